Source: an optimization exercise on an open RTL-to-GDS flow (aim: small area). Production flows keep margins and buffers that such runs may drop. RTL that was checked went through simulation tests only; none was proved equivalent to the original. Order is by start time. A run may have started before the one above it ended, and the first run may already hold edits. The series may have gaps, and a smaller design here may also do less where the tests do not look. The RTL of runs 2 to 4, 10, 12 to 16, 19, 21, 23 to 25 and 31 was laid out without a check of its function. No activity file was given, so power comes from the tool's default toggle rates.

==> design.v <==
module multAdd4x8(
	input [0:7] a_pq, input [0:7] b_pq, 
	input [0:7] a_rs, input [0:7] b_rs, 
	output [0:16] c_mn
	);
	wire [0:15] ab_pq = a_pq*b_pq;
	wire [0:15] ab_rs = a_rs*b_rs;
	assign c_mn = ab_pq+ab_rs;
endmodule
module matMult4x4x8(
	input [0:7] a_11, input [0:7] b_11, 
	input [0:7] a_12, input [0:7] b_12, 
	input [0:7] a_21, input [0:7] b_21, 
	input [0:7] a_22, input [0:7] b_22, 
	output [0:16] c_11,
	output [0:16] c_12,
	output [0:16] c_21,
	output [0:16] c_22
	);
	multAdd4x8 ma_11 (a_11, b_11, a_12, b_21, c_11);
	multAdd4x8 ma_12 (a_11, b_12, a_12, b_22, c_12);
	multAdd4x8 ma_21 (a_21, b_11, a_22, b_21, c_21);
	multAdd4x8 ma_22 (a_21, b_12, a_22, b_22, c_22);
endmodule
module p_1d(
	input clk, input rst, 
	input [0:7] a_11, input [0:7] b_11, 
	input [0:7] a_12, input [0:7] b_12, 
	input [0:7] a_21, input [0:7] b_21, 
	input [0:7] a_22, input [0:7] b_22, 
	output [0:16] c_11,
	output [0:16] c_12,
	output [0:16] c_21,
	output [0:16] c_22
	);
	wire [0:16] w_11, w_12, w_21, w_22;
	reg [0:16] r_11, r_12, r_21, r_22;
	assign c_11 = r_11;
	assign c_12 = r_12;
	assign c_21 = r_21;
	assign c_22 = r_22;
	matMult4x4x8 mm4x4x8 (	
		a_11, b_11, a_12, b_12,
		a_21, b_21, a_22, b_22,	
		w_11, w_12, w_21, w_22
		);
	always @(posedge clk) begin
		if (rst) begin
			r_11 <= 8'b0;
			r_12 <= 8'b0;
			r_21 <= 8'b0;
			r_22 <= 8'b0;
		end
		else begin
			r_11 <= w_11;
			r_12 <= w_12;
			r_21 <= w_21;
			r_22 <= w_22;
		end
	end
endmodule
==> run.sh <==
#!/bin/bash
# synth_recipe.tcl (not shown) runs the flow's synth.tcl, then flattens the netlist and writes it again
# the make line also repeats each setting of config.mk as NAME=value (left out here)
make -C /OpenROAD-flow-scripts/flow DESIGN_CONFIG=/design/flow/config.mk WORK_HOME=/design/flow/orfs CLKGATE_MAP_FILE= SYNTH_SCRIPT=/design/flow/synth_recipe.tcl finish
==> config.mk <==
export PLATFORM = sky130hd
export DESIGN_NAME = p_1d
export DESIGN_NICKNAME = p_1d
export VERILOG_FILES = /design/flow/design.v
export SDC_FILE = /design/flow/constraint.sdc
export NUM_CORES = 4
export LEC_CHECK = 0
export CAP_MARGIN = 20
export CORE_MARGIN = 2
export CORE_UTILIZATION = 40
export SLEW_MARGIN = 20
==> constraint.sdc <==
create_clock -name core_clock -period 7.0 [get_ports {clk}]
set_input_delay 1.4000 -clock core_clock [delete_from_list [all_inputs] [get_ports {clk}]]
set_output_delay 1.4000 -clock core_clock [all_outputs]
set_load 0.01 [all_outputs]
==> summary.txt, run 1 <==
- The flow ran to the end and the layout has no timing, DRC or antenna violations.
- The worst endpoint required time is about 7.3 ns.
- The cell-internal power is 0.00619 W.
- For this run the aggregate overflow at the end of global routing stands at 0.
- The register share of total power is 0.054.
- The worst setup path is captured at a flip-flop.
- The setup slack of the critical path after layout is ~0.24 ns.
- The warning count from the yosys run is 1.
- The category of the worst setup path launch point is a primary input.
- The power after layout is between 0.01 and 0.015 W.
- For this design, the CTS-stage hold fixing added 0 buffers.
- The proportion of layout cells with a drive suffix above 1 is 0.0744.
- In the global route stage, overall resource usage came out at 0.202.
- Before CTS, the worst setup slack after placement is -0.113 ns.
- The share of async-settable or async-resettable flops after synthesis is 0.
- The maximum count of clock buffers along a single path is 2.
- The net switching component of the power is 0.00577 W.
- The number of antenna violations at the first check in global routing is 2.
- In this run the horizontal extent of the chip is between 200 and 250 um.
- The main flop type after synthesis is sky130_fd_sc_hd__dfxtp_1.
- The number of nets in the final layout is 3102.
- The number of global-route vias before repair came to 16541.
- After synthesis, the cell types taking the most area are sky130_fd_sc_hd__fa_1 40%, sky130_fd_sc_hd__ha_1 17%, sky130_fd_sc_hd__and2_1 11%, sky130_fd_sc_hd__inv_1 10%, sky130_fd_sc_hd__dfxtp_1 7.0%.
- The post-route DRC violation count is 0.
- The average wire length per cell after detail routing is about 16 um.
- The cell sitting at the root of the clock tree is a sky130_fd_sc_hd__clkbuf_16.
- The switching power as a share of total power is 0.482.
- The final hold violation count is 0.
- After synthesis the netlist holds a flip-flop and latch count of between 60 and 70.
- The final antenna diode count is 0.
- The CTS tree is done.
- The initial utilization of the core area, before any placement, comes to 0.402.
- The number of vias per cell is between 4 and 5.
- The clock transition at the register clock pins on the worst setup and hold paths after CTS is roughly 0.070 ns.
- The clock buffer count from CTS is 9.
- The initialized floorplan defines between 80 and 90 standard-cell rows.
- For this run, the share of the core covered by cells in the final layout is 0.479.
- Post-CTS timing repair inserted 0 buffers for setup.
- The congestion estimate from routability-driven global placement came to between 0.8 and 0.9.
- The max-capacitance violation count is 0.
- Summing over every cut layer, the via total after detailed routing is about 15000.
- Along the worst path, the maximum fanout reaches 7.
- For this block, the initial DRC count from the detailed router was slightly below 700.
- The mapped netlist covers 19600 um2.
- In this run, synthesis inferred 0 flip-flops with an integrated enable.
- Detailed placement finished with a half-perimeter wire length of ~39000 um.
- The share of the cycle needed by the critical path after routing is 0.965.
- The number of gates resized after cts is 0.
- The relative slew slack is 0.339.
- By startpoint and endpoint, the worst setup path is classified as primary input to flip-flop.
- The synthesized netlist cell count is ~2200.
- The instance area at placement is approximately 23000 um2.
- The min-delay analysis places its worst path in the category primary input to flip-flop.
- The number of pins exceeding their max-slew limit in the final report is 0.
- The die covers a little over 50000 um2.
- The fill cell total of the finished layout is 4727.
- Setup repair after global routing left no endpoint under its margin.
- The final number of setup-violating endpoints is 0.
- around 130 I/O pins were placed.
- The pre-antenna-repair detailed-routing pass consisted of 4 iterations.
- The maximum number of pins on one net before global-route repair is 90.
- For the pin with the worst max-slew slack, the measured transition is 0.991 ns.
- The area growth from synthesis to layout is 19.1%.
- The static leakage power is ~12 nW.
- The post-route standard cell area excluding fillers is between 20000 and 25000 um2.
- The post-synthesis area per instance is about 9 um2.
- Static timing analysis puts the maximum clock frequency at about 150 MHz.
- The number of I/O port buffers is between 100 and 150.
- The tree built by TritonCTS fans out to just under 70 sinks.
- The total power per unit cell area is between 500 and 600 nW/um2.
- The share of total power dissipated in combinational logic is 0.902.
- The time the worst path needs with I/O delays and setup is between 6 and 7 ns.
- The dominant cell type by area after synthesis is sky130_fd_sc_hd__fa_1.
- Yosys mapped the design onto 56 distinct sky130hd cell types.
- The floorplan die height is 225 um.
- The routed design has roughly 47000 um of wire.
- The depth of the CTS H-tree is 3.
- The share of total power dissipated in the clock network is 0.045.
- Once detail routing completed, the nets flagged for antenna violations numbered 0.
- The area fraction of the dominant cell type after synthesis is 0.397.
- For this run, the register share of the synthesized area comes to 0.0695.
- The global-route wire length before repair is 80600 um.
- VDD sags by at most around 0.00049 V.
- The region available for standard cell placement spans a little under 50000 um2.
- The data arrival time of the critical path is between 7 and 8 ns.
metal layers:
layer  share of wire  vias to the layer above  wire [um]  GRT usage
met5         0.00051                        -         24          0
met4           0.029                        4       1340     0.0688
met3           0.045                       68       2090     0.0336
met2            0.49                      297      23200      0.344
met1            0.43                     7526      20200      0.259
li1                -                     6896          -          -
worst paths after layout:
| check | startpoint | end | depth (start not counted) |
|---|---|---|---|
| max | b_22[5] | r_12[1]$_SDFF_PP0_ | 17 |
| min | rst | r_22[4]$_SDFF_PP0_ | 2 |
cells in the final DEF, fill, tap and decap left out, types with 12 or more instances in the layout:
cell	count
sky130_fd_sc_hd__nand2_1	199
sky130_fd_sc_hd__buf_4	96
sky130_fd_sc_hd__fa_1	388
sky130_fd_sc_hd__clkdlybuf4s50_1	132
sky130_fd_sc_hd__o21ai_0	19
sky130_fd_sc_hd__dfxtp_1	68
sky130_fd_sc_hd__xor2_1	15
sky130_fd_sc_hd__ha_1	260
sky130_fd_sc_hd__nor2_1	54
sky130_fd_sc_hd__and2_1	339
sky130_fd_sc_hd__a21oi_1	46
sky130_fd_sc_hd__buf_12	43
sky130_fd_sc_hd__mux2_2	12
sky130_fd_sc_hd__a21o_1	19
sky130_fd_sc_hd__xnor2_1	16
sky130_fd_sc_hd__inv_1	534
sky130_fd_sc_hd__nand3_1	14
sky130_fd_sc_hd__nor2b_1	33
through the flow:
stage | cells | hold WS, ns | TNS (ns)
6_report | 3015 | 1.65 | 0
4_1_cts | 3015 | 1.64 | 0
3_5_place_dp | 2999 | 2.07 | -0.429
3_3_place_gp | 2999 | 2.05 | -0.0229
5_1_grt | 3015 | 1.70 | 0
2_1_floorplan | 2182 | 1.70 | 0
kinds of logic (layout without fill, tap and decap cells):
family	Yosys count	in the layout	share of synthesized area
and+or+nand+nor	671	671	0.182
adders and majority gates	648	648	0.563
buffers and inverters	610	821	0.117
xor gates and xnor gates	31	31	0.0139
AOI/OAI and AO/OA	141	141	0.0472
DFF	68	68	0.0695
muxes	13	13	0.00741
synth_stat cells (2+ instances only):
library cell,count
sky130_fd_sc_hd__inv_1,534
sky130_fd_sc_hd__fa_1,388
sky130_fd_sc_hd__and2_1,339
sky130_fd_sc_hd__ha_1,260
sky130_fd_sc_hd__nand2_1,199
sky130_fd_sc_hd__clkbuf_1,72
sky130_fd_sc_hd__dfxtp_1,68
sky130_fd_sc_hd__nor2_1,54
sky130_fd_sc_hd__a21oi_1,46
sky130_fd_sc_hd__nor2b_1,33
sky130_fd_sc_hd__a21o_1,19
sky130_fd_sc_hd__o21ai_0,19
sky130_fd_sc_hd__xnor2_1,16
sky130_fd_sc_hd__xor2_1,15
sky130_fd_sc_hd__nand3_1,14
sky130_fd_sc_hd__mux2_2,12
sky130_fd_sc_hd__a211oi_1,6
sky130_fd_sc_hd__and3_1,6
sky130_fd_sc_hd__nor3_1,6
sky130_fd_sc_hd__o211ai_1,6
sky130_fd_sc_hd__a31oi_1,5
sky130_fd_sc_hd__nand4_1,5
sky130_fd_sc_hd__buf_1,4
sky130_fd_sc_hd__o21a_1,4
sky130_fd_sc_hd__o21bai_1,4
sky130_fd_sc_hd__or3_1,4
sky130_fd_sc_hd__a311oi_1,3
sky130_fd_sc_hd__o21ai_1,3
sky130_fd_sc_hd__a211o_1,2
sky130_fd_sc_hd__a21boi_0,2
sky130_fd_sc_hd__a221o_1,2
sky130_fd_sc_hd__a221oi_1,2
sky130_fd_sc_hd__a31o_2,2
sky130_fd_sc_hd__a41oi_1,2
sky130_fd_sc_hd__nor3b_1,2
sky130_fd_sc_hd__o211a_1,2
sky130_fd_sc_hd__o311ai_0,2
sky130_fd_sc_hd__or2_2,2
registers in the layout, indices dropped and copies added, names as in the netlist:
name	cells
r_12	17
r_21	17
r_11	17
r_22	17
worst max-delay path, cell delays in order:
cell	delay, ns
sky130_fd_sc_hd__clkdlybuf4s50_1	0.58
sky130_fd_sc_hd__buf_4	0.25
sky130_fd_sc_hd__and2_1	0.16
sky130_fd_sc_hd__fa_1	0.51
sky130_fd_sc_hd__fa_1	0.58
sky130_fd_sc_hd__fa_1	0.46
sky130_fd_sc_hd__fa_1	0.42
sky130_fd_sc_hd__fa_1	0.51
sky130_fd_sc_hd__inv_1	0.05
sky130_fd_sc_hd__fa_1	0.47
sky130_fd_sc_hd__inv_1	0.04
sky130_fd_sc_hd__ha_1	0.34
sky130_fd_sc_hd__a21o_1	0.18
sky130_fd_sc_hd__a31oi_1	0.19
sky130_fd_sc_hd__o21ai_1	0.14
sky130_fd_sc_hd__a311oi_1	0.35
sky130_fd_sc_hd__mux2_2	0.38
power by group through the flow:
stage | registers, W | logic [W] | clock network [W]
floorplan | 0.000713 | 0.00718 | 0
global placement | 0.000660 | 0.0106 | 0
detailed placement | 0.000655 | 0.0108 | 0
CTS | 0.000650 | 0.0109 | 0.000564
global route | 0.000659 | 0.0123 | 0.000576
finish | 0.000642 | 0.0108 | 0.000534
cell type report:
class                           instances  area [um2]  share of cell area
Clock inverter                          5        83.8             0.00360
Timing Repair Buffer                  271        2900               0.124
Tap cell                              622         778              0.0334
Clock buffer                           11         253              0.0108
Sequential cell                        68        1360              0.0584
Multi-Input combinational cell       1504       15900               0.683
Inverter                              534        2000              0.0860
==> inputs of run 2 (changes only) <==
==> design.v (replaced) <==
module fa(input a, input b, input c, output s, output co);
	assign s = a ^ b ^ c;
	assign co = (a & b) | (a & c) | (b & c);
endmodule
module hac(input a, input b, output s, output co);
	assign s = ~(a ^ b);
	assign co = a | b;
endmodule
module dotc(input [7:0] x1, input [7:0] y1, input [7:0] x2, input [7:0] y2, output [16:0] t);
  hac un1(.a(~(x1[0]&y1[0])),.b(~(x2[0]&y2[0])),.s(n1),.co(n2));
  fa un3(.a(~(x1[0]&y1[1])),.b(~(x1[1]&y1[0])),.c(~(x2[0]&y2[1])),.s(n3),.co(n4));
  fa un5(.a(~(x2[1]&y2[0])),.b(n2),.c(n3),.s(n5),.co(n6));
  fa un7(.a(~(x1[0]&y1[2])),.b(~(x1[1]&y1[1])),.c(~(x1[2]&y1[0])),.s(n7),.co(n8));
  fa un9(.a(~(x2[0]&y2[2])),.b(~(x2[1]&y2[1])),.c(~(x2[2]&y2[0])),.s(n9),.co(n10));
  fa un11(.a(n4),.b(n7),.c(n9),.s(n11),.co(n12));
  hac un13(.a(n6),.b(n11),.s(n13),.co(n14));
  fa un15(.a(~(x1[0]&y1[3])),.b(~(x1[1]&y1[2])),.c(~(x1[2]&y1[1])),.s(n15),.co(n16));
  fa un17(.a(~(x1[3]&y1[0])),.b(~(x2[0]&y2[3])),.c(~(x2[1]&y2[2])),.s(n17),.co(n18));
  fa un19(.a(~(x2[2]&y2[1])),.b(~(x2[3]&y2[0])),.c(n10),.s(n19),.co(n20));
  fa un21(.a(n8),.b(n15),.c(n17),.s(n21),.co(n22));
  fa un23(.a(n19),.b(n12),.c(n21),.s(n23),.co(n24));
  hac un25(.a(n14),.b(n23),.s(n25),.co(n26));
  fa un27(.a(~(x1[0]&y1[4])),.b(~(x1[1]&y1[3])),.c(~(x1[2]&y1[2])),.s(n27),.co(n28));
  fa un29(.a(~(x1[3]&y1[1])),.b(~(x1[4]&y1[0])),.c(~(x2[0]&y2[4])),.s(n29),.co(n30));
  fa un31(.a(~(x2[1]&y2[3])),.b(~(x2[2]&y2[2])),.c(~(x2[3]&y2[1])),.s(n31),.co(n32));
  fa un33(.a(~(x2[4]&y2[0])),.b(n16),.c(n18),.s(n33),.co(n34));
  fa un35(.a(n27),.b(n29),.c(n31),.s(n35),.co(n36));
  fa un37(.a(n20),.b(n22),.c(n33),.s(n37),.co(n38));
  fa un39(.a(n35),.b(n24),.c(n37),.s(n39),.co(n40));
  hac un41(.a(n26),.b(n39),.s(n41),.co(n42));
  fa un43(.a(~(x1[0]&y1[5])),.b(~(x1[1]&y1[4])),.c(~(x1[2]&y1[3])),.s(n43),.co(n44));
  fa un45(.a(~(x1[3]&y1[2])),.b(~(x1[4]&y1[1])),.c(~(x1[5]&y1[0])),.s(n45),.co(n46));
  fa un47(.a(~(x2[0]&y2[5])),.b(~(x2[1]&y2[4])),.c(~(x2[2]&y2[3])),.s(n47),.co(n48));
  fa un49(.a(~(x2[3]&y2[2])),.b(~(x2[4]&y2[1])),.c(~(x2[5]&y2[0])),.s(n49),.co(n50));
  fa un51(.a(n28),.b(n30),.c(n32),.s(n51),.co(n52));
  fa un53(.a(n43),.b(n45),.c(n47),.s(n53),.co(n54));
  fa un55(.a(n49),.b(n34),.c(n36),.s(n55),.co(n56));
  fa un57(.a(n51),.b(n53),.c(n38),.s(n57),.co(n58));
  fa un59(.a(n55),.b(n40),.c(n57),.s(n59),.co(n60));
  hac un61(.a(n42),.b(n59),.s(n61),.co(n62));
  fa un63(.a(~(x1[0]&y1[6])),.b(~(x1[1]&y1[5])),.c(~(x1[2]&y1[4])),.s(n63),.co(n64));
  fa un65(.a(~(x1[3]&y1[3])),.b(~(x1[4]&y1[2])),.c(~(x1[5]&y1[1])),.s(n65),.co(n66));
  fa un67(.a(~(x1[6]&y1[0])),.b(~(x2[0]&y2[6])),.c(~(x2[1]&y2[5])),.s(n67),.co(n68));
  fa un69(.a(~(x2[2]&y2[4])),.b(~(x2[3]&y2[3])),.c(~(x2[4]&y2[2])),.s(n69),.co(n70));
  fa un71(.a(~(x2[5]&y2[1])),.b(~(x2[6]&y2[0])),.c(n44),.s(n71),.co(n72));
  fa un73(.a(n46),.b(n48),.c(n50),.s(n73),.co(n74));
  fa un75(.a(n63),.b(n65),.c(n67),.s(n75),.co(n76));
  fa un77(.a(n69),.b(n52),.c(n71),.s(n77),.co(n78));
  fa un79(.a(n54),.b(n73),.c(n75),.s(n79),.co(n80));
  fa un81(.a(n56),.b(n77),.c(n79),.s(n81),.co(n82));
  fa un83(.a(n58),.b(n81),.c(n60),.s(n83),.co(n84));
  hac un85(.a(n62),.b(n83),.s(n85),.co(n86));
  fa un87(.a(~(x1[0]&y1[7])),.b(~(x1[1]&y1[6])),.c(~(x1[2]&y1[5])),.s(n87),.co(n88));
  fa un89(.a(~(x1[3]&y1[4])),.b(~(x1[4]&y1[3])),.c(~(x1[5]&y1[2])),.s(n89),.co(n90));
  fa un91(.a(~(x1[6]&y1[1])),.b(~(x1[7]&y1[0])),.c(~(x2[0]&y2[7])),.s(n91),.co(n92));
  fa un93(.a(~(x2[1]&y2[6])),.b(~(x2[2]&y2[5])),.c(~(x2[3]&y2[4])),.s(n93),.co(n94));
  fa un95(.a(~(x2[4]&y2[3])),.b(~(x2[5]&y2[2])),.c(~(x2[6]&y2[1])),.s(n95),.co(n96));
  fa un97(.a(~(x2[7]&y2[0])),.b(n64),.c(n66),.s(n97),.co(n98));
  fa un99(.a(n68),.b(n70),.c(n87),.s(n99),.co(n100));
  fa un101(.a(n89),.b(n91),.c(n93),.s(n101),.co(n102));
  fa un103(.a(n95),.b(n72),.c(n74),.s(n103),.co(n104));
  fa un105(.a(n76),.b(n97),.c(n99),.s(n105),.co(n106));
  fa un107(.a(n101),.b(n78),.c(n103),.s(n107),.co(n108));
  fa un109(.a(n80),.b(n105),.c(n107),.s(n109),.co(n110));
  fa un111(.a(n82),.b(n109),.c(n84),.s(n111),.co(n112));
  hac un113(.a(n86),.b(n111),.s(n113),.co(n114));
  fa un115(.a(~(x1[1]&y1[7])),.b(~(x1[2]&y1[6])),.c(~(x1[3]&y1[5])),.s(n115),.co(n116));
  fa un117(.a(~(x1[4]&y1[4])),.b(~(x1[5]&y1[3])),.c(~(x1[6]&y1[2])),.s(n117),.co(n118));
  fa un119(.a(~(x1[7]&y1[1])),.b(~(x2[1]&y2[7])),.c(~(x2[2]&y2[6])),.s(n119),.co(n120));
  fa un121(.a(~(x2[3]&y2[5])),.b(~(x2[4]&y2[4])),.c(~(x2[5]&y2[3])),.s(n121),.co(n122));
  fa un123(.a(~(x2[6]&y2[2])),.b(~(x2[7]&y2[1])),.c(n88),.s(n123),.co(n124));
  fa un125(.a(n90),.b(n92),.c(n94),.s(n125),.co(n126));
  fa un127(.a(n96),.b(n115),.c(n117),.s(n127),.co(n128));
  fa un129(.a(n119),.b(n121),.c(n98),.s(n129),.co(n130));
  fa un131(.a(n100),.b(n123),.c(n102),.s(n131),.co(n132));
  fa un133(.a(n125),.b(n127),.c(n104),.s(n133),.co(n134));
  fa un135(.a(n129),.b(n106),.c(n131),.s(n135),.co(n136));
  fa un137(.a(n133),.b(n108),.c(n135),.s(n137),.co(n138));
  fa un139(.a(n110),.b(n137),.c(n112),.s(n139),.co(n140));
  hac un141(.a(n114),.b(n139),.s(n141),.co(n142));
  fa un143(.a(~(x1[2]&y1[7])),.b(~(x1[3]&y1[6])),.c(~(x1[4]&y1[5])),.s(n143),.co(n144));
  fa un145(.a(~(x1[5]&y1[4])),.b(~(x1[6]&y1[3])),.c(~(x1[7]&y1[2])),.s(n145),.co(n146));
  fa un147(.a(~(x2[2]&y2[7])),.b(~(x2[3]&y2[6])),.c(~(x2[4]&y2[5])),.s(n147),.co(n148));
  fa un149(.a(~(x2[5]&y2[4])),.b(~(x2[6]&y2[3])),.c(~(x2[7]&y2[2])),.s(n149),.co(n150));
  fa un151(.a(n116),.b(n118),.c(n120),.s(n151),.co(n152));
  fa un153(.a(n122),.b(n143),.c(n145),.s(n153),.co(n154));
  fa un155(.a(n147),.b(n149),.c(n124),.s(n155),.co(n156));
  fa un157(.a(n126),.b(n128),.c(n151),.s(n157),.co(n158));
  fa un159(.a(n153),.b(n130),.c(n155),.s(n159),.co(n160));
  fa un161(.a(n132),.b(n157),.c(n134),.s(n161),.co(n162));
  fa un163(.a(n159),.b(n136),.c(n161),.s(n163),.co(n164));
  fa un165(.a(n138),.b(n163),.c(n140),.s(n165),.co(n166));
  hac un167(.a(n142),.b(n165),.s(n167),.co(n168));
  fa un169(.a(~(x1[3]&y1[7])),.b(~(x1[4]&y1[6])),.c(~(x1[5]&y1[5])),.s(n169),.co(n170));
  fa un171(.a(~(x1[6]&y1[4])),.b(~(x1[7]&y1[3])),.c(~(x2[3]&y2[7])),.s(n171),.co(n172));
  fa un173(.a(~(x2[4]&y2[6])),.b(~(x2[5]&y2[5])),.c(~(x2[6]&y2[4])),.s(n173),.co(n174));
  fa un175(.a(~(x2[7]&y2[3])),.b(n144),.c(n146),.s(n175),.co(n176));
  fa un177(.a(n148),.b(n150),.c(n169),.s(n177),.co(n178));
  fa un179(.a(n171),.b(n173),.c(n152),.s(n179),.co(n180));
  fa un181(.a(n154),.b(n175),.c(n177),.s(n181),.co(n182));
  fa un183(.a(n156),.b(n179),.c(n158),.s(n183),.co(n184));
  fa un185(.a(n181),.b(n160),.c(n183),.s(n185),.co(n186));
  fa un187(.a(n162),.b(n185),.c(n164),.s(n187),.co(n188));
  fa un189(.a(n187),.b(n166),.c(n168),.s(n189),.co(n190));
  fa un191(.a(~(x1[4]&y1[7])),.b(~(x1[5]&y1[6])),.c(~(x1[6]&y1[5])),.s(n191),.co(n192));
  fa un193(.a(~(x1[7]&y1[4])),.b(~(x2[4]&y2[7])),.c(~(x2[5]&y2[6])),.s(n193),.co(n194));
  fa un195(.a(~(x2[6]&y2[5])),.b(~(x2[7]&y2[4])),.c(n170),.s(n195),.co(n196));
  fa un197(.a(n172),.b(n174),.c(n191),.s(n197),.co(n198));
  fa un199(.a(n193),.b(n176),.c(n178),.s(n199),.co(n200));
  fa un201(.a(n195),.b(n197),.c(n180),.s(n201),.co(n202));
  fa un203(.a(n182),.b(n199),.c(n201),.s(n203),.co(n204));
  fa un205(.a(n184),.b(n203),.c(n186),.s(n205),.co(n206));
  fa un207(.a(n205),.b(n188),.c(n190),.s(n207),.co(n208));
  fa un209(.a(~(x1[5]&y1[7])),.b(~(x1[6]&y1[6])),.c(~(x1[7]&y1[5])),.s(n209),.co(n210));
  fa un211(.a(~(x2[5]&y2[7])),.b(~(x2[6]&y2[6])),.c(~(x2[7]&y2[5])),.s(n211),.co(n212));
  fa un213(.a(n192),.b(n194),.c(n209),.s(n213),.co(n214));
  fa un215(.a(n211),.b(n196),.c(n198),.s(n215),.co(n216));
  fa un217(.a(n213),.b(n200),.c(n215),.s(n217),.co(n218));
  fa un219(.a(n202),.b(n217),.c(n204),.s(n219),.co(n220));
  fa un221(.a(n219),.b(n206),.c(n208),.s(n221),.co(n222));
  fa un223(.a(~(x1[6]&y1[7])),.b(~(x1[7]&y1[6])),.c(~(x2[6]&y2[7])),.s(n223),.co(n224));
  fa un225(.a(~(x2[7]&y2[6])),.b(n210),.c(n212),.s(n225),.co(n226));
  fa un227(.a(n223),.b(n214),.c(n225),.s(n227),.co(n228));
  fa un229(.a(n216),.b(n227),.c(n218),.s(n229),.co(n230));
  fa un231(.a(n229),.b(n220),.c(n222),.s(n231),.co(n232));
  fa un233(.a(~(x1[7]&y1[7])),.b(~(x2[7]&y2[7])),.c(n224),.s(n233),.co(n234));
  fa un235(.a(n226),.b(n233),.c(n228),.s(n235),.co(n236));
  fa un237(.a(n235),.b(n230),.c(n232),.s(n237),.co(n238));
  fa un239(.a(n234),.b(n236),.c(n238),.s(n239),.co(n240));
  assign t[0] = n1;
  assign t[1] = n5;
  assign t[2] = n13;
  assign t[3] = n25;
  assign t[4] = n41;
  assign t[5] = n61;
  assign t[6] = n85;
  assign t[7] = n113;
  assign t[8] = n141;
  assign t[9] = n167;
  assign t[10] = n189;
  assign t[11] = n207;
  assign t[12] = n221;
  assign t[13] = n231;
  assign t[14] = n237;
  assign t[15] = n239;
  assign t[16] = n240;
endmodule
module p_1d(
	input clk, input rst,
	input [0:7] a_11, input [0:7] b_11,
	input [0:7] a_12, input [0:7] b_12,
	input [0:7] a_21, input [0:7] b_21,
	input [0:7] a_22, input [0:7] b_22,
	output [0:16] c_11,
	output [0:16] c_12,
	output [0:16] c_21,
	output [0:16] c_22
	);
	wire [16:0] t_11, t_12, t_21, t_22;
	reg [0:16] r_11, r_12, r_21, r_22;
	assign c_11 = r_11;
	assign c_12 = r_12;
	assign c_21 = r_21;
	assign c_22 = r_22;
	dotc d_11 (a_11, b_11, a_12, b_21, t_11);
	dotc d_12 (a_11, b_12, a_12, b_22, t_12);
	dotc d_21 (a_21, b_11, a_22, b_21, t_21);
	dotc d_22 (a_21, b_12, a_22, b_22, t_22);
	always @(posedge clk) begin
		if (rst) begin
			r_11 <= 17'b0;
			r_12 <= 17'b0;
			r_21 <= 17'b0;
			r_22 <= 17'b0;
		end
		else begin
			r_11 <= ~t_11;
			r_12 <= ~t_12;
			r_21 <= ~t_21;
			r_22 <= ~t_22;
		end
	end
endmodule
--- a/config.mk
+++ b/config.mk
@@ -9,3 +9,4 @@
 export CORE_MARGIN = 2
 export CORE_UTILIZATION = 40
 export SLEW_MARGIN = 20
+export SYNTH_HIERARCHICAL = 1
==> run 2 against run 1 <==
Against the previous run: critical endpoint is now r_21[1]$_SDFF_PP0_; now fails the layout checks on setup timing; highest routed layer is now met4; utilization up 2.4 points; sequential cell count unchanged; first-iteration DRC count grew 12%.
==> summary.txt, run 2 <==
- The worst hold path belongs to the class primary input to flip-flop.
- Setup repair after global routing could not meet its margin everywhere.
- The top cell types in the final layout, fill and taps aside, are 458 x sky130_fd_sc_hd__nand2_1, 325 x sky130_fd_sc_hd__fa_1, 197 x sky130_fd_sc_hd__buf_4, 141 x sky130_fd_sc_hd__inv_1, 119 x sky130_fd_sc_hd__fa_2.
- In the synthesized netlist the dominant register cell turns out to be sky130_fd_sc_hd__dfxtp_1.
- The count of flip-flops with a built-in enable after synthesis is 0 (unchanged).
- The clock sink total is 68 (unchanged).
- The post-route standard cell area excluding fillers is 19400 um2 (-17%).
- The setup slack of the critical path after layout came to -0.631 ns (-0.874 ns).
- The worst hold slack was 1.37 ns (-0.276 ns).
- The share of async-settable or async-resettable flops after synthesis is 0 (unchanged).
- The floorplan die height is 201 um (-11%).
- The final routed wirelength across all metal layers came to 43400 um (-7.3%).
- The synthesized netlist cell count is 1476 (-32%).
- The number of I/O port buffers came to 133 (unchanged).
- The post-synthesis area per instance was 10.5 um2 (+17%).
- The final antenna diode count is 0 (unchanged).
- The I/O pin count is 134 (unchanged).
- The number of vias per cell was 4.89 (-0.25%).
- The switching power as a share of total power is 0.453 (-0.0291).
- By instance count, the cell type seen most on the critical path is sky130_fd_sc_hd__fa_2.
- The average wire length per cell after detail routing was 19.5 um (+26%).
- The final number of setup-violating endpoints was 12 (+12).
- The path type of the worst setup path is primary input to flip-flop.
- The post-route DRC violation count is 0 (unchanged).
- The width of the die came to 201 um (-11%).
- The final cell count without fillers is 2220 (-26%).
- By count the netlist is led by 512 x sky130_fd_sc_hd__nand2_1, 444 x sky130_fd_sc_hd__fa_1, 144 x sky130_fd_sc_hd__inv_1, 131 x sky130_fd_sc_hd__buf_6.
- The clock transition at the register clock pins on the worst setup and hold paths after CTS was 0.06 ns (about the same).
- Walking the worst path, the cells encountered are clkdlybuf4s15_1 > buf_12 > nand2_1 > fa_1 > fa_1 > fa_1 > fa_1 > fa_2 > fa_2 > fa_2 > fa_1 > inv_1 > ha_2 > inv_2 > fa_2 > fa_2 > fa_2 > fa_2 > fa_2 > fa_2 > nor2_1.
- The number of pins exceeding their max-slew limit in the final report is 0 (unchanged).
- The top fanout value on the critical path is 5 (-2).
- The DRC marker count from the first detailed-route iteration is 755 (+12%).
- The number of antenna violations at the first check in global routing was 0 (-2).
- The total iterations of the first detailed-routing run was 5 (+1).
- The maximum number of pins on one net before global-route repair is 46 (-49%).
- The clock share of power is 0.073 (+0.028).
- The maximum count of clock buffers along a single path is 2 (unchanged).
- The total number of vias is 10864 (-27%).
- The depth of the CTS H-tree is 3 (unchanged).
- The global-route wire length before repair is 69700 um (-14%).
- The count of antenna-violating nets left after detailed routing is 0 (unchanged).
- The total power per unit cell area came to 334 nW/um2 (-35%).
- By instance count, the leading cell after synthesis is sky130_fd_sc_hd__nand2_1.
- The final hold violation count is 0 (unchanged).
- The total grt overflow is 0 (unchanged).
- The time the worst path needs with I/O delays and setup came to 7.63 ns (+0.874 ns).
- The fill cell total of the finished layout is 3396 (-28%).
- The instance area at placement is 17800 um2 (-23%).
- The count of standard-cell rows was 72 (-11%).
- The number of instances in the placed design is 2112 (-30%).
- The run finished, with violations left.
- A clean result was blocked by setup timing.
- The highest achievable clock rate came to 131 MHz (-11%).
- The clock tree root driver cell is sky130_fd_sc_hd__clkbuf_16.
- The net switching component of the power is 0.00293 W (-49%).
- The placed wire-length estimate after detailed placement is 34100 um (-14%).
- The stage delay of the slowest cell on the critical path is 0.57 ns (about the same).
- The global-route usage over all layers is 0.230 (+0.0286).
- The area fraction of the dominant cell type after synthesis is 0.572 (+0.175).
- The cell-internal power is 0.00353 W (-43%).
- The worst setup path is captured at a flip-flop.
- The number of nets in the final layout is 2243 (-28%).
- The worst endpoint required time was 7.24 ns (-0.02 ns).
- The count of unique library cells instantiated by Yosys is 12 (-79%).
- The register share of total power came to 0.095 (+0.041).
- The number of synthesized register bits was 68 (unchanged).
- The effective utilization at floorplan was 0.404 (+0.00164).
- The transition time at the pin with the least slew margin is 0.739 ns (-0.252 ns).
- The static leakage power is 7.86 nW (-35%).
- sky130_fd_sc_hd__fa_1 takes more of the synthesized area than any other cell.
- TritonCTS built the clock tree.
- In this design, the largest share of critical-path delay is due to adder cells.
- The proportion of layout cells with a drive suffix above 1 is 0.317 (+0.242).
- The count of buffering cells on the critical path with inverters included came to 4 (unchanged).
- The relative slew slack is 0.507 (+0.168).
- The max-capacitance violation count came to 0 (unchanged).
- The clock buffer count from CTS is 9 (unchanged).
- The placeable core region is 38500 um2 (-21%).
- The warning count from the yosys run is 247 (+246).
- The maximum vdd drop is 0.000366 V (-26%).
- Compared with the post-synthesis result, the final layout area differs by 24.7%.
- After synthesis, the cell types taking the most area are sky130_fd_sc_hd__fa_1 57%, sky130_fd_sc_hd__nand2_1 12%, sky130_fd_sc_hd__buf_6 9.5%, sky130_fd_sc_hd__dfxtp_1 8.8%, sky130_fd_sc_hd__inv_1 3.5%.
- The relative contribution of combinational cells to total power came to 0.832 (-0.070).
- The die area is 40500 um2 (-20%).
- The library cell contributing the largest single delay on the critical path is sky130_fd_sc_hd__fa_1.
- The number of global-route vias before repair came to 12591 (-24%).
- The post-synthesis instance area is 15500 um2 (-21%).
- The share of the cycle needed by the critical path after routing is 1.09 (+0.125).
- The category of the worst setup path launch point is a primary input.
- The data arrival time of the critical path was 7.87 ns (+0.85 ns).
- The final core area utilization was 0.504 (+0.0245).
- The global placement routability congestion is 0.942 (+11%).
- Leaving out fill and tap cells, the most frequent cell in the layout is sky130_fd_sc_hd__nand2_1.
- The fraction of the yosys area taken by sequential cells is 0.0876 (+0.0180).
## run 2: changes by cell type in the layout (fill, tap and decap cells not counted), sizes merged, moves of 22 or more
cell	before	now
nor2b	33	0
inv	534	144
fa	388	444
clkdlybuf4s50	132	74
and2	339	0
buf	139	305
o21ai	22	0
a21oi	47	0
nand2	199	512
ha	260	36
## run 2: worst paths after layout
kind / end / depth (start not counted) / from / slack (ns)
hold / removal: r_21[13]$_SDFF_PP0_ / 2 / rst / 1.37
setup / recovery: r_21[1]$_SDFF_PP0_ / 21 / b_11[2] / -0.63
## run 2: area by class of cell
cell class	count	area [um2]	area share
well taps	518	648	0.0334
clock inverters	7	67.6	0.00349
repair buffers	414	4400	0.227
clock buffers	9	225	0.0116
flip-flops and latches	68	1360	0.0702
multi-input cells	1060	12100	0.626
inverters	144	541	0.0279
## run 2: what timing repair did
action                     4_1_cts  5_1_grt
cloned                          10        0
resized for setup              332       34
hold buffers                     0        0
pin swaps                       70       45
setup endpoints to repair       20       16
setup buffers                   84        3
## run 2: power by group through the flow
| stage | Sequential, W | Clock (W) | Combinational (W) |
|---|---|---|---|
| after CTS | 0.000618 | 0.000494 | 0.00556 |
| after floorplan | 0.000687 | 0 | 0.00538 |
| after global routing | 0.000628 | 0.000507 | 0.00627 |
| after detailed placement | 0.000625 | 0 | 0.00540 |
| final | 0.000613 | 0.000471 | 0.00538 |
| after global placement | 0.000626 | 0 | 0.00534 |
## run 2: metrics by stage
step | TNS (ns) | setup slack [ns] | power, W
floorplan | -7.39 | -0.755 | 0.00607
global placement | -21.03 | -1.47 | 0.00596
detailed placement | -22.21 | -1.52 | 0.00603
CTS | -5.85 | -0.678 | 0.00667
global route | -7.55 | -0.799 | 0.00741
finish | -5.21 | -0.631 | 0.00646
## run 2: cells by family (layout without fill, tap and decap cells)
family,Yosys count,count (layout),synth area share
simple gates,580,580,0.147
fa+ha+maj,480,480,0.601
buf+inv,348,574,0.165
flops,68,68,0.0876
## run 2: Yosys stat by module, one instance, submodules excluded
| module | copies in the design | flip-flops and latches | cell area [um2] |
|---|---|---|---|
| fa | 444 | 0 | 20.0 |
| p_1d | 1 | 68 | 1790 |
| hac | 36 | 0 | 27.5 |
| dotc | 4 | 0 | 968 |
## run 2: per-layer routing
metal	global-route usage	up-vias	part of all wire
li1	-	4585	-
met1	0.289	5600	0.38
met2	0.376	542	0.49
met3	0.0486	137	0.078
met4	0.122	0	0.053
met5	0	-	0
==> inputs of run 3 (changes only) <==
==> design.v (replaced) <==
module fa(input a, input b, input c, output s, output co);
	assign s = a ^ b ^ c;
	assign co = (a & b) | (a & c) | (b & c);
endmodule
module hac(input a, input b, output s, output co);
	assign s = ~(a ^ b);
	assign co = a | b;
endmodule
module add10(input [9:0] x, input [9:0] y, input ci, output [9:0] s);
	wire [10:0] g = {x & y, ci};
	wire [10:0] p = {x ^ y, 1'b0};
	wire [9:0] hp = x ^ y;
	wire G1 = g[1] | (p[1] & g[0]);
	wire P1 = p[1] & p[0];
	wire G2 = g[3] | (p[3] & g[2]);
	wire P2 = p[3] & p[2];
	wire G3 = g[5] | (p[5] & g[4]);
	wire P3 = p[5] & p[4];
	wire G4 = g[7] | (p[7] & g[6]);
	wire P4 = p[7] & p[6];
	wire G5 = g[9] | (p[9] & g[8]);
	wire P5 = p[9] & p[8];
	wire G6 = G2 | (P2 & G1);
	wire P6 = P2 & P1;
	wire G7 = G4 | (P4 & G3);
	wire P7 = P4 & P3;
	wire G8 = G7 | (P7 & G6);
	wire P8 = P7 & P6;
	wire G9 = G3 | (P3 & G6);
	wire P9 = P3 & P6;
	wire G10 = G5 | (P5 & G8);
	wire P10 = P5 & P8;
	wire G11 = g[2] | (p[2] & G1);
	wire P11 = p[2] & P1;
	wire G12 = g[4] | (p[4] & G6);
	wire P12 = p[4] & P6;
	wire G13 = g[6] | (p[6] & G9);
	wire P13 = p[6] & P9;
	wire G14 = g[8] | (p[8] & G8);
	wire P14 = p[8] & P8;
	wire G15 = g[10] | (p[10] & G10);
	wire P15 = p[10] & P10;
	assign s[0] = hp[0] ^ g[0];
	assign s[1] = hp[1] ^ G1;
	assign s[2] = hp[2] ^ G11;
	assign s[3] = hp[3] ^ G6;
	assign s[4] = hp[4] ^ G12;
	assign s[5] = hp[5] ^ G9;
	assign s[6] = hp[6] ^ G13;
	assign s[7] = hp[7] ^ G8;
	assign s[8] = hp[8] ^ G14;
	assign s[9] = hp[9] ^ G10;
endmodule
module dotc(input [7:0] x1, input [7:0] y1, input [7:0] x2, input [7:0] y2, output [16:0] t);
	hac un1 (.a(~(x1[0] & y1[0])), .b(~(x2[0] & y2[0])), .s(n1), .co(n2));
	fa un3 (.a(~(x1[0] & y1[1])), .b(~(x1[1] & y1[0])), .c(~(x2[0] & y2[1])), .s(n3), .co(n4));
	fa un5 (.a(~(x2[1] & y2[0])), .b(n2), .c(n3), .s(n5), .co(n6));
	fa un7 (.a(~(x1[0] & y1[2])), .b(~(x1[1] & y1[1])), .c(~(x1[2] & y1[0])), .s(n7), .co(n8));
	fa un9 (.a(~(x2[0] & y2[2])), .b(~(x2[1] & y2[1])), .c(~(x2[2] & y2[0])), .s(n9), .co(n10));
	fa un11 (.a(n4), .b(n7), .c(n9), .s(n11), .co(n12));
	hac un13 (.a(n6), .b(n11), .s(n13), .co(n14));
	fa un15 (.a(~(x1[0] & y1[3])), .b(~(x1[1] & y1[2])), .c(~(x1[2] & y1[1])), .s(n15), .co(n16));
	fa un17 (.a(~(x1[3] & y1[0])), .b(~(x2[0] & y2[3])), .c(~(x2[1] & y2[2])), .s(n17), .co(n18));
	fa un19 (.a(~(x2[2] & y2[1])), .b(~(x2[3] & y2[0])), .c(n10), .s(n19), .co(n20));
	fa un21 (.a(n8), .b(n15), .c(n17), .s(n21), .co(n22));
	fa un23 (.a(n19), .b(n12), .c(n21), .s(n23), .co(n24));
	hac un25 (.a(n14), .b(n23), .s(n25), .co(n26));
	fa un27 (.a(~(x1[0] & y1[4])), .b(~(x1[1] & y1[3])), .c(~(x1[2] & y1[2])), .s(n27), .co(n28));
	fa un29 (.a(~(x1[3] & y1[1])), .b(~(x1[4] & y1[0])), .c(~(x2[0] & y2[4])), .s(n29), .co(n30));
	fa un31 (.a(~(x2[1] & y2[3])), .b(~(x2[2] & y2[2])), .c(~(x2[3] & y2[1])), .s(n31), .co(n32));
	fa un33 (.a(~(x2[4] & y2[0])), .b(n16), .c(n18), .s(n33), .co(n34));
	fa un35 (.a(n27), .b(n29), .c(n31), .s(n35), .co(n36));
	fa un37 (.a(n20), .b(n22), .c(n33), .s(n37), .co(n38));
	fa un39 (.a(n35), .b(n24), .c(n37), .s(n39), .co(n40));
	hac un41 (.a(n26), .b(n39), .s(n41), .co(n42));
	fa un43 (.a(~(x1[0] & y1[5])), .b(~(x1[1] & y1[4])), .c(~(x1[2] & y1[3])), .s(n43), .co(n44));
	fa un45 (.a(~(x1[3] & y1[2])), .b(~(x1[4] & y1[1])), .c(~(x1[5] & y1[0])), .s(n45), .co(n46));
	fa un47 (.a(~(x2[0] & y2[5])), .b(~(x2[1] & y2[4])), .c(~(x2[2] & y2[3])), .s(n47), .co(n48));
	fa un49 (.a(~(x2[3] & y2[2])), .b(~(x2[4] & y2[1])), .c(~(x2[5] & y2[0])), .s(n49), .co(n50));
	fa un51 (.a(n28), .b(n30), .c(n32), .s(n51), .co(n52));
	fa un53 (.a(n43), .b(n45), .c(n47), .s(n53), .co(n54));
	fa un55 (.a(n49), .b(n34), .c(n36), .s(n55), .co(n56));
	fa un57 (.a(n51), .b(n53), .c(n38), .s(n57), .co(n58));
	fa un59 (.a(n55), .b(n40), .c(n57), .s(n59), .co(n60));
	hac un61 (.a(n42), .b(n59), .s(n61), .co(n62));
	fa un63 (.a(~(x1[0] & y1[6])), .b(~(x1[1] & y1[5])), .c(~(x1[2] & y1[4])), .s(n63), .co(n64));
	fa un65 (.a(~(x1[3] & y1[3])), .b(~(x1[4] & y1[2])), .c(~(x1[5] & y1[1])), .s(n65), .co(n66));
	fa un67 (.a(~(x1[6] & y1[0])), .b(~(x2[0] & y2[6])), .c(~(x2[1] & y2[5])), .s(n67), .co(n68));
	fa un69 (.a(~(x2[2] & y2[4])), .b(~(x2[3] & y2[3])), .c(~(x2[4] & y2[2])), .s(n69), .co(n70));
	fa un71 (.a(~(x2[5] & y2[1])), .b(~(x2[6] & y2[0])), .c(n44), .s(n71), .co(n72));
	fa un73 (.a(n46), .b(n48), .c(n50), .s(n73), .co(n74));
	fa un75 (.a(n63), .b(n65), .c(n67), .s(n75), .co(n76));
	fa un77 (.a(n69), .b(n52), .c(n71), .s(n77), .co(n78));
	fa un79 (.a(n54), .b(n73), .c(n75), .s(n79), .co(n80));
	fa un81 (.a(n56), .b(n77), .c(n79), .s(n81), .co(n82));
	fa un83 (.a(n58), .b(n81), .c(n60), .s(n83), .co(n84));
	hac un85 (.a(n62), .b(n83), .s(n85), .co(n86));
	fa un87 (.a(~(x1[0] & y1[7])), .b(~(x1[1] & y1[6])), .c(~(x1[2] & y1[5])), .s(n87), .co(n88));
	fa un89 (.a(~(x1[3] & y1[4])), .b(~(x1[4] & y1[3])), .c(~(x1[5] & y1[2])), .s(n89), .co(n90));
	fa un91 (.a(~(x1[6] & y1[1])), .b(~(x1[7] & y1[0])), .c(~(x2[0] & y2[7])), .s(n91), .co(n92));
	fa un93 (.a(~(x2[1] & y2[6])), .b(~(x2[2] & y2[5])), .c(~(x2[3] & y2[4])), .s(n93), .co(n94));
	fa un95 (.a(~(x2[4] & y2[3])), .b(~(x2[5] & y2[2])), .c(~(x2[6] & y2[1])), .s(n95), .co(n96));
	fa un97 (.a(~(x2[7] & y2[0])), .b(n64), .c(n66), .s(n97), .co(n98));
	fa un99 (.a(n68), .b(n70), .c(n87), .s(n99), .co(n100));
	fa un101 (.a(n89), .b(n91), .c(n93), .s(n101), .co(n102));
	fa un103 (.a(n95), .b(n72), .c(n74), .s(n103), .co(n104));
	fa un105 (.a(n76), .b(n97), .c(n99), .s(n105), .co(n106));
	fa un107 (.a(n101), .b(n78), .c(n103), .s(n107), .co(n108));
	fa un109 (.a(n80), .b(n105), .c(n107), .s(n109), .co(n110));
	fa un111 (.a(n82), .b(n109), .c(n84), .s(n111), .co(n112));
	fa un113 (.a(~(x1[1] & y1[7])), .b(~(x1[2] & y1[6])), .c(~(x1[3] & y1[5])), .s(n113), .co(n114));
	fa un115 (.a(~(x1[4] & y1[4])), .b(~(x1[5] & y1[3])), .c(~(x1[6] & y1[2])), .s(n115), .co(n116));
	fa un117 (.a(~(x1[7] & y1[1])), .b(~(x2[1] & y2[7])), .c(~(x2[2] & y2[6])), .s(n117), .co(n118));
	fa un119 (.a(~(x2[3] & y2[5])), .b(~(x2[4] & y2[4])), .c(~(x2[5] & y2[3])), .s(n119), .co(n120));
	fa un121 (.a(~(x2[6] & y2[2])), .b(~(x2[7] & y2[1])), .c(n88), .s(n121), .co(n122));
	fa un123 (.a(n90), .b(n92), .c(n94), .s(n123), .co(n124));
	fa un125 (.a(n96), .b(n113), .c(n115), .s(n125), .co(n126));
	fa un127 (.a(n117), .b(n119), .c(n98), .s(n127), .co(n128));
	fa un129 (.a(n100), .b(n121), .c(n102), .s(n129), .co(n130));
	fa un131 (.a(n123), .b(n125), .c(n104), .s(n131), .co(n132));
	fa un133 (.a(n127), .b(n106), .c(n129), .s(n133), .co(n134));
	fa un135 (.a(n131), .b(n108), .c(n133), .s(n135), .co(n136));
	fa un137 (.a(n110), .b(n135), .c(n112), .s(n137), .co(n138));
	fa un139 (.a(~(x1[2] & y1[7])), .b(~(x1[3] & y1[6])), .c(~(x1[4] & y1[5])), .s(n139), .co(n140));
	fa un141 (.a(~(x1[5] & y1[4])), .b(~(x1[6] & y1[3])), .c(~(x1[7] & y1[2])), .s(n141), .co(n142));
	fa un143 (.a(~(x2[2] & y2[7])), .b(~(x2[3] & y2[6])), .c(~(x2[4] & y2[5])), .s(n143), .co(n144));
	fa un145 (.a(~(x2[5] & y2[4])), .b(~(x2[6] & y2[3])), .c(~(x2[7] & y2[2])), .s(n145), .co(n146));
	fa un147 (.a(n114), .b(n116), .c(n118), .s(n147), .co(n148));
	fa un149 (.a(n120), .b(n139), .c(n141), .s(n149), .co(n150));
	fa un151 (.a(n143), .b(n145), .c(n122), .s(n151), .co(n152));
	fa un153 (.a(n124), .b(n126), .c(n147), .s(n153), .co(n154));
	fa un155 (.a(n149), .b(n128), .c(n151), .s(n155), .co(n156));
	fa un157 (.a(n130), .b(n153), .c(n132), .s(n157), .co(n158));
	fa un159 (.a(n155), .b(n134), .c(n157), .s(n159), .co(n160));
	fa un161 (.a(n136), .b(n159), .c(n138), .s(n161), .co(n162));
	fa un163 (.a(~(x1[3] & y1[7])), .b(~(x1[4] & y1[6])), .c(~(x1[5] & y1[5])), .s(n163), .co(n164));
	fa un165 (.a(~(x1[6] & y1[4])), .b(~(x1[7] & y1[3])), .c(~(x2[3] & y2[7])), .s(n165), .co(n166));
	fa un167 (.a(~(x2[4] & y2[6])), .b(~(x2[5] & y2[5])), .c(~(x2[6] & y2[4])), .s(n167), .co(n168));
	fa un169 (.a(~(x2[7] & y2[3])), .b(n140), .c(n142), .s(n169), .co(n170));
	fa un171 (.a(n144), .b(n146), .c(n163), .s(n171), .co(n172));
	fa un173 (.a(n165), .b(n167), .c(n148), .s(n173), .co(n174));
	fa un175 (.a(n150), .b(n169), .c(n171), .s(n175), .co(n176));
	fa un177 (.a(n152), .b(n173), .c(n154), .s(n177), .co(n178));
	fa un179 (.a(n175), .b(n156), .c(n177), .s(n179), .co(n180));
	fa un181 (.a(n158), .b(n179), .c(n160), .s(n181), .co(n182));
	fa un183 (.a(~(x1[4] & y1[7])), .b(~(x1[5] & y1[6])), .c(~(x1[6] & y1[5])), .s(n183), .co(n184));
	fa un185 (.a(~(x1[7] & y1[4])), .b(~(x2[4] & y2[7])), .c(~(x2[5] & y2[6])), .s(n185), .co(n186));
	fa un187 (.a(~(x2[6] & y2[5])), .b(~(x2[7] & y2[4])), .c(n164), .s(n187), .co(n188));
	fa un189 (.a(n166), .b(n168), .c(n183), .s(n189), .co(n190));
	fa un191 (.a(n185), .b(n170), .c(n172), .s(n191), .co(n192));
	fa un193 (.a(n187), .b(n189), .c(n174), .s(n193), .co(n194));
	fa un195 (.a(n176), .b(n191), .c(n193), .s(n195), .co(n196));
	fa un197 (.a(n178), .b(n195), .c(n180), .s(n197), .co(n198));
	fa un199 (.a(~(x1[5] & y1[7])), .b(~(x1[6] & y1[6])), .c(~(x1[7] & y1[5])), .s(n199), .co(n200));
	fa un201 (.a(~(x2[5] & y2[7])), .b(~(x2[6] & y2[6])), .c(~(x2[7] & y2[5])), .s(n201), .co(n202));
	fa un203 (.a(n184), .b(n186), .c(n199), .s(n203), .co(n204));
	fa un205 (.a(n201), .b(n188), .c(n190), .s(n205), .co(n206));
	fa un207 (.a(n203), .b(n192), .c(n205), .s(n207), .co(n208));
	fa un209 (.a(n194), .b(n207), .c(n196), .s(n209), .co(n210));
	fa un211 (.a(~(x1[6] & y1[7])), .b(~(x1[7] & y1[6])), .c(~(x2[6] & y2[7])), .s(n211), .co(n212));
	fa un213 (.a(~(x2[7] & y2[6])), .b(n200), .c(n202), .s(n213), .co(n214));
	fa un215 (.a(n211), .b(n204), .c(n213), .s(n215), .co(n216));
	fa un217 (.a(n206), .b(n215), .c(n208), .s(n217), .co(n218));
	fa un219 (.a(~(x1[7] & y1[7])), .b(~(x2[7] & y2[7])), .c(n212), .s(n219), .co(n220));
	fa un221 (.a(n214), .b(n219), .c(n216), .s(n221), .co(n222));
	assign t[0] = n1;
	assign t[1] = n5;
	assign t[2] = n13;
	assign t[3] = n25;
	assign t[4] = n41;
	assign t[5] = n61;
	assign t[6] = n85;
	add10 ua (.x({1'b1, n220, n221, n217, n209, n197, n181, n161, n137, n111}), .y({1'b1, n222, n218, n210, n198, n182, n162, 1'b1, 1'b1, 1'b1}), .ci(n86), .s(t[16:7]));
endmodule
module p_1d(
	input clk, input rst,
	input [0:7] a_11, input [0:7] b_11,
	input [0:7] a_12, input [0:7] b_12,
	input [0:7] a_21, input [0:7] b_21,
	input [0:7] a_22, input [0:7] b_22,
	output [0:16] c_11,
	output [0:16] c_12,
	output [0:16] c_21,
	output [0:16] c_22
	);
	wire [16:0] t_11, t_12, t_21, t_22;
	reg [0:16] r_11, r_12, r_21, r_22;
	assign c_11 = r_11;
	assign c_12 = r_12;
	assign c_21 = r_21;
	assign c_22 = r_22;
	dotc d_11 (a_11, b_11, a_12, b_21, t_11);
	dotc d_12 (a_11, b_12, a_12, b_22, t_12);
	dotc d_21 (a_21, b_11, a_22, b_21, t_21);
	dotc d_22 (a_21, b_12, a_22, b_22, t_22);
	always @(posedge clk) begin
		if (rst) begin
			r_11 <= 17'b0;
			r_12 <= 17'b0;
			r_21 <= 17'b0;
			r_22 <= 17'b0;
		end
		else begin
			r_11 <= ~t_11;
			r_12 <= ~t_12;
			r_21 <= ~t_21;
			r_22 <= ~t_22;
		end
	end
endmodule
==> run 3 against run 2 <==
Against the previous run: the run now finishes clean; combinational power increased by 83%; first-iteration DRC count grew 12%; non-clock buffer count shrank 65; count of clock-buffer cells in the layout did not move; critical path depth down 2; die area is 2.9% higher; cell count rose by 2.6%; design area shrank 0.63%; total power grew 71%; critical endpoint is now r_21[4]$_SDFF_PP0_; highest routed layer is now met5.
==> summary.txt, run 3 <==
- The run finished with no timing, DRC or antenna violations.
- The startpoint of the tightest hold check path is rst.
- The count of standard-cell rows came to 73 (+1.4%).
- The die area is 41600 um2 (+2.9%).
- The placeable core region is 39600 um2 (+3.1%).
- The floorplan die height was 204 um (+1.4%).
- The fraction of the yosys area taken by sequential cells is 0.0851 (-0.00252).
- The final cell count without fillers is 2278 (+2.6%).
- By area the synthesized netlist is led by sky130_fd_sc_hd__fa_1 55%, sky130_fd_sc_hd__nand2_1 12%, sky130_fd_sc_hd__buf_6 9.2%, sky130_fd_sc_hd__dfxtp_1 8.5%, sky130_fd_sc_hd__ha_1 4.4%.
- The global-route usage over all layers was 0.213 (-0.0176).
- The met3 demand-to-capacity share in global routing is 0.0445 (-0.00411).
- The total of hold buffers inserted after clock tree synthesis is 0 (unchanged).
- The post-synthesis area per instance is 10.4 um2 (-0.80%).
- The transition time at the pin with the least slew margin came to 0.630 ns (-0.109 ns).
- The final number of setup-violating endpoints is 0 (-12).
- The setup slack of the critical path after layout is 0.163 ns (+0.794 ns).
- The total power per unit cell area is 572 nW/um2 (+72%).
- After global routing, the most crowded layer is met2.
- The clock tree root driver cell is sky130_fd_sc_hd__clkbuf_16.
- The number of vias per cell is 4.93 (+0.84%).
- The worst min-delay path class is primary input to flip-flop.
- Setup repair after global routing left no endpoint under its margin.
- The relative slew slack is 0.580 (+0.0727).
- The clock buffer count from CTS is 9 (unchanged).
- In the layout the commonest cells are 513 x sky130_fd_sc_hd__nand2_1, 370 x sky130_fd_sc_hd__fa_1, 161 x sky130_fd_sc_hd__buf_4, 112 x sky130_fd_sc_hd__inv_1, 98 x sky130_fd_sc_hd__clkdlybuf4s50_1.
- The met2 track demand over resource in global routing came to 0.349 (-0.0264).
- The count of flip-flops with a built-in enable after synthesis is 0 (unchanged).
- The final hold violation count is 0 (unchanged).
- The clock transition at the register clock pins on the worst setup and hold paths after CTS is 0.06 ns (about the same).
- The share of async-settable or async-resettable flops after synthesis is 0 (unchanged).
- The category of the worst setup path launch point is a primary input.
- The top fanout value on the critical path is 5 (unchanged).
- The total iterations of the first detailed-routing run is 5 (unchanged).
- The number of global-route vias before repair is 12339 (-2.0%).
- The average wire length per cell after detail routing came to 18.5 um (-5.5%).
- The share of the cycle needed by the critical path after routing was 0.977 (-0.113).
- The time the worst path needs with I/O delays and setup is 6.84 ns (-0.794 ns).
- The static leakage power was 7.82 nW (-0.56%).
- The number of nets in the final layout is 2306 (+2.8%).
- The cell that appears most often on the critical path is sky130_fd_sc_hd__fa_2.
- The number of instances in the placed design is 2247 (+6.4%).
- The instance area at placement is 18300 um2 (+3.3%).
- The area fraction of the dominant cell type after synthesis is 0.545 (-0.0265).
- The highest achievable clock rate came to 146 MHz (+12%).
- The global-route wire length before repair is 66900 um (-4.0%).
- The biggest area contributor in the post-synthesis netlist is sky130_fd_sc_hd__fa_1.
- The post-route standard cell area excluding fillers is 19300 um2 (-0.63%).
- The area growth from synthesis to layout is 20.3%.
- The maximum number of pins on one net before global-route repair is 38 (-17%).
- The post-synthesis instance area came to 16000 um2 (+3.0%).
- The proportion of layout cells with a drive suffix above 1 was 0.200 (-0.116).
- The placed wire-length estimate after detailed placement is 35900 um (+5.3%).
- The number of I/O port buffers is 133 (unchanged).
- The number of pins exceeding their max-slew limit in the final report is 0 (unchanged).
- The worst setup path is of the primary input to flip-flop kind.
- The CTS tree is done.
- The max-capacitance violation count is 0 (unchanged).
- The number of synthesized register bits is 68 (unchanged).
- The total grt overflow is 0 (unchanged).
- The stage delay of the slowest cell on the critical path is 0.59 ns (+0.02 ns).
- The synthesized netlist cell count is 1532 (+3.8%).
- Among all stages on the critical path, the largest delay is contributed by sky130_fd_sc_hd__fa_2.
- The clock sink total was 68 (unchanged).
- The warning count from the yosys run is 229 (-7.3%).
- The number of stages on the worst hold path is 2 (unchanged).
- The worst slack at placement is -0.809 ns (+0.712 ns).
- The worst endpoint required time is 7.25 ns (about the same).
- The maximum vdd drop came to 0.000571 V (+56%).
- The final antenna diode count was 0 (unchanged).
- The count of antenna-violating nets left after detailed routing came to 0 (unchanged).
- The effective utilization at floorplan is 0.404 (about the same).
- The dominant cell by count in the synthesized netlist is sky130_fd_sc_hd__nand2_1.
- The maximum count of clock buffers along a single path came to 2 (unchanged).
- The fill cell total of the finished layout was 3725 (+9.7%).
- The path with the worst hold slack has its endpoint at r_21[8]$_SDFF_PP0_.
- The I/O pin count is 134 (unchanged).
- The signal on the critical path passes through dlygate4sd2_1 > buf_4 > buf_4 > nand2_1 > fa_1 > fa_2 > fa_1 > fa_2 > fa_2 > fa_2 > fa_2 > fa_1 > ha_4 > o21ai_4 > nor2_2 > o21ai_1 > nand2b_1 > fa_2 > nor2_1.
- The power after layout is 0.0110 W (+71%).
- The met1 demand-to-capacity share in global routing is 0.285 (-0.00431).
- The commonest cells after synthesis are 516 x sky130_fd_sc_hd__nand2_1, 436 x sky130_fd_sc_hd__fa_1, 131 x sky130_fd_sc_hd__buf_6, 112 x sky130_fd_sc_hd__inv_1.
- The DRC marker count from the first detailed-route iteration is 848 (+12%).
- The total number of vias is 11241 (+3.5%).
- The post-route DRC violation count is 0 (unchanged).
- For this run, the leading register cell type out of synthesis is sky130_fd_sc_hd__dfxtp_1.
- The number of antenna violations at the first check in global routing came to 1 (+1).
- The width of the die is 204 um (+1.4%).
- The depth of the CTS H-tree was 3 (unchanged).
- The global placement routability congestion was 0.920 (-2.3%).
- The data arrival time of the critical path is 7.09 ns (-0.78 ns).
- The worst setup path is captured at a flip-flop.
- The count of unique library cells instantiated by Yosys is 28 (+16).
- The final routed wirelength across all metal layers is 42100 um (-3.1%).
- The commonest non-fill, non-tap cell in the layout is sky130_fd_sc_hd__nand2_1.
- The worst hold slack is 1.42 ns (+0.0406 ns).
## run 3: layer usage
layer	routed length [um]	vias to the layer above
li1	-	4885
met1	17000	5804
met2	20700	488
met3	3280	62
met4	1070	2
met5	13	-
## run 3: worst max path at each step
stage | start | depth (start not counted) | end | slack [ns]
after floorplan | a_11[7] | 19 | r_12[3]$_SDFF_PP0_ | 0.08
after global placement | a_21[6] | 20 | r_21[3]$_SDFF_PP0_ | -0.72
after detailed placement | a_21[6] | 20 | r_21[3]$_SDFF_PP0_ | -0.81
after CTS | a_11[5] | 18 | r_12[2]$_SDFF_PP0_ | 0.002
after global routing | b_21[7] | 19 | r_21[4]$_SDFF_PP0_ | 0.002
final | a_21[6] | 19 | r_21[4]$_SDFF_PP0_ | 0.16
## run 3: timing repair
item	in CTS	in global routing
resized for setup	62	83
cloned	0	3
buffers inserted	5	7
pin swaps	20	57
setup endpoints to repair	20	20
## run 3: logic make-up (layout without fill, tap and decap cells)
logic type / Yosys count / count (layout) / share of synthesized area
other: 4 / 24 / 0.000938
AO/OA/AOI/OAI: 48 / 48 / 0.0231
adder cells (fa/ha/maj): 492 / 492 / 0.589
flip-flops: 68 / 68 / 0.0851
XOR/XNOR: 20 / 20 / 0.0109
buffers and inverters: 276 / 477 / 0.134
AND/OR/NAND/NOR: 624 / 624 / 0.157
## run 3: area by class of cell
type                       instances  area [um2]  share of cell area
sequential                        68        1360              0.0707
multi-input combinational       1208       12800               0.667
clock buffer                       9         225              0.0117
tap                              525         657              0.0341
inverter                         112         420              0.0218
timing repair buffer             349        3630               0.189
clock inverter                     7         124             0.00643
## run 3: per-module statistics from Yosys, one instance, submodules excluded
module / times used / cells inside / flops+latches
dotc: 4 / 168 / 0
add10: 4 / 44 / 0
p_1d: 1 / 144 / 68
fa: 420 / 1 / 0
hac: 24 / 5 / 0
## run 3: where the power goes
| part | total [W] | leakage, nW | internal, W | switching [W] |
|---|---|---|---|---|
| clock | 0.000547 | 0.166 | 0.000350 | 0.000197 |
| sequential | 0.000649 | 0.566 | 0.000604 | 0.0000456 |
| combinational | 0.00983 | 7.09 | 0.00509 | 0.00474 |
| total | 0.0110 | 7.82 | 0.00604 | 0.00498 |
## run 3: through the flow
stage	setup TNS, ns	util
2_1_floorplan	0	-
3_3_place_gp	-13.98	0.463
3_5_place_dp	-15.34	0.463
4_1_cts	0	0.476
5_1_grt	0	0.486
6_report	0	0.486
## run 3: worst max-delay path, delay by kind of cell
kind | cells | cell delay, ns
simple gates | 4 | 0.27
buf+inv | 3 | 0.72
fa+ha+maj | 10 | 4.37
compound gates | 2 | 0.30
==> inputs of run 4 (changes only) <==
--- a/config.mk
+++ b/config.mk
@@ -7,6 +7,7 @@
 export LEC_CHECK = 0
 export CAP_MARGIN = 20
 export CORE_MARGIN = 2
-export CORE_UTILIZATION = 40
+export CORE_UTILIZATION = 65
+export PLACE_DENSITY = 0.75
 export SLEW_MARGIN = 20
 export SYNTH_HIERARCHICAL = 1
==> run 4 against run 3 <==
Against the previous run: still clean on timing, DRC and antenna; critical endpoint is now r_21[0]$_SDFF_PP0_; synthesized cell count unchanged; total power grew 4.0%; sequential power fell by 0.6%; non-clock buffer count is 5 higher; sequential cell count unchanged; routed wire length up 0.82%; highest routed layer is now met4; setup slack worse by 0.050 ns; sequential share of layout area is 0.13 points higher; clock power down 4.4%; first-iteration DRC count rose by 34%.
==> summary.txt, run 4 <==
- The run finished with no timing, DRC or antenna violations.
- The clock transition at the register clock pins on the worst setup and hold paths after CTS is 0.06 ns (about the same).
- The top cell types in the final layout, fill and taps aside, are 511 x sky130_fd_sc_hd__nand2_1, 350 x sky130_fd_sc_hd__fa_1, 163 x sky130_fd_sc_hd__buf_4, 112 x sky130_fd_sc_hd__inv_1, 89 x sky130_fd_sc_hd__clkdlybuf4s50_1.
- The cell-internal power is 0.00616 W (+2.0%).
- The count of unique library cells instantiated by Yosys is 28 (unchanged).
- The I/O pin count is 134 (unchanged).
- The maximum count of clock buffers along a single path is 2 (unchanged).
- The worst slack at placement came to -0.849 ns (-0.0406 ns).
- The dominant cell type by area after synthesis is sky130_fd_sc_hd__fa_1.
- The share of async-settable or async-resettable flops after synthesis is 0 (unchanged).
- The floorplan die height is 161 um (-21%).
- The post-synthesis area per instance is 10.4 um2 (unchanged).
- The number of nets in the final layout is 2311 (+0.22%).
- The relative slew slack came to 0.340 (-0.240).
- The clock sink total was 68 (unchanged).
- CTS placed an instance of sky130_fd_sc_hd__clkbuf_16 at the clock tree root.
- The depth of the CTS H-tree is 3 (unchanged).
- The effective utilization at floorplan was 0.660 (+0.256).
- The count of standard-cell rows came to 57 (-22%).
- The post-route DRC violation count is 0 (unchanged).
- The final hold violation count is 0 (unchanged).
- Sorting the synthesized cells by area gives the leading types as sky130_fd_sc_hd__fa_1 55%, sky130_fd_sc_hd__nand2_1 12%, sky130_fd_sc_hd__buf_6 9.2%, sky130_fd_sc_hd__dfxtp_1 8.5%, sky130_fd_sc_hd__ha_1 4.4%.
- The post-synthesis instance area was 16000 um2 (unchanged).
- The fraction of the yosys area taken by sequential cells is 0.0851 (unchanged).
- The count of antenna-violating nets left after detailed routing is 0 (unchanged).
- The final routed wirelength across all metal layers is 42400 um (+0.82%).
- The count of flip-flops with a built-in enable after synthesis is 0 (unchanged).
- The DRC marker count from the first detailed-route iteration came to 1138 (+34%).
- The transition time at the pin with the least slew margin is 0.990 ns (+0.360 ns).
- The placeable core region came to 24200 um2 (-39%).
- The path type of the worst setup path is primary input to flip-flop.
- The total iterations of the first detailed-routing run was 6 (+1).
- The register share of total power came to 0.056 (-0.003).
- sky130_fd_sc_hd__nand2_1 is the most common cell in the netlist.
- The type of destination of the critical path is a flip-flop.
- The global placement routability congestion is 0.970 (+5.4%).
- The total power per unit cell area was 606 nW/um2 (+5.9%).
- The final cell count without fillers is 2082 (-8.6%).
- The main flop type after synthesis is sky130_fd_sc_hd__dfxtp_1.
- The max-capacitance violation count is 0 (unchanged).
- The global-route wire length before repair is 68000 um (+1.6%).
- The clock buffer count from CTS is 9 (unchanged).
- The data arrival time of the critical path came to 7.17 ns (+0.08 ns).
- The number of instances in the placed design is 2041 (-9.2%).
- The setup slack of the critical path after layout was 0.113 ns (-0.0503 ns).
- The total number of vias is 11820 (+5.2%).
- The number of global-route vias before repair is 13287 (+7.7%).
- The highest achievable clock rate was 145 MHz (-0.73%).
- The number of vias per cell is 5.68 (+15%).
- The power after layout came to 0.0115 W (+4.0%).
- The number of I/O port buffers came to 133 (unchanged).
- The switching power as a share of total power is 0.463 (+0.0107).
- The static leakage power came to 7.71 nW (-1.4%).
- The worst endpoint required time is 7.29 ns (+0.04 ns).
- Ranked by instance count, the synthesized netlist is headed by 516 x sky130_fd_sc_hd__nand2_1, 436 x sky130_fd_sc_hd__fa_1, 131 x sky130_fd_sc_hd__buf_6, 112 x sky130_fd_sc_hd__inv_1.
- The area growth from synthesis to layout is 18.2%.
- The total grt overflow was 0 (unchanged).
- The placed wire-length estimate after detailed placement came to 34100 um (-5.0%).
- The flip-flop and latch area is 1360 um2 (unchanged).
- The worst min-delay path class is primary input to flip-flop.
- The area fraction of the dominant cell type after synthesis is 0.545 (unchanged).
- The worst hold slack is 1.64 ns (+0.228 ns).
- The fill cell total of the finished layout is 1552 (-58%).
- The width of the die was 161 um (-21%).
- The relative contribution of combinational cells to total power was 0.898 (+0.006).
- The multi-input logic area is 12900 um2 (+0.66%).
- The proportion of layout cells with a drive suffix above 1 is 0.219 (+0.0189).
- The number of pins exceeding their max-slew limit in the final report was 0 (unchanged).
- The worst setup path is launched from a primary input.
- The time the worst path needs with I/O delays and setup was 6.89 ns (+0.0503 ns).
- The net switching component of the power is 0.00531 W (+6.5%).
- The warning count from the yosys run is 229 (unchanged).
- The number of synthesized register bits is 68 (unchanged).
- The number of antenna violations at the first check in global routing was 1 (unchanged).
- The CTS tree is done.
- The die area is 25900 um2 (-38%).
- The average wire length per cell after detail routing came to 20.4 um (+10%).
- The global-route usage over all layers came to 0.348 (+0.135).
- The share of the cycle needed by the critical path after routing is 0.984 (+0.00719).
- The maximum vdd drop is 0.00131 V (+130%).
- The final number of setup-violating endpoints is 0 (unchanged).
- The clock share of power came to 0.046 (-0.004).
- The top fanout value on the critical path is 5 (unchanged).
- The maximum number of pins on one net before global-route repair is 69 (+82%).
- The library cell used most frequently in the layout, excluding fill and tap cells, is sky130_fd_sc_hd__nand2_1.
- The synthesized netlist cell count is 1532 (unchanged).
[run 4: cell count changes in the layout (fill, tap and decap cells not counted), moves of 8 or more]
| cell | previous run | this run |
|---|---|---|
| sky130_fd_sc_hd__clkdlybuf4s50_1 | 98 | 89 |
| sky130_fd_sc_hd__fa_1 | 370 | 350 |
| sky130_fd_sc_hd__clkbuf_2 | 1 | 9 |
| sky130_fd_sc_hd__buf_12 | 41 | 31 |
| sky130_fd_sc_hd__dlymetal6s2s_1 | 29 | 19 |
| sky130_fd_sc_hd__buf_6 | 10 | 26 |
| sky130_fd_sc_hd__fa_2 | 66 | 86 |
| sky130_fd_sc_hd__dlygate4sd2_1 | 4 | 14 |
[run 4: kinds of logic (layout without fill, tap and decap cells)]
group,Yosys count,count (layout),share of synthesized area
AND/OR/NAND/NOR,624,624,0.157
flip-flops,68,68,0.0851
buffers and inverters,276,481,0.134
AO/OA/AOI/OAI,48,48,0.0231
adder cells (fa/ha/maj),492,492,0.589
other,4,25,0.000938
XOR/XNOR,20,20,0.0109
[run 4: worst paths after layout]
check / start / end / depth (start not counted)
worst max-delay path: b_11[7] / r_21[0]$_SDFF_PP0_ / 21
worst min-delay path: rst / r_12[12]$_SDFF_PP0_ / 2
[run 4: cell type report]
class,instances,area share
clock buffers,9,0.0119
repair buffers,354,0.185
flip-flops and latches,68,0.0720
diodes,1,0.000132
multi-input cells,1208,0.683
clock inverters,6,0.00470
inverters,112,0.0222
well taps,324,0.0214
[run 4: critical path: stages]
cell	delay, ns
sky130_fd_sc_hd__dlygate4sd2_1	0.26
sky130_fd_sc_hd__buf_12	0.13
sky130_fd_sc_hd__buf_4	0.16
sky130_fd_sc_hd__buf_4	0.15
sky130_fd_sc_hd__nand2_1	0.08
sky130_fd_sc_hd__fa_1	0.44
sky130_fd_sc_hd__fa_1	0.60
sky130_fd_sc_hd__fa_1	0.44
sky130_fd_sc_hd__fa_1	0.49
sky130_fd_sc_hd__fa_2	0.38
sky130_fd_sc_hd__fa_2	0.34
sky130_fd_sc_hd__fa_2	0.35
sky130_fd_sc_hd__fa_1	0.51
sky130_fd_sc_hd__ha_4	0.21
sky130_fd_sc_hd__a211oi_4	0.20
sky130_fd_sc_hd__o211ai_1	0.20
sky130_fd_sc_hd__buf_4	0.18
sky130_fd_sc_hd__buf_4	0.12
sky130_fd_sc_hd__a2111oi_2	0.31
sky130_fd_sc_hd__a211oi_1	0.10
sky130_fd_sc_hd__nor2_1	0.11
[run 4: repair_timing]
action,in CTS,in global routing
resized for setup,111,99
cloned,1,0
buffers inserted,13,11
pin swaps,53,78
hold buffers,0,0
setup endpoints to repair,21,20
[run 4: per-layer routing]
| metal | vias to the layer above | track usage | share of wire |
|---|---|---|---|
| li1 | 4896 | - | - |
| met1 | 5955 | 0.424 | 0.34 |
| met2 | 745 | 0.573 | 0.50 |
| met3 | 224 | 0.0808 | 0.094 |
| met4 | 0 | 0.200 | 0.065 |
| met5 | - | 0 | 0 |
[run 4: power by group through the flow]
stage / combinational (W) / sequential, W / clock (W)
2_1_floorplan: 0.00651 / 0.000720 / 0
3_3_place_gp: 0.00878 / 0.000652 / 0
3_5_place_dp: 0.00909 / 0.000652 / 0
4_1_cts: 0.00968 / 0.000647 / 0.000525
5_1_grt: 0.0115 / 0.000659 / 0.000546
6_report: 0.0103 / 0.000645 / 0.000523
[run 4: per-module statistics from Yosys, one instance, submodules excluded]
module | copies in the design | cells | area [um2] | flip-flops and latches
p_1d | 1 | 144 | 1790 | 68
dotc | 4 | 168 | 897 | 0
hac | 24 | 5 | 27.5 | 0
fa | 420 | 1 | 20.0 | 0
add10 | 4 | 44 | 389 | 0
[run 4: through the flow]
stage	TNS (ns)	area [um2]	util
after floorplan	0	16100	-
after global placement	-13.36	17900	0.740
after detailed placement	-16.05	17900	0.740
after CTS	0	18600	0.767
after global routing	-0.0301	18900	0.780
final	0	18900	0.780
==> inputs of run 5 (changes only) <==
--- a/design.v
+++ b/design.v
@@ -5,51 +5,6 @@
 module hac(input a, input b, output s, output co);
 	assign s = ~(a ^ b);
 	assign co = a | b;
-endmodule
-module add10(input [9:0] x, input [9:0] y, input ci, output [9:0] s);
-	wire [10:0] g = {x & y, ci};
-	wire [10:0] p = {x ^ y, 1'b0};
-	wire [9:0] hp = x ^ y;
-	wire G1 = g[1] | (p[1] & g[0]);
-	wire P1 = p[1] & p[0];
-	wire G2 = g[3] | (p[3] & g[2]);
-	wire P2 = p[3] & p[2];
-	wire G3 = g[5] | (p[5] & g[4]);
-	wire P3 = p[5] & p[4];
-	wire G4 = g[7] | (p[7] & g[6]);
-	wire P4 = p[7] & p[6];
-	wire G5 = g[9] | (p[9] & g[8]);
-	wire P5 = p[9] & p[8];
-	wire G6 = G2 | (P2 & G1);
-	wire P6 = P2 & P1;
-	wire G7 = G4 | (P4 & G3);
-	wire P7 = P4 & P3;
-	wire G8 = G7 | (P7 & G6);
-	wire P8 = P7 & P6;
-	wire G9 = G3 | (P3 & G6);
-	wire P9 = P3 & P6;
-	wire G10 = G5 | (P5 & G8);
-	wire P10 = P5 & P8;
-	wire G11 = g[2] | (p[2] & G1);
-	wire P11 = p[2] & P1;
-	wire G12 = g[4] | (p[4] & G6);
-	wire P12 = p[4] & P6;
-	wire G13 = g[6] | (p[6] & G9);
-	wire P13 = p[6] & P9;
-	wire G14 = g[8] | (p[8] & G8);
-	wire P14 = p[8] & P8;
-	wire G15 = g[10] | (p[10] & G10);
-	wire P15 = p[10] & P10;
-	assign s[0] = hp[0] ^ g[0];
-	assign s[1] = hp[1] ^ G1;
-	assign s[2] = hp[2] ^ G11;
-	assign s[3] = hp[3] ^ G6;
-	assign s[4] = hp[4] ^ G12;
-	assign s[5] = hp[5] ^ G9;
-	assign s[6] = hp[6] ^ G13;
-	assign s[7] = hp[7] ^ G8;
-	assign s[8] = hp[8] ^ G14;
-	assign s[9] = hp[9] ^ G10;
 endmodule
 module dotc(input [7:0] x1, input [7:0] y1, input [7:0] x2, input [7:0] y2, output [16:0] t);
 	hac un1 (.a(~(x1[0] & y1[0])), .b(~(x2[0] & y2[0])), .s(n1), .co(n2));
@@ -170,7 +125,54 @@
 	assign t[4] = n41;
 	assign t[5] = n61;
 	assign t[6] = n85;
-	add10 ua (.x({1'b1, n220, n221, n217, n209, n197, n181, n161, n137, n111}), .y({1'b1, n222, n218, n210, n198, n182, n162, 1'b1, 1'b1, 1'b1}), .ci(n86), .s(t[16:7]));
+	wire [9:0] x = {1'b1, n220, n221, n217, n209, n197, n181, n161, n137, n111};
+	wire [9:0] y = {1'b1, n222, n218, n210, n198, n182, n162, 1'b1, 1'b1, 1'b1};
+	wire ci = n86;
+	wire [9:0] s;
+	assign t[16:7] = s;
+	wire [10:0] g = {x & y, ci};
+	wire [10:0] p = {x ^ y, 1'b0};
+	wire [9:0] hp = x ^ y;
+	wire G1 = g[1] | (p[1] & g[0]);
+	wire P1 = p[1] & p[0];
+	wire G2 = g[3] | (p[3] & g[2]);
+	wire P2 = p[3] & p[2];
+	wire G3 = g[5] | (p[5] & g[4]);
+	wire P3 = p[5] & p[4];
+	wire G4 = g[7] | (p[7] & g[6]);
+	wire P4 = p[7] & p[6];
+	wire G5 = g[9] | (p[9] & g[8]);
+	wire P5 = p[9] & p[8];
+	wire G6 = G2 | (P2 & G1);
+	wire P6 = P2 & P1;
+	wire G7 = G4 | (P4 & G3);
+	wire P7 = P4 & P3;
+	wire G8 = G7 | (P7 & G6);
+	wire P8 = P7 & P6;
+	wire G9 = G3 | (P3 & G6);
+	wire P9 = P3 & P6;
+	wire G10 = G5 | (P5 & G8);
+	wire P10 = P5 & P8;
+	wire G11 = g[2] | (p[2] & G1);
+	wire P11 = p[2] & P1;
+	wire G12 = g[4] | (p[4] & G6);
+	wire P12 = p[4] & P6;
+	wire G13 = g[6] | (p[6] & G9);
+	wire P13 = p[6] & P9;
+	wire G14 = g[8] | (p[8] & G8);
+	wire P14 = p[8] & P8;
+	wire G15 = g[10] | (p[10] & G10);
+	wire P15 = p[10] & P10;
+	assign s[0] = hp[0] ^ g[0];
+	assign s[1] = hp[1] ^ G1;
+	assign s[2] = hp[2] ^ G11;
+	assign s[3] = hp[3] ^ G6;
+	assign s[4] = hp[4] ^ G12;
+	assign s[5] = hp[5] ^ G9;
+	assign s[6] = hp[6] ^ G13;
+	assign s[7] = hp[7] ^ G8;
+	assign s[8] = hp[8] ^ G14;
+	assign s[9] = hp[9] ^ G10;
 endmodule
 module p_1d(
 	input clk, input rst,
--- a/config.mk
+++ b/config.mk
@@ -7,7 +7,7 @@
 export LEC_CHECK = 0
 export CAP_MARGIN = 20
 export CORE_MARGIN = 2
-export CORE_UTILIZATION = 65
-export PLACE_DENSITY = 0.75
+export CORE_UTILIZATION = 40
+export GPL_TIMING_DRIVEN = 0
 export SLEW_MARGIN = 20
 export SYNTH_HIERARCHICAL = 1
==> run 5 against run 4 <==
Against the previous run: routed wire length is 11% lower; die area up 49%; sequential cell count is the same; still clean on timing, DRC and antenna; largest cell class unchanged; cell count down 1.2%; clock power is 9.8% lower; sequential power shrank 4.2%; worst hold slack got worse by 0.20 ns; setup slack gained 0.048 ns.
==> summary.txt, run 5 <==
- The flow ran to the end and the layout has no timing, DRC or antenna violations.
- The end point of the most critical hold path is r_21[9]$_SDFF_PP0_.
- The maximum vdd drop is 0.000736 V (-44%).
- The total iterations of the first detailed-routing run was 7 (+1).
- The worst min-delay path class is primary input to flip-flop.
- The fill cell total of the finished layout is 3558 (+130%).
- The number of global-route vias before repair is 11633 (-12%).
- The most used flip-flop cell after synthesis is sky130_fd_sc_hd__dfxtp_1.
- The clock sink total came to 68 (unchanged).
- The number of pins exceeding their max-slew limit in the final report is 0 (unchanged).
- The number of I/O port buffers is 68 (-49%).
- The transition time at the pin with the least slew margin is 0.575 ns (-0.415 ns).
- The path type of the worst setup path is primary input to flip-flop.
- The commonest non-fill, non-tap cell in the layout is sky130_fd_sc_hd__nand2_1.
- The final number of setup-violating endpoints was 0 (unchanged).
- The width of the die came to 196 um (+22%).
- The global-route usage over all layers was 0.214 (-0.134).
- The synthesized netlist cell count came to 1504 (-1.8%).
- The highest achievable clock rate is 146 MHz (+0.71%).
- Leaving out fill and tap cells, the most frequent cells in the layout are 524 x sky130_fd_sc_hd__nand2_1, 432 x sky130_fd_sc_hd__fa_1, 140 x sky130_fd_sc_hd__inv_1, 90 x sky130_fd_sc_hd__clkbuf_1.
- The proportion of layout cells with a drive suffix above 1 was 0.0793 (-0.140).
- The number of antenna violations at the first check in global routing is 0 (-1).
- The total number of vias is 10207 (-14%).
- The buffer count from post-CTS setup fixing came to 0 (-13).
- The count of standard-cell rows is 70 (+23%).
- The total grt overflow came to 0 (unchanged).
- The fraction of the yosys area taken by sequential cells is 0.0920 (+0.00693).
- The global placement routability congestion is 0.945 (-2.6%).
- The number of vias per cell is 4.96 (-13%).
- Relative to the synthesized area, the layout overhead comes to 10.8%.
- The total of hold buffers inserted after clock tree synthesis is 0 (unchanged).
- The multi-input logic area came to 12100 um2 (-6.2%).
- The depth of the CTS H-tree was 3 (unchanged).
- The placeable core region is 36500 um2 (+51%).
- The count of flip-flops with a built-in enable after synthesis is 0 (unchanged).
- The worst setup path is captured at a flip-flop.
- The flip-flop and latch area is 1360 um2 (unchanged).
- The most critical setup path has its startpoint at a_22[6].
- The maximum number of pins on one net before global-route repair is 12 (-83%).
- Setup repair after global routing could not meet its margin everywhere.
- The effective utilization at floorplan is 0.405 (-0.255).
- The floorplan die height was 196 um (+22%).
- The category of the worst setup path launch point is a primary input.
- The final hold violation count came to 0 (unchanged).
- After synthesis, the cell types taking the most area are sky130_fd_sc_hd__fa_1 58%, sky130_fd_sc_hd__nand2_1 13%, sky130_fd_sc_hd__dfxtp_1 9.2%, sky130_fd_sc_hd__ha_1 4.7%, sky130_fd_sc_hd__inv_1 3.6%.
- The final cell count without fillers is 2056 (-1.2%).
- The static leakage power came to 6.42 nW (-17%).
- The final core area utilization is 0.449 (-0.331).
- The data arrival time of the critical path is 7.10 ns (-0.07 ns).
- The max-capacitance violation count was 0 (unchanged).
- The number of synthesized register bits was 68 (unchanged).
- The share of async-settable or async-resettable flops after synthesis is 0 (unchanged).
- The final antenna diode count is 0 (-1).
- The global-route wire length before repair is 62200 um (-8.5%).
- In the synthesized netlist, the cells that appear most often are 524 x sky130_fd_sc_hd__nand2_1, 432 x sky130_fd_sc_hd__fa_1, 140 x sky130_fd_sc_hd__inv_1, 128 x sky130_fd_sc_hd__clkbuf_1, 68 x sky130_fd_sc_hd__dfxtp_1.
- The total power per unit cell area came to 470 nW/um2 (-22%).
- The DRC marker count from the first detailed-route iteration is 725 (-36%).
- The relative slew slack is 0.617 (+0.277).
- The area fraction of the dominant cell type after synthesis is 0.584 (+0.0390).
- The post-synthesis instance area is 14800 um2 (-7.5%).
- The number of stages on the worst hold path is 3 (+1).
- The time the worst path needs with I/O delays and setup is 6.84 ns (-0.0483 ns).
- The number of instances in the placed design is 2040 (-0.049%).
- The count of unique library cells instantiated by Yosys came to 21 (-25%).
- The dominant cell type by area after synthesis is sky130_fd_sc_hd__fa_1.
- The final routed wirelength across all metal layers is 37800 um (-11%).
- The clock tree root driver cell is sky130_fd_sc_hd__clkbuf_16.
- The clock transition at the register clock pins on the worst setup and hold paths after CTS is 0.07 ns (about the same).
- The count of antenna-violating nets left after detailed routing came to 0 (unchanged).
- The worst endpoint required time was 7.27 ns (-0.02 ns).
- The instance area at placement is 16100 um2 (-10%).
- The die area came to 38500 um2 (+49%).
- The post-synthesis area per instance came to 9.84 um2 (-5.8%).
- The post-route DRC violation count is 0 (unchanged).
- The post-route standard cell area excluding fillers came to 16400 um2 (-13%).
- The clock buffer count from CTS is 9 (unchanged).
- The startpoint of the tightest hold check path is rst.
- The CTS tree is done.
- The average wire length per cell after detail routing was 18.4 um (-9.8%).
- The I/O pin count came to 134 (unchanged).
- The top fanout value on the critical path is 8 (+3).
- The placed wire-length estimate after detailed placement came to 32800 um (-3.6%).
- The number of nets in the final layout is 2137 (-7.5%).
- The warning count from the yosys run is 229 (unchanged).
- The maximum count of clock buffers along a single path is 2 (unchanged).
- The share of the cycle needed by the critical path after routing is 0.977 (-0.00690).
- The dominant cell by count in the synthesized netlist is sky130_fd_sc_hd__nand2_1.
run 5: changes by cell type in the layout (fill, tap and decap cells not counted), sizes merged, moves of 8 or more:
| cell | previous run | this run |
|---|---|---|
| dlygate4sd2 | 14 | 0 |
| dlymetal6s2s | 19 | 0 |
| o21a | 0 | 8 |
| and2 | 8 | 0 |
| clkbuf | 18 | 141 |
| nor2 | 88 | 68 |
| nand2 | 516 | 524 |
| clkdlybuf4s50 | 89 | 68 |
| buf | 221 | 40 |
| inv | 113 | 140 |
| a21oi | 4 | 12 |
| o21ai | 16 | 4 |
| a211oi | 12 | 0 |
| conb | 24 | 0 |
run 5: power breakdown:
group          internal [W]  switching, W  leakage [nW]
registers          0.000580     0.0000376         0.566
clock network      0.000268      0.000204         0.138
logic               0.00315       0.00346          5.72
total               0.00400       0.00371          6.42
run 5: worst max-delay path: stages:
cell	delay [ns]
sky130_fd_sc_hd__clkbuf_1	0.32
sky130_fd_sc_hd__nand2_1	0.15
sky130_fd_sc_hd__fa_1	0.44
sky130_fd_sc_hd__fa_1	0.48
sky130_fd_sc_hd__fa_1	0.45
sky130_fd_sc_hd__fa_1	0.44
sky130_fd_sc_hd__fa_1	0.43
sky130_fd_sc_hd__fa_1	0.41
sky130_fd_sc_hd__fa_1	0.41
sky130_fd_sc_hd__fa_1	0.39
sky130_fd_sc_hd__fa_1	0.49
sky130_fd_sc_hd__nor3b_2	0.27
sky130_fd_sc_hd__o21a_4	0.22
sky130_fd_sc_hd__o21ai_1	0.08
sky130_fd_sc_hd__fa_1	0.38
sky130_fd_sc_hd__xor2_1	0.26
sky130_fd_sc_hd__nor2_1	0.08
run 5: cell type report:
type,instances,share of cell area
Multi-Input combinational cell,1128,0.739
Tap cell,468,0.0357
Clock buffer,13,0.0165
Buffer,168,0.0514
Timing Repair Buffer,68,0.0415
Clock inverter,3,0.00122
Sequential cell,68,0.0830
Inverter,140,0.0320
run 5: per-layer routing:
metal  wire (um)  vias to the layer above  part of all wire  GRT usage
met2       18500                      362              0.49      0.350
li1            -                     4469                 -          -
met5           0                        -                 0          0
met1       14700                     5321              0.39      0.276
met3        3630                       55             0.096     0.0654
met4         863                        0             0.023     0.0570
run 5: worst max path at each step:
| stage | end | slack (ns) | depth (start not counted) |
|---|---|---|---|
| 2_1_floorplan | r_12[1]$_SDFF_PP0_ | 0.17 | 17 |
| 3_3_place_gp | r_21[1]$_SDFF_PP0_ | -0.30 | 17 |
| 3_5_place_dp | r_12[1]$_SDFF_PP0_ | -0.35 | 18 |
| 4_1_cts | r_12[1]$_SDFF_PP0_ | 0.05 | 17 |
| 5_1_grt | r_22[1]$_SDFF_PP0_ | -0.01 | 17 |
| 6_report | r_21[1]$_SDFF_PP0_ | 0.16 | 17 |
run 5: timing repair:
item	CTS	global route
resized for setup	0	78
setup endpoints to repair	0	8
endpoints found under the hold margin	0	0
run 5: kinds of logic (layout without fill, tap and decap cells):
kind of cell             after synthesis  in the layout  share of synthesized area
AO/OA/AOI/OAI                         28             28                     0.0172
adder cells (fa/ha/maj)              488            488                      0.632
buffers and inverters                308            392                     0.0892
flip-flops                            68             68                     0.0920
AND/OR/NAND/NOR                      596            596                      0.160
XOR/XNOR                              16             16                    0.00947
run 5: per-stage QoR:
stage	hold slack [ns]	total power, W	setup WS (ns)	TNS [ns]
2_1_floorplan	1.69	0.00590	0.170	0
3_3_place_gp	1.82	0.00718	-0.299	-2.17
3_5_place_dp	1.83	0.00736	-0.355	-3.00
4_1_cts	1.43	0.00789	0.0480	0
5_1_grt	1.44	0.00885	-0.0126	-0.0126
6_report	1.44	0.00771	0.161	0
run 5: per-module statistics from Yosys, one instance, submodules excluded:
module  area [um2]  times used
hac           27.5          24
fa            20.0         420
dotc           985           4
p_1d          1790           1
==> inputs of run 6 (changes only) <==
==> config.mk (replaced) <==
export PLATFORM = sky130hd
export DESIGN_NAME = p_1d
export DESIGN_NICKNAME = p_1d
export VERILOG_FILES = /design/flow/design.v
export SDC_FILE = /design/flow/constraint.sdc
export NUM_CORES = 4
export LEC_CHECK = 0
export CAP_MARGIN = 0
export CORE_MARGIN = 2
export CORE_UTILIZATION = 60
export GPL_TIMING_DRIVEN = 0
export SLEW_MARGIN = 0
export SYNTH_HIERARCHICAL = 1
==> run 6 against run 5 <==
Against the previous run: clock power shrank 4.9%; synthesized cell count is the same; utilization grew 22 points; total power shrank 1.1%; critical path depth is the same; via count grew 1.9%; critical endpoint unchanged; highest routed layer unchanged.
==> summary.txt, run 6 <==
- The data arrival time of the critical path came to 7.07 ns (-0.03 ns).
- The dominant cell by count in the synthesized netlist is sky130_fd_sc_hd__nand2_1.
- The final setup TNS is 0 ns (unchanged).
- The worst endpoint required time is 7.23 ns (-0.04 ns).
- The worst hold path belongs to the class primary input to flip-flop.
- The area fraction of the dominant cell type after synthesis is 0.584 (unchanged).
- The power after layout came to 0.00762 W (-1.1%).
- The depth of the CTS H-tree is 3 (unchanged).
- The number of I/O port buffers is 68 (unchanged).
- The dominant cell type by area after synthesis is sky130_fd_sc_hd__fa_1.
- The global-route usage over all layers is 0.305 (+0.0915).
- The share of async-settable or async-resettable flops after synthesis was 0 (unchanged).
- The critical path startpoint is b_21[4].
- The floorplan die height is 161 um (-18%).
- The worst setup path is captured at a flip-flop.
- The synthesized netlist cell count is 1504 (unchanged).
- The share of the cycle needed by the critical path after routing is 0.977 (about the same).
- The time the worst path needs with I/O delays and setup is 6.84 ns (+0.00103 ns).
- The critical path is of the primary input to flip-flop type.
- The average wire length per cell after detail routing was 19.0 um (+3.7%).
- The post-synthesis instance area is 14800 um2 (unchanged).
- The main flop type after synthesis is sky130_fd_sc_hd__dfxtp_1.
- The number of antenna violations at the first check in global routing is 0 (unchanged).
- The fraction of the yosys area taken by sequential cells is 0.0920 (unchanged).
- The instance area at placement is 15900 um2 (-1.1%).
- The proportion of layout cells with a drive suffix above 1 is 0.0750 (-0.00436).
- The number of global-route vias before repair is 11517 (-1.0%).
- In the synthesized netlist, the cells that appear most often are 524 x sky130_fd_sc_hd__nand2_1, 432 x sky130_fd_sc_hd__fa_1, 140 x sky130_fd_sc_hd__inv_1, 128 x sky130_fd_sc_hd__clkbuf_1, 68 x sky130_fd_sc_hd__dfxtp_1.
- The total power per unit cell area is 470 nW/um2 (about the same).
- The total number of vias is 10396 (+1.9%).
- The clock transition at the register clock pins on the worst setup and hold paths after CTS is 0.06 ns (about the same).
- The final hold violation count is 0 (unchanged).
- The I/O pin count is 134 (unchanged).
- The multi-input logic area is 12100 um2 (about the same).
- The worst hold slack was 1.46 ns (+0.0172 ns).
- In the layout the commonest cells are 524 x sky130_fd_sc_hd__nand2_1, 432 x sky130_fd_sc_hd__fa_1, 140 x sky130_fd_sc_hd__inv_1, 97 x sky130_fd_sc_hd__clkbuf_1.
- The effective utilization at floorplan is 0.610 (+0.205).
- The fill cell total of the finished layout is 2017 (-43%).
- The tree is rooted in a sky130_fd_sc_hd__clkbuf_16.
- The number of synthesized register bits is 68 (unchanged).
- The placed wire-length estimate after detailed placement is 30300 um (-7.6%).
- The number of vias per cell was 5.44 (+9.6%).
- The max-capacitance violation count is 0 (unchanged).
- The top fanout value on the critical path is 8 (unchanged).
- The number of stages on the worst hold path is 3 (unchanged).
- The flip-flop and latch area came to 1360 um2 (unchanged).
- The post-synthesis area per instance is 9.84 um2 (unchanged).
- The transition time at the pin with the least slew margin is 0.594 ns (+0.0195 ns).
- The width of the die was 161 um (-18%).
- The startpoint of the tightest hold check path is rst.
- The maximum number of pins on one net before global-route repair is 11 (-1).
- The final antenna diode count came to 0 (unchanged).
- The clock sink total is 68 (unchanged).
- The final routed wirelength across all metal layers came to 36400 um (-3.6%).
- The warning count from the yosys run was 229 (unchanged).
- The category of the worst setup path launch point is a primary input.
- The run finished with no timing, DRC or antenna violations.
- Leaving out fill and tap cells, the most frequent cell in the layout is sky130_fd_sc_hd__nand2_1.
- The final number of setup-violating endpoints is 0 (unchanged).
- The number of pins exceeding their max-slew limit in the final report was 0 (unchanged).
- The placeable core region is 24200 um2 (-34%).
- The number of nets in the final layout was 2137 (unchanged).
- The post-route DRC violation count is 0 (unchanged).
- The post-route standard cell area excluding fillers came to 16200 um2 (-1.2%).
- The buffer count from post-CTS setup fixing was 0 (unchanged).
- The maximum vdd drop was 0.000891 V (+21%).
- The total iterations of the first detailed-routing run is 5 (-2).
- The global-route wire length before repair was 60400 um (-2.9%).
- The worst hold path terminates at r_22[10]$_SDFF_PP0_.
- The count of antenna-violating nets left after detailed routing came to 0 (unchanged).
- The DRC marker count from the first detailed-route iteration was 772 (+6.5%).
- The static leakage power came to 6.40 nW (-0.29%).
- The die area is 25900 um2 (-33%).
- The global placement routability congestion is 0.919 (-2.7%).
- The CTS tree is done.
- The count of flip-flops with a built-in enable after synthesis is 0 (unchanged).
- The maximum count of clock buffers along a single path is 2 (unchanged).
- The highest achievable clock rate is 146 MHz (about the same).
- The clock buffer count from CTS is 9 (unchanged).
- The relative slew slack is 0.604 (-0.0130).
- Relative to the synthesized area, the layout overhead comes to 9.53%.
- Sorting the synthesized cells by area gives the leading types as sky130_fd_sc_hd__fa_1 58%, sky130_fd_sc_hd__nand2_1 13%, sky130_fd_sc_hd__dfxtp_1 9.2%, sky130_fd_sc_hd__ha_1 4.7%, sky130_fd_sc_hd__inv_1 3.6%.
- The count of unique library cells instantiated by Yosys is 21 (unchanged).
- The total grt overflow came to 0 (unchanged).
- The count of standard-cell rows is 57 (-19%).
run 6: cell types whose count changed in the layout (fill, tap and decap cells not counted), sizes merged:
cell,previous run,this run
buf,40,42
clkbuf,141,139
clkinvlp,2,0
clkinv,1,2
run 6: timing repair:
item / in CTS / in global routing
hold endpoints to repair: 0 / 0
hold buffers: 0 / 0
setup endpoints to repair: 0 / 8
gates resized for setup: 0 / 73
run 6: cell families (layout without fill, tap and decap cells):
kind of cell | count (synthesis) | in the layout | share of synthesized area
simple gates | 596 | 596 | 0.160
buf+inv | 308 | 391 | 0.0892
xor+xnor | 16 | 16 | 0.00947
compound gates | 28 | 28 | 0.0172
flops | 68 | 68 | 0.0920
fa+ha+maj | 488 | 488 | 0.632
run 6: per-stage QoR:
step	utilization	setup slack [ns]	cells
after floorplan	-	0.170	1504
after global placement	0.655	-0.316	1896
after CTS	0.666	0.0145	1911
after global routing	0.668	-0.0157	1911
final	0.668	0.160	1911
after detailed placement	0.655	-0.343	1896
run 6: cell type report:
cell class | instances | share of cell area
inverters | 140 | 0.0324
multi-input cells | 1128 | 0.748
flip-flops and latches | 68 | 0.0840
clock buffers | 13 | 0.0161
repair buffers | 68 | 0.0420
clock inverters | 2 | 0.000618
well taps | 324 | 0.0250
plain buffers | 168 | 0.0519
run 6: how the worst max path moves through the flow:
stage / end / slack, ns / cells past startpoint
5_1_grt: r_12[1]$_SDFF_PP0_ / -0.02 / 18
2_1_floorplan: r_12[1]$_SDFF_PP0_ / 0.17 / 17
3_3_place_gp: r_12[1]$_SDFF_PP0_ / -0.32 / 17
6_report: r_21[1]$_SDFF_PP0_ / 0.16 / 17
3_5_place_dp: r_12[1]$_SDFF_PP0_ / -0.34 / 18
4_1_cts: r_12[1]$_SDFF_PP0_ / 0.01 / 17
run 6: critical path: stages:
cell                       delay, ns
sky130_fd_sc_hd__clkbuf_1       0.39
sky130_fd_sc_hd__nand2_1        0.15
sky130_fd_sc_hd__fa_1           0.55
sky130_fd_sc_hd__fa_1           0.43
sky130_fd_sc_hd__fa_1           0.41
sky130_fd_sc_hd__fa_1           0.43
sky130_fd_sc_hd__fa_1           0.43
sky130_fd_sc_hd__fa_1           0.39
sky130_fd_sc_hd__fa_1           0.40
sky130_fd_sc_hd__fa_1           0.39
sky130_fd_sc_hd__fa_1           0.50
sky130_fd_sc_hd__nor3b_2        0.31
sky130_fd_sc_hd__o21a_4         0.22
sky130_fd_sc_hd__o21ai_1        0.08
sky130_fd_sc_hd__fa_1           0.38
sky130_fd_sc_hd__xor2_1         0.16
sky130_fd_sc_hd__nor2_1         0.06
run 6: report_power, final:
part           leakage, nW  total, W  switching (W)  internal [W]
combinational         5.70   0.00656        0.00341       0.00316
sequential           0.566  0.000613      0.0000326      0.000580
clock                0.135  0.000449       0.000192      0.000257
total                 6.40   0.00762        0.00363       0.00399
run 6: layer usage:
metal | GRT usage | up-vias | routed length, um
li1 | - | 4465 | -
met1 | 0.404 | 5361 | 14100
met2 | 0.500 | 483 | 18000
met3 | 0.0734 | 87 | 2990
met4 | 0.108 | 0 | 1230
met5 | 0 | - | 0
run 6: Yosys stat by module (local to each module, per instance):
module  cells  flops+latches
p_1d      144             68
dotc      205              0
hac         5              0
fa          1              0
==> inputs of run 7 (changes only) <==
--- a/design.v
+++ b/design.v
@@ -6,20 +6,22 @@
 	assign s = ~(a ^ b);
 	assign co = a | b;
 endmodule
-module dotc(input [7:0] x1, input [7:0] y1, input [7:0] x2, input [7:0] y2, output [16:0] t);
-	hac un1 (.a(~(x1[0] & y1[0])), .b(~(x2[0] & y2[0])), .s(n1), .co(n2));
+module dotc(input rst, input [7:0] x1, input [7:0] y1, input [7:0] x2, input [7:0] y2, output [16:0] o);
+	wire [16:0] t;
+	assign o = ~(t | {17{rst}});
+	fa un1 (.a(~(x1[0] & y1[0])), .b(~(x2[0] & y2[0])), .c(1'b1), .s(n1), .co(n2));
 	fa un3 (.a(~(x1[0] & y1[1])), .b(~(x1[1] & y1[0])), .c(~(x2[0] & y2[1])), .s(n3), .co(n4));
 	fa un5 (.a(~(x2[1] & y2[0])), .b(n2), .c(n3), .s(n5), .co(n6));
 	fa un7 (.a(~(x1[0] & y1[2])), .b(~(x1[1] & y1[1])), .c(~(x1[2] & y1[0])), .s(n7), .co(n8));
 	fa un9 (.a(~(x2[0] & y2[2])), .b(~(x2[1] & y2[1])), .c(~(x2[2] & y2[0])), .s(n9), .co(n10));
 	fa un11 (.a(n4), .b(n7), .c(n9), .s(n11), .co(n12));
-	hac un13 (.a(n6), .b(n11), .s(n13), .co(n14));
+	fa un13 (.a(n6), .b(n11), .c(1'b1), .s(n13), .co(n14));
 	fa un15 (.a(~(x1[0] & y1[3])), .b(~(x1[1] & y1[2])), .c(~(x1[2] & y1[1])), .s(n15), .co(n16));
 	fa un17 (.a(~(x1[3] & y1[0])), .b(~(x2[0] & y2[3])), .c(~(x2[1] & y2[2])), .s(n17), .co(n18));
 	fa un19 (.a(~(x2[2] & y2[1])), .b(~(x2[3] & y2[0])), .c(n10), .s(n19), .co(n20));
 	fa un21 (.a(n8), .b(n15), .c(n17), .s(n21), .co(n22));
 	fa un23 (.a(n19), .b(n12), .c(n21), .s(n23), .co(n24));
-	hac un25 (.a(n14), .b(n23), .s(n25), .co(n26));
+	fa un25 (.a(n14), .b(n23), .c(1'b1), .s(n25), .co(n26));
 	fa un27 (.a(~(x1[0] & y1[4])), .b(~(x1[1] & y1[3])), .c(~(x1[2] & y1[2])), .s(n27), .co(n28));
 	fa un29 (.a(~(x1[3] & y1[1])), .b(~(x1[4] & y1[0])), .c(~(x2[0] & y2[4])), .s(n29), .co(n30));
 	fa un31 (.a(~(x2[1] & y2[3])), .b(~(x2[2] & y2[2])), .c(~(x2[3] & y2[1])), .s(n31), .co(n32));
@@ -27,7 +29,7 @@
 	fa un35 (.a(n27), .b(n29), .c(n31), .s(n35), .co(n36));
 	fa un37 (.a(n20), .b(n22), .c(n33), .s(n37), .co(n38));
 	fa un39 (.a(n35), .b(n24), .c(n37), .s(n39), .co(n40));
-	hac un41 (.a(n26), .b(n39), .s(n41), .co(n42));
+	fa un41 (.a(n26), .b(n39), .c(1'b1), .s(n41), .co(n42));
 	fa un43 (.a(~(x1[0] & y1[5])), .b(~(x1[1] & y1[4])), .c(~(x1[2] & y1[3])), .s(n43), .co(n44));
 	fa un45 (.a(~(x1[3] & y1[2])), .b(~(x1[4] & y1[1])), .c(~(x1[5] & y1[0])), .s(n45), .co(n46));
 	fa un47 (.a(~(x2[0] & y2[5])), .b(~(x2[1] & y2[4])), .c(~(x2[2] & y2[3])), .s(n47), .co(n48));
@@ -37,7 +39,7 @@
 	fa un55 (.a(n49), .b(n34), .c(n36), .s(n55), .co(n56));
 	fa un57 (.a(n51), .b(n53), .c(n38), .s(n57), .co(n58));
 	fa un59 (.a(n55), .b(n40), .c(n57), .s(n59), .co(n60));
-	hac un61 (.a(n42), .b(n59), .s(n61), .co(n62));
+	fa un61 (.a(n42), .b(n59), .c(1'b1), .s(n61), .co(n62));
 	fa un63 (.a(~(x1[0] & y1[6])), .b(~(x1[1] & y1[5])), .c(~(x1[2] & y1[4])), .s(n63), .co(n64));
 	fa un65 (.a(~(x1[3] & y1[3])), .b(~(x1[4] & y1[2])), .c(~(x1[5] & y1[1])), .s(n65), .co(n66));
 	fa un67 (.a(~(x1[6] & y1[0])), .b(~(x2[0] & y2[6])), .c(~(x2[1] & y2[5])), .s(n67), .co(n68));
@@ -49,7 +51,7 @@
 	fa un79 (.a(n54), .b(n73), .c(n75), .s(n79), .co(n80));
 	fa un81 (.a(n56), .b(n77), .c(n79), .s(n81), .co(n82));
 	fa un83 (.a(n58), .b(n81), .c(n60), .s(n83), .co(n84));
-	hac un85 (.a(n62), .b(n83), .s(n85), .co(n86));
+	fa un85 (.a(n62), .b(n83), .c(1'b1), .s(n85), .co(n86));
 	fa un87 (.a(~(x1[0] & y1[7])), .b(~(x1[1] & y1[6])), .c(~(x1[2] & y1[5])), .s(n87), .co(n88));
 	fa un89 (.a(~(x1[3] & y1[4])), .b(~(x1[4] & y1[3])), .c(~(x1[5] & y1[2])), .s(n89), .co(n90));
 	fa un91 (.a(~(x1[6] & y1[1])), .b(~(x1[7] & y1[0])), .c(~(x2[0] & y2[7])), .s(n91), .co(n92));
@@ -191,22 +193,14 @@
 	assign c_12 = r_12;
 	assign c_21 = r_21;
 	assign c_22 = r_22;
-	dotc d_11 (a_11, b_11, a_12, b_21, t_11);
-	dotc d_12 (a_11, b_12, a_12, b_22, t_12);
-	dotc d_21 (a_21, b_11, a_22, b_21, t_21);
-	dotc d_22 (a_21, b_12, a_22, b_22, t_22);
+	dotc d_11 (rst, a_11, b_11, a_12, b_21, t_11);
+	dotc d_12 (rst, a_11, b_12, a_12, b_22, t_12);
+	dotc d_21 (rst, a_21, b_11, a_22, b_21, t_21);
+	dotc d_22 (rst, a_21, b_12, a_22, b_22, t_22);
 	always @(posedge clk) begin
-		if (rst) begin
-			r_11 <= 17'b0;
-			r_12 <= 17'b0;
-			r_21 <= 17'b0;
-			r_22 <= 17'b0;
-		end
-		else begin
-			r_11 <= ~t_11;
-			r_12 <= ~t_12;
-			r_21 <= ~t_21;
-			r_22 <= ~t_22;
-		end
+		r_11 <= t_11;
+		r_12 <= t_12;
+		r_21 <= t_21;
+		r_22 <= t_22;
 	end
 endmodule
--- a/config.mk
+++ b/config.mk
@@ -8,6 +8,9 @@
 export CAP_MARGIN = 0
 export CORE_MARGIN = 2
 export CORE_UTILIZATION = 60
+export CTS_BUF_LIST = sky130_fd_sc_hd__clkbuf_4 sky130_fd_sc_hd__clkbuf_8
+export CTS_CLUSTER_DIAMETER = 100
+export CTS_CLUSTER_SIZE = 30
 export GPL_TIMING_DRIVEN = 0
 export SLEW_MARGIN = 0
 export SYNTH_HIERARCHICAL = 1
==> run 7 against run 6 <==
Against the previous run: sequential cell count unchanged; highest routed layer unchanged; critical endpoint is now r_22[1]$_DFF_P_; cell count decreased by 6.4%; fmax increased by 0.40%; die area decreased by 4.0%; largest power group unchanged; utilization increased by 0.16 points; sequential power increased by 3%.
==> summary.txt, run 7 <==
- The time the worst path needs with I/O delays and setup is 6.81 ns (-0.0276 ns).
- The effective utilization at floorplan is 0.608 (-0.00195).
- The synthesized netlist cell count is 1364 (-9.3%).
- The total iterations of the first detailed-routing run is 5 (unchanged).
- The width of the die was 158 um (-2.0%).
- The total number of vias is 10077 (-3.1%).
- The final setup TNS was 0 ns (unchanged).
- The main flop type after synthesis is sky130_fd_sc_hd__dfxtp_1.
- The number of pins exceeding their max-slew limit in the final report is 0 (unchanged).
- Leaving out fill and tap cells, the most frequent cell in the layout is sky130_fd_sc_hd__nand2_1.
- Traced cell by cell, the critical path runs through clkbuf_1 > nand2_1 > fa_1 > fa_1 > fa_1 > fa_1 > fa_1 > fa_1 > fa_1 > fa_1 > fa_1 > ha_1 > a21oi_1 > o21a_2 > o21ai_1 > fa_1 > xor2_1 > nor2_1.
- The final number of setup-violating endpoints is 0 (unchanged).
- The final antenna diode count is 0 (unchanged).
- Of all cell types, the one taking the most synthesized area is sky130_fd_sc_hd__fa_1.
- CTS placed an instance of sky130_fd_sc_hd__clkbuf_8 at the clock tree root.
- The fraction of the yosys area taken by sequential cells came to 0.0959 (+0.00392).
- The depth of the CTS H-tree is 3 (unchanged).
- The die area is 24900 um2 (-4.0%).
- The number of global-route vias before repair is 11546 (+0.25%).
- The final core area utilization is 0.670 (+0.00162).
- The number of nets in the final layout is 2018 (-5.6%).
- The transition time at the pin with the least slew margin is 0.799 ns (+0.205 ns).
- Counting stages on the worst path, the most repeated cell is sky130_fd_sc_hd__fa_1.
- The fill cell total of the finished layout is 1935 (-4.1%).
- The final routed wirelength across all metal layers is 35400 um (-2.7%).
- The share of the cycle needed by the critical path after routing is 0.973 (-0.00394).
- The global-route usage over all layers came to 0.317 (+0.0117).
- The data arrival time of the critical path is 7.08 ns (about the same).
- The clock transition at the register clock pins on the worst setup and hold paths after CTS is 0.09 ns (+0.03 ns).
- The post-synthesis instance area is 14200 um2 (-4.1%).
- The warning count from the yosys run is 229 (unchanged).
- The count of standard-cell rows is 56 (-1.8%).
- The number of synthesized register bits is 68 (unchanged).
- The global placement routability congestion is 0.906 (-1.5%).
- The count of flip-flops with a built-in enable after synthesis was 0 (unchanged).
- The clock sink total is 68 (unchanged).
- The number of antenna violations at the first check in global routing came to 0 (unchanged).
- Setup repair after global routing could not meet its margin everywhere.
- The total grt overflow is 0 (unchanged).
- STA classifies the critical path endpoint as a flip-flop.
- The final hold violation count is 0 (unchanged).
- Leaving out fill and tap cells, the most frequent cells in the layout are 524 x sky130_fd_sc_hd__nand2_1, 456 x sky130_fd_sc_hd__fa_1, 99 x sky130_fd_sc_hd__clkbuf_1, 68 x sky130_fd_sc_hd__clkdlybuf4s50_1, 68 x sky130_fd_sc_hd__dfxtp_1.
- The static leakage power is 5.61 nW (-12%).
- The clock share of power is 0.057 (-0.002).
- The number of instances in the placed design was 1772 (-6.5%).
- The highest achievable clock rate was 147 MHz (+0.40%).
- The clock buffer count from CTS is 9 (unchanged).
- From synthesis to final layout, the design area changed by 10.1%.
- The worst endpoint required time came to 7.26 ns (+0.03 ns).
- The stage delay of the slowest cell on the critical path came to 0.58 ns (+0.03 ns).
- The floorplan die height is 158 um (-2.0%).
- The maximum count of clock buffers along a single path was 2 (unchanged).
- The path type of the worst setup path is primary input to flip-flop.
- The area fraction of the dominant cell type after synthesis came to 0.643 (+0.0587).
- The number of I/O port buffers is 69 (+1.5%).
- The setup slack of the critical path after layout is 0.188 ns (+0.0276 ns).
- The placeable core region came to 23300 um2 (-3.8%).
- The total of hold buffers inserted after clock tree synthesis was 0 (unchanged).
- The CTS tree is done.
- The proportion of layout cells with a drive suffix above 1 came to 0.0395 (-0.0355).
- The average wire length per cell after detail routing came to 19.8 um (+4.0%).
- The worst min-delay path class is primary input to flip-flop.
- The count of antenna-violating nets left after detailed routing is 0 (unchanged).
- The placed wire-length estimate after detailed placement is 29100 um (-4.2%).
- The total power per unit cell area came to 479 nW/um2 (+1.8%).
- The global-route wire length before repair is 58500 um (-3.2%).
- The register share of total power came to 0.084 (+0.004).
- The dominant cell by count in the synthesized netlist is sky130_fd_sc_hd__nand2_1.
- The post-route DRC violation count is 0 (unchanged).
- The power after layout is 0.00749 W (-1.8%).
- The count of unique library cells instantiated by Yosys came to 21 (unchanged).
- The maximum vdd drop is 0.000648 V (-27%).
- The I/O pin count is 134 (unchanged).
- The share of async-settable or async-resettable flops after synthesis is 0 (unchanged).
- The maximum number of pins on one net before global-route repair is 33 (+22).
- The final cell count without fillers is 1788 (-6.4%).
- The relative slew slack was 0.467 (-0.137).
- The post-synthesis area per instance came to 10.4 um2 (+5.8%).
- The top fanout value on the critical path is 8 (unchanged).
- The relative contribution of combinational cells to total power is 0.859 (-0.002).
- The net switching component of the power is 0.00347 W (-4.6%).
- The max-capacitance violation count is 0 (unchanged).
- The flow ran to the end and the layout has no timing, DRC or antenna violations.
- The switching power as a share of total power was 0.463 (-0.0134).
- Sorting the synthesized cells by area gives the leading types as sky130_fd_sc_hd__fa_1 64%, sky130_fd_sc_hd__nand2_1 14%, sky130_fd_sc_hd__dfxtp_1 9.6%, sky130_fd_sc_hd__clkbuf_1 3.4%, sky130_fd_sc_hd__ha_1 2.8%.
- The cell-internal power is 0.00402 W (+0.73%).
- The category of the worst setup path launch point is a primary input.
- The library cell contributing the largest single delay on the critical path is sky130_fd_sc_hd__fa_1.
- The DRC marker count from the first detailed-route iteration came to 619 (-20%).
- The number of vias per cell is 5.64 (+3.6%).
- Ranked by instance count, the synthesized netlist is headed by 524 x sky130_fd_sc_hd__nand2_1, 456 x sky130_fd_sc_hd__fa_1, 128 x sky130_fd_sc_hd__clkbuf_1, 68 x sky130_fd_sc_hd__dfxtp_1, 48 x sky130_fd_sc_hd__nor2_1.
- The worst slack at placement came to -0.281 ns (+0.0629 ns).
run 7: changes by cell type in the layout (fill, tap and decap cells not counted), sizes merged, moves of 16 or more:
cell	change
conb	+24
inv	-112
ha	-24
fa	+24
buf	-37
nor2b	+16
nor2	-20
run 7: worst max-delay path, delay by kind of cell:
family                   cells  cell delay, ns
buffers and inverters        1            0.34
XOR/XNOR                     1            0.19
AND/OR/NAND/NOR              2            0.20
adder cells (fa/ha/maj)     11            4.50
AO/OA/AOI/OAI                3            0.45
run 7: logic make-up after synthesis:
family                   after synthesis  share of synthesized area
AO/OA/AOI/OAI                         32                     0.0138
XOR/XNOR                              16                    0.00987
adder cells (fa/ha/maj)              488                      0.671
buffers and inverters                160                     0.0427
flip-flops                            68                     0.0959
other                                  4                    0.00106
AND/OR/NAND/NOR                      596                      0.165
run 7: final timing paths:
kind / start / to / slack [ns] / cells past startpoint
worst max-delay path: b_12[7] / r_22[1]$_DFF_P_ / 0.19 / 18
worst min-delay path: a_11[7] / r_12[16]$_DFF_P_ / 1.54 / 4
run 7: metrics by stage:
stage / hold slack [ns] / instance area (um2)
global placement: 1.96 / 15400
CTS: 1.55 / 15600
detailed placement: 1.98 / 15400
global route: 1.56 / 15600
finish: 1.54 / 15600
floorplan: 1.47 / 14300
run 7: power groups by stage:
stage | clock network (W) | logic [W] | registers (W)
2_1_floorplan | 0 | 0.00511 | 0.000716
3_3_place_gp | 0 | 0.00638 | 0.000639
3_5_place_dp | 0 | 0.00652 | 0.000641
4_1_cts | 0.000438 | 0.00658 | 0.000632
5_1_grt | 0.000451 | 0.00761 | 0.000644
6_report | 0.000424 | 0.00643 | 0.000630
run 7: timing repair:
item / in CTS / in global routing
setup endpoints to repair: 0 / 7
setup buffers: 0 / 0
gates resized for setup: 0 / 58
run 7: modules after synthesis (local to each module, per instance):
module / flip-flops and latches / times used
dotc: 0 / 4
p_1d: 68 / 1
fa: 0 / 444
run 7: layout make-up:
class | instances | area [um2] | share of cell area
multi-input combinational | 1156 | 12300 | 0.787
sequential | 68 | 1360 | 0.0871
timing repair buffer | 69 | 686 | 0.0439
buffer | 132 | 537 | 0.0343
tap | 319 | 399 | 0.0255
clock buffer | 10 | 131 | 0.00840
clock inverter | 6 | 113 | 0.00720
inverter | 28 | 105 | 0.00672
run 7: routing by layer:
metal | vias up | part of all wire | track usage
li1 | 4200 | - | -
met2 | 466 | 0.51 | 0.541
met1 | 5299 | 0.36 | 0.396
met3 | 112 | 0.080 | 0.0605
met4 | 0 | 0.048 | 0.142
met5 | - | 0 | 0
==> inputs of run 8 (changes only) <==
==> flow/run.sh (new file) <==
#!/bin/bash
# Own layout flow: the standard flow (standard.sh, unchanged synthesis)
# with smaller port buffers, a leaner clock tree (no dummy loads) and area
# recovery on paths with slack. The make output goes to flow_standard.log;
# ORFS keeps each step's own log under orfs/logs/.
set -euo pipefail
bash standard.sh \
  "BUFFER_PORTS_ARGS=-buffer_cell sky130_fd_sc_hd__buf_1" \
  "CTS_ARGS=-sink_clustering_enable -repair_clock_nets -sink_clustering_size 30 -sink_clustering_max_diameter 100 -buf_list {sky130_fd_sc_hd__clkbuf_4 sky130_fd_sc_hd__clkbuf_8} -dont_use_dummy_load" \
  RECOVER_POWER=100 REMOVE_ABC_BUFFERS=1 \
  finish > flow_standard.log 2>&1
==> standard.sh (new file) <==
#!/bin/bash
# synth_recipe.tcl (not shown) runs the flow's synth.tcl, then flattens the netlist and writes it again
# the make line also repeats each setting of config.mk as NAME=value (left out here)
make -C /OpenROAD-flow-scripts/flow DESIGN_CONFIG=/design/flow/config.mk WORK_HOME=/design/flow/orfs CLKGATE_MAP_FILE= SYNTH_SCRIPT=/design/flow/synth_recipe.tcl "${@:-finish}"
removed: run.sh
==> run 8 against run 7 <==
Against the previous run: count of clock-buffer cells in the layout down 1; synthesized cell count unchanged; critical path depth down 2; clock power down 32%; combinational power up 3%; synthesized area unchanged; largest cell class unchanged; die area unchanged; routed wire length down 4.0%; worst hold slack worse by 0.020 ns.
==> summary.txt, run 8 <==
- The placed wire-length estimate after detailed placement was 24700 um (-15%).
- The count of flip-flops with a built-in enable after synthesis was 0 (unchanged).
- The worst min-delay path class is primary input to flip-flop.
- The maximum number of pins on one net before global-route repair is 42 (+27%).
- The number of stages on the worst hold path came to 2 (-2).
- The max-capacitance violation count is 0 (unchanged).
- The number of global-route vias before repair was 10461 (-9.4%).
- TritonCTS built the clock tree.
- The post-route DRC violation count is 0 (unchanged).
- The maximum vdd drop is 0.000415 V (-36%).
- The clock sink total is 68 (unchanged).
- The die area is 24900 um2 (unchanged).
- The fraction of the yosys area taken by sequential cells is 0.0959 (unchanged).
- The main flop type after synthesis is sky130_fd_sc_hd__dfxtp_1.
- The warning count from the yosys run is 229 (unchanged).
- The number of antenna violations at the first check in global routing came to 0 (unchanged).
- The startpoint of the tightest hold check path is rst.
- The average wire length per cell after detail routing is 19.8 um (about the same).
- The global placement routability congestion is 0.844 (-6.8%).
- The total grt overflow is 0 (unchanged).
- The total of hold buffers inserted after clock tree synthesis is 0 (unchanged).
- The relative slew slack is 0.345 (-0.122).
- The I/O pin count came to 134 (unchanged).
- The number of pins exceeding their max-slew limit in the final report is 0 (unchanged).
- Setup repair after global routing left no endpoint under its margin.
- The library cell used most frequently in the layout, excluding fill and tap cells, is sky130_fd_sc_hd__nand2_1.
- The total number of vias is 9674 (-4.0%).
- The commonest cells after synthesis are 524 x sky130_fd_sc_hd__nand2_1, 456 x sky130_fd_sc_hd__fa_1, 128 x sky130_fd_sc_hd__clkbuf_1, 68 x sky130_fd_sc_hd__dfxtp_1, 48 x sky130_fd_sc_hd__nor2_1.
- The type of destination of the critical path is a flip-flop.
- The final hold violation count is 0 (unchanged).
- The worst hold slack came to 1.52 ns (-0.0201 ns).
- The final antenna diode count came to 0 (unchanged).
- The total iterations of the first detailed-routing run is 5 (unchanged).
- The number of vias per cell came to 5.64 (about the same).
- The flow ran to the end and the layout has no timing, DRC or antenna violations.
- The proportion of layout cells with a drive suffix above 1 came to 0.0537 (+0.0142).
- The share of async-settable or async-resettable flops after synthesis was 0 (unchanged).
- The dominant cell type by area after synthesis is sky130_fd_sc_hd__fa_1.
- The transition time at the pin with the least slew margin was 0.983 ns (+0.183 ns).
- The final cell count without fillers is 1716 (-4.0%).
- The static leakage power is 5.41 nW (-3.6%).
- The top fanout value on the critical path came to 16 (+8).
- The number of synthesized register bits is 68 (unchanged).
- The data arrival time of the critical path was 7.03 ns (-0.05 ns).
- The time the worst path needs with I/O delays and setup was 6.80 ns (-0.0112 ns).
- The count of antenna-violating nets left after detailed routing is 0 (unchanged).
- The maximum count of clock buffers along a single path is 2 (unchanged).
- The count of standard-cell rows is 56 (unchanged).
- The instance area at placement is 14700 um2 (-4.3%).
- The placeable core region is 23300 um2 (unchanged).
- The number of instances in the placed design was 1705 (-3.8%).
- In the layout the commonest cells are 524 x sky130_fd_sc_hd__nand2_1, 456 x sky130_fd_sc_hd__fa_1, 78 x sky130_fd_sc_hd__buf_1, 68 x sky130_fd_sc_hd__dfxtp_1, 48 x sky130_fd_sc_hd__nor2_1.
- The clock tree root driver cell is sky130_fd_sc_hd__clkbuf_8.
- By startpoint and endpoint, the worst setup path is classified as primary input to flip-flop.
- The effective utilization at floorplan was 0.608 (unchanged).
- The clock buffer count from CTS is 9 (unchanged).
- The number of I/O port buffers is 133 (+93%).
- The final number of setup-violating endpoints is 0 (unchanged).
- The count of unique library cells instantiated by Yosys is 21 (unchanged).
- The floorplan die height came to 158 um (unchanged).
- The worst setup path is launched from a primary input.
- The highest achievable clock rate is 147 MHz (+0.16%).
- The DRC marker count from the first detailed-route iteration is 703 (+14%).
- The post-synthesis instance area came to 14200 um2 (unchanged).
- The post-synthesis area per instance was 10.4 um2 (unchanged).
- The post-route standard cell area excluding fillers is 15100 um2 (-3.7%).
- By area the synthesized netlist is led by sky130_fd_sc_hd__fa_1 64%, sky130_fd_sc_hd__nand2_1 14%, sky130_fd_sc_hd__dfxtp_1 9.6%, sky130_fd_sc_hd__clkbuf_1 3.4%, sky130_fd_sc_hd__ha_1 2.8%.
- The clock transition at the register clock pins on the worst setup and hold paths after CTS is 0.09 ns (about the same).
- The end point of the most critical hold path is r_21[12]$_DFF_P_.
- The synthesized netlist cell count is 1364 (unchanged).
- The worst endpoint required time is 7.23 ns (-0.03 ns).
- The share of the cycle needed by the critical path after routing is 0.972 (-0.00160).
- The final routed wirelength across all metal layers is 34000 um (-4.0%).
- From synthesis to final layout, the design area changed by 6.06%.
- The width of the die is 158 um (unchanged).
- The total power per unit cell area is 500 nW/um2 (+4.5%).
- The depth of the CTS H-tree is 3 (unchanged).
- The global-route usage over all layers is 0.308 (-0.00913).
- The area fraction of the dominant cell type after synthesis is 0.643 (unchanged).
- Yosys instantiated no cell more often than sky130_fd_sc_hd__nand2_1.
- The number of nets in the final layout came to 1953 (-3.2%).
- The global-route wire length before repair is 57000 um (-2.5%).
==> run 8: final cells by class <==
type,instances,area [um2]
inverters,28,105
flip-flops and latches,68,1360
multi-input cells,1156,12300
fillers,1968,8280
well taps,319,399
repair buffers,136,762
clock buffers,9,124
==> run 8: logic make-up (layout without fill, tap and decap cells) <==
kind of cell,Yosys count,after routing,share of synthesized area
AO/OA/AOI/OAI,32,32,0.0138
adder cells (fa/ha/maj),488,488,0.671
flip-flops,68,68,0.0959
AND/OR/NAND/NOR,596,596,0.165
buffers and inverters,160,173,0.0427
other,4,24,0.00106
XOR/XNOR,16,16,0.00987
==> run 8: repair_timing <==
action | 4_1_cts | 5_1_grt
resized for setup | 116 | 87
pin swaps | 0 | 1
setup endpoints to repair | 20 | 16
cloned | 0 | 0
buffers inserted | 0 | 2
==> run 8: per-layer routing <==
| layer | track usage | up-vias | share of wire |
|---|---|---|---|
| met4 | 0.0615 | 0 | 0.015 |
| met5 | 0 | - | 0 |
| met3 | 0.0898 | 31 | 0.12 |
| li1 | - | 4062 | - |
| met2 | 0.451 | 540 | 0.44 |
| met1 | 0.466 | 5041 | 0.43 |
==> run 8: worst max-delay path by stage <==
stage | startpoint | end | slack (ns) | cells past startpoint
floorplan | b_11[4] | r_11[1]$_DFF_P_ | 0.52 | 16
global route | b_11[1] | r_11[1]$_DFF_P_ | 0.003 | 17
finish | b_12[2] | r_22[1]$_DFF_P_ | 0.20 | 16
detailed placement | b_22[4] | r_22[1]$_DFF_P_ | -0.84 | 17
global placement | b_22[4] | r_22[1]$_DFF_P_ | -0.84 | 17
CTS | a_21[6] | r_22[1]$_DFF_P_ | 0.0009 | 17
==> run 8: power by group <==
group          switching [W]  internal [W]
Sequential         0.0000301      0.000599
Clock               0.000171      0.000115
Combinational        0.00351       0.00311
Total                0.00371       0.00382
==> run 8: critical path: stages <==
cell and delay, ns:
sky130_fd_sc_hd__clkdlybuf4s18_2 0.48, sky130_fd_sc_hd__nand2_1 0.15, sky130_fd_sc_hd__fa_1 0.53, sky130_fd_sc_hd__fa_1 0.46, sky130_fd_sc_hd__fa_1 0.57, sky130_fd_sc_hd__fa_1 0.44, sky130_fd_sc_hd__fa_1 0.42, sky130_fd_sc_hd__fa_1 0.39
sky130_fd_sc_hd__fa_1 0.39, sky130_fd_sc_hd__fa_1 0.52, sky130_fd_sc_hd__nor3b_4 0.32, sky130_fd_sc_hd__o21a_2 0.21, sky130_fd_sc_hd__o21ai_1 0.10, sky130_fd_sc_hd__fa_1 0.40, sky130_fd_sc_hd__xor2_1 0.17, sky130_fd_sc_hd__nor2_1 0.06
==> run 8: stage by stage <==
| stage | setup slack (ns) | total power, W | utilization | setup TNS [ns] |
|---|---|---|---|---|
| 5_1_grt | 0.00322 | 0.00866 | 0.645 | 0 |
| 6_report | 0.199 | 0.00753 | 0.645 | 0 |
| 3_3_place_gp | -0.841 | 0.00717 | 0.629 | -15.24 |
| 3_5_place_dp | -0.843 | 0.00727 | 0.630 | -14.15 |
| 4_1_cts | 0.000941 | 0.00764 | 0.647 | 0 |
| 2_1_floorplan | 0.523 | 0.00576 | - | 0 |
==> run 8: modules after synthesis, one instance, submodules excluded <==
module,cell area (um2),cells inside,flops+latches,times used
fa,20.0,1,0,444
dotc,986,213,0,4
p_1d,1360,68,68,1
==> inputs of run 9 (changes only) <==
--- a/flow/run.sh
+++ b/flow/run.sh
@@ -7,5 +7,5 @@
 bash standard.sh \
   "BUFFER_PORTS_ARGS=-buffer_cell sky130_fd_sc_hd__buf_1" \
   "CTS_ARGS=-sink_clustering_enable -repair_clock_nets -sink_clustering_size 30 -sink_clustering_max_diameter 100 -buf_list {sky130_fd_sc_hd__clkbuf_4 sky130_fd_sc_hd__clkbuf_8} -dont_use_dummy_load" \
-  RECOVER_POWER=100 REMOVE_ABC_BUFFERS=1 \
+  RECOVER_POWER=100 \
   finish > flow_standard.log 2>&1
==> run 9 against run 8 <==
Against the previous run: critical endpoint is now r_11[1]$_DFF_P_; synthesized area did not move; non-clock buffer count rose by 65; via count rose by 3.0%; utilization rose by 0.15 points; still clean on timing, DRC and antenna; worst hold slack improved by 0.032 ns; design area rose by 0.23%.
==> summary.txt, run 9 <==
- The run finished with no timing, DRC or antenna violations.
- The time the worst path needs with I/O delays and setup is 6.78 ns (-0.0255 ns).
- By count the netlist is led by 524 x sky130_fd_sc_hd__nand2_1, 456 x sky130_fd_sc_hd__fa_1, 128 x sky130_fd_sc_hd__clkbuf_1, 68 x sky130_fd_sc_hd__dfxtp_1, 48 x sky130_fd_sc_hd__nor2_1.
- The final antenna diode count is 0 (unchanged).
- The final core area utilization is 0.647 (+0.00150).
- The width of the die is 158 um (unchanged).
- The share of async-settable or async-resettable flops after synthesis is 0 (unchanged).
- The fill cell total of the finished layout is 2034 (+3.4%).
- The top cell types in the final layout, fill and taps aside, are 524 x sky130_fd_sc_hd__nand2_1, 456 x sky130_fd_sc_hd__fa_1, 99 x sky130_fd_sc_hd__clkbuf_1, 68 x sky130_fd_sc_hd__buf_1, 68 x sky130_fd_sc_hd__dfxtp_1.
- The switching power as a share of total power is 0.478 (-0.0139).
- The final setup TNS is 0 ns (unchanged).
- The top fanout value on the critical path came to 8 (-8).
- The static leakage power was 5.39 nW (-0.47%).
- The effective utilization at floorplan is 0.608 (unchanged).
- The xor-xnor portion of the synthesized cell area came to 0.00987 (unchanged).
- The count of standard-cell rows came to 56 (unchanged).
- The number of global-route vias before repair is 11263 (+7.7%).
- The register share of total power came to 0.088 (+0.004).
- The number of gates resized after cts is 0 (-100%).
- The worst setup path is launched from a primary input.
- The CTS tree is done.
- The worst hold path belongs to the class primary input to flip-flop.
- The worst slack at placement is -0.281 ns (+0.562 ns).
- The maximum vdd drop was 0.000661 V (+59%).
- The tree is rooted in a sky130_fd_sc_hd__clkbuf_8.
- Setup repair after global routing left no endpoint under its margin.
- The net switching component of the power was 0.00342 W (-7.8%).
- The setup slack of the critical path after layout is 0.224 ns (+0.0255 ns).
- The mux share of post-synthesis cell area came to 0 (unchanged).
- The number of vias per cell was 5.59 (-0.77%).
- The multi-input logic area is 12300 um2 (unchanged).
- The data arrival time of the critical path is 7.04 ns (about the same).
- The count of unique library cells instantiated by Yosys is 21 (unchanged).
- The placeable core region came to 23300 um2 (unchanged).
- The number of nets in the final layout is 2018 (+3.3%).
- The post-route DRC violation count came to 0 (unchanged).
- The I/O pin count was 134 (unchanged).
- The total iterations of the first detailed-routing run came to 6 (+1).
- The cell-internal power came to 0.00373 W (-2.5%).
- By area the synthesized netlist is led by sky130_fd_sc_hd__fa_1 64%, sky130_fd_sc_hd__nand2_1 14%, sky130_fd_sc_hd__dfxtp_1 9.6%, sky130_fd_sc_hd__clkbuf_1 3.4%, sky130_fd_sc_hd__ha_1 2.8%.
- The post-synthesis instance area came to 14200 um2 (unchanged).
- The clock buffer count from CTS is 9 (unchanged).
- The global placement routability congestion is 0.921 (+9.1%).
- The post-synthesis area per instance came to 10.4 um2 (unchanged).
- The main flop type after synthesis is sky130_fd_sc_hd__dfxtp_1.
- The number of pins exceeding their max-slew limit in the final report is 0 (unchanged).
- The synthesized-area fraction occupied by ao, oa, aoi and oai cells is 0.0138 (unchanged).
- The floorplan die height is 158 um (unchanged).
- The clock share of power is 0.038 (about the same).
- The count of antenna-violating nets left after detailed routing is 0 (unchanged).
- The clock sink total is 68 (unchanged).
- The flip-flop and latch area is 1360 um2 (unchanged).
- The proportion of layout cells with a drive suffix above 1 is 0.0349 (-0.0188).
- The number of I/O port buffers came to 69 (-48%).
- The average wire length per cell after detail routing is 19.8 um (+0.11%).
- The depth of the CTS H-tree was 3 (unchanged).
- The maximum count of clock buffers along a single path came to 2 (unchanged).
- The buffer count from post-CTS setup fixing was 0 (unchanged).
- The global-route wire length before repair came to 57900 um (+1.6%).
- The max-capacitance violation count is 0 (unchanged).
- The placed wire-length estimate after detailed placement is 29000 um (+17%).
- The worst endpoint required time was 7.27 ns (+0.04 ns).
- Leaving out fill and tap cells, the most frequent cell in the layout is sky130_fd_sc_hd__nand2_1.
- The number of synthesized register bits came to 68 (unchanged).
- The biggest area contributor in the post-synthesis netlist is sky130_fd_sc_hd__fa_1.
- The maximum number of pins on one net before global-route repair is 33 (-21%).
- The share of the cycle needed by the critical path after routing is 0.968 (-0.00364).
- The count of flip-flops with a built-in enable after synthesis is 0 (unchanged).
- Yosys instantiated no cell more often than sky130_fd_sc_hd__nand2_1.
- The total grt overflow is 0 (unchanged).
- The post-synthesis share of cell area spent on full adders, half adders and majority gates is 0.671 (unchanged).
- The synthesized netlist cell count was 1364 (unchanged).
- The total power per unit cell area is 474 nW/um2 (-5.3%).
- The relative slew slack is 0.465 (+0.120).
- The final routed wirelength across all metal layers is 35300 um (+3.9%).
- The type of destination of the critical path is a flip-flop.
- The die area is 24900 um2 (unchanged).
- The highest achievable clock rate was 148 MHz (+0.38%).
- The DRC marker count from the first detailed-route iteration is 625 (-11%).
- The total number of vias was 9963 (+3.0%).
- The clock transition at the register clock pins on the worst setup and hold paths after CTS came to 0.09 ns (about the same).
- The final number of setup-violating endpoints is 0 (unchanged).
- The final hold violation count is 0 (unchanged).
- After synthesis, the largest family of logic cells by area is adder cells.
- The fraction of the yosys area taken by sequential cells is 0.0959 (unchanged).
- The warning count from the yosys run came to 229 (unchanged).
- The number of antenna violations at the first check in global routing was 0 (unchanged).
- Compared with the post-synthesis result, the final layout area differs by 6.30%.
- The relative contribution of combinational cells to total power came to 0.874 (-0.004).
- The path type of the worst setup path is primary input to flip-flop.
- The total of hold buffers inserted after clock tree synthesis is 0 (unchanged).
- The power after layout is 0.00715 W (-5.1%).
- The global-route usage over all layers is 0.312 (+0.00453).
- The transition time at the pin with the least slew margin is 0.803 ns (-0.180 ns).
- The area fraction of the dominant cell type after synthesis was 0.643 (unchanged).
- The area fraction in and, or, nand and nor cells after synthesis is 0.165 (unchanged).
==> run 9: cell counts after synthesis <==
Identical to the previous run, type by type.
==> run 9: power by group through the flow <==
| stage | clock, W | combinational, W | sequential [W] |
|---|---|---|---|
| finish | 0.000270 | 0.00625 | 0.000628 |
| global route | 0.000296 | 0.00734 | 0.000644 |
| CTS | 0.000284 | 0.00640 | 0.000630 |
| detailed placement | 0 | 0.00636 | 0.000639 |
| global placement | 0 | 0.00620 | 0.000636 |
| floorplan | 0 | 0.00511 | 0.000716 |
==> run 9: layer usage <==
layer	wire, um	vias up	GRT usage	part of all wire
met5	0	-	0	0
met4	1590	0	0.127	0.045
met3	2680	92	0.0591	0.076
met2	17900	451	0.533	0.51
met1	13200	5224	0.397	0.37
li1	-	4196	-	-
==> run 9: worst paths after layout <==
path | start | endpoint | slack (ns) | depth (start not counted)
hold / removal | a_21[7] | r_22[16]$_DFF_P_ | 1.55 | 4
setup / recovery | a_11[4] | r_11[1]$_DFF_P_ | 0.22 | 17
==> run 9: final cells by class <==
class / count / share of cell area
Buffer: 132 / 0.0356
Timing Repair Buffer: 69 / 0.0172
Clock buffer: 9 / 0.00821
Sequential cell: 68 / 0.0902
Inverter: 28 / 0.00697
Tap cell: 319 / 0.0265
Multi-Input combinational cell: 1156 / 0.815
==> run 9: cells by family after synthesis <==
kind of cell	count (synthesis)
compound gates	32
xor+xnor	16
fa+ha+maj	488
buf+inv	160
flops	68
other cells	4
simple gates	596
==> run 9: per-stage QoR <==
stage,cell area (um2),hold WS [ns],cells
final,15100,1.55,1781
after global routing,15100,1.58,1781
after CTS,15100,1.57,1781
after detailed placement,14900,1.79,1772
after global placement,14900,1.79,1772
after floorplan,14300,1.47,1384
==> run 9: worst max-delay path: stages <==
cell and delay (ns):
sky130_fd_sc_hd__clkbuf_1 0.38, sky130_fd_sc_hd__nand2_1 0.16, sky130_fd_sc_hd__fa_1 0.57, sky130_fd_sc_hd__fa_1 0.44, sky130_fd_sc_hd__fa_1 0.42, sky130_fd_sc_hd__fa_1 0.44
sky130_fd_sc_hd__fa_1 0.42, sky130_fd_sc_hd__fa_1 0.38, sky130_fd_sc_hd__fa_1 0.38, sky130_fd_sc_hd__fa_1 0.38, sky130_fd_sc_hd__fa_1 0.51, sky130_fd_sc_hd__nor3b_4 0.28
sky130_fd_sc_hd__o21a_2 0.19, sky130_fd_sc_hd__o21ai_1 0.09, sky130_fd_sc_hd__fa_1 0.38, sky130_fd_sc_hd__xor2_1 0.15, sky130_fd_sc_hd__nor2_1 0.05
==> run 9: modules after synthesis, one instance, submodules excluded <==
module,cells inside,copies in the design
dotc,213,4
fa,1,444
p_1d,68,1
==> inputs of run 10 (changes only) <==
==> design.v (replaced) <==
module fa(input a, input b, input c, output s, output co);
	assign s = a ^ b ^ c;
	assign co = (a & b) | (a & c) | (b & c);
endmodule
module hac(input a, input b, output s, output co);
	assign s = ~(a ^ b);
	assign co = a | b;
endmodule
module dotc(input rst, input [7:0] x1, input [7:0] y1, input [7:0] x2, input [7:0] y2, output [16:0] o);
	wire [16:0] t;
	assign o = ~(t | {17{rst}});
	fa un1 (.a(~(x1[0] & y1[0])), .b(~(x2[0] & y2[0])), .c(1'b1), .s(n1), .co(n2));
	fa un3 (.a(~(x1[0] & y1[1])), .b(~(x1[1] & y1[0])), .c(~(x2[0] & y2[1])), .s(n3), .co(n4));
	fa un5 (.a(~(x2[1] & y2[0])), .b(n2), .c(n3), .s(n5), .co(n6));
	fa un7 (.a(~(x1[0] & y1[2])), .b(~(x1[1] & y1[1])), .c(~(x1[2] & y1[0])), .s(n7), .co(n8));
	fa un9 (.a(~(x2[0] & y2[2])), .b(~(x2[1] & y2[1])), .c(~(x2[2] & y2[0])), .s(n9), .co(n10));
	fa un11 (.a(n4), .b(n7), .c(n9), .s(n11), .co(n12));
	fa un13 (.a(n6), .b(n11), .c(1'b1), .s(n13), .co(n14));
	fa un15 (.a(~(x1[0] & y1[3])), .b(~(x1[1] & y1[2])), .c(~(x1[2] & y1[1])), .s(n15), .co(n16));
	fa un17 (.a(~(x1[3] & y1[0])), .b(~(x2[0] & y2[3])), .c(~(x2[1] & y2[2])), .s(n17), .co(n18));
	fa un19 (.a(~(x2[2] & y2[1])), .b(~(x2[3] & y2[0])), .c(n10), .s(n19), .co(n20));
	fa un21 (.a(n8), .b(n15), .c(n17), .s(n21), .co(n22));
	fa un23 (.a(n19), .b(n12), .c(n21), .s(n23), .co(n24));
	fa un25 (.a(n14), .b(n23), .c(1'b1), .s(n25), .co(n26));
	fa un27 (.a(~(x1[0] & y1[4])), .b(~(x1[1] & y1[3])), .c(~(x1[2] & y1[2])), .s(n27), .co(n28));
	fa un29 (.a(~(x1[3] & y1[1])), .b(~(x1[4] & y1[0])), .c(~(x2[0] & y2[4])), .s(n29), .co(n30));
	fa un31 (.a(~(x2[1] & y2[3])), .b(~(x2[2] & y2[2])), .c(~(x2[3] & y2[1])), .s(n31), .co(n32));
	fa un33 (.a(~(x2[4] & y2[0])), .b(n16), .c(n18), .s(n33), .co(n34));
	fa un35 (.a(n27), .b(n29), .c(n31), .s(n35), .co(n36));
	fa un37 (.a(n20), .b(n22), .c(n33), .s(n37), .co(n38));
	fa un39 (.a(n35), .b(n24), .c(n37), .s(n39), .co(n40));
	fa un41 (.a(n26), .b(n39), .c(1'b1), .s(n41), .co(n42));
	fa un43 (.a(~(x1[0] & y1[5])), .b(~(x1[1] & y1[4])), .c(~(x1[2] & y1[3])), .s(n43), .co(n44));
	fa un45 (.a(~(x1[3] & y1[2])), .b(~(x1[4] & y1[1])), .c(~(x1[5] & y1[0])), .s(n45), .co(n46));
	fa un47 (.a(~(x2[0] & y2[5])), .b(~(x2[1] & y2[4])), .c(~(x2[2] & y2[3])), .s(n47), .co(n48));
	fa un49 (.a(~(x2[3] & y2[2])), .b(~(x2[4] & y2[1])), .c(~(x2[5] & y2[0])), .s(n49), .co(n50));
	fa un51 (.a(n28), .b(n30), .c(n32), .s(n51), .co(n52));
	fa un53 (.a(n43), .b(n45), .c(n47), .s(n53), .co(n54));
	fa un55 (.a(n49), .b(n34), .c(n36), .s(n55), .co(n56));
	fa un57 (.a(n51), .b(n53), .c(n38), .s(n57), .co(n58));
	fa un59 (.a(n55), .b(n40), .c(n57), .s(n59), .co(n60));
	fa un61 (.a(~(x1[0] & y1[6])), .b(~(x1[1] & y1[5])), .c(~(x1[2] & y1[4])), .s(n61), .co(n62));
	fa un63 (.a(~(x1[3] & y1[3])), .b(~(x1[4] & y1[2])), .c(~(x1[5] & y1[1])), .s(n63), .co(n64));
	fa un65 (.a(~(x1[6] & y1[0])), .b(~(x2[0] & y2[6])), .c(~(x2[1] & y2[5])), .s(n65), .co(n66));
	fa un67 (.a(~(x2[2] & y2[4])), .b(~(x2[3] & y2[3])), .c(~(x2[4] & y2[2])), .s(n67), .co(n68));
	fa un69 (.a(~(x2[5] & y2[1])), .b(~(x2[6] & y2[0])), .c(n44), .s(n69), .co(n70));
	fa un71 (.a(n46), .b(n48), .c(n50), .s(n71), .co(n72));
	fa un73 (.a(n61), .b(n63), .c(n65), .s(n73), .co(n74));
	fa un75 (.a(n67), .b(n52), .c(n69), .s(n75), .co(n76));
	fa un77 (.a(n54), .b(n71), .c(n73), .s(n77), .co(n78));
	fa un79 (.a(n56), .b(n75), .c(n77), .s(n79), .co(n80));
	fa un81 (.a(n58), .b(n79), .c(n60), .s(n81), .co(n82));
	fa un83 (.a(~(x1[0] & y1[7])), .b(~(x1[1] & y1[6])), .c(~(x1[2] & y1[5])), .s(n83), .co(n84));
	fa un85 (.a(~(x1[3] & y1[4])), .b(~(x1[4] & y1[3])), .c(~(x1[5] & y1[2])), .s(n85), .co(n86));
	fa un87 (.a(~(x1[6] & y1[1])), .b(~(x1[7] & y1[0])), .c(~(x2[0] & y2[7])), .s(n87), .co(n88));
	fa un89 (.a(~(x2[1] & y2[6])), .b(~(x2[2] & y2[5])), .c(~(x2[3] & y2[4])), .s(n89), .co(n90));
	fa un91 (.a(~(x2[4] & y2[3])), .b(~(x2[5] & y2[2])), .c(~(x2[6] & y2[1])), .s(n91), .co(n92));
	fa un93 (.a(~(x2[7] & y2[0])), .b(n62), .c(n64), .s(n93), .co(n94));
	fa un95 (.a(n66), .b(n68), .c(n83), .s(n95), .co(n96));
	fa un97 (.a(n85), .b(n87), .c(n89), .s(n97), .co(n98));
	fa un99 (.a(n91), .b(n70), .c(n72), .s(n99), .co(n100));
	fa un101 (.a(n74), .b(n93), .c(n95), .s(n101), .co(n102));
	fa un103 (.a(n97), .b(n76), .c(n99), .s(n103), .co(n104));
	fa un105 (.a(n78), .b(n101), .c(n103), .s(n105), .co(n106));
	fa un107 (.a(n80), .b(n105), .c(n82), .s(n107), .co(n108));
	fa un109 (.a(~(x1[1] & y1[7])), .b(~(x1[2] & y1[6])), .c(~(x1[3] & y1[5])), .s(n109), .co(n110));
	fa un111 (.a(~(x1[4] & y1[4])), .b(~(x1[5] & y1[3])), .c(~(x1[6] & y1[2])), .s(n111), .co(n112));
	fa un113 (.a(~(x1[7] & y1[1])), .b(~(x2[1] & y2[7])), .c(~(x2[2] & y2[6])), .s(n113), .co(n114));
	fa un115 (.a(~(x2[3] & y2[5])), .b(~(x2[4] & y2[4])), .c(~(x2[5] & y2[3])), .s(n115), .co(n116));
	fa un117 (.a(~(x2[6] & y2[2])), .b(~(x2[7] & y2[1])), .c(n84), .s(n117), .co(n118));
	fa un119 (.a(n86), .b(n88), .c(n90), .s(n119), .co(n120));
	fa un121 (.a(n92), .b(n109), .c(n111), .s(n121), .co(n122));
	fa un123 (.a(n113), .b(n115), .c(n94), .s(n123), .co(n124));
	fa un125 (.a(n96), .b(n117), .c(n119), .s(n125), .co(n126));
	fa un127 (.a(n98), .b(n121), .c(n100), .s(n127), .co(n128));
	fa un129 (.a(n123), .b(n102), .c(n125), .s(n129), .co(n130));
	fa un131 (.a(n127), .b(n104), .c(n129), .s(n131), .co(n132));
	fa un133 (.a(n106), .b(n131), .c(n108), .s(n133), .co(n134));
	fa un135 (.a(~(x1[2] & y1[7])), .b(~(x1[3] & y1[6])), .c(~(x1[4] & y1[5])), .s(n135), .co(n136));
	fa un137 (.a(~(x1[5] & y1[4])), .b(~(x1[6] & y1[3])), .c(~(x1[7] & y1[2])), .s(n137), .co(n138));
	fa un139 (.a(~(x2[2] & y2[7])), .b(~(x2[3] & y2[6])), .c(~(x2[4] & y2[5])), .s(n139), .co(n140));
	fa un141 (.a(~(x2[5] & y2[4])), .b(~(x2[6] & y2[3])), .c(~(x2[7] & y2[2])), .s(n141), .co(n142));
	fa un143 (.a(n110), .b(n112), .c(n114), .s(n143), .co(n144));
	fa un145 (.a(n116), .b(n135), .c(n137), .s(n145), .co(n146));
	fa un147 (.a(n139), .b(n141), .c(n118), .s(n147), .co(n148));
	fa un149 (.a(n120), .b(n122), .c(n143), .s(n149), .co(n150));
	fa un151 (.a(n145), .b(n124), .c(n147), .s(n151), .co(n152));
	fa un153 (.a(n126), .b(n149), .c(n128), .s(n153), .co(n154));
	fa un155 (.a(n151), .b(n130), .c(n153), .s(n155), .co(n156));
	fa un157 (.a(n132), .b(n155), .c(n134), .s(n157), .co(n158));
	fa un159 (.a(~(x1[3] & y1[7])), .b(~(x1[4] & y1[6])), .c(~(x1[5] & y1[5])), .s(n159), .co(n160));
	fa un161 (.a(~(x1[6] & y1[4])), .b(~(x1[7] & y1[3])), .c(~(x2[3] & y2[7])), .s(n161), .co(n162));
	fa un163 (.a(~(x2[4] & y2[6])), .b(~(x2[5] & y2[5])), .c(~(x2[6] & y2[4])), .s(n163), .co(n164));
	fa un165 (.a(~(x2[7] & y2[3])), .b(n136), .c(n138), .s(n165), .co(n166));
	fa un167 (.a(n140), .b(n142), .c(n159), .s(n167), .co(n168));
	fa un169 (.a(n161), .b(n163), .c(n144), .s(n169), .co(n170));
	fa un171 (.a(n146), .b(n165), .c(n167), .s(n171), .co(n172));
	fa un173 (.a(n148), .b(n169), .c(n150), .s(n173), .co(n174));
	fa un175 (.a(n171), .b(n152), .c(n173), .s(n175), .co(n176));
	fa un177 (.a(n154), .b(n175), .c(n156), .s(n177), .co(n178));
	fa un179 (.a(~(x1[4] & y1[7])), .b(~(x1[5] & y1[6])), .c(~(x1[6] & y1[5])), .s(n179), .co(n180));
	fa un181 (.a(~(x1[7] & y1[4])), .b(~(x2[4] & y2[7])), .c(~(x2[5] & y2[6])), .s(n181), .co(n182));
	fa un183 (.a(~(x2[6] & y2[5])), .b(~(x2[7] & y2[4])), .c(n160), .s(n183), .co(n184));
	fa un185 (.a(n162), .b(n164), .c(n179), .s(n185), .co(n186));
	fa un187 (.a(n181), .b(n166), .c(n168), .s(n187), .co(n188));
	fa un189 (.a(n183), .b(n185), .c(n170), .s(n189), .co(n190));
	fa un191 (.a(n172), .b(n187), .c(n189), .s(n191), .co(n192));
	fa un193 (.a(n174), .b(n191), .c(n176), .s(n193), .co(n194));
	fa un195 (.a(~(x1[5] & y1[7])), .b(~(x1[6] & y1[6])), .c(~(x1[7] & y1[5])), .s(n195), .co(n196));
	fa un197 (.a(~(x2[5] & y2[7])), .b(~(x2[6] & y2[6])), .c(~(x2[7] & y2[5])), .s(n197), .co(n198));
	fa un199 (.a(n180), .b(n182), .c(n195), .s(n199), .co(n200));
	fa un201 (.a(n197), .b(n184), .c(n186), .s(n201), .co(n202));
	fa un203 (.a(n199), .b(n188), .c(n201), .s(n203), .co(n204));
	fa un205 (.a(n190), .b(n203), .c(n192), .s(n205), .co(n206));
	fa un207 (.a(~(x1[6] & y1[7])), .b(~(x1[7] & y1[6])), .c(~(x2[6] & y2[7])), .s(n207), .co(n208));
	fa un209 (.a(~(x2[7] & y2[6])), .b(n196), .c(n198), .s(n209), .co(n210));
	fa un211 (.a(n207), .b(n200), .c(n209), .s(n211), .co(n212));
	fa un213 (.a(n202), .b(n211), .c(n204), .s(n213), .co(n214));
	fa un215 (.a(~(x1[7] & y1[7])), .b(~(x2[7] & y2[7])), .c(n208), .s(n215), .co(n216));
	fa un217 (.a(n210), .b(n215), .c(n212), .s(n217), .co(n218));
	assign t[0] = n1;
	assign t[1] = n5;
	assign t[2] = n13;
	assign t[3] = n25;
	assign t[4] = n41;
	wire [11:0] x = {1'b1, n216, n217, n213, n205, n193, n177, n157, n133, n107, n81, n59};
	wire [11:0] y = {1'b1, n218, n214, n206, n194, n178, n158, 1'b1, 1'b1, 1'b1, 1'b1, 1'b1};
	wire ci = n42;
	wire [11:0] s;
	assign t[16:5] = s;
	wire [12:0] g = {x & y, ci};
	wire [12:0] p = {x ^ y, 1'b0};
	wire [11:0] hp = x ^ y;
	wire G1 = g[1] | (p[1] & g[0]);
	wire P1 = p[1] & p[0];
	wire G2 = g[3] | (p[3] & g[2]);
	wire P2 = p[3] & p[2];
	wire G3 = g[5] | (p[5] & g[4]);
	wire P3 = p[5] & p[4];
	wire G4 = g[7] | (p[7] & g[6]);
	wire P4 = p[7] & p[6];
	wire G5 = g[9] | (p[9] & g[8]);
	wire P5 = p[9] & p[8];
	wire G6 = g[11] | (p[11] & g[10]);
	wire P6 = p[11] & p[10];
	wire G7 = G2 | (P2 & G1);
	wire P7 = P2 & P1;
	wire G8 = G4 | (P4 & G3);
	wire P8 = P4 & P3;
	wire G9 = G6 | (P6 & G5);
	wire P9 = P6 & P5;
	wire G10 = G8 | (P8 & G7);
	wire P10 = P8 & P7;
	wire G11 = G9 | (P9 & G10);
	wire P11 = P9 & P10;
	wire G12 = G3 | (P3 & G7);
	wire P12 = P3 & P7;
	wire G13 = G5 | (P5 & G10);
	wire P13 = P5 & P10;
	wire G14 = g[2] | (p[2] & G1);
	wire P14 = p[2] & P1;
	wire G15 = g[4] | (p[4] & G7);
	wire P15 = p[4] & P7;
	wire G16 = g[6] | (p[6] & G12);
	wire P16 = p[6] & P12;
	wire G17 = g[8] | (p[8] & G10);
	wire P17 = p[8] & P10;
	wire G18 = g[10] | (p[10] & G13);
	wire P18 = p[10] & P13;
	wire G19 = g[12] | (p[12] & G11);
	wire P19 = p[12] & P11;
	assign s[0] = hp[0] ^ g[0];
	assign s[1] = hp[1] ^ G1;
	assign s[2] = hp[2] ^ G14;
	assign s[3] = hp[3] ^ G7;
	assign s[4] = hp[4] ^ G15;
	assign s[5] = hp[5] ^ G12;
	assign s[6] = hp[6] ^ G16;
	assign s[7] = hp[7] ^ G10;
	assign s[8] = hp[8] ^ G17;
	assign s[9] = hp[9] ^ G13;
	assign s[10] = hp[10] ^ G18;
	assign s[11] = hp[11] ^ G11;
endmodule
module p_1d(
	input clk, input rst,
	input [0:7] a_11, input [0:7] b_11,
	input [0:7] a_12, input [0:7] b_12,
	input [0:7] a_21, input [0:7] b_21,
	input [0:7] a_22, input [0:7] b_22,
	output [0:16] c_11,
	output [0:16] c_12,
	output [0:16] c_21,
	output [0:16] c_22
	);
	wire [16:0] t_11, t_12, t_21, t_22;
	reg [0:16] r_11, r_12, r_21, r_22;
	assign c_11 = r_11;
	assign c_12 = r_12;
	assign c_21 = r_21;
	assign c_22 = r_22;
	dotc d_11 (rst, a_11, b_11, a_12, b_21, t_11);
	dotc d_12 (rst, a_11, b_12, a_12, b_22, t_12);
	dotc d_21 (rst, a_21, b_11, a_22, b_21, t_21);
	dotc d_22 (rst, a_21, b_12, a_22, b_22, t_22);
	always @(posedge clk) begin
		r_11 <= t_11;
		r_12 <= t_12;
		r_21 <= t_21;
		r_22 <= t_22;
	end
endmodule
--- a/flow/run.sh
+++ b/flow/run.sh
@@ -7,5 +7,5 @@
 bash standard.sh \
   "BUFFER_PORTS_ARGS=-buffer_cell sky130_fd_sc_hd__buf_1" \
   "CTS_ARGS=-sink_clustering_enable -repair_clock_nets -sink_clustering_size 30 -sink_clustering_max_diameter 100 -buf_list {sky130_fd_sc_hd__clkbuf_4 sky130_fd_sc_hd__clkbuf_8} -dont_use_dummy_load" \
-  RECOVER_POWER=100 \
+  RECOVER_POWER=100 REMOVE_ABC_BUFFERS=1 \
   finish > flow_standard.log 2>&1
==> run 10 against run 9 <==
Against the previous run: sequential power decreased by 1%; die area rose by 0.65%; synthesized cell count increased by 1.2%; global-route usage shrank 0.57 points; total power increased by 8.7%; fmax is 0.25% lower; critical path type unchanged; largest cell class unchanged; largest power group unchanged.
==> summary.txt, run 10 <==
- The run finished with no timing, DRC or antenna violations.
- The number of instances in the placed design was 1713 (-3.3%).
- The worst setup path is launched from a primary input.
- The final hold violation count came to 0 (unchanged).
- The width of the die was 158 um (+0.33%).
- The number of vias per cell came to 5.68 (+1.6%).
- The top fanout value on the critical path came to 16 (+8).
- The commonest non-fill, non-tap cell in the layout is sky130_fd_sc_hd__nand2_1.
- The main flop type after synthesis is sky130_fd_sc_hd__dfxtp_1.
- The CTS tree is done.
- The highest achievable clock rate came to 147 MHz (-0.25%).
- The post-synthesis instance area is 14300 um2 (+0.67%).
- The total number of vias came to 9789 (-1.7%).
- The number of stages on the worst hold path is 4 (unchanged).
- The type of destination of the critical path is a flip-flop.
- The final number of setup-violating endpoints is 0 (unchanged).
- The max-capacitance violation count is 0 (unchanged).
- The count of antenna-violating nets left after detailed routing is 0 (unchanged).
- The clock tree root driver cell is sky130_fd_sc_hd__clkbuf_8.
- The total power per unit cell area is 512 nW/um2 (+8.1%).
- The average wire length per cell after detail routing is 19.9 um (+0.62%).
- Setup repair after global routing could not meet its margin everywhere.
- The relative slew slack is 0.249 (-0.216).
- The I/O pin count is 134 (unchanged).
- The die area was 25100 um2 (+0.65%).
- The maximum count of clock buffers along a single path was 2 (unchanged).
- The warning count from the yosys run was 225 (-1.7%).
- The final routed wirelength across all metal layers was 34400 um (-2.7%).
- The share of the cycle needed by the critical path after routing was 0.970 (+0.00242).
- The power after layout is 0.00777 W (+8.7%).
- The depth of the CTS H-tree is 3 (unchanged).
- The global-route usage over all layers is 0.307 (-0.00569).
- The critical path goes through clkdlybuf4s18_2 > nand2_1 > fa_1 > fa_1 > fa_1 > fa_1 > fa_1 > fa_1 > fa_1 > fa_2 > ha_1 > nor3_2 > a211o_1 > o21ai_1 > fa_1 > xor2_1 > nor2_1.
- The worst endpoint required time was 7.23 ns (-0.04 ns).
- The post-synthesis share of cell area spent on full adders, half adders and majority gates is 0.659 (-0.0122).
- The final antenna diode count came to 0 (unchanged).
- The global-route wire length before repair is 57000 um (-1.6%).
- The dominant cell by count in the synthesized netlist is sky130_fd_sc_hd__nand2_1.
- The placed wire-length estimate after detailed placement came to 25200 um (-13%).
- For hold timing, the worst endpoint is r_12[16]$_DFF_P_.
- The area fraction of the dominant cell type after synthesis is 0.628 (-0.0155).
- The mux share of post-synthesis cell area was 0 (unchanged).
- The effective utilization at floorplan came to 0.611 (+0.00224).
- The largest total area in the synthesized netlist belongs to sky130_fd_sc_hd__fa_1.
- The final cell count without fillers is 1723 (-3.3%).
- The library cell appearing most often on the critical path is sky130_fd_sc_hd__fa_1.
- The placeable core region came to 23400 um2 (+0.30%).
- The number of antenna violations at the first check in global routing was 0 (unchanged).
- Relative to the synthesized area, the layout overhead comes to 6.17%.
- The combinational family with the most area after synthesis is adder cells.
- The commonest cells after synthesis are 516 x sky130_fd_sc_hd__nand2_1, 448 x sky130_fd_sc_hd__fa_1, 132 x sky130_fd_sc_hd__clkbuf_1, 68 x sky130_fd_sc_hd__dfxtp_1, 48 x sky130_fd_sc_hd__nor2_1.
- The count of unique library cells instantiated by Yosys was 23 (+9.5%).
- The startpoint of the tightest hold check path is b_12[7].
- The fraction of the yosys area taken by sequential cells is 0.0953 (-0.000638).
- The data arrival time of the critical path is 7.02 ns (-0.02 ns).
- The synthesized netlist cell count is 1380 (+1.2%).
- The number of pins exceeding their max-slew limit in the final report is 0 (unchanged).
- The area fraction in and, or, nand and nor cells after synthesis came to 0.172 (+0.00696).
- The static leakage power is 5.48 nW (+1.8%).
- The number of global-route vias before repair is 10386 (-7.8%).
- The time the worst path needs with I/O delays and setup is 6.79 ns (+0.0169 ns).
- Yosys attributes the largest share of cell area to sky130_fd_sc_hd__fa_1 63%, sky130_fd_sc_hd__nand2_1 14%, sky130_fd_sc_hd__dfxtp_1 9.5%, sky130_fd_sc_hd__clkbuf_1 3.5%, sky130_fd_sc_hd__ha_1 3.2%.
- The clock buffer count from CTS is 9 (unchanged).
- The maximum number of pins on one net before global-route repair is 42 (+27%).
- The share of async-settable or async-resettable flops after synthesis was 0 (unchanged).
- The post-route DRC violation count came to 0 (unchanged).
- The worst min-delay path class is primary input to flip-flop.
- The global placement routability congestion is 0.835 (-9.3%).
- The count of standard-cell rows was 56 (unchanged).
- The total iterations of the first detailed-routing run is 8 (+2).
- The number of synthesized register bits is 68 (unchanged).
- The number of I/O port buffers was 133 (+93%).
- In the layout the commonest cells are 516 x sky130_fd_sc_hd__nand2_1, 447 x sky130_fd_sc_hd__fa_1, 78 x sky130_fd_sc_hd__buf_1, 68 x sky130_fd_sc_hd__dfxtp_1, 48 x sky130_fd_sc_hd__nor2_1.
- The proportion of layout cells with a drive suffix above 1 was 0.0591 (+0.0242).
- The number of nets in the final layout came to 1956 (-3.1%).
- The clock sink total is 68 (unchanged).
- The count of flip-flops with a built-in enable after synthesis was 0 (unchanged).
- The xor-xnor portion of the synthesized cell area is 0.0123 (+0.00239).
- The maximum vdd drop is 0.000538 V (-19%).
- The stage delay of the slowest cell on the critical path is 0.58 ns (about the same).
- Among cell families on the critical path, the largest total delay comes from adder cells.
- The worst hold slack came to 1.51 ns (-0.0374 ns).
- The floorplan die height came to 158 um (+0.33%).
- The total of hold buffers inserted after clock tree synthesis is 0 (unchanged).
- The critical path in this run is classified as primary input to flip-flop.
- The synthesized-area fraction occupied by ao, oa, aoi and oai cells is 0.0158 (+0.00201).
- The clock transition at the register clock pins on the worst setup and hold paths after CTS is 0.09 ns (about the same).
- The DRC marker count from the first detailed-route iteration is 686 (+9.8%).
- The fill cell total of the finished layout is 1951 (-4.1%).
- The post-synthesis area per instance is 10.4 um2 (-0.50%).
- The final core area utilization is 0.648 (+0.00159).
- The count of buffering cells on the critical path with inverters included is 1 (unchanged).
- The slowest stage of the critical path belongs to the cell sky130_fd_sc_hd__fa_1.
- The total grt overflow was 0 (unchanged).
- The transition time at the pin with the least slew margin is 1.13 ns (+0.324 ns).
==> run 10: how the worst max path moves through the flow <==
stage / startpoint / endpoint / slack (ns) / cells past startpoint
global route: a_11[7] / r_12[1]$_DFF_P_ / -0.02 / 18
detailed placement: b_22[4] / r_22[1]$_DFF_P_ / -0.91 / 18
global placement: b_21[5] / r_11[1]$_DFF_P_ / -0.91 / 18
floorplan: b_11[4] / r_11[1]$_DFF_P_ / 0.40 / 17
finish: b_11[1] / r_11[1]$_DFF_P_ / 0.21 / 17
CTS: b_21[7] / r_21[1]$_DFF_P_ / 0.0006 / 18
==> run 10: cell type report <==
type                       instances  area, um2  share of cell area
clock buffer                       9        124             0.00816
sequential                        68       1360              0.0897
inverter                          36        135             0.00891
tap                              319        399              0.0263
timing repair buffer             135        778              0.0513
multi-input combinational       1156      12400               0.816
==> run 10: repair_timing <==
item / in CTS / in global routing
resized for setup: 156 / 86
buffers inserted: 0 / 1
endpoints found under the setup margin: 20 / 15
pin swaps: 0 / 4
==> run 10: cell families after synthesis <==
logic type      after synthesis
simple gates                608
other cells                   4
flops                        68
buf+inv                     168
xor+xnor                     20
fa+ha+maj                   484
compound gates               28
==> run 10: per-module statistics from Yosys, one instance, submodules excluded <==
module  cell area (um2)  flip-flops and latches
p_1d               1360                      68
dotc               1050                       0
fa                 20.0                       0
==> run 10: routing by layer <==
metal | wire [um] | GRT usage | up-vias
met3 | 3710 | 0.0792 | 20
met5 | 0 | 0 | -
met1 | 15100 | 0.474 | 5142
met2 | 15300 | 0.455 | 500
li1 | - | - | 4127
met4 | 303 | 0.0433 | 0
==> run 10: stage by stage <==
stage | area (um2) | setup TNS (ns) | setup slack [ns]
after floorplan | 13800 | 0 | 0.396
after global placement | 14700 | -17.98 | -0.910
after detailed placement | 14800 | -16.58 | -0.908
after CTS | 15100 | 0 | 0.000613
after global routing | 15200 | -0.0272 | -0.0156
final | 15200 | 0 | 0.207
==> run 10: power breakdown <==
part           internal [W]  leakage [nW]  switching (W)  total [W]
clock network      0.000115        0.0647       0.000164   0.000279
logic               0.00316          4.85        0.00371    0.00687
registers          0.000591         0.566      0.0000319   0.000622
==> inputs of run 11 (changes only) <==
==> design.v: back to that of run 7 <==
--- a/config.mk
+++ b/config.mk
@@ -7,7 +7,7 @@
 export LEC_CHECK = 0
 export CAP_MARGIN = 0
 export CORE_MARGIN = 2
-export CORE_UTILIZATION = 60
+export CORE_UTILIZATION = 75
 export CTS_BUF_LIST = sky130_fd_sc_hd__clkbuf_4 sky130_fd_sc_hd__clkbuf_8
 export CTS_CLUSTER_DIAMETER = 100
 export CTS_CLUSTER_SIZE = 30
==> run 11 against run 10 <==
Against the previous run: first-iteration DRC count is 15% higher; fmax is 0.62% higher; total power is 1.7% lower; die area is 20% lower; sequential cell count stayed put; sequential share of layout area is 0.19 points higher; utilization is 15 points higher; critical path depth stayed put; routed wire length is 2.3% lower.
==> summary.txt, run 11 <==
- STA classifies the critical path startpoint as a primary input.
- The CTS tree is done.
- In this run the most critical hold path is launched from rst.
- The max-capacitance violation count is 0 (unchanged).
- The library cell contributing the largest single delay on the critical path is sky130_fd_sc_hd__fa_1.
- The highest achievable clock rate is 148 MHz (+0.62%).
- The critical path goes through clkbuf_4 > nand2_1 > fa_1 > fa_1 > fa_1 > fa_1 > fa_1 > fa_1 > fa_1 > fa_1 > fa_1 > nor3b_4 > o21a_2 > o21ai_1 > fa_1 > xor2_1 > nor2_1.
- The path type of the worst setup path is primary input to flip-flop.
- Counting instances in the post-synthesis netlist gives the leading cell types as 524 x sky130_fd_sc_hd__nand2_1, 456 x sky130_fd_sc_hd__fa_1, 128 x sky130_fd_sc_hd__clkbuf_1, 68 x sky130_fd_sc_hd__dfxtp_1, 48 x sky130_fd_sc_hd__nor2_1.
- The synthesized-area fraction occupied by ao, oa, aoi and oai cells is 0.0138 (-0.00201).
- The average wire length per cell after detail routing is 20.6 um (+3.2%).
- The global-route wire length before repair came to 57100 um (+0.30%).
- The transition time at the pin with the least slew margin was 1.00 ns (-0.124 ns).
- The clock transition at the register clock pins on the worst setup and hold paths after CTS is 0.09 ns (about the same).
- The top cell types in the final layout, fill and taps aside, are 524 x sky130_fd_sc_hd__nand2_1, 456 x sky130_fd_sc_hd__fa_1, 77 x sky130_fd_sc_hd__buf_1, 68 x sky130_fd_sc_hd__dfxtp_1, 48 x sky130_fd_sc_hd__nor2_1.
- The worst slack at placement is -0.721 ns (+0.187 ns).
- The power after layout is 0.00764 W (-1.7%).
- The worst endpoint required time is 7.23 ns (about the same).
- The main flop type after synthesis is sky130_fd_sc_hd__dfxtp_1.
- The xor-xnor portion of the synthesized cell area is 0.00987 (-0.00239).
- The final core area utilization was 0.797 (+0.149).
- The final hold violation count came to 0 (unchanged).
- The number of nets in the final layout is 1952 (-0.20%).
- The largest total area in the synthesized netlist belongs to sky130_fd_sc_hd__fa_1.
- The share of the cycle needed by the critical path after routing is 0.964 (-0.00601).
- The number of synthesized register bits is 68 (unchanged).
- The warning count from the yosys run is 229 (+1.8%).
- The count of flip-flops with a built-in enable after synthesis is 0 (unchanged).
- From synthesis to final layout, the design area changed by 4.68%.
- Setup repair after global routing left no endpoint under its margin.
- The floorplan die height is 142 um (-11%).
- The relative slew slack was 0.331 (+0.0827).
- The proportion of layout cells with a drive suffix above 1 is 0.0537 (-0.00539).
- The count of unique library cells instantiated by Yosys is 21 (-8.7%).
- The fill cell total of the finished layout is 1220 (-37%).
- The post-synthesis instance area was 14200 um2 (-0.67%).
- The number of I/O port buffers is 133 (unchanged).
- The dominant cell by count in the synthesized netlist is sky130_fd_sc_hd__nand2_1.
- The effective utilization at floorplan is 0.761 (+0.151).
- The area fraction in and, or, nand and nor cells after synthesis was 0.165 (-0.00696).
- The number of antenna violations at the first check in global routing came to 0 (unchanged).
- The clock buffer count from CTS is 9 (unchanged).
- The post-route DRC violation count is 0 (unchanged).
- The DRC marker count from the first detailed-route iteration is 792 (+15%).
- The count of standard-cell rows is 50 (-11%).
- The data arrival time of the critical path came to 6.98 ns (-0.04 ns).
- The mux share of post-synthesis cell area came to 0 (unchanged).
- In this run the worst hold path is classified as primary input to flip-flop.
- The worst hold slack came to 1.50 ns (-0.0145 ns).
- After synthesis, the largest family of logic cells by area is adder cells.
- The stage delay of the slowest cell on the critical path is 0.52 ns (-0.06 ns).
- The final antenna diode count is 0 (unchanged).
- The static leakage power is 5.40 nW (-1.5%).
- The total grt overflow came to 0 (unchanged).
- The library cell appearing most often on the critical path is sky130_fd_sc_hd__fa_1.
- The commonest non-fill, non-tap cell in the layout is sky130_fd_sc_hd__nand2_1.
- The fraction of the yosys area taken by sequential cells is 0.0959 (+0.000638).
- The area fraction of the dominant cell type after synthesis was 0.643 (+0.0155).
- The maximum number of pins on one net before global-route repair is 43 (+2.4%).
- The time the worst path needs with I/O delays and setup is 6.75 ns (-0.0421 ns).
- The global-route usage over all layers is 0.378 (+0.0716).
- The number of vias per cell is 6.17 (+8.6%).
- The depth of the CTS H-tree is 3 (unchanged).
- The placed wire-length estimate after detailed placement is 24400 um (-3.3%).
- The die area is 20000 um2 (-20%).
- The maximum vdd drop is 0.000681 V (+27%).
- The total of hold buffers inserted after clock tree synthesis is 0 (unchanged).
- The final number of setup-violating endpoints is 0 (unchanged).
- The flow ran to the end and the layout has no timing, DRC or antenna violations.
- In the post-synthesis netlist, the biggest area contributors are sky130_fd_sc_hd__fa_1 64%, sky130_fd_sc_hd__nand2_1 14%, sky130_fd_sc_hd__dfxtp_1 9.6%, sky130_fd_sc_hd__clkbuf_1 3.4%, sky130_fd_sc_hd__ha_1 2.8%.
- The width of the die is 142 um (-11%).
- The I/O pin count is 134 (unchanged).
- The top fanout value on the critical path was 16 (unchanged).
- The total iterations of the first detailed-routing run came to 5 (-3).
- The total number of vias is 10058 (+2.7%).
- The share of async-settable or async-resettable flops after synthesis is 0 (unchanged).
- The number of global-route vias before repair came to 11336 (+9.1%).
- The number of pins exceeding their max-slew limit in the final report is 0 (unchanged).
- The count of antenna-violating nets left after detailed routing is 0 (unchanged).
- The setup slack of the critical path after layout was 0.250 ns (+0.0421 ns).
- The post-synthesis area per instance is 10.4 um2 (+0.50%).
- The post-synthesis share of cell area spent on full adders, half adders and majority gates came to 0.671 (+0.0122).
- The clock tree root driver cell is sky130_fd_sc_hd__clkbuf_8.
- The critical path startpoint is b_22[5].
- The synthesized netlist cell count came to 1364 (-1.2%).
- The total power per unit cell area is 514 nW/um2 (+0.34%).
- The clock sink total is 68 (unchanged).
- The global placement routability congestion is 0.879 (+5.3%).
- The final routed wirelength across all metal layers is 33600 um (-2.3%).
- The maximum count of clock buffers along a single path is 2 (unchanged).
- The placeable core region is 18600 um2 (-20%).
- The final setup TNS is 0 ns (unchanged).
- The type of destination of the critical path is a flip-flop.
==> run 11: critical path, delay by kind of cell <==
family / cells / cell delay, ns
AOI/OAI and AO/OA: 2 / 0.29
xor gates and xnor gates: 1 / 0.16
adders and majority gates: 10 / 4.31
buffers and inverters: 1 / 0.30
and+or+nand+nor: 3 / 0.51
==> run 11: cell families (layout without fill, tap and decap cells) <==
family	Yosys count	after routing
buffers and inverters	160	172
other	4	24
XOR/XNOR	16	16
AND/OR/NAND/NOR	596	596
flip-flops	68	68
adder cells (fa/ha/maj)	488	488
AO/OA/AOI/OAI	32	32
==> run 11: path summary, 6_finish.rpt <==
check	endpoint	slack, ns	depth (start not counted)
worst max-delay path	r_22[1]$_DFF_P_	0.25	17
worst min-delay path	r_22[12]$_DFF_P_	1.50	2
==> run 11: metal layers <==
metal / global-route usage / up-vias / routed length (um) / part of all wire
li1: - / 4070 / - / -
met1: 0.542 / 5135 / 12300 / 0.37
met2: 0.589 / 774 / 15600 / 0.47
met3: 0.109 / 79 / 4770 / 0.14
met4: 0.0984 / 0 / 888 / 0.026
met5: 0 / - / 0 / 0
==> run 11: repair_timing <==
item | 4_1_cts | 5_1_grt
buffers inserted | 0 | 1
resized for setup | 68 | 126
setup endpoints to repair | 19 | 16
pin swaps | 0 | 1
==> run 11: final cells by class <==
class / count / area (um2) / area share
clock buffers: 9 / 124 / 0.00834
inverters: 28 / 105 / 0.00707
multi-input cells: 1156 / 12300 / 0.828
flip-flops and latches: 68 / 1360 / 0.0916
well taps: 234 / 293 / 0.0197
repair buffers: 135 / 669 / 0.0451
==> run 11: report_power, final <==
part | internal, W | switching (W)
Clock | 0.000115 | 0.000157
Combinational | 0.00314 | 0.00359
Sequential | 0.000600 | 0.0000348
==> run 11: per-stage QoR <==
step           instances  area (um2)
3_3_place_gp        1619       14600
3_5_place_dp        1620       14600
5_1_grt             1630       14900
4_1_cts             1629       14900
2_1_floorplan       1252       13800
6_report            1630       14900
==> run 11: Yosys stat by module, one instance, submodules excluded <==
module  area, um2  cells inside  times used
dotc          986           213           4
p_1d         1360            68           1
fa           20.0             1         444
==> inputs of run 12 (changes only) <==
==> design.v (replaced) <==
module fa(input a, input b, input c, output s, output co);
	assign s = a ^ b ^ c;
	assign co = (a & b) | (a & c) | (b & c);
endmodule
module hac(input a, input b, output s, output co);
	assign s = ~(a ^ b);
	assign co = a | b;
endmodule
module dotc(input rst, input [7:0] x1, input [7:0] y1, input [7:0] x2, input [7:0] y2, output [16:0] o);
	wire [16:0] t;
	assign o = ~(t | {17{rst}});
	fa un1 (.a(~(x1[0] & y1[0])), .b(~(x2[0] & y2[0])), .c(1'b1), .s(n1), .co(n2));
	fa un3 (.a(~(x1[0] & y1[1])), .b(~(x1[1] & y1[0])), .c(~(x2[0] & y2[1])), .s(n3), .co(n4));
	fa un5 (.a(~(x2[1] & y2[0])), .b(n2), .c(n3), .s(n5), .co(n6));
	fa un7 (.a(~(x1[0] & y1[2])), .b(~(x1[1] & y1[1])), .c(~(x1[2] & y1[0])), .s(n7), .co(n8));
	fa un9 (.a(~(x2[0] & y2[2])), .b(~(x2[1] & y2[1])), .c(~(x2[2] & y2[0])), .s(n9), .co(n10));
	fa un11 (.a(n4), .b(n7), .c(n9), .s(n11), .co(n12));
	fa un13 (.a(n6), .b(n11), .c(1'b1), .s(n13), .co(n14));
	fa un15 (.a(~(x1[0] & y1[3])), .b(~(x1[1] & y1[2])), .c(~(x1[2] & y1[1])), .s(n15), .co(n16));
	fa un17 (.a(~(x1[3] & y1[0])), .b(~(x2[0] & y2[3])), .c(~(x2[1] & y2[2])), .s(n17), .co(n18));
	fa un19 (.a(~(x2[2] & y2[1])), .b(~(x2[3] & y2[0])), .c(n10), .s(n19), .co(n20));
	fa un21 (.a(n8), .b(n15), .c(n17), .s(n21), .co(n22));
	fa un23 (.a(n19), .b(n12), .c(n21), .s(n23), .co(n24));
	fa un25 (.a(n14), .b(n23), .c(1'b1), .s(n25), .co(n26));
	fa un27 (.a(~(x1[0] & y1[4])), .b(~(x1[1] & y1[3])), .c(~(x1[2] & y1[2])), .s(n27), .co(n28));
	fa un29 (.a(~(x1[3] & y1[1])), .b(~(x1[4] & y1[0])), .c(~(x2[0] & y2[4])), .s(n29), .co(n30));
	fa un31 (.a(~(x2[1] & y2[3])), .b(~(x2[2] & y2[2])), .c(~(x2[3] & y2[1])), .s(n31), .co(n32));
	fa un33 (.a(~(x2[4] & y2[0])), .b(n16), .c(n18), .s(n33), .co(n34));
	fa un35 (.a(n27), .b(n29), .c(n31), .s(n35), .co(n36));
	fa un37 (.a(n20), .b(n22), .c(n33), .s(n37), .co(n38));
	fa un39 (.a(n35), .b(n24), .c(n37), .s(n39), .co(n40));
	fa un41 (.a(n26), .b(n39), .c(1'b1), .s(n41), .co(n42));
	fa un43 (.a(~(x1[0] & y1[5])), .b(~(x1[1] & y1[4])), .c(~(x1[2] & y1[3])), .s(n43), .co(n44));
	fa un45 (.a(~(x1[3] & y1[2])), .b(~(x1[4] & y1[1])), .c(~(x1[5] & y1[0])), .s(n45), .co(n46));
	fa un47 (.a(~(x2[0] & y2[5])), .b(~(x2[1] & y2[4])), .c(~(x2[2] & y2[3])), .s(n47), .co(n48));
	fa un49 (.a(~(x2[3] & y2[2])), .b(~(x2[4] & y2[1])), .c(~(x2[5] & y2[0])), .s(n49), .co(n50));
	fa un51 (.a(n28), .b(n30), .c(n32), .s(n51), .co(n52));
	fa un53 (.a(n43), .b(n45), .c(n47), .s(n53), .co(n54));
	fa un55 (.a(n49), .b(n34), .c(n36), .s(n55), .co(n56));
	fa un57 (.a(n51), .b(n53), .c(n38), .s(n57), .co(n58));
	fa un59 (.a(n55), .b(n40), .c(n57), .s(n59), .co(n60));
	fa un61 (.a(n42), .b(n59), .c(1'b1), .s(n61), .co(n62));
	fa un63 (.a(~(x1[0] & y1[6])), .b(~(x1[1] & y1[5])), .c(~(x1[2] & y1[4])), .s(n63), .co(n64));
	fa un65 (.a(~(x1[3] & y1[3])), .b(~(x1[4] & y1[2])), .c(~(x1[5] & y1[1])), .s(n65), .co(n66));
	fa un67 (.a(~(x1[6] & y1[0])), .b(~(x2[0] & y2[6])), .c(~(x2[1] & y2[5])), .s(n67), .co(n68));
	fa un69 (.a(~(x2[2] & y2[4])), .b(~(x2[3] & y2[3])), .c(~(x2[4] & y2[2])), .s(n69), .co(n70));
	fa un71 (.a(~(x2[5] & y2[1])), .b(~(x2[6] & y2[0])), .c(n44), .s(n71), .co(n72));
	fa un73 (.a(n46), .b(n48), .c(n50), .s(n73), .co(n74));
	fa un75 (.a(n63), .b(n65), .c(n67), .s(n75), .co(n76));
	fa un77 (.a(n69), .b(n52), .c(n71), .s(n77), .co(n78));
	fa un79 (.a(n54), .b(n73), .c(n75), .s(n79), .co(n80));
	fa un81 (.a(n56), .b(n77), .c(n79), .s(n81), .co(n82));
	fa un83 (.a(n58), .b(n81), .c(n60), .s(n83), .co(n84));
	fa un85 (.a(~(x1[0] & y1[7])), .b(~(x1[1] & y1[6])), .c(~(x1[2] & y1[5])), .s(n85), .co(n86));
	fa un87 (.a(~(x1[3] & y1[4])), .b(~(x1[4] & y1[3])), .c(~(x1[5] & y1[2])), .s(n87), .co(n88));
	fa un89 (.a(~(x1[6] & y1[1])), .b(~(x1[7] & y1[0])), .c(~(x2[0] & y2[7])), .s(n89), .co(n90));
	fa un91 (.a(~(x2[1] & y2[6])), .b(~(x2[2] & y2[5])), .c(~(x2[3] & y2[4])), .s(n91), .co(n92));
	fa un93 (.a(~(x2[4] & y2[3])), .b(~(x2[5] & y2[2])), .c(~(x2[6] & y2[1])), .s(n93), .co(n94));
	fa un95 (.a(~(x2[7] & y2[0])), .b(n64), .c(n66), .s(n95), .co(n96));
	fa un97 (.a(n68), .b(n70), .c(n85), .s(n97), .co(n98));
	fa un99 (.a(n87), .b(n89), .c(n91), .s(n99), .co(n100));
	fa un101 (.a(n93), .b(n72), .c(n74), .s(n101), .co(n102));
	fa un103 (.a(n76), .b(n95), .c(n97), .s(n103), .co(n104));
	fa un105 (.a(n99), .b(n78), .c(n101), .s(n105), .co(n106));
	fa un107 (.a(n80), .b(n103), .c(n105), .s(n107), .co(n108));
	fa un109 (.a(n82), .b(n107), .c(n84), .s(n109), .co(n110));
	fa un111 (.a(~(x1[1] & y1[7])), .b(~(x1[2] & y1[6])), .c(~(x1[3] & y1[5])), .s(n111), .co(n112));
	fa un113 (.a(~(x1[4] & y1[4])), .b(~(x1[5] & y1[3])), .c(~(x1[6] & y1[2])), .s(n113), .co(n114));
	fa un115 (.a(~(x1[7] & y1[1])), .b(~(x2[1] & y2[7])), .c(~(x2[2] & y2[6])), .s(n115), .co(n116));
	fa un117 (.a(~(x2[3] & y2[5])), .b(~(x2[4] & y2[4])), .c(~(x2[5] & y2[3])), .s(n117), .co(n118));
	fa un119 (.a(~(x2[6] & y2[2])), .b(~(x2[7] & y2[1])), .c(n86), .s(n119), .co(n120));
	fa un121 (.a(n88), .b(n90), .c(n92), .s(n121), .co(n122));
	fa un123 (.a(n94), .b(n111), .c(n113), .s(n123), .co(n124));
	fa un125 (.a(n115), .b(n117), .c(n96), .s(n125), .co(n126));
	fa un127 (.a(n98), .b(n119), .c(n100), .s(n127), .co(n128));
	fa un129 (.a(n121), .b(n123), .c(n102), .s(n129), .co(n130));
	fa un131 (.a(n125), .b(n104), .c(n127), .s(n131), .co(n132));
	fa un133 (.a(n129), .b(n106), .c(n131), .s(n133), .co(n134));
	fa un135 (.a(n108), .b(n133), .c(n110), .s(n135), .co(n136));
	fa un137 (.a(~(x1[2] & y1[7])), .b(~(x1[3] & y1[6])), .c(~(x1[4] & y1[5])), .s(n137), .co(n138));
	fa un139 (.a(~(x1[5] & y1[4])), .b(~(x1[6] & y1[3])), .c(~(x1[7] & y1[2])), .s(n139), .co(n140));
	fa un141 (.a(~(x2[2] & y2[7])), .b(~(x2[3] & y2[6])), .c(~(x2[4] & y2[5])), .s(n141), .co(n142));
	fa un143 (.a(~(x2[5] & y2[4])), .b(~(x2[6] & y2[3])), .c(~(x2[7] & y2[2])), .s(n143), .co(n144));
	fa un145 (.a(n112), .b(n114), .c(n116), .s(n145), .co(n146));
	fa un147 (.a(n118), .b(n137), .c(n139), .s(n147), .co(n148));
	fa un149 (.a(n141), .b(n143), .c(n120), .s(n149), .co(n150));
	fa un151 (.a(n122), .b(n124), .c(n145), .s(n151), .co(n152));
	fa un153 (.a(n147), .b(n126), .c(n149), .s(n153), .co(n154));
	fa un155 (.a(n128), .b(n151), .c(n130), .s(n155), .co(n156));
	fa un157 (.a(n153), .b(n132), .c(n155), .s(n157), .co(n158));
	fa un159 (.a(n134), .b(n157), .c(n136), .s(n159), .co(n160));
	fa un161 (.a(~(x1[3] & y1[7])), .b(~(x1[4] & y1[6])), .c(~(x1[5] & y1[5])), .s(n161), .co(n162));
	fa un163 (.a(~(x1[6] & y1[4])), .b(~(x1[7] & y1[3])), .c(~(x2[3] & y2[7])), .s(n163), .co(n164));
	fa un165 (.a(~(x2[4] & y2[6])), .b(~(x2[5] & y2[5])), .c(~(x2[6] & y2[4])), .s(n165), .co(n166));
	fa un167 (.a(~(x2[7] & y2[3])), .b(n138), .c(n140), .s(n167), .co(n168));
	fa un169 (.a(n142), .b(n144), .c(n161), .s(n169), .co(n170));
	fa un171 (.a(n163), .b(n165), .c(n146), .s(n171), .co(n172));
	fa un173 (.a(n148), .b(n167), .c(n169), .s(n173), .co(n174));
	fa un175 (.a(n150), .b(n171), .c(n152), .s(n175), .co(n176));
	fa un177 (.a(n173), .b(n154), .c(n175), .s(n177), .co(n178));
	fa un179 (.a(n156), .b(n177), .c(n158), .s(n179), .co(n180));
	fa un181 (.a(~(x1[4] & y1[7])), .b(~(x1[5] & y1[6])), .c(~(x1[6] & y1[5])), .s(n181), .co(n182));
	fa un183 (.a(~(x1[7] & y1[4])), .b(~(x2[4] & y2[7])), .c(~(x2[5] & y2[6])), .s(n183), .co(n184));
	fa un185 (.a(~(x2[6] & y2[5])), .b(~(x2[7] & y2[4])), .c(n162), .s(n185), .co(n186));
	fa un187 (.a(n164), .b(n166), .c(n181), .s(n187), .co(n188));
	fa un189 (.a(n183), .b(n168), .c(n170), .s(n189), .co(n190));
	fa un191 (.a(n185), .b(n187), .c(n172), .s(n191), .co(n192));
	fa un193 (.a(n174), .b(n189), .c(n191), .s(n193), .co(n194));
	fa un195 (.a(n176), .b(n193), .c(n178), .s(n195), .co(n196));
	fa un197 (.a(~(x1[5] & y1[7])), .b(~(x1[6] & y1[6])), .c(~(x1[7] & y1[5])), .s(n197), .co(n198));
	fa un199 (.a(~(x2[5] & y2[7])), .b(~(x2[6] & y2[6])), .c(~(x2[7] & y2[5])), .s(n199), .co(n200));
	fa un201 (.a(n182), .b(n184), .c(n197), .s(n201), .co(n202));
	fa un203 (.a(n199), .b(n186), .c(n188), .s(n203), .co(n204));
	fa un205 (.a(n201), .b(n190), .c(n203), .s(n205), .co(n206));
	fa un207 (.a(n192), .b(n205), .c(n194), .s(n207), .co(n208));
	fa un209 (.a(~(x1[6] & y1[7])), .b(~(x1[7] & y1[6])), .c(~(x2[6] & y2[7])), .s(n209), .co(n210));
	fa un211 (.a(~(x2[7] & y2[6])), .b(n198), .c(n200), .s(n211), .co(n212));
	fa un213 (.a(n209), .b(n202), .c(n211), .s(n213), .co(n214));
	fa un215 (.a(n204), .b(n213), .c(n206), .s(n215), .co(n216));
	fa un217 (.a(~(x1[7] & y1[7])), .b(~(x2[7] & y2[7])), .c(n210), .s(n217), .co(n218));
	fa un219 (.a(n212), .b(n217), .c(n214), .s(n219), .co(n220));
	assign t[0] = n1;
	assign t[1] = n5;
	assign t[2] = n13;
	assign t[3] = n25;
	assign t[4] = n41;
	assign t[5] = n61;
	wire [10:0] x = {1'b1, n218, n219, n215, n207, n195, n179, n159, n135, n109, n83};
	wire [10:0] y = {1'b1, n220, n216, n208, n196, n180, n160, 1'b1, 1'b1, 1'b1, 1'b1};
	wire ci = n62;
	wire [10:0] s;
	assign t[16:6] = s;
	wire [11:0] g = {x & y, ci};
	wire [11:0] p = {x ^ y, 1'b0};
	wire [10:0] hp = x ^ y;
	wire G1 = g[1] | (p[1] & g[0]);
	wire P1 = p[1] & p[0];
	wire G2 = g[3] | (p[3] & g[2]);
	wire P2 = p[3] & p[2];
	wire G3 = g[5] | (p[5] & g[4]);
	wire P3 = p[5] & p[4];
	wire G4 = g[7] | (p[7] & g[6]);
	wire P4 = p[7] & p[6];
	wire G5 = g[9] | (p[9] & g[8]);
	wire P5 = p[9] & p[8];
	wire G6 = g[11] | (p[11] & g[10]);
	wire P6 = p[11] & p[10];
	wire G7 = G2 | (P2 & G1);
	wire P7 = P2 & P1;
	wire G8 = G4 | (P4 & G3);
	wire P8 = P4 & P3;
	wire G9 = G6 | (P6 & G5);
	wire P9 = P6 & P5;
	wire G10 = G8 | (P8 & G7);
	wire P10 = P8 & P7;
	wire G11 = G9 | (P9 & G10);
	wire P11 = P9 & P10;
	wire G12 = G3 | (P3 & G7);
	wire P12 = P3 & P7;
	wire G13 = G5 | (P5 & G10);
	wire P13 = P5 & P10;
	wire G14 = g[2] | (p[2] & G1);
	wire P14 = p[2] & P1;
	wire G15 = g[4] | (p[4] & G7);
	wire P15 = p[4] & P7;
	wire G16 = g[6] | (p[6] & G12);
	wire P16 = p[6] & P12;
	wire G17 = g[8] | (p[8] & G10);
	wire P17 = p[8] & P10;
	wire G18 = g[10] | (p[10] & G13);
	wire P18 = p[10] & P13;
	assign s[0] = hp[0] ^ g[0];
	assign s[1] = hp[1] ^ G1;
	assign s[2] = hp[2] ^ G14;
	assign s[3] = hp[3] ^ G7;
	assign s[4] = hp[4] ^ G15;
	assign s[5] = hp[5] ^ G12;
	assign s[6] = hp[6] ^ G16;
	assign s[7] = hp[7] ^ G10;
	assign s[8] = hp[8] ^ G17;
	assign s[9] = hp[9] ^ G13;
	assign s[10] = hp[10] ^ G18;
endmodule
module p_1d(
	input clk, input rst,
	input [0:7] a_11, input [0:7] b_11,
	input [0:7] a_12, input [0:7] b_12,
	input [0:7] a_21, input [0:7] b_21,
	input [0:7] a_22, input [0:7] b_22,
	output [0:16] c_11,
	output [0:16] c_12,
	output [0:16] c_21,
	output [0:16] c_22
	);
	wire [16:0] t_11, t_12, t_21, t_22;
	reg [0:16] r_11, r_12, r_21, r_22;
	assign c_11 = r_11;
	assign c_12 = r_12;
	assign c_21 = r_21;
	assign c_22 = r_22;
	dotc d_11 (rst, a_11, b_11, a_12, b_21, t_11);
	dotc d_12 (rst, a_11, b_12, a_12, b_22, t_12);
	dotc d_21 (rst, a_21, b_11, a_22, b_21, t_21);
	dotc d_22 (rst, a_21, b_12, a_22, b_22, t_22);
	always @(posedge clk) begin
		r_11 <= t_11;
		r_12 <= t_12;
		r_21 <= t_21;
		r_22 <= t_22;
	end
endmodule
--- a/config.mk
+++ b/config.mk
@@ -7,7 +7,7 @@
 export LEC_CHECK = 0
 export CAP_MARGIN = 0
 export CORE_MARGIN = 2
-export CORE_UTILIZATION = 75
+export CORE_UTILIZATION = 60
 export CTS_BUF_LIST = sky130_fd_sc_hd__clkbuf_4 sky130_fd_sc_hd__clkbuf_8
 export CTS_CLUSTER_DIAMETER = 100
 export CTS_CLUSTER_SIZE = 30
==> run 12 against run 11 <==
Against the previous run: largest power group unchanged; routed wire length rose by 0.16%; sequential cell count unchanged; largest cell class unchanged; first-iteration DRC count is 17% lower.
==> summary.txt, run 12 <==
- The fraction of the yosys area taken by sequential cells was 0.0964 (+0.000476).
- The width of the die was 157 um (+11%).
- The maximum vdd drop came to 0.000511 V (-25%).
- The worst setup path is launched from a primary input.
- The number of antenna violations at the first check in global routing came to 0 (unchanged).
- The final number of setup-violating endpoints was 0 (unchanged).
- The top fanout value on the critical path came to 16 (unchanged).
- The placeable core region came to 23300 um2 (+25%).
- The count of buffering cells on the critical path with inverters included is 1 (unchanged).
- The synthesized netlist cell count is 1360 (-0.29%).
- The count of standard-cell rows is 56 (+12%).
- The highest achievable clock rate was 146 MHz (-1.4%).
- The dominant cell type by area after synthesis is sky130_fd_sc_hd__fa_1.
- The worst slack at placement is -1.07 ns (-0.350 ns).
- The post-synthesis instance area is 14100 um2 (-0.49%).
- The global-route usage over all layers is 0.299 (-0.0788).
- The post-synthesis area per instance was 10.4 um2 (-0.20%).
- The share of the cycle needed by the critical path after routing is 0.978 (+0.0134).
- The relative contribution of combinational cells to total power came to 0.879 (-0.002).
- The cell-internal power came to 0.00391 W (+1.5%).
- The total of hold buffers inserted after clock tree synthesis came to 0 (unchanged).
- The total grt overflow came to 0 (unchanged).
- The area growth from synthesis to layout is 6.98%.
- The clock sink total is 68 (unchanged).
- The maximum number of pins on one net before global-route repair is 38 (-12%).
- The die area came to 24800 um2 (+24%).
- The global placement routability congestion is 0.830 (-5.6%).
- The number of I/O port buffers is 133 (unchanged).
- The count of unique library cells instantiated by Yosys is 16 (-24%).
- The data arrival time of the critical path is 7.08 ns (+0.10 ns).
- The relative slew slack is 0.344 (+0.0127).
- The worst setup path is captured at a flip-flop.
- The clock buffer count from CTS came to 9 (unchanged).
- The net switching component of the power is 0.00355 W (-6.2%).
- Among cell families on the critical path, the largest total delay comes from adder cells.
- The run finished with no timing, DRC or antenna violations.
- The register share of total power came to 0.085 (+0.002).
- The worst endpoint required time was 7.24 ns (about the same).
- The CTS tree is done.
- The fill cell total of the finished layout is 1992 (+63%).
- The final routed wirelength across all metal layers was 33600 um (+0.16%).
- The share of async-settable or async-resettable flops after synthesis is 0 (unchanged).
- The stage delay of the slowest cell on the critical path is 0.58 ns (+0.06 ns).
- The final hold violation count is 0 (unchanged).
- The number of synthesized register bits is 68 (unchanged).
- The number of global-route vias before repair came to 10168 (-10%).
- The dominant cell by count in the synthesized netlist is sky130_fd_sc_hd__nand2_1.
- The clock transition at the register clock pins on the worst setup and hold paths after CTS is 0.09 ns (about the same).
- The final antenna diode count is 0 (unchanged).
- The warning count from the yosys run was 227 (-0.87%).
- The placed wire-length estimate after detailed placement was 24500 um (+0.40%).
- The max-capacitance violation count is 0 (unchanged).
- The global-route wire length before repair is 55200 um (-3.4%).
- The count of antenna-violating nets left after detailed routing is 0 (unchanged).
- By count the netlist is led by 516 x sky130_fd_sc_hd__nand2_1, 452 x sky130_fd_sc_hd__fa_1, 132 x sky130_fd_sc_hd__clkbuf_1, 68 x sky130_fd_sc_hd__dfxtp_1, 44 x sky130_fd_sc_hd__nor2_1.
- In the post-synthesis netlist, the biggest area contributors are sky130_fd_sc_hd__fa_1 64%, sky130_fd_sc_hd__nand2_1 14%, sky130_fd_sc_hd__dfxtp_1 9.6%, sky130_fd_sc_hd__clkbuf_1 3.5%, sky130_fd_sc_hd__ha_1 2.8%.
- The main flop type after synthesis is sky130_fd_sc_hd__dfxtp_1.
- The average wire length per cell after detail routing is 19.7 um (-4.5%).
- The clock share of power is 0.037 (about the same).
- The effective utilization at floorplan is 0.607 (-0.154).
- The setup slack of the critical path after layout is 0.156 ns (-0.0937 ns).
- The proportion of layout cells with a drive suffix above 1 came to 0.0654 (+0.0117).
- The transition time at the pin with the least slew margin was 0.984 ns (-0.0190 ns).
- The number of pins exceeding their max-slew limit in the final report is 0 (unchanged).
- In the layout the commonest cells are 516 x sky130_fd_sc_hd__nand2_1, 444 x sky130_fd_sc_hd__fa_1, 72 x sky130_fd_sc_hd__buf_1, 68 x sky130_fd_sc_hd__dfxtp_1, 44 x sky130_fd_sc_hd__nor2_1.
- The library cell contributing the largest single delay on the critical path is sky130_fd_sc_hd__fa_1.
- The total number of vias is 9619 (-4.4%).
- The maximum count of clock buffers along a single path is 2 (unchanged).
- The total power per unit cell area was 494 nW/um2 (-3.9%).
- The clock tree root driver cell is sky130_fd_sc_hd__clkbuf_8.
- The number of nets in the final layout is 1943 (-0.46%).
- The DRC marker count from the first detailed-route iteration came to 661 (-17%).
- The library cell appearing most often on the critical path is sky130_fd_sc_hd__fa_1.
- The I/O pin count is 134 (unchanged).
- The path type of the worst setup path is primary input to flip-flop.
- The power after layout came to 0.00746 W (-2.3%).
- The total iterations of the first detailed-routing run came to 5 (unchanged).
- The switching power as a share of total power is 0.475 (-0.0197).
- The time the worst path needs with I/O delays and setup came to 6.84 ns (+0.0937 ns).
- The library cell used most frequently in the layout, excluding fill and tap cells, is sky130_fd_sc_hd__nand2_1.
- The floorplan die height is 157 um (+11%).
- The number of vias per cell is 5.63 (-8.8%).
- The post-route DRC violation count was 0 (unchanged).
- The signal on the critical path passes through buf_2 > nand2_1 > fa_1 > fa_1 > fa_1 > fa_1 > fa_1 > fa_1 > fa_2 > fa_1 > ha_1 > a21boi_2 > a311oi_2 > o21a_1 > fa_1 > nor2b_1.
- In this run the worst hold path is classified as primary input to flip-flop.
- The depth of the CTS H-tree is 3 (unchanged).
- The static leakage power is 5.53 nW (+2.4%).
- The area fraction of the dominant cell type after synthesis is 0.641 (-0.00248).
- The count of flip-flops with a built-in enable after synthesis is 0 (unchanged).
run 12: cells by family (layout without fill, tap and decap cells):
logic type                 after synthesis  count (layout)  synth area share
and+or+nand+nor                        596             596             0.167
DFF                                     68              68            0.0964
adders and majority gates              484             484             0.669
xor gates and xnor gates                16              16           0.00992
other                                    4              20           0.00106
buffers and inverters                  172             187            0.0457
AOI/OAI and AO/OA                       20              20            0.0113
run 12: layer usage:
layer / wire length (um) / global-route usage / vias up
met5: 0 / 0 / -
met3: 3480 / 0.0688 / 23
li1: - / - / 4018
met4: 538 / 0.0619 / 0
met2: 15200 / 0.443 / 497
met1: 14400 / 0.461 / 5081
run 12: final cells by class:
| class | count | area, um2 | share of cell area |
|---|---|---|---|
| clock buffers | 9 | 124 | 0.00820 |
| well taps | 319 | 399 | 0.0264 |
| flip-flops and latches | 68 | 1360 | 0.0901 |
| multi-input cells | 1136 | 12200 | 0.808 |
| inverters | 40 | 150 | 0.00994 |
| repair buffers | 138 | 863 | 0.0571 |
run 12: worst paths after layout:
check,from,to,slack (ns),cells past startpoint
min,a_22[6],r_22[15]$_DFF_P_,1.51,4
max,b_11[2],r_21[1]$_DFF_P_,0.16,16
run 12: per-module statistics from Yosys (local to each module, per instance):
module / cells inside / flops+latches / area, um2 / copies in the design
dotc: 213 / 0 / 988 / 4
fa: 1 / 0 / 20.0 / 440
p_1d: 68 / 68 / 1360 / 1
run 12: tightest hold or removal path: cells and delay by family:
kind / cells / cell delay [ns]
fa+ha+maj: 1 / 0.16
buf+inv: 1 / 0.15
simple gates: 2 / 0.14
run 12: per-stage QoR:
step	cell area, um2	instances	hold WS (ns)	TNS (ns)	util
2_1_floorplan	13700	1244	1.47	0	-
3_3_place_gp	14600	1696	1.79	-22.10	0.627
3_5_place_dp	14600	1697	1.78	-20.59	0.628
4_1_cts	15000	1706	1.53	0	0.645
5_1_grt	15100	1710	1.53	-0.0233	0.650
6_report	15100	1710	1.51	0	0.650
run 12: power groups by stage:
| stage | sequential [W] | clock, W | combinational (W) |
|---|---|---|---|
| after floorplan | 0.000717 | 0 | 0.00477 |
| after global placement | 0.000643 | 0 | 0.00620 |
| after detailed placement | 0.000640 | 0 | 0.00635 |
| after CTS | 0.000632 | 0.000286 | 0.00644 |
| after global routing | 0.000646 | 0.000300 | 0.00760 |
| final | 0.000631 | 0.000275 | 0.00656 |
run 12: repair_timing:
action	in CTS	in global routing
setup buffers	0	4
endpoints found under the setup margin	24	15
resized for setup	198	91
pin swaps	2	6
==> inputs of run 13 (changes only) <==
--- a/config.mk
+++ b/config.mk
@@ -7,7 +7,7 @@
 export LEC_CHECK = 0
 export CAP_MARGIN = 0
 export CORE_MARGIN = 2
-export CORE_UTILIZATION = 60
+export CORE_UTILIZATION = 75
 export CTS_BUF_LIST = sky130_fd_sc_hd__clkbuf_4 sky130_fd_sc_hd__clkbuf_8
 export CTS_CLUSTER_DIAMETER = 100
 export CTS_CLUSTER_SIZE = 30
==> run 13 against run 12 <==
Against the previous run: worst hold slack worse by 0.012 ns; critical path depth decreased by 1; still clean on timing, DRC and antenna; synthesized cell count unchanged; via count increased by 3.0%.
==> summary.txt, run 13 <==
- After global routing, the most crowded layer is met2.
- The count of unique library cells instantiated by Yosys came to 16 (unchanged).
- The library cells used most frequently in the layout, excluding fill and tap cells, are 516 x sky130_fd_sc_hd__nand2_1, 445 x sky130_fd_sc_hd__fa_1, 72 x sky130_fd_sc_hd__buf_1, 68 x sky130_fd_sc_hd__dfxtp_1, 44 x sky130_fd_sc_hd__nor2_1.
- The count of antenna-violating nets left after detailed routing was 0 (unchanged).
- The final hold violation count is 0 (unchanged).
- In this run the most critical hold path is launched from rst.
- The worst setup path is of the primary input to flip-flop kind.
- The count of flip-flops with a built-in enable after synthesis is 0 (unchanged).
- The end point of the most critical hold path is r_22[12]$_DFF_P_.
- The I/O pin count is 134 (unchanged).
- The fraction of the yosys area taken by sequential cells is 0.0964 (unchanged).
- In the post-synthesis netlist, the cell with the most instances is sky130_fd_sc_hd__nand2_1.
- The global-route usage over all layers is 0.373 (+0.0735).
- The stage delay of the slowest cell on the critical path is 0.69 ns (+0.11 ns).
- The final setup TNS is 0 ns (unchanged).
- The average wire length per cell after detail routing is 20.7 um (+5.1%).
- The path class of the tightest hold or removal check is primary input to flip-flop.
- The final routed wirelength across all metal layers is 33500 um (-0.32%).
- The placed wire-length estimate after detailed placement is 24000 um (-1.9%).
- The count of standard-cell rows is 50 (-11%).
- The data arrival time of the critical path is 7.09 ns (about the same).
- The total number of vias came to 9908 (+3.0%).
- The met2 track demand over resource in global routing came to 0.576 (+0.133).
- The run finished with no timing, DRC or antenna violations.
- The total power per unit cell area is 495 nW/um2 (+0.18%).
- The most used flip-flop cell after synthesis is sky130_fd_sc_hd__dfxtp_1.
- The met3 demand-to-capacity share in global routing is 0.0927 (+0.0239).
- The number of antenna violations at the first check in global routing is 0 (unchanged).
- The static leakage power was 5.51 nW (-0.30%).
- The share of the cycle needed by the critical path after routing came to 0.980 (+0.00208).
- The clock buffer count from CTS is 9 (unchanged).
- The max-capacitance violation count is 0 (unchanged).
- The number of I/O port buffers is 133 (unchanged).
- The width of the die is 141 um (-10%).
- The number of vias per cell is 6.11 (+8.6%).
- The CTS tree is done.
- The number of stages on the worst hold path was 2 (-2).
- The time the worst path needs with I/O delays and setup is 6.86 ns (+0.0145 ns).
- Setup repair after global routing left no endpoint under its margin.
- The share of async-settable or async-resettable flops after synthesis is 0 (unchanged).
- By count the netlist is led by 516 x sky130_fd_sc_hd__nand2_1, 452 x sky130_fd_sc_hd__fa_1, 132 x sky130_fd_sc_hd__clkbuf_1, 68 x sky130_fd_sc_hd__dfxtp_1, 44 x sky130_fd_sc_hd__nor2_1.
- The instance area at placement is 14500 um2 (-0.73%).
- The cell that appears most often on the critical path is sky130_fd_sc_hd__fa_1.
- Yosys attributes the largest share of cell area to sky130_fd_sc_hd__fa_1 64%, sky130_fd_sc_hd__nand2_1 14%, sky130_fd_sc_hd__dfxtp_1 9.6%, sky130_fd_sc_hd__clkbuf_1 3.5%, sky130_fd_sc_hd__ha_1 2.8%.
- The dominant cell type by area after synthesis is sky130_fd_sc_hd__fa_1.
- The post-synthesis area per instance was 10.4 um2 (unchanged).
- The number of global-route vias before repair is 11035 (+8.5%).
- The total grt overflow was 0 (unchanged).
- The maximum number of pins on one net before global-route repair came to 43 (+13%).
- The clock sink total is 68 (unchanged).
- The number of synthesized register bits is 68 (unchanged).
- The post-route DRC violation count is 0 (unchanged).
- The total iterations of the first detailed-routing run is 6 (+1).
- The number of pins exceeding their max-slew limit in the final report is 0 (unchanged).
- The final number of setup-violating endpoints is 0 (unchanged).
- The placeable core region is 18600 um2 (-20%).
- The proportion of layout cells with a drive suffix above 1 came to 0.0641 (-0.00130).
- The synthesized netlist cell count is 1360 (unchanged).
- The library cell contributing the largest single delay on the critical path is sky130_fd_sc_hd__clkbuf_1.
- STA classifies the critical path startpoint as a primary input.
- The post-synthesis instance area is 14100 um2 (unchanged).
- The post-route standard cell area excluding fillers came to 15000 um2 (-0.98%).
- The worst endpoint required time came to 7.23 ns (about the same).
- The depth of the CTS H-tree is 3 (unchanged).
- The global placement routability congestion is 0.879 (+5.9%).
- The met1 demand-to-capacity share in global routing is 0.546 (+0.0854).
- The area fraction of the dominant cell type after synthesis came to 0.641 (unchanged).
- The commonest non-fill, non-tap cell in the layout is sky130_fd_sc_hd__nand2_1.
- The worst setup path is captured at a flip-flop.
- The warning count from the yosys run was 227 (unchanged).
- The global-route wire length before repair is 56300 um (+1.9%).
- The area growth from synthesis to layout is 5.94%.
- The top fanout value on the critical path is 16 (unchanged).
- The number of nets in the final layout is 1940 (-0.15%).
- The DRC marker count from the first detailed-route iteration was 838 (+27%).
- The signal on the critical path passes through clkbuf_1 > nand2_1 > fa_1 > fa_1 > fa_1 > fa_1 > fa_1 > fa_2 > fa_1 > ha_1 > a21boi_2 > a311oi_2 > clkbuf_4 > fa_1 > nor2b_1.
- The final antenna diode count is 0 (unchanged).
- The maximum vdd drop came to 0.000521 V (+1.9%).
- The clock tree root driver cell is sky130_fd_sc_hd__clkbuf_8.
- The maximum count of clock buffers along a single path is 2 (unchanged).
- The floorplan die height is 141 um (-10%).
- The relative slew slack came to 0.337 (-0.00712).
- The effective utilization at floorplan is 0.760 (+0.153).
- The highest achievable clock rate is 146 MHz (-0.21%).
- The transition time at the pin with the least slew margin is 0.995 ns (+0.0107 ns).
- The clock transition at the register clock pins on the worst setup and hold paths after CTS is 0.10 ns (about the same).
- The die area is 19900 um2 (-20%).
## run 13: worst max-delay path by stage
stage,startpoint,to,slack (ns),depth (start not counted)
after floorplan,b_11[4],r_11[1]$_DFF_P_,0.26,16
after global placement,b_21[5],r_11[1]$_DFF_P_,-1.01,17
after detailed placement,b_21[5],r_21[1]$_DFF_P_,-1.02,17
after CTS,b_21[5],r_21[1]$_DFF_P_,0.007,17
after global routing,b_21[0],r_11[1]$_DFF_P_,0.003,15
final,b_21[0],r_21[3]$_DFF_P_,0.14,15
## run 13: metal layers
| layer | routed length [um] | share of wire |
|---|---|---|
| met2 | 15800 | 0.47 |
| met4 | 755 | 0.023 |
| met3 | 4550 | 0.14 |
| met5 | 0 | 0 |
| met1 | 12400 | 0.37 |
## run 13: modules after synthesis, one instance, submodules excluded
module | flip-flops and latches | times used | cells | cell area, um2
p_1d | 68 | 1 | 68 | 1360
dotc | 0 | 4 | 213 | 988
fa | 0 | 440 | 1 | 20.0
## run 13: repair_timing
item | 4_1_cts | 5_1_grt
resized for setup | 191 | 95
pin swaps | 1 | 8
hold buffers | 0 | 0
setup endpoints to repair | 24 | 14
buffers inserted | 0 | 1
## run 13: kinds of logic after synthesis
logic type,synth area share
other,0.00106
AOI/OAI and AO/OA,0.0113
buffers and inverters,0.0457
adders and majority gates,0.669
and+or+nand+nor,0.167
DFF,0.0964
xor gates and xnor gates,0.00992
## run 13: stage by stage
step,std cells,hold slack (ns),worst slack (ns),total power [W],util
floorplan,1244,1.47,0.257,0.00549,-
global placement,1611,1.79,-1.01,0.00670,0.779
detailed placement,1612,1.78,-1.02,0.00697,0.780
CTS,1621,1.50,0.00723,0.00733,0.802
global route,1622,1.51,0.00334,0.00839,0.805
finish,1622,1.50,0.141,0.00740,0.805
## run 13: area by class of cell
cell class                 instances  area (um2)
multi-input combinational       1136       12200
clock buffer                       9         124
inverter                          40         150
timing repair buffer             135         828
fill                            1183        3620
sequential                        68        1360
tap                              234         293
## run 13: worst max-delay path: cells and delay by family
family,cells,cell delay [ns]
buffers and inverters,2,0.90
adders and majority gates,9,3.89
and+or+nand+nor,2,0.29
AOI/OAI and AO/OA,2,0.58
## run 13: where the power goes
group          internal, W  leakage (nW)  total (W)  switching, W
registers         0.000599         0.566   0.000633     0.0000339
logic              0.00309          4.88    0.00650       0.00340
clock network     0.000115        0.0647   0.000273      0.000158
==> inputs of run 14 (changes only) <==
==> design.v (replaced) <==
module fa(input a, input b, input c, output s, output co);
	assign s = a ^ b ^ c;
	assign co = (a & b) | (a & c) | (b & c);
endmodule
module hac(input a, input b, output s, output co);
	assign s = ~(a ^ b);
	assign co = a | b;
endmodule
module dotc(input rst, input [7:0] x1, input [7:0] y1, input [7:0] x2, input [7:0] y2, output [16:0] o);
	wire [16:0] t;
	assign o = ~(t | {17{rst}});
	fa un1 (.a(~(x1[0] & y1[0])), .b(~(x2[0] & y2[0])), .c(1'b1), .s(n1), .co(n2));
	fa un3 (.a(~(x1[0] & y1[1])), .b(~(x1[1] & y1[0])), .c(~(x2[0] & y2[1])), .s(n3), .co(n4));
	fa un5 (.a(~(x2[1] & y2[0])), .b(n2), .c(n3), .s(n5), .co(n6));
	fa un7 (.a(~(x1[0] & y1[2])), .b(~(x1[1] & y1[1])), .c(~(x1[2] & y1[0])), .s(n7), .co(n8));
	fa un9 (.a(~(x2[0] & y2[2])), .b(~(x2[1] & y2[1])), .c(~(x2[2] & y2[0])), .s(n9), .co(n10));
	fa un11 (.a(n4), .b(n7), .c(n9), .s(n11), .co(n12));
	fa un13 (.a(n6), .b(n11), .c(1'b1), .s(n13), .co(n14));
	fa un15 (.a(~(x1[0] & y1[3])), .b(~(x1[1] & y1[2])), .c(~(x1[2] & y1[1])), .s(n15), .co(n16));
	fa un17 (.a(~(x1[3] & y1[0])), .b(~(x2[0] & y2[3])), .c(~(x2[1] & y2[2])), .s(n17), .co(n18));
	fa un19 (.a(~(x2[2] & y2[1])), .b(~(x2[3] & y2[0])), .c(n10), .s(n19), .co(n20));
	fa un21 (.a(n8), .b(n15), .c(n17), .s(n21), .co(n22));
	fa un23 (.a(n19), .b(n12), .c(n21), .s(n23), .co(n24));
	fa un25 (.a(n14), .b(n23), .c(1'b1), .s(n25), .co(n26));
	fa un27 (.a(~(x1[0] & y1[4])), .b(~(x1[1] & y1[3])), .c(~(x1[2] & y1[2])), .s(n27), .co(n28));
	fa un29 (.a(~(x1[3] & y1[1])), .b(~(x1[4] & y1[0])), .c(~(x2[0] & y2[4])), .s(n29), .co(n30));
	fa un31 (.a(~(x2[1] & y2[3])), .b(~(x2[2] & y2[2])), .c(~(x2[3] & y2[1])), .s(n31), .co(n32));
	fa un33 (.a(~(x2[4] & y2[0])), .b(n16), .c(n18), .s(n33), .co(n34));
	fa un35 (.a(n27), .b(n29), .c(n31), .s(n35), .co(n36));
	fa un37 (.a(n20), .b(n22), .c(n33), .s(n37), .co(n38));
	fa un39 (.a(n35), .b(n24), .c(n37), .s(n39), .co(n40));
	fa un41 (.a(n26), .b(n39), .c(1'b1), .s(n41), .co(n42));
	fa un43 (.a(~(x1[0] & y1[5])), .b(~(x1[1] & y1[4])), .c(~(x1[2] & y1[3])), .s(n43), .co(n44));
	fa un45 (.a(~(x1[3] & y1[2])), .b(~(x1[4] & y1[1])), .c(~(x1[5] & y1[0])), .s(n45), .co(n46));
	fa un47 (.a(~(x2[0] & y2[5])), .b(~(x2[1] & y2[4])), .c(~(x2[2] & y2[3])), .s(n47), .co(n48));
	fa un49 (.a(~(x2[3] & y2[2])), .b(~(x2[4] & y2[1])), .c(~(x2[5] & y2[0])), .s(n49), .co(n50));
	fa un51 (.a(n28), .b(n30), .c(n32), .s(n51), .co(n52));
	fa un53 (.a(n43), .b(n45), .c(n47), .s(n53), .co(n54));
	fa un55 (.a(n49), .b(n34), .c(n36), .s(n55), .co(n56));
	fa un57 (.a(n51), .b(n53), .c(n38), .s(n57), .co(n58));
	fa un59 (.a(n55), .b(n40), .c(n57), .s(n59), .co(n60));
	fa un61 (.a(n42), .b(n59), .c(1'b1), .s(n61), .co(n62));
	fa un63 (.a(~(x1[0] & y1[6])), .b(~(x1[1] & y1[5])), .c(~(x1[2] & y1[4])), .s(n63), .co(n64));
	fa un65 (.a(~(x1[3] & y1[3])), .b(~(x1[4] & y1[2])), .c(~(x1[5] & y1[1])), .s(n65), .co(n66));
	fa un67 (.a(~(x1[6] & y1[0])), .b(~(x2[0] & y2[6])), .c(~(x2[1] & y2[5])), .s(n67), .co(n68));
	fa un69 (.a(~(x2[2] & y2[4])), .b(~(x2[3] & y2[3])), .c(~(x2[4] & y2[2])), .s(n69), .co(n70));
	fa un71 (.a(~(x2[5] & y2[1])), .b(~(x2[6] & y2[0])), .c(n44), .s(n71), .co(n72));
	fa un73 (.a(n46), .b(n48), .c(n50), .s(n73), .co(n74));
	fa un75 (.a(n63), .b(n65), .c(n67), .s(n75), .co(n76));
	fa un77 (.a(n69), .b(n52), .c(n71), .s(n77), .co(n78));
	fa un79 (.a(n54), .b(n73), .c(n75), .s(n79), .co(n80));
	fa un81 (.a(n56), .b(n77), .c(n79), .s(n81), .co(n82));
	fa un83 (.a(n58), .b(n81), .c(n60), .s(n83), .co(n84));
	fa un85 (.a(n62), .b(n83), .c(1'b1), .s(n85), .co(n86));
	fa un87 (.a(~(x1[0] & y1[7])), .b(~(x1[1] & y1[6])), .c(~(x1[2] & y1[5])), .s(n87), .co(n88));
	fa un89 (.a(~(x1[3] & y1[4])), .b(~(x1[4] & y1[3])), .c(~(x1[5] & y1[2])), .s(n89), .co(n90));
	fa un91 (.a(~(x1[6] & y1[1])), .b(~(x1[7] & y1[0])), .c(~(x2[0] & y2[7])), .s(n91), .co(n92));
	fa un93 (.a(~(x2[1] & y2[6])), .b(~(x2[2] & y2[5])), .c(~(x2[3] & y2[4])), .s(n93), .co(n94));
	fa un95 (.a(~(x2[4] & y2[3])), .b(~(x2[5] & y2[2])), .c(~(x2[6] & y2[1])), .s(n95), .co(n96));
	fa un97 (.a(~(x2[7] & y2[0])), .b(n64), .c(n66), .s(n97), .co(n98));
	fa un99 (.a(n68), .b(n70), .c(n87), .s(n99), .co(n100));
	fa un101 (.a(n89), .b(n91), .c(n93), .s(n101), .co(n102));
	fa un103 (.a(n95), .b(n72), .c(n74), .s(n103), .co(n104));
	fa un105 (.a(n76), .b(n97), .c(n99), .s(n105), .co(n106));
	fa un107 (.a(n101), .b(n78), .c(n103), .s(n107), .co(n108));
	fa un109 (.a(n80), .b(n105), .c(n107), .s(n109), .co(n110));
	fa un111 (.a(n82), .b(n109), .c(n84), .s(n111), .co(n112));
	fa un113 (.a(n86), .b(n111), .c(1'b1), .s(n113), .co(n114));
	fa un115 (.a(~(x1[1] & y1[7])), .b(~(x1[2] & y1[6])), .c(~(x1[3] & y1[5])), .s(n115), .co(n116));
	fa un117 (.a(~(x1[4] & y1[4])), .b(~(x1[5] & y1[3])), .c(~(x1[6] & y1[2])), .s(n117), .co(n118));
	fa un119 (.a(~(x1[7] & y1[1])), .b(~(x2[1] & y2[7])), .c(~(x2[2] & y2[6])), .s(n119), .co(n120));
	fa un121 (.a(~(x2[3] & y2[5])), .b(~(x2[4] & y2[4])), .c(~(x2[5] & y2[3])), .s(n121), .co(n122));
	fa un123 (.a(~(x2[6] & y2[2])), .b(~(x2[7] & y2[1])), .c(n88), .s(n123), .co(n124));
	fa un125 (.a(n90), .b(n92), .c(n94), .s(n125), .co(n126));
	fa un127 (.a(n96), .b(n115), .c(n117), .s(n127), .co(n128));
	fa un129 (.a(n119), .b(n121), .c(n98), .s(n129), .co(n130));
	fa un131 (.a(n100), .b(n123), .c(n102), .s(n131), .co(n132));
	fa un133 (.a(n125), .b(n127), .c(n104), .s(n133), .co(n134));
	fa un135 (.a(n129), .b(n106), .c(n131), .s(n135), .co(n136));
	fa un137 (.a(n133), .b(n108), .c(n135), .s(n137), .co(n138));
	fa un139 (.a(n110), .b(n137), .c(n112), .s(n139), .co(n140));
	fa un141 (.a(~(x1[2] & y1[7])), .b(~(x1[3] & y1[6])), .c(~(x1[4] & y1[5])), .s(n141), .co(n142));
	fa un143 (.a(~(x1[5] & y1[4])), .b(~(x1[6] & y1[3])), .c(~(x1[7] & y1[2])), .s(n143), .co(n144));
	fa un145 (.a(~(x2[2] & y2[7])), .b(~(x2[3] & y2[6])), .c(~(x2[4] & y2[5])), .s(n145), .co(n146));
	fa un147 (.a(~(x2[5] & y2[4])), .b(~(x2[6] & y2[3])), .c(~(x2[7] & y2[2])), .s(n147), .co(n148));
	fa un149 (.a(n116), .b(n118), .c(n120), .s(n149), .co(n150));
	fa un151 (.a(n122), .b(n141), .c(n143), .s(n151), .co(n152));
	fa un153 (.a(n145), .b(n147), .c(n124), .s(n153), .co(n154));
	fa un155 (.a(n126), .b(n128), .c(n149), .s(n155), .co(n156));
	fa un157 (.a(n151), .b(n130), .c(n153), .s(n157), .co(n158));
	fa un159 (.a(n132), .b(n155), .c(n134), .s(n159), .co(n160));
	fa un161 (.a(n157), .b(n136), .c(n159), .s(n161), .co(n162));
	fa un163 (.a(n138), .b(n161), .c(n140), .s(n163), .co(n164));
	fa un165 (.a(~(x1[3] & y1[7])), .b(~(x1[4] & y1[6])), .c(~(x1[5] & y1[5])), .s(n165), .co(n166));
	fa un167 (.a(~(x1[6] & y1[4])), .b(~(x1[7] & y1[3])), .c(~(x2[3] & y2[7])), .s(n167), .co(n168));
	fa un169 (.a(~(x2[4] & y2[6])), .b(~(x2[5] & y2[5])), .c(~(x2[6] & y2[4])), .s(n169), .co(n170));
	fa un171 (.a(~(x2[7] & y2[3])), .b(n142), .c(n144), .s(n171), .co(n172));
	fa un173 (.a(n146), .b(n148), .c(n165), .s(n173), .co(n174));
	fa un175 (.a(n167), .b(n169), .c(n150), .s(n175), .co(n176));
	fa un177 (.a(n152), .b(n171), .c(n173), .s(n177), .co(n178));
	fa un179 (.a(n154), .b(n175), .c(n156), .s(n179), .co(n180));
	fa un181 (.a(n177), .b(n158), .c(n179), .s(n181), .co(n182));
	fa un183 (.a(n160), .b(n181), .c(n162), .s(n183), .co(n184));
	fa un185 (.a(~(x1[4] & y1[7])), .b(~(x1[5] & y1[6])), .c(~(x1[6] & y1[5])), .s(n185), .co(n186));
	fa un187 (.a(~(x1[7] & y1[4])), .b(~(x2[4] & y2[7])), .c(~(x2[5] & y2[6])), .s(n187), .co(n188));
	fa un189 (.a(~(x2[6] & y2[5])), .b(~(x2[7] & y2[4])), .c(n166), .s(n189), .co(n190));
	fa un191 (.a(n168), .b(n170), .c(n185), .s(n191), .co(n192));
	fa un193 (.a(n187), .b(n172), .c(n174), .s(n193), .co(n194));
	fa un195 (.a(n189), .b(n191), .c(n176), .s(n195), .co(n196));
	fa un197 (.a(n178), .b(n193), .c(n195), .s(n197), .co(n198));
	fa un199 (.a(n180), .b(n197), .c(n182), .s(n199), .co(n200));
	fa un201 (.a(~(x1[5] & y1[7])), .b(~(x1[6] & y1[6])), .c(~(x1[7] & y1[5])), .s(n201), .co(n202));
	fa un203 (.a(~(x2[5] & y2[7])), .b(~(x2[6] & y2[6])), .c(~(x2[7] & y2[5])), .s(n203), .co(n204));
	fa un205 (.a(n186), .b(n188), .c(n201), .s(n205), .co(n206));
	fa un207 (.a(n203), .b(n190), .c(n192), .s(n207), .co(n208));
	fa un209 (.a(n205), .b(n194), .c(n207), .s(n209), .co(n210));
	fa un211 (.a(n196), .b(n209), .c(n198), .s(n211), .co(n212));
	fa un213 (.a(~(x1[6] & y1[7])), .b(~(x1[7] & y1[6])), .c(~(x2[6] & y2[7])), .s(n213), .co(n214));
	fa un215 (.a(~(x2[7] & y2[6])), .b(n202), .c(n204), .s(n215), .co(n216));
	fa un217 (.a(n213), .b(n206), .c(n215), .s(n217), .co(n218));
	fa un219 (.a(n208), .b(n217), .c(n210), .s(n219), .co(n220));
	fa un221 (.a(~(x1[7] & y1[7])), .b(~(x2[7] & y2[7])), .c(n214), .s(n221), .co(n222));
	fa un223 (.a(n216), .b(n221), .c(n218), .s(n223), .co(n224));
	assign t[0] = n1;
	assign t[1] = n5;
	assign t[2] = n13;
	assign t[3] = n25;
	assign t[4] = n41;
	assign t[5] = n61;
	assign t[6] = n85;
	assign t[7] = n113;
	wire [8:0] x = {1'b1, n222, n223, n219, n211, n199, n183, n163, n139};
	wire [8:0] y = {1'b1, n224, n220, n212, n200, n184, n164, 1'b1, 1'b1};
	wire ci = n114;
	wire [8:0] s;
	assign t[16:8] = s;
	wire [9:0] g = {x & y, ci};
	wire [9:0] p = {x ^ y, 1'b0};
	wire [8:0] hp = x ^ y;
	wire G1 = g[1] | (p[1] & g[0]);
	wire P1 = p[1] & p[0];
	wire G2 = g[3] | (p[3] & g[2]);
	wire P2 = p[3] & p[2];
	wire G3 = g[5] | (p[5] & g[4]);
	wire P3 = p[5] & p[4];
	wire G4 = g[7] | (p[7] & g[6]);
	wire P4 = p[7] & p[6];
	wire G5 = g[9] | (p[9] & g[8]);
	wire P5 = p[9] & p[8];
	wire G6 = G2 | (P2 & G1);
	wire P6 = P2 & P1;
	wire G7 = G4 | (P4 & G3);
	wire P7 = P4 & P3;
	wire G8 = G7 | (P7 & G6);
	wire P8 = P7 & P6;
	wire G9 = G3 | (P3 & G6);
	wire P9 = P3 & P6;
	wire G10 = G5 | (P5 & G8);
	wire P10 = P5 & P8;
	wire G11 = g[2] | (p[2] & G1);
	wire P11 = p[2] & P1;
	wire G12 = g[4] | (p[4] & G6);
	wire P12 = p[4] & P6;
	wire G13 = g[6] | (p[6] & G9);
	wire P13 = p[6] & P9;
	wire G14 = g[8] | (p[8] & G8);
	wire P14 = p[8] & P8;
	assign s[0] = hp[0] ^ g[0];
	assign s[1] = hp[1] ^ G1;
	assign s[2] = hp[2] ^ G11;
	assign s[3] = hp[3] ^ G6;
	assign s[4] = hp[4] ^ G12;
	assign s[5] = hp[5] ^ G9;
	assign s[6] = hp[6] ^ G13;
	assign s[7] = hp[7] ^ G8;
	assign s[8] = hp[8] ^ G14;
endmodule
module p_1d(
	input clk, input rst,
	input [0:7] a_11, input [0:7] b_11,
	input [0:7] a_12, input [0:7] b_12,
	input [0:7] a_21, input [0:7] b_21,
	input [0:7] a_22, input [0:7] b_22,
	output [0:16] c_11,
	output [0:16] c_12,
	output [0:16] c_21,
	output [0:16] c_22
	);
	wire [16:0] t_11, t_12, t_21, t_22;
	reg [0:16] r_11, r_12, r_21, r_22;
	assign c_11 = r_11;
	assign c_12 = r_12;
	assign c_21 = r_21;
	assign c_22 = r_22;
	dotc d_11 (rst, a_11, b_11, a_12, b_21, t_11);
	dotc d_12 (rst, a_11, b_12, a_12, b_22, t_12);
	dotc d_21 (rst, a_21, b_11, a_22, b_21, t_21);
	dotc d_22 (rst, a_21, b_12, a_22, b_22, t_22);
	always @(posedge clk) begin
		r_11 <= t_11;
		r_12 <= t_12;
		r_21 <= t_21;
		r_22 <= t_22;
	end
endmodule
--- a/config.mk
+++ b/config.mk
@@ -7,7 +7,7 @@
 export LEC_CHECK = 0
 export CAP_MARGIN = 0
 export CORE_MARGIN = 2
-export CORE_UTILIZATION = 75
+export CORE_UTILIZATION = 60
 export CTS_BUF_LIST = sky130_fd_sc_hd__clkbuf_4 sky130_fd_sc_hd__clkbuf_8
 export CTS_CLUSTER_DIAMETER = 100
 export CTS_CLUSTER_SIZE = 30
==> run 14 against run 13 <==
Against the previous run: design area up 0.85%; non-clock buffer count is 1 lower; setup slack improved by 0.030 ns; fmax up 0.45%; utilization shrank 16 points; routed wire length grew 0.32%; sequential power rose by 1%; total power rose by 3.9%; count of clock-buffer cells in the layout did not move; combinational power grew 4.3%; sequential cell count stayed put; global-route usage fell by 7.3 points; highest routed layer unchanged.
==> summary.txt, run 14 <==
- The total grt overflow was 0 (unchanged).
- The area fraction of the dominant cell type after synthesis came to 0.647 (+0.00652).
- The post-synthesis instance area is 14200 um2 (+0.74%).
- The final number of setup-violating endpoints is 0 (unchanged).
- The floorplan die height was 158 um (+12%).
- The data arrival time of the critical path is 7.07 ns (-0.02 ns).
- The global-route usage over all layers is 0.300 (-0.0732).
- The time the worst path needs with I/O delays and setup is 6.83 ns (-0.0305 ns).
- The final antenna diode count is 0 (unchanged).
- The layout overhead on the synthesized area is 6.05%.
- The maximum count of clock buffers along a single path was 2 (unchanged).
- The final routed wirelength across all metal layers is 33600 um (+0.32%).
- The dominant cell by count in the synthesized netlist is sky130_fd_sc_hd__nand2_1.
- The post-route DRC violation count came to 0 (unchanged).
- The number of I/O port buffers is 133 (unchanged).
- Setup repair after global routing left no endpoint under its margin.
- The placed wire-length estimate after detailed placement is 24500 um (+1.9%).
- The worst slack at placement is -0.802 ns (+0.217 ns).
- The I/O pin count came to 134 (unchanged).
- The total of hold buffers inserted after clock tree synthesis is 0 (unchanged).
- The number of pins exceeding their max-slew limit in the final report came to 0 (unchanged).
- The CTS tree is done.
- The relative contribution of combinational cells to total power is 0.881 (+0.003).
- The count of unique library cells instantiated by Yosys is 17 (+1).
- The clock transition at the register clock pins on the worst setup and hold paths after CTS is 0.08 ns (-0.02 ns).
- The relative slew slack is 0.265 (-0.0724).
- The width of the die was 158 um (+12%).
- The global placement routability congestion is 0.837 (-4.8%).
- The die area is 25000 um2 (+25%).
- The number of antenna violations at the first check in global routing is 0 (unchanged).
- The total iterations of the first detailed-routing run was 5 (-1).
- The share of async-settable or async-resettable flops after synthesis is 0 (unchanged).
- The path type of the worst setup path is primary input to flip-flop.
- The clock sink total is 68 (unchanged).
- The count of flip-flops with a built-in enable after synthesis is 0 (unchanged).
- The switching power as a share of total power is 0.488 (+0.00242).
- The register share of total power came to 0.083 (-0.003).
- The worst endpoint required time is 7.24 ns (about the same).
- The cell-internal power is 0.00394 W (+3.5%).
- The DRC marker count from the first detailed-route iteration is 710 (-15%).
- The transition time at the pin with the least slew margin is 1.10 ns (+0.109 ns).
- In the synthesized netlist the dominant register cell turns out to be sky130_fd_sc_hd__dfxtp_1.
- The number of vias per cell came to 5.66 (-7.4%).
- The final setup TNS is 0 ns (unchanged).
- The warning count from the yosys run is 231 (+1.8%).
- The global-route wire length before repair is 55600 um (-1.2%).
- The clock buffer count from CTS came to 9 (unchanged).
- The top fanout value on the critical path came to 16 (unchanged).
- The total number of vias was 9696 (-2.1%).
- The highest achievable clock rate came to 146 MHz (+0.45%).
- The count of standard-cell rows is 56 (+12%).
- The net switching component of the power is 0.00376 W (+4.5%).
- The static leakage power is 5.46 nW (-0.89%).
- The final hold violation count came to 0 (unchanged).
- The clock tree root driver cell is sky130_fd_sc_hd__clkbuf_8.
- The number of nets in the final layout is 1951 (+0.57%).
- The commonest non-fill, non-tap cell in the layout is sky130_fd_sc_hd__nand2_1.
- The run finished with no timing, DRC or antenna violations.
- STA classifies the critical path endpoint as a flip-flop.
- The fraction of the yosys area taken by sequential cells was 0.0957 (-0.000712).
- The effective utilization at floorplan is 0.608 (-0.152).
- The placeable core region is 23400 um2 (+26%).
- The proportion of layout cells with a drive suffix above 1 came to 0.0552 (-0.00892).
- Ranked by total cell area, the synthesized netlist is headed by sky130_fd_sc_hd__fa_1 65%, sky130_fd_sc_hd__nand2_1 14%, sky130_fd_sc_hd__dfxtp_1 9.6%, sky130_fd_sc_hd__clkbuf_1 3.4%, sky130_fd_sc_hd__ha_1 2.5%.
- The share of the cycle needed by the critical path after routing was 0.975 (-0.00435).
- The instance area at placement is 14700 um2 (+1.6%).
- The synthesized netlist cell count is 1360 (unchanged).
- The worst min-delay path class is primary input to flip-flop.
- The buffer count from post-CTS setup fixing is 0 (unchanged).
- The number of global-route vias before repair was 10146 (-8.1%).
- The max-capacitance violation count was 0 (unchanged).
- The total power per unit cell area is 510 nW/um2 (+3.1%).
- The setup slack of the critical path after layout is 0.172 ns (+0.0305 ns).
- The count of antenna-violating nets left after detailed routing came to 0 (unchanged).
- The clock share of power is 0.036 (about the same).
- In the layout the commonest cells are 516 x sky130_fd_sc_hd__nand2_1, 460 x sky130_fd_sc_hd__fa_1, 78 x sky130_fd_sc_hd__buf_1, 68 x sky130_fd_sc_hd__dfxtp_1, 48 x sky130_fd_sc_hd__nor2_1.
- After synthesis, the most frequently instantiated cells are 516 x sky130_fd_sc_hd__nand2_1, 460 x sky130_fd_sc_hd__fa_1, 128 x sky130_fd_sc_hd__clkbuf_1, 68 x sky130_fd_sc_hd__dfxtp_1, 48 x sky130_fd_sc_hd__nor2_1.
- The category of the worst setup path launch point is a primary input.
- The number of synthesized register bits is 68 (unchanged).
- The dominant cell type by area after synthesis is sky130_fd_sc_hd__fa_1.
- The post-route standard cell area excluding fillers is 15100 um2 (+0.85%).
- The final core area utilization is 0.645 (-0.160).
- The post-synthesis area per instance came to 10.5 um2 (+0.74%).
- The depth of the CTS H-tree is 3 (unchanged).
- The average wire length per cell after detail routing was 19.6 um (-5.1%).
- The maximum number of pins on one net before global-route repair is 42 (-2.3%).
- The maximum vdd drop is 0.000524 V (+0.72%).
## run 14: cells by family (layout without fill, tap and decap cells)
family,Yosys count,after routing,share of synthesized area
simple gates,596,596,0.165
xor+xnor,12,12,0.00739
buf+inv,168,179,0.0454
fa+ha+maj,488,488,0.672
other cells,4,28,0.00105
flops,68,68,0.0957
compound gates,24,24,0.0141
## run 14: Yosys stat by module, one instance, submodules excluded
module | cell area, um2 | flops+latches | cells | copies in the design
dotc | 975 | 0 | 211 | 4
fa | 20.0 | 0 | 1 | 448
p_1d | 1360 | 68 | 68 | 1
## run 14: area by class of cell
| cell class | count | area [um2] |
|---|---|---|
| multi-input cells | 1148 | 12300 |
| fillers | 1991 | 8310 |
| flip-flops and latches | 68 | 1360 |
| repair buffers | 134 | 758 |
| well taps | 319 | 399 |
| inverters | 36 | 135 |
| clock buffers | 9 | 124 |
## run 14: metal layers
metal  up-vias  GRT usage  wire length (um)
met5         -          0                 0
met4         0     0.0541               512
met3        33     0.0786              3440
met2       496      0.438             15000
met1      5135      0.465             14700
li1       4032          -                 -
## run 14: final timing paths
kind,start,end,cells past startpoint
max,b_12[1],r_22[1]$_DFF_P_,16
min,rst,r_21[11]$_DFF_P_,2
## run 14: what timing repair did
action                     in CTS  in global routing
pin swaps                       0                  0
gates resized for setup       117                 70
setup endpoints to repair      24                 16
cloned                          0                  0
## run 14: worst max-delay path, stage by stage
cell and delay [ns]:
sky130_fd_sc_hd__clkdlybuf4s15_2 0.48, sky130_fd_sc_hd__nand2_1 0.15, sky130_fd_sc_hd__fa_1 0.53, sky130_fd_sc_hd__fa_1 0.59, sky130_fd_sc_hd__fa_1 0.43, sky130_fd_sc_hd__fa_1 0.46
sky130_fd_sc_hd__fa_1 0.41, sky130_fd_sc_hd__fa_1 0.39, sky130_fd_sc_hd__fa_1 0.42, sky130_fd_sc_hd__fa_1 0.38, sky130_fd_sc_hd__ha_1 0.36, sky130_fd_sc_hd__o211ai_2 0.22
sky130_fd_sc_hd__o211ai_2 0.11, sky130_fd_sc_hd__o211ai_1 0.15, sky130_fd_sc_hd__fa_1 0.45, sky130_fd_sc_hd__nor2b_1 0.13
## run 14: power groups by stage
stage          clock network [W]  logic, W  registers (W)
2_1_floorplan                  0   0.00517       0.000732
3_3_place_gp                   0   0.00677       0.000656
3_5_place_dp                   0   0.00692       0.000649
4_1_cts                 0.000292   0.00697       0.000640
5_1_grt                 0.000302   0.00784       0.000659
6_report                0.000275   0.00678       0.000640
## run 14: through the flow
stage	power (W)	cells	hold WS (ns)
final	0.00769	1714	1.51
after global routing	0.00880	1714	1.52
after CTS	0.00791	1714	1.50
after detailed placement	0.00756	1705	1.78
after global placement	0.00743	1704	1.79
after floorplan	0.00590	1252	1.47
==> inputs of run 15 (changes only) <==
--- a/design.v
+++ b/design.v
@@ -1,6 +1,10 @@
 module fa(input a, input b, input c, output s, output co);
 	assign s = a ^ b ^ c;
 	assign co = (a & b) | (a & c) | (b & c);
+endmodule
+module ha(input a, input b, output s, output co);
+	assign s = a ^ b;
+	assign co = a & b;
 endmodule
 module hac(input a, input b, output s, output co);
 	assign s = ~(a ^ b);
@@ -65,62 +69,61 @@
 	fa un107 (.a(n101), .b(n78), .c(n103), .s(n107), .co(n108));
 	fa un109 (.a(n80), .b(n105), .c(n107), .s(n109), .co(n110));
 	fa un111 (.a(n82), .b(n109), .c(n84), .s(n111), .co(n112));
-	fa un113 (.a(n86), .b(n111), .c(1'b1), .s(n113), .co(n114));
-	fa un115 (.a(~(x1[1] & y1[7])), .b(~(x1[2] & y1[6])), .c(~(x1[3] & y1[5])), .s(n115), .co(n116));
-	fa un117 (.a(~(x1[4] & y1[4])), .b(~(x1[5] & y1[3])), .c(~(x1[6] & y1[2])), .s(n117), .co(n118));
-	fa un119 (.a(~(x1[7] & y1[1])), .b(~(x2[1] & y2[7])), .c(~(x2[2] & y2[6])), .s(n119), .co(n120));
-	fa un121 (.a(~(x2[3] & y2[5])), .b(~(x2[4] & y2[4])), .c(~(x2[5] & y2[3])), .s(n121), .co(n122));
-	fa un123 (.a(~(x2[6] & y2[2])), .b(~(x2[7] & y2[1])), .c(n88), .s(n123), .co(n124));
-	fa un125 (.a(n90), .b(n92), .c(n94), .s(n125), .co(n126));
-	fa un127 (.a(n96), .b(n115), .c(n117), .s(n127), .co(n128));
-	fa un129 (.a(n119), .b(n121), .c(n98), .s(n129), .co(n130));
-	fa un131 (.a(n100), .b(n123), .c(n102), .s(n131), .co(n132));
-	fa un133 (.a(n125), .b(n127), .c(n104), .s(n133), .co(n134));
-	fa un135 (.a(n129), .b(n106), .c(n131), .s(n135), .co(n136));
-	fa un137 (.a(n133), .b(n108), .c(n135), .s(n137), .co(n138));
-	fa un139 (.a(n110), .b(n137), .c(n112), .s(n139), .co(n140));
-	fa un141 (.a(~(x1[2] & y1[7])), .b(~(x1[3] & y1[6])), .c(~(x1[4] & y1[5])), .s(n141), .co(n142));
-	fa un143 (.a(~(x1[5] & y1[4])), .b(~(x1[6] & y1[3])), .c(~(x1[7] & y1[2])), .s(n143), .co(n144));
-	fa un145 (.a(~(x2[2] & y2[7])), .b(~(x2[3] & y2[6])), .c(~(x2[4] & y2[5])), .s(n145), .co(n146));
-	fa un147 (.a(~(x2[5] & y2[4])), .b(~(x2[6] & y2[3])), .c(~(x2[7] & y2[2])), .s(n147), .co(n148));
-	fa un149 (.a(n116), .b(n118), .c(n120), .s(n149), .co(n150));
-	fa un151 (.a(n122), .b(n141), .c(n143), .s(n151), .co(n152));
-	fa un153 (.a(n145), .b(n147), .c(n124), .s(n153), .co(n154));
-	fa un155 (.a(n126), .b(n128), .c(n149), .s(n155), .co(n156));
-	fa un157 (.a(n151), .b(n130), .c(n153), .s(n157), .co(n158));
-	fa un159 (.a(n132), .b(n155), .c(n134), .s(n159), .co(n160));
-	fa un161 (.a(n157), .b(n136), .c(n159), .s(n161), .co(n162));
-	fa un163 (.a(n138), .b(n161), .c(n140), .s(n163), .co(n164));
-	fa un165 (.a(~(x1[3] & y1[7])), .b(~(x1[4] & y1[6])), .c(~(x1[5] & y1[5])), .s(n165), .co(n166));
-	fa un167 (.a(~(x1[6] & y1[4])), .b(~(x1[7] & y1[3])), .c(~(x2[3] & y2[7])), .s(n167), .co(n168));
-	fa un169 (.a(~(x2[4] & y2[6])), .b(~(x2[5] & y2[5])), .c(~(x2[6] & y2[4])), .s(n169), .co(n170));
-	fa un171 (.a(~(x2[7] & y2[3])), .b(n142), .c(n144), .s(n171), .co(n172));
-	fa un173 (.a(n146), .b(n148), .c(n165), .s(n173), .co(n174));
-	fa un175 (.a(n167), .b(n169), .c(n150), .s(n175), .co(n176));
-	fa un177 (.a(n152), .b(n171), .c(n173), .s(n177), .co(n178));
-	fa un179 (.a(n154), .b(n175), .c(n156), .s(n179), .co(n180));
-	fa un181 (.a(n177), .b(n158), .c(n179), .s(n181), .co(n182));
-	fa un183 (.a(n160), .b(n181), .c(n162), .s(n183), .co(n184));
-	fa un185 (.a(~(x1[4] & y1[7])), .b(~(x1[5] & y1[6])), .c(~(x1[6] & y1[5])), .s(n185), .co(n186));
-	fa un187 (.a(~(x1[7] & y1[4])), .b(~(x2[4] & y2[7])), .c(~(x2[5] & y2[6])), .s(n187), .co(n188));
-	fa un189 (.a(~(x2[6] & y2[5])), .b(~(x2[7] & y2[4])), .c(n166), .s(n189), .co(n190));
-	fa un191 (.a(n168), .b(n170), .c(n185), .s(n191), .co(n192));
-	fa un193 (.a(n187), .b(n172), .c(n174), .s(n193), .co(n194));
-	fa un195 (.a(n189), .b(n191), .c(n176), .s(n195), .co(n196));
-	fa un197 (.a(n178), .b(n193), .c(n195), .s(n197), .co(n198));
-	fa un199 (.a(n180), .b(n197), .c(n182), .s(n199), .co(n200));
-	fa un201 (.a(~(x1[5] & y1[7])), .b(~(x1[6] & y1[6])), .c(~(x1[7] & y1[5])), .s(n201), .co(n202));
-	fa un203 (.a(~(x2[5] & y2[7])), .b(~(x2[6] & y2[6])), .c(~(x2[7] & y2[5])), .s(n203), .co(n204));
-	fa un205 (.a(n186), .b(n188), .c(n201), .s(n205), .co(n206));
-	fa un207 (.a(n203), .b(n190), .c(n192), .s(n207), .co(n208));
-	fa un209 (.a(n205), .b(n194), .c(n207), .s(n209), .co(n210));
-	fa un211 (.a(n196), .b(n209), .c(n198), .s(n211), .co(n212));
-	fa un213 (.a(~(x1[6] & y1[7])), .b(~(x1[7] & y1[6])), .c(~(x2[6] & y2[7])), .s(n213), .co(n214));
-	fa un215 (.a(~(x2[7] & y2[6])), .b(n202), .c(n204), .s(n215), .co(n216));
-	fa un217 (.a(n213), .b(n206), .c(n215), .s(n217), .co(n218));
-	fa un219 (.a(n208), .b(n217), .c(n210), .s(n219), .co(n220));
-	fa un221 (.a(~(x1[7] & y1[7])), .b(~(x2[7] & y2[7])), .c(n214), .s(n221), .co(n222));
-	fa un223 (.a(n216), .b(n221), .c(n218), .s(n223), .co(n224));
+	fa un113 (.a(~(x1[1] & y1[7])), .b(~(x1[2] & y1[6])), .c(~(x1[3] & y1[5])), .s(n113), .co(n114));
+	fa un115 (.a(~(x1[4] & y1[4])), .b(~(x1[5] & y1[3])), .c(~(x1[6] & y1[2])), .s(n115), .co(n116));
+	fa un117 (.a(~(x1[7] & y1[1])), .b(~(x2[1] & y2[7])), .c(~(x2[2] & y2[6])), .s(n117), .co(n118));
+	fa un119 (.a(~(x2[3] & y2[5])), .b(~(x2[4] & y2[4])), .c(~(x2[5] & y2[3])), .s(n119), .co(n120));
+	fa un121 (.a(~(x2[6] & y2[2])), .b(~(x2[7] & y2[1])), .c(n88), .s(n121), .co(n122));
+	fa un123 (.a(n90), .b(n92), .c(n94), .s(n123), .co(n124));
+	fa un125 (.a(n96), .b(n113), .c(n115), .s(n125), .co(n126));
+	fa un127 (.a(n117), .b(n119), .c(n98), .s(n127), .co(n128));
+	fa un129 (.a(n100), .b(n121), .c(n102), .s(n129), .co(n130));
+	fa un131 (.a(n123), .b(n125), .c(n104), .s(n131), .co(n132));
+	fa un133 (.a(n127), .b(n106), .c(n129), .s(n133), .co(n134));
+	fa un135 (.a(n131), .b(n108), .c(n133), .s(n135), .co(n136));
+	fa un137 (.a(n110), .b(n135), .c(n112), .s(n137), .co(n138));
+	fa un139 (.a(~(x1[2] & y1[7])), .b(~(x1[3] & y1[6])), .c(~(x1[4] & y1[5])), .s(n139), .co(n140));
+	fa un141 (.a(~(x1[5] & y1[4])), .b(~(x1[6] & y1[3])), .c(~(x1[7] & y1[2])), .s(n141), .co(n142));
+	fa un143 (.a(~(x2[2] & y2[7])), .b(~(x2[3] & y2[6])), .c(~(x2[4] & y2[5])), .s(n143), .co(n144));
+	fa un145 (.a(~(x2[5] & y2[4])), .b(~(x2[6] & y2[3])), .c(~(x2[7] & y2[2])), .s(n145), .co(n146));
+	fa un147 (.a(n114), .b(n116), .c(n118), .s(n147), .co(n148));
+	fa un149 (.a(n120), .b(n139), .c(n141), .s(n149), .co(n150));
+	fa un151 (.a(n143), .b(n145), .c(n122), .s(n151), .co(n152));
+	fa un153 (.a(n124), .b(n126), .c(n147), .s(n153), .co(n154));
+	fa un155 (.a(n149), .b(n128), .c(n151), .s(n155), .co(n156));
+	fa un157 (.a(n130), .b(n153), .c(n132), .s(n157), .co(n158));
+	fa un159 (.a(n155), .b(n134), .c(n157), .s(n159), .co(n160));
+	fa un161 (.a(n136), .b(n159), .c(n138), .s(n161), .co(n162));
+	fa un163 (.a(~(x1[3] & y1[7])), .b(~(x1[4] & y1[6])), .c(~(x1[5] & y1[5])), .s(n163), .co(n164));
+	fa un165 (.a(~(x1[6] & y1[4])), .b(~(x1[7] & y1[3])), .c(~(x2[3] & y2[7])), .s(n165), .co(n166));
+	fa un167 (.a(~(x2[4] & y2[6])), .b(~(x2[5] & y2[5])), .c(~(x2[6] & y2[4])), .s(n167), .co(n168));
+	fa un169 (.a(~(x2[7] & y2[3])), .b(n140), .c(n142), .s(n169), .co(n170));
+	fa un171 (.a(n144), .b(n146), .c(n163), .s(n171), .co(n172));
+	fa un173 (.a(n165), .b(n167), .c(n148), .s(n173), .co(n174));
+	fa un175 (.a(n150), .b(n169), .c(n171), .s(n175), .co(n176));
+	fa un177 (.a(n152), .b(n173), .c(n154), .s(n177), .co(n178));
+	fa un179 (.a(n175), .b(n156), .c(n177), .s(n179), .co(n180));
+	fa un181 (.a(n158), .b(n179), .c(n160), .s(n181), .co(n182));
+	fa un183 (.a(~(x1[4] & y1[7])), .b(~(x1[5] & y1[6])), .c(~(x1[6] & y1[5])), .s(n183), .co(n184));
+	fa un185 (.a(~(x1[7] & y1[4])), .b(~(x2[4] & y2[7])), .c(~(x2[5] & y2[6])), .s(n185), .co(n186));
+	fa un187 (.a(~(x2[6] & y2[5])), .b(~(x2[7] & y2[4])), .c(n164), .s(n187), .co(n188));
+	fa un189 (.a(n166), .b(n168), .c(n183), .s(n189), .co(n190));
+	fa un191 (.a(n185), .b(n170), .c(n172), .s(n191), .co(n192));
+	fa un193 (.a(n187), .b(n189), .c(n174), .s(n193), .co(n194));
+	fa un195 (.a(n176), .b(n191), .c(n193), .s(n195), .co(n196));
+	fa un197 (.a(n178), .b(n195), .c(n180), .s(n197), .co(n198));
+	fa un199 (.a(~(x1[5] & y1[7])), .b(~(x1[6] & y1[6])), .c(~(x1[7] & y1[5])), .s(n199), .co(n200));
+	fa un201 (.a(~(x2[5] & y2[7])), .b(~(x2[6] & y2[6])), .c(~(x2[7] & y2[5])), .s(n201), .co(n202));
+	fa un203 (.a(n184), .b(n186), .c(n199), .s(n203), .co(n204));
+	fa un205 (.a(n201), .b(n188), .c(n190), .s(n205), .co(n206));
+	fa un207 (.a(n203), .b(n192), .c(n205), .s(n207), .co(n208));
+	fa un209 (.a(n194), .b(n207), .c(n196), .s(n209), .co(n210));
+	fa un211 (.a(~(x1[6] & y1[7])), .b(~(x1[7] & y1[6])), .c(~(x2[6] & y2[7])), .s(n211), .co(n212));
+	fa un213 (.a(~(x2[7] & y2[6])), .b(n200), .c(n202), .s(n213), .co(n214));
+	fa un215 (.a(n211), .b(n204), .c(n213), .s(n215), .co(n216));
+	fa un217 (.a(n206), .b(n215), .c(n208), .s(n217), .co(n218));
+	fa un219 (.a(~(x1[7] & y1[7])), .b(~(x2[7] & y2[7])), .c(n212), .s(n219), .co(n220));
+	fa un221 (.a(n214), .b(n219), .c(n216), .s(n221), .co(n222));
 	assign t[0] = n1;
 	assign t[1] = n5;
 	assign t[2] = n13;
@@ -128,15 +131,30 @@
 	assign t[4] = n41;
 	assign t[5] = n61;
 	assign t[6] = n85;
-	assign t[7] = n113;
-	wire [8:0] x = {1'b1, n222, n223, n219, n211, n199, n183, n163, n139};
-	wire [8:0] y = {1'b1, n224, n220, n212, n200, n184, n164, 1'b1, 1'b1};
-	wire ci = n114;
-	wire [8:0] s;
-	assign t[16:8] = s;
-	wire [9:0] g = {x & y, ci};
-	wire [9:0] p = {x ^ y, 1'b0};
-	wire [8:0] hp = x ^ y;
+	wire [9:0] x = {1'b1, n220, n221, n217, n209, n197, n181, n161, n137, n111};
+	wire [9:0] y = {1'b1, n222, n218, n210, n198, n182, n162, 1'b1, 1'b1, 1'b1};
+	wire ci = n86;
+	wire [9:0] s;
+	assign t[16:7] = s;
+	wire [10:0] g, p;
+	wire [9:0] hp;
+	assign g[0] = ci;
+	assign p[0] = 1'b0;
+	assign hp[0] = ~x[0];
+	assign g[1] = x[0];
+	assign hp[1] = ~x[1];
+	assign g[2] = x[1];
+	assign hp[2] = ~x[2];
+	assign g[3] = x[2];
+	ha ug3 (.a(x[3]), .b(y[3]), .s(hp[3]), .co(g[4]));
+	ha ug4 (.a(x[4]), .b(y[4]), .s(hp[4]), .co(g[5]));
+	ha ug5 (.a(x[5]), .b(y[5]), .s(hp[5]), .co(g[6]));
+	ha ug6 (.a(x[6]), .b(y[6]), .s(hp[6]), .co(g[7]));
+	ha ug7 (.a(x[7]), .b(y[7]), .s(hp[7]), .co(g[8]));
+	ha ug8 (.a(x[8]), .b(y[8]), .s(hp[8]), .co(g[9]));
+	assign hp[9] = 1'b0;
+	assign g[10] = 1'b1;
+	assign p[10:1] = hp;
 	wire G1 = g[1] | (p[1] & g[0]);
 	wire P1 = p[1] & p[0];
 	wire G2 = g[3] | (p[3] & g[2]);
@@ -165,6 +183,8 @@
 	wire P13 = p[6] & P9;
 	wire G14 = g[8] | (p[8] & G8);
 	wire P14 = p[8] & P8;
+	wire G15 = g[10] | (p[10] & G10);
+	wire P15 = p[10] & P10;
 	assign s[0] = hp[0] ^ g[0];
 	assign s[1] = hp[1] ^ G1;
 	assign s[2] = hp[2] ^ G11;
@@ -174,6 +194,7 @@
 	assign s[6] = hp[6] ^ G13;
 	assign s[7] = hp[7] ^ G8;
 	assign s[8] = hp[8] ^ G14;
+	assign s[9] = hp[9] ^ G10;
 endmodule
 module p_1d(
 	input clk, input rst,
--- a/config.mk
+++ b/config.mk
@@ -7,7 +7,7 @@
 export LEC_CHECK = 0
 export CAP_MARGIN = 0
 export CORE_MARGIN = 2
-export CORE_UTILIZATION = 60
+export CORE_UTILIZATION = 75
 export CTS_BUF_LIST = sky130_fd_sc_hd__clkbuf_4 sky130_fd_sc_hd__clkbuf_8
 export CTS_CLUSTER_DIAMETER = 100
 export CTS_CLUSTER_SIZE = 30
==> run 15 against run 14 <==
Against the previous run: combinational power fell by 5.6%; worst hold slack improved by 0.029 ns; setup slack got worse by 0.070 ns; cell count fell by 4.8%; critical path depth did not move; clock power fell by 4%; first-iteration DRC count rose by 21%; total power fell by 5.3%; sequential cell count did not move; utilization rose by 15 points; sequential share of layout area rose by 0.15 points; largest power group unchanged.
==> summary.txt, run 15 <==
- The transition time at the pin with the least slew margin is 0.982 ns (-0.121 ns).
- The final cell count without fillers is 1631 (-4.8%).
- The run finished with no timing, DRC or antenna violations.
- STA classifies the critical path endpoint as a flip-flop.
- The total of hold buffers inserted after clock tree synthesis is 0 (unchanged).
- The maximum count of clock buffers along a single path is 2 (unchanged).
- The relative slew slack came to 0.345 (+0.0807).
- The category of cells accounting for the largest share of critical-path delay is adder cells.
- The dominant cell by count in the synthesized netlist is sky130_fd_sc_hd__nand2_1.
- The placeable core region is 18600 um2 (-21%).
- Clock tree synthesis selected as its root buffer the cell sky130_fd_sc_hd__clkbuf_8.
- The switching power as a share of total power is 0.505 (+0.0166).
- The highest achievable clock rate is 145 MHz (-1.0%).
- The signal on the critical path passes through clkdlybuf4s15_2 > nand2_1 > fa_1 > fa_1 > fa_1 > fa_1 > fa_1 > fa_1 > fa_1 > fa_1 > nor3b_4 > o22ai_1 > nand2b_1 > ha_1 > or3_1 > a21oi_1.
- The number of instances in the placed design is 1620 (-5.0%).
- The stage delay of the slowest cell on the critical path was 0.54 ns (-0.05 ns).
- The area fraction of the dominant cell type after synthesis is 0.631 (-0.0165).
- The fraction of the yosys area taken by sequential cells is 0.0966 (+0.000917).
- The synthesized netlist cell count is 1368 (+0.59%).
- The clock sink total is 68 (unchanged).
- The max-capacitance violation count is 0 (unchanged).
- The post-synthesis instance area is 14100 um2 (-0.95%).
- The data arrival time of the critical path is 7.17 ns (+0.10 ns).
- The total stage count of the critical path is 16 (unchanged).
- The maximum number of pins on one net before global-route repair is 42 (unchanged).
- The number of nets in the final layout is 1953 (+0.10%).
- By count the netlist is led by 524 x sky130_fd_sc_hd__nand2_1, 444 x sky130_fd_sc_hd__fa_1, 128 x sky130_fd_sc_hd__clkbuf_1, 68 x sky130_fd_sc_hd__dfxtp_1.
- The net switching component of the power is 0.00368 W (-2.1%).
- The I/O pin count is 134 (unchanged).
- The count of unique library cells instantiated by Yosys came to 21 (+4).
- The final antenna diode count was 0 (unchanged).
- Yosys attributes the largest share of cell area to sky130_fd_sc_hd__fa_1 63%, sky130_fd_sc_hd__nand2_1 14%, sky130_fd_sc_hd__dfxtp_1 9.7%, sky130_fd_sc_hd__ha_1 3.9%, sky130_fd_sc_hd__clkbuf_1 3.4%.
- The relative contribution of combinational cells to total power is 0.878 (-0.003).
- The clock buffer count from CTS is 9 (unchanged).
- The maximum vdd drop is 0.000569 V (+8.4%).
- The placed wire-length estimate after detailed placement came to 24200 um (-1.0%).
- The cell-internal power came to 0.00361 W (-8.3%).
- The share of async-settable or async-resettable flops after synthesis is 0 (unchanged).
- The static leakage power is 5.32 nW (-2.6%).
- The floorplan die height is 141 um (-11%).
- The global placement routability congestion is 0.874 (+4.5%).
- The layout overhead on the synthesized area is 5.26%.
- The final core area utilization is 0.798 (+0.154).
- The warning count from the yosys run was 229 (-0.87%).
- By instance count, the cell type seen most on the critical path is sky130_fd_sc_hd__fa_1.
- The main flop type after synthesis is sky130_fd_sc_hd__dfxtp_1.
- The number of synthesized register bits was 68 (unchanged).
- The depth of the CTS H-tree is 3 (unchanged).
- The post-route DRC violation count was 0 (unchanged).
- The global-route wire length before repair came to 55800 um (+0.35%).
- The setup path with the least slack is of type primary input to flip-flop.
- The count of standard-cell rows is 50 (-11%).
- The average wire length per cell after detail routing is 20.4 um (+3.7%).
- In this run the worst setup path begins at b_22[3].
- The worst endpoint required time came to 7.27 ns (+0.03 ns).
- The time the worst path needs with I/O delays and setup is 6.90 ns (+0.0696 ns).
- The clock share of power came to 0.036 (about the same).
- The share of the cycle needed by the critical path after routing is 0.985 (+0.00995).
- The register share of total power is 0.086 (+0.003).
- The final hold violation count is 0 (unchanged).
- The dominant cell type by area after synthesis is sky130_fd_sc_hd__fa_1.
- The total number of vias was 10099 (+4.2%).
- The die area is 19900 um2 (-20%).
- The library cell contributing the largest single delay on the critical path is sky130_fd_sc_hd__fa_1.
- The number of global-route vias before repair came to 11063 (+9.0%).
- The effective utilization at floorplan is 0.759 (+0.151).
- The proportion of layout cells with a drive suffix above 1 is 0.0530 (-0.00223).
- The fill cell total of the finished layout was 1200 (-40%).
- The total iterations of the first detailed-routing run is 6 (+1).
- The CTS tree is done.
- The clock transition at the register clock pins on the worst setup and hold paths after CTS came to 0.07 ns (about the same).
- The final number of setup-violating endpoints is 0 (unchanged).
- The post-synthesis area per instance is 10.3 um2 (-1.5%).
- The count of antenna-violating nets left after detailed routing is 0 (unchanged).
- The total grt overflow is 0 (unchanged).
- The library cells used most frequently in the layout, excluding fill and tap cells, are 524 x sky130_fd_sc_hd__nand2_1, 444 x sky130_fd_sc_hd__fa_1, 78 x sky130_fd_sc_hd__buf_1, 68 x sky130_fd_sc_hd__dfxtp_1.
- The number of I/O port buffers was 133 (unchanged).
- The library cell used most frequently in the layout, excluding fill and tap cells, is sky130_fd_sc_hd__nand2_1.
- The category of the worst setup path launch point is a primary input.
- The number of antenna violations at the first check in global routing is 0 (unchanged).
- The global-route usage over all layers is 0.369 (+0.0696).
- The count of buffering cells on the critical path with inverters included is 1 (unchanged).
- The number of pins exceeding their max-slew limit in the final report is 0 (unchanged).
- The total power per unit cell area is 491 nW/um2 (-3.7%).
- The count of flip-flops with a built-in enable after synthesis is 0 (unchanged).
- The worst hold path belongs to the class primary input to flip-flop.
- The DRC marker count from the first detailed-route iteration is 856 (+21%).
- The width of the die is 141 um (-11%).
- The number of vias per cell is 6.19 (+9.5%).
- The final routed wirelength across all metal layers is 33200 um (-1.3%).
- The top fanout value on the critical path was 16 (unchanged).
- The number of stages on the worst hold path came to 2 (unchanged).
- The multi-input logic area is 12200 um2 (-0.63%).
- The critical path ends at r_12[1]$_DFF_P_.
- The flip-flop and latch area is 1360 um2 (unchanged).
run 15: cell types whose count changed after synthesis, moves of 8 or more:
cell	previous run	this run
sky130_fd_sc_hd__or3_1	4	12
sky130_fd_sc_hd__inv_1	36	16
sky130_fd_sc_hd__o211ai_2	8	0
sky130_fd_sc_hd__a21oi_1	8	20
sky130_fd_sc_hd__nor2b_1	24	8
sky130_fd_sc_hd__nand2_1	516	524
sky130_fd_sc_hd__o21ai_0	0	20
sky130_fd_sc_hd__ha_1	28	44
sky130_fd_sc_hd__fa_1	460	444
sky130_fd_sc_hd__xnor2_1	12	0
run 15: cells by family after synthesis:
logic type / after synthesis / share of synthesized area
other: 4 / 0.00107
buffers and inverters: 152 / 0.0430
xor gates and xnor gates: 4 / 0.00249
and+or+nand+nor: 600 / 0.167
DFF: 68 / 0.0966
adders and majority gates: 488 / 0.670
AOI/OAI and AO/OA: 52 / 0.0199
run 15: through the flow:
step                      hold WS, ns  worst slack [ns]  setup TNS (ns)  total power (W)  instance area, um2
after floorplan                  1.47             0.499               0          0.00524               13600
after global routing             1.55           -0.0353         -0.0622          0.00832               14800
final                            1.54             0.102               0          0.00729               14800
after global placement           1.79            -0.747          -10.42          0.00642               14400
after CTS                        1.53           0.00109               0          0.00711               14800
after detailed placement         1.78            -0.866          -11.20          0.00673               14400
run 15: layout make-up:
| type | count | share of cell area |
|---|---|---|
| clock buffers | 9 | 0.00835 |
| repair buffers | 136 | 0.0514 |
| inverters | 16 | 0.00405 |
| flip-flops and latches | 68 | 0.0918 |
| well taps | 234 | 0.0197 |
| multi-input cells | 1168 | 0.825 |
run 15: modules after synthesis (local to each module, per instance):
module	flip-flops and latches	cells	area, um2
p_1d	68	68	1360
fa	0	1	20.0
dotc	0	208	886
ha	0	1	12.5
run 15: worst min path at each step:
stage / start / endpoint / slack, ns
after floorplan: rst / r_11[1]$_DFF_P_ / 1.47
after global placement: r_22[12]$_DFF_P_ / c_22[12] / 1.79
after detailed placement: r_22[16]$_DFF_P_ / c_22[16] / 1.78
after CTS: rst / r_22[11]$_DFF_P_ / 1.53
after global routing: a_11[7] / r_12[16]$_DFF_P_ / 1.55
final: rst / r_22[10]$_DFF_P_ / 1.54
run 15: repair_timing:
| item | CTS | global route |
|---|---|---|
| endpoints found under the setup margin | 16 | 7 |
| gates resized for setup | 136 | 90 |
| pin swaps | 0 | 3 |
| setup buffers | 0 | 2 |
run 15: routing by layer:
| metal | track usage | vias to the layer above | wire length [um] |
|---|---|---|---|
| li1 | - | 4126 | - |
| met1 | 0.534 | 5136 | 12300 |
| met2 | 0.570 | 744 | 15400 |
| met3 | 0.0965 | 93 | 4460 |
| met4 | 0.108 | 0 | 974 |
| met5 | 0 | - | 0 |
run 15: power by group through the flow:
stage / Combinational, W / Sequential [W] / Clock, W
3_5_place_dp: 0.00610 / 0.000635 / 0
6_report: 0.00640 / 0.000627 / 0.000263
2_1_floorplan: 0.00453 / 0.000712 / 0
5_1_grt: 0.00740 / 0.000639 / 0.000283
3_3_place_gp: 0.00578 / 0.000639 / 0
4_1_cts: 0.00622 / 0.000627 / 0.000266
==> inputs of run 16 (changes only) <==
--- a/config.mk
+++ b/config.mk
@@ -7,10 +7,11 @@
 export LEC_CHECK = 0
 export CAP_MARGIN = 0
 export CORE_MARGIN = 2
-export CORE_UTILIZATION = 75
+export CORE_UTILIZATION = 85
 export CTS_BUF_LIST = sky130_fd_sc_hd__clkbuf_4 sky130_fd_sc_hd__clkbuf_8
 export CTS_CLUSTER_DIAMETER = 100
 export CTS_CLUSTER_SIZE = 30
 export GPL_TIMING_DRIVEN = 0
+export PLACE_DENSITY = 0.9
 export SLEW_MARGIN = 0
 export SYNTH_HIERARCHICAL = 1
==> run 16 against run 15 <==
Against the previous run: the layout now fails its checks (setup timing); critical endpoint unchanged; clock power hardly changed; first-iteration DRC count rose by 79%; count of clock-buffer cells in the layout stayed put; total power increased by 9.9%; synthesized cell count is the same; combinational power grew 11%; setup slack worse by 0.12 ns; non-clock buffer count unchanged; utilization is 11 points higher.
==> summary.txt, run 16 <==
- The time the worst path needs with I/O delays and setup was 7.02 ns (+0.119 ns).
- The I/O pin count was 134 (unchanged).
- The main flop type after synthesis is sky130_fd_sc_hd__dfxtp_1.
- The area fraction of the dominant cell type after synthesis came to 0.631 (unchanged).
- The final routed wirelength across all metal layers is 40000 um (+21%).
- By startpoint and endpoint, the worst setup path is classified as primary input to flip-flop.
- The run finished, with violations left.
- By count the netlist is led by 524 x sky130_fd_sc_hd__nand2_1, 444 x sky130_fd_sc_hd__fa_1, 128 x sky130_fd_sc_hd__clkbuf_1, 68 x sky130_fd_sc_hd__dfxtp_1.
- The number of I/O port buffers came to 133 (unchanged).
- The clock buffer count from CTS is 9 (unchanged).
- The total grt overflow is 0 (unchanged).
- The transition time at the pin with the least slew margin is 1.14 ns (+0.159 ns).
- The global placement routability congestion was 0.904 (+3.5%).
- The final cell count without fillers is 1617 (-0.86%).
- The placed wire-length estimate after detailed placement is 26900 um (+11%).
- The total power per unit cell area is 538 nW/um2 (+9.6%).
- The fill cell total of the finished layout is 651 (-46%).
- The net switching component of the power was 0.00421 W (+15%).
- The number of synthesized register bits is 68 (unchanged).
- The highest achievable clock rate is 143 MHz (-1.7%).
- The count of unique library cells instantiated by Yosys came to 21 (unchanged).
- Among all cell types in the netlist, the one instantiated most often is sky130_fd_sc_hd__nand2_1.
- The data arrival time of the critical path was 7.28 ns (+0.11 ns).
- The maximum vdd drop is 0.000560 V (-1.6%).
- The top fanout value on the critical path came to 16 (unchanged).
- The global-route usage over all layers came to 0.470 (+0.101).
- The switching power as a share of total power was 0.526 (+0.0215).
- The worst endpoint required time was 7.26 ns (about the same).
- The DRC marker count from the first detailed-route iteration is 1535 (+79%).
- The effective utilization at floorplan was 0.859 (+0.100).
- The total number of vias came to 11059 (+9.5%).
- The checks that failed: setup timing.
- The number of pins exceeding their max-slew limit in the final report is 0 (unchanged).
- The clock transition at the register clock pins on the worst setup and hold paths after CTS came to 0.06 ns (about the same).
- The share of the cycle needed by the critical path after routing was 1.00 (+0.0170).
- The number of instances in the placed design is 1606 (-0.86%).
- The depth of the CTS H-tree is 3 (unchanged).
- The setup slack of the critical path after layout is -0.0166 ns (-0.119 ns).
- The count of antenna-violating nets left after detailed routing is 0 (unchanged).
- The placeable core region came to 16400 um2 (-12%).
- Ranked by total cell area, the synthesized netlist is headed by sky130_fd_sc_hd__fa_1 63%, sky130_fd_sc_hd__nand2_1 14%, sky130_fd_sc_hd__dfxtp_1 9.7%, sky130_fd_sc_hd__ha_1 3.9%, sky130_fd_sc_hd__clkbuf_1 3.4%.
- The share of async-settable or async-resettable flops after synthesis came to 0 (unchanged).
- The type of destination of the critical path is a flip-flop.
- The max-capacitance violation count is 0 (unchanged).
- The relative slew slack is 0.239 (-0.106).
- The category of the worst setup path launch point is a primary input.
- The proportion of layout cells with a drive suffix above 1 is 0.0537 (+0.000716).
- The fraction of the yosys area taken by sequential cells came to 0.0966 (unchanged).
- The register share of total power is 0.079 (-0.007).
- The width of the die is 133 um (-5.9%).
- The count of standard-cell rows came to 47 (-6.0%).
- The final number of setup-violating endpoints is 1 (+1).
- The number of antenna violations at the first check in global routing is 0 (unchanged).
- The worst min-delay path class is primary input to flip-flop.
- The warning count from the yosys run is 229 (unchanged).
- The static leakage power was 5.34 nW (+0.48%).
- From synthesis to final layout, the design area changed by 5.54%.
- The synthesized netlist cell count came to 1368 (unchanged).
- The clock sink total was 68 (unchanged).
- The number of vias per cell is 6.84 (+10%).
- The dominant cell type by area after synthesis is sky130_fd_sc_hd__fa_1.
- The maximum count of clock buffers along a single path is 2 (unchanged).
- The floorplan die height was 133 um (-5.9%).
- The cell-internal power is 0.00379 W (+5.1%).
- In the layout the commonest cells are 524 x sky130_fd_sc_hd__nand2_1, 443 x sky130_fd_sc_hd__fa_1, 77 x sky130_fd_sc_hd__buf_1, 68 x sky130_fd_sc_hd__dfxtp_1.
- The number of nets in the final layout is 1953 (unchanged).
- The total of hold buffers inserted after clock tree synthesis is 0 (unchanged).
- The total iterations of the first detailed-routing run came to 7 (+1).
- The count of flip-flops with a built-in enable after synthesis came to 0 (unchanged).
- The power after layout was 0.00801 W (+9.9%).
- The cell sitting at the root of the clock tree is a sky130_fd_sc_hd__clkbuf_8.
- The global-route wire length before repair came to 61900 um (+11%).
- The library cell used most frequently in the layout, excluding fill and tap cells, is sky130_fd_sc_hd__nand2_1.
- The CTS tree is done.
- The die area is 17600 um2 (-11%).
- The final antenna diode count came to 0 (unchanged).
- The post-synthesis instance area is 14100 um2 (unchanged).
- The post-synthesis area per instance is 10.3 um2 (unchanged).
- The final hold violation count is 0 (unchanged).
- The clock share of power is 0.032 (-0.004).
- The maximum number of pins on one net before global-route repair is 38 (-9.5%).
- The number of global-route vias before repair is 12382 (+12%).
- The relative contribution of combinational cells to total power was 0.888 (+0.010).
- The post-route DRC violation count came to 0 (unchanged).
- The average wire length per cell after detail routing is 24.8 um (+22%).
-- run 16: cell counts after synthesis --
Identical to the previous run, type by type.
-- run 16: worst paths after layout --
| kind | to | slack (ns) | cells past startpoint | start |
|---|---|---|---|---|
| setup / recovery | r_12[1]$_DFF_P_ | -0.02 | 16 | a_12[4] |
| hold / removal | r_12[15]$_DFF_P_ | 1.55 | 4 | a_12[6] |
-- run 16: worst max-delay path: stages --
cell and delay (ns):
sky130_fd_sc_hd__clkdlybuf4s15_2 0.52, sky130_fd_sc_hd__nand2_1 0.18, sky130_fd_sc_hd__fa_1 0.45, sky130_fd_sc_hd__fa_1 0.40, sky130_fd_sc_hd__fa_1 0.46, sky130_fd_sc_hd__fa_1 0.55
sky130_fd_sc_hd__fa_1 0.46, sky130_fd_sc_hd__fa_1 0.44, sky130_fd_sc_hd__fa_1 0.42, sky130_fd_sc_hd__fa_2 0.52, sky130_fd_sc_hd__nor3b_4 0.36, sky130_fd_sc_hd__o22ai_2 0.16
sky130_fd_sc_hd__nand2b_1 0.18, sky130_fd_sc_hd__ha_1 0.19, sky130_fd_sc_hd__or3_1 0.38, sky130_fd_sc_hd__a21oi_1 0.21
-- run 16: through the flow --
stage	setup TNS (ns)	worst slack [ns]	hold slack (ns)	cell area, um2	util
after floorplan	0	0.499	1.47	13600	-
after global placement	-8.19	-0.663	1.78	14400	0.878
after detailed placement	-13.38	-0.961	1.78	14400	0.879
after CTS	0	0.00141	1.55	14800	0.902
after global routing	-0.202	-0.0637	1.55	14900	0.907
final	-0.0166	-0.0166	1.55	14900	0.907
-- run 16: cell families after synthesis --
logic type | synth area share
fa+ha+maj | 0.670
flops | 0.0966
buf+inv | 0.0430
compound gates | 0.0199
other cells | 0.00107
simple gates | 0.167
xor+xnor | 0.00249
-- run 16: cell type report --
cell class / count / area, um2 / share of cell area
Multi-Input combinational cell: 1168 / 12200 / 0.823
Sequential cell: 68 / 1360 / 0.0915
Timing Repair Buffer: 136 / 812 / 0.0546
Tap cell: 220 / 275 / 0.0185
Clock buffer: 9 / 124 / 0.00833
Inverter: 16 / 60.1 / 0.00404
-- run 16: power by group through the flow --
stage / sequential [W] / clock [W] / combinational, W
after global routing: 0.000644 / 0.000278 / 0.00782
final: 0.000636 / 0.000260 / 0.00711
after detailed placement: 0.000638 / 0 / 0.00643
after floorplan: 0.000712 / 0 / 0.00453
after CTS: 0.000631 / 0.000262 / 0.00663
after global placement: 0.000639 / 0 / 0.00569
-- run 16: per-module statistics from Yosys, one instance, submodules excluded --
module / cell area (um2) / cells inside / flip-flops and latches
fa: 20.0 / 1 / 0
dotc: 886 / 208 / 0
p_1d: 1360 / 68 / 68
ha: 12.5 / 1 / 0
-- run 16: timing repair --
item	CTS	global route
gates resized for setup	170	77
setup endpoints to repair	18	5
gates cloned	0	0
buffers inserted	0	2
pin swaps	0	3
-- run 16: per-layer routing --
layer / track usage / wire, um / vias up
met2: 0.742 / 19000 / 1208
met4: 0.275 / 3220 / 0
met3: 0.141 / 6180 / 334
met1: 0.589 / 11600 / 5391
li1: - / - / 4126
met5: 0 / 0 / -
==> inputs of run 17 (changes only) <==
--- a/design.v
+++ b/design.v
@@ -6,26 +6,28 @@
 	assign s = a ^ b;
 	assign co = a & b;
 endmodule
+module xo(input a, input b, input r, output o);
+	assign o = ~(~(a ^ b) | r);
+endmodule
 module hac(input a, input b, output s, output co);
 	assign s = ~(a ^ b);
 	assign co = a | b;
 endmodule
 module dotc(input rst, input [7:0] x1, input [7:0] y1, input [7:0] x2, input [7:0] y2, output [16:0] o);
 	wire [16:0] t;
-	assign o = ~(t | {17{rst}});
-	fa un1 (.a(~(x1[0] & y1[0])), .b(~(x2[0] & y2[0])), .c(1'b1), .s(n1), .co(n2));
+	wire n2 = ~(x1[0] & y1[0]) | ~(x2[0] & y2[0]);
 	fa un3 (.a(~(x1[0] & y1[1])), .b(~(x1[1] & y1[0])), .c(~(x2[0] & y2[1])), .s(n3), .co(n4));
 	fa un5 (.a(~(x2[1] & y2[0])), .b(n2), .c(n3), .s(n5), .co(n6));
 	fa un7 (.a(~(x1[0] & y1[2])), .b(~(x1[1] & y1[1])), .c(~(x1[2] & y1[0])), .s(n7), .co(n8));
 	fa un9 (.a(~(x2[0] & y2[2])), .b(~(x2[1] & y2[1])), .c(~(x2[2] & y2[0])), .s(n9), .co(n10));
 	fa un11 (.a(n4), .b(n7), .c(n9), .s(n11), .co(n12));
-	fa un13 (.a(n6), .b(n11), .c(1'b1), .s(n13), .co(n14));
+	wire n14 = n6 | n11;
 	fa un15 (.a(~(x1[0] & y1[3])), .b(~(x1[1] & y1[2])), .c(~(x1[2] & y1[1])), .s(n15), .co(n16));
 	fa un17 (.a(~(x1[3] & y1[0])), .b(~(x2[0] & y2[3])), .c(~(x2[1] & y2[2])), .s(n17), .co(n18));
 	fa un19 (.a(~(x2[2] & y2[1])), .b(~(x2[3] & y2[0])), .c(n10), .s(n19), .co(n20));
 	fa un21 (.a(n8), .b(n15), .c(n17), .s(n21), .co(n22));
 	fa un23 (.a(n19), .b(n12), .c(n21), .s(n23), .co(n24));
-	fa un25 (.a(n14), .b(n23), .c(1'b1), .s(n25), .co(n26));
+	wire n26 = n14 | n23;
 	fa un27 (.a(~(x1[0] & y1[4])), .b(~(x1[1] & y1[3])), .c(~(x1[2] & y1[2])), .s(n27), .co(n28));
 	fa un29 (.a(~(x1[3] & y1[1])), .b(~(x1[4] & y1[0])), .c(~(x2[0] & y2[4])), .s(n29), .co(n30));
 	fa un31 (.a(~(x2[1] & y2[3])), .b(~(x2[2] & y2[2])), .c(~(x2[3] & y2[1])), .s(n31), .co(n32));
@@ -33,7 +35,7 @@
 	fa un35 (.a(n27), .b(n29), .c(n31), .s(n35), .co(n36));
 	fa un37 (.a(n20), .b(n22), .c(n33), .s(n37), .co(n38));
 	fa un39 (.a(n35), .b(n24), .c(n37), .s(n39), .co(n40));
-	fa un41 (.a(n26), .b(n39), .c(1'b1), .s(n41), .co(n42));
+	wire n42 = n26 | n39;
 	fa un43 (.a(~(x1[0] & y1[5])), .b(~(x1[1] & y1[4])), .c(~(x1[2] & y1[3])), .s(n43), .co(n44));
 	fa un45 (.a(~(x1[3] & y1[2])), .b(~(x1[4] & y1[1])), .c(~(x1[5] & y1[0])), .s(n45), .co(n46));
 	fa un47 (.a(~(x2[0] & y2[5])), .b(~(x2[1] & y2[4])), .c(~(x2[2] & y2[3])), .s(n47), .co(n48));
@@ -43,7 +45,7 @@
 	fa un55 (.a(n49), .b(n34), .c(n36), .s(n55), .co(n56));
 	fa un57 (.a(n51), .b(n53), .c(n38), .s(n57), .co(n58));
 	fa un59 (.a(n55), .b(n40), .c(n57), .s(n59), .co(n60));
-	fa un61 (.a(n42), .b(n59), .c(1'b1), .s(n61), .co(n62));
+	wire n62 = n42 | n59;
 	fa un63 (.a(~(x1[0] & y1[6])), .b(~(x1[1] & y1[5])), .c(~(x1[2] & y1[4])), .s(n63), .co(n64));
 	fa un65 (.a(~(x1[3] & y1[3])), .b(~(x1[4] & y1[2])), .c(~(x1[5] & y1[1])), .s(n65), .co(n66));
 	fa un67 (.a(~(x1[6] & y1[0])), .b(~(x2[0] & y2[6])), .c(~(x2[1] & y2[5])), .s(n67), .co(n68));
@@ -55,7 +57,7 @@
 	fa un79 (.a(n54), .b(n73), .c(n75), .s(n79), .co(n80));
 	fa un81 (.a(n56), .b(n77), .c(n79), .s(n81), .co(n82));
 	fa un83 (.a(n58), .b(n81), .c(n60), .s(n83), .co(n84));
-	fa un85 (.a(n62), .b(n83), .c(1'b1), .s(n85), .co(n86));
+	wire n86 = n62 | n83;
 	fa un87 (.a(~(x1[0] & y1[7])), .b(~(x1[1] & y1[6])), .c(~(x1[2] & y1[5])), .s(n87), .co(n88));
 	fa un89 (.a(~(x1[3] & y1[4])), .b(~(x1[4] & y1[3])), .c(~(x1[5] & y1[2])), .s(n89), .co(n90));
 	fa un91 (.a(~(x1[6] & y1[1])), .b(~(x1[7] & y1[0])), .c(~(x2[0] & y2[7])), .s(n91), .co(n92));
@@ -124,13 +126,30 @@
 	fa un217 (.a(n206), .b(n215), .c(n208), .s(n217), .co(n218));
 	fa un219 (.a(~(x1[7] & y1[7])), .b(~(x2[7] & y2[7])), .c(n212), .s(n219), .co(n220));
 	fa un221 (.a(n214), .b(n219), .c(n216), .s(n221), .co(n222));
-	assign t[0] = n1;
+	xo ux0 (.a(~(x1[0] & y1[0])), .b(~(x2[0] & y2[0])), .r(rst), .o(o[0]));
+	assign t[0] = 1'b0;
 	assign t[1] = n5;
-	assign t[2] = n13;
-	assign t[3] = n25;
-	assign t[4] = n41;
-	assign t[5] = n61;
-	assign t[6] = n85;
+	xo ux2 (.a(n6), .b(n11), .r(rst), .o(o[2]));
+	assign t[2] = 1'b0;
+	xo ux3 (.a(n14), .b(n23), .r(rst), .o(o[3]));
+	assign t[3] = 1'b0;
+	xo ux4 (.a(n26), .b(n39), .r(rst), .o(o[4]));
+	assign t[4] = 1'b0;
+	xo ux5 (.a(n42), .b(n59), .r(rst), .o(o[5]));
+	assign t[5] = 1'b0;
+	xo ux6 (.a(n62), .b(n83), .r(rst), .o(o[6]));
+	assign t[6] = 1'b0;
+	assign o[1] = ~(t[1] | rst);
+	assign o[7] = ~(t[7] | rst);
+	assign o[8] = ~(t[8] | rst);
+	assign o[9] = ~(t[9] | rst);
+	assign o[10] = ~(t[10] | rst);
+	assign o[11] = ~(t[11] | rst);
+	assign o[12] = ~(t[12] | rst);
+	assign o[13] = ~(t[13] | rst);
+	assign o[14] = ~(t[14] | rst);
+	assign o[15] = ~(t[15] | rst);
+	assign o[16] = ~(t[16] | rst);
 	wire [9:0] x = {1'b1, n220, n221, n217, n209, n197, n181, n161, n137, n111};
 	wire [9:0] y = {1'b1, n222, n218, n210, n198, n182, n162, 1'b1, 1'b1, 1'b1};
 	wire ci = n86;
==> flow/run.sh (replaced) <==
#!/bin/bash
# Own layout flow: the standard flow (standard.sh, unchanged synthesis)
# with smaller port buffers, a leaner clock tree (no dummy loads), the ABC
# buffers left to the resizer, and the delay cells kept out of the resizer's
# choices. The make output goes to flow_standard.log; ORFS keeps each step's
# own log under orfs/logs/.
set -euo pipefail
# appended to the platform's own DONT_USE_CELLS list by its config.mk
export DONT_USE_CELLS="sky130_fd_sc_hd__clkdlybuf4s15_1 sky130_fd_sc_hd__clkdlybuf4s15_2 sky130_fd_sc_hd__clkdlybuf4s18_1 sky130_fd_sc_hd__clkdlybuf4s18_2 sky130_fd_sc_hd__clkdlybuf4s25_1 sky130_fd_sc_hd__clkdlybuf4s25_2 sky130_fd_sc_hd__clkdlybuf4s50_1 sky130_fd_sc_hd__clkdlybuf4s50_2 sky130_fd_sc_hd__dlygate4sd1_1 sky130_fd_sc_hd__dlygate4sd2_1 sky130_fd_sc_hd__dlygate4sd3_1 sky130_fd_sc_hd__dlymetal6s2s_1 sky130_fd_sc_hd__dlymetal6s4s_1 sky130_fd_sc_hd__dlymetal6s6s_1"
bash standard.sh \
  "BUFFER_PORTS_ARGS=-buffer_cell sky130_fd_sc_hd__buf_1" \
  "CTS_ARGS=-sink_clustering_enable -repair_clock_nets -sink_clustering_size 30 -sink_clustering_max_diameter 100 -buf_list {sky130_fd_sc_hd__clkbuf_4 sky130_fd_sc_hd__clkbuf_8} -dont_use_dummy_load" \
  REMOVE_ABC_BUFFERS=1 \
  finish > flow_standard.log 2>&1
--- a/config.mk
+++ b/config.mk
@@ -7,11 +7,10 @@
 export LEC_CHECK = 0
 export CAP_MARGIN = 0
 export CORE_MARGIN = 2
-export CORE_UTILIZATION = 85
+export CORE_UTILIZATION = 70
 export CTS_BUF_LIST = sky130_fd_sc_hd__clkbuf_4 sky130_fd_sc_hd__clkbuf_8
 export CTS_CLUSTER_DIAMETER = 100
 export CTS_CLUSTER_SIZE = 30
 export GPL_TIMING_DRIVEN = 0
-export PLACE_DENSITY = 0.9
 export SLEW_MARGIN = 0
 export SYNTH_HIERARCHICAL = 1
==> run 17 against run 16 <==
Against the previous run: now clean on timing, DRC and antenna; sequential power fell by 4.2%; fmax rose by 2.9%; global-route usage fell by 12 points; utilization fell by 15 points; combinational power fell by 22%; via count fell by 9.6%; total power fell by 19%.
==> summary.txt, run 17 <==
- The run finished with no timing, DRC or antenna violations.
- The cell-internal power is 0.00323 W (-15%).
- The total power per unit cell area is 441 nW/um2 (-18%).
- The worst min-delay path class is primary input to flip-flop.
- The net switching component of the power came to 0.00323 W (-23%).
- The met3 demand-to-capacity share in global routing is 0.0871 (-0.0543).
- The maximum number of pins on one net before global-route repair is 38 (unchanged).
- For this run, the leading register cell type out of synthesis is sky130_fd_sc_hd__dfxtp_1.
- The fill cell total of the finished layout is 1405 (+120%).
- The final number of setup-violating endpoints is 0 (-1).
- The highest achievable clock rate is 147 MHz (+2.9%).
- The I/O pin count was 134 (unchanged).
- The count of flip-flops with a built-in enable after synthesis came to 0 (unchanged).
- Setup repair after global routing left no endpoint under its margin.
- The relative contribution of combinational cells to total power is 0.864 (-0.024).
- Tracing the worst setup path back leads to its startpoint at b_11[1].
- The buffer count from post-CTS setup fixing is 0 (unchanged).
- The share of the cycle needed by the critical path after routing is 0.974 (-0.0283).
- The final core area utilization is 0.754 (-0.153).
- The synthesized netlist cell count came to 1380 (+0.88%).
- The fraction of the yosys area taken by sequential cells is 0.0979 (+0.00129).
- The clock tree root driver cell is sky130_fd_sc_hd__clkbuf_8.
- The number of pins exceeding their max-slew limit in the final report is 0 (unchanged).
- The top fanout value on the critical path is 16 (unchanged).
- The number of nets in the final layout was 1923 (-1.5%).
- The met2 track demand over resource in global routing was 0.533 (-0.209).
- The total iterations of the first detailed-routing run is 5 (-2).
- The global-route wire length before repair is 57400 um (-7.4%).
- The CTS tree is done.
- The maximum count of clock buffers along a single path is 2 (unchanged).
- The post-synthesis area per instance came to 10.1 um2 (-2.2%).
- The dominant cell by count in the synthesized netlist is sky130_fd_sc_hd__nand2_1.
- The path type of the worst setup path is primary input to flip-flop.
- The count of unique library cells instantiated by Yosys is 24 (+14%).
- The final cell count without fillers is 1656 (+2.4%).
- The area fraction of the dominant cell type after synthesis is 0.605 (-0.0261).
- The width of the die came to 145 um (+9.2%).
- The number of I/O port buffers is 133 (unchanged).
- The average wire length per cell after detail routing is 20.1 um (-19%).
- The met1 demand-to-capacity share in global routing is 0.521 (-0.0681).
- The worst setup path endpoint is r_21[1]$_DFF_P_.
- Yosys attributes the largest share of cell area to sky130_fd_sc_hd__fa_1 60%, sky130_fd_sc_hd__nand2_1 14%, sky130_fd_sc_hd__dfxtp_1 9.8%, sky130_fd_sc_hd__ha_1 4.0%, sky130_fd_sc_hd__clkbuf_1 3.6%.
- The final antenna diode count is 0 (unchanged).
- STA classifies the critical path startpoint as a primary input.
- The effective utilization at floorplan is 0.715 (-0.144).
- The synthesized design spends more area on one cell type than any other, namely sky130_fd_sc_hd__fa_1.
- The total grt overflow came to 0 (unchanged).
- The post-route DRC violation count was 0 (unchanged).
- The number of instances in the placed design is 1647 (+2.6%).
- The global placement routability congestion is 0.885 (-2.2%).
- The warning count from the yosys run is 217 (-5.2%).
- The maximum vdd drop is 0.000493 V (-12%).
- The count of standard-cell rows was 51 (+8.5%).
- The number of global-route vias before repair is 11171 (-9.8%).
- In this run the most used layer during global routing was met2.
- The transition time at the pin with the least slew margin came to 1.02 ns (-0.119 ns).
- The number of vias per cell is 6.04 (-12%).
- The placeable core region is 19500 um2 (+19%).
- The commonest cells after synthesis are 524 x sky130_fd_sc_hd__nand2_1, 420 x sky130_fd_sc_hd__fa_1, 132 x sky130_fd_sc_hd__clkbuf_1, 68 x sky130_fd_sc_hd__dfxtp_1.
- The depth of the CTS H-tree was 3 (unchanged).
- The post-synthesis instance area is 13900 um2 (-1.3%).
- Leaving out fill and tap cells, the most frequent cells in the layout are 524 x sky130_fd_sc_hd__nand2_1, 420 x sky130_fd_sc_hd__fa_1, 78 x sky130_fd_sc_hd__buf_1, 68 x sky130_fd_sc_hd__dfxtp_1.
- The worst endpoint required time is 7.32 ns (+0.06 ns).
- The number of synthesized register bits is 68 (unchanged).
- The relative slew slack is 0.319 (+0.0794).
- The static leakage power was 5.16 nW (-3.5%).
- The count of antenna-violating nets left after detailed routing was 0 (unchanged).
- The clock buffer count from CTS is 9 (unchanged).
- The floorplan die height was 145 um (+9.2%).
- The number of antenna violations at the first check in global routing came to 0 (unchanged).
- The max-capacitance violation count was 0 (unchanged).
- The clock sink total was 68 (unchanged).
- The share of async-settable or async-resettable flops after synthesis is 0 (unchanged).
- The time the worst path needs with I/O delays and setup is 6.82 ns (-0.198 ns).
- The proportion of layout cells with a drive suffix above 1 is 0.0640 (+0.0103).
- Leaving out fill and tap cells, the most frequent cell in the layout is sky130_fd_sc_hd__nand2_1.
- The total number of vias is 9994 (-9.6%).
- The clock share of power is 0.042 (+0.010).
- The register share of total power is 0.094 (+0.015).
- The final routed wirelength across all metal layers is 33200 um (-17%).
- The data arrival time of the critical path came to 7.13 ns (-0.15 ns).
- The switching power as a share of total power was 0.500 (-0.0258).
- The type of destination of the critical path is a flip-flop.
- The placed wire-length estimate after detailed placement came to 24100 um (-10%).
- The die area is 21000 um2 (+19%).
- The DRC marker count from the first detailed-route iteration is 859 (-44%).
- The clock transition at the register clock pins on the worst setup and hold paths after CTS was 0.08 ns (+0.02 ns).
- The final hold violation count is 0 (unchanged).
- The global-route usage over all layers is 0.351 (-0.119).
- The power after layout is 0.00646 W (-19%).
- The layout overhead on the synthesized area was 5.47% (about the same).
-- run 17: kinds of logic after synthesis --
kind of cell / Yosys count / synth area share
AO/OA/AOI/OAI: 52 / 0.0202
XOR/XNOR: 28 / 0.0176
adder cells (fa/ha/maj): 464 / 0.644
buffers and inverters: 144 / 0.0389
flip-flops: 68 / 0.0979
AND/OR/NAND/NOR: 624 / 0.181
-- run 17: how the worst min path moves through the flow --
stage          cells past startpoint          endpoint  slack, ns             start
6_report                           4  r_21[16]$_DFF_P_       1.43           b_11[7]
5_1_grt                            4  r_22[16]$_DFF_P_       1.45           b_12[7]
4_1_cts                            4  r_21[16]$_DFF_P_       1.55           a_21[7]
3_5_place_dp                       1          c_22[11]       1.78  r_22[11]$_DFF_P_
3_3_place_gp                       1          c_22[10]       1.79  r_22[10]$_DFF_P_
2_1_floorplan                      1   r_11[1]$_DFF_P_       1.47               rst
-- run 17: critical path: stages --
cell,delay (ns)
sky130_fd_sc_hd__clkdlybuf4s18_2,0.45
sky130_fd_sc_hd__nand2_1,0.15
sky130_fd_sc_hd__fa_1,0.53
sky130_fd_sc_hd__fa_1,0.58
sky130_fd_sc_hd__fa_1,0.43
sky130_fd_sc_hd__fa_1,0.48
sky130_fd_sc_hd__fa_1,0.43
sky130_fd_sc_hd__fa_1,0.40
sky130_fd_sc_hd__fa_1,0.39
sky130_fd_sc_hd__fa_1,0.53
sky130_fd_sc_hd__nor3b_4,0.34
sky130_fd_sc_hd__o22ai_1,0.16
sky130_fd_sc_hd__nand2b_1,0.18
sky130_fd_sc_hd__ha_1,0.19
sky130_fd_sc_hd__or3_1,0.36
sky130_fd_sc_hd__a21oi_1,0.14
-- run 17: repair_timing --
item	CTS	global route
resized for setup	142	100
hold buffers	0	0
pin swaps	0	1
endpoints found under the setup margin	23	11
-- run 17: through the flow --
| step | TNS [ns] | setup slack, ns | hold slack (ns) | instance area, um2 |
|---|---|---|---|---|
| floorplan | 0 | 0.458 | 1.47 | 13400 |
| global placement | -16.85 | -0.963 | 1.79 | 14200 |
| detailed placement | -18.13 | -1.05 | 1.78 | 14300 |
| CTS | 0 | 0.000943 | 1.55 | 14700 |
| global route | 0 | 0.000392 | 1.45 | 14700 |
| finish | 0 | 0.182 | 1.43 | 14700 |
-- run 17: modules after synthesis, one instance, submodules excluded --
module / flops+latches / area [um2]
fa: 0 / 20.0
ha: 0 / 12.5
p_1d: 68 / 1360
dotc: 0 / 885
xo: 0 / 12.5
-- run 17: final cells by class --
cell class                      count  area (um2)  share of cell area
Inverter                           12        45.0             0.00307
Sequential cell                    68        1360              0.0928
Timing Repair Buffer              134         762              0.0519
Tap cell                          265         332              0.0226
Multi-Input combinational cell   1168       12000               0.821
Clock buffer                        9         124             0.00844
-- run 17: routing by layer --
layer  vias up  wire [um]
met5         -          0
li1       4181          -
met3        78       4030
met4         0        866
met2       642      15100
met1      5093      13200
-- run 17: power by group through the flow --
stage               combinational, W  clock (W)  sequential (W)
floorplan                    0.00407          0        0.000692
global placement             0.00520          0        0.000619
detailed placement           0.00542          0        0.000617
CTS                          0.00553   0.000276        0.000609
global route                 0.00650   0.000292        0.000619
finish                       0.00558   0.000270        0.000609
==> inputs of run 18 (changes only) <==
--- a/flow/run.sh
+++ b/flow/run.sh
@@ -10,5 +10,5 @@
 bash standard.sh \
   "BUFFER_PORTS_ARGS=-buffer_cell sky130_fd_sc_hd__buf_1" \
   "CTS_ARGS=-sink_clustering_enable -repair_clock_nets -sink_clustering_size 30 -sink_clustering_max_diameter 100 -buf_list {sky130_fd_sc_hd__clkbuf_4 sky130_fd_sc_hd__clkbuf_8} -dont_use_dummy_load" \
-  REMOVE_ABC_BUFFERS=1 \
+  REMOVE_ABC_BUFFERS=1 RECOVER_POWER=100 \
   finish > flow_standard.log 2>&1
==> run 18 against run 17 <==
Against the previous run: the layout now fails its checks (capacitance limit, slew limit); utilization hardly changed; cell count stayed put; combinational power hardly changed; first-iteration DRC count stayed put; count of clock-buffer cells in the layout stayed put; global-route usage stayed put; critical path type unchanged.
==> summary.txt, run 18 <==
- The most used flip-flop cell after synthesis is sky130_fd_sc_hd__dfxtp_1.
- The maximum vdd drop is 0.000494 V (+0.32%).
- The final hold violation count is 0 (unchanged).
- The buffer count from post-CTS setup fixing is 0 (unchanged).
- The path type of the worst setup path is primary input to flip-flop.
- By instance count, the cell type seen most on the critical path is sky130_fd_sc_hd__fa_1.
- The maximum count of clock buffers along a single path is 2 (unchanged).
- The time the worst path needs with I/O delays and setup was 6.82 ns (+0.00323 ns).
- TritonCTS built the clock tree.
- The static leakage power is 5.15 nW (about the same).
- The number of vias per cell is 6.06 (+0.34%).
- The average wire length per cell after detail routing is 20.1 um (+0.11%).
- The total iterations of the first detailed-routing run is 5 (unchanged).
- The final core area utilization is 0.753 (about the same).
- The count of flip-flops with a built-in enable after synthesis is 0 (unchanged).
- The final cell count without fillers is 1656 (unchanged).
- The number of synthesized register bits is 68 (unchanged).
- The layout overhead on the synthesized area is 5.43% (about the same).
- The count of standard-cell rows is 51 (unchanged).
- The maximum number of pins on one net before global-route repair is 38 (unchanged).
- The die area is 21000 um2 (unchanged).
- The count of antenna-violating nets left after detailed routing came to 0 (unchanged).
- The category of cells accounting for the largest share of critical-path delay is adder cells.
- The clock transition at the register clock pins on the worst setup and hold paths after CTS came to 0.08 ns (about the same).
- The effective utilization at floorplan came to 0.715 (unchanged).
- The instance area at placement came to 14300 um2 (unchanged).
- The commonest non-fill, non-tap cell in the layout is sky130_fd_sc_hd__nand2_1.
- The count of buffering cells on the critical path with inverters included is 1 (unchanged).
- The library cell contributing the largest single delay on the critical path is sky130_fd_sc_hd__fa_1.
- The post-route DRC violation count came to 0 (unchanged).
- The setup slack of the critical path after layout came to 0.178 ns (-0.00323 ns).
- The highest achievable clock rate came to 147 MHz (about the same).
- Summed over all instances, the cell type with the most area after synthesis is sky130_fd_sc_hd__fa_1.
- The data arrival time of the critical path was 7.14 ns (about the same).
- The final routed wirelength across all metal layers was 33300 um (+0.11%).
- The total power per unit cell area is 441 nW/um2 (+0.15%).
- The post-synthesis area per instance came to 10.1 um2 (unchanged).
- The warning count from the yosys run was 217 (unchanged).
- The number of pins exceeding their max-slew limit in the final report was 37 (+37).
- The fraction of the yosys area taken by sequential cells is 0.0979 (unchanged).
- Setup repair after global routing left no endpoint under its margin.
- The share of the cycle needed by the critical path after routing came to 0.975 (about the same).
- The floorplan die height is 145 um (unchanged).
- The I/O pin count is 134 (unchanged).
- The stage delay of the slowest cell on the critical path is 0.58 ns (about the same).
- The relative slew slack was -0.229 (-0.548).
- The flow ran to the end, but the layout failed its checks.
- The final antenna diode count is 0 (unchanged).
- The count of unique library cells instantiated by Yosys is 24 (unchanged).
- The number of antenna violations at the first check in global routing is 0 (unchanged).
- In this run the clock root is driven by a sky130_fd_sc_hd__clkbuf_8.
- The dominant cell by count in the synthesized netlist is sky130_fd_sc_hd__nand2_1.
- The placed wire-length estimate after detailed placement is 24100 um (unchanged).
- The fill cell total of the finished layout is 1407 (+0.14%).
- The placeable core region is 19500 um2 (unchanged).
- In the post-synthesis netlist, the biggest area contributors are sky130_fd_sc_hd__fa_1 60%, sky130_fd_sc_hd__nand2_1 14%, sky130_fd_sc_hd__dfxtp_1 9.8%, sky130_fd_sc_hd__ha_1 4.0%, sky130_fd_sc_hd__clkbuf_1 3.6%.
- The global-route wire length before repair is 57400 um (unchanged).
- Traced cell by cell, the critical path runs through clkdlybuf4s18_2 > nand2_1 > fa_1 > fa_1 > fa_1 > fa_1 > fa_1 > fa_1 > fa_1 > fa_1 > nor3b_4 > o22ai_1 > nand2b_1 > ha_1 > or3_1 > a21oi_1.
- The clock buffer count from CTS came to 9 (unchanged).
- The post-route standard cell area excluding fillers is 14700 um2 (about the same).
- The top fanout value on the critical path is 16 (unchanged).
- The final number of setup-violating endpoints is 0 (unchanged).
- The total grt overflow is 0 (unchanged).
- The width of the die is 145 um (unchanged).
- The worst slack at placement came to -1.05 ns (unchanged).
- The type of destination of the critical path is a flip-flop.
- The max-capacitance violation count was 1 (+1).
- The commonest cells after synthesis are 524 x sky130_fd_sc_hd__nand2_1, 420 x sky130_fd_sc_hd__fa_1, 132 x sky130_fd_sc_hd__clkbuf_1, 68 x sky130_fd_sc_hd__dfxtp_1.
- The worst min-delay path class is primary input to flip-flop.
- The worst endpoint required time is 7.31 ns (about the same).
- The number of instances in the placed design came to 1647 (unchanged).
- The layout checks failed on capacitance limit, slew limit.
- The share of async-settable or async-resettable flops after synthesis was 0 (unchanged).
- The category of the worst setup path launch point is a primary input.
- The clock sink total was 68 (unchanged).
- The number of global-route vias before repair was 11171 (unchanged).
- The post-synthesis instance area came to 13900 um2 (unchanged).
- The library cells used most frequently in the layout, excluding fill and tap cells, are 524 x sky130_fd_sc_hd__nand2_1, 420 x sky130_fd_sc_hd__fa_1, 78 x sky130_fd_sc_hd__buf_1, 68 x sky130_fd_sc_hd__dfxtp_1.
- The number of I/O port buffers is 133 (unchanged).
- The proportion of layout cells with a drive suffix above 1 is 0.0625 (-0.00144).
- The DRC marker count from the first detailed-route iteration is 859 (unchanged).
- The area fraction of the dominant cell type after synthesis is 0.605 (unchanged).
- The transition time at the pin with the least slew margin is 1.84 ns (+0.822 ns).
- The number of nets in the final layout was 1923 (unchanged).
- The global placement routability congestion was 0.885 (unchanged).
- The synthesized netlist cell count is 1380 (unchanged).
- The depth of the CTS H-tree came to 3 (unchanged).
- The global-route usage over all layers is 0.351 (unchanged).
- The total number of vias is 10028 (+0.34%).
- The total of hold buffers inserted after clock tree synthesis is 0 (unchanged).
==> run 18: cell counts after synthesis <==
No cell type changed its count.
==> run 18: layout make-up <==
cell class,count,area [um2],area share
Clock buffer,9,124,0.00845
Inverter,12,45.0,0.00307
Multi-Input combinational cell,1168,12000,0.821
Sequential cell,68,1360,0.0928
Tap cell,265,332,0.0226
Timing Repair Buffer,134,761,0.0519
==> run 18: logic make-up (layout without fill, tap and decap cells) <==
family / Yosys count / in the layout / synth area share
compound gates: 52 / 52 / 0.0202
xor+xnor: 28 / 28 / 0.0176
buf+inv: 144 / 155 / 0.0389
fa+ha+maj: 464 / 464 / 0.644
simple gates: 624 / 624 / 0.181
flops: 68 / 68 / 0.0979
==> run 18: timing repair <==
| item | 4_1_cts | 5_1_grt |
|---|---|---|
| pin swaps | 0 | 1 |
| cloned | 0 | 0 |
| resized for setup | 142 | 100 |
| setup endpoints to repair | 23 | 11 |
==> run 18: stage by stage <==
| stage | hold WS (ns) | setup TNS (ns) | total power, W |
|---|---|---|---|
| global placement | 1.79 | -16.85 | 0.00582 |
| CTS | 1.55 | 0 | 0.00641 |
| floorplan | 1.47 | 0 | 0.00476 |
| detailed placement | 1.78 | -18.13 | 0.00604 |
| finish | 1.43 | 0 | 0.00647 |
| global route | 1.45 | 0 | 0.00741 |
==> run 18: power by group <==
| group | total, W | switching [W] | internal, W |
|---|---|---|---|
| combinational | 0.00559 | 0.00305 | 0.00254 |
| sequential | 0.000609 | 0.0000311 | 0.000578 |
| clock | 0.000269 | 0.000155 | 0.000115 |
| total | 0.00647 | 0.00324 | 0.00323 |
==> run 18: path summary, 6_finish.rpt <==
kind / start / endpoint / slack (ns) / cells past startpoint
hold / removal: b_11[7] / r_21[16]$_DFF_P_ / 1.43 / 4
setup / recovery: b_11[1] / r_21[1]$_DFF_P_ / 0.18 / 16
==> run 18: metal layers <==
metal	vias to the layer above	track usage	wire [um]
li1	4181	-	-
met3	67	0.0871	4010
met2	657	0.533	15200
met1	5123	0.521	13300
met4	0	0.0886	807
met5	-	0	0
==> run 18: modules after synthesis, one instance, submodules excluded <==
module	flops+latches	cell area (um2)
p_1d	68	1360
dotc	0	885
fa	0	20.0
ha	0	12.5
xo	0	12.5
==> run 18: tightest hold or removal path, stage by stage <==
cell                      delay [ns]
sky130_fd_sc_hd__buf_6          0.15
sky130_fd_sc_hd__nand2_1        0.08
sky130_fd_sc_hd__xnor2_1        0.06
sky130_fd_sc_hd__nor2_1         0.07
==> inputs of run 19 (changes only) <==
--- a/design.v
+++ b/design.v
@@ -184,36 +184,40 @@
 	wire P4 = p[7] & p[6];
 	wire G5 = g[9] | (p[9] & g[8]);
 	wire P5 = p[9] & p[8];
-	wire G6 = G2 | (P2 & G1);
-	wire P6 = P2 & P1;
-	wire G7 = G4 | (P4 & G3);
-	wire P7 = P4 & P3;
-	wire G8 = G7 | (P7 & G6);
-	wire P8 = P7 & P6;
-	wire G9 = G3 | (P3 & G6);
-	wire P9 = P3 & P6;
-	wire G10 = G5 | (P5 & G8);
-	wire P10 = P5 & P8;
-	wire G11 = g[2] | (p[2] & G1);
-	wire P11 = p[2] & P1;
-	wire G12 = g[4] | (p[4] & G6);
-	wire P12 = p[4] & P6;
-	wire G13 = g[6] | (p[6] & G9);
-	wire P13 = p[6] & P9;
-	wire G14 = g[8] | (p[8] & G8);
-	wire P14 = p[8] & P8;
-	wire G15 = g[10] | (p[10] & G10);
-	wire P15 = p[10] & P10;
+	wire G6 = g[2] | (p[2] & G1);
+	wire P6 = p[2] & P1;
+	wire G7 = G2 | (P2 & G1);
+	wire P7 = P2 & P1;
+	wire G8 = g[6] | (p[6] & G3);
+	wire P8 = p[6] & P3;
+	wire G9 = G4 | (P4 & G3);
+	wire P9 = P4 & P3;
+	wire G10 = g[10] | (p[10] & G5);
+	wire P10 = p[10] & P5;
+	wire G11 = g[4] | (p[4] & G7);
+	wire P11 = p[4] & P7;
+	wire G12 = G3 | (P3 & G7);
+	wire P12 = P3 & P7;
+	wire G13 = G8 | (P8 & G7);
+	wire P13 = P8 & P7;
+	wire G14 = G9 | (P9 & G7);
+	wire P14 = P9 & P7;
+	wire G15 = g[8] | (p[8] & G14);
+	wire P15 = p[8] & P14;
+	wire G16 = G5 | (P5 & G14);
+	wire P16 = P5 & P14;
+	wire G17 = G10 | (P10 & G14);
+	wire P17 = P10 & P14;
 	assign s[0] = hp[0] ^ g[0];
 	assign s[1] = hp[1] ^ G1;
-	assign s[2] = hp[2] ^ G11;
-	assign s[3] = hp[3] ^ G6;
-	assign s[4] = hp[4] ^ G12;
-	assign s[5] = hp[5] ^ G9;
+	assign s[2] = hp[2] ^ G6;
+	assign s[3] = hp[3] ^ G7;
+	assign s[4] = hp[4] ^ G11;
+	assign s[5] = hp[5] ^ G12;
 	assign s[6] = hp[6] ^ G13;
-	assign s[7] = hp[7] ^ G8;
-	assign s[8] = hp[8] ^ G14;
-	assign s[9] = hp[9] ^ G10;
+	assign s[7] = hp[7] ^ G14;
+	assign s[8] = hp[8] ^ G15;
+	assign s[9] = hp[9] ^ G16;
 endmodule
 module p_1d(
 	input clk, input rst,
--- a/flow/run.sh
+++ b/flow/run.sh
@@ -10,5 +10,5 @@
 bash standard.sh \
   "BUFFER_PORTS_ARGS=-buffer_cell sky130_fd_sc_hd__buf_1" \
   "CTS_ARGS=-sink_clustering_enable -repair_clock_nets -sink_clustering_size 30 -sink_clustering_max_diameter 100 -buf_list {sky130_fd_sc_hd__clkbuf_4 sky130_fd_sc_hd__clkbuf_8} -dont_use_dummy_load" \
-  REMOVE_ABC_BUFFERS=1 RECOVER_POWER=100 \
+  REMOVE_ABC_BUFFERS=1 \
   finish > flow_standard.log 2>&1
==> run 19 against run 18 <==
Against the previous run: now clean on timing, DRC and antenna; sequential share of layout area down 0.20 points; total power up 8.4%; count of clock-buffer cells in the layout unchanged; cell count up 1.5%; global-route usage about the same; sequential cell count unchanged; utilization down 0.53 points; critical path depth up 1; critical endpoint is now r_12[1]$_DFF_P_; highest routed layer unchanged.
==> summary.txt, run 19 <==
- The maximum vdd drop is 0.000462 V (-6.4%).
- In the synthesized netlist the dominant register cell turns out to be sky130_fd_sc_hd__dfxtp_1.
- The count of unique library cells instantiated by Yosys is 31 (+29%).
- The placeable core region is 20000 um2 (+3.0%).
- The transition time at the pin with the least slew margin came to 1.04 ns (-0.800 ns).
- The clock tree root driver cell is sky130_fd_sc_hd__clkbuf_8.
- By area the synthesized netlist is led by sky130_fd_sc_hd__fa_1 59%, sky130_fd_sc_hd__nand2_1 14%, sky130_fd_sc_hd__dfxtp_1 9.6%, sky130_fd_sc_hd__ha_1 3.5%, sky130_fd_sc_hd__clkbuf_1 3.4%.
- The placed wire-length estimate after detailed placement is 24500 um (+1.7%).
- The final antenna diode count came to 0 (unchanged).
- The top fanout value on the critical path came to 16 (unchanged).
- The commonest non-fill, non-tap cell in the layout is sky130_fd_sc_hd__nand2_1.
- The area fraction in and, or, nand and nor cells after synthesis came to 0.183 (+0.00145).
- The instance area at placement was 14500 um2 (+1.4%).
- The final number of setup-violating endpoints came to 0 (unchanged).
- The dominant cell type by area after synthesis is sky130_fd_sc_hd__fa_1.
- The number of vias per cell is 6.13 (+1.3%).
- The worst hold slack is 1.42 ns (-0.0117 ns).
- The number of I/O port buffers was 133 (unchanged).
- The final routed wirelength across all metal layers is 34100 um (+2.5%).
- The max-capacitance violation count came to 0 (-1).
- The worst setup path is launched from a primary input.
- In this run the worst hold path is classified as primary input to flip-flop.
- The share of async-settable or async-resettable flops after synthesis was 0 (unchanged).
- The area growth from synthesis to layout is 5.93%.
- The fraction of the yosys area taken by sequential cells is 0.0962 (-0.00170).
- The clock sink total came to 68 (unchanged).
- The CTS tree is done.
- The number of antenna violations at the first check in global routing is 0 (unchanged).
- The maximum number of pins on one net before global-route repair is 45 (+18%).
- The count of flip-flops with a built-in enable after synthesis is 0 (unchanged).
- The mux share of post-synthesis cell area is 0.00318 (+0.00318).
- The I/O pin count is 134 (unchanged).
- The final cell count without fillers is 1681 (+1.5%).
- The highest achievable clock rate is 146 MHz (-0.24%).
- The worst endpoint required time is 7.28 ns (-0.03 ns).
- The number of synthesized register bits is 68 (unchanged).
- The met2 track demand over resource in global routing came to 0.532 (-0.00149).
- The floorplan die height is 146 um (+0.86%).
- The number of global-route vias before repair is 11157 (-0.13%).
- The static leakage power is 5.31 nW (+3.1%).
- The met3 demand-to-capacity share in global routing is 0.0719 (-0.0152).
- The proportion of layout cells with a drive suffix above 1 is 0.0673 (+0.00478).
- The post-route DRC violation count is 0 (unchanged).
- The DRC marker count from the first detailed-route iteration is 782 (-9.0%).
- The time the worst path needs with I/O delays and setup is 6.84 ns (+0.0165 ns).
- The met1 demand-to-capacity share in global routing is 0.531 (+0.0107).
- The post-synthesis instance area is 14200 um2 (+1.8%).
- The layer with the highest usage is met2.
- The total iterations of the first detailed-routing run is 5 (unchanged).
- The final hold violation count is 0 (unchanged).
- The number of nets in the final layout was 1939 (+0.83%).
- The synthesized netlist cell count is 1400 (+1.4%).
- The warning count from the yosys run was 217 (unchanged).
- The most common cell in the synthesized netlist is sky130_fd_sc_hd__nand2_1.
- The count of antenna-violating nets left after detailed routing came to 0 (unchanged).
- The global-route wire length before repair is 58100 um (+1.2%).
- The total grt overflow is 0 (unchanged).
- The post-synthesis area per instance was 10.1 um2 (+0.31%).
- The total of hold buffers inserted after clock tree synthesis is 0 (unchanged).
- Sorting the synthesized cells by how often they occur yields 516 x sky130_fd_sc_hd__nand2_1, 420 x sky130_fd_sc_hd__fa_1, 128 x sky130_fd_sc_hd__clkbuf_1, 68 x sky130_fd_sc_hd__dfxtp_1, 52 x sky130_fd_sc_hd__nor2_1.
- The global placement routability congestion is 0.878 (-0.79%).
- The clock buffer count from CTS is 9 (unchanged).
- The maximum count of clock buffers along a single path came to 2 (unchanged).
- The number of instances in the placed design is 1668 (+1.3%).
- The width of the die is 146 um (+0.86%).
- The area fraction of the dominant cell type after synthesis is 0.594 (-0.0105).
- The data arrival time of the critical path is 7.12 ns (-0.02 ns).
- The fill cell total of the finished layout was 1430 (+1.6%).
- The effective utilization at floorplan is 0.706 (-0.00833).
- The synthesized-area fraction occupied by ao, oa, aoi and oai cells came to 0.0304 (+0.0103).
- The worst setup path is of the primary input to flip-flop kind.
- The final setup TNS is 0 ns (unchanged).
- The flow ran to the end and the layout has no timing, DRC or antenna violations.
- The number of pins exceeding their max-slew limit in the final report is 0 (-100%).
- The die area is 21400 um2 (+1.7%).
- After synthesis, the largest family of logic cells by area is adder cells.
- The total number of vias was 10311 (+2.8%).
- The total power per unit cell area was 468 nW/um2 (+6.0%).
- The depth of the CTS H-tree came to 3 (unchanged).
- In the layout the commonest cells are 516 x sky130_fd_sc_hd__nand2_1, 415 x sky130_fd_sc_hd__fa_1, 72 x sky130_fd_sc_hd__buf_1, 68 x sky130_fd_sc_hd__dfxtp_1, 52 x sky130_fd_sc_hd__nor2_1.
- The global-route usage over all layers is 0.351 (about the same).
- The xor-xnor portion of the synthesized cell area is 0.0173 (-0.000306).
- The relative slew slack was 0.305 (+0.533).
- The post-synthesis share of cell area spent on full adders, half adders and majority gates is 0.629 (-0.0147).
- The post-route standard cell area excluding fillers is 15000 um2 (+2.2%).
- The type of destination of the critical path is a flip-flop.
- The share of the cycle needed by the critical path after routing is 0.977 (+0.00236).
- The clock transition at the register clock pins on the worst setup and hold paths after CTS is 0.09 ns (about the same).
- The average wire length per cell after detail routing is 20.3 um (+0.99%).
- The count of standard-cell rows was 52 (+2.0%).
## run 19: changes by cell type in the layout (fill, tap and decap cells not counted), sizes merged, moves of 8 or more
cell | before | now
a21oi | 20 | 12
buf | 105 | 121
clkdlybuf4s15 | 9 | 1
o21a | 0 | 8
and3b | 0 | 8
o21ai | 20 | 12
nand2 | 524 | 516
## run 19: kinds of logic after synthesis
kind of cell / after synthesis
flops: 68
compound gates: 60
fa+ha+maj: 460
simple gates: 636
xor+xnor: 28
buf+inv: 144
mux: 4
## run 19: routing by layer
| layer | up-vias | part of all wire | wire (um) |
|---|---|---|---|
| li1 | 4293 | - | - |
| met1 | 5291 | 0.40 | 13700 |
| met2 | 668 | 0.45 | 15500 |
| met3 | 59 | 0.12 | 4220 |
| met4 | 0 | 0.022 | 741 |
| met5 | - | 0 | 0 |
## run 19: per-module statistics from Yosys (local to each module, per instance)
module / cell area (um2) / cells inside / flops+latches / copies in the design
dotc: 946 / 210 / 0 / 4
ha: 12.5 / 1 / 0 / 24
fa: 20.0 / 1 / 0 / 420
p_1d: 1360 / 68 / 68 / 1
xo: 12.5 / 2 / 0 / 24
## run 19: worst paths after layout
check	from	to	slack (ns)	cells after the start
worst min-delay path	a_11[7]	r_12[16]$_DFF_P_	1.42	4
worst max-delay path	b_12[4]	r_12[1]$_DFF_P_	0.16	17
## run 19: layout make-up
cell class,instances,area [um2],share of cell area
well taps,270,338,0.0225
clock buffers,9,124,0.00826
inverters,8,30.0,0.00200
multi-input cells,1188,12300,0.818
repair buffers,138,875,0.0583
flip-flops and latches,68,1360,0.0908
## run 19: metrics by stage
stage / utilization / total power [W] / setup slack (ns)
floorplan: - / 0.00511 / 0.227
global placement: 0.721 / 0.00626 / -1.00
detailed placement: 0.722 / 0.00649 / -1.04
CTS: 0.741 / 0.00684 / 0.00364
global route: 0.748 / 0.00794 / -0.000620
finish: 0.748 / 0.00701 / 0.162
## run 19: where the power goes
group | switching, W | internal (W) | leakage (nW) | total [W]
combinational | 0.00333 | 0.00279 | 4.68 | 0.00612
sequential | 0.0000324 | 0.000580 | 0.566 | 0.000613
clock | 0.000159 | 0.000115 | 0.0647 | 0.000274
total | 0.00352 | 0.00349 | 5.31 | 0.00701
## run 19: critical path, cell delays in order
cell                      delay (ns)
sky130_fd_sc_hd__buf_6          0.17
sky130_fd_sc_hd__nand2_1        0.10
sky130_fd_sc_hd__fa_1           0.57
sky130_fd_sc_hd__fa_1           0.46
sky130_fd_sc_hd__fa_1           0.41
sky130_fd_sc_hd__fa_2           0.39
sky130_fd_sc_hd__fa_1           0.42
sky130_fd_sc_hd__fa_1           0.39
sky130_fd_sc_hd__fa_1           0.41
sky130_fd_sc_hd__fa_1           0.39
sky130_fd_sc_hd__fa_1           0.48
sky130_fd_sc_hd__or3b_4         0.44
sky130_fd_sc_hd__a31oi_4        0.22
sky130_fd_sc_hd__o21ai_0        0.13
sky130_fd_sc_hd__ha_1           0.20
sky130_fd_sc_hd__or3_1          0.37
sky130_fd_sc_hd__a21oi_1        0.16
## run 19: repair_timing
action                                 in CTS  in global routing
pin swaps                                   0                  4
setup endpoints to repair                  18                  4
buffers inserted                            0                  4
endpoints found under the hold margin       0                  0
resized for setup                         216                 90
==> inputs of run 20 (changes only) <==
--- a/design.v
+++ b/design.v
@@ -184,40 +184,36 @@
 	wire P4 = p[7] & p[6];
 	wire G5 = g[9] | (p[9] & g[8]);
 	wire P5 = p[9] & p[8];
-	wire G6 = g[2] | (p[2] & G1);
-	wire P6 = p[2] & P1;
-	wire G7 = G2 | (P2 & G1);
-	wire P7 = P2 & P1;
-	wire G8 = g[6] | (p[6] & G3);
-	wire P8 = p[6] & P3;
-	wire G9 = G4 | (P4 & G3);
-	wire P9 = P4 & P3;
-	wire G10 = g[10] | (p[10] & G5);
-	wire P10 = p[10] & P5;
-	wire G11 = g[4] | (p[4] & G7);
-	wire P11 = p[4] & P7;
-	wire G12 = G3 | (P3 & G7);
-	wire P12 = P3 & P7;
-	wire G13 = G8 | (P8 & G7);
-	wire P13 = P8 & P7;
-	wire G14 = G9 | (P9 & G7);
-	wire P14 = P9 & P7;
-	wire G15 = g[8] | (p[8] & G14);
-	wire P15 = p[8] & P14;
-	wire G16 = G5 | (P5 & G14);
-	wire P16 = P5 & P14;
-	wire G17 = G10 | (P10 & G14);
-	wire P17 = P10 & P14;
+	wire G6 = G2 | (P2 & G1);
+	wire P6 = P2 & P1;
+	wire G7 = G4 | (P4 & G3);
+	wire P7 = P4 & P3;
+	wire G8 = G7 | (P7 & G6);
+	wire P8 = P7 & P6;
+	wire G9 = G3 | (P3 & G6);
+	wire P9 = P3 & P6;
+	wire G10 = G5 | (P5 & G8);
+	wire P10 = P5 & P8;
+	wire G11 = g[2] | (p[2] & G1);
+	wire P11 = p[2] & P1;
+	wire G12 = g[4] | (p[4] & G6);
+	wire P12 = p[4] & P6;
+	wire G13 = g[6] | (p[6] & G9);
+	wire P13 = p[6] & P9;
+	wire G14 = g[8] | (p[8] & G8);
+	wire P14 = p[8] & P8;
+	wire G15 = g[10] | (p[10] & G10);
+	wire P15 = p[10] & P10;
 	assign s[0] = hp[0] ^ g[0];
 	assign s[1] = hp[1] ^ G1;
-	assign s[2] = hp[2] ^ G6;
-	assign s[3] = hp[3] ^ G7;
-	assign s[4] = hp[4] ^ G11;
-	assign s[5] = hp[5] ^ G12;
+	assign s[2] = hp[2] ^ G11;
+	assign s[3] = hp[3] ^ G6;
+	assign s[4] = hp[4] ^ G12;
+	assign s[5] = hp[5] ^ G9;
 	assign s[6] = hp[6] ^ G13;
-	assign s[7] = hp[7] ^ G14;
-	assign s[8] = hp[8] ^ G15;
-	assign s[9] = hp[9] ^ G16;
+	assign s[7] = hp[7] ^ G8;
+	assign s[8] = hp[8] ^ G14;
+	assign s[9] = hp[9] ^ G10;
 endmodule
 module p_1d(
 	input clk, input rst,
--- a/flow/run.sh
+++ b/flow/run.sh
@@ -9,6 +9,6 @@
 export DONT_USE_CELLS="sky130_fd_sc_hd__clkdlybuf4s15_1 sky130_fd_sc_hd__clkdlybuf4s15_2 sky130_fd_sc_hd__clkdlybuf4s18_1 sky130_fd_sc_hd__clkdlybuf4s18_2 sky130_fd_sc_hd__clkdlybuf4s25_1 sky130_fd_sc_hd__clkdlybuf4s25_2 sky130_fd_sc_hd__clkdlybuf4s50_1 sky130_fd_sc_hd__clkdlybuf4s50_2 sky130_fd_sc_hd__dlygate4sd1_1 sky130_fd_sc_hd__dlygate4sd2_1 sky130_fd_sc_hd__dlygate4sd3_1 sky130_fd_sc_hd__dlymetal6s2s_1 sky130_fd_sc_hd__dlymetal6s4s_1 sky130_fd_sc_hd__dlymetal6s6s_1"
 bash standard.sh \
   "BUFFER_PORTS_ARGS=-buffer_cell sky130_fd_sc_hd__buf_1" \
-  "CTS_ARGS=-sink_clustering_enable -repair_clock_nets -sink_clustering_size 30 -sink_clustering_max_diameter 100 -buf_list {sky130_fd_sc_hd__clkbuf_4 sky130_fd_sc_hd__clkbuf_8} -dont_use_dummy_load" \
+  "CTS_ARGS=-sink_clustering_enable -repair_clock_nets -sink_clustering_size 40 -sink_clustering_max_diameter 250 -root_buf sky130_fd_sc_hd__clkbuf_8 -buf_list {sky130_fd_sc_hd__clkbuf_4} -dont_use_dummy_load" \
   REMOVE_ABC_BUFFERS=1 \
   finish > flow_standard.log 2>&1
==> run 20 against run 19 <==
Against the previous run: still clean; combinational power down 8.8%; sequential cell count unchanged; synthesized area down 1.7%; setup slack better by 0.020 ns; via count down 3.1%; fmax up 0.29%; sequential power down 0.7%; count of clock-buffer cells in the layout unchanged; non-clock buffer count down 4.
==> summary.txt, run 20 <==
- The clock transition at the register clock pins on the worst setup and hold paths after CTS is 0.08 ns (about the same).
- The count of buffering cells on the critical path with inverters included is 1 (unchanged).
- The I/O pin count is 134 (unchanged).
- The global-route usage over all layers is 0.351 (about the same).
- Compared with the post-synthesis result, the final layout area differs by 5.47%.
- For hold timing, the worst endpoint is r_21[16]$_DFF_P_.
- The count of flip-flops with a built-in enable after synthesis is 0 (unchanged).
- The post-synthesis instance area is 13900 um2 (-1.7%).
- The depth of the CTS H-tree is 3 (unchanged).
- The global-route wire length before repair is 57400 um (-1.2%).
- The final cell count without fillers is 1656 (-1.5%).
- The number of stages on the worst hold path is 4 (unchanged).
- The library cell used most frequently in the layout, excluding fill and tap cells, is sky130_fd_sc_hd__nand2_1.
- Of all cell types, the one taking the most synthesized area is sky130_fd_sc_hd__fa_1.
- The total number of vias was 9994 (-3.1%).
- Setup repair after global routing left no endpoint under its margin.
- The total of hold buffers inserted after clock tree synthesis is 0 (unchanged).
- The time the worst path needs with I/O delays and setup is 6.82 ns (-0.0197 ns).
- The most common cell in the synthesized netlist is sky130_fd_sc_hd__nand2_1.
- The fraction of the yosys area taken by sequential cells is 0.0979 (+0.00170).
- The wire length on met3 is 4030 um (-4.6%).
- The category of cells accounting for the largest share of critical-path delay is adder cells.
- In the post-synthesis netlist, the biggest area contributors are sky130_fd_sc_hd__fa_1 60%, sky130_fd_sc_hd__nand2_1 14%, sky130_fd_sc_hd__dfxtp_1 9.8%, sky130_fd_sc_hd__ha_1 4.0%, sky130_fd_sc_hd__clkbuf_1 3.6%.
- The final setup TNS is 0 ns (unchanged).
- The share of the cycle needed by the critical path after routing is 0.974 (-0.00282).
- The total routed wire length on the met1 layer is 13200 um (-3.2%).
- The synthesized netlist cell count was 1380 (-1.4%).
- The number of vias per cell is 6.04 (-1.6%).
- STA classifies the critical path endpoint as a flip-flop.
- The top fanout value on the critical path is 16 (unchanged).
- The total iterations of the first detailed-routing run was 5 (unchanged).
- The stage delay of the slowest cell on the critical path came to 0.58 ns (about the same).
- The post-route DRC violation count came to 0 (unchanged).
- The count of unique library cells instantiated by Yosys is 24 (-23%).
- The average wire length per cell after detail routing is 20.1 um (-1.1%).
- By instance count, the cell type seen most on the critical path is sky130_fd_sc_hd__fa_1.
- The final core area utilization is 0.754 (+0.00552).
- The maximum vdd drop is 0.000493 V (+6.5%).
- The placed wire-length estimate after detailed placement is 24100 um (-1.7%).
- The data arrival time of the critical path came to 7.13 ns (about the same).
- The highest achievable clock rate came to 147 MHz (+0.29%).
- The global placement routability congestion was 0.885 (+0.80%).
- The maximum number of pins on one net before global-route repair came to 38 (-16%).
- The count of antenna-violating nets left after detailed routing is 0 (unchanged).
- The die area was 21000 um2 (-1.7%).
- The effective utilization at floorplan is 0.715 (+0.00833).
- The amount of wire on met2 after detailed routing is 15100 um (-2.3%).
- By count the netlist is led by 524 x sky130_fd_sc_hd__nand2_1, 420 x sky130_fd_sc_hd__fa_1, 132 x sky130_fd_sc_hd__clkbuf_1, 68 x sky130_fd_sc_hd__dfxtp_1.
- The transition time at the pin with the least slew margin is 1.02 ns (-0.0215 ns).
- On the critical path, the stage with the largest delay is an instance of sky130_fd_sc_hd__fa_1.
- TritonCTS built the clock tree.
- The flip-flop and latch area came to 1360 um2 (unchanged).
- The DRC marker count from the first detailed-route iteration came to 859 (+9.8%).
- The final antenna diode count was 0 (unchanged).
- The proportion of layout cells with a drive suffix above 1 was 0.0640 (-0.00335).
- The maximum count of clock buffers along a single path was 2 (unchanged).
- The final number of setup-violating endpoints came to 0 (unchanged).
- The buffer count from post-CTS setup fixing is 0 (unchanged).
- The placeable core region is 19500 um2 (-2.9%).
- The count of standard-cell rows came to 51 (-1.9%).
- The number of I/O port buffers is 133 (unchanged).
- The final routed wirelength across all metal layers is 33200 um (-2.6%).
- The floorplan die height is 145 um (-0.85%).
- The multi-input logic area is 12000 um2 (-1.8%).
- The category of the worst setup path launch point is a primary input.
- The relative slew slack is 0.319 (+0.0143).
- The share of async-settable or async-resettable flops after synthesis came to 0 (unchanged).
- The post-synthesis area per instance is 10.1 um2 (-0.31%).
- The power after layout came to 0.00646 W (-7.8%).
- The warning count from the yosys run is 217 (unchanged).
- The final hold violation count was 0 (unchanged).
- Signal routing reaches up to met4.
- The clock sink total came to 68 (unchanged).
- The worst endpoint required time is 7.32 ns (+0.04 ns).
- The critical path goes through clkdlybuf4s18_2 > nand2_1 > fa_1 > fa_1 > fa_1 > fa_1 > fa_1 > fa_1 > fa_1 > fa_1 > nor3b_4 > o22ai_1 > nand2b_1 > ha_1 > or3_1 > a21oi_1.
- The max-capacitance violation count was 0 (unchanged).
- The number of global-route vias before repair is 11171 (+0.13%).
- The static leakage power is 5.16 nW (-2.9%).
- The total grt overflow is 0 (unchanged).
- The number of synthesized register bits is 68 (unchanged).
- The area fraction of the dominant cell type after synthesis is 0.605 (+0.0105).
- The fill cell total of the finished layout is 1405 (-1.7%).
- The main flop type after synthesis is sky130_fd_sc_hd__dfxtp_1.
- The cell sitting at the root of the clock tree is a sky130_fd_sc_hd__clkbuf_8.
- The number of nets in the final layout is 1923 (-0.83%).
- The number of pins exceeding their max-slew limit in the final report is 0 (unchanged).
- The startpoint identified for the worst hold timing path is b_11[7].
- The clock buffer count from CTS is 9 (unchanged).
- The worst min-delay path class is primary input to flip-flop.
- The library cells used most frequently in the layout, excluding fill and tap cells, are 524 x sky130_fd_sc_hd__nand2_1, 420 x sky130_fd_sc_hd__fa_1, 78 x sky130_fd_sc_hd__buf_1, 68 x sky130_fd_sc_hd__dfxtp_1.
- The flow ran to the end and the layout has no timing, DRC or antenna violations.
- The width of the die came to 145 um (-0.85%).
- The number of antenna violations at the first check in global routing was 0 (unchanged).
- The worst setup path is of the primary input to flip-flop kind.
- The number of instances in the placed design is 1647 (-1.3%).
- The total power per unit cell area came to 441 nW/um2 (-5.8%).
run 20: cell types whose count changed after synthesis, moves of 8 or more:
cell                      delta
sky130_fd_sc_hd__o21ai_0     +8
sky130_fd_sc_hd__a21oi_1     +8
sky130_fd_sc_hd__and3b_1     -8
sky130_fd_sc_hd__nor2_1      -8
sky130_fd_sc_hd__o21a_1      -8
sky130_fd_sc_hd__nand2_1     +8
run 20: per-layer routing:
metal | global-route usage | vias up
met5 | 0 | -
met4 | 0.0886 | 0
met3 | 0.0871 | 78
met2 | 0.533 | 642
met1 | 0.521 | 5093
li1 | - | 4181
run 20: timing repair:
item / CTS / global route
setup endpoints to repair: 23 / 11
gates resized for setup: 142 / 100
pin swaps: 0 / 1
run 20: area by class of cell:
class                   count  area share
repair buffers            134      0.0519
multi-input cells        1168       0.821
inverters                  12     0.00307
clock buffers               9     0.00844
flip-flops and latches     68      0.0928
well taps                 265      0.0226
run 20: how the worst max path moves through the flow:
stage / from / endpoint / slack [ns] / cells after the start
after floorplan: b_11[4] / r_11[1]$_DFF_P_ / 0.46 / 16
after global placement: b_21[4] / r_21[1]$_DFF_P_ / -0.96 / 17
after detailed placement: b_22[5] / r_12[1]$_DFF_P_ / -1.05 / 17
after CTS: b_22[7] / r_12[1]$_DFF_P_ / 0.0009 / 17
after global routing: b_12[4] / r_12[1]$_DFF_P_ / 0.0004 / 18
final: b_11[1] / r_21[1]$_DFF_P_ / 0.18 / 16
run 20: cell families (layout without fill, tap and decap cells):
| logic type | count (synthesis) | count (layout) | share of synthesized area |
|---|---|---|---|
| and+or+nand+nor | 624 | 624 | 0.181 |
| adders and majority gates | 464 | 464 | 0.644 |
| buffers and inverters | 144 | 155 | 0.0389 |
| DFF | 68 | 68 | 0.0979 |
| AOI/OAI and AO/OA | 52 | 52 | 0.0202 |
| xor gates and xnor gates | 28 | 28 | 0.0176 |
run 20: power breakdown:
| group | switching [W] | internal, W |
|---|---|---|
| clock | 0.000155 | 0.000115 |
| combinational | 0.00305 | 0.00254 |
| sequential | 0.0000311 | 0.000578 |
run 20: through the flow:
stage          setup WS, ns  area (um2)  hold WS [ns]
2_1_floorplan         0.458       13400          1.47
3_3_place_gp         -0.963       14200          1.79
3_5_place_dp          -1.05       14300          1.78
4_1_cts            0.000943       14700          1.55
5_1_grt            0.000392       14700          1.45
6_report              0.182       14700          1.43
run 20: per-module statistics from Yosys (local to each module, per instance):
| module | cells inside | cell area [um2] | flops+latches | times used |
|---|---|---|---|---|
| ha | 1 | 12.5 | 0 | 24 |
| p_1d | 68 | 1360 | 68 | 1 |
| dotc | 205 | 885 | 0 | 4 |
| xo | 2 | 12.5 | 0 | 24 |
| fa | 1 | 20.0 | 0 | 420 |
==> inputs of run 21 (changes only) <==
--- a/design.v
+++ b/design.v
@@ -71,61 +71,62 @@
 	fa un107 (.a(n101), .b(n78), .c(n103), .s(n107), .co(n108));
 	fa un109 (.a(n80), .b(n105), .c(n107), .s(n109), .co(n110));
 	fa un111 (.a(n82), .b(n109), .c(n84), .s(n111), .co(n112));
-	fa un113 (.a(~(x1[1] & y1[7])), .b(~(x1[2] & y1[6])), .c(~(x1[3] & y1[5])), .s(n113), .co(n114));
-	fa un115 (.a(~(x1[4] & y1[4])), .b(~(x1[5] & y1[3])), .c(~(x1[6] & y1[2])), .s(n115), .co(n116));
-	fa un117 (.a(~(x1[7] & y1[1])), .b(~(x2[1] & y2[7])), .c(~(x2[2] & y2[6])), .s(n117), .co(n118));
-	fa un119 (.a(~(x2[3] & y2[5])), .b(~(x2[4] & y2[4])), .c(~(x2[5] & y2[3])), .s(n119), .co(n120));
-	fa un121 (.a(~(x2[6] & y2[2])), .b(~(x2[7] & y2[1])), .c(n88), .s(n121), .co(n122));
-	fa un123 (.a(n90), .b(n92), .c(n94), .s(n123), .co(n124));
-	fa un125 (.a(n96), .b(n113), .c(n115), .s(n125), .co(n126));
-	fa un127 (.a(n117), .b(n119), .c(n98), .s(n127), .co(n128));
-	fa un129 (.a(n100), .b(n121), .c(n102), .s(n129), .co(n130));
-	fa un131 (.a(n123), .b(n125), .c(n104), .s(n131), .co(n132));
-	fa un133 (.a(n127), .b(n106), .c(n129), .s(n133), .co(n134));
-	fa un135 (.a(n131), .b(n108), .c(n133), .s(n135), .co(n136));
-	fa un137 (.a(n110), .b(n135), .c(n112), .s(n137), .co(n138));
-	fa un139 (.a(~(x1[2] & y1[7])), .b(~(x1[3] & y1[6])), .c(~(x1[4] & y1[5])), .s(n139), .co(n140));
-	fa un141 (.a(~(x1[5] & y1[4])), .b(~(x1[6] & y1[3])), .c(~(x1[7] & y1[2])), .s(n141), .co(n142));
-	fa un143 (.a(~(x2[2] & y2[7])), .b(~(x2[3] & y2[6])), .c(~(x2[4] & y2[5])), .s(n143), .co(n144));
-	fa un145 (.a(~(x2[5] & y2[4])), .b(~(x2[6] & y2[3])), .c(~(x2[7] & y2[2])), .s(n145), .co(n146));
-	fa un147 (.a(n114), .b(n116), .c(n118), .s(n147), .co(n148));
-	fa un149 (.a(n120), .b(n139), .c(n141), .s(n149), .co(n150));
-	fa un151 (.a(n143), .b(n145), .c(n122), .s(n151), .co(n152));
-	fa un153 (.a(n124), .b(n126), .c(n147), .s(n153), .co(n154));
-	fa un155 (.a(n149), .b(n128), .c(n151), .s(n155), .co(n156));
-	fa un157 (.a(n130), .b(n153), .c(n132), .s(n157), .co(n158));
-	fa un159 (.a(n155), .b(n134), .c(n157), .s(n159), .co(n160));
-	fa un161 (.a(n136), .b(n159), .c(n138), .s(n161), .co(n162));
-	fa un163 (.a(~(x1[3] & y1[7])), .b(~(x1[4] & y1[6])), .c(~(x1[5] & y1[5])), .s(n163), .co(n164));
-	fa un165 (.a(~(x1[6] & y1[4])), .b(~(x1[7] & y1[3])), .c(~(x2[3] & y2[7])), .s(n165), .co(n166));
-	fa un167 (.a(~(x2[4] & y2[6])), .b(~(x2[5] & y2[5])), .c(~(x2[6] & y2[4])), .s(n167), .co(n168));
-	fa un169 (.a(~(x2[7] & y2[3])), .b(n140), .c(n142), .s(n169), .co(n170));
-	fa un171 (.a(n144), .b(n146), .c(n163), .s(n171), .co(n172));
-	fa un173 (.a(n165), .b(n167), .c(n148), .s(n173), .co(n174));
-	fa un175 (.a(n150), .b(n169), .c(n171), .s(n175), .co(n176));
-	fa un177 (.a(n152), .b(n173), .c(n154), .s(n177), .co(n178));
-	fa un179 (.a(n175), .b(n156), .c(n177), .s(n179), .co(n180));
-	fa un181 (.a(n158), .b(n179), .c(n160), .s(n181), .co(n182));
-	fa un183 (.a(~(x1[4] & y1[7])), .b(~(x1[5] & y1[6])), .c(~(x1[6] & y1[5])), .s(n183), .co(n184));
-	fa un185 (.a(~(x1[7] & y1[4])), .b(~(x2[4] & y2[7])), .c(~(x2[5] & y2[6])), .s(n185), .co(n186));
-	fa un187 (.a(~(x2[6] & y2[5])), .b(~(x2[7] & y2[4])), .c(n164), .s(n187), .co(n188));
-	fa un189 (.a(n166), .b(n168), .c(n183), .s(n189), .co(n190));
-	fa un191 (.a(n185), .b(n170), .c(n172), .s(n191), .co(n192));
-	fa un193 (.a(n187), .b(n189), .c(n174), .s(n193), .co(n194));
-	fa un195 (.a(n176), .b(n191), .c(n193), .s(n195), .co(n196));
-	fa un197 (.a(n178), .b(n195), .c(n180), .s(n197), .co(n198));
-	fa un199 (.a(~(x1[5] & y1[7])), .b(~(x1[6] & y1[6])), .c(~(x1[7] & y1[5])), .s(n199), .co(n200));
-	fa un201 (.a(~(x2[5] & y2[7])), .b(~(x2[6] & y2[6])), .c(~(x2[7] & y2[5])), .s(n201), .co(n202));
-	fa un203 (.a(n184), .b(n186), .c(n199), .s(n203), .co(n204));
-	fa un205 (.a(n201), .b(n188), .c(n190), .s(n205), .co(n206));
-	fa un207 (.a(n203), .b(n192), .c(n205), .s(n207), .co(n208));
-	fa un209 (.a(n194), .b(n207), .c(n196), .s(n209), .co(n210));
-	fa un211 (.a(~(x1[6] & y1[7])), .b(~(x1[7] & y1[6])), .c(~(x2[6] & y2[7])), .s(n211), .co(n212));
-	fa un213 (.a(~(x2[7] & y2[6])), .b(n200), .c(n202), .s(n213), .co(n214));
-	fa un215 (.a(n211), .b(n204), .c(n213), .s(n215), .co(n216));
-	fa un217 (.a(n206), .b(n215), .c(n208), .s(n217), .co(n218));
-	fa un219 (.a(~(x1[7] & y1[7])), .b(~(x2[7] & y2[7])), .c(n212), .s(n219), .co(n220));
-	fa un221 (.a(n214), .b(n219), .c(n216), .s(n221), .co(n222));
+	wire n114 = n86 | n111;
+	fa un115 (.a(~(x1[1] & y1[7])), .b(~(x1[2] & y1[6])), .c(~(x1[3] & y1[5])), .s(n115), .co(n116));
+	fa un117 (.a(~(x1[4] & y1[4])), .b(~(x1[5] & y1[3])), .c(~(x1[6] & y1[2])), .s(n117), .co(n118));
+	fa un119 (.a(~(x1[7] & y1[1])), .b(~(x2[1] & y2[7])), .c(~(x2[2] & y2[6])), .s(n119), .co(n120));
+	fa un121 (.a(~(x2[3] & y2[5])), .b(~(x2[4] & y2[4])), .c(~(x2[5] & y2[3])), .s(n121), .co(n122));
+	fa un123 (.a(~(x2[6] & y2[2])), .b(~(x2[7] & y2[1])), .c(n88), .s(n123), .co(n124));
+	fa un125 (.a(n90), .b(n92), .c(n94), .s(n125), .co(n126));
+	fa un127 (.a(n96), .b(n115), .c(n117), .s(n127), .co(n128));
+	fa un129 (.a(n119), .b(n121), .c(n98), .s(n129), .co(n130));
+	fa un131 (.a(n100), .b(n123), .c(n102), .s(n131), .co(n132));
+	fa un133 (.a(n125), .b(n127), .c(n104), .s(n133), .co(n134));
+	fa un135 (.a(n129), .b(n106), .c(n131), .s(n135), .co(n136));
+	fa un137 (.a(n133), .b(n108), .c(n135), .s(n137), .co(n138));
+	fa un139 (.a(n110), .b(n137), .c(n112), .s(n139), .co(n140));
+	fa un141 (.a(~(x1[2] & y1[7])), .b(~(x1[3] & y1[6])), .c(~(x1[4] & y1[5])), .s(n141), .co(n142));
+	fa un143 (.a(~(x1[5] & y1[4])), .b(~(x1[6] & y1[3])), .c(~(x1[7] & y1[2])), .s(n143), .co(n144));
+	fa un145 (.a(~(x2[2] & y2[7])), .b(~(x2[3] & y2[6])), .c(~(x2[4] & y2[5])), .s(n145), .co(n146));
+	fa un147 (.a(~(x2[5] & y2[4])), .b(~(x2[6] & y2[3])), .c(~(x2[7] & y2[2])), .s(n147), .co(n148));
+	fa un149 (.a(n116), .b(n118), .c(n120), .s(n149), .co(n150));
+	fa un151 (.a(n122), .b(n141), .c(n143), .s(n151), .co(n152));
+	fa un153 (.a(n145), .b(n147), .c(n124), .s(n153), .co(n154));
+	fa un155 (.a(n126), .b(n128), .c(n149), .s(n155), .co(n156));
+	fa un157 (.a(n151), .b(n130), .c(n153), .s(n157), .co(n158));
+	fa un159 (.a(n132), .b(n155), .c(n134), .s(n159), .co(n160));
+	fa un161 (.a(n157), .b(n136), .c(n159), .s(n161), .co(n162));
+	fa un163 (.a(n138), .b(n161), .c(n140), .s(n163), .co(n164));
+	fa un165 (.a(~(x1[3] & y1[7])), .b(~(x1[4] & y1[6])), .c(~(x1[5] & y1[5])), .s(n165), .co(n166));
+	fa un167 (.a(~(x1[6] & y1[4])), .b(~(x1[7] & y1[3])), .c(~(x2[3] & y2[7])), .s(n167), .co(n168));
+	fa un169 (.a(~(x2[4] & y2[6])), .b(~(x2[5] & y2[5])), .c(~(x2[6] & y2[4])), .s(n169), .co(n170));
+	fa un171 (.a(~(x2[7] & y2[3])), .b(n142), .c(n144), .s(n171), .co(n172));
+	fa un173 (.a(n146), .b(n148), .c(n165), .s(n173), .co(n174));
+	fa un175 (.a(n167), .b(n169), .c(n150), .s(n175), .co(n176));
+	fa un177 (.a(n152), .b(n171), .c(n173), .s(n177), .co(n178));
+	fa un179 (.a(n154), .b(n175), .c(n156), .s(n179), .co(n180));
+	fa un181 (.a(n177), .b(n158), .c(n179), .s(n181), .co(n182));
+	fa un183 (.a(n160), .b(n181), .c(n162), .s(n183), .co(n184));
+	fa un185 (.a(~(x1[4] & y1[7])), .b(~(x1[5] & y1[6])), .c(~(x1[6] & y1[5])), .s(n185), .co(n186));
+	fa un187 (.a(~(x1[7] & y1[4])), .b(~(x2[4] & y2[7])), .c(~(x2[5] & y2[6])), .s(n187), .co(n188));
+	fa un189 (.a(~(x2[6] & y2[5])), .b(~(x2[7] & y2[4])), .c(n166), .s(n189), .co(n190));
+	fa un191 (.a(n168), .b(n170), .c(n185), .s(n191), .co(n192));
+	fa un193 (.a(n187), .b(n172), .c(n174), .s(n193), .co(n194));
+	fa un195 (.a(n189), .b(n191), .c(n176), .s(n195), .co(n196));
+	fa un197 (.a(n178), .b(n193), .c(n195), .s(n197), .co(n198));
+	fa un199 (.a(n180), .b(n197), .c(n182), .s(n199), .co(n200));
+	fa un201 (.a(~(x1[5] & y1[7])), .b(~(x1[6] & y1[6])), .c(~(x1[7] & y1[5])), .s(n201), .co(n202));
+	fa un203 (.a(~(x2[5] & y2[7])), .b(~(x2[6] & y2[6])), .c(~(x2[7] & y2[5])), .s(n203), .co(n204));
+	fa un205 (.a(n186), .b(n188), .c(n201), .s(n205), .co(n206));
+	fa un207 (.a(n203), .b(n190), .c(n192), .s(n207), .co(n208));
+	fa un209 (.a(n205), .b(n194), .c(n207), .s(n209), .co(n210));
+	fa un211 (.a(n196), .b(n209), .c(n198), .s(n211), .co(n212));
+	fa un213 (.a(~(x1[6] & y1[7])), .b(~(x1[7] & y1[6])), .c(~(x2[6] & y2[7])), .s(n213), .co(n214));
+	fa un215 (.a(~(x2[7] & y2[6])), .b(n202), .c(n204), .s(n215), .co(n216));
+	fa un217 (.a(n213), .b(n206), .c(n215), .s(n217), .co(n218));
+	fa un219 (.a(n208), .b(n217), .c(n210), .s(n219), .co(n220));
+	fa un221 (.a(~(x1[7] & y1[7])), .b(~(x2[7] & y2[7])), .c(n214), .s(n221), .co(n222));
+	fa un223 (.a(n216), .b(n221), .c(n218), .s(n223), .co(n224));
 	xo ux0 (.a(~(x1[0] & y1[0])), .b(~(x2[0] & y2[0])), .r(rst), .o(o[0]));
 	assign t[0] = 1'b0;
 	assign t[1] = n5;
@@ -139,8 +140,9 @@
 	assign t[5] = 1'b0;
 	xo ux6 (.a(n62), .b(n83), .r(rst), .o(o[6]));
 	assign t[6] = 1'b0;
+	xo ux7 (.a(n86), .b(n111), .r(rst), .o(o[7]));
+	assign t[7] = 1'b0;
 	assign o[1] = ~(t[1] | rst);
-	assign o[7] = ~(t[7] | rst);
 	assign o[8] = ~(t[8] | rst);
 	assign o[9] = ~(t[9] | rst);
 	assign o[10] = ~(t[10] | rst);
@@ -150,30 +152,28 @@
 	assign o[14] = ~(t[14] | rst);
 	assign o[15] = ~(t[15] | rst);
 	assign o[16] = ~(t[16] | rst);
-	wire [9:0] x = {1'b1, n220, n221, n217, n209, n197, n181, n161, n137, n111};
-	wire [9:0] y = {1'b1, n222, n218, n210, n198, n182, n162, 1'b1, 1'b1, 1'b1};
-	wire ci = n86;
-	wire [9:0] s;
-	assign t[16:7] = s;
-	wire [10:0] g, p;
-	wire [9:0] hp;
+	wire [8:0] x = {1'b1, n222, n223, n219, n211, n199, n183, n163, n139};
+	wire [8:0] y = {1'b1, n224, n220, n212, n200, n184, n164, 1'b1, 1'b1};
+	wire ci = n114;
+	wire [8:0] s;
+	assign t[16:8] = s;
+	wire [9:0] g, p;
+	wire [8:0] hp;
 	assign g[0] = ci;
 	assign p[0] = 1'b0;
 	assign hp[0] = ~x[0];
 	assign g[1] = x[0];
 	assign hp[1] = ~x[1];
 	assign g[2] = x[1];
-	assign hp[2] = ~x[2];
-	assign g[3] = x[2];
+	ha ug2 (.a(x[2]), .b(y[2]), .s(hp[2]), .co(g[3]));
 	ha ug3 (.a(x[3]), .b(y[3]), .s(hp[3]), .co(g[4]));
 	ha ug4 (.a(x[4]), .b(y[4]), .s(hp[4]), .co(g[5]));
 	ha ug5 (.a(x[5]), .b(y[5]), .s(hp[5]), .co(g[6]));
 	ha ug6 (.a(x[6]), .b(y[6]), .s(hp[6]), .co(g[7]));
 	ha ug7 (.a(x[7]), .b(y[7]), .s(hp[7]), .co(g[8]));
-	ha ug8 (.a(x[8]), .b(y[8]), .s(hp[8]), .co(g[9]));
-	assign hp[9] = 1'b0;
-	assign g[10] = 1'b1;
-	assign p[10:1] = hp;
+	assign hp[8] = 1'b0;
+	assign g[9] = 1'b1;
+	assign p[9:1] = hp;
 	wire G1 = g[1] | (p[1] & g[0]);
 	wire P1 = p[1] & p[0];
 	wire G2 = g[3] | (p[3] & g[2]);
@@ -202,8 +202,6 @@
 	wire P13 = p[6] & P9;
 	wire G14 = g[8] | (p[8] & G8);
 	wire P14 = p[8] & P8;
-	wire G15 = g[10] | (p[10] & G10);
-	wire P15 = p[10] & P10;
 	assign s[0] = hp[0] ^ g[0];
 	assign s[1] = hp[1] ^ G1;
 	assign s[2] = hp[2] ^ G11;
@@ -213,7 +211,6 @@
 	assign s[6] = hp[6] ^ G13;
 	assign s[7] = hp[7] ^ G8;
 	assign s[8] = hp[8] ^ G14;
-	assign s[9] = hp[9] ^ G10;
 endmodule
 module p_1d(
 	input clk, input rst,
--- a/flow/run.sh
+++ b/flow/run.sh
@@ -9,6 +9,6 @@
 export DONT_USE_CELLS="sky130_fd_sc_hd__clkdlybuf4s15_1 sky130_fd_sc_hd__clkdlybuf4s15_2 sky130_fd_sc_hd__clkdlybuf4s18_1 sky130_fd_sc_hd__clkdlybuf4s18_2 sky130_fd_sc_hd__clkdlybuf4s25_1 sky130_fd_sc_hd__clkdlybuf4s25_2 sky130_fd_sc_hd__clkdlybuf4s50_1 sky130_fd_sc_hd__clkdlybuf4s50_2 sky130_fd_sc_hd__dlygate4sd1_1 sky130_fd_sc_hd__dlygate4sd2_1 sky130_fd_sc_hd__dlygate4sd3_1 sky130_fd_sc_hd__dlymetal6s2s_1 sky130_fd_sc_hd__dlymetal6s4s_1 sky130_fd_sc_hd__dlymetal6s6s_1"
 bash standard.sh \
   "BUFFER_PORTS_ARGS=-buffer_cell sky130_fd_sc_hd__buf_1" \
-  "CTS_ARGS=-sink_clustering_enable -repair_clock_nets -sink_clustering_size 40 -sink_clustering_max_diameter 250 -root_buf sky130_fd_sc_hd__clkbuf_8 -buf_list {sky130_fd_sc_hd__clkbuf_4} -dont_use_dummy_load" \
+  "CTS_ARGS=-sink_clustering_enable -repair_clock_nets -sink_clustering_size 30 -sink_clustering_max_diameter 100 -buf_list {sky130_fd_sc_hd__clkbuf_4 sky130_fd_sc_hd__clkbuf_8} -dont_use_dummy_load" \
   REMOVE_ABC_BUFFERS=1 \
   finish > flow_standard.log 2>&1
==> run 21 against run 20 <==
Against the previous run: still clean on timing, DRC and antenna; global-route usage up 0.38 points; sequential cell count is the same; setup slack improved by 0.071 ns; sequential share of layout area is essentially flat; count of clock-buffer cells in the layout unchanged; worst hold slack worse by 0.012 ns; first-iteration DRC count down 16%; synthesized area decreased by 0.18%; total power fell by 1.7%; non-clock buffer count unchanged; design area down 0.27%; routed wire length shrank 0.59%; critical path type unchanged; critical endpoint is now r_21[2]$_DFF_P_; largest power group unchanged; highest routed layer unchanged.
==> summary.txt, run 21 <==
- The total of hold buffers inserted after clock tree synthesis is 0 (unchanged).
- The number of global-route vias before repair is 10853 (-2.8%).
- The number of nets in the final layout came to 1911 (-0.62%).
- After synthesis, the cell types taking the most area are sky130_fd_sc_hd__fa_1 61%, sky130_fd_sc_hd__nand2_1 14%, sky130_fd_sc_hd__dfxtp_1 9.8%, sky130_fd_sc_hd__ha_1 4.0%, sky130_fd_sc_hd__clkbuf_1 3.6%.
- The global-route usage over all layers is 0.355 (+0.00384).
- The library cell appearing most often on the critical path is sky130_fd_sc_hd__fa_1.
- The commonest cells after synthesis are 516 x sky130_fd_sc_hd__nand2_1, 420 x sky130_fd_sc_hd__fa_1, 132 x sky130_fd_sc_hd__clkbuf_1, 68 x sky130_fd_sc_hd__dfxtp_1, 52 x sky130_fd_sc_hd__nor2_1.
- The total iterations of the first detailed-routing run is 8 (+3).
- The number of I/O port buffers came to 133 (unchanged).
- The final antenna diode count is 0 (unchanged).
- The clock buffer count from CTS is 9 (unchanged).
- The effective utilization at floorplan is 0.713 (-0.00129).
- The maximum vdd drop is 0.000588 V (+19%).
- STA classifies the critical path startpoint as a primary input.
- The area fraction of the dominant cell type after synthesis is 0.606 (+0.00109).
- The highest achievable clock rate came to 148 MHz (+1.1%).
- The total number of vias is 9931 (-0.63%).
- The stage delay of the slowest cell on the critical path was 0.55 ns (-0.03 ns).
- The slowest stage of the critical path is the sky130_fd_sc_hd__fa_1 cell.
- The time the worst path needs with I/O delays and setup is 6.75 ns (-0.0713 ns).
- The count of unique library cells instantiated by Yosys was 23 (-4.2%).
- The transition time at the pin with the least slew margin is 1.12 ns (+0.0965 ns).
- The main flop type after synthesis is sky130_fd_sc_hd__dfxtp_1.
- The clock tree root driver cell is sky130_fd_sc_hd__clkbuf_8.
- The global-route wire length before repair is 55600 um (-3.1%).
- The number of pins exceeding their max-slew limit in the final report was 0 (unchanged).
- The critical path startpoint is a_22[2].
- The post-route DRC violation count is 0 (unchanged).
- The post-synthesis share of cell area spent on full adders, half adders and majority gates is 0.645 (+0.00116).
- The post-synthesis instance area came to 13900 um2 (-0.18%).
- The worst slack at placement was -0.821 ns (+0.230 ns).
- The commonest non-fill, non-tap cell in the layout is sky130_fd_sc_hd__nand2_1.
- The final core area utilization is 0.752 (-0.00206).
- The maximum count of clock buffers along a single path was 2 (unchanged).
- The depth of the CTS H-tree was 3 (unchanged).
- The warning count from the yosys run was 217 (unchanged).
- The area fraction in and, or, nand and nor cells after synthesis is 0.182 (+0.000327).
- The worst min-delay path class is primary input to flip-flop.
- The mux share of post-synthesis cell area is 0 (unchanged).
- The number of antenna violations at the first check in global routing is 0 (unchanged).
- The synthesized-area fraction occupied by ao, oa, aoi and oai cells is 0.0169 (-0.00321).
- The number of stages on the worst hold path is 4 (unchanged).
- The final routed wirelength across all metal layers is 33000 um (-0.59%).
- The placeable core region is 19500 um2 (unchanged).
- The fraction of the yosys area taken by sequential cells was 0.0981 (+0.000176).
- The global placement routability congestion is 0.890 (+0.57%).
- The synthesized netlist cell count is 1368 (-0.87%).
- The critical path goes through clkdlybuf4s15_2 > nand2_1 > fa_1 > fa_1 > fa_1 > fa_1 > fa_1 > fa_1 > fa_1 > fa_1 > ha_1 > o211a_1 > o21ai_0 > nand2_1 > ha_1 > or3_1 > a21oi_1.
- The count of antenna-violating nets left after detailed routing came to 0 (unchanged).
- The proportion of layout cells with a drive suffix above 1 came to 0.0660 (+0.00201).
- The dominant cell type by area after synthesis is sky130_fd_sc_hd__fa_1.
- The relative slew slack is 0.254 (-0.0643).
- The startpoint of the tightest hold check path is b_11[7].
- The post-route standard cell area excluding fillers was 14600 um2 (-0.27%).
- The number of vias per cell is 6.04 (about the same).
- The setup slack of the critical path after layout is 0.253 ns (+0.0713 ns).
- Among all cell types in the netlist, the one instantiated most often is sky130_fd_sc_hd__nand2_1.
- The buffer count from post-CTS setup fixing is 0 (unchanged).
- The CTS tree is done.
- The total grt overflow was 0 (unchanged).
- The die area was 21000 um2 (-0.17%).
- Setup repair after global routing could not meet its margin everywhere.
- The number of synthesized register bits is 68 (unchanged).
- The top fanout value on the critical path came to 16 (unchanged).
- The maximum number of pins on one net before global-route repair is 41 (+7.9%).
- The share of async-settable or async-resettable flops after synthesis is 0 (unchanged).
- The data arrival time of the critical path is 7.04 ns (-0.09 ns).
- The fill cell total of the finished layout is 1413 (+0.57%).
- The clock sink total is 68 (unchanged).
- The worst hold slack is 1.42 ns (-0.0124 ns).
- The share of the cycle needed by the critical path after routing is 0.964 (-0.0102).
- The path type of the worst setup path is primary input to flip-flop.
- The layout overhead on the synthesized area came to 5.37% (about the same).
- The floorplan die height is 145 um (about the same).
- The xor-xnor portion of the synthesized cell area is 0.0202 (+0.00256).
- The worst endpoint required time came to 7.29 ns (-0.03 ns).
- The top cell types in the final layout, fill and taps aside, are 516 x sky130_fd_sc_hd__nand2_1, 420 x sky130_fd_sc_hd__fa_1, 74 x sky130_fd_sc_hd__buf_1, 68 x sky130_fd_sc_hd__dfxtp_1, 52 x sky130_fd_sc_hd__nor2_1.
- The static leakage power is 5.21 nW (+1.0%).
- The total power per unit cell area came to 434 nW/um2 (-1.4%).
- The width of the die came to 145 um (about the same).
- The I/O pin count is 134 (unchanged).
- The final hold violation count came to 0 (unchanged).
- The average wire length per cell after detail routing was 20.1 um (+0.14%).
- The count of standard-cell rows is 51 (unchanged).
- The clock transition at the register clock pins on the worst setup and hold paths after CTS is 0.08 ns (about the same).
- The instance area at placement is 14200 um2 (-0.18%).
- The combinational family with the most area after synthesis is adder cells.
- The placed wire-length estimate after detailed placement is 23700 um (-1.8%).
- STA classifies the critical path endpoint as a flip-flop.
- The DRC marker count from the first detailed-route iteration is 722 (-16%).
- The final number of setup-violating endpoints is 0 (unchanged).
- The max-capacitance violation count was 0 (unchanged).
- The count of flip-flops with a built-in enable after synthesis was 0 (unchanged).
- The run finished with no timing, DRC or antenna violations.
- The post-synthesis area per instance is 10.1 um2 (+0.70%).
==> run 21: changes by cell type in the layout (fill, tap and decap cells not counted), moves of 8 or more <==
cell                              before  now
sky130_fd_sc_hd__a21oi_1              20   12
sky130_fd_sc_hd__buf_2                10   19
sky130_fd_sc_hd__buf_6                 8   23
sky130_fd_sc_hd__clkbuf_4             12    1
sky130_fd_sc_hd__clkdlybuf4s15_2       9    1
sky130_fd_sc_hd__nand2_1             524  516
sky130_fd_sc_hd__nor2_1               44   52
sky130_fd_sc_hd__xnor2_1              24   32
==> run 21: worst paths after layout <==
kind,endpoint,slack (ns)
worst min-delay path,r_11[16]$_DFF_P_,1.42
worst max-delay path,r_21[2]$_DFF_P_,0.25
==> run 21: final cells by class <==
type / instances / area, um2 / share of cell area
multi-input combinational: 1160 / 12000 / 0.820
inverter: 8 / 30.0 / 0.00205
sequential: 68 / 1360 / 0.0931
clock buffer: 9 / 124 / 0.00847
timing repair buffer: 134 / 786 / 0.0537
tap: 265 / 332 / 0.0227
==> run 21: logic make-up (layout without fill, tap and decap cells) <==
group / count (synthesis) / after routing
buffers and inverters: 140 / 151
XOR/XNOR: 32 / 32
flip-flops: 68 / 68
AND/OR/NAND/NOR: 624 / 624
AO/OA/AOI/OAI: 40 / 40
adder cells (fa/ha/maj): 464 / 464
==> run 21: repair_timing <==
item	4_1_cts	5_1_grt
hold endpoints to repair	0	0
resized for setup	135	153
cloned	0	0
setup endpoints to repair	20	15
pin swaps	0	0
==> run 21: power breakdown <==
group	switching (W)	internal [W]	leakage, nW
logic	0.00286	0.00261	4.58
clock network	0.000154	0.000115	0.0647
registers	0.0000333	0.000580	0.566
==> run 21: modules after synthesis (local to each module, per instance) <==
module  area, um2  flops+latches  cells inside
ha           12.5              0             1
p_1d         1360             68            68
fa           20.0              0             1
xo           12.5              0             2
dotc          866              0           200
==> run 21: metrics by stage <==
step	std cells	setup TNS [ns]	power (W)
after detailed placement	1635	-11.23	0.00606
after CTS	1644	0	0.00638
after global routing	1644	-0.00484	0.00732
after global placement	1634	-10.82	0.00589
after floorplan	1236	0	0.00483
final	1644	0	0.00636
==> run 21: routing by layer <==
layer	up-vias	track usage	share of wire
met5	-	0	0
met4	0	0.104	0.026
met3	62	0.0800	0.12
met2	679	0.537	0.45
met1	5058	0.527	0.40
li1	4132	-	-
==> run 21: worst max-delay path: cells and delay by family <==
kind / cells / cell delay (ns)
compound gates: 3 / 0.50
fa+ha+maj: 10 / 4.02
simple gates: 3 / 0.60
buf+inv: 1 / 0.50
==> inputs of run 22 (changes only) <==
==> design.v: back to that of run 17 <==
--- a/flow/run.sh
+++ b/flow/run.sh
@@ -9,6 +9,6 @@
 export DONT_USE_CELLS="sky130_fd_sc_hd__clkdlybuf4s15_1 sky130_fd_sc_hd__clkdlybuf4s15_2 sky130_fd_sc_hd__clkdlybuf4s18_1 sky130_fd_sc_hd__clkdlybuf4s18_2 sky130_fd_sc_hd__clkdlybuf4s25_1 sky130_fd_sc_hd__clkdlybuf4s25_2 sky130_fd_sc_hd__clkdlybuf4s50_1 sky130_fd_sc_hd__clkdlybuf4s50_2 sky130_fd_sc_hd__dlygate4sd1_1 sky130_fd_sc_hd__dlygate4sd2_1 sky130_fd_sc_hd__dlygate4sd3_1 sky130_fd_sc_hd__dlymetal6s2s_1 sky130_fd_sc_hd__dlymetal6s4s_1 sky130_fd_sc_hd__dlymetal6s6s_1"
 bash standard.sh \
   "BUFFER_PORTS_ARGS=-buffer_cell sky130_fd_sc_hd__buf_1" \
-  "CTS_ARGS=-sink_clustering_enable -repair_clock_nets -sink_clustering_size 30 -sink_clustering_max_diameter 100 -buf_list {sky130_fd_sc_hd__clkbuf_4 sky130_fd_sc_hd__clkbuf_8} -dont_use_dummy_load" \
-  REMOVE_ABC_BUFFERS=1 \
+  "CTS_ARGS=-sink_clustering_enable -repair_clock_nets -sink_clustering_size 30 -sink_clustering_max_diameter 100 -root_buf sky130_fd_sc_hd__clkbuf_8 -tree_buf sky130_fd_sc_hd__clkbuf_4 -buf_list {sky130_fd_sc_hd__clkbuf_4} -dont_use_dummy_load" \
+  REMOVE_ABC_BUFFERS=1 MATCH_CELL_FOOTPRINT=0 \
   finish > flow_standard.log 2>&1
==> run 22 against run 21 <==
Against the previous run: sequential share of layout area about the same; largest cell class unchanged; highest routed layer unchanged; combinational power grew 3%; worst hold slack improved by 0.011 ns; setup slack worse by 0.030 ns; fmax shrank 0.45%.
==> summary.txt, run 22 <==
- The instance area at placement was 14300 um2 (+0.18%).
- The floorplan die height was 145 um (about the same).
- In this run the clock root is driven by a sky130_fd_sc_hd__clkbuf_8.
- Walking the worst path, the cells encountered are clkbuf_4 > nand2_1 > fa_1 > fa_1 > fa_1 > fa_1 > fa_1 > fa_1 > fa_1 > fa_1 > fa_1 > nor3b_4 > o22ai_1 > nand2b_1 > ha_1 > or3_1 > a21oi_1.
- The post-synthesis area per instance is 10.1 um2 (-0.69%).
- For hold timing, the worst endpoint is r_21[16]$_DFF_P_.
- The fraction of the yosys area taken by sequential cells is 0.0979 (-0.000176).
- The startpoint of the tightest hold check path is b_11[7].
- The stage delay of the slowest cell on the critical path is 0.56 ns (about the same).
- The maximum count of clock buffers along a single path was 2 (unchanged).
- The warning count from the yosys run is 217 (unchanged).
- The DRC marker count from the first detailed-route iteration is 871 (+21%).
- The placeable core region was 19500 um2 (unchanged).
- The clock sink total is 68 (unchanged).
- The total iterations of the first detailed-routing run is 5 (-3).
- The worst setup path is launched from a primary input.
- The global-route wire length before repair is 57000 um (+2.6%).
- Relative to the synthesized area, the layout overhead comes to 5.03%.
- The share of the cycle needed by the critical path after routing is 0.968 (+0.00436).
- The final routed wirelength across all metal layers is 33000 um (-0.10%).
- The commonest cells after synthesis are 524 x sky130_fd_sc_hd__nand2_1, 420 x sky130_fd_sc_hd__fa_1, 132 x sky130_fd_sc_hd__clkbuf_1, 68 x sky130_fd_sc_hd__dfxtp_1.
- The area fraction of the dominant cell type after synthesis came to 0.605 (-0.00109).
- The number of nets in the final layout was 1923 (+0.63%).
- The post-synthesis instance area is 13900 um2 (+0.18%).
- By startpoint and endpoint, the worst setup path is classified as primary input to flip-flop.
- The max-capacitance violation count is 0 (unchanged).
- The post-route DRC violation count was 0 (unchanged).
- The commonest non-fill, non-tap cell in the layout is sky130_fd_sc_hd__nand2_1.
- The transition time at the pin with the least slew margin was 1.02 ns (-0.0952 ns).
- Setup repair after global routing left no endpoint under its margin.
- The die area was 21000 um2 (+0.17%).
- The I/O pin count is 134 (unchanged).
- The number of global-route vias before repair came to 11097 (+2.2%).
- sky130_fd_sc_hd__nand2_1 is the most common cell in the netlist.
- The worst min-delay path class is primary input to flip-flop.
- The placed wire-length estimate after detailed placement came to 24100 um (+1.8%).
- The power after layout was 0.00649 W (+2.1%).
- The global placement routability congestion is 0.885 (-0.56%).
- The maximum number of pins on one net before global-route repair is 38 (-7.3%).
- The global-route usage over all layers is 0.349 (-0.00569).
- Ranked by total cell area, the synthesized netlist is headed by sky130_fd_sc_hd__fa_1 60%, sky130_fd_sc_hd__nand2_1 14%, sky130_fd_sc_hd__dfxtp_1 9.8%, sky130_fd_sc_hd__ha_1 4.0%, sky130_fd_sc_hd__clkbuf_1 3.6%.
- The final hold violation count is 0 (unchanged).
- The worst endpoint required time came to 7.31 ns (+0.02 ns).
- The share of async-settable or async-resettable flops after synthesis is 0 (unchanged).
- The average wire length per cell after detail routing is 19.9 um (-0.83%).
- The data arrival time of the critical path is 7.09 ns (+0.05 ns).
- The CTS tree is done.
- STA classifies the critical path endpoint as a flip-flop.
- The count of standard-cell rows was 51 (unchanged).
- The run finished with no timing, DRC or antenna violations.
- The count of antenna-violating nets left after detailed routing is 0 (unchanged).
- The proportion of layout cells with a drive suffix above 1 is 0.0640 (-0.00201).
- The relative slew slack is 0.318 (+0.0635).
- The synthesized netlist cell count is 1380 (+0.88%).
- The total number of vias is 10053 (+1.2%).
- The dominant cell type by area after synthesis is sky130_fd_sc_hd__fa_1.
- The final antenna diode count is 0 (unchanged).
- The top fanout value on the critical path is 16 (unchanged).
- The number of antenna violations at the first check in global routing is 0 (unchanged).
- The highest achievable clock rate is 148 MHz (-0.45%).
- The number of stages on the worst hold path is 4 (unchanged).
- The static leakage power is 5.16 nW (-1.0%).
- The total grt overflow came to 0 (unchanged).
- The buffer count from post-CTS setup fixing is 0 (unchanged).
- The count of unique library cells instantiated by Yosys is 24 (+4.3%).
- The number of synthesized register bits is 68 (unchanged).
- The most used flip-flop cell after synthesis is sky130_fd_sc_hd__dfxtp_1.
- In the layout the commonest cells are 524 x sky130_fd_sc_hd__nand2_1, 420 x sky130_fd_sc_hd__fa_1, 78 x sky130_fd_sc_hd__buf_1, 68 x sky130_fd_sc_hd__dfxtp_1.
- The post-route standard cell area excluding fillers is 14600 um2 (-0.14%).
- The maximum vdd drop is 0.000492 V (-16%).
- The effective utilization at floorplan is 0.715 (+0.00129).
- The total power per unit cell area is 444 nW/um2 (+2.3%).
- The number of pins exceeding their max-slew limit in the final report is 0 (unchanged).
- The number of vias per cell is 6.07 (+0.49%).
- The width of the die is 145 um (about the same).
- The library cell appearing most often on the critical path is sky130_fd_sc_hd__fa_1.
- The time the worst path needs with I/O delays and setup is 6.78 ns (+0.0305 ns).
- The count of flip-flops with a built-in enable after synthesis is 0 (unchanged).
- Among all stages on the critical path, the largest delay is contributed by sky130_fd_sc_hd__fa_1.
- The clock buffer count from CTS is 9 (unchanged).
- The depth of the CTS H-tree is 3 (unchanged).
- The clock transition at the register clock pins on the worst setup and hold paths after CTS is 0.08 ns (about the same).
- The total of hold buffers inserted after clock tree synthesis came to 0 (unchanged).
- The final number of setup-violating endpoints is 0 (unchanged).
- The number of I/O port buffers is 133 (unchanged).
## run 22: changes by cell type after synthesis, moves of 8 or more
cell                      delta
sky130_fd_sc_hd__xnor2_1     -8
sky130_fd_sc_hd__nor2_1      -8
sky130_fd_sc_hd__a21oi_1     +8
sky130_fd_sc_hd__nand2_1     +8
## run 22: per-layer routing
layer	global-route usage	part of all wire	up-vias	routed length, um
met5	0	0	-	0
met4	0.0847	0.019	0	643
met3	0.0868	0.12	51	4050
met2	0.526	0.46	645	15100
met1	0.523	0.40	5174	13300
li1	-	-	4183	-
## run 22: critical path: cells and delay by family
| kind | cells | cell delay, ns |
|---|---|---|
| simple gates | 4 | 0.97 |
| compound gates | 2 | 0.30 |
| buf+inv | 1 | 0.27 |
| fa+ha+maj | 10 | 4.14 |
## run 22: layout make-up
| cell class | count | area (um2) |
|---|---|---|
| clock buffer | 9 | 124 |
| tap | 265 | 332 |
| fill | 1408 | 4850 |
| sequential | 68 | 1360 |
| inverter | 12 | 45.0 |
| multi-input combinational | 1168 | 12100 |
| timing repair buffer | 134 | 694 |
## run 22: worst max path at each step
stage          startpoint               to  slack [ns]  cells past startpoint
2_1_floorplan     b_11[4]  r_11[1]$_DFF_P_        0.46                     16
3_3_place_gp      b_21[4]  r_21[1]$_DFF_P_       -0.96                     17
3_5_place_dp      b_22[5]  r_12[1]$_DFF_P_       -1.05                     17
4_1_cts           b_11[4]  r_21[1]$_DFF_P_      0.0004                     17
5_1_grt           b_12[6]  r_12[1]$_DFF_P_       0.002                     18
6_report          a_21[4]  r_21[1]$_DFF_P_        0.22                     17
## run 22: per-module statistics from Yosys (local to each module, per instance)
module | times used | cells inside | flops+latches
xo | 24 | 2 | 0
dotc | 4 | 205 | 0
ha | 24 | 1 | 0
p_1d | 1 | 68 | 68
fa | 420 | 1 | 0
## run 22: cells by family (layout without fill, tap and decap cells)
logic type,Yosys count,after routing,share of synthesized area
simple gates,624,624,0.181
fa+ha+maj,464,464,0.644
buf+inv,144,155,0.0389
flops,68,68,0.0979
compound gates,52,52,0.0202
xor+xnor,28,28,0.0176
## run 22: repair_timing
| action | CTS | global route |
|---|---|---|
| endpoints found under the setup margin | 23 | 11 |
| pin swaps | 0 | 1 |
| resized for setup | 105 | 95 |
## run 22: stage by stage
| step | TNS, ns | std cells | utilization | worst slack [ns] | hold WS (ns) |
|---|---|---|---|---|---|
| floorplan | 0 | 1248 | - | 0.458 | 1.47 |
| global placement | -16.85 | 1646 | 0.732 | -0.963 | 1.79 |
| detailed placement | -18.13 | 1647 | 0.733 | -1.05 | 1.78 |
| CTS | 0 | 1656 | 0.744 | 0.000386 | 1.56 |
| global route | 0 | 1656 | 0.751 | 0.00236 | 1.45 |
| finish | 0 | 1656 | 0.751 | 0.222 | 1.43 |
## run 22: report_power, final
group	switching (W)	internal [W]	total (W)
registers	0.0000314	0.000578	0.000609
clock network	0.000153	0.000115	0.000267
logic	0.00307	0.00254	0.00561
total	0.00326	0.00323	0.00649
==> inputs of run 23 (changes only) <==
==> design.v: back to that of run 21 <==
--- a/flow/run.sh
+++ b/flow/run.sh
@@ -9,6 +9,6 @@
 export DONT_USE_CELLS="sky130_fd_sc_hd__clkdlybuf4s15_1 sky130_fd_sc_hd__clkdlybuf4s15_2 sky130_fd_sc_hd__clkdlybuf4s18_1 sky130_fd_sc_hd__clkdlybuf4s18_2 sky130_fd_sc_hd__clkdlybuf4s25_1 sky130_fd_sc_hd__clkdlybuf4s25_2 sky130_fd_sc_hd__clkdlybuf4s50_1 sky130_fd_sc_hd__clkdlybuf4s50_2 sky130_fd_sc_hd__dlygate4sd1_1 sky130_fd_sc_hd__dlygate4sd2_1 sky130_fd_sc_hd__dlygate4sd3_1 sky130_fd_sc_hd__dlymetal6s2s_1 sky130_fd_sc_hd__dlymetal6s4s_1 sky130_fd_sc_hd__dlymetal6s6s_1"
 bash standard.sh \
   "BUFFER_PORTS_ARGS=-buffer_cell sky130_fd_sc_hd__buf_1" \
-  "CTS_ARGS=-sink_clustering_enable -repair_clock_nets -sink_clustering_size 30 -sink_clustering_max_diameter 100 -root_buf sky130_fd_sc_hd__clkbuf_8 -tree_buf sky130_fd_sc_hd__clkbuf_4 -buf_list {sky130_fd_sc_hd__clkbuf_4} -dont_use_dummy_load" \
+  "CTS_ARGS=-sink_clustering_enable -repair_clock_nets -sink_clustering_size 30 -sink_clustering_max_diameter 100 -buf_list {sky130_fd_sc_hd__clkbuf_4 sky130_fd_sc_hd__clkbuf_8} -dont_use_dummy_load" \
   REMOVE_ABC_BUFFERS=1 MATCH_CELL_FOOTPRINT=0 \
   finish > flow_standard.log 2>&1
==> run 23 against run 22 <==
Against the previous run: largest cell class unchanged; sequential cell count is the same; first-iteration DRC count shrank 15%; critical path depth unchanged; cell count fell by 0.72%; setup slack lost 0.0030 ns; critical path type unchanged; non-clock buffer count is the same; routed wire length fell by 0.15%; synthesized area decreased by 0.18%.
==> summary.txt, run 23 <==
- The number of vias per cell is 6.03 (-0.63%).
- The share of the cycle needed by the critical path after routing is 0.969 (about the same).
- The highest achievable clock rate was 147 MHz (about the same).
- The post-synthesis area per instance was 10.1 um2 (+0.70%).
- The stage delay of the slowest cell on the critical path was 0.57 ns (about the same).
- The global-route usage over all layers is 0.352 (+0.00261).
- The area fraction of the dominant cell type after synthesis was 0.606 (+0.00109).
- The maximum vdd drop is 0.000573 V (+16%).
- The category of the worst setup path launch point is a primary input.
- The global placement routability congestion came to 0.890 (+0.57%).
- The I/O pin count was 134 (unchanged).
- The post-synthesis instance area was 13900 um2 (-0.18%).
- The number of instances in the placed design came to 1635 (-0.73%).
- The time the worst path needs with I/O delays and setup is 6.78 ns (+0.00299 ns).
- The worst hold slack is 1.41 ns (-0.0194 ns).
- The effective utilization at floorplan is 0.713 (-0.00129).
- On the critical path, the stage with the largest delay is an instance of sky130_fd_sc_hd__fa_1.
- The placeable core region is 19500 um2 (unchanged).
- The transition time at the pin with the least slew margin is 1.08 ns (+0.0594 ns).
- The max-capacitance violation count is 0 (unchanged).
- The final hold violation count is 0 (unchanged).
- The number of I/O port buffers is 133 (unchanged).
- The critical path startpoint is b_11[1].
- The static leakage power is 5.21 nW (+1.1%).
- The flow ran to the end and the layout has no timing, DRC or antenna violations.
- The min-delay analysis places its worst path in the category primary input to flip-flop.
- The share of async-settable or async-resettable flops after synthesis is 0 (unchanged).
- The setup slack of the critical path after layout came to 0.219 ns (-0.00299 ns).
- The clock buffer count from CTS is 9 (unchanged).
- The total of hold buffers inserted after clock tree synthesis is 0 (unchanged).
- The post-route DRC violation count was 0 (unchanged).
- The final antenna diode count is 0 (unchanged).
- In this design, the critical path's most frequently occurring cell is sky130_fd_sc_hd__fa_1.
- The CTS tree is done.
- The proportion of layout cells with a drive suffix above 1 was 0.0667 (+0.00273).
- The die area is 21000 um2 (-0.17%).
- The number of nets in the final layout is 1911 (-0.62%).
- Ranked by instance count, the synthesized netlist is headed by 516 x sky130_fd_sc_hd__nand2_1, 420 x sky130_fd_sc_hd__fa_1, 132 x sky130_fd_sc_hd__clkbuf_1, 68 x sky130_fd_sc_hd__dfxtp_1, 52 x sky130_fd_sc_hd__nor2_1.
- The number of synthesized register bits is 68 (unchanged).
- The total iterations of the first detailed-routing run is 5 (unchanged).
- The number of antenna violations at the first check in global routing came to 0 (unchanged).
- The total grt overflow is 0 (unchanged).
- The number of global-route vias before repair is 10690 (-3.7%).
- The dominant cell type by area after synthesis is sky130_fd_sc_hd__fa_1.
- The total power per unit cell area is 439 nW/um2 (-1.3%).
- The relative slew slack is 0.278 (-0.0396).
- The warning count from the yosys run is 217 (unchanged).
- The total number of vias was 9917 (-1.4%).
- The maximum count of clock buffers along a single path came to 2 (unchanged).
- The count of unique library cells instantiated by Yosys came to 23 (-4.2%).
- The final number of setup-violating endpoints is 0 (unchanged).
- The width of the die came to 145 um (about the same).
- The number of pins exceeding their max-slew limit in the final report is 0 (unchanged).
- The data arrival time of the critical path came to 7.07 ns (-0.02 ns).
- The power after layout is 0.00642 W (-1.1%).
- By area the synthesized netlist is led by sky130_fd_sc_hd__fa_1 61%, sky130_fd_sc_hd__nand2_1 14%, sky130_fd_sc_hd__dfxtp_1 9.8%, sky130_fd_sc_hd__ha_1 4.0%, sky130_fd_sc_hd__clkbuf_1 3.6%.
- In the post-synthesis netlist, the cell with the most instances is sky130_fd_sc_hd__nand2_1.
- The global-route wire length before repair was 55100 um (-3.5%).
- The type of destination of the critical path is a flip-flop.
- The clock transition at the register clock pins on the worst setup and hold paths after CTS was 0.08 ns (about the same).
- The depth of the CTS H-tree is 3 (unchanged).
- The synthesized netlist cell count is 1368 (-0.87%).
- The number of stages on the worst hold path is 4 (unchanged).
- From synthesis to final layout, the design area changed by 5.43%.
- The average wire length per cell after detail routing was 20.1 um (+0.58%).
- The startpoint of the tightest hold check path is a_11[7].
- The count of flip-flops with a built-in enable after synthesis came to 0 (unchanged).
- For hold timing, the worst endpoint is r_11[16]$_DFF_P_.
- The top fanout value on the critical path is 16 (unchanged).
- The count of standard-cell rows was 51 (unchanged).
- The DRC marker count from the first detailed-route iteration is 740 (-15%).
- The worst slack at placement is -0.801 ns (+0.250 ns).
- The path type of the worst setup path is primary input to flip-flop.
- The commonest non-fill, non-tap cell in the layout is sky130_fd_sc_hd__nand2_1.
- The count of antenna-violating nets left after detailed routing is 0 (unchanged).
- The floorplan die height was 145 um (about the same).
- The placed wire-length estimate after detailed placement is 23700 um (-1.7%).
- The fraction of the yosys area taken by sequential cells is 0.0981 (+0.000176).
- The signal on the critical path passes through clkbuf_2 > nand2_1 > fa_1 > fa_1 > fa_1 > fa_1 > fa_1 > fa_1 > fa_1 > fa_1 > ha_1 > o211a_1 > o21ai_0 > nand2_1 > ha_1 > or3_1 > a21oi_1.
- The fill cell total of the finished layout is 1407 (-0.071%).
- The worst endpoint required time is 7.29 ns (-0.02 ns).
- The final core area utilization is 0.752 (+0.00148).
- The final cell count without fillers is 1644 (-0.72%).
- The clock tree root driver cell is sky130_fd_sc_hd__clkbuf_8.
- The maximum number of pins on one net before global-route repair is 41 (+7.9%).
- The final routed wirelength across all metal layers is 33000 um (-0.15%).
- The top cell types in the final layout, fill and taps aside, are 516 x sky130_fd_sc_hd__nand2_1, 420 x sky130_fd_sc_hd__fa_1, 75 x sky130_fd_sc_hd__buf_1, 68 x sky130_fd_sc_hd__dfxtp_1, 52 x sky130_fd_sc_hd__nor2_1.
- The clock sink total is 68 (unchanged).
- The main flop type after synthesis is sky130_fd_sc_hd__dfxtp_1.
[run 23: through the flow]
stage	cell area (um2)	TNS, ns
3_5_place_dp	14200	-11.18
4_1_cts	14500	0
5_1_grt	14600	-0.00678
3_3_place_gp	14200	-10.82
6_report	14600	0
2_1_floorplan	13400	0
[run 23: critical path, delay by kind of cell]
family	cells	cell delay, ns
and+or+nand+nor	3	0.62
adders and majority gates	10	4.16
buffers and inverters	1	0.38
AOI/OAI and AO/OA	3	0.52
[run 23: final cells by class]
type / instances / area, um2 / share of cell area
inverters: 8 / 30.0 / 0.00205
clock buffers: 9 / 124 / 0.00846
multi-input cells: 1160 / 12000 / 0.820
well taps: 265 / 332 / 0.0227
repair buffers: 134 / 781 / 0.0533
flip-flops and latches: 68 / 1360 / 0.0930
[run 23: routing by layer]
layer  GRT usage  vias up  part of all wire
li1            -     4126                 -
met1       0.523     5095              0.40
met2       0.531      642              0.46
met3      0.0849       54              0.12
met4      0.0966        0             0.022
met5           0        -                 0
[run 23: Yosys stat by module (local to each module, per instance)]
module / flip-flops and latches / copies in the design / cells inside / cell area (um2)
p_1d: 68 / 1 / 68 / 1360
xo: 0 / 28 / 2 / 12.5
ha: 0 / 24 / 1 / 12.5
dotc: 0 / 4 / 200 / 866
fa: 0 / 420 / 1 / 20.0
[run 23: worst max-delay path by stage]
stage / endpoint / slack, ns
global placement: r_21[2]$_DFF_P_ / -0.72
global route: r_21[2]$_DFF_P_ / -0.007
floorplan: r_11[2]$_DFF_P_ / 0.42
CTS: r_12[2]$_DFF_P_ / 0.001
finish: r_21[2]$_DFF_P_ / 0.22
detailed placement: r_12[2]$_DFF_P_ / -0.80
[run 23: power breakdown]
group          internal [W]  switching (W)
Clock              0.000115       0.000147
Combinational       0.00267        0.00288
Sequential         0.000580      0.0000328
[run 23: kinds of logic after synthesis]
logic type / after synthesis / share of synthesized area
and+or+nand+nor: 624 / 0.182
adders and majority gates: 464 / 0.645
buffers and inverters: 140 / 0.0379
DFF: 68 / 0.0981
AOI/OAI and AO/OA: 40 / 0.0169
xor gates and xnor gates: 32 / 0.0202
[run 23: timing repair]
item | CTS | global route
buffers inserted | 0 | 0
pin swaps | 0 | 0
setup endpoints to repair | 19 | 9
gates resized for setup | 101 | 134
hold endpoints to repair | 0 | 0
==> inputs of run 24 (changes only) <==
--- a/design.v
+++ b/design.v
@@ -85,48 +85,50 @@
 	fa un135 (.a(n129), .b(n106), .c(n131), .s(n135), .co(n136));
 	fa un137 (.a(n133), .b(n108), .c(n135), .s(n137), .co(n138));
 	fa un139 (.a(n110), .b(n137), .c(n112), .s(n139), .co(n140));
-	fa un141 (.a(~(x1[2] & y1[7])), .b(~(x1[3] & y1[6])), .c(~(x1[4] & y1[5])), .s(n141), .co(n142));
-	fa un143 (.a(~(x1[5] & y1[4])), .b(~(x1[6] & y1[3])), .c(~(x1[7] & y1[2])), .s(n143), .co(n144));
-	fa un145 (.a(~(x2[2] & y2[7])), .b(~(x2[3] & y2[6])), .c(~(x2[4] & y2[5])), .s(n145), .co(n146));
-	fa un147 (.a(~(x2[5] & y2[4])), .b(~(x2[6] & y2[3])), .c(~(x2[7] & y2[2])), .s(n147), .co(n148));
-	fa un149 (.a(n116), .b(n118), .c(n120), .s(n149), .co(n150));
-	fa un151 (.a(n122), .b(n141), .c(n143), .s(n151), .co(n152));
-	fa un153 (.a(n145), .b(n147), .c(n124), .s(n153), .co(n154));
-	fa un155 (.a(n126), .b(n128), .c(n149), .s(n155), .co(n156));
-	fa un157 (.a(n151), .b(n130), .c(n153), .s(n157), .co(n158));
-	fa un159 (.a(n132), .b(n155), .c(n134), .s(n159), .co(n160));
-	fa un161 (.a(n157), .b(n136), .c(n159), .s(n161), .co(n162));
-	fa un163 (.a(n138), .b(n161), .c(n140), .s(n163), .co(n164));
-	fa un165 (.a(~(x1[3] & y1[7])), .b(~(x1[4] & y1[6])), .c(~(x1[5] & y1[5])), .s(n165), .co(n166));
-	fa un167 (.a(~(x1[6] & y1[4])), .b(~(x1[7] & y1[3])), .c(~(x2[3] & y2[7])), .s(n167), .co(n168));
-	fa un169 (.a(~(x2[4] & y2[6])), .b(~(x2[5] & y2[5])), .c(~(x2[6] & y2[4])), .s(n169), .co(n170));
-	fa un171 (.a(~(x2[7] & y2[3])), .b(n142), .c(n144), .s(n171), .co(n172));
-	fa un173 (.a(n146), .b(n148), .c(n165), .s(n173), .co(n174));
-	fa un175 (.a(n167), .b(n169), .c(n150), .s(n175), .co(n176));
-	fa un177 (.a(n152), .b(n171), .c(n173), .s(n177), .co(n178));
-	fa un179 (.a(n154), .b(n175), .c(n156), .s(n179), .co(n180));
-	fa un181 (.a(n177), .b(n158), .c(n179), .s(n181), .co(n182));
-	fa un183 (.a(n160), .b(n181), .c(n162), .s(n183), .co(n184));
-	fa un185 (.a(~(x1[4] & y1[7])), .b(~(x1[5] & y1[6])), .c(~(x1[6] & y1[5])), .s(n185), .co(n186));
-	fa un187 (.a(~(x1[7] & y1[4])), .b(~(x2[4] & y2[7])), .c(~(x2[5] & y2[6])), .s(n187), .co(n188));
-	fa un189 (.a(~(x2[6] & y2[5])), .b(~(x2[7] & y2[4])), .c(n166), .s(n189), .co(n190));
-	fa un191 (.a(n168), .b(n170), .c(n185), .s(n191), .co(n192));
-	fa un193 (.a(n187), .b(n172), .c(n174), .s(n193), .co(n194));
-	fa un195 (.a(n189), .b(n191), .c(n176), .s(n195), .co(n196));
-	fa un197 (.a(n178), .b(n193), .c(n195), .s(n197), .co(n198));
-	fa un199 (.a(n180), .b(n197), .c(n182), .s(n199), .co(n200));
-	fa un201 (.a(~(x1[5] & y1[7])), .b(~(x1[6] & y1[6])), .c(~(x1[7] & y1[5])), .s(n201), .co(n202));
-	fa un203 (.a(~(x2[5] & y2[7])), .b(~(x2[6] & y2[6])), .c(~(x2[7] & y2[5])), .s(n203), .co(n204));
-	fa un205 (.a(n186), .b(n188), .c(n201), .s(n205), .co(n206));
-	fa un207 (.a(n203), .b(n190), .c(n192), .s(n207), .co(n208));
-	fa un209 (.a(n205), .b(n194), .c(n207), .s(n209), .co(n210));
-	fa un211 (.a(n196), .b(n209), .c(n198), .s(n211), .co(n212));
-	fa un213 (.a(~(x1[6] & y1[7])), .b(~(x1[7] & y1[6])), .c(~(x2[6] & y2[7])), .s(n213), .co(n214));
-	fa un215 (.a(~(x2[7] & y2[6])), .b(n202), .c(n204), .s(n215), .co(n216));
-	fa un217 (.a(n213), .b(n206), .c(n215), .s(n217), .co(n218));
-	fa un219 (.a(n208), .b(n217), .c(n210), .s(n219), .co(n220));
-	fa un221 (.a(~(x1[7] & y1[7])), .b(~(x2[7] & y2[7])), .c(n214), .s(n221), .co(n222));
-	fa un223 (.a(n216), .b(n221), .c(n218), .s(n223), .co(n224));
+	wire n142 = n114 | n139;
+	fa un143 (.a(~(x1[2] & y1[7])), .b(~(x1[3] & y1[6])), .c(~(x1[4] & y1[5])), .s(n143), .co(n144));
+	fa un145 (.a(~(x1[5] & y1[4])), .b(~(x1[6] & y1[3])), .c(~(x1[7] & y1[2])), .s(n145), .co(n146));
+	fa un147 (.a(~(x2[2] & y2[7])), .b(~(x2[3] & y2[6])), .c(~(x2[4] & y2[5])), .s(n147), .co(n148));
+	fa un149 (.a(~(x2[5] & y2[4])), .b(~(x2[6] & y2[3])), .c(~(x2[7] & y2[2])), .s(n149), .co(n150));
+	fa un151 (.a(n116), .b(n118), .c(n120), .s(n151), .co(n152));
+	fa un153 (.a(n122), .b(n143), .c(n145), .s(n153), .co(n154));
+	fa un155 (.a(n147), .b(n149), .c(n124), .s(n155), .co(n156));
+	fa un157 (.a(n126), .b(n128), .c(n151), .s(n157), .co(n158));
+	fa un159 (.a(n153), .b(n130), .c(n155), .s(n159), .co(n160));
+	fa un161 (.a(n132), .b(n157), .c(n134), .s(n161), .co(n162));
+	fa un163 (.a(n159), .b(n136), .c(n161), .s(n163), .co(n164));
+	fa un165 (.a(n138), .b(n163), .c(n140), .s(n165), .co(n166));
+	wire n168 = n142 | n165;
+	fa un169 (.a(~(x1[3] & y1[7])), .b(~(x1[4] & y1[6])), .c(~(x1[5] & y1[5])), .s(n169), .co(n170));
+	fa un171 (.a(~(x1[6] & y1[4])), .b(~(x1[7] & y1[3])), .c(~(x2[3] & y2[7])), .s(n171), .co(n172));
+	fa un173 (.a(~(x2[4] & y2[6])), .b(~(x2[5] & y2[5])), .c(~(x2[6] & y2[4])), .s(n173), .co(n174));
+	fa un175 (.a(~(x2[7] & y2[3])), .b(n144), .c(n146), .s(n175), .co(n176));
+	fa un177 (.a(n148), .b(n150), .c(n169), .s(n177), .co(n178));
+	fa un179 (.a(n171), .b(n173), .c(n152), .s(n179), .co(n180));
+	fa un181 (.a(n154), .b(n175), .c(n177), .s(n181), .co(n182));
+	fa un183 (.a(n156), .b(n179), .c(n158), .s(n183), .co(n184));
+	fa un185 (.a(n181), .b(n160), .c(n183), .s(n185), .co(n186));
+	fa un187 (.a(n162), .b(n185), .c(n164), .s(n187), .co(n188));
+	fa un189 (.a(~(x1[4] & y1[7])), .b(~(x1[5] & y1[6])), .c(~(x1[6] & y1[5])), .s(n189), .co(n190));
+	fa un191 (.a(~(x1[7] & y1[4])), .b(~(x2[4] & y2[7])), .c(~(x2[5] & y2[6])), .s(n191), .co(n192));
+	fa un193 (.a(~(x2[6] & y2[5])), .b(~(x2[7] & y2[4])), .c(n170), .s(n193), .co(n194));
+	fa un195 (.a(n172), .b(n174), .c(n189), .s(n195), .co(n196));
+	fa un197 (.a(n191), .b(n176), .c(n178), .s(n197), .co(n198));
+	fa un199 (.a(n193), .b(n195), .c(n180), .s(n199), .co(n200));
+	fa un201 (.a(n182), .b(n197), .c(n199), .s(n201), .co(n202));
+	fa un203 (.a(n184), .b(n201), .c(n186), .s(n203), .co(n204));
+	fa un205 (.a(~(x1[5] & y1[7])), .b(~(x1[6] & y1[6])), .c(~(x1[7] & y1[5])), .s(n205), .co(n206));
+	fa un207 (.a(~(x2[5] & y2[7])), .b(~(x2[6] & y2[6])), .c(~(x2[7] & y2[5])), .s(n207), .co(n208));
+	fa un209 (.a(n190), .b(n192), .c(n205), .s(n209), .co(n210));
+	fa un211 (.a(n207), .b(n194), .c(n196), .s(n211), .co(n212));
+	fa un213 (.a(n209), .b(n198), .c(n211), .s(n213), .co(n214));
+	fa un215 (.a(n200), .b(n213), .c(n202), .s(n215), .co(n216));
+	fa un217 (.a(~(x1[6] & y1[7])), .b(~(x1[7] & y1[6])), .c(~(x2[6] & y2[7])), .s(n217), .co(n218));
+	fa un219 (.a(~(x2[7] & y2[6])), .b(n206), .c(n208), .s(n219), .co(n220));
+	fa un221 (.a(n217), .b(n210), .c(n219), .s(n221), .co(n222));
+	fa un223 (.a(n212), .b(n221), .c(n214), .s(n223), .co(n224));
+	fa un225 (.a(~(x1[7] & y1[7])), .b(~(x2[7] & y2[7])), .c(n218), .s(n225), .co(n226));
+	fa un227 (.a(n220), .b(n225), .c(n222), .s(n227), .co(n228));
 	xo ux0 (.a(~(x1[0] & y1[0])), .b(~(x2[0] & y2[0])), .r(rst), .o(o[0]));
 	assign t[0] = 1'b0;
 	assign t[1] = n5;
@@ -142,9 +144,11 @@
 	assign t[6] = 1'b0;
 	xo ux7 (.a(n86), .b(n111), .r(rst), .o(o[7]));
 	assign t[7] = 1'b0;
+	xo ux8 (.a(n114), .b(n139), .r(rst), .o(o[8]));
+	assign t[8] = 1'b0;
+	xo ux9 (.a(n142), .b(n165), .r(rst), .o(o[9]));
+	assign t[9] = 1'b0;
 	assign o[1] = ~(t[1] | rst);
-	assign o[8] = ~(t[8] | rst);
-	assign o[9] = ~(t[9] | rst);
 	assign o[10] = ~(t[10] | rst);
 	assign o[11] = ~(t[11] | rst);
 	assign o[12] = ~(t[12] | rst);
@@ -152,28 +156,24 @@
 	assign o[14] = ~(t[14] | rst);
 	assign o[15] = ~(t[15] | rst);
 	assign o[16] = ~(t[16] | rst);
-	wire [8:0] x = {1'b1, n222, n223, n219, n211, n199, n183, n163, n139};
-	wire [8:0] y = {1'b1, n224, n220, n212, n200, n184, n164, 1'b1, 1'b1};
-	wire ci = n114;
-	wire [8:0] s;
-	assign t[16:8] = s;
-	wire [9:0] g, p;
-	wire [8:0] hp;
+	wire [6:0] x = {1'b1, n226, n227, n223, n215, n203, n187};
+	wire [6:0] y = {1'b1, n228, n224, n216, n204, n188, n166};
+	wire ci = n168;
+	wire [6:0] s;
+	assign t[16:10] = s;
+	wire [7:0] g, p;
+	wire [6:0] hp;
 	assign g[0] = ci;
 	assign p[0] = 1'b0;
-	assign hp[0] = ~x[0];
-	assign g[1] = x[0];
-	assign hp[1] = ~x[1];
-	assign g[2] = x[1];
+	ha ug0 (.a(x[0]), .b(y[0]), .s(hp[0]), .co(g[1]));
+	ha ug1 (.a(x[1]), .b(y[1]), .s(hp[1]), .co(g[2]));
 	ha ug2 (.a(x[2]), .b(y[2]), .s(hp[2]), .co(g[3]));
 	ha ug3 (.a(x[3]), .b(y[3]), .s(hp[3]), .co(g[4]));
 	ha ug4 (.a(x[4]), .b(y[4]), .s(hp[4]), .co(g[5]));
 	ha ug5 (.a(x[5]), .b(y[5]), .s(hp[5]), .co(g[6]));
-	ha ug6 (.a(x[6]), .b(y[6]), .s(hp[6]), .co(g[7]));
-	ha ug7 (.a(x[7]), .b(y[7]), .s(hp[7]), .co(g[8]));
-	assign hp[8] = 1'b0;
-	assign g[9] = 1'b1;
-	assign p[9:1] = hp;
+	assign hp[6] = 1'b0;
+	assign g[7] = 1'b1;
+	assign p[7:1] = hp;
 	wire G1 = g[1] | (p[1] & g[0]);
 	wire P1 = p[1] & p[0];
 	wire G2 = g[3] | (p[3] & g[2]);
@@ -182,35 +182,27 @@
 	wire P3 = p[5] & p[4];
 	wire G4 = g[7] | (p[7] & g[6]);
 	wire P4 = p[7] & p[6];
-	wire G5 = g[9] | (p[9] & g[8]);
-	wire P5 = p[9] & p[8];
-	wire G6 = G2 | (P2 & G1);
-	wire P6 = P2 & P1;
-	wire G7 = G4 | (P4 & G3);
-	wire P7 = P4 & P3;
-	wire G8 = G7 | (P7 & G6);
-	wire P8 = P7 & P6;
-	wire G9 = G3 | (P3 & G6);
-	wire P9 = P3 & P6;
-	wire G10 = G5 | (P5 & G8);
-	wire P10 = P5 & P8;
-	wire G11 = g[2] | (p[2] & G1);
-	wire P11 = p[2] & P1;
-	wire G12 = g[4] | (p[4] & G6);
-	wire P12 = p[4] & P6;
-	wire G13 = g[6] | (p[6] & G9);
-	wire P13 = p[6] & P9;
-	wire G14 = g[8] | (p[8] & G8);
-	wire P14 = p[8] & P8;
+	wire G5 = G2 | (P2 & G1);
+	wire P5 = P2 & P1;
+	wire G6 = G4 | (P4 & G3);
+	wire P6 = P4 & P3;
+	wire G7 = G6 | (P6 & G5);
+	wire P7 = P6 & P5;
+	wire G8 = G3 | (P3 & G5);
+	wire P8 = P3 & P5;
+	wire G9 = g[2] | (p[2] & G1);
+	wire P9 = p[2] & P1;
+	wire G10 = g[4] | (p[4] & G5);
+	wire P10 = p[4] & P5;
+	wire G11 = g[6] | (p[6] & G8);
+	wire P11 = p[6] & P8;
 	assign s[0] = hp[0] ^ g[0];
 	assign s[1] = hp[1] ^ G1;
-	assign s[2] = hp[2] ^ G11;
-	assign s[3] = hp[3] ^ G6;
-	assign s[4] = hp[4] ^ G12;
-	assign s[5] = hp[5] ^ G9;
-	assign s[6] = hp[6] ^ G13;
-	assign s[7] = hp[7] ^ G8;
-	assign s[8] = hp[8] ^ G14;
+	assign s[2] = hp[2] ^ G9;
+	assign s[3] = hp[3] ^ G5;
+	assign s[4] = hp[4] ^ G10;
+	assign s[5] = hp[5] ^ G8;
+	assign s[6] = hp[6] ^ G11;
 endmodule
 module p_1d(
 	input clk, input rst,
==> run 24 against run 23 <==
Against the previous run: count of clock-buffer cells in the layout is the same; global-route usage grew 0.78 points; routed wire length grew 1.7%; design area up 1.6%; sequential share of layout area decreased by 0.15 points; via count up 0.81%; critical endpoint is now r_11[4]$_DFF_P_; setup slack worse by 0.10 ns; total power grew 6.4%; sequential cell count is the same; first-iteration DRC count increased by 18%; clock power grew 2%.
==> summary.txt, run 24 <==
- The run finished with no timing, DRC or antenna violations.
- The relative slew slack is 0.326 (+0.0471).
- The dominant cell type by area after synthesis is sky130_fd_sc_hd__fa_1.
- The warning count from the yosys run was 217 (unchanged).
- The number of global-route vias before repair is 10797 (+1.0%).
- The static leakage power came to 5.19 nW (-0.50%).
- The number of nets in the final layout is 1897 (-0.73%).
- The time the worst path needs with I/O delays and setup is 6.88 ns (+0.0998 ns).
- The number of I/O port buffers is 133 (unchanged).
- The synthesized netlist cell count is 1352 (-1.2%).
- The layer with the highest usage is met2.
- The cell-internal power is 0.00364 W (+8.2%).
- The area fraction of the dominant cell type after synthesis is 0.610 (+0.00396).
- In the post-synthesis netlist, the biggest area contributors are sky130_fd_sc_hd__fa_1 61%, sky130_fd_sc_hd__nand2_1 14%, sky130_fd_sc_hd__dfxtp_1 9.9%, sky130_fd_sc_hd__ha_1 3.6%, sky130_fd_sc_hd__clkbuf_1 3.6%.
- The die area was 20800 um2 (-0.63%).
- The global-route usage over all layers was 0.359 (+0.00782).
- The global placement routability congestion was 0.903 (+1.5%).
- The placeable core region is 19400 um2 (-0.33%).
- The effective utilization at floorplan came to 0.711 (-0.00230).
- The width of the die is 144 um (-0.31%).
- The met1 demand-to-capacity share in global routing came to 0.530 (+0.00683).
- The share of async-settable or async-resettable flops after synthesis is 0 (unchanged).
- Traced cell by cell, the critical path runs through buf_8 > nand2_1 > fa_1 > fa_2 > fa_1 > fa_1 > fa_2 > fa_1 > fa_2 > fa_1 > fa_1 > or4_4 > ha_2 > or2_2 > ha_1 > or3_1 > a21oi_2.
- The worst endpoint required time is 7.29 ns (about the same).
- The clock sink total is 68 (unchanged).
- The global-route wire length before repair was 55900 um (+1.5%).
- The max-capacitance violation count is 0 (unchanged).
- The data arrival time of the critical path is 7.17 ns (+0.10 ns).
- The DRC marker count from the first detailed-route iteration is 872 (+18%).
- In this design, the critical path's most frequently occurring cell is sky130_fd_sc_hd__fa_1.
- The top fanout value on the critical path came to 16 (unchanged).
- The final cell count without fillers is 1634 (-0.61%).
- The setup slack of the critical path after layout came to 0.120 ns (-0.0998 ns).
- The floorplan die height came to 144 um (-0.31%).
- The total number of vias was 9997 (+0.81%).
- The final antenna diode count is 0 (unchanged).
- The number of synthesized register bits is 68 (unchanged).
- The I/O pin count is 134 (unchanged).
- STA classifies the critical path endpoint as a flip-flop.
- On the critical path, the stage with the largest delay is an instance of sky130_fd_sc_hd__or4_4.
- The final number of setup-violating endpoints came to 0 (unchanged).
- The met3 demand-to-capacity share in global routing was 0.0828 (-0.00211).
- The number of instances in the placed design is 1619 (-0.98%).
- The category of the worst setup path launch point is a primary input.
- The total of hold buffers inserted after clock tree synthesis is 0 (unchanged).
- The clock tree root driver cell is sky130_fd_sc_hd__clkbuf_8.
- The transition time at the pin with the least slew margin is 1.01 ns (-0.0707 ns).
- The clock share of power was 0.039 (-0.002).
- The post-synthesis instance area is 13800 um2 (-0.65%).
- The count of flip-flops with a built-in enable after synthesis is 0 (unchanged).
- Leaving out fill and tap cells, the most frequent cell in the layout is sky130_fd_sc_hd__nand2_1.
- The count of standard-cell rows came to 51 (unchanged).
- The count of antenna-violating nets left after detailed routing is 0 (unchanged).
- In the layout the commonest cells are 512 x sky130_fd_sc_hd__nand2_1, 393 x sky130_fd_sc_hd__fa_1, 70 x sky130_fd_sc_hd__buf_1, 68 x sky130_fd_sc_hd__dfxtp_1, 56 x sky130_fd_sc_hd__nor2_1.
- The total grt overflow is 0 (unchanged).
- The total power per unit cell area is 459 nW/um2 (+4.6%).
- Sorting the synthesized cells by how often they occur yields 516 x sky130_fd_sc_hd__nand2_1, 420 x sky130_fd_sc_hd__fa_1, 132 x sky130_fd_sc_hd__clkbuf_1, 68 x sky130_fd_sc_hd__dfxtp_1, 56 x sky130_fd_sc_hd__nor2_1.
- The met2 track demand over resource in global routing is 0.563 (+0.0324).
- The number of vias per cell is 6.12 (+1.4%).
- The fraction of the yosys area taken by sequential cells is 0.0987 (+0.000640).
- The post-synthesis area per instance is 10.2 um2 (+0.53%).
- The proportion of layout cells with a drive suffix above 1 is 0.112 (+0.0450).
- The switching power as a share of total power is 0.468 (-0.00915).
- Compared with the post-synthesis result, the final layout area differs by 7.86%.
- The share of the cycle needed by the critical path after routing is 0.983 (+0.0143).
- The post-route standard cell area excluding fillers is 14900 um2 (+1.6%).
- The worst slack at placement is -1.26 ns (-0.462 ns).
- The final hold violation count was 0 (unchanged).
- The number of pins exceeding their max-slew limit in the final report is 0 (unchanged).
- The register share of total power was 0.090 (-0.005).
- The net switching component of the power was 0.00319 W (+4.3%).
- The clock buffer count from CTS is 9 (unchanged).
- The tightest min-delay check is of the primary input to flip-flop type.
- In the post-synthesis netlist, the cell with the most instances is sky130_fd_sc_hd__nand2_1.
- The clock transition at the register clock pins on the worst setup and hold paths after CTS is 0.09 ns (about the same).
- The relative contribution of combinational cells to total power is 0.871 (+0.007).
- The stage delay of the slowest cell on the critical path is 0.53 ns (-0.04 ns).
- The total iterations of the first detailed-routing run is 5 (unchanged).
- The main flop type after synthesis is sky130_fd_sc_hd__dfxtp_1.
- The maximum number of pins on one net before global-route repair is 37 (-9.8%).
- The depth of the CTS H-tree is 3 (unchanged).
- The path type of the worst setup path is primary input to flip-flop.
- The average wire length per cell after detail routing came to 20.5 um (+2.3%).
- The final routed wirelength across all metal layers was 33500 um (+1.7%).
- The highest achievable clock rate is 145 MHz (-1.5%).
- The number of antenna violations at the first check in global routing is 0 (unchanged).
- The maximum vdd drop came to 0.000456 V (-20%).
- The post-route DRC violation count came to 0 (unchanged).
- The instance area at placement is 14100 um2 (-0.63%).
- TritonCTS built the clock tree.
- The placed wire-length estimate after detailed placement was 23800 um (+0.52%).
- The maximum count of clock buffers along a single path is 2 (unchanged).
- The count of unique library cells instantiated by Yosys was 20 (-13%).
==> run 24: path summary, 6_finish.rpt <==
path | slack, ns | depth (start not counted) | from | endpoint
worst min-delay path | 1.42 | 4 | b_11[7] | r_21[16]$_DFF_P_
worst max-delay path | 0.12 | 17 | b_21[4] | r_11[4]$_DFF_P_
==> run 24: worst max-delay path: cells and delay by family <==
family | cells | cell delay, ns
adder cells (fa/ha/maj) | 11 | 4.11
AND/OR/NAND/NOR | 4 | 1.32
AO/OA/AOI/OAI | 1 | 0.17
buffers and inverters | 1 | 0.16
==> run 24: per-stage QoR <==
stage | TNS (ns) | hold WS, ns | utilization | power (W)
global route | -0.0264 | 1.41 | 0.767 | 0.00777
floorplan | 0 | 1.47 | - | 0.00473
detailed placement | -25.77 | 1.78 | 0.729 | 0.00605
finish | 0 | 1.42 | 0.767 | 0.00683
global placement | -26.29 | 1.79 | 0.728 | 0.00578
CTS | 0 | 1.41 | 0.757 | 0.00662
==> run 24: what timing repair did <==
item,in CTS,in global routing
setup buffers,3,3
gates resized for setup,291,77
cloned,0,0
pin swaps,5,8
endpoints found under the setup margin,27,16
==> run 24: power groups by stage <==
stage	sequential [W]	combinational [W]	clock (W)
finish	0.000612	0.00595	0.000266
global route	0.000626	0.00686	0.000286
CTS	0.000610	0.00574	0.000272
detailed placement	0.000618	0.00543	0
global placement	0.000619	0.00516	0
floorplan	0.000691	0.00404	0
==> run 24: per-layer routing <==
layer	wire, um	part of all wire	up-vias
met5	0	0	-
met4	558	0.017	0
met3	4000	0.12	43
met2	15800	0.47	665
met1	13100	0.39	5201
li1	-	-	4088
==> run 24: kinds of logic (layout without fill, tap and decap cells) <==
kind of cell | Yosys count | after routing | share of synthesized area
fa+ha+maj | 460 | 460 | 0.646
xor+xnor | 36 | 36 | 0.0229
compound gates | 32 | 32 | 0.0142
flops | 68 | 68 | 0.0987
buf+inv | 132 | 149 | 0.0359
simple gates | 624 | 624 | 0.183
==> run 24: final cells by class <==
type	count	area [um2]
fill	1338	4520
tap	265	332
timing repair buffer	140	1010
clock buffer	9	124
sequential	68	1360
multi-input combinational	1152	12100
==> run 24: modules after synthesis (local to each module, per instance) <==
module | copies in the design | cells | cell area (um2) | flip-flops and latches
p_1d | 1 | 68 | 1360 | 68
xo | 36 | 2 | 12.5 | 0
fa | 420 | 1 | 20.0 | 0
ha | 24 | 1 | 12.5 | 0
dotc | 4 | 192 | 818 | 0
==> inputs of run 25 (changes only) <==
==> design.v: back to that of run 21 <==
--- a/flow/run.sh
+++ b/flow/run.sh
@@ -9,6 +9,6 @@
 export DONT_USE_CELLS="sky130_fd_sc_hd__clkdlybuf4s15_1 sky130_fd_sc_hd__clkdlybuf4s15_2 sky130_fd_sc_hd__clkdlybuf4s18_1 sky130_fd_sc_hd__clkdlybuf4s18_2 sky130_fd_sc_hd__clkdlybuf4s25_1 sky130_fd_sc_hd__clkdlybuf4s25_2 sky130_fd_sc_hd__clkdlybuf4s50_1 sky130_fd_sc_hd__clkdlybuf4s50_2 sky130_fd_sc_hd__dlygate4sd1_1 sky130_fd_sc_hd__dlygate4sd2_1 sky130_fd_sc_hd__dlygate4sd3_1 sky130_fd_sc_hd__dlymetal6s2s_1 sky130_fd_sc_hd__dlymetal6s4s_1 sky130_fd_sc_hd__dlymetal6s6s_1"
 bash standard.sh \
   "BUFFER_PORTS_ARGS=-buffer_cell sky130_fd_sc_hd__buf_1" \
-  "CTS_ARGS=-sink_clustering_enable -repair_clock_nets -sink_clustering_size 30 -sink_clustering_max_diameter 100 -buf_list {sky130_fd_sc_hd__clkbuf_4 sky130_fd_sc_hd__clkbuf_8} -dont_use_dummy_load" \
+  "CTS_ARGS=-sink_clustering_enable -repair_clock_nets -sink_clustering_size 30 -sink_clustering_max_diameter 100 -root_buf sky130_fd_sc_hd__clkbuf_8 -tree_buf sky130_fd_sc_hd__clkbuf_4 -buf_list {sky130_fd_sc_hd__clkbuf_4} -dont_use_dummy_load" \
   REMOVE_ABC_BUFFERS=1 MATCH_CELL_FOOTPRINT=0 \
   finish > flow_standard.log 2>&1
==> run 25 against run 24 <==
Against the previous run: via count shrank 0.80%; utilization shrank 1.5 points; synthesized cell count grew 1.2%; count of clock-buffer cells in the layout is the same; critical path depth is the same; global-route usage shrank 0.78 points; design area shrank 1.6%; die area grew 0.63%; fmax grew 1.5%; critical endpoint is now r_21[2]$_DFF_P_; largest cell class unchanged.
==> summary.txt, run 25 <==
- The share of the cycle needed by the critical path after routing is 0.969 (-0.0143).
- The flip-flop and latch area is 1360 um2 (unchanged).
- The final antenna diode count is 0 (unchanged).
- The effective utilization at floorplan is 0.713 (+0.00230).
- The number of vias per cell came to 6.03 (-1.4%).
- The library cell appearing most often on the critical path is sky130_fd_sc_hd__fa_1.
- The post-synthesis area per instance is 10.1 um2 (-0.52%).
- The layout overhead on the synthesized area is 5.43%.
- The share of async-settable or async-resettable flops after synthesis is 0 (unchanged).
- The maximum number of pins on one net before global-route repair is 41 (+11%).
- The final cell count without fillers is 1644 (+0.61%).
- The number of instances in the placed design is 1635 (+0.99%).
- The number of synthesized register bits is 68 (unchanged).
- The worst slack at placement is -0.801 ns (+0.462 ns).
- The total grt overflow is 0 (unchanged).
- The time the worst path needs with I/O delays and setup is 6.78 ns (-0.0998 ns).
- The count of antenna-violating nets left after detailed routing was 0 (unchanged).
- The count of flip-flops with a built-in enable after synthesis is 0 (unchanged).
- The maximum count of clock buffers along a single path is 2 (unchanged).
- The category of the worst setup path launch point is a primary input.
- The I/O pin count is 134 (unchanged).
- The multi-input logic area is 12000 um2 (-0.34%).
- The warning count from the yosys run was 217 (unchanged).
- The area fraction of the dominant cell type after synthesis was 0.606 (-0.00396).
- The width of the die is 145 um (+0.32%).
- Sorting the synthesized cells by how often they occur yields 516 x sky130_fd_sc_hd__nand2_1, 420 x sky130_fd_sc_hd__fa_1, 132 x sky130_fd_sc_hd__clkbuf_1, 68 x sky130_fd_sc_hd__dfxtp_1, 52 x sky130_fd_sc_hd__nor2_1.
- The final setup TNS came to 0 ns (unchanged).
- The critical path goes through clkbuf_2 > nand2_1 > fa_1 > fa_1 > fa_1 > fa_1 > fa_1 > fa_1 > fa_1 > fa_1 > ha_1 > o211a_1 > o21ai_0 > nand2_1 > ha_1 > or3_1 > a21oi_1.
- The number of global-route vias before repair is 10690 (-0.99%).
- The data arrival time of the critical path is 7.07 ns (-0.10 ns).
- The count of standard-cell rows is 51 (unchanged).
- The placed wire-length estimate after detailed placement is 23700 um (-0.52%).
- The setup slack of the critical path after layout is 0.219 ns (+0.0998 ns).
- The transition time at the pin with the least slew margin is 1.08 ns (+0.0707 ns).
- The DRC marker count from the first detailed-route iteration is 740 (-15%).
- The library cell used most frequently in the layout, excluding fill and tap cells, is sky130_fd_sc_hd__nand2_1.
- The dominant cell type by area after synthesis is sky130_fd_sc_hd__fa_1.
- The relative slew slack is 0.278 (-0.0471).
- The number of I/O port buffers is 133 (unchanged).
- The number of nets in the final layout is 1911 (+0.74%).
- The global placement routability congestion was 0.890 (-1.5%).
- The clock transition at the register clock pins on the worst setup and hold paths after CTS was 0.08 ns (about the same).
- The switching power as a share of total power was 0.477 (+0.00915).
- The die area is 21000 um2 (+0.63%).
- The clock tree root driver cell is sky130_fd_sc_hd__clkbuf_8.
- The max-capacitance violation count came to 0 (unchanged).
- The clock sink total is 68 (unchanged).
- The proportion of layout cells with a drive suffix above 1 is 0.0667 (-0.0450).
- The final hold violation count came to 0 (unchanged).
- The average wire length per cell after detail routing is 20.1 um (-2.3%).
- In the layout the commonest cells are 516 x sky130_fd_sc_hd__nand2_1, 420 x sky130_fd_sc_hd__fa_1, 75 x sky130_fd_sc_hd__buf_1, 68 x sky130_fd_sc_hd__dfxtp_1, 52 x sky130_fd_sc_hd__nor2_1.
- The most used flip-flop cell after synthesis is sky130_fd_sc_hd__dfxtp_1.
- The highest achievable clock rate is 147 MHz (+1.5%).
- The depth of the CTS H-tree is 3 (unchanged).
- The top fanout value on the critical path is 16 (unchanged).
- The maximum vdd drop is 0.000573 V (+26%).
- The instance area at placement was 14200 um2 (+0.64%).
- The fill cell total of the finished layout was 1407 (+5.2%).
- The final number of setup-violating endpoints is 0 (unchanged).
- The cell-internal power came to 0.00336 W (-7.6%).
- The number of antenna violations at the first check in global routing was 0 (unchanged).
- The number of pins exceeding their max-slew limit in the final report is 0 (unchanged).
- The total number of vias is 9917 (-0.80%).
- The post-synthesis instance area is 13900 um2 (+0.65%).
- The worst min-delay path class is primary input to flip-flop.
- The total power per unit cell area was 439 nW/um2 (-4.4%).
- Yosys instantiated no cell more often than sky130_fd_sc_hd__nand2_1.
- Grouping stages by cell kind, the critical path spends the most delay in adder cells.
- The count of buffering cells on the critical path with inverters included came to 1 (unchanged).
- The worst endpoint required time is 7.29 ns (about the same).
- The CTS tree is done.
- The count of unique library cells instantiated by Yosys came to 23 (+15%).
- The register share of total power is 0.095 (+0.005).
- The global-route wire length before repair is 55100 um (-1.5%).
- The synthesized netlist cell count is 1368 (+1.2%).
- The stage delay of the slowest cell on the critical path is 0.57 ns (+0.04 ns).
- The placeable core region is 19500 um2 (+0.33%).
- The net switching component of the power is 0.00306 W (-4.1%).
- The post-route standard cell area excluding fillers is 14600 um2 (-1.6%).
- The post-route DRC violation count is 0 (unchanged).
- Among all stages on the critical path, the largest delay is contributed by sky130_fd_sc_hd__fa_1.
- STA classifies the critical path endpoint as a flip-flop.
- After synthesis, the cell types taking the most area are sky130_fd_sc_hd__fa_1 61%, sky130_fd_sc_hd__nand2_1 14%, sky130_fd_sc_hd__dfxtp_1 9.8%, sky130_fd_sc_hd__ha_1 4.0%, sky130_fd_sc_hd__clkbuf_1 3.6%.
- The clock share of power was 0.041 (+0.002).
- The static leakage power was 5.21 nW (+0.50%).
- The total of hold buffers inserted after clock tree synthesis is 0 (unchanged).
- The relative contribution of combinational cells to total power is 0.864 (-0.007).
- The fraction of the yosys area taken by sequential cells is 0.0981 (-0.000640).
- The clock buffer count from CTS is 9 (unchanged).
- The final routed wirelength across all metal layers is 33000 um (-1.7%).
- The critical path is of the primary input to flip-flop type.
- The floorplan die height is 145 um (+0.32%).
- The global-route usage over all layers came to 0.352 (-0.00782).
- The flow ran to the end and the layout has no timing, DRC or antenna violations.
- The total iterations of the first detailed-routing run is 5 (unchanged).
- The worst hold slack is 1.41 ns (-0.00717 ns).
[run 25: changes by cell type after synthesis, moves of 8 or more]
cell                      before  now
sky130_fd_sc_hd__or2_2        16    8
sky130_fd_sc_hd__inv_1         0    8
sky130_fd_sc_hd__o21ai_0       8   16
sky130_fd_sc_hd__nor2b_1       0    8
[run 25: final cells by class]
type                       count  area share
timing repair buffer         134      0.0533
sequential                    68      0.0930
inverter                       8     0.00205
multi-input combinational   1160       0.820
tap                          265      0.0227
clock buffer                   9     0.00846
[run 25: worst paths after layout]
kind	to	slack, ns	cells past startpoint	from
max	r_21[2]$_DFF_P_	0.22	17	b_11[1]
min	r_11[16]$_DFF_P_	1.41	4	a_11[7]
[run 25: modules after synthesis, one instance, submodules excluded]
| module | cell area, um2 | cells |
|---|---|---|
| p_1d | 1360 | 68 |
| dotc | 866 | 200 |
| xo | 12.5 | 2 |
| ha | 12.5 | 1 |
| fa | 20.0 | 1 |
[run 25: metal layers]
layer | track usage | routed length, um | up-vias
met5 | 0 | 0 | -
li1 | - | - | 4126
met3 | 0.0849 | 3980 | 54
met1 | 0.523 | 13200 | 5095
met2 | 0.531 | 15100 | 642
met4 | 0.0966 | 714 | 0
[run 25: metrics by stage]
| step | power, W | utilization |
|---|---|---|
| floorplan | 0.00483 | - |
| global placement | 0.00589 | 0.731 |
| detailed placement | 0.00606 | 0.732 |
| CTS | 0.00637 | 0.742 |
| global route | 0.00737 | 0.752 |
| finish | 0.00642 | 0.752 |
[run 25: cell families after synthesis]
logic type / Yosys count / synth area share
XOR/XNOR: 32 / 0.0202
AND/OR/NAND/NOR: 624 / 0.182
buffers and inverters: 140 / 0.0379
flip-flops: 68 / 0.0981
AO/OA/AOI/OAI: 40 / 0.0169
adder cells (fa/ha/maj): 464 / 0.645
[run 25: power groups by stage]
stage	Clock, W	Sequential [W]	Combinational [W]
after floorplan	0	0.000694	0.00413
after global placement	0	0.000622	0.00527
after detailed placement	0	0.000620	0.00544
after CTS	0.000274	0.000613	0.00548
after global routing	0.000280	0.000627	0.00647
final	0.000262	0.000613	0.00555
[run 25: what timing repair did]
item	CTS	global route
gates cloned	0	0
setup buffers	0	0
endpoints found under the setup margin	19	9
resized for setup	101	134
==> inputs of run 26 (changes only) <==
==> design.v: back to that of run 17 <==
--- a/flow/run.sh
+++ b/flow/run.sh
@@ -9,6 +9,6 @@
 export DONT_USE_CELLS="sky130_fd_sc_hd__clkdlybuf4s15_1 sky130_fd_sc_hd__clkdlybuf4s15_2 sky130_fd_sc_hd__clkdlybuf4s18_1 sky130_fd_sc_hd__clkdlybuf4s18_2 sky130_fd_sc_hd__clkdlybuf4s25_1 sky130_fd_sc_hd__clkdlybuf4s25_2 sky130_fd_sc_hd__clkdlybuf4s50_1 sky130_fd_sc_hd__clkdlybuf4s50_2 sky130_fd_sc_hd__dlygate4sd1_1 sky130_fd_sc_hd__dlygate4sd2_1 sky130_fd_sc_hd__dlygate4sd3_1 sky130_fd_sc_hd__dlymetal6s2s_1 sky130_fd_sc_hd__dlymetal6s4s_1 sky130_fd_sc_hd__dlymetal6s6s_1"
 bash standard.sh \
   "BUFFER_PORTS_ARGS=-buffer_cell sky130_fd_sc_hd__buf_1" \
-  "CTS_ARGS=-sink_clustering_enable -repair_clock_nets -sink_clustering_size 30 -sink_clustering_max_diameter 100 -root_buf sky130_fd_sc_hd__clkbuf_8 -tree_buf sky130_fd_sc_hd__clkbuf_4 -buf_list {sky130_fd_sc_hd__clkbuf_4} -dont_use_dummy_load" \
+  "CTS_ARGS=-sink_clustering_enable -repair_clock_nets -sink_clustering_size 30 -sink_clustering_max_diameter 100 -buf_list {sky130_fd_sc_hd__clkbuf_4 sky130_fd_sc_hd__clkbuf_8} -dont_use_dummy_load" \
   REMOVE_ABC_BUFFERS=1 MATCH_CELL_FOOTPRINT=0 \
   finish > flow_standard.log 2>&1
==> run 26 against run 25 <==
Against the previous run: fmax about the same; first-iteration DRC count up 18%; largest cell class unchanged; sequential power down 0.7%; non-clock buffer count unchanged; utilization down 0.15 points; routed wire length up 0.15%; count of clock-buffer cells in the layout unchanged; clock power up 2%; sequential cell count unchanged; design area down 0.20%; still clean.
==> summary.txt, run 26 <==
- The flow ran to the end and the layout has no timing, DRC or antenna violations.
- The total number of vias is 10053 (+1.4%).
- The startpoint identified for the worst hold timing path is b_11[7].
- The final routed wirelength across all metal layers is 33000 um (+0.15%).
- The synthesized netlist cell count is 1380 (+0.88%).
- The area fraction of the dominant cell type after synthesis was 0.605 (-0.00109).
- The number of stages on the worst hold path is 4 (unchanged).
- The instance area at placement is 14300 um2 (+0.18%).
- The average wire length per cell after detail routing is 19.9 um (-0.58%).
- The effective utilization at floorplan came to 0.715 (+0.00129).
- The clock transition at the register clock pins on the worst setup and hold paths after CTS is 0.08 ns (about the same).
- The amount of wire on met2 after detailed routing is 15100 um (about the same).
- The flip-flop and latch area was 1360 um2 (unchanged).
- The total power per unit cell area is 444 nW/um2 (+1.3%).
- The count of standard-cell rows is 51 (unchanged).
- The width of the die is 145 um (about the same).
- The top fanout value on the critical path was 16 (unchanged).
- The biggest area contributor in the post-synthesis netlist is sky130_fd_sc_hd__fa_1.
- The worst setup path is launched from a primary input.
- The main flop type after synthesis is sky130_fd_sc_hd__dfxtp_1.
- The total iterations of the first detailed-routing run was 5 (unchanged).
- The number of nets in the final layout came to 1923 (+0.63%).
- The I/O pin count came to 134 (unchanged).
- The final core area utilization came to 0.751 (-0.00148).
- The die area is 21000 um2 (+0.17%).
- The share of the cycle needed by the critical path after routing is 0.968 (about the same).
- The total of hold buffers inserted after clock tree synthesis is 0 (unchanged).
- The final hold violation count came to 0 (unchanged).
- The number of antenna violations at the first check in global routing came to 0 (unchanged).
- The multi-input logic area is 12100 um2 (+0.35%).
- sky130_fd_sc_hd__nand2_1 is the most common cell in the netlist.
- The count of antenna-violating nets left after detailed routing is 0 (unchanged).
- The post-route DRC violation count is 0 (unchanged).
- The final number of setup-violating endpoints was 0 (unchanged).
- From synthesis to final layout, the design area changed by 5.03%.
- The final antenna diode count was 0 (unchanged).
- The post-synthesis instance area came to 13900 um2 (+0.18%).
- Ranked by total cell area, the synthesized netlist is headed by sky130_fd_sc_hd__fa_1 60%, sky130_fd_sc_hd__nand2_1 14%, sky130_fd_sc_hd__dfxtp_1 9.8%, sky130_fd_sc_hd__ha_1 4.0%, sky130_fd_sc_hd__clkbuf_1 3.6%.
- The global-route usage over all layers is 0.349 (-0.00261).
- The fraction of the yosys area taken by sequential cells is 0.0979 (-0.000176).
- The highest achievable clock rate was 148 MHz (about the same).
- The number of pins exceeding their max-slew limit in the final report was 0 (unchanged).
- The number of vias per cell is 6.07 (+0.64%).
- The placed wire-length estimate after detailed placement is 24100 um (+1.7%).
- The depth of the CTS H-tree came to 3 (unchanged).
- The maximum vdd drop is 0.000492 V (-14%).
- The DRC marker count from the first detailed-route iteration is 871 (+18%).
- The number of synthesized register bits is 68 (unchanged).
- By count the netlist is led by 524 x sky130_fd_sc_hd__nand2_1, 420 x sky130_fd_sc_hd__fa_1, 132 x sky130_fd_sc_hd__clkbuf_1, 68 x sky130_fd_sc_hd__dfxtp_1.
- The relative slew slack was 0.318 (+0.0396).
- The maximum number of pins on one net before global-route repair is 38 (-7.3%).
- The wire length on met3 came to 4050 um (+1.6%).
- The power after layout was 0.00649 W (+1.1%).
- The detailed router used layers up to and including met4.
- Setup repair after global routing left no endpoint under its margin.
- The floorplan die height is 145 um (about the same).
- The global-route wire length before repair is 57000 um (+3.6%).
- The clock sink total is 68 (unchanged).
- The number of global-route vias before repair is 11097 (+3.8%).
- The path type of the worst setup path is primary input to flip-flop.
- The count of unique library cells instantiated by Yosys came to 24 (+4.3%).
- The number of I/O port buffers came to 133 (unchanged).
- The warning count from the yosys run came to 217 (unchanged).
- The post-route standard cell area excluding fillers came to 14600 um2 (-0.20%).
- The type of destination of the critical path is a flip-flop.
- The time the worst path needs with I/O delays and setup was 6.78 ns (-0.00299 ns).
- The share of async-settable or async-resettable flops after synthesis is 0 (unchanged).
- The top cell types in the final layout, fill and taps aside, are 524 x sky130_fd_sc_hd__nand2_1, 420 x sky130_fd_sc_hd__fa_1, 78 x sky130_fd_sc_hd__buf_1, 68 x sky130_fd_sc_hd__dfxtp_1.
- The total grt overflow is 0 (unchanged).
- The worst endpoint required time is 7.31 ns (+0.02 ns).
- Leaving out fill and tap cells, the most frequent cell in the layout is sky130_fd_sc_hd__nand2_1.
- The global placement routability congestion is 0.885 (-0.56%).
- The total routed wire length on the met1 layer is 13300 um (+0.45%).
- The clock tree root driver cell is sky130_fd_sc_hd__clkbuf_8.
- The transition time at the pin with the least slew margin is 1.02 ns (-0.0594 ns).
- The clock buffer count from CTS was 9 (unchanged).
- The data arrival time of the critical path was 7.09 ns (+0.02 ns).
- The placeable core region is 19500 um2 (unchanged).
- The static leakage power is 5.16 nW (-1.0%).
- The max-capacitance violation count is 0 (unchanged).
- The count of flip-flops with a built-in enable after synthesis came to 0 (unchanged).
- The proportion of layout cells with a drive suffix above 1 came to 0.0640 (-0.00273).
- The min-delay analysis places its worst path in the category primary input to flip-flop.
- The maximum count of clock buffers along a single path is 2 (unchanged).
- The post-synthesis area per instance is 10.1 um2 (-0.69%).
- The worst hold slack is 1.43 ns (+0.0194 ns).
- The end point of the most critical hold path is r_21[16]$_DFF_P_.
- The CTS tree is done.
- The fill cell total of the finished layout is 1408 (+0.071%).
## run 26: cell type report
type                    instances  share of cell area
inverters                      12             0.00308
clock buffers                   9             0.00848
flip-flops and latches         68              0.0932
multi-input cells            1168               0.825
repair buffers                134              0.0475
well taps                     265              0.0227
## run 26: cell families after synthesis
kind of cell / Yosys count / synth area share
flops: 68 / 0.0979
compound gates: 52 / 0.0202
xor+xnor: 28 / 0.0176
fa+ha+maj: 464 / 0.644
simple gates: 624 / 0.181
buf+inv: 144 / 0.0389
## run 26: power breakdown
group	internal, W	total, W	switching, W
Sequential	0.000578	0.000609	0.0000314
Combinational	0.00254	0.00561	0.00307
Clock	0.000115	0.000267	0.000153
Total	0.00323	0.00649	0.00326
## run 26: worst max path at each step
stage / start / to / slack, ns / depth (start not counted)
2_1_floorplan: b_11[4] / r_11[1]$_DFF_P_ / 0.46 / 16
3_3_place_gp: b_21[4] / r_21[1]$_DFF_P_ / -0.96 / 17
3_5_place_dp: b_22[5] / r_12[1]$_DFF_P_ / -1.05 / 17
4_1_cts: b_11[4] / r_21[1]$_DFF_P_ / 0.0004 / 17
5_1_grt: b_12[6] / r_12[1]$_DFF_P_ / 0.002 / 18
6_report: a_21[4] / r_21[1]$_DFF_P_ / 0.22 / 17
## run 26: per-layer routing
metal / vias to the layer above / GRT usage
met1: 5174 / 0.523
li1: 4183 / -
met2: 645 / 0.526
met3: 51 / 0.0868
met4: 0 / 0.0847
met5: - / 0
## run 26: worst max-delay path, cell delays in order
cell and delay (ns):
sky130_fd_sc_hd__clkbuf_4 0.27, sky130_fd_sc_hd__nand2_1 0.12, sky130_fd_sc_hd__fa_1 0.56, sky130_fd_sc_hd__fa_1 0.43
sky130_fd_sc_hd__fa_1 0.40, sky130_fd_sc_hd__fa_1 0.42, sky130_fd_sc_hd__fa_1 0.43, sky130_fd_sc_hd__fa_1 0.40
sky130_fd_sc_hd__fa_1 0.40, sky130_fd_sc_hd__fa_1 0.39, sky130_fd_sc_hd__fa_1 0.52, sky130_fd_sc_hd__nor3b_4 0.32
sky130_fd_sc_hd__o22ai_1 0.16, sky130_fd_sc_hd__nand2b_1 0.17, sky130_fd_sc_hd__ha_1 0.19, sky130_fd_sc_hd__or3_1 0.36
sky130_fd_sc_hd__a21oi_1 0.14
## run 26: per-stage QoR
step,std cells,TNS (ns),worst slack (ns)
after floorplan,1248,0,0.458
after global placement,1646,-16.85,-0.963
after detailed placement,1647,-18.13,-1.05
after CTS,1656,0,0.000386
after global routing,1656,0,0.00236
final,1656,0,0.222
## run 26: per-module statistics from Yosys (local to each module, per instance)
module / cells inside / copies in the design
fa: 1 / 420
ha: 1 / 24
dotc: 205 / 4
xo: 2 / 24
p_1d: 68 / 1
## run 26: timing repair
item,4_1_cts,5_1_grt
gates cloned,0,0
pin swaps,0,1
buffers inserted,0,0
resized for setup,105,95
endpoints found under the setup margin,23,11
==> inputs of run 27 (changes only) <==
==> design.v (replaced) <==
module fa(input a, input b, input c, output s, output co);
	assign s = a ^ b ^ c;
	assign co = (a & b) | (a & c) | (b & c);
endmodule
module ha(input a, input b, output s, output co);
	assign s = a ^ b;
	assign co = a & b;
endmodule
module xo(input a, input b, input r, output o);
	assign o = ~(~(a ^ b) | r);
endmodule
module hac(input a, input b, output s, output co);
	assign s = ~(a ^ b);
	assign co = a | b;
endmodule
module dotc(input rst, input [7:0] x1, input [7:0] y1, input [7:0] x2, input [7:0] y2, output [16:0] o);
	wire [16:0] t;
	wire n2 = ~(x1[0] & y1[0]) | ~(x2[0] & y2[0]);
	fa un3 (.a(~(x1[0] & y1[1])), .b(~(x1[1] & y1[0])), .c(~(x2[0] & y2[1])), .s(n3), .co(n4));
	fa un5 (.a(~(x2[1] & y2[0])), .b(n2), .c(n3), .s(n5), .co(n6));
	fa un7 (.a(~(x1[0] & y1[2])), .b(~(x1[1] & y1[1])), .c(~(x1[2] & y1[0])), .s(n7), .co(n8));
	fa un9 (.a(~(x2[0] & y2[2])), .b(~(x2[1] & y2[1])), .c(~(x2[2] & y2[0])), .s(n9), .co(n10));
	fa un11 (.a(n4), .b(n7), .c(n9), .s(n11), .co(n12));
	wire n14 = n6 | n11;
	fa un15 (.a(~(x1[0] & y1[3])), .b(~(x1[1] & y1[2])), .c(~(x1[2] & y1[1])), .s(n15), .co(n16));
	fa un17 (.a(~(x1[3] & y1[0])), .b(~(x2[0] & y2[3])), .c(~(x2[1] & y2[2])), .s(n17), .co(n18));
	fa un19 (.a(~(x2[2] & y2[1])), .b(~(x2[3] & y2[0])), .c(n10), .s(n19), .co(n20));
	fa un21 (.a(n8), .b(n15), .c(n17), .s(n21), .co(n22));
	fa un23 (.a(n19), .b(n12), .c(n21), .s(n23), .co(n24));
	wire n26 = n14 | n23;
	fa un27 (.a(~(x1[0] & y1[4])), .b(~(x1[1] & y1[3])), .c(~(x1[2] & y1[2])), .s(n27), .co(n28));
	fa un29 (.a(~(x1[3] & y1[1])), .b(~(x1[4] & y1[0])), .c(~(x2[0] & y2[4])), .s(n29), .co(n30));
	fa un31 (.a(~(x2[1] & y2[3])), .b(~(x2[2] & y2[2])), .c(~(x2[3] & y2[1])), .s(n31), .co(n32));
	fa un33 (.a(~(x2[4] & y2[0])), .b(n16), .c(n18), .s(n33), .co(n34));
	fa un35 (.a(n27), .b(n29), .c(n31), .s(n35), .co(n36));
	fa un37 (.a(n20), .b(n22), .c(n33), .s(n37), .co(n38));
	fa un39 (.a(n35), .b(n24), .c(n37), .s(n39), .co(n40));
	wire n42 = n26 | n39;
	fa un43 (.a(~(x1[0] & y1[5])), .b(~(x1[1] & y1[4])), .c(~(x1[2] & y1[3])), .s(n43), .co(n44));
	fa un45 (.a(~(x1[3] & y1[2])), .b(~(x1[4] & y1[1])), .c(~(x1[5] & y1[0])), .s(n45), .co(n46));
	fa un47 (.a(~(x2[0] & y2[5])), .b(~(x2[1] & y2[4])), .c(~(x2[2] & y2[3])), .s(n47), .co(n48));
	fa un49 (.a(~(x2[3] & y2[2])), .b(~(x2[4] & y2[1])), .c(~(x2[5] & y2[0])), .s(n49), .co(n50));
	fa un51 (.a(n28), .b(n30), .c(n32), .s(n51), .co(n52));
	fa un53 (.a(n43), .b(n45), .c(n47), .s(n53), .co(n54));
	fa un55 (.a(n49), .b(n34), .c(n36), .s(n55), .co(n56));
	fa un57 (.a(n51), .b(n53), .c(n38), .s(n57), .co(n58));
	fa un59 (.a(n55), .b(n40), .c(n57), .s(n59), .co(n60));
	wire n62 = n42 | n59;
	fa un63 (.a(~(x1[0] & y1[6])), .b(~(x1[1] & y1[5])), .c(~(x1[2] & y1[4])), .s(n63), .co(n64));
	fa un65 (.a(~(x1[3] & y1[3])), .b(~(x1[4] & y1[2])), .c(~(x1[5] & y1[1])), .s(n65), .co(n66));
	fa un67 (.a(~(x1[6] & y1[0])), .b(~(x2[0] & y2[6])), .c(~(x2[1] & y2[5])), .s(n67), .co(n68));
	fa un69 (.a(~(x2[2] & y2[4])), .b(~(x2[3] & y2[3])), .c(~(x2[4] & y2[2])), .s(n69), .co(n70));
	fa un71 (.a(~(x2[5] & y2[1])), .b(~(x2[6] & y2[0])), .c(n44), .s(n71), .co(n72));
	fa un73 (.a(n46), .b(n48), .c(n50), .s(n73), .co(n74));
	fa un75 (.a(n63), .b(n65), .c(n67), .s(n75), .co(n76));
	fa un77 (.a(n69), .b(n52), .c(n71), .s(n77), .co(n78));
	fa un79 (.a(n54), .b(n73), .c(n75), .s(n79), .co(n80));
	fa un81 (.a(n56), .b(n77), .c(n79), .s(n81), .co(n82));
	fa un83 (.a(n58), .b(n81), .c(n60), .s(n83), .co(n84));
	wire n86 = n62 | n83;
	fa un87 (.a(~(x1[0] & y1[7])), .b(~(x1[1] & y1[6])), .c(~(x1[2] & y1[5])), .s(n87), .co(n88));
	fa un89 (.a(~(x1[3] & y1[4])), .b(~(x1[4] & y1[3])), .c(~(x1[5] & y1[2])), .s(n89), .co(n90));
	fa un91 (.a(~(x1[6] & y1[1])), .b(~(x1[7] & y1[0])), .c(~(x2[0] & y2[7])), .s(n91), .co(n92));
	fa un93 (.a(~(x2[1] & y2[6])), .b(~(x2[2] & y2[5])), .c(~(x2[3] & y2[4])), .s(n93), .co(n94));
	fa un95 (.a(~(x2[4] & y2[3])), .b(~(x2[5] & y2[2])), .c(~(x2[6] & y2[1])), .s(n95), .co(n96));
	fa un97 (.a(~(x2[7] & y2[0])), .b(n64), .c(n66), .s(n97), .co(n98));
	fa un99 (.a(n68), .b(n70), .c(n87), .s(n99), .co(n100));
	fa un101 (.a(n89), .b(n91), .c(n93), .s(n101), .co(n102));
	fa un103 (.a(n95), .b(n72), .c(n74), .s(n103), .co(n104));
	fa un105 (.a(n76), .b(n97), .c(n99), .s(n105), .co(n106));
	fa un107 (.a(n101), .b(n78), .c(n103), .s(n107), .co(n108));
	fa un109 (.a(n80), .b(n105), .c(n107), .s(n109), .co(n110));
	fa un111 (.a(n82), .b(n109), .c(n84), .s(n111), .co(n112));
	wire n114 = n86 | n111;
	fa un115 (.a(~(x1[1] & y1[7])), .b(~(x1[2] & y1[6])), .c(~(x1[3] & y1[5])), .s(n115), .co(n116));
	fa un117 (.a(~(x1[4] & y1[4])), .b(~(x1[5] & y1[3])), .c(~(x1[6] & y1[2])), .s(n117), .co(n118));
	fa un119 (.a(~(x1[7] & y1[1])), .b(~(x2[1] & y2[7])), .c(~(x2[2] & y2[6])), .s(n119), .co(n120));
	fa un121 (.a(~(x2[3] & y2[5])), .b(~(x2[4] & y2[4])), .c(~(x2[5] & y2[3])), .s(n121), .co(n122));
	fa un123 (.a(~(x2[6] & y2[2])), .b(~(x2[7] & y2[1])), .c(n88), .s(n123), .co(n124));
	fa un125 (.a(n90), .b(n92), .c(n94), .s(n125), .co(n126));
	fa un127 (.a(n96), .b(n115), .c(n117), .s(n127), .co(n128));
	fa un129 (.a(n119), .b(n121), .c(n98), .s(n129), .co(n130));
	fa un131 (.a(n100), .b(n123), .c(n102), .s(n131), .co(n132));
	fa un133 (.a(n125), .b(n127), .c(n104), .s(n133), .co(n134));
	fa un135 (.a(n129), .b(n106), .c(n131), .s(n135), .co(n136));
	fa un137 (.a(n133), .b(n108), .c(n135), .s(n137), .co(n138));
	fa un139 (.a(n110), .b(n137), .c(n112), .s(n139), .co(n140));
	wire n142 = n114 | n139;
	fa un143 (.a(~(x1[2] & y1[7])), .b(~(x1[3] & y1[6])), .c(~(x1[4] & y1[5])), .s(n143), .co(n144));
	fa un145 (.a(~(x1[5] & y1[4])), .b(~(x1[6] & y1[3])), .c(~(x1[7] & y1[2])), .s(n145), .co(n146));
	fa un147 (.a(~(x2[2] & y2[7])), .b(~(x2[3] & y2[6])), .c(~(x2[4] & y2[5])), .s(n147), .co(n148));
	fa un149 (.a(~(x2[5] & y2[4])), .b(~(x2[6] & y2[3])), .c(~(x2[7] & y2[2])), .s(n149), .co(n150));
	fa un151 (.a(n116), .b(n118), .c(n120), .s(n151), .co(n152));
	fa un153 (.a(n122), .b(n143), .c(n145), .s(n153), .co(n154));
	fa un155 (.a(n147), .b(n149), .c(n124), .s(n155), .co(n156));
	fa un157 (.a(n126), .b(n128), .c(n151), .s(n157), .co(n158));
	fa un159 (.a(n153), .b(n130), .c(n155), .s(n159), .co(n160));
	fa un161 (.a(n132), .b(n157), .c(n134), .s(n161), .co(n162));
	fa un163 (.a(n159), .b(n136), .c(n161), .s(n163), .co(n164));
	fa un165 (.a(n138), .b(n163), .c(n140), .s(n165), .co(n166));
	fa un167 (.a(~(x1[3] & y1[7])), .b(~(x1[4] & y1[6])), .c(~(x1[5] & y1[5])), .s(n167), .co(n168));
	fa un169 (.a(~(x1[6] & y1[4])), .b(~(x1[7] & y1[3])), .c(~(x2[3] & y2[7])), .s(n169), .co(n170));
	fa un171 (.a(~(x2[4] & y2[6])), .b(~(x2[5] & y2[5])), .c(~(x2[6] & y2[4])), .s(n171), .co(n172));
	fa un173 (.a(~(x2[7] & y2[3])), .b(n144), .c(n146), .s(n173), .co(n174));
	fa un175 (.a(n148), .b(n150), .c(n167), .s(n175), .co(n176));
	fa un177 (.a(n169), .b(n171), .c(n152), .s(n177), .co(n178));
	fa un179 (.a(n154), .b(n173), .c(n175), .s(n179), .co(n180));
	fa un181 (.a(n156), .b(n177), .c(n158), .s(n181), .co(n182));
	fa un183 (.a(n179), .b(n160), .c(n181), .s(n183), .co(n184));
	fa un185 (.a(n162), .b(n183), .c(n164), .s(n185), .co(n186));
	fa un187 (.a(~(x1[4] & y1[7])), .b(~(x1[5] & y1[6])), .c(~(x1[6] & y1[5])), .s(n187), .co(n188));
	fa un189 (.a(~(x1[7] & y1[4])), .b(~(x2[4] & y2[7])), .c(~(x2[5] & y2[6])), .s(n189), .co(n190));
	fa un191 (.a(~(x2[6] & y2[5])), .b(~(x2[7] & y2[4])), .c(n168), .s(n191), .co(n192));
	fa un193 (.a(n170), .b(n172), .c(n187), .s(n193), .co(n194));
	fa un195 (.a(n189), .b(n174), .c(n176), .s(n195), .co(n196));
	fa un197 (.a(n191), .b(n193), .c(n178), .s(n197), .co(n198));
	fa un199 (.a(n180), .b(n195), .c(n197), .s(n199), .co(n200));
	fa un201 (.a(n182), .b(n199), .c(n184), .s(n201), .co(n202));
	fa un203 (.a(~(x1[5] & y1[7])), .b(~(x1[6] & y1[6])), .c(~(x1[7] & y1[5])), .s(n203), .co(n204));
	fa un205 (.a(~(x2[5] & y2[7])), .b(~(x2[6] & y2[6])), .c(~(x2[7] & y2[5])), .s(n205), .co(n206));
	fa un207 (.a(n188), .b(n190), .c(n203), .s(n207), .co(n208));
	fa un209 (.a(n205), .b(n192), .c(n194), .s(n209), .co(n210));
	fa un211 (.a(n207), .b(n196), .c(n209), .s(n211), .co(n212));
	fa un213 (.a(n198), .b(n211), .c(n200), .s(n213), .co(n214));
	fa un215 (.a(~(x1[6] & y1[7])), .b(~(x1[7] & y1[6])), .c(~(x2[6] & y2[7])), .s(n215), .co(n216));
	fa un217 (.a(~(x2[7] & y2[6])), .b(n204), .c(n206), .s(n217), .co(n218));
	fa un219 (.a(n215), .b(n208), .c(n217), .s(n219), .co(n220));
	fa un221 (.a(n210), .b(n219), .c(n212), .s(n221), .co(n222));
	fa un223 (.a(~(x1[7] & y1[7])), .b(~(x2[7] & y2[7])), .c(n216), .s(n223), .co(n224));
	fa un225 (.a(n218), .b(n223), .c(n220), .s(n225), .co(n226));
	xo ux0 (.a(~(x1[0] & y1[0])), .b(~(x2[0] & y2[0])), .r(rst), .o(o[0]));
	assign t[0] = 1'b0;
	assign t[1] = n5;
	xo ux2 (.a(n6), .b(n11), .r(rst), .o(o[2]));
	assign t[2] = 1'b0;
	xo ux3 (.a(n14), .b(n23), .r(rst), .o(o[3]));
	assign t[3] = 1'b0;
	xo ux4 (.a(n26), .b(n39), .r(rst), .o(o[4]));
	assign t[4] = 1'b0;
	xo ux5 (.a(n42), .b(n59), .r(rst), .o(o[5]));
	assign t[5] = 1'b0;
	xo ux6 (.a(n62), .b(n83), .r(rst), .o(o[6]));
	assign t[6] = 1'b0;
	xo ux7 (.a(n86), .b(n111), .r(rst), .o(o[7]));
	assign t[7] = 1'b0;
	xo ux8 (.a(n114), .b(n139), .r(rst), .o(o[8]));
	assign t[8] = 1'b0;
	assign o[1] = ~(t[1] | rst);
	assign o[9] = ~(t[9] | rst);
	assign o[10] = ~(t[10] | rst);
	assign o[11] = ~(t[11] | rst);
	assign o[12] = ~(t[12] | rst);
	assign o[13] = ~(t[13] | rst);
	assign o[14] = ~(t[14] | rst);
	assign o[15] = ~(t[15] | rst);
	assign o[16] = ~(t[16] | rst);
	wire [7:0] x = {1'b1, n224, n225, n221, n213, n201, n185, n165};
	wire [7:0] y = {1'b1, n226, n222, n214, n202, n186, n166, 1'b1};
	wire ci = n142;
	wire [7:0] s;
	assign t[16:9] = s;
	wire [8:0] g, p;
	wire [7:0] hp;
	assign g[0] = ci;
	assign p[0] = 1'b0;
	assign hp[0] = ~x[0];
	assign g[1] = x[0];
	ha ug1 (.a(x[1]), .b(y[1]), .s(hp[1]), .co(g[2]));
	ha ug2 (.a(x[2]), .b(y[2]), .s(hp[2]), .co(g[3]));
	ha ug3 (.a(x[3]), .b(y[3]), .s(hp[3]), .co(g[4]));
	ha ug4 (.a(x[4]), .b(y[4]), .s(hp[4]), .co(g[5]));
	ha ug5 (.a(x[5]), .b(y[5]), .s(hp[5]), .co(g[6]));
	ha ug6 (.a(x[6]), .b(y[6]), .s(hp[6]), .co(g[7]));
	assign hp[7] = 1'b0;
	assign g[8] = 1'b1;
	assign p[8:1] = hp;
	wire G1 = g[1] | (p[1] & g[0]);
	wire P1 = p[1] & p[0];
	wire G2 = g[3] | (p[3] & g[2]);
	wire P2 = p[3] & p[2];
	wire G3 = g[5] | (p[5] & g[4]);
	wire P3 = p[5] & p[4];
	wire G4 = g[7] | (p[7] & g[6]);
	wire P4 = p[7] & p[6];
	wire G5 = G2 | (P2 & G1);
	wire P5 = P2 & P1;
	wire G6 = G4 | (P4 & G3);
	wire P6 = P4 & P3;
	wire G7 = G6 | (P6 & G5);
	wire P7 = P6 & P5;
	wire G8 = G3 | (P3 & G5);
	wire P8 = P3 & P5;
	wire G9 = g[2] | (p[2] & G1);
	wire P9 = p[2] & P1;
	wire G10 = g[4] | (p[4] & G5);
	wire P10 = p[4] & P5;
	wire G11 = g[6] | (p[6] & G8);
	wire P11 = p[6] & P8;
	wire G12 = g[8] | (p[8] & G7);
	wire P12 = p[8] & P7;
	assign s[0] = hp[0] ^ g[0];
	assign s[1] = hp[1] ^ G1;
	assign s[2] = hp[2] ^ G9;
	assign s[3] = hp[3] ^ G5;
	assign s[4] = hp[4] ^ G10;
	assign s[5] = hp[5] ^ G8;
	assign s[6] = hp[6] ^ G11;
	assign s[7] = hp[7] ^ G7;
endmodule
module p_1d(
	input clk, input rst,
	input [0:7] a_11, input [0:7] b_11,
	input [0:7] a_12, input [0:7] b_12,
	input [0:7] a_21, input [0:7] b_21,
	input [0:7] a_22, input [0:7] b_22,
	output [0:16] c_11,
	output [0:16] c_12,
	output [0:16] c_21,
	output [0:16] c_22
	);
	wire [16:0] t_11, t_12, t_21, t_22;
	reg [0:16] r_11, r_12, r_21, r_22;
	assign c_11 = r_11;
	assign c_12 = r_12;
	assign c_21 = r_21;
	assign c_22 = r_22;
	dotc d_11 (rst, a_11, b_11, a_12, b_21, t_11);
	dotc d_12 (rst, a_11, b_12, a_12, b_22, t_12);
	dotc d_21 (rst, a_21, b_11, a_22, b_21, t_21);
	dotc d_22 (rst, a_21, b_12, a_22, b_22, t_22);
	always @(posedge clk) begin
		r_11 <= t_11;
		r_12 <= t_12;
		r_21 <= t_21;
		r_22 <= t_22;
	end
endmodule
==> run 27 against run 26 <==
Against the previous run: worst hold slack improved by 0.045 ns; utilization is 0.50 points lower; still clean on timing, DRC and antenna; critical endpoint is now r_22[1]$_DFF_P_; setup slack got worse by 0.0073 ns.
==> summary.txt, run 27 <==
- The count of buffering cells on the critical path with inverters included is 1 (unchanged).
- The number of global-route vias before repair came to 10529 (-5.1%).
- The static leakage power is 5.08 nW (-1.4%).
- The commonest non-fill, non-tap cell in the layout is sky130_fd_sc_hd__nand2_1.
- The final routed wirelength across all metal layers is 32700 um (-0.99%).
- The clock sink total is 68 (unchanged).
- The average wire length per cell after detail routing was 19.8 um (-0.75%).
- The category of cells accounting for the largest share of critical-path delay is adder cells.
- The placed wire-length estimate after detailed placement is 23700 um (-1.9%).
- The synthesized design spends more area on one cell type than any other, namely sky130_fd_sc_hd__fa_1.
- The die area is 21000 um2 (-0.14%).
- The stage delay of the slowest cell on the critical path is 0.47 ns (-0.09 ns).
- The maximum count of clock buffers along a single path is 2 (unchanged).
- The dominant cell by count in the synthesized netlist is sky130_fd_sc_hd__nand2_1.
- The global-route usage over all layers is 0.349 (about the same).
- The count of flip-flops with a built-in enable after synthesis is 0 (unchanged).
- The DRC marker count from the first detailed-route iteration is 849 (-2.5%).
- The number of pins exceeding their max-slew limit in the final report is 0 (unchanged).
- The number of vias per cell came to 6.01 (-1.0%).
- The worst hold path begins at a_11[7].
- The number of stages on the worst hold path came to 4 (unchanged).
- The area fraction of the dominant cell type after synthesis is 0.605 (+0.000871).
- The clock tree root driver cell is sky130_fd_sc_hd__clkbuf_8.
- The post-synthesis instance area is 13900 um2 (-0.14%).
- The total of hold buffers inserted after clock tree synthesis came to 0 (unchanged).
- The relative contribution of combinational cells to total power was 0.857 (-0.008).
- The fraction of the yosys area taken by sequential cells was 0.0980 (+0.000141).
- The net switching component of the power is 0.00302 W (-7.3%).
- By area the synthesized netlist is led by sky130_fd_sc_hd__fa_1 61%, sky130_fd_sc_hd__nand2_1 14%, sky130_fd_sc_hd__dfxtp_1 9.8%, sky130_fd_sc_hd__ha_1 3.6%, sky130_fd_sc_hd__clkbuf_1 3.6%.
- The total number of vias is 9927 (-1.3%).
- On the critical path, the stage with the largest delay is an instance of sky130_fd_sc_hd__fa_1.
- The placeable core region is 19500 um2 (unchanged).
- The count of unique library cells instantiated by Yosys is 23 (-4.2%).
- The width of the die is 145 um (about the same).
- The end point of the most critical hold path is r_11[16]$_DFF_P_.
- The total power per unit cell area came to 427 nW/um2 (-3.8%).
- The share of the cycle needed by the critical path after routing is 0.969 (+0.00105).
- The post-route DRC violation count is 0 (unchanged).
- In the layout the commonest cells are 520 x sky130_fd_sc_hd__nand2_1, 420 x sky130_fd_sc_hd__fa_1, 78 x sky130_fd_sc_hd__buf_1, 68 x sky130_fd_sc_hd__dfxtp_1, 48 x sky130_fd_sc_hd__nor2_1.
- The total grt overflow is 0 (unchanged).
- The global-route wire length before repair is 54300 um (-4.8%).
- The floorplan die height is 145 um (about the same).
- The transition time at the pin with the least slew margin is 1.04 ns (+0.0136 ns).
- In the synthesized netlist, the cells that appear most often are 520 x sky130_fd_sc_hd__nand2_1, 420 x sky130_fd_sc_hd__fa_1, 132 x sky130_fd_sc_hd__clkbuf_1, 68 x sky130_fd_sc_hd__dfxtp_1, 48 x sky130_fd_sc_hd__nor2_1.
- The share of async-settable or async-resettable flops after synthesis is 0 (unchanged).
- The main flop type after synthesis is sky130_fd_sc_hd__dfxtp_1.
- The signal on the critical path passes through clkbuf_4 > nand2_1 > fa_1 > fa_1 > fa_1 > fa_1 > fa_1 > fa_1 > fa_1 > fa_1 > fa_1 > ha_1 > nand2_1 > o21ai_0 > a21bo_2 > ha_1 > or3_1 > a21oi_1.
- The number of nets in the final layout was 1915 (-0.42%).
- The maximum number of pins on one net before global-route repair is 39 (+2.6%).
- The depth of the CTS H-tree was 3 (unchanged).
- The most numerous cell type found on the critical path is sky130_fd_sc_hd__fa_1.
- STA classifies the critical path startpoint as a primary input.
- The switching power as a share of total power came to 0.487 (-0.0148).
- The buffer count from post-CTS setup fixing came to 0 (unchanged).
- The highest achievable clock rate is 147 MHz (-0.11%).
- The proportion of layout cells with a drive suffix above 1 came to 0.0642 (+0.000185).
- The area growth from synthesis to layout is 4.49%.
- The type of destination of the critical path is a flip-flop.
- The count of antenna-violating nets left after detailed routing is 0 (unchanged).
- The final setup TNS was 0 ns (unchanged).
- The final number of setup-violating endpoints is 0 (unchanged).
- The register share of total power is 0.098 (+0.004).
- The synthesized netlist cell count is 1376 (-0.29%).
- The worst min-delay path class is primary input to flip-flop.
- The global placement routability congestion is 0.878 (-0.71%).
- The final antenna diode count is 0 (unchanged).
- The post-synthesis area per instance was 10.1 um2 (+0.15%).
- The total iterations of the first detailed-routing run came to 5 (unchanged).
- The warning count from the yosys run is 217 (unchanged).
- The worst endpoint required time came to 7.30 ns (about the same).
- The count of standard-cell rows is 51 (unchanged).
- The final hold violation count was 0 (unchanged).
- The relative slew slack is 0.309 (-0.00906).
- The data arrival time of the critical path came to 7.09 ns (about the same).
- The I/O pin count is 134 (unchanged).
- The power after layout was 0.00620 W (-4.4%).
- The clock buffer count from CTS is 9 (unchanged).
- The number of synthesized register bits was 68 (unchanged).
- The time the worst path needs with I/O delays and setup is 6.79 ns (+0.00735 ns).
- The effective utilization at floorplan is 0.714 (-0.00103).
- The cell-internal power is 0.00318 W (-1.6%).
- The path type of the worst setup path is primary input to flip-flop.
- The run finished with no timing, DRC or antenna violations.
- Setup repair after global routing left no endpoint under its margin.
- The maximum vdd drop was 0.000469 V (-4.7%).
- The clock transition at the register clock pins on the worst setup and hold paths after CTS was 0.08 ns (about the same).
- The number of I/O port buffers is 133 (unchanged).
- The clock share of power is 0.045 (+0.004).
- The number of antenna violations at the first check in global routing came to 0 (unchanged).
- TritonCTS built the clock tree.
- The max-capacitance violation count was 0 (unchanged).
- The top fanout value on the critical path was 16 (unchanged).
==> run 27: stage by stage <==
stage / std cells / util / setup slack, ns / area (um2) / hold WS (ns)
5_1_grt: 1652 / 0.746 / 0.00686 / 14500 / 1.53
2_1_floorplan: 1244 / - / 0.444 / 13400 / 1.47
4_1_cts: 1652 / 0.742 / 0.00382 / 14400 / 1.55
3_5_place_dp: 1643 / 0.732 / -0.789 / 14200 / 1.78
3_3_place_gp: 1642 / 0.731 / -0.717 / 14200 / 1.79
6_report: 1652 / 0.746 / 0.215 / 14500 / 1.47
==> run 27: what timing repair did <==
| action | 4_1_cts | 5_1_grt |
|---|---|---|
| setup endpoints to repair | 17 | 11 |
| resized for setup | 90 | 89 |
| pin swaps | 0 | 0 |
==> run 27: kinds of logic (layout without fill, tap and decap cells) <==
family / Yosys count / in the layout / share of synthesized area
flops: 68 / 68 / 0.0980
buf+inv: 140 / 151 / 0.0378
xor+xnor: 32 / 32 / 0.0202
fa+ha+maj: 460 / 460 / 0.641
simple gates: 624 / 624 / 0.182
compound gates: 52 / 52 / 0.0209
==> run 27: power by group through the flow <==
stage / clock network (W) / logic (W) / registers (W)
floorplan: 0 / 0.00401 / 0.000691
global placement: 0 / 0.00513 / 0.000617
detailed placement: 0 / 0.00531 / 0.000617
CTS: 0.000284 / 0.00534 / 0.000609
global route: 0.000293 / 0.00616 / 0.000623
finish: 0.000277 / 0.00532 / 0.000608
==> run 27: cell type report <==
| type | count | area [um2] |
|---|---|---|
| Multi-Input combinational cell | 1168 | 12000 |
| Fill cell | 1408 | 4950 |
| Sequential cell | 68 | 1360 |
| Timing Repair Buffer | 134 | 663 |
| Tap cell | 265 | 332 |
| Clock buffer | 9 | 124 |
| Inverter | 8 | 30.0 |
==> run 27: metal layers <==
layer	global-route usage	share of wire	vias up
met3	0.0879	0.12	54
li1	-	-	4161
met5	0	0	-
met1	0.518	0.40	5088
met4	0.118	0.026	0
met2	0.513	0.45	624
==> run 27: Yosys stat by module, one instance, submodules excluded <==
module,cell area [um2],cells,times used
dotc,855,200,4
fa,20.0,1,420
ha,12.5,1,24
p_1d,1360,68,1
xo,12.5,2,32
==> run 27: worst max-delay path by stage <==
stage,cells past startpoint,startpoint,to
5_1_grt,18,b_11[4],r_21[1]$_DFF_P_
6_report,18,b_22[5],r_22[1]$_DFF_P_
2_1_floorplan,17,a_11[7],r_11[1]$_DFF_P_
4_1_cts,17,a_11[1],r_12[1]$_DFF_P_
3_5_place_dp,18,b_21[5],r_11[1]$_DFF_P_
3_3_place_gp,18,b_21[5],r_21[1]$_DFF_P_
==> inputs of run 28 (changes only) <==
--- a/config.mk
+++ b/config.mk
@@ -7,7 +7,7 @@
 export LEC_CHECK = 0
 export CAP_MARGIN = 0
 export CORE_MARGIN = 2
-export CORE_UTILIZATION = 70
+export CORE_UTILIZATION = 65
 export CTS_BUF_LIST = sky130_fd_sc_hd__clkbuf_4 sky130_fd_sc_hd__clkbuf_8
 export CTS_CLUSTER_DIAMETER = 100
 export CTS_CLUSTER_SIZE = 30
==> run 28 against run 27 <==
Against the previous run: still clean on timing, DRC and antenna; routed wire length rose by 0.72%; non-clock buffer count did not move; first-iteration DRC count fell by 19%; synthesized cell count did not move; die area rose by 7.5%; setup slack got worse by 0.021 ns; via count fell by 0.25%; sequential share of layout area barely moved; global-route usage fell by 2.0 points; worst hold slack improved by 0.0018 ns; clock power barely moved; largest cell class unchanged.
==> summary.txt, run 28 <==
- The number of nets in the final layout is 1915 (unchanged).
- The flip-flop and latch area came to 1360 um2 (unchanged).
- The fraction of the yosys area taken by sequential cells is 0.0980 (unchanged).
- TritonCTS built the clock tree.
- In the layout the commonest cells are 520 x sky130_fd_sc_hd__nand2_1, 420 x sky130_fd_sc_hd__fa_1, 78 x sky130_fd_sc_hd__buf_1, 68 x sky130_fd_sc_hd__dfxtp_1, 48 x sky130_fd_sc_hd__nor2_1.
- The met2 track demand over resource in global routing is 0.497 (-0.0161).
- The mux share of post-synthesis cell area is 0 (unchanged).
- The placeable core region was 21000 um2 (+8.0%).
- The share of the cycle needed by the critical path after routing is 0.972 (+0.00302).
- The count of flip-flops with a built-in enable after synthesis was 0 (unchanged).
- The layer with the highest usage is met2.
- The clock buffer count from CTS is 9 (unchanged).
- After synthesis, the cell types taking the most area are sky130_fd_sc_hd__fa_1 61%, sky130_fd_sc_hd__nand2_1 14%, sky130_fd_sc_hd__dfxtp_1 9.8%, sky130_fd_sc_hd__ha_1 3.6%, sky130_fd_sc_hd__clkbuf_1 3.6%.
- The global-route wire length before repair is 55400 um (+2.0%).
- The area fraction of the dominant cell type after synthesis came to 0.605 (unchanged).
- The global-route usage over all layers was 0.328 (-0.0204).
- The stage delay of the slowest cell on the critical path is 0.47 ns (about the same).
- The maximum number of pins on one net before global-route repair is 40 (+2.6%).
- The clock sink total came to 68 (unchanged).
- For this design, the slowest cell found on the critical path is sky130_fd_sc_hd__fa_1.
- Sorting the synthesized cells by how often they occur yields 520 x sky130_fd_sc_hd__nand2_1, 420 x sky130_fd_sc_hd__fa_1, 132 x sky130_fd_sc_hd__clkbuf_1, 68 x sky130_fd_sc_hd__dfxtp_1, 48 x sky130_fd_sc_hd__nor2_1.
- The maximum count of clock buffers along a single path is 2 (unchanged).
- The register share of total power is 0.098 (about the same).
- The library cell appearing most often on the critical path is sky130_fd_sc_hd__fa_1.
- The post-synthesis area per instance is 10.1 um2 (unchanged).
- The floorplan die height was 150 um (+3.7%).
- Setup repair after global routing left no endpoint under its margin.
- The transition time at the pin with the least slew margin was 1.00 ns (-0.0327 ns).
- The relative slew slack was 0.331 (+0.0218).
- The final cell count without fillers came to 1662 (+0.61%).
- The number of vias per cell is 5.96 (-0.85%).
- The clock transition at the register clock pins on the worst setup and hold paths after CTS is 0.09 ns (about the same).
- The die area is 22600 um2 (+7.5%).
- The clock tree root driver cell is sky130_fd_sc_hd__clkbuf_8.
- The total number of vias is 9902 (-0.25%).
- The count of standard-cell rows is 53 (+3.9%).
- The switching power as a share of total power is 0.486 (-0.000728).
- The warning count from the yosys run was 217 (unchanged).
- The net switching component of the power is 0.00301 W (-0.28%).
- Leaving out fill and tap cells, the most frequent cell in the layout is sky130_fd_sc_hd__nand2_1.
- The final routed wirelength across all metal layers was 32900 um (+0.72%).
- The count of buffering cells on the critical path with inverters included is 1 (unchanged).
- The final number of setup-violating endpoints is 0 (unchanged).
- The count of antenna-violating nets left after detailed routing was 0 (unchanged).
- STA classifies the critical path startpoint as a primary input.
- The cell-internal power is 0.00318 W (about the same).
- The time the worst path needs with I/O delays and setup is 6.81 ns (+0.0211 ns).
- The setup slack of the critical path after layout is 0.194 ns (-0.0211 ns).
- The path type of the worst setup path is primary input to flip-flop.
- The DRC marker count from the first detailed-route iteration is 690 (-19%).
- The met1 demand-to-capacity share in global routing is 0.496 (-0.0222).
- The type of destination of the critical path is a flip-flop.
- The maximum vdd drop is 0.000483 V (+3.0%).
- The average wire length per cell after detail routing is 19.8 um (+0.12%).
- The width of the die was 150 um (+3.7%).
- The main flop type after synthesis is sky130_fd_sc_hd__dfxtp_1.
- The number of pins exceeding their max-slew limit in the final report is 0 (unchanged).
- The final hold violation count was 0 (unchanged).
- The post-synthesis instance area is 13900 um2 (unchanged).
- The number of I/O port buffers is 133 (unchanged).
- The area fraction in and, or, nand and nor cells after synthesis is 0.182 (unchanged).
- The fill cell total of the finished layout was 1659 (+18%).
- The xor-xnor portion of the synthesized cell area is 0.0202 (unchanged).
- After synthesis, the largest family of logic cells by area is adder cells.
- The met3 demand-to-capacity share in global routing is 0.0606 (-0.0273).
- The post-synthesis share of cell area spent on full adders, half adders and majority gates is 0.641 (unchanged).
- The multi-input logic area is 12000 um2 (unchanged).
- The depth of the CTS H-tree was 3 (unchanged).
- The I/O pin count is 134 (unchanged).
- The count of unique library cells instantiated by Yosys was 23 (unchanged).
- The critical path goes through clkbuf_4 > nand2_1 > fa_1 > fa_1 > fa_1 > fa_1 > fa_1 > fa_1 > fa_1 > fa_1 > fa_1 > ha_1 > nand2_1 > o21ai_0 > a21bo_2 > ha_1 > or3_1 > a21oi_1.
- The total iterations of the first detailed-routing run is 5 (unchanged).
- The worst endpoint required time is 7.29 ns (about the same).
- The post-route DRC violation count is 0 (unchanged).
- The placed wire-length estimate after detailed placement is 24100 um (+1.7%).
- The share of async-settable or async-resettable flops after synthesis is 0 (unchanged).
- The layout overhead on the synthesized area is 4.56% (about the same).
- The category of cells accounting for the largest share of critical-path delay is adder cells.
- The number of synthesized register bits is 68 (unchanged).
- The highest achievable clock rate is 147 MHz (-0.31%).
- The worst min-delay path class is primary input to flip-flop.
- The total power per unit cell area is 427 nW/um2 (-0.20%).
- The total grt overflow came to 0 (unchanged).
- The data arrival time of the critical path came to 7.10 ns (about the same).
- The top fanout value on the critical path came to 16 (unchanged).
- The number of global-route vias before repair was 10537 (+0.076%).
- Yosys instantiated no cell more often than sky130_fd_sc_hd__nand2_1.
- The max-capacitance violation count came to 0 (unchanged).
- The dominant cell type by area after synthesis is sky130_fd_sc_hd__fa_1.
- The global placement routability congestion is 0.848 (-3.5%).
- The total of hold buffers inserted after clock tree synthesis is 0 (unchanged).
- The flow ran to the end and the layout has no timing, DRC or antenna violations.
- The worst slack at placement was -0.780 ns (+0.00924 ns).
- The proportion of layout cells with a drive suffix above 1 is 0.0642 (unchanged).
- The clock share of power is 0.044 (about the same).
- The number of antenna violations at the first check in global routing is 0 (unchanged).
- The synthesized netlist cell count is 1376 (unchanged).
- The synthesized-area fraction occupied by ao, oa, aoi and oai cells is 0.0209 (unchanged).
- The number of instances in the placed design is 1653 (+0.61%).
- The effective utilization at floorplan is 0.661 (-0.0529).
- The final antenna diode count is 0 (unchanged).
- The static leakage power is 5.08 nW (about the same).
- The relative contribution of combinational cells to total power was 0.858 (about the same).
run 28: layout make-up:
type / count / share of cell area
clock buffer: 9 / 0.00853
inverter: 8 / 0.00207
multi-input combinational: 1168 / 0.826
sequential: 68 / 0.0937
tap: 275 / 0.0237
timing repair buffer: 134 / 0.0455
run 28: tightest hold or removal path, cell delays in order:
cell                      delay [ns]
sky130_fd_sc_hd__buf_4          0.20
sky130_fd_sc_hd__nand2_1        0.10
sky130_fd_sc_hd__xnor2_1        0.06
sky130_fd_sc_hd__nor2_1         0.07
run 28: path summary, 6_finish.rpt:
path	startpoint	endpoint	slack, ns	depth (start not counted)
worst max-delay path	b_22[5]	r_22[1]$_DFF_P_	0.19	18
worst min-delay path	b_11[7]	r_11[16]$_DFF_P_	1.47	4
run 28: stage by stage:
stage               utilization  power (W)  TNS [ns]  cell area (um2)  hold WS (ns)
floorplan                     -    0.00470         0            13400          1.47
global placement          0.677    0.00577    -11.55            14200          1.79
detailed placement        0.678    0.00597    -11.86            14300          1.78
CTS                       0.688    0.00627         0            14500          1.55
global route              0.691    0.00706         0            14500          1.47
finish                    0.691    0.00619         0            14500          1.47
run 28: per-module statistics from Yosys, one instance, submodules excluded:
module | cell area [um2] | flip-flops and latches
fa | 20.0 | 0
p_1d | 1360 | 68
dotc | 855 | 0
xo | 12.5 | 0
ha | 12.5 | 0
run 28: logic make-up after synthesis:
family,Yosys count
simple gates,624
compound gates,52
fa+ha+maj,460
buf+inv,140
xor+xnor,32
flops,68
run 28: metal layers:
metal | vias up | part of all wire
li1 | 4161 | -
met1 | 5125 | 0.42
met2 | 571 | 0.45
met3 | 45 | 0.11
met4 | 0 | 0.025
met5 | - | 0
run 28: repair_timing:
| item | CTS | global route |
|---|---|---|
| gates resized for setup | 97 | 78 |
| buffers inserted | 0 | 0 |
| setup endpoints to repair | 18 | 10 |
| cloned | 0 | 0 |
run 28: power groups by stage:
stage / registers [W] / logic, W / clock network [W]
after detailed placement: 0.000615 / 0.00535 / 0
after global routing: 0.000623 / 0.00614 / 0.000297
after CTS: 0.000608 / 0.00538 / 0.000286
after floorplan: 0.000691 / 0.00401 / 0
final: 0.000608 / 0.00531 / 0.000274
after global placement: 0.000619 / 0.00516 / 0
==> inputs of run 29 (changes only) <==
--- a/flow/run.sh
+++ b/flow/run.sh
@@ -9,6 +9,6 @@
 export DONT_USE_CELLS="sky130_fd_sc_hd__clkdlybuf4s15_1 sky130_fd_sc_hd__clkdlybuf4s15_2 sky130_fd_sc_hd__clkdlybuf4s18_1 sky130_fd_sc_hd__clkdlybuf4s18_2 sky130_fd_sc_hd__clkdlybuf4s25_1 sky130_fd_sc_hd__clkdlybuf4s25_2 sky130_fd_sc_hd__clkdlybuf4s50_1 sky130_fd_sc_hd__clkdlybuf4s50_2 sky130_fd_sc_hd__dlygate4sd1_1 sky130_fd_sc_hd__dlygate4sd2_1 sky130_fd_sc_hd__dlygate4sd3_1 sky130_fd_sc_hd__dlymetal6s2s_1 sky130_fd_sc_hd__dlymetal6s4s_1 sky130_fd_sc_hd__dlymetal6s6s_1"
 bash standard.sh \
   "BUFFER_PORTS_ARGS=-buffer_cell sky130_fd_sc_hd__buf_1" \
-  "CTS_ARGS=-sink_clustering_enable -repair_clock_nets -sink_clustering_size 30 -sink_clustering_max_diameter 100 -buf_list {sky130_fd_sc_hd__clkbuf_4 sky130_fd_sc_hd__clkbuf_8} -dont_use_dummy_load" \
+  "CTS_ARGS=-sink_clustering_enable -repair_clock_nets -sink_clustering_size 20 -sink_clustering_max_diameter 80 -buf_list {sky130_fd_sc_hd__clkbuf_2 sky130_fd_sc_hd__clkbuf_4 sky130_fd_sc_hd__clkbuf_8} -dont_use_dummy_load" \
   REMOVE_ABC_BUFFERS=1 MATCH_CELL_FOOTPRINT=0 \
   finish > flow_standard.log 2>&1
--- a/config.mk
+++ b/config.mk
@@ -7,7 +7,7 @@
 export LEC_CHECK = 0
 export CAP_MARGIN = 0
 export CORE_MARGIN = 2
-export CORE_UTILIZATION = 65
+export CORE_UTILIZATION = 70
 export CTS_BUF_LIST = sky130_fd_sc_hd__clkbuf_4 sky130_fd_sc_hd__clkbuf_8
 export CTS_CLUSTER_DIAMETER = 100
 export CTS_CLUSTER_SIZE = 30
==> run 29 against run 28 <==
Against the previous run: sequential power about the same; synthesized cell count unchanged; global-route usage up 2.0 points; critical path depth unchanged; fmax up 0.31%; total power up 0.14%; first-iteration DRC count up 23%; count of clock-buffer cells in the layout unchanged; cell count down 0.60%; design area about the same.
==> summary.txt, run 29 <==
- The flow ran to the end and the layout has no timing, DRC or antenna violations.
- Setup repair after global routing left no endpoint under its margin.
- The time the worst path needs with I/O delays and setup is 6.79 ns (-0.0211 ns).
- The number of vias per cell was 6.01 (+0.86%).
- The maximum vdd drop was 0.000469 V (-2.9%).
- The global-route usage over all layers is 0.349 (+0.0204).
- The clock buffer count from CTS is 9 (unchanged).
- The area fraction of the dominant cell type after synthesis is 0.605 (unchanged).
- The final setup TNS is 0 ns (unchanged).
- The worst endpoint required time is 7.30 ns (about the same).
- The count of standard-cell rows is 51 (-3.8%).
- The static leakage power was 5.08 nW (about the same).
- The final core area utilization is 0.746 (+0.0548).
- The commonest non-fill, non-tap cell in the layout is sky130_fd_sc_hd__nand2_1.
- The global-route wire length before repair is 54300 um (-2.0%).
- The final antenna diode count is 0 (unchanged).
- The count of antenna-violating nets left after detailed routing is 0 (unchanged).
- The number of global-route vias before repair is 10529 (-0.076%).
- By area the synthesized netlist is led by sky130_fd_sc_hd__fa_1 61%, sky130_fd_sc_hd__nand2_1 14%, sky130_fd_sc_hd__dfxtp_1 9.8%, sky130_fd_sc_hd__ha_1 3.6%, sky130_fd_sc_hd__clkbuf_1 3.6%.
- The final number of setup-violating endpoints is 0 (unchanged).
- The maximum count of clock buffers along a single path is 2 (unchanged).
- In the synthesized netlist, the cells that appear most often are 520 x sky130_fd_sc_hd__nand2_1, 420 x sky130_fd_sc_hd__fa_1, 132 x sky130_fd_sc_hd__clkbuf_1, 68 x sky130_fd_sc_hd__dfxtp_1, 48 x sky130_fd_sc_hd__nor2_1.
- The placeable core region is 19500 um2 (-7.4%).
- The end point of the most critical hold path is r_11[16]$_DFF_P_.
- For this run, the leading register cell type out of synthesis is sky130_fd_sc_hd__dfxtp_1.
- The final routed wirelength across all metal layers is 32700 um (-0.72%).
- The number of I/O port buffers is 133 (unchanged).
- The clock transition at the register clock pins on the worst setup and hold paths after CTS is 0.08 ns (about the same).
- The I/O pin count is 134 (unchanged).
- The startpoint of the tightest hold check path is a_11[7].
- The count of unique library cells instantiated by Yosys is 23 (unchanged).
- The layout overhead on the synthesized area was 4.49% (about the same).
- The number of antenna violations at the first check in global routing is 0 (unchanged).
- The highest achievable clock rate is 147 MHz (+0.31%).
- The clock tree root driver cell is sky130_fd_sc_hd__clkbuf_8.
- The floorplan die height is 145 um (-3.5%).
- The depth of the CTS H-tree is 3 (unchanged).
- The number of synthesized register bits is 68 (unchanged).
- The number of pins exceeding their max-slew limit in the final report came to 0 (unchanged).
- The total grt overflow came to 0 (unchanged).
- STA classifies the critical path startpoint as a primary input.
- The post-synthesis area per instance is 10.1 um2 (unchanged).
- The power after layout came to 0.00620 W (+0.14%).
- The type of destination of the critical path is a flip-flop.
- The warning count from the yosys run is 217 (unchanged).
- The fraction of the yosys area taken by sequential cells is 0.0980 (unchanged).
- The proportion of layout cells with a drive suffix above 1 is 0.0642 (unchanged).
- The transition time at the pin with the least slew margin is 1.04 ns (+0.0327 ns).
- The global placement routability congestion is 0.878 (+3.6%).
- The effective utilization at floorplan is 0.714 (+0.0529).
- The buffer count from post-CTS setup fixing came to 0 (unchanged).
- The post-synthesis instance area was 13900 um2 (unchanged).
- The top fanout value on the critical path is 16 (unchanged).
- The count of flip-flops with a built-in enable after synthesis came to 0 (unchanged).
- The share of async-settable or async-resettable flops after synthesis is 0 (unchanged).
- The worst min-delay path class is primary input to flip-flop.
- The total iterations of the first detailed-routing run is 5 (unchanged).
- The post-route DRC violation count is 0 (unchanged).
- The clock sink total was 68 (unchanged).
- The die area is 21000 um2 (-7.0%).
- Leaving out fill and tap cells, the most frequent cells in the layout are 520 x sky130_fd_sc_hd__nand2_1, 420 x sky130_fd_sc_hd__fa_1, 78 x sky130_fd_sc_hd__buf_1, 68 x sky130_fd_sc_hd__dfxtp_1, 48 x sky130_fd_sc_hd__nor2_1.
- The synthesized netlist cell count was 1376 (unchanged).
- The CTS tree is done.
- The share of the cycle needed by the critical path after routing is 0.969 (-0.00302).
- The DRC marker count from the first detailed-route iteration is 849 (+23%).
- The total power per unit cell area is 427 nW/um2 (+0.20%).
- The number of stages on the worst hold path is 4 (unchanged).
- The max-capacitance violation count is 0 (unchanged).
- The average wire length per cell after detail routing is 19.8 um (-0.12%).
- The number of nets in the final layout was 1915 (unchanged).
- The width of the die was 145 um (-3.5%).
- The placed wire-length estimate after detailed placement came to 23700 um (-1.7%).
- The most common cell in the synthesized netlist is sky130_fd_sc_hd__nand2_1.
- The total number of vias was 9927 (+0.25%).
- The maximum number of pins on one net before global-route repair is 39 (-2.5%).
- The critical path is of the primary input to flip-flop type.
- The dominant cell type by area after synthesis is sky130_fd_sc_hd__fa_1.
- The final hold violation count came to 0 (unchanged).
- The relative slew slack is 0.309 (-0.0218).
- The data arrival time of the critical path came to 7.09 ns (about the same).
==> run 29: worst max-delay path by stage <==
stage | startpoint | to | slack, ns | cells after the start
final | b_22[5] | r_22[1]$_DFF_P_ | 0.21 | 18
after global routing | b_11[4] | r_21[1]$_DFF_P_ | 0.007 | 18
after CTS | a_11[1] | r_12[1]$_DFF_P_ | 0.004 | 17
after detailed placement | b_21[5] | r_11[1]$_DFF_P_ | -0.79 | 18
after global placement | b_21[5] | r_21[1]$_DFF_P_ | -0.72 | 18
after floorplan | a_11[7] | r_11[1]$_DFF_P_ | 0.44 | 17
==> run 29: report_power, final <==
| part | leakage (nW) | switching (W) | internal, W |
|---|---|---|---|
| combinational | 4.45 | 0.00283 | 0.00249 |
| sequential | 0.566 | 0.0000310 | 0.000577 |
| clock | 0.0647 | 0.000162 | 0.000115 |
==> run 29: timing repair <==
item                       in CTS  in global routing
hold buffers                    0                  0
setup endpoints to repair      17                 11
gates resized for setup        90                 89
==> run 29: final cells by class <==
| type | instances | area, um2 |
|---|---|---|
| Multi-Input combinational cell | 1168 | 12000 |
| Clock buffer | 9 | 124 |
| Inverter | 8 | 30.0 |
| Fill cell | 1408 | 4950 |
| Sequential cell | 68 | 1360 |
| Tap cell | 265 | 332 |
| Timing Repair Buffer | 134 | 663 |
==> run 29: modules after synthesis (local to each module, per instance) <==
module	flip-flops and latches	cells inside	times used
fa	0	1	420
p_1d	68	68	1
ha	0	1	24
xo	0	2	32
dotc	0	200	4
==> run 29: cells by family (layout without fill, tap and decap cells) <==
family          Yosys count  count (layout)  share of synthesized area
compound gates           52              52                     0.0209
fa+ha+maj               460             460                      0.641
simple gates            624             624                      0.182
flops                    68              68                     0.0980
xor+xnor                 32              32                     0.0202
buf+inv                 140             151                     0.0378
==> run 29: worst max-delay path, cell delays in order <==
cell and delay (ns):
sky130_fd_sc_hd__clkbuf_4 0.30, sky130_fd_sc_hd__nand2_1 0.14, sky130_fd_sc_hd__fa_1 0.45, sky130_fd_sc_hd__fa_1 0.47
sky130_fd_sc_hd__fa_1 0.45, sky130_fd_sc_hd__fa_1 0.42, sky130_fd_sc_hd__fa_1 0.41, sky130_fd_sc_hd__fa_1 0.39
sky130_fd_sc_hd__fa_1 0.38, sky130_fd_sc_hd__fa_1 0.39, sky130_fd_sc_hd__fa_1 0.39, sky130_fd_sc_hd__ha_1 0.31
sky130_fd_sc_hd__nand2_1 0.07, sky130_fd_sc_hd__o21ai_0 0.17, sky130_fd_sc_hd__a21bo_2 0.25, sky130_fd_sc_hd__ha_1 0.18
sky130_fd_sc_hd__or3_1 0.36, sky130_fd_sc_hd__a21oi_1 0.14
==> run 29: per-layer routing <==
metal / track usage / up-vias / wire length [um] / part of all wire
met3: 0.0879 / 54 / 4030 / 0.12
met1: 0.518 / 5088 / 13100 / 0.40
met2: 0.513 / 624 / 14700 / 0.45
met5: 0 / - / 0 / 0
li1: - / 4161 / - / -
met4: 0.118 / 0 / 847 / 0.026
==> run 29: stage by stage <==
step                      instances  worst slack (ns)  area (um2)  hold slack (ns)
after global routing           1652           0.00686       14500             1.53
final                          1652             0.215       14500             1.47
after CTS                      1652           0.00382       14400             1.55
after global placement         1642            -0.717       14200             1.79
after floorplan                1244             0.444       13400             1.47
after detailed placement       1643            -0.789       14200             1.78
==> inputs of run 30 (changes only) <==
--- a/flow/run.sh
+++ b/flow/run.sh
@@ -9,6 +9,6 @@
 export DONT_USE_CELLS="sky130_fd_sc_hd__clkdlybuf4s15_1 sky130_fd_sc_hd__clkdlybuf4s15_2 sky130_fd_sc_hd__clkdlybuf4s18_1 sky130_fd_sc_hd__clkdlybuf4s18_2 sky130_fd_sc_hd__clkdlybuf4s25_1 sky130_fd_sc_hd__clkdlybuf4s25_2 sky130_fd_sc_hd__clkdlybuf4s50_1 sky130_fd_sc_hd__clkdlybuf4s50_2 sky130_fd_sc_hd__dlygate4sd1_1 sky130_fd_sc_hd__dlygate4sd2_1 sky130_fd_sc_hd__dlygate4sd3_1 sky130_fd_sc_hd__dlymetal6s2s_1 sky130_fd_sc_hd__dlymetal6s4s_1 sky130_fd_sc_hd__dlymetal6s6s_1"
 bash standard.sh \
   "BUFFER_PORTS_ARGS=-buffer_cell sky130_fd_sc_hd__buf_1" \
-  "CTS_ARGS=-sink_clustering_enable -repair_clock_nets -sink_clustering_size 20 -sink_clustering_max_diameter 80 -buf_list {sky130_fd_sc_hd__clkbuf_2 sky130_fd_sc_hd__clkbuf_4 sky130_fd_sc_hd__clkbuf_8} -dont_use_dummy_load" \
+  "CTS_ARGS=-sink_clustering_enable -repair_clock_nets -sink_clustering_size 10 -sink_clustering_max_diameter 60 -buf_list {sky130_fd_sc_hd__clkbuf_4 sky130_fd_sc_hd__clkbuf_8} -dont_use_dummy_load" \
   REMOVE_ABC_BUFFERS=1 MATCH_CELL_FOOTPRINT=0 \
   finish > flow_standard.log 2>&1
==> run 30 against run 29 <==
Against the previous run: via count unchanged; utilization is the same; still clean on timing, DRC and antenna; clock power about the same; global-route usage unchanged; largest cell class unchanged; worst hold slack did not move; sequential power is essentially flat; critical endpoint unchanged.
==> summary.txt, run 30 <==
- The number of I/O port buffers is 133 (unchanged).
- The fill cell total of the finished layout is 1408 (unchanged).
- The post-synthesis area per instance is 10.1 um2 (unchanged).
- The maximum number of pins on one net before global-route repair is 39 (unchanged).
- The total of hold buffers inserted after clock tree synthesis is 0 (unchanged).
- The number of vias per cell is 6.01 (unchanged).
- The clock sink total was 68 (unchanged).
- The main flop type after synthesis is sky130_fd_sc_hd__dfxtp_1.
- The highest achievable clock rate was 147 MHz (unchanged).
- The area fraction of the dominant cell type after synthesis is 0.605 (unchanged).
- The depth of the CTS H-tree is 3 (unchanged).
- The CTS tree is done.
- The average wire length per cell after detail routing came to 19.8 um (unchanged).
- The final routed wirelength across all metal layers was 32700 um (unchanged).
- The post-route DRC violation count is 0 (unchanged).
- The total grt overflow is 0 (unchanged).
- The count of flip-flops with a built-in enable after synthesis is 0 (unchanged).
- The count of unique library cells instantiated by Yosys came to 23 (unchanged).
- The total iterations of the first detailed-routing run is 5 (unchanged).
- The top fanout value on the critical path was 16 (unchanged).
- The effective utilization at floorplan came to 0.714 (unchanged).
- The I/O pin count was 134 (unchanged).
- The synthesized netlist cell count is 1376 (unchanged).
- The max-capacitance violation count was 0 (unchanged).
- The slowest stage of the critical path is the sky130_fd_sc_hd__fa_1 cell.
- The run finished with no timing, DRC or antenna violations.
- The dominant cell type by area after synthesis is sky130_fd_sc_hd__fa_1.
- The clock buffer count from CTS came to 9 (unchanged).
- The time the worst path needs with I/O delays and setup came to 6.79 ns (unchanged).
- The share of the cycle needed by the critical path after routing is 0.969 (unchanged).
- The global-route usage over all layers is 0.349 (unchanged).
- The layout overhead on the synthesized area is 4.49% (unchanged).
- The clock transition at the register clock pins on the worst setup and hold paths after CTS was 0.08 ns (about the same).
- The static leakage power is 5.08 nW (unchanged).
- The number of instances in the placed design is 1643 (unchanged).
- The total power per unit cell area is 427 nW/um2 (unchanged).
- Ranked by instance count, the synthesized netlist is headed by 520 x sky130_fd_sc_hd__nand2_1, 420 x sky130_fd_sc_hd__fa_1, 132 x sky130_fd_sc_hd__clkbuf_1, 68 x sky130_fd_sc_hd__dfxtp_1, 48 x sky130_fd_sc_hd__nor2_1.
- The DRC marker count from the first detailed-route iteration is 849 (unchanged).
- The post-synthesis instance area is 13900 um2 (unchanged).
- The global placement routability congestion came to 0.878 (unchanged).
- The number of nets in the final layout came to 1915 (unchanged).
- STA classifies the critical path startpoint as a primary input.
- The width of the die came to 145 um (unchanged).
- The final setup TNS is 0 ns (unchanged).
- The flip-flop and latch area is 1360 um2 (unchanged).
- The stage delay of the slowest cell on the critical path is 0.47 ns (about the same).
- By instance count, the leading cell after synthesis is sky130_fd_sc_hd__nand2_1.
- The total number of vias is 9927 (unchanged).
- The transition time at the pin with the least slew margin came to 1.04 ns (unchanged).
- The fraction of the yosys area taken by sequential cells is 0.0980 (unchanged).
- The count of antenna-violating nets left after detailed routing is 0 (unchanged).
- The final number of setup-violating endpoints is 0 (unchanged).
- The number of pins exceeding their max-slew limit in the final report is 0 (unchanged).
- The final core area utilization was 0.746 (unchanged).
- The clock tree root driver cell is sky130_fd_sc_hd__clkbuf_8.
- The proportion of layout cells with a drive suffix above 1 is 0.0642 (unchanged).
- The critical path goes through clkbuf_4 > nand2_1 > fa_1 > fa_1 > fa_1 > fa_1 > fa_1 > fa_1 > fa_1 > fa_1 > fa_1 > ha_1 > nand2_1 > o21ai_0 > a21bo_2 > ha_1 > or3_1 > a21oi_1.
- The maximum count of clock buffers along a single path is 2 (unchanged).
- The placeable core region is 19500 um2 (unchanged).
- The share of async-settable or async-resettable flops after synthesis came to 0 (unchanged).
- Setup repair after global routing left no endpoint under its margin.
- The floorplan die height was 145 um (unchanged).
- The number of antenna violations at the first check in global routing is 0 (unchanged).
- Ranked by total cell area, the synthesized netlist is headed by sky130_fd_sc_hd__fa_1 61%, sky130_fd_sc_hd__nand2_1 14%, sky130_fd_sc_hd__dfxtp_1 9.8%, sky130_fd_sc_hd__ha_1 3.6%, sky130_fd_sc_hd__clkbuf_1 3.6%.
- The final hold violation count is 0 (unchanged).
- The global-route wire length before repair is 54300 um (unchanged).
- The die area came to 21000 um2 (unchanged).
- The most numerous cell type found on the critical path is sky130_fd_sc_hd__fa_1.
- The maximum vdd drop came to 0.000469 V (unchanged).
- In the layout the commonest cells are 520 x sky130_fd_sc_hd__nand2_1, 420 x sky130_fd_sc_hd__fa_1, 78 x sky130_fd_sc_hd__buf_1, 68 x sky130_fd_sc_hd__dfxtp_1, 48 x sky130_fd_sc_hd__nor2_1.
- The count of standard-cell rows is 51 (unchanged).
- The path class of the tightest hold or removal check is primary input to flip-flop.
- The startpoint identified for the worst hold timing path is a_11[7].
- The worst setup path is of the primary input to flip-flop kind.
- STA classifies the critical path endpoint as a flip-flop.
- The worst endpoint required time is 7.30 ns (about the same).
- The final cell count without fillers is 1652 (unchanged).
- The multi-input logic area is 12000 um2 (unchanged).
- The relative slew slack is 0.309 (unchanged).
- The data arrival time of the critical path was 7.09 ns (about the same).
- The critical path startpoint is b_22[5].
- The commonest non-fill, non-tap cell in the layout is sky130_fd_sc_hd__nand2_1.
- The placed wire-length estimate after detailed placement was 23700 um (unchanged).
- The number of synthesized register bits is 68 (unchanged).
- The number of global-route vias before repair is 10529 (unchanged).
- The warning count from the yosys run is 217 (unchanged).
- The final antenna diode count came to 0 (unchanged).
==> run 30: modules after synthesis, one instance, submodules excluded <==
module | copies in the design | cells inside
dotc | 4 | 200
ha | 24 | 1
p_1d | 1 | 68
xo | 32 | 2
fa | 420 | 1
==> run 30: per-layer routing <==
| metal | track usage | vias to the layer above | wire length, um |
|---|---|---|---|
| met5 | 0 | - | 0 |
| met1 | 0.518 | 5088 | 13100 |
| met4 | 0.118 | 0 | 847 |
| li1 | - | 4161 | - |
| met2 | 0.513 | 624 | 14700 |
| met3 | 0.0879 | 54 | 4030 |
==> run 30: worst paths after layout <==
check          endpoint  slack [ns]  depth (start not counted)
max     r_22[1]$_DFF_P_        0.21                         18
min    r_11[16]$_DFF_P_        1.47                          4
==> run 30: cell families after synthesis <==
kind of cell	share of synthesized area
xor+xnor	0.0202
compound gates	0.0209
fa+ha+maj	0.641
buf+inv	0.0378
flops	0.0980
simple gates	0.182
==> run 30: metrics by stage <==
stage | hold WS [ns] | total power, W | instance area, um2 | setup slack [ns]
6_report | 1.47 | 0.00620 | 14500 | 0.215
3_5_place_dp | 1.78 | 0.00593 | 14200 | -0.789
3_3_place_gp | 1.79 | 0.00574 | 14200 | -0.717
5_1_grt | 1.53 | 0.00707 | 14500 | 0.00686
2_1_floorplan | 1.47 | 0.00470 | 13400 | 0.444
4_1_cts | 1.55 | 0.00623 | 14400 | 0.00382
==> run 30: cell type report <==
class                           count  share of cell area
Multi-Input combinational cell   1168               0.827
Sequential cell                    68              0.0938
Timing Repair Buffer              134              0.0457
Tap cell                          265              0.0228
Clock buffer                        9             0.00854
Inverter                            8             0.00207
==> run 30: where the power goes <==
part / total, W / switching [W] / internal, W
Combinational: 0.00532 / 0.00283 / 0.00249
Sequential: 0.000608 / 0.0000310 / 0.000577
Clock: 0.000277 / 0.000162 / 0.000115
==> run 30: what timing repair did <==
action | 4_1_cts | 5_1_grt
cloned | 0 | 0
hold endpoints to repair | 0 | 0
setup buffers | 0 | 0
gates resized for setup | 90 | 89
endpoints found under the setup margin | 17 | 11
==> run 30: worst max-delay path, delay by kind of cell <==
family | cells | cell delay, ns
compound gates | 3 | 0.56
buf+inv | 1 | 0.30
simple gates | 3 | 0.57
fa+ha+maj | 11 | 4.24
==> inputs of run 31 (changes only) <==
--- a/design.v
+++ b/design.v
@@ -182,30 +182,32 @@
 	wire P3 = p[5] & p[4];
 	wire G4 = g[7] | (p[7] & g[6]);
 	wire P4 = p[7] & p[6];
-	wire G5 = G2 | (P2 & G1);
-	wire P5 = P2 & P1;
-	wire G6 = G4 | (P4 & G3);
-	wire P6 = P4 & P3;
-	wire G7 = G6 | (P6 & G5);
-	wire P7 = P6 & P5;
-	wire G8 = G3 | (P3 & G5);
-	wire P8 = P3 & P5;
-	wire G9 = g[2] | (p[2] & G1);
-	wire P9 = p[2] & P1;
-	wire G10 = g[4] | (p[4] & G5);
-	wire P10 = p[4] & P5;
-	wire G11 = g[6] | (p[6] & G8);
-	wire P11 = p[6] & P8;
-	wire G12 = g[8] | (p[8] & G7);
-	wire P12 = p[8] & P7;
+	wire G5 = g[2] | (p[2] & G1);
+	wire P5 = p[2] & P1;
+	wire G6 = G2 | (P2 & G1);
+	wire P6 = P2 & P1;
+	wire G7 = g[6] | (p[6] & G3);
+	wire P7 = p[6] & P3;
+	wire G8 = G4 | (P4 & G3);
+	wire P8 = P4 & P3;
+	wire G9 = g[4] | (p[4] & G6);
+	wire P9 = p[4] & P6;
+	wire G10 = G3 | (P3 & G6);
+	wire P10 = P3 & P6;
+	wire G11 = G7 | (P7 & G6);
+	wire P11 = P7 & P6;
+	wire G12 = G8 | (P8 & G6);
+	wire P12 = P8 & P6;
+	wire G13 = g[8] | (p[8] & G12);
+	wire P13 = p[8] & P12;
 	assign s[0] = hp[0] ^ g[0];
 	assign s[1] = hp[1] ^ G1;
-	assign s[2] = hp[2] ^ G9;
-	assign s[3] = hp[3] ^ G5;
-	assign s[4] = hp[4] ^ G10;
-	assign s[5] = hp[5] ^ G8;
+	assign s[2] = hp[2] ^ G5;
+	assign s[3] = hp[3] ^ G6;
+	assign s[4] = hp[4] ^ G9;
+	assign s[5] = hp[5] ^ G10;
 	assign s[6] = hp[6] ^ G11;
-	assign s[7] = hp[7] ^ G7;
+	assign s[7] = hp[7] ^ G12;
 endmodule
 module p_1d(
 	input clk, input rst,
--- a/flow/run.sh
+++ b/flow/run.sh
@@ -9,6 +9,6 @@
 export DONT_USE_CELLS="sky130_fd_sc_hd__clkdlybuf4s15_1 sky130_fd_sc_hd__clkdlybuf4s15_2 sky130_fd_sc_hd__clkdlybuf4s18_1 sky130_fd_sc_hd__clkdlybuf4s18_2 sky130_fd_sc_hd__clkdlybuf4s25_1 sky130_fd_sc_hd__clkdlybuf4s25_2 sky130_fd_sc_hd__clkdlybuf4s50_1 sky130_fd_sc_hd__clkdlybuf4s50_2 sky130_fd_sc_hd__dlygate4sd1_1 sky130_fd_sc_hd__dlygate4sd2_1 sky130_fd_sc_hd__dlygate4sd3_1 sky130_fd_sc_hd__dlymetal6s2s_1 sky130_fd_sc_hd__dlymetal6s4s_1 sky130_fd_sc_hd__dlymetal6s6s_1"
 bash standard.sh \
   "BUFFER_PORTS_ARGS=-buffer_cell sky130_fd_sc_hd__buf_1" \
-  "CTS_ARGS=-sink_clustering_enable -repair_clock_nets -sink_clustering_size 10 -sink_clustering_max_diameter 60 -buf_list {sky130_fd_sc_hd__clkbuf_4 sky130_fd_sc_hd__clkbuf_8} -dont_use_dummy_load" \
+  "CTS_ARGS=-sink_clustering_enable -repair_clock_nets -sink_clustering_size 30 -sink_clustering_max_diameter 100 -buf_list {sky130_fd_sc_hd__clkbuf_4 sky130_fd_sc_hd__clkbuf_8} -dont_use_dummy_load" \
   REMOVE_ABC_BUFFERS=1 MATCH_CELL_FOOTPRINT=0 \
   finish > flow_standard.log 2>&1
==> run 31 against run 30 <==
Against the previous run: utilization is 0.13 points higher; non-clock buffer count unchanged; fmax decreased by 0.22%; worst hold slack better by 0.019 ns; sequential cell count is the same; setup slack worse by 0.015 ns; via count grew 1.2%; clock power shrank 3%; cell count increased by 0.97%; routed wire length grew 1.7%; total power grew 5.1%; die area up 0.95%; critical endpoint is now r_12[3]$_DFF_P_; highest routed layer unchanged.
==> summary.txt, run 31 <==
- The tree is rooted in a sky130_fd_sc_hd__clkbuf_8.
- The warning count from the yosys run is 217 (unchanged).
- The total of hold buffers inserted after clock tree synthesis came to 0 (unchanged).
- On the critical path, the stage with the largest delay is an instance of sky130_fd_sc_hd__fa_1.
- The top fanout value on the critical path is 16 (unchanged).
- The post-route standard cell area excluding fillers is 14600 um2 (+0.83%).
- The data arrival time of the critical path is 7.08 ns (about the same).
- The depth of the CTS H-tree was 3 (unchanged).
- The number of synthesized register bits came to 68 (unchanged).
- The total number of vias is 10042 (+1.2%).
- The run finished with no timing, DRC or antenna violations.
- The max-capacitance violation count is 0 (unchanged).
- The count of unique library cells instantiated by Yosys is 28 (+22%).
- The worst endpoint required time came to 7.28 ns (-0.02 ns).
- The category of the worst setup path launch point is a primary input.
- The worst min-delay path class is primary input to flip-flop.
- The maximum count of clock buffers along a single path is 2 (unchanged).
- The time the worst path needs with I/O delays and setup was 6.80 ns (+0.0149 ns).
- The DRC marker count from the first detailed-route iteration came to 817 (-3.8%).
- The critical path is of the primary input to flip-flop type.
- The met3 demand-to-capacity share in global routing came to 0.0815 (-0.00635).
- The post-synthesis area per instance is 10.1 um2 (-0.19%).
- The number of vias per cell is 6.02 (+0.19%).
- The commonest non-fill, non-tap cell in the layout is sky130_fd_sc_hd__nand2_1.
- The final antenna diode count came to 0 (unchanged).
- The final core area utilization is 0.747 (+0.00127).
- The global-route wire length before repair came to 56900 um (+4.8%).
- The share of the cycle needed by the critical path after routing is 0.971 (+0.00213).
- The final routed wirelength across all metal layers is 33200 um (+1.7%).
- The area fraction of the dominant cell type after synthesis is 0.600 (-0.00583).
- The number of antenna violations at the first check in global routing was 0 (unchanged).
- The power after layout is 0.00652 W (+5.1%).
- The met1 demand-to-capacity share in global routing was 0.517 (-0.00145).
- The layer with the highest usage is met2.
- The final cell count without fillers was 1668 (+0.97%).
- The fraction of the yosys area taken by sequential cells is 0.0971 (-0.000944).
- The transition time at the pin with the least slew margin is 0.960 ns (-0.0767 ns).
- The number of instances in the placed design came to 1659 (+0.97%).
- The count of standard-cell rows is 51 (unchanged).
- The number of pins exceeding their max-slew limit in the final report was 0 (unchanged).
- The maximum number of pins on one net before global-route repair was 45 (+15%).
- The global placement routability congestion is 0.871 (-0.80%).
- The most critical setup path has its endpoint at r_12[3]$_DFF_P_.
- The final hold violation count is 0 (unchanged).
- By count the netlist is led by 516 x sky130_fd_sc_hd__nand2_1, 420 x sky130_fd_sc_hd__fa_1, 132 x sky130_fd_sc_hd__clkbuf_1, 68 x sky130_fd_sc_hd__dfxtp_1, 52 x sky130_fd_sc_hd__nor2_1.
- The number of global-route vias before repair came to 10883 (+3.4%).
- The width of the die is 146 um (+0.47%).
- The instance area at placement was 14400 um2 (+0.95%).
- The dominant cell by count in the synthesized netlist is sky130_fd_sc_hd__nand2_1.
- The I/O pin count came to 134 (unchanged).
- After synthesis, the cell types taking the most area are sky130_fd_sc_hd__fa_1 60%, sky130_fd_sc_hd__nand2_1 14%, sky130_fd_sc_hd__dfxtp_1 9.7%, sky130_fd_sc_hd__clkbuf_1 3.5%, sky130_fd_sc_hd__ha_1 3.2%.
- The layout overhead on the synthesized area is 4.34%.
- In the layout the commonest cells are 516 x sky130_fd_sc_hd__nand2_1, 420 x sky130_fd_sc_hd__fa_1, 78 x sky130_fd_sc_hd__buf_1, 68 x sky130_fd_sc_hd__dfxtp_1, 52 x sky130_fd_sc_hd__nor2_1.
- The global-route usage over all layers is 0.346 (-0.00270).
- The signal on the critical path passes through buf_2 > nand2_1 > fa_1 > fa_1 > fa_1 > fa_1 > fa_1 > fa_1 > fa_1 > fa_1 > fa_1 > inv_1 > ha_1 > nand2b_1 > nand2b_1 > a21o_1 > ha_1 > or3_1 > a21oi_1.
- The stage delay of the slowest cell on the critical path was 0.52 ns (+0.05 ns).
- The share of async-settable or async-resettable flops after synthesis is 0 (unchanged).
- The number of I/O port buffers is 133 (unchanged).
- The final number of setup-violating endpoints is 0 (unchanged).
- The static leakage power is 5.10 nW (+0.38%).
- The most numerous cell type found on the critical path is sky130_fd_sc_hd__fa_1.
- The total iterations of the first detailed-routing run is 6 (+1).
- The relative slew slack was 0.360 (+0.0511).
- The placeable core region was 19600 um2 (+0.66%).
- The post-synthesis instance area is 14000 um2 (+0.97%).
- The number of nets in the final layout came to 1927 (+0.63%).
- The total grt overflow is 0 (unchanged).
- The maximum vdd drop was 0.000390 V (-17%).
- Of all cell types, the one taking the most synthesized area is sky130_fd_sc_hd__fa_1.
- The floorplan die height is 146 um (+0.47%).
- The proportion of layout cells with a drive suffix above 1 is 0.0720 (+0.00782).
- The clock transition at the register clock pins on the worst setup and hold paths after CTS is 0.08 ns (about the same).
- The effective utilization at floorplan came to 0.716 (+0.00225).
- The post-route DRC violation count came to 0 (unchanged).
- The main flop type after synthesis is sky130_fd_sc_hd__dfxtp_1.
- The clock buffer count from CTS is 9 (unchanged).
- The count of antenna-violating nets left after detailed routing is 0 (unchanged).
- The synthesized netlist cell count is 1392 (+1.2%).
- The most critical setup path has its startpoint at a_11[5].
- The die area is 21200 um2 (+0.95%).
- The average wire length per cell after detail routing is 19.9 um (+0.70%).
- The type of destination of the critical path is a flip-flop.
- The clock sink total is 68 (unchanged).
- The highest achievable clock rate is 147 MHz (-0.22%).
- The total power per unit cell area is 445 nW/um2 (+4.2%).
- The count of flip-flops with a built-in enable after synthesis was 0 (unchanged).
- The met2 track demand over resource in global routing is 0.531 (+0.0172).
- The placed wire-length estimate after detailed placement was 24100 um (+2.0%).
- The CTS tree is done.
[run 31: modules after synthesis (local to each module, per instance)]
module	times used	cell area, um2
p_1d	1	1360
dotc	4	888
fa	420	20.0
xo	32	12.5
ha	24	12.5
[run 31: repair_timing]
item	4_1_cts	5_1_grt
setup endpoints to repair	14	14
resized for setup	69	91
setup buffers	0	0
pin swaps	0	0
[run 31: worst min-delay path by stage]
stage,start,end,cells after the start
final,a_21[7],r_22[16]$_DFF_P_,4
after global routing,a_21[7],r_22[16]$_DFF_P_,4
after CTS,rst,r_22[13]$_DFF_P_,2
after detailed placement,r_12[16]$_DFF_P_,c_12[16],1
after global placement,r_21[16]$_DFF_P_,c_21[16],1
after floorplan,rst,r_11[3]$_DFF_P_,1
[run 31: logic make-up (layout without fill, tap and decap cells)]
kind of cell	after synthesis	count (layout)	share of synthesized area
simple gates	644	644	0.190
fa+ha+maj	456	456	0.632
buf+inv	140	151	0.0375
flops	68	68	0.0971
compound gates	48	48	0.0211
xor+xnor	32	32	0.0200
mux	4	4	0.00321
[run 31: critical path: cells and delay by family]
kind | cells | cell delay [ns]
and+or+nand+nor | 4 | 0.70
adders and majority gates | 11 | 4.22
AOI/OAI and AO/OA | 2 | 0.33
buffers and inverters | 2 | 0.42
[run 31: through the flow]
stage / hold WS [ns] / setup WS (ns) / setup TNS [ns]
2_1_floorplan: 1.47 / 0.516 / 0
3_3_place_gp: 1.78 / -0.613 / -9.34
3_5_place_dp: 1.78 / -0.638 / -9.87
4_1_cts: 1.55 / 0.00780 / 0
5_1_grt: 1.51 / -0.0106 / -0.0106
6_report: 1.49 / 0.200 / 0
[run 31: final cells by class]
cell class / instances / area [um2]
multi-input combinational: 1184 / 12100
inverter: 8 / 30.0
timing repair buffer: 134 / 648
fill: 1409 / 4960
tap: 265 / 332
clock buffer: 9 / 124
sequential: 68 / 1360
[run 31: where the power goes]
part | switching [W] | internal [W]
registers | 0.0000305 | 0.000577
logic | 0.00299 | 0.00265
clock network | 0.000154 | 0.000115
total | 0.00318 | 0.00334
[run 31: layer usage]
layer	vias up	wire length, um
li1	4222	-
met1	5151	13500
met2	619	15000
met3	50	3950
met4	0	745
met5	-	0

## port drivers added, routing unchanged
The results above use ideal ports. As a check the final layouts listed here were re-extracted and re-timed, cells and wires unchanged. Step 1 assumes that a clkbuf_16 drives the clock port and a buf_2 every other input. Step 2, shift: input delay + t, output delay - t, t = (earliest + latest rising clock arrival at the registers) / 2. This alone moves slack from input paths to output paths. Three values: ideal, step 1, step 2; two values: the first two.
| run | t, ns | setup WS [ns] | hold WS [ns] | worst setup path after step 2 | latest minus earliest clock arrival (ns) |
|---|---|---|---|---|---|
| run 1 | 0.435 | 0.243 / 0.253 / -0.183 | 1.651 / 1.617 / 2.052 | input to register | 0.014 / 0.013 |
| run 2 | 0.428 | -0.631 / -0.624 / -1.053 | 1.375 / 1.348 / 1.776 | input to register | 0.011 / 0.011 |
| run 3 | 0.420 | 0.163 / 0.195 / -0.226 | 1.415 / 1.392 / 1.813 | input to register | 0.010 / 0.009 |
| run 4 | 0.405 | 0.113 / 0.139 / -0.266 | 1.643 / 1.616 / 2.021 | input to register | 0.014 / 0.014 |
| run 5 | 0.420 | 0.161 / 0.134 / -0.286 | 1.444 / 1.428 / 1.848 | input to register | 0.012 / 0.012 |
| run 6 | 0.398 | 0.160 / 0.142 / -0.256 | 1.461 / 1.444 / 1.842 | input to register | 0.012 / 0.012 |
| run 7 | 0.423 | 0.188 / 0.161 / -0.262 | 1.538 / 1.542 / 1.965 | input to register | 0.018 / 0.018 |
| run 8 | 0.411 | 0.199 / 0.218 / -0.193 | 1.517 / 1.504 / 1.793 | input to register | 0.029 / 0.030 |
| run 9 | 0.412 | 0.224 / 0.169 / -0.243 | 1.549 / 1.547 / 1.794 | input to register | 0.028 / 0.029 |
| run 10 | 0.405 | 0.207 / 0.224 / -0.181 | 1.512 / 1.500 / 1.795 | input to register | 0.022 / 0.021 |
| run 11 | 0.411 | 0.250 / 0.266 / -0.145 | 1.497 / 1.475 / 1.791 | input to register | 0.028 / 0.028 |
| run 12 | 0.409 | 0.156 / 0.170 / -0.239 | 1.513 / 1.504 / 1.794 | input to register | 0.027 / 0.027 |
| run 13 | 0.413 | 0.141 / 0.154 / -0.259 | 1.500 / 1.476 / 1.794 | input to register | 0.028 / 0.028 |
| run 14 | 0.411 | 0.172 / 0.176 / -0.236 | 1.509 / 1.485 / 1.796 | input to register | 0.021 / 0.021 |
| run 15 | 0.405 | 0.102 / 0.125 / -0.280 | 1.538 / 1.514 / 1.804 | input to register | 0.023 / 0.023 |
| run 16 | 0.400 | -0.017 / -0.006 / -0.407 | 1.547 / 1.544 / 1.800 | input to register | 0.018 / 0.019 |
| run 17 | 0.412 | 0.182 / 0.196 / -0.216 | 1.429 / 1.419 / 1.800 | input to register | 0.024 / 0.024 |
| run 18 | 0.410 | 0.178 / 0.192 / -0.218 | 1.433 / 1.422 / 1.799 | input to register | 0.024 / 0.023 |
| run 19 | 0.400 | 0.162 / 0.162 / -0.238 | 1.421 / 1.417 / 1.800 | input to register | 0.020 / 0.021 |
| run 20 | 0.412 | 0.182 / 0.196 / -0.216 | 1.429 / 1.419 / 1.800 | input to register | 0.024 / 0.024 |
| run 21 | 0.402 | 0.253 / 0.257 / -0.145 | 1.417 / 1.409 / 1.798 | input to register | 0.020 / 0.021 |
| run 22 | 0.412 | 0.222 / 0.227 / -0.186 | 1.428 / 1.416 / 1.797 | input to register | 0.022 / 0.023 |
| run 23 | 0.405 | 0.219 / 0.234 / -0.171 | 1.408 / 1.404 / 1.800 | input to register | 0.021 / 0.021 |
| run 24 | 0.412 | 0.120 / 0.110 / -0.302 | 1.415 / 1.418 / 1.791 | input to register | 0.029 / 0.029 |
| run 25 | 0.405 | 0.219 / 0.234 / -0.171 | 1.408 / 1.404 / 1.800 | input to register | 0.021 / 0.021 |
| run 26 | 0.412 | 0.222 / 0.227 / -0.186 | 1.428 / 1.416 / 1.797 | input to register | 0.022 / 0.023 |
| run 27 | 0.418 | 0.215 / 0.234 / -0.185 | 1.473 / 1.451 / 1.791 | input to register | 0.031 / 0.031 |
| run 28 | 0.414 | 0.194 / 0.211 / -0.203 | 1.475 / 1.454 / 1.795 | input to register | 0.023 / 0.024 |
| run 29 | 0.418 | 0.215 / 0.234 / -0.185 | 1.473 / 1.451 / 1.791 | input to register | 0.031 / 0.031 |
| run 30 | 0.418 | 0.215 / 0.234 / -0.185 | 1.473 / 1.451 / 1.791 | input to register | 0.031 / 0.031 |
| run 31 | 0.406 | 0.200 / 0.214 / -0.193 | 1.492 / 1.477 / 1.795 | input to register | 0.029 / 0.029 |
The setup slack of run 9, which loses most, moves by -0.055 ns with the drivers and by -0.467 ns with both steps.
